This design comes from an exercise in tuning for small area and a short achievable clock period on the open sky130 flow, not from production work.
At most, simulation tests tie the RTL to the original design; equivalence was not proved.
The runs stand in the order in which they began. Some may have run side by side, so a run need not build on the results above it, and the first need not be the original design.
The series may have gaps, and a smaller design here may also do less where the tests do not look.
Function not checked in runs 1 to 7, 14, 26 and 29: the RTL went through the layout flow alone.
Power and IR drop assume default switching activity.

<file path="design/flow/run.sh">
#!/bin/bash
# synth_recipe.tcl (not shown) runs the flow's synth.tcl, then flattens the netlist and writes it again
# the make line also repeats each setting of config.mk as NAME=value (left out here)
make -C /OpenROAD-flow-scripts/flow DESIGN_CONFIG=/design/flow/config.mk WORK_HOME=/design/flow/orfs CLKGATE_MAP_FILE= SYNTH_SCRIPT=/design/flow/synth_recipe.tcl finish
</file>
<file path="design/flow/config.mk">
export PLATFORM = sky130hd
export DESIGN_NAME = distortion
export DESIGN_NICKNAME = distortion
export VERILOG_FILES = /design/flow/design.v
export SDC_FILE = /design/flow/constraint.sdc
export NUM_CORES = 4
export LEC_CHECK = 0
export CAP_MARGIN = 20
export CORE_MARGIN = 2
export CORE_UTILIZATION = 40
export SLEW_MARGIN = 20
</file>
<file path="design/flow/constraint.sdc">
create_clock -name core_clock -period 7.5 [get_ports {clk}]
set_input_delay 1.5000 -clock core_clock [delete_from_list [all_inputs] [get_ports {clk}]]
set_output_delay 1.5000 -clock core_clock [all_outputs]
set_load 0.01 [all_outputs]
</file>
<file path="design/flow/design.v">
module register
#(
    parameter int WIDTH = 24
)
(
    input logic clk,
    input logic reset,
    input logic enable,
    input logic [WIDTH-1:0] in,
    output logic [WIDTH-1:0] out
);
always_ff @(posedge clk or posedge reset) begin
    if(reset)
        out <= '0;
    else if (enable)
        out <= in;
end
endmodule
module delay 
#(
    parameter int WIDTH = 24,
    parameter int CYCLES = 2
)
(
    input logic clk,
    input logic reset,
    input logic enable,
    input logic [WIDTH-1:0] in,
    output logic [WIDTH-1:0] out
);
logic [WIDTH-1:0] regs [CYCLES+1];
for(genvar i = 0; i < CYCLES; i++) begin : reg_array
    register #(.WIDTH(WIDTH))
    reg_array (
        .clk(clk),
        .reset(reset),
        .enable(enable),
        .in(regs[i]),
        .out(regs[i+1])
    );
end 
assign regs[0] = in;
assign out = regs[CYCLES];
endmodule
module multiplexer
#(
    parameter int WIDTH = 24
)
(
    input logic [WIDTH-1:0] in0,
    input logic [WIDTH-1:0] in1,
    input logic sel,
    output logic [WIDTH-1:0]out
);
assign out = sel == 1'b1 ? in1 : in0;
endmodule
module multiplier
#(
    parameter int WIDTH = 24
)
(
    input logic[WIDTH-1:0] a,
    input logic[WIDTH-1:0] b,
    output logic[2*WIDTH-1:0] product
);
assign product = signed'(a) * signed'(b); 
endmodule
module adder
#(
    parameter int WIDTH = 24
)
(
    input logic [WIDTH-1:0] in0, in1,
    input logic carry_in,
    output logic [WIDTH-1:0] sum,
    output logic carry_out
);
assign {carry_out, sum} = in0 + in1 + carry_in;
endmodule
module comparator
#(
    parameter int WIDTH = 24
)
(
    input logic [WIDTH-1:0] in0, in1,
    output logic out
);
    assign out = (in0 >= in1);
endmodule
module rectifier
#(
    parameter int WIDTH = 24
)
(
    input logic [WIDTH-1:0] in,
    output logic [WIDTH-1:0] out
);
    assign out = in[WIDTH-1] ? ~in + 1 : in;
endmodule
module distortion
#(
    parameter int WIDTH = 24
)
(
    input logic clk,
    input logic reset,
    input logic enable,
    input logic [WIDTH-1:0] in,
    input logic [WIDTH-1:0] gain,
    input logic [WIDTH-1:0] threshold,
    output logic [WIDTH-1:0] out
);
logic[WIDTH-1:0] data_register_out;
logic[WIDTH-1:0] gain_register_out;
logic[WIDTH-1:0] threshold_register_out; 
logic[2*WIDTH-1:0] data_register_out_fixed_point;
logic[2*WIDTH-1:0] gain_register_out_fixed_point;
logic[4*WIDTH-1:0] gained_signal;
logic[WIDTH-1:0] gained_signal_registered;
logic[WIDTH-1:0] comparator_in;
logic comparator_out;
logic[WIDTH-1:0] rectifier_out;
logic[WIDTH-1:0] gained_signal_delayed;
logic[WIDTH-1:0] clipped_signal;
logic[WIDTH-1:0] clip_level;
register #(.WIDTH(WIDTH)) data_in (.in(in), .out(data_register_out), .clk(clk), .reset(reset), .enable(enable));
register #(.WIDTH(WIDTH)) gain_knob_in (.in(gain), .out(gain_register_out), .clk(clk), .reset(reset), .enable(enable));
register #(.WIDTH(WIDTH)) threshold_in (.in(threshold), .out(threshold_register_out), .clk(clk), .reset(reset), .enable(enable));
assign data_register_out_fixed_point = {data_register_out, {WIDTH{1'b0}}};
assign gain_register_out_fixed_point = {20'b00000000000000000000, gain_register_out, 4'b0000};
multiplier #(.WIDTH(WIDTH*2)) gain_multiplier (.a(data_register_out_fixed_point), .b(gain_register_out_fixed_point), .product(gained_signal));
register #(.WIDTH(WIDTH)) multiplier_register (.in(gained_signal[3*WIDTH-1:2*WIDTH]), .out(gained_signal_registered), .clk(clk), .reset(reset), .enable(enable));
rectifier #(.WIDTH(WIDTH)) signal_rectifier (.in(gained_signal_registered), .out(rectifier_out));
register #(.WIDTH(WIDTH)) rectifier_register (.in(rectifier_out), .out(comparator_in), .clk(clk), .reset(reset), .enable(enable));
comparator #(.WIDTH(WIDTH)) threshold_comparator (.in0(comparator_in), .in1(threshold_register_out), .out(comparator_out));
register #(.WIDTH(WIDTH)) gained_signal_delay_register (.in(gained_signal_registered), .out(gained_signal_delayed), .clk(clk), .reset(reset), .enable(enable));
assign clip_level = gained_signal_delayed[WIDTH-1] ? (~threshold_register_out + 1'b1) : threshold_register_out;
multiplexer #(.WIDTH(WIDTH)) threshold_mux (.in0(gained_signal_delayed), .in1(clip_level), .sel(comparator_out), .out(clipped_signal));
register #(.WIDTH(WIDTH)) output_register (.in(clipped_signal), .out(out), .clk(clk), .reset(reset), .enable(enable));
endmodule
</file>
==> run notes, run 1 <==
* Final Setup Violations at 0
* Detailed-route vias per instance at 5.13
* List of cells traversed by the critical path: nand2_1, fa_1, inv_1, fa_1, inv_1, fa_1, inv_1, fa_1, fa_1, fa_1, inv_1, fa_1, inv_1, ha_1, o21ai_0, o21ai_0, a211o_1, nor4b_2, buf_4, o211a_1, nor3_1, or4_1, nand4_1
* CTS Hold Buffers Added at 0
* Number of nets in the synthesized netlist at 3460
* Class of the tightest hold or removal check: reg2reg
* Antenna violations before repair at 3
* Critical path buffers and inverters at 6
* CTS tree: yes
* Share of flip-flops with an asynchronous set or reset at 100%
* Core Area at around 64000 um^2
* DRC violations left at 0
* Placed inst area at 27900 um^2
* Final global-route overflow total at 0
* Mean area per synthesized cell at approximately 9.5 um^2
* Arrival time reported for the critical path endpoint at around 7.6 ns
* Startpoint of the worst-slack reg-to-reg timing path: data_in.out[16]
* Overall Global Routing Usage at about a fifth
* Worst path depth at 23
* Hold Path Cell Cnt at 2
* Cell Area, Synth at between 20000 and 30000 um^2
* Required @ worst endpoint at between 7 and 8 ns
* Slew of the pin with the lowest slew margin at 0.969 ns
* Number of violations reported at the end of detailed-routing iteration 0 at between 900 and 1000
* Setup slack of the critical path after layout at 0.322 ns
* Post-layout min period at approximately 7 ns
* Slew Limit Headroom at between 30% and 40%
* Ratio of cells with drive above 1 in the final layout at about 7.9%
* Routed length per instance at between 15 and 20 um
* Overall die area at roughly 67000 um^2
* Final Non-Filler Cells at 3636
* Setup slack of the most critical reg-to-reg path at between 0.3 and 0.4 ns
* Count of pins on the block boundary at 99
* Area used by multi-input combinational logic at roughly 19000 um^2
* Max-slew violations at 0
* Final number of hold-violating endpoints at 0
* CTS Buf Count at 17
* WS Path Type: reg2reg
* Number of filler cells placed in the layout at roughly 6100
* Layout area overhead at 10.8%
* Crit path largest cell delay at roughly 0.76 ns
* Number of clock sinks at ~170
* Sum of routed wire length over all layers at around 66000 um
* Maximum number of pins on one net before global-route repair at 111
* Number of antenna-violating nets in the routed design at 0
* Top_reg_cell synth: dfrtp_1
* Via count of the first global-routing pass at 20922
* Unique cell type count in the Yosys netlist at 61
* Count of synthesis-stage warnings from yosys at 1
* Slowest cell on the critical path: dfrtp_1
* Maximum buffer depth of the clock tree at 2
* Height of the die at 258 um
* Area of all sequential standard cells at about 4200 um^2
* Number of cells on the worst reg-to-reg path at 23
* Gate Count Post-Synth at around 2700
* Post-placement cell count at around 3600
* Crit path to: multiplier_register.out[19]
* CP Max Fanout at 14
* HPWL after DPL at approximately 54000 um
* CP startpoint kind: flip-flop
* H-tree levels at 4
* Clock Tree Root: clkbuf_16
* Cell taking the most area after synthesis: fa_1
* Commonest cells after routing, fill and taps aside: inv_1 (542), fa_1 (477), nand2_1 (374)
* End of the worst register-to-register path: multiplier_register.out[19]
* Kind of cell adding the most delay to the critical path: adder cells
* Setup repair after global routing missed its margin: true
* Sequential cell area fraction in the yosys report at around 16%
* Initial cell density of the core at between 40 and 50%
* Post-route fraction of the period consumed by the critical path at 95.7%
* First-pass iteration count of the detailed router at 6
* Die width at 258 um
* Number of placement rows at 93
* Post-CTS setup-driven buffer insertion count at 0
* Top cells by area in the synthesized netlist: fa_1 (37%), dfrtp_1 (16%), ha_1 (9.2%), inv_1 (7.9%), and2_1 (6.4%)
* Final design instance area without fill at about 29000 um^2
* Placer's final routability congestion estimate at ~0.9
* Total vias in the final route at approximately 19000
* Status: no timing/DRC/antenna violations
* Most common cell after layout, fill and taps aside: inv_1
* CTS clock-pin slew for the worst setup and hold paths at 0.09 ns
* Count of flip-flops with a built-in enable after synthesis at 0
* Final #Nets at 3511
* Maximum clock skew at final layout at 0.0174 ns
* Setup slack after placement at 0.241 ns
* Maximum achievable frequency at about 0.14 GHz
* Worst setup startpoint: data_in.out[16]
* Insertion delay of the later-clocked pin in the worst-skew pair at 0.48 ns
* Register bit count reported by yosys at 167
* Share of the synthesized area in the top cell type at 36.9%
* # diodes at 0
* Max-Cap Viols at 0
* Port Buffers at slightly below 100
* Global-route wire length before repair at between 100000 and 150000 um
* Cell with the most instances on the worst path: fa_1
* Endpoint type of the worst setup path: flip-flop
## registers in the layout, indices dropped and copies added (netlist names)
| register | flops |
|---|---|
| rectifier_register.out | 24 |
| threshold_in.out | 24 |
| multiplier_register.out | 24 |
| output_register.out | 24 |
| gained_signal_delay_register.out | 23 |
| data_in.out | 24 |
| gain_knob_in.out | 24 |
## metal layers
metal  vias to the layer above  wire length [um]  global-route usage [%]
met5                         -                 0                       0
met4                         0              2330                    7.71
li1                       8463                 -                       -
met2                       371             34400                    38.5
met1                      9716             27500                    26.6
met3                       110              1920                    1.93
## how the worst min path moves through the flow
stage	start	to	slack, ns
floorplan	rectifier_register.out[23]	rectifier_register.out[23]	0.46
global placement	output_register.out[0]	output_register.out[0]	0.50
detailed placement	output_register.out[0]	output_register.out[0]	0.50
CTS	output_register.out[0]	output_register.out[0]	0.51
global route	rectifier_register.out[23]	rectifier_register.out[23]	0.53
finish	output_register.out[0]	output_register.out[0]	0.51
## Yosys cell counts, types with 15 or more instances
cell and n:
inv_1 543, fa_1 477, nand2_1 374, and2_1 266, ha_1 191, dfrtp_1 167, clkbuf_1 137, mux2_2 79
o21ai_0 59, a21oi_1 53, nor2_1 49, xnor2_1 42, o2111ai_1 26, xor2_1 24, o311ai_0 21, a21o_1 20
nand2b_1 17, o31ai_1 16, nor2b_1 15
## logic make-up after synthesis
group / share of synthesized area, %
compound gates: 6.77
xor+xnor: 2.24
fa+ha+maj: 46.2
buf+inv: 9.97
flops: 16.2
mux: 3.56
simple gates: 15.1
## layout make-up
cell class,instances,share of cell area [%]
flip-flops and latches,167,14.7
repair buffers,174,5.57
clock buffers,17,1.49
well taps,855,3.73
inverters,544,7.15
multi-input cells,1864,66.7
clock inverters,15,0.677
## worst register-to-register path, delay by kind of cell, from the launching register on
| family | cells | cell delay, ns |
|---|---|---|
| compound gates | 4 | 0.77 |
| simple gates | 5 | 1.23 |
| buf+inv | 6 | 0.45 |
| fa+ha+maj | 8 | 3.90 |
| flops | 1 | 0.76 |
## per-stage QoR
stage,TNS (ns),hold WS [ns],util [%]
6_report,0,0.508,44.7
5_1_grt,-0.151,0.535,44.7
4_1_cts,0,0.513,44.5
3_5_place_dp,0,0.496,43.6
3_3_place_gp,0,0.497,43.6
2_1_floorplan,0,0.461,-
## timing repair
action                                  CTS  global route
endpoints found under the setup margin    0             8
endpoints found under the hold margin     0             0
resized for setup                         0            18
Power of run 1 is left out: the tool's default activity adds up to more than one toggle a clock period on the data nets, which glitch-free logic cannot reach.
==> run 2: changes to the inputs <==
==> design/flow/design.v (replaced) <==
module register
#(
    parameter int WIDTH = 24
)
(
    input logic clk,
    input logic reset,
    input logic enable,
    input logic [WIDTH-1:0] in,
    output logic [WIDTH-1:0] out
);
always_ff @(posedge clk or posedge reset) begin
    if(reset)
        out <= '0;
    else if (enable)
        out <= in;
end
endmodule
module delay 
#(
    parameter int WIDTH = 24,
    parameter int CYCLES = 2
)
(
    input logic clk,
    input logic reset,
    input logic enable,
    input logic [WIDTH-1:0] in,
    output logic [WIDTH-1:0] out
);
logic [WIDTH-1:0] regs [CYCLES+1];
for(genvar i = 0; i < CYCLES; i++) begin : reg_array
    register #(.WIDTH(WIDTH))
    reg_array (
        .clk(clk),
        .reset(reset),
        .enable(enable),
        .in(regs[i]),
        .out(regs[i+1])
    );
end 
assign regs[0] = in;
assign out = regs[CYCLES];
endmodule
module multiplexer
#(
    parameter int WIDTH = 24
)
(
    input logic [WIDTH-1:0] in0,
    input logic [WIDTH-1:0] in1,
    input logic sel,
    output logic [WIDTH-1:0]out
);
assign out = sel == 1'b1 ? in1 : in0;
endmodule
module multiplier
#(
    parameter int WIDTH = 24
)
(
    input logic[WIDTH-1:0] a,
    input logic[WIDTH-1:0] b,
    output logic[2*WIDTH-1:0] product
);
assign product = signed'(a) * signed'(b); 
endmodule
module adder
#(
    parameter int WIDTH = 24
)
(
    input logic [WIDTH-1:0] in0, in1,
    input logic carry_in,
    output logic [WIDTH-1:0] sum,
    output logic carry_out
);
assign {carry_out, sum} = in0 + in1 + carry_in;
endmodule
module comparator
#(
    parameter int WIDTH = 24
)
(
    input logic [WIDTH-1:0] in0, in1,
    output logic out
);
    assign out = (in0 >= in1);
endmodule
module rectifier
#(
    parameter int WIDTH = 24
)
(
    input logic [WIDTH-1:0] in,
    output logic [WIDTH-1:0] out
);
    assign out = in[WIDTH-1] ? ~in + 1 : in;
endmodule
module distortion
#(
    parameter int WIDTH = 24
)
(
    input logic clk,
    input logic reset,
    input logic enable,
    input logic [WIDTH-1:0] in,
    input logic [WIDTH-1:0] gain,
    input logic [WIDTH-1:0] threshold,
    output logic [WIDTH-1:0] out
);
logic [23:0] d;
logic [11:0] b_one, b_two, b_neg;
logic        b_g23;
logic [11:0] e_one, e_two, e_neg;
wire  [24:0] gx = {gain, 1'b0};
always_comb begin
    for (int i = 0; i < 12; i++) begin
        e_one[i] = gx[2*i+1] ^ gx[2*i];
        e_two[i] = (gx[2*i+2] & ~gx[2*i+1] & ~gx[2*i]) | (~gx[2*i+2] & gx[2*i+1] & gx[2*i]);
        e_neg[i] = gx[2*i+2] & ~(gx[2*i+1] & gx[2*i]);
    end
end
always_ff @(posedge clk or posedge reset) begin
    if (reset) begin
        d <= '0; b_one <= '0; b_two <= '0; b_neg <= '0; b_g23 <= 1'b0;
    end else if (enable) begin
        d <= in; b_one <= e_one; b_two <= e_two; b_neg <= e_neg; b_g23 <= gain[23];
    end
end
wire pp_0_0 = ((b_one[0] & d[0]) | (b_two[0] & 1'b0)) ^ b_neg[0];
wire pp_0_1 = ((b_one[0] & d[1]) | (b_two[0] & d[0])) ^ b_neg[0];
wire pp_0_2 = ((b_one[0] & d[2]) | (b_two[0] & d[1])) ^ b_neg[0];
wire pp_0_3 = ((b_one[0] & d[3]) | (b_two[0] & d[2])) ^ b_neg[0];
wire pp_0_4 = ((b_one[0] & d[4]) | (b_two[0] & d[3])) ^ b_neg[0];
wire pp_0_5 = ((b_one[0] & d[5]) | (b_two[0] & d[4])) ^ b_neg[0];
wire pp_0_6 = ((b_one[0] & d[6]) | (b_two[0] & d[5])) ^ b_neg[0];
wire pp_0_7 = ((b_one[0] & d[7]) | (b_two[0] & d[6])) ^ b_neg[0];
wire pp_0_8 = ((b_one[0] & d[8]) | (b_two[0] & d[7])) ^ b_neg[0];
wire pp_0_9 = ((b_one[0] & d[9]) | (b_two[0] & d[8])) ^ b_neg[0];
wire pp_0_10 = ((b_one[0] & d[10]) | (b_two[0] & d[9])) ^ b_neg[0];
wire pp_0_11 = ((b_one[0] & d[11]) | (b_two[0] & d[10])) ^ b_neg[0];
wire pp_0_12 = ((b_one[0] & d[12]) | (b_two[0] & d[11])) ^ b_neg[0];
wire pp_0_13 = ((b_one[0] & d[13]) | (b_two[0] & d[12])) ^ b_neg[0];
wire pp_0_14 = ((b_one[0] & d[14]) | (b_two[0] & d[13])) ^ b_neg[0];
wire pp_0_15 = ((b_one[0] & d[15]) | (b_two[0] & d[14])) ^ b_neg[0];
wire pp_0_16 = ((b_one[0] & d[16]) | (b_two[0] & d[15])) ^ b_neg[0];
wire pp_0_17 = ((b_one[0] & d[17]) | (b_two[0] & d[16])) ^ b_neg[0];
wire pp_0_18 = ((b_one[0] & d[18]) | (b_two[0] & d[17])) ^ b_neg[0];
wire pp_0_19 = ((b_one[0] & d[19]) | (b_two[0] & d[18])) ^ b_neg[0];
wire pp_0_20 = ((b_one[0] & d[20]) | (b_two[0] & d[19])) ^ b_neg[0];
wire pp_0_21 = ((b_one[0] & d[21]) | (b_two[0] & d[20])) ^ b_neg[0];
wire pp_0_22 = ((b_one[0] & d[22]) | (b_two[0] & d[21])) ^ b_neg[0];
wire pp_0_23 = ((b_one[0] & d[23]) | (b_two[0] & d[22])) ^ b_neg[0];
wire pp_0_24 = ~(((b_one[0] | b_two[0]) & d[23]) ^ b_neg[0]);
wire pp_1_0 = ((b_one[1] & d[0]) | (b_two[1] & 1'b0)) ^ b_neg[1];
wire pp_1_1 = ((b_one[1] & d[1]) | (b_two[1] & d[0])) ^ b_neg[1];
wire pp_1_2 = ((b_one[1] & d[2]) | (b_two[1] & d[1])) ^ b_neg[1];
wire pp_1_3 = ((b_one[1] & d[3]) | (b_two[1] & d[2])) ^ b_neg[1];
wire pp_1_4 = ((b_one[1] & d[4]) | (b_two[1] & d[3])) ^ b_neg[1];
wire pp_1_5 = ((b_one[1] & d[5]) | (b_two[1] & d[4])) ^ b_neg[1];
wire pp_1_6 = ((b_one[1] & d[6]) | (b_two[1] & d[5])) ^ b_neg[1];
wire pp_1_7 = ((b_one[1] & d[7]) | (b_two[1] & d[6])) ^ b_neg[1];
wire pp_1_8 = ((b_one[1] & d[8]) | (b_two[1] & d[7])) ^ b_neg[1];
wire pp_1_9 = ((b_one[1] & d[9]) | (b_two[1] & d[8])) ^ b_neg[1];
wire pp_1_10 = ((b_one[1] & d[10]) | (b_two[1] & d[9])) ^ b_neg[1];
wire pp_1_11 = ((b_one[1] & d[11]) | (b_two[1] & d[10])) ^ b_neg[1];
wire pp_1_12 = ((b_one[1] & d[12]) | (b_two[1] & d[11])) ^ b_neg[1];
wire pp_1_13 = ((b_one[1] & d[13]) | (b_two[1] & d[12])) ^ b_neg[1];
wire pp_1_14 = ((b_one[1] & d[14]) | (b_two[1] & d[13])) ^ b_neg[1];
wire pp_1_15 = ((b_one[1] & d[15]) | (b_two[1] & d[14])) ^ b_neg[1];
wire pp_1_16 = ((b_one[1] & d[16]) | (b_two[1] & d[15])) ^ b_neg[1];
wire pp_1_17 = ((b_one[1] & d[17]) | (b_two[1] & d[16])) ^ b_neg[1];
wire pp_1_18 = ((b_one[1] & d[18]) | (b_two[1] & d[17])) ^ b_neg[1];
wire pp_1_19 = ((b_one[1] & d[19]) | (b_two[1] & d[18])) ^ b_neg[1];
wire pp_1_20 = ((b_one[1] & d[20]) | (b_two[1] & d[19])) ^ b_neg[1];
wire pp_1_21 = ((b_one[1] & d[21]) | (b_two[1] & d[20])) ^ b_neg[1];
wire pp_1_22 = ((b_one[1] & d[22]) | (b_two[1] & d[21])) ^ b_neg[1];
wire pp_1_23 = ((b_one[1] & d[23]) | (b_two[1] & d[22])) ^ b_neg[1];
wire pp_1_24 = ~(((b_one[1] | b_two[1]) & d[23]) ^ b_neg[1]);
wire pp_2_0 = ((b_one[2] & d[0]) | (b_two[2] & 1'b0)) ^ b_neg[2];
wire pp_2_1 = ((b_one[2] & d[1]) | (b_two[2] & d[0])) ^ b_neg[2];
wire pp_2_2 = ((b_one[2] & d[2]) | (b_two[2] & d[1])) ^ b_neg[2];
wire pp_2_3 = ((b_one[2] & d[3]) | (b_two[2] & d[2])) ^ b_neg[2];
wire pp_2_4 = ((b_one[2] & d[4]) | (b_two[2] & d[3])) ^ b_neg[2];
wire pp_2_5 = ((b_one[2] & d[5]) | (b_two[2] & d[4])) ^ b_neg[2];
wire pp_2_6 = ((b_one[2] & d[6]) | (b_two[2] & d[5])) ^ b_neg[2];
wire pp_2_7 = ((b_one[2] & d[7]) | (b_two[2] & d[6])) ^ b_neg[2];
wire pp_2_8 = ((b_one[2] & d[8]) | (b_two[2] & d[7])) ^ b_neg[2];
wire pp_2_9 = ((b_one[2] & d[9]) | (b_two[2] & d[8])) ^ b_neg[2];
wire pp_2_10 = ((b_one[2] & d[10]) | (b_two[2] & d[9])) ^ b_neg[2];
wire pp_2_11 = ((b_one[2] & d[11]) | (b_two[2] & d[10])) ^ b_neg[2];
wire pp_2_12 = ((b_one[2] & d[12]) | (b_two[2] & d[11])) ^ b_neg[2];
wire pp_2_13 = ((b_one[2] & d[13]) | (b_two[2] & d[12])) ^ b_neg[2];
wire pp_2_14 = ((b_one[2] & d[14]) | (b_two[2] & d[13])) ^ b_neg[2];
wire pp_2_15 = ((b_one[2] & d[15]) | (b_two[2] & d[14])) ^ b_neg[2];
wire pp_2_16 = ((b_one[2] & d[16]) | (b_two[2] & d[15])) ^ b_neg[2];
wire pp_2_17 = ((b_one[2] & d[17]) | (b_two[2] & d[16])) ^ b_neg[2];
wire pp_2_18 = ((b_one[2] & d[18]) | (b_two[2] & d[17])) ^ b_neg[2];
wire pp_2_19 = ((b_one[2] & d[19]) | (b_two[2] & d[18])) ^ b_neg[2];
wire pp_2_20 = ((b_one[2] & d[20]) | (b_two[2] & d[19])) ^ b_neg[2];
wire pp_2_21 = ((b_one[2] & d[21]) | (b_two[2] & d[20])) ^ b_neg[2];
wire pp_2_22 = ((b_one[2] & d[22]) | (b_two[2] & d[21])) ^ b_neg[2];
wire pp_2_23 = ((b_one[2] & d[23]) | (b_two[2] & d[22])) ^ b_neg[2];
wire pp_2_24 = ~(((b_one[2] | b_two[2]) & d[23]) ^ b_neg[2]);
wire pp_3_0 = ((b_one[3] & d[0]) | (b_two[3] & 1'b0)) ^ b_neg[3];
wire pp_3_1 = ((b_one[3] & d[1]) | (b_two[3] & d[0])) ^ b_neg[3];
wire pp_3_2 = ((b_one[3] & d[2]) | (b_two[3] & d[1])) ^ b_neg[3];
wire pp_3_3 = ((b_one[3] & d[3]) | (b_two[3] & d[2])) ^ b_neg[3];
wire pp_3_4 = ((b_one[3] & d[4]) | (b_two[3] & d[3])) ^ b_neg[3];
wire pp_3_5 = ((b_one[3] & d[5]) | (b_two[3] & d[4])) ^ b_neg[3];
wire pp_3_6 = ((b_one[3] & d[6]) | (b_two[3] & d[5])) ^ b_neg[3];
wire pp_3_7 = ((b_one[3] & d[7]) | (b_two[3] & d[6])) ^ b_neg[3];
wire pp_3_8 = ((b_one[3] & d[8]) | (b_two[3] & d[7])) ^ b_neg[3];
wire pp_3_9 = ((b_one[3] & d[9]) | (b_two[3] & d[8])) ^ b_neg[3];
wire pp_3_10 = ((b_one[3] & d[10]) | (b_two[3] & d[9])) ^ b_neg[3];
wire pp_3_11 = ((b_one[3] & d[11]) | (b_two[3] & d[10])) ^ b_neg[3];
wire pp_3_12 = ((b_one[3] & d[12]) | (b_two[3] & d[11])) ^ b_neg[3];
wire pp_3_13 = ((b_one[3] & d[13]) | (b_two[3] & d[12])) ^ b_neg[3];
wire pp_3_14 = ((b_one[3] & d[14]) | (b_two[3] & d[13])) ^ b_neg[3];
wire pp_3_15 = ((b_one[3] & d[15]) | (b_two[3] & d[14])) ^ b_neg[3];
wire pp_3_16 = ((b_one[3] & d[16]) | (b_two[3] & d[15])) ^ b_neg[3];
wire pp_3_17 = ((b_one[3] & d[17]) | (b_two[3] & d[16])) ^ b_neg[3];
wire pp_3_18 = ((b_one[3] & d[18]) | (b_two[3] & d[17])) ^ b_neg[3];
wire pp_3_19 = ((b_one[3] & d[19]) | (b_two[3] & d[18])) ^ b_neg[3];
wire pp_3_20 = ((b_one[3] & d[20]) | (b_two[3] & d[19])) ^ b_neg[3];
wire pp_3_21 = ((b_one[3] & d[21]) | (b_two[3] & d[20])) ^ b_neg[3];
wire pp_3_22 = ((b_one[3] & d[22]) | (b_two[3] & d[21])) ^ b_neg[3];
wire pp_3_23 = ((b_one[3] & d[23]) | (b_two[3] & d[22])) ^ b_neg[3];
wire pp_3_24 = ~(((b_one[3] | b_two[3]) & d[23]) ^ b_neg[3]);
wire pp_4_0 = ((b_one[4] & d[0]) | (b_two[4] & 1'b0)) ^ b_neg[4];
wire pp_4_1 = ((b_one[4] & d[1]) | (b_two[4] & d[0])) ^ b_neg[4];
wire pp_4_2 = ((b_one[4] & d[2]) | (b_two[4] & d[1])) ^ b_neg[4];
wire pp_4_3 = ((b_one[4] & d[3]) | (b_two[4] & d[2])) ^ b_neg[4];
wire pp_4_4 = ((b_one[4] & d[4]) | (b_two[4] & d[3])) ^ b_neg[4];
wire pp_4_5 = ((b_one[4] & d[5]) | (b_two[4] & d[4])) ^ b_neg[4];
wire pp_4_6 = ((b_one[4] & d[6]) | (b_two[4] & d[5])) ^ b_neg[4];
wire pp_4_7 = ((b_one[4] & d[7]) | (b_two[4] & d[6])) ^ b_neg[4];
wire pp_4_8 = ((b_one[4] & d[8]) | (b_two[4] & d[7])) ^ b_neg[4];
wire pp_4_9 = ((b_one[4] & d[9]) | (b_two[4] & d[8])) ^ b_neg[4];
wire pp_4_10 = ((b_one[4] & d[10]) | (b_two[4] & d[9])) ^ b_neg[4];
wire pp_4_11 = ((b_one[4] & d[11]) | (b_two[4] & d[10])) ^ b_neg[4];
wire pp_4_12 = ((b_one[4] & d[12]) | (b_two[4] & d[11])) ^ b_neg[4];
wire pp_4_13 = ((b_one[4] & d[13]) | (b_two[4] & d[12])) ^ b_neg[4];
wire pp_4_14 = ((b_one[4] & d[14]) | (b_two[4] & d[13])) ^ b_neg[4];
wire pp_4_15 = ((b_one[4] & d[15]) | (b_two[4] & d[14])) ^ b_neg[4];
wire pp_4_16 = ((b_one[4] & d[16]) | (b_two[4] & d[15])) ^ b_neg[4];
wire pp_4_17 = ((b_one[4] & d[17]) | (b_two[4] & d[16])) ^ b_neg[4];
wire pp_4_18 = ((b_one[4] & d[18]) | (b_two[4] & d[17])) ^ b_neg[4];
wire pp_4_19 = ((b_one[4] & d[19]) | (b_two[4] & d[18])) ^ b_neg[4];
wire pp_4_20 = ((b_one[4] & d[20]) | (b_two[4] & d[19])) ^ b_neg[4];
wire pp_4_21 = ((b_one[4] & d[21]) | (b_two[4] & d[20])) ^ b_neg[4];
wire pp_4_22 = ((b_one[4] & d[22]) | (b_two[4] & d[21])) ^ b_neg[4];
wire pp_4_23 = ((b_one[4] & d[23]) | (b_two[4] & d[22])) ^ b_neg[4];
wire pp_4_24 = ~(((b_one[4] | b_two[4]) & d[23]) ^ b_neg[4]);
wire pp_5_0 = ((b_one[5] & d[0]) | (b_two[5] & 1'b0)) ^ b_neg[5];
wire pp_5_1 = ((b_one[5] & d[1]) | (b_two[5] & d[0])) ^ b_neg[5];
wire pp_5_2 = ((b_one[5] & d[2]) | (b_two[5] & d[1])) ^ b_neg[5];
wire pp_5_3 = ((b_one[5] & d[3]) | (b_two[5] & d[2])) ^ b_neg[5];
wire pp_5_4 = ((b_one[5] & d[4]) | (b_two[5] & d[3])) ^ b_neg[5];
wire pp_5_5 = ((b_one[5] & d[5]) | (b_two[5] & d[4])) ^ b_neg[5];
wire pp_5_6 = ((b_one[5] & d[6]) | (b_two[5] & d[5])) ^ b_neg[5];
wire pp_5_7 = ((b_one[5] & d[7]) | (b_two[5] & d[6])) ^ b_neg[5];
wire pp_5_8 = ((b_one[5] & d[8]) | (b_two[5] & d[7])) ^ b_neg[5];
wire pp_5_9 = ((b_one[5] & d[9]) | (b_two[5] & d[8])) ^ b_neg[5];
wire pp_5_10 = ((b_one[5] & d[10]) | (b_two[5] & d[9])) ^ b_neg[5];
wire pp_5_11 = ((b_one[5] & d[11]) | (b_two[5] & d[10])) ^ b_neg[5];
wire pp_5_12 = ((b_one[5] & d[12]) | (b_two[5] & d[11])) ^ b_neg[5];
wire pp_5_13 = ((b_one[5] & d[13]) | (b_two[5] & d[12])) ^ b_neg[5];
wire pp_5_14 = ((b_one[5] & d[14]) | (b_two[5] & d[13])) ^ b_neg[5];
wire pp_5_15 = ((b_one[5] & d[15]) | (b_two[5] & d[14])) ^ b_neg[5];
wire pp_5_16 = ((b_one[5] & d[16]) | (b_two[5] & d[15])) ^ b_neg[5];
wire pp_5_17 = ((b_one[5] & d[17]) | (b_two[5] & d[16])) ^ b_neg[5];
wire pp_5_18 = ((b_one[5] & d[18]) | (b_two[5] & d[17])) ^ b_neg[5];
wire pp_5_19 = ((b_one[5] & d[19]) | (b_two[5] & d[18])) ^ b_neg[5];
wire pp_5_20 = ((b_one[5] & d[20]) | (b_two[5] & d[19])) ^ b_neg[5];
wire pp_5_21 = ((b_one[5] & d[21]) | (b_two[5] & d[20])) ^ b_neg[5];
wire pp_5_22 = ((b_one[5] & d[22]) | (b_two[5] & d[21])) ^ b_neg[5];
wire pp_5_23 = ((b_one[5] & d[23]) | (b_two[5] & d[22])) ^ b_neg[5];
wire pp_5_24 = ~(((b_one[5] | b_two[5]) & d[23]) ^ b_neg[5]);
wire pp_6_0 = ((b_one[6] & d[0]) | (b_two[6] & 1'b0)) ^ b_neg[6];
wire pp_6_1 = ((b_one[6] & d[1]) | (b_two[6] & d[0])) ^ b_neg[6];
wire pp_6_2 = ((b_one[6] & d[2]) | (b_two[6] & d[1])) ^ b_neg[6];
wire pp_6_3 = ((b_one[6] & d[3]) | (b_two[6] & d[2])) ^ b_neg[6];
wire pp_6_4 = ((b_one[6] & d[4]) | (b_two[6] & d[3])) ^ b_neg[6];
wire pp_6_5 = ((b_one[6] & d[5]) | (b_two[6] & d[4])) ^ b_neg[6];
wire pp_6_6 = ((b_one[6] & d[6]) | (b_two[6] & d[5])) ^ b_neg[6];
wire pp_6_7 = ((b_one[6] & d[7]) | (b_two[6] & d[6])) ^ b_neg[6];
wire pp_6_8 = ((b_one[6] & d[8]) | (b_two[6] & d[7])) ^ b_neg[6];
wire pp_6_9 = ((b_one[6] & d[9]) | (b_two[6] & d[8])) ^ b_neg[6];
wire pp_6_10 = ((b_one[6] & d[10]) | (b_two[6] & d[9])) ^ b_neg[6];
wire pp_6_11 = ((b_one[6] & d[11]) | (b_two[6] & d[10])) ^ b_neg[6];
wire pp_6_12 = ((b_one[6] & d[12]) | (b_two[6] & d[11])) ^ b_neg[6];
wire pp_6_13 = ((b_one[6] & d[13]) | (b_two[6] & d[12])) ^ b_neg[6];
wire pp_6_14 = ((b_one[6] & d[14]) | (b_two[6] & d[13])) ^ b_neg[6];
wire pp_6_15 = ((b_one[6] & d[15]) | (b_two[6] & d[14])) ^ b_neg[6];
wire pp_6_16 = ((b_one[6] & d[16]) | (b_two[6] & d[15])) ^ b_neg[6];
wire pp_6_17 = ((b_one[6] & d[17]) | (b_two[6] & d[16])) ^ b_neg[6];
wire pp_6_18 = ((b_one[6] & d[18]) | (b_two[6] & d[17])) ^ b_neg[6];
wire pp_6_19 = ((b_one[6] & d[19]) | (b_two[6] & d[18])) ^ b_neg[6];
wire pp_6_20 = ((b_one[6] & d[20]) | (b_two[6] & d[19])) ^ b_neg[6];
wire pp_6_21 = ((b_one[6] & d[21]) | (b_two[6] & d[20])) ^ b_neg[6];
wire pp_6_22 = ((b_one[6] & d[22]) | (b_two[6] & d[21])) ^ b_neg[6];
wire pp_6_23 = ((b_one[6] & d[23]) | (b_two[6] & d[22])) ^ b_neg[6];
wire pp_6_24 = ~(((b_one[6] | b_two[6]) & d[23]) ^ b_neg[6]);
wire pp_7_0 = ((b_one[7] & d[0]) | (b_two[7] & 1'b0)) ^ b_neg[7];
wire pp_7_1 = ((b_one[7] & d[1]) | (b_two[7] & d[0])) ^ b_neg[7];
wire pp_7_2 = ((b_one[7] & d[2]) | (b_two[7] & d[1])) ^ b_neg[7];
wire pp_7_3 = ((b_one[7] & d[3]) | (b_two[7] & d[2])) ^ b_neg[7];
wire pp_7_4 = ((b_one[7] & d[4]) | (b_two[7] & d[3])) ^ b_neg[7];
wire pp_7_5 = ((b_one[7] & d[5]) | (b_two[7] & d[4])) ^ b_neg[7];
wire pp_7_6 = ((b_one[7] & d[6]) | (b_two[7] & d[5])) ^ b_neg[7];
wire pp_7_7 = ((b_one[7] & d[7]) | (b_two[7] & d[6])) ^ b_neg[7];
wire pp_7_8 = ((b_one[7] & d[8]) | (b_two[7] & d[7])) ^ b_neg[7];
wire pp_7_9 = ((b_one[7] & d[9]) | (b_two[7] & d[8])) ^ b_neg[7];
wire pp_7_10 = ((b_one[7] & d[10]) | (b_two[7] & d[9])) ^ b_neg[7];
wire pp_7_11 = ((b_one[7] & d[11]) | (b_two[7] & d[10])) ^ b_neg[7];
wire pp_7_12 = ((b_one[7] & d[12]) | (b_two[7] & d[11])) ^ b_neg[7];
wire pp_7_13 = ((b_one[7] & d[13]) | (b_two[7] & d[12])) ^ b_neg[7];
wire pp_7_14 = ((b_one[7] & d[14]) | (b_two[7] & d[13])) ^ b_neg[7];
wire pp_7_15 = ((b_one[7] & d[15]) | (b_two[7] & d[14])) ^ b_neg[7];
wire pp_7_16 = ((b_one[7] & d[16]) | (b_two[7] & d[15])) ^ b_neg[7];
wire pp_7_17 = ((b_one[7] & d[17]) | (b_two[7] & d[16])) ^ b_neg[7];
wire pp_7_18 = ((b_one[7] & d[18]) | (b_two[7] & d[17])) ^ b_neg[7];
wire pp_7_19 = ((b_one[7] & d[19]) | (b_two[7] & d[18])) ^ b_neg[7];
wire pp_7_20 = ((b_one[7] & d[20]) | (b_two[7] & d[19])) ^ b_neg[7];
wire pp_7_21 = ((b_one[7] & d[21]) | (b_two[7] & d[20])) ^ b_neg[7];
wire pp_7_22 = ((b_one[7] & d[22]) | (b_two[7] & d[21])) ^ b_neg[7];
wire pp_7_23 = ((b_one[7] & d[23]) | (b_two[7] & d[22])) ^ b_neg[7];
wire pp_7_24 = ~(((b_one[7] | b_two[7]) & d[23]) ^ b_neg[7]);
wire pp_8_0 = ((b_one[8] & d[0]) | (b_two[8] & 1'b0)) ^ b_neg[8];
wire pp_8_1 = ((b_one[8] & d[1]) | (b_two[8] & d[0])) ^ b_neg[8];
wire pp_8_2 = ((b_one[8] & d[2]) | (b_two[8] & d[1])) ^ b_neg[8];
wire pp_8_3 = ((b_one[8] & d[3]) | (b_two[8] & d[2])) ^ b_neg[8];
wire pp_8_4 = ((b_one[8] & d[4]) | (b_two[8] & d[3])) ^ b_neg[8];
wire pp_8_5 = ((b_one[8] & d[5]) | (b_two[8] & d[4])) ^ b_neg[8];
wire pp_8_6 = ((b_one[8] & d[6]) | (b_two[8] & d[5])) ^ b_neg[8];
wire pp_8_7 = ((b_one[8] & d[7]) | (b_two[8] & d[6])) ^ b_neg[8];
wire pp_8_8 = ((b_one[8] & d[8]) | (b_two[8] & d[7])) ^ b_neg[8];
wire pp_8_9 = ((b_one[8] & d[9]) | (b_two[8] & d[8])) ^ b_neg[8];
wire pp_8_10 = ((b_one[8] & d[10]) | (b_two[8] & d[9])) ^ b_neg[8];
wire pp_8_11 = ((b_one[8] & d[11]) | (b_two[8] & d[10])) ^ b_neg[8];
wire pp_8_12 = ((b_one[8] & d[12]) | (b_two[8] & d[11])) ^ b_neg[8];
wire pp_8_13 = ((b_one[8] & d[13]) | (b_two[8] & d[12])) ^ b_neg[8];
wire pp_8_14 = ((b_one[8] & d[14]) | (b_two[8] & d[13])) ^ b_neg[8];
wire pp_8_15 = ((b_one[8] & d[15]) | (b_two[8] & d[14])) ^ b_neg[8];
wire pp_8_16 = ((b_one[8] & d[16]) | (b_two[8] & d[15])) ^ b_neg[8];
wire pp_8_17 = ((b_one[8] & d[17]) | (b_two[8] & d[16])) ^ b_neg[8];
wire pp_8_18 = ((b_one[8] & d[18]) | (b_two[8] & d[17])) ^ b_neg[8];
wire pp_8_19 = ((b_one[8] & d[19]) | (b_two[8] & d[18])) ^ b_neg[8];
wire pp_8_20 = ((b_one[8] & d[20]) | (b_two[8] & d[19])) ^ b_neg[8];
wire pp_8_21 = ((b_one[8] & d[21]) | (b_two[8] & d[20])) ^ b_neg[8];
wire pp_8_22 = ((b_one[8] & d[22]) | (b_two[8] & d[21])) ^ b_neg[8];
wire pp_8_23 = ((b_one[8] & d[23]) | (b_two[8] & d[22])) ^ b_neg[8];
wire pp_8_24 = ~(((b_one[8] | b_two[8]) & d[23]) ^ b_neg[8]);
wire pp_9_0 = ((b_one[9] & d[0]) | (b_two[9] & 1'b0)) ^ b_neg[9];
wire pp_9_1 = ((b_one[9] & d[1]) | (b_two[9] & d[0])) ^ b_neg[9];
wire pp_9_2 = ((b_one[9] & d[2]) | (b_two[9] & d[1])) ^ b_neg[9];
wire pp_9_3 = ((b_one[9] & d[3]) | (b_two[9] & d[2])) ^ b_neg[9];
wire pp_9_4 = ((b_one[9] & d[4]) | (b_two[9] & d[3])) ^ b_neg[9];
wire pp_9_5 = ((b_one[9] & d[5]) | (b_two[9] & d[4])) ^ b_neg[9];
wire pp_9_6 = ((b_one[9] & d[6]) | (b_two[9] & d[5])) ^ b_neg[9];
wire pp_9_7 = ((b_one[9] & d[7]) | (b_two[9] & d[6])) ^ b_neg[9];
wire pp_9_8 = ((b_one[9] & d[8]) | (b_two[9] & d[7])) ^ b_neg[9];
wire pp_9_9 = ((b_one[9] & d[9]) | (b_two[9] & d[8])) ^ b_neg[9];
wire pp_9_10 = ((b_one[9] & d[10]) | (b_two[9] & d[9])) ^ b_neg[9];
wire pp_9_11 = ((b_one[9] & d[11]) | (b_two[9] & d[10])) ^ b_neg[9];
wire pp_9_12 = ((b_one[9] & d[12]) | (b_two[9] & d[11])) ^ b_neg[9];
wire pp_9_13 = ((b_one[9] & d[13]) | (b_two[9] & d[12])) ^ b_neg[9];
wire pp_9_14 = ((b_one[9] & d[14]) | (b_two[9] & d[13])) ^ b_neg[9];
wire pp_9_15 = ((b_one[9] & d[15]) | (b_two[9] & d[14])) ^ b_neg[9];
wire pp_9_16 = ((b_one[9] & d[16]) | (b_two[9] & d[15])) ^ b_neg[9];
wire pp_9_17 = ((b_one[9] & d[17]) | (b_two[9] & d[16])) ^ b_neg[9];
wire pp_9_18 = ((b_one[9] & d[18]) | (b_two[9] & d[17])) ^ b_neg[9];
wire pp_9_19 = ((b_one[9] & d[19]) | (b_two[9] & d[18])) ^ b_neg[9];
wire pp_9_20 = ((b_one[9] & d[20]) | (b_two[9] & d[19])) ^ b_neg[9];
wire pp_9_21 = ((b_one[9] & d[21]) | (b_two[9] & d[20])) ^ b_neg[9];
wire pp_9_22 = ((b_one[9] & d[22]) | (b_two[9] & d[21])) ^ b_neg[9];
wire pp_9_23 = ((b_one[9] & d[23]) | (b_two[9] & d[22])) ^ b_neg[9];
wire pp_9_24 = ~(((b_one[9] | b_two[9]) & d[23]) ^ b_neg[9]);
wire pp_10_0 = ((b_one[10] & d[0]) | (b_two[10] & 1'b0)) ^ b_neg[10];
wire pp_10_1 = ((b_one[10] & d[1]) | (b_two[10] & d[0])) ^ b_neg[10];
wire pp_10_2 = ((b_one[10] & d[2]) | (b_two[10] & d[1])) ^ b_neg[10];
wire pp_10_3 = ((b_one[10] & d[3]) | (b_two[10] & d[2])) ^ b_neg[10];
wire pp_10_4 = ((b_one[10] & d[4]) | (b_two[10] & d[3])) ^ b_neg[10];
wire pp_10_5 = ((b_one[10] & d[5]) | (b_two[10] & d[4])) ^ b_neg[10];
wire pp_10_6 = ((b_one[10] & d[6]) | (b_two[10] & d[5])) ^ b_neg[10];
wire pp_10_7 = ((b_one[10] & d[7]) | (b_two[10] & d[6])) ^ b_neg[10];
wire pp_10_8 = ((b_one[10] & d[8]) | (b_two[10] & d[7])) ^ b_neg[10];
wire pp_10_9 = ((b_one[10] & d[9]) | (b_two[10] & d[8])) ^ b_neg[10];
wire pp_10_10 = ((b_one[10] & d[10]) | (b_two[10] & d[9])) ^ b_neg[10];
wire pp_10_11 = ((b_one[10] & d[11]) | (b_two[10] & d[10])) ^ b_neg[10];
wire pp_10_12 = ((b_one[10] & d[12]) | (b_two[10] & d[11])) ^ b_neg[10];
wire pp_10_13 = ((b_one[10] & d[13]) | (b_two[10] & d[12])) ^ b_neg[10];
wire pp_10_14 = ((b_one[10] & d[14]) | (b_two[10] & d[13])) ^ b_neg[10];
wire pp_10_15 = ((b_one[10] & d[15]) | (b_two[10] & d[14])) ^ b_neg[10];
wire pp_10_16 = ((b_one[10] & d[16]) | (b_two[10] & d[15])) ^ b_neg[10];
wire pp_10_17 = ((b_one[10] & d[17]) | (b_two[10] & d[16])) ^ b_neg[10];
wire pp_10_18 = ((b_one[10] & d[18]) | (b_two[10] & d[17])) ^ b_neg[10];
wire pp_10_19 = ((b_one[10] & d[19]) | (b_two[10] & d[18])) ^ b_neg[10];
wire pp_10_20 = ((b_one[10] & d[20]) | (b_two[10] & d[19])) ^ b_neg[10];
wire pp_10_21 = ((b_one[10] & d[21]) | (b_two[10] & d[20])) ^ b_neg[10];
wire pp_10_22 = ((b_one[10] & d[22]) | (b_two[10] & d[21])) ^ b_neg[10];
wire pp_10_23 = ((b_one[10] & d[23]) | (b_two[10] & d[22])) ^ b_neg[10];
wire pp_11_0 = ((b_one[11] & d[0]) | (b_two[11] & 1'b0)) ^ b_neg[11];
wire pp_11_1 = ((b_one[11] & d[1]) | (b_two[11] & d[0])) ^ b_neg[11];
wire pp_11_2 = ((b_one[11] & d[2]) | (b_two[11] & d[1])) ^ b_neg[11];
wire pp_11_3 = ((b_one[11] & d[3]) | (b_two[11] & d[2])) ^ b_neg[11];
wire pp_11_4 = ((b_one[11] & d[4]) | (b_two[11] & d[3])) ^ b_neg[11];
wire pp_11_5 = ((b_one[11] & d[5]) | (b_two[11] & d[4])) ^ b_neg[11];
wire pp_11_6 = ((b_one[11] & d[6]) | (b_two[11] & d[5])) ^ b_neg[11];
wire pp_11_7 = ((b_one[11] & d[7]) | (b_two[11] & d[6])) ^ b_neg[11];
wire pp_11_8 = ((b_one[11] & d[8]) | (b_two[11] & d[7])) ^ b_neg[11];
wire pp_11_9 = ((b_one[11] & d[9]) | (b_two[11] & d[8])) ^ b_neg[11];
wire pp_11_10 = ((b_one[11] & d[10]) | (b_two[11] & d[9])) ^ b_neg[11];
wire pp_11_11 = ((b_one[11] & d[11]) | (b_two[11] & d[10])) ^ b_neg[11];
wire pp_11_12 = ((b_one[11] & d[12]) | (b_two[11] & d[11])) ^ b_neg[11];
wire pp_11_13 = ((b_one[11] & d[13]) | (b_two[11] & d[12])) ^ b_neg[11];
wire pp_11_14 = ((b_one[11] & d[14]) | (b_two[11] & d[13])) ^ b_neg[11];
wire pp_11_15 = ((b_one[11] & d[15]) | (b_two[11] & d[14])) ^ b_neg[11];
wire pp_11_16 = ((b_one[11] & d[16]) | (b_two[11] & d[15])) ^ b_neg[11];
wire pp_11_17 = ((b_one[11] & d[17]) | (b_two[11] & d[16])) ^ b_neg[11];
wire pp_11_18 = ((b_one[11] & d[18]) | (b_two[11] & d[17])) ^ b_neg[11];
wire pp_11_19 = ((b_one[11] & d[19]) | (b_two[11] & d[18])) ^ b_neg[11];
wire pp_11_20 = ((b_one[11] & d[20]) | (b_two[11] & d[19])) ^ b_neg[11];
wire pp_11_21 = ((b_one[11] & d[21]) | (b_two[11] & d[20])) ^ b_neg[11];
wire pp_12_0 = b_g23 & d[0];
wire pp_12_1 = b_g23 & d[1];
wire pp_12_2 = b_g23 & d[2];
wire pp_12_3 = b_g23 & d[3];
wire pp_12_4 = b_g23 & d[4];
wire pp_12_5 = b_g23 & d[5];
wire pp_12_6 = b_g23 & d[6];
wire pp_12_7 = b_g23 & d[7];
wire pp_12_8 = b_g23 & d[8];
wire pp_12_9 = b_g23 & d[9];
wire pp_12_10 = b_g23 & d[10];
wire pp_12_11 = b_g23 & d[11];
wire pp_12_12 = b_g23 & d[12];
wire pp_12_13 = b_g23 & d[13];
wire pp_12_14 = b_g23 & d[14];
wire pp_12_15 = b_g23 & d[15];
wire pp_12_16 = b_g23 & d[16];
wire pp_12_17 = b_g23 & d[17];
wire pp_12_18 = b_g23 & d[18];
wire pp_12_19 = b_g23 & d[19];
wire s1 = b_neg[8] ^ pp_0_16;
wire c2 = b_neg[8] & pp_0_16;
wire s3 = pp_0_17 ^ pp_1_15;
wire c4 = pp_0_17 & pp_1_15;
wire s5 = b_neg[9] ^ pp_0_18 ^ pp_1_16;
wire c6 = (b_neg[9] & pp_0_18) | (b_neg[9] & pp_1_16) | (pp_0_18 & pp_1_16);
wire s7 = pp_2_14 ^ pp_3_12;
wire c8 = pp_2_14 & pp_3_12;
wire s9 = pp_0_19 ^ pp_1_17 ^ pp_2_15;
wire c10 = (pp_0_19 & pp_1_17) | (pp_0_19 & pp_2_15) | (pp_1_17 & pp_2_15);
wire s11 = pp_3_13 ^ pp_4_11;
wire c12 = pp_3_13 & pp_4_11;
wire s13 = b_neg[10] ^ pp_0_20 ^ pp_1_18;
wire c14 = (b_neg[10] & pp_0_20) | (b_neg[10] & pp_1_18) | (pp_0_20 & pp_1_18);
wire s15 = pp_2_16 ^ pp_3_14 ^ pp_4_12;
wire c16 = (pp_2_16 & pp_3_14) | (pp_2_16 & pp_4_12) | (pp_3_14 & pp_4_12);
wire s17 = pp_5_10 ^ pp_6_8;
wire c18 = pp_5_10 & pp_6_8;
wire s19 = pp_0_21 ^ pp_1_19 ^ pp_2_17;
wire c20 = (pp_0_21 & pp_1_19) | (pp_0_21 & pp_2_17) | (pp_1_19 & pp_2_17);
wire s21 = pp_3_15 ^ pp_4_13 ^ pp_5_11;
wire c22 = (pp_3_15 & pp_4_13) | (pp_3_15 & pp_5_11) | (pp_4_13 & pp_5_11);
wire s23 = pp_6_9 ^ pp_7_7;
wire c24 = pp_6_9 & pp_7_7;
wire s25 = b_neg[11] ^ pp_0_22 ^ pp_1_20;
wire c26 = (b_neg[11] & pp_0_22) | (b_neg[11] & pp_1_20) | (pp_0_22 & pp_1_20);
wire s27 = pp_2_18 ^ pp_3_16 ^ pp_4_14;
wire c28 = (pp_2_18 & pp_3_16) | (pp_2_18 & pp_4_14) | (pp_3_16 & pp_4_14);
wire s29 = pp_5_12 ^ pp_6_10 ^ pp_7_8;
wire c30 = (pp_5_12 & pp_6_10) | (pp_5_12 & pp_7_8) | (pp_6_10 & pp_7_8);
wire s31 = pp_8_6 ^ pp_9_4;
wire c32 = pp_8_6 & pp_9_4;
wire s33 = pp_0_23 ^ pp_1_21 ^ pp_2_19;
wire c34 = (pp_0_23 & pp_1_21) | (pp_0_23 & pp_2_19) | (pp_1_21 & pp_2_19);
wire s35 = pp_3_17 ^ pp_4_15 ^ pp_5_13;
wire c36 = (pp_3_17 & pp_4_15) | (pp_3_17 & pp_5_13) | (pp_4_15 & pp_5_13);
wire s37 = pp_6_11 ^ pp_7_9 ^ pp_8_7;
wire c38 = (pp_6_11 & pp_7_9) | (pp_6_11 & pp_8_7) | (pp_7_9 & pp_8_7);
wire s39 = pp_9_5 ^ pp_10_3;
wire c40 = pp_9_5 & pp_10_3;
wire s41 = pp_12_0 ^ pp_0_24 ^ pp_1_22;
wire c42 = (pp_12_0 & pp_0_24) | (pp_12_0 & pp_1_22) | (pp_0_24 & pp_1_22);
wire s43 = pp_2_20 ^ pp_3_18 ^ pp_4_16;
wire c44 = (pp_2_20 & pp_3_18) | (pp_2_20 & pp_4_16) | (pp_3_18 & pp_4_16);
wire s45 = pp_5_14 ^ pp_6_12 ^ pp_7_10;
wire c46 = (pp_5_14 & pp_6_12) | (pp_5_14 & pp_7_10) | (pp_6_12 & pp_7_10);
wire s47 = pp_8_8 ^ pp_9_6 ^ pp_10_4;
wire c48 = (pp_8_8 & pp_9_6) | (pp_8_8 & pp_10_4) | (pp_9_6 & pp_10_4);
wire s49 = pp_12_1 ^ pp_1_23 ^ pp_2_21;
wire c50 = (pp_12_1 & pp_1_23) | (pp_12_1 & pp_2_21) | (pp_1_23 & pp_2_21);
wire s51 = pp_3_19 ^ pp_4_17 ^ pp_5_15;
wire c52 = (pp_3_19 & pp_4_17) | (pp_3_19 & pp_5_15) | (pp_4_17 & pp_5_15);
wire s53 = pp_6_13 ^ pp_7_11 ^ pp_8_9;
wire c54 = (pp_6_13 & pp_7_11) | (pp_6_13 & pp_8_9) | (pp_7_11 & pp_8_9);
wire s55 = pp_9_7 ^ pp_10_5;
wire c56 = pp_9_7 & pp_10_5;
wire s57 = pp_12_2 ^ pp_1_24 ^ pp_2_22;
wire c58 = (pp_12_2 & pp_1_24) | (pp_12_2 & pp_2_22) | (pp_1_24 & pp_2_22);
wire s59 = pp_3_20 ^ pp_4_18 ^ pp_5_16;
wire c60 = (pp_3_20 & pp_4_18) | (pp_3_20 & pp_5_16) | (pp_4_18 & pp_5_16);
wire s61 = pp_6_14 ^ pp_7_12 ^ pp_8_10;
wire c62 = (pp_6_14 & pp_7_12) | (pp_6_14 & pp_8_10) | (pp_7_12 & pp_8_10);
wire s63 = pp_9_8 ^ pp_10_6;
wire c64 = pp_9_8 & pp_10_6;
wire s65 = pp_12_3 ^ pp_2_23 ^ pp_3_21;
wire c66 = (pp_12_3 & pp_2_23) | (pp_12_3 & pp_3_21) | (pp_2_23 & pp_3_21);
wire s67 = pp_4_19 ^ pp_5_17 ^ pp_6_15;
wire c68 = (pp_4_19 & pp_5_17) | (pp_4_19 & pp_6_15) | (pp_5_17 & pp_6_15);
wire s69 = pp_7_13 ^ pp_8_11 ^ pp_9_9;
wire c70 = (pp_7_13 & pp_8_11) | (pp_7_13 & pp_9_9) | (pp_8_11 & pp_9_9);
wire s71 = pp_12_4 ^ pp_2_24 ^ pp_3_22;
wire c72 = (pp_12_4 & pp_2_24) | (pp_12_4 & pp_3_22) | (pp_2_24 & pp_3_22);
wire s73 = pp_4_20 ^ pp_5_18 ^ pp_6_16;
wire c74 = (pp_4_20 & pp_5_18) | (pp_4_20 & pp_6_16) | (pp_5_18 & pp_6_16);
wire s75 = pp_7_14 ^ pp_8_12;
wire c76 = pp_7_14 & pp_8_12;
wire s77 = pp_12_5 ^ pp_3_23 ^ pp_4_21;
wire c78 = (pp_12_5 & pp_3_23) | (pp_12_5 & pp_4_21) | (pp_3_23 & pp_4_21);
wire s79 = pp_5_19 ^ pp_6_17 ^ pp_7_15;
wire c80 = (pp_5_19 & pp_6_17) | (pp_5_19 & pp_7_15) | (pp_6_17 & pp_7_15);
wire s81 = pp_12_6 ^ pp_3_24 ^ pp_4_22;
wire c82 = (pp_12_6 & pp_3_24) | (pp_12_6 & pp_4_22) | (pp_3_24 & pp_4_22);
wire s83 = pp_5_20 ^ pp_6_18;
wire c84 = pp_5_20 & pp_6_18;
wire s85 = pp_12_7 ^ pp_4_23 ^ pp_5_21;
wire c86 = (pp_12_7 & pp_4_23) | (pp_12_7 & pp_5_21) | (pp_4_23 & pp_5_21);
wire s87 = pp_12_8 ^ pp_4_24;
wire c88 = pp_12_8 & pp_4_24;
wire s89 = b_neg[5] ^ pp_0_10;
wire c90 = b_neg[5] & pp_0_10;
wire s91 = pp_0_11 ^ pp_1_9;
wire c92 = pp_0_11 & pp_1_9;
wire s93 = b_neg[6] ^ pp_0_12 ^ pp_1_10;
wire c94 = (b_neg[6] & pp_0_12) | (b_neg[6] & pp_1_10) | (pp_0_12 & pp_1_10);
wire s95 = pp_2_8 ^ pp_3_6;
wire c96 = pp_2_8 & pp_3_6;
wire s97 = pp_0_13 ^ pp_1_11 ^ pp_2_9;
wire c98 = (pp_0_13 & pp_1_11) | (pp_0_13 & pp_2_9) | (pp_1_11 & pp_2_9);
wire s99 = pp_3_7 ^ pp_4_5;
wire c100 = pp_3_7 & pp_4_5;
wire s101 = b_neg[7] ^ pp_0_14 ^ pp_1_12;
wire c102 = (b_neg[7] & pp_0_14) | (b_neg[7] & pp_1_12) | (pp_0_14 & pp_1_12);
wire s103 = pp_2_10 ^ pp_3_8 ^ pp_4_6;
wire c104 = (pp_2_10 & pp_3_8) | (pp_2_10 & pp_4_6) | (pp_3_8 & pp_4_6);
wire s105 = pp_5_4 ^ pp_6_2;
wire c106 = pp_5_4 & pp_6_2;
wire s107 = pp_0_15 ^ pp_1_13 ^ pp_2_11;
wire c108 = (pp_0_15 & pp_1_13) | (pp_0_15 & pp_2_11) | (pp_1_13 & pp_2_11);
wire s109 = pp_3_9 ^ pp_4_7 ^ pp_5_5;
wire c110 = (pp_3_9 & pp_4_7) | (pp_3_9 & pp_5_5) | (pp_4_7 & pp_5_5);
wire s111 = pp_6_3 ^ pp_7_1;
wire c112 = pp_6_3 & pp_7_1;
wire s113 = pp_1_14 ^ pp_2_12 ^ pp_3_10;
wire c114 = (pp_1_14 & pp_2_12) | (pp_1_14 & pp_3_10) | (pp_2_12 & pp_3_10);
wire s115 = pp_4_8 ^ pp_5_6 ^ pp_6_4;
wire c116 = (pp_4_8 & pp_5_6) | (pp_4_8 & pp_6_4) | (pp_5_6 & pp_6_4);
wire s117 = pp_7_2 ^ pp_8_0 ^ s1;
wire c118 = (pp_7_2 & pp_8_0) | (pp_7_2 & s1) | (pp_8_0 & s1);
wire s119 = pp_2_13 ^ pp_3_11 ^ pp_4_9;
wire c120 = (pp_2_13 & pp_3_11) | (pp_2_13 & pp_4_9) | (pp_3_11 & pp_4_9);
wire s121 = pp_5_7 ^ pp_6_5 ^ pp_7_3;
wire c122 = (pp_5_7 & pp_6_5) | (pp_5_7 & pp_7_3) | (pp_6_5 & pp_7_3);
wire s123 = pp_8_1 ^ c2 ^ s3;
wire c124 = (pp_8_1 & c2) | (pp_8_1 & s3) | (c2 & s3);
wire s125 = pp_4_10 ^ pp_5_8 ^ pp_6_6;
wire c126 = (pp_4_10 & pp_5_8) | (pp_4_10 & pp_6_6) | (pp_5_8 & pp_6_6);
wire s127 = pp_7_4 ^ pp_8_2 ^ pp_9_0;
wire c128 = (pp_7_4 & pp_8_2) | (pp_7_4 & pp_9_0) | (pp_8_2 & pp_9_0);
wire s129 = c4 ^ s7 ^ s5;
wire c130 = (c4 & s7) | (c4 & s5) | (s7 & s5);
wire s131 = pp_5_9 ^ pp_6_7 ^ pp_7_5;
wire c132 = (pp_5_9 & pp_6_7) | (pp_5_9 & pp_7_5) | (pp_6_7 & pp_7_5);
wire s133 = pp_8_3 ^ pp_9_1 ^ c8;
wire c134 = (pp_8_3 & pp_9_1) | (pp_8_3 & c8) | (pp_9_1 & c8);
wire s135 = s11 ^ c6 ^ s9;
wire c136 = (s11 & c6) | (s11 & s9) | (c6 & s9);
wire s137 = pp_7_6 ^ pp_8_4 ^ pp_9_2;
wire c138 = (pp_7_6 & pp_8_4) | (pp_7_6 & pp_9_2) | (pp_8_4 & pp_9_2);
wire s139 = pp_10_0 ^ c12 ^ s17;
wire c140 = (pp_10_0 & c12) | (pp_10_0 & s17) | (c12 & s17);
wire s141 = c10 ^ s13 ^ s15;
wire c142 = (c10 & s13) | (c10 & s15) | (s13 & s15);
wire s143 = pp_8_5 ^ pp_9_3 ^ pp_10_1;
wire c144 = (pp_8_5 & pp_9_3) | (pp_8_5 & pp_10_1) | (pp_9_3 & pp_10_1);
wire s145 = c18 ^ s23 ^ c14;
wire c146 = (c18 & s23) | (c18 & c14) | (s23 & c14);
wire s147 = c16 ^ s19 ^ s21;
wire c148 = (c16 & s19) | (c16 & s21) | (s19 & s21);
wire s149 = pp_10_2 ^ pp_11_0 ^ c24;
wire c150 = (pp_10_2 & pp_11_0) | (pp_10_2 & c24) | (pp_11_0 & c24);
wire s151 = s31 ^ c20 ^ c22;
wire c152 = (s31 & c20) | (s31 & c22) | (c20 & c22);
wire s153 = s25 ^ s27 ^ s29;
wire c154 = (s25 & s27) | (s25 & s29) | (s27 & s29);
wire s155 = pp_11_1 ^ c32 ^ s39;
wire c156 = (pp_11_1 & c32) | (pp_11_1 & s39) | (c32 & s39);
wire s157 = c26 ^ c28 ^ c30;
wire c158 = (c26 & c28) | (c26 & c30) | (c28 & c30);
wire s159 = s33 ^ s35 ^ s37;
wire c160 = (s33 & s35) | (s33 & s37) | (s35 & s37);
wire s161 = pp_11_2 ^ c40 ^ c34;
wire c162 = (pp_11_2 & c40) | (pp_11_2 & c34) | (c40 & c34);
wire s163 = c36 ^ c38 ^ s41;
wire c164 = (c36 & c38) | (c36 & s41) | (c38 & s41);
wire s165 = s43 ^ s45 ^ s47;
wire c166 = (s43 & s45) | (s43 & s47) | (s45 & s47);
wire s167 = pp_11_3 ^ s55 ^ c42;
wire c168 = (pp_11_3 & s55) | (pp_11_3 & c42) | (s55 & c42);
wire s169 = c44 ^ c46 ^ c48;
wire c170 = (c44 & c46) | (c44 & c48) | (c46 & c48);
wire s171 = s49 ^ s51 ^ s53;
wire c172 = (s49 & s51) | (s49 & s53) | (s51 & s53);
wire s173 = pp_11_4 ^ c56 ^ s63;
wire c174 = (pp_11_4 & c56) | (pp_11_4 & s63) | (c56 & s63);
wire s175 = c50 ^ c52 ^ c54;
wire c176 = (c50 & c52) | (c50 & c54) | (c52 & c54);
wire s177 = s57 ^ s59 ^ s61;
wire c178 = (s57 & s59) | (s57 & s61) | (s59 & s61);
wire s179 = pp_10_7 ^ pp_11_5 ^ c64;
wire c180 = (pp_10_7 & pp_11_5) | (pp_10_7 & c64) | (pp_11_5 & c64);
wire s181 = c58 ^ c60 ^ c62;
wire c182 = (c58 & c60) | (c58 & c62) | (c60 & c62);
wire s183 = s65 ^ s67 ^ s69;
wire c184 = (s65 & s67) | (s65 & s69) | (s67 & s69);
wire s185 = pp_9_10 ^ pp_10_8 ^ pp_11_6;
wire c186 = (pp_9_10 & pp_10_8) | (pp_9_10 & pp_11_6) | (pp_10_8 & pp_11_6);
wire s187 = s75 ^ c66 ^ c68;
wire c188 = (s75 & c66) | (s75 & c68) | (c66 & c68);
wire s189 = c70 ^ s71 ^ s73;
wire c190 = (c70 & s71) | (c70 & s73) | (s71 & s73);
wire s191 = pp_8_13 ^ pp_9_11 ^ pp_10_9;
wire c192 = (pp_8_13 & pp_9_11) | (pp_8_13 & pp_10_9) | (pp_9_11 & pp_10_9);
wire s193 = pp_11_7 ^ c76 ^ c72;
wire c194 = (pp_11_7 & c76) | (pp_11_7 & c72) | (c76 & c72);
wire s195 = c74 ^ s77 ^ s79;
wire c196 = (c74 & s77) | (c74 & s79) | (s77 & s79);
wire s197 = pp_7_16 ^ pp_8_14 ^ pp_9_12;
wire c198 = (pp_7_16 & pp_8_14) | (pp_7_16 & pp_9_12) | (pp_8_14 & pp_9_12);
wire s199 = pp_10_10 ^ pp_11_8 ^ s83;
wire c200 = (pp_10_10 & pp_11_8) | (pp_10_10 & s83) | (pp_11_8 & s83);
wire s201 = c78 ^ c80 ^ s81;
wire c202 = (c78 & c80) | (c78 & s81) | (c80 & s81);
wire s203 = pp_6_19 ^ pp_7_17 ^ pp_8_15;
wire c204 = (pp_6_19 & pp_7_17) | (pp_6_19 & pp_8_15) | (pp_7_17 & pp_8_15);
wire s205 = pp_9_13 ^ pp_10_11 ^ pp_11_9;
wire c206 = (pp_9_13 & pp_10_11) | (pp_9_13 & pp_11_9) | (pp_10_11 & pp_11_9);
wire s207 = c84 ^ c82 ^ s85;
wire c208 = (c84 & c82) | (c84 & s85) | (c82 & s85);
wire s209 = pp_5_22 ^ pp_6_20 ^ pp_7_18;
wire c210 = (pp_5_22 & pp_6_20) | (pp_5_22 & pp_7_18) | (pp_6_20 & pp_7_18);
wire s211 = pp_8_16 ^ pp_9_14 ^ pp_10_12;
wire c212 = (pp_8_16 & pp_9_14) | (pp_8_16 & pp_10_12) | (pp_9_14 & pp_10_12);
wire s213 = pp_11_10 ^ s87 ^ c86;
wire c214 = (pp_11_10 & s87) | (pp_11_10 & c86) | (s87 & c86);
wire s215 = pp_12_9 ^ pp_5_23 ^ pp_6_21;
wire c216 = (pp_12_9 & pp_5_23) | (pp_12_9 & pp_6_21) | (pp_5_23 & pp_6_21);
wire s217 = pp_7_19 ^ pp_8_17 ^ pp_9_15;
wire c218 = (pp_7_19 & pp_8_17) | (pp_7_19 & pp_9_15) | (pp_8_17 & pp_9_15);
wire s219 = pp_10_13 ^ pp_11_11 ^ c88;
wire c220 = (pp_10_13 & pp_11_11) | (pp_10_13 & c88) | (pp_11_11 & c88);
wire s221 = pp_12_10 ^ pp_5_24 ^ pp_6_22;
wire c222 = (pp_12_10 & pp_5_24) | (pp_12_10 & pp_6_22) | (pp_5_24 & pp_6_22);
wire s223 = pp_7_20 ^ pp_8_18 ^ pp_9_16;
wire c224 = (pp_7_20 & pp_8_18) | (pp_7_20 & pp_9_16) | (pp_8_18 & pp_9_16);
wire s225 = pp_10_14 ^ pp_11_12;
wire c226 = pp_10_14 & pp_11_12;
wire s227 = pp_12_11 ^ pp_6_23 ^ pp_7_21;
wire c228 = (pp_12_11 & pp_6_23) | (pp_12_11 & pp_7_21) | (pp_6_23 & pp_7_21);
wire s229 = pp_8_19 ^ pp_9_17 ^ pp_10_15;
wire c230 = (pp_8_19 & pp_9_17) | (pp_8_19 & pp_10_15) | (pp_9_17 & pp_10_15);
wire s231 = pp_12_12 ^ pp_6_24 ^ pp_7_22;
wire c232 = (pp_12_12 & pp_6_24) | (pp_12_12 & pp_7_22) | (pp_6_24 & pp_7_22);
wire s233 = pp_8_20 ^ pp_9_18;
wire c234 = pp_8_20 & pp_9_18;
wire s235 = pp_12_13 ^ pp_7_23 ^ pp_8_21;
wire c236 = (pp_12_13 & pp_7_23) | (pp_12_13 & pp_8_21) | (pp_7_23 & pp_8_21);
wire s237 = pp_12_14 ^ pp_7_24;
wire c238 = pp_12_14 & pp_7_24;
wire s239 = b_neg[3] ^ pp_0_6;
wire c240 = b_neg[3] & pp_0_6;
wire s241 = pp_0_7 ^ pp_1_5;
wire c242 = pp_0_7 & pp_1_5;
wire s243 = b_neg[4] ^ pp_0_8 ^ pp_1_6;
wire c244 = (b_neg[4] & pp_0_8) | (b_neg[4] & pp_1_6) | (pp_0_8 & pp_1_6);
wire s245 = pp_2_4 ^ pp_3_2;
wire c246 = pp_2_4 & pp_3_2;
wire s247 = pp_0_9 ^ pp_1_7 ^ pp_2_5;
wire c248 = (pp_0_9 & pp_1_7) | (pp_0_9 & pp_2_5) | (pp_1_7 & pp_2_5);
wire s249 = pp_3_3 ^ pp_4_1;
wire c250 = pp_3_3 & pp_4_1;
wire s251 = pp_1_8 ^ pp_2_6 ^ pp_3_4;
wire c252 = (pp_1_8 & pp_2_6) | (pp_1_8 & pp_3_4) | (pp_2_6 & pp_3_4);
wire s253 = pp_4_2 ^ pp_5_0 ^ s89;
wire c254 = (pp_4_2 & pp_5_0) | (pp_4_2 & s89) | (pp_5_0 & s89);
wire s255 = pp_2_7 ^ pp_3_5 ^ pp_4_3;
wire c256 = (pp_2_7 & pp_3_5) | (pp_2_7 & pp_4_3) | (pp_3_5 & pp_4_3);
wire s257 = pp_5_1 ^ c90 ^ s91;
wire c258 = (pp_5_1 & c90) | (pp_5_1 & s91) | (c90 & s91);
wire s259 = pp_4_4 ^ pp_5_2 ^ pp_6_0;
wire c260 = (pp_4_4 & pp_5_2) | (pp_4_4 & pp_6_0) | (pp_5_2 & pp_6_0);
wire s261 = c92 ^ s95 ^ s93;
wire c262 = (c92 & s95) | (c92 & s93) | (s95 & s93);
wire s263 = pp_5_3 ^ pp_6_1 ^ c96;
wire c264 = (pp_5_3 & pp_6_1) | (pp_5_3 & c96) | (pp_6_1 & c96);
wire s265 = s99 ^ c94 ^ s97;
wire c266 = (s99 & c94) | (s99 & s97) | (c94 & s97);
wire s267 = pp_7_0 ^ c100 ^ s105;
wire c268 = (pp_7_0 & c100) | (pp_7_0 & s105) | (c100 & s105);
wire s269 = c98 ^ s101 ^ s103;
wire c270 = (c98 & s101) | (c98 & s103) | (s101 & s103);
wire s271 = c106 ^ s111 ^ c102;
wire c272 = (c106 & s111) | (c106 & c102) | (s111 & c102);
wire s273 = c104 ^ s107 ^ s109;
wire c274 = (c104 & s107) | (c104 & s109) | (s107 & s109);
wire s275 = c112 ^ c108 ^ c110;
wire c276 = (c112 & c108) | (c112 & c110) | (c108 & c110);
wire s277 = s113 ^ s115 ^ s117;
wire c278 = (s113 & s115) | (s113 & s117) | (s115 & s117);
wire s279 = c114 ^ c116 ^ s119;
wire c280 = (c114 & c116) | (c114 & s119) | (c116 & s119);
wire s281 = s121 ^ c118 ^ s123;
wire c282 = (s121 & c118) | (s121 & s123) | (c118 & s123);
wire s283 = c120 ^ c122 ^ s125;
wire c284 = (c120 & c122) | (c120 & s125) | (c122 & s125);
wire s285 = s127 ^ c124 ^ s129;
wire c286 = (s127 & c124) | (s127 & s129) | (c124 & s129);
wire s287 = c126 ^ c128 ^ s131;
wire c288 = (c126 & c128) | (c126 & s131) | (c128 & s131);
wire s289 = s133 ^ c130 ^ s135;
wire c290 = (s133 & c130) | (s133 & s135) | (c130 & s135);
wire s291 = c132 ^ s137 ^ c134;
wire c292 = (c132 & s137) | (c132 & c134) | (s137 & c134);
wire s293 = s139 ^ c136 ^ s141;
wire c294 = (s139 & c136) | (s139 & s141) | (c136 & s141);
wire s295 = c138 ^ s143 ^ c140;
wire c296 = (c138 & s143) | (c138 & c140) | (s143 & c140);
wire s297 = c142 ^ s145 ^ s147;
wire c298 = (c142 & s145) | (c142 & s147) | (s145 & s147);
wire s299 = c144 ^ s149 ^ c146;
wire c300 = (c144 & s149) | (c144 & c146) | (s149 & c146);
wire s301 = c148 ^ s151 ^ s153;
wire c302 = (c148 & s151) | (c148 & s153) | (s151 & s153);
wire s303 = c150 ^ s155 ^ c152;
wire c304 = (c150 & s155) | (c150 & c152) | (s155 & c152);
wire s305 = c154 ^ s157 ^ s159;
wire c306 = (c154 & s157) | (c154 & s159) | (s157 & s159);
wire s307 = c156 ^ c158 ^ c160;
wire c308 = (c156 & c158) | (c156 & c160) | (c158 & c160);
wire s309 = s161 ^ s163 ^ s165;
wire c310 = (s161 & s163) | (s161 & s165) | (s163 & s165);
wire s311 = c162 ^ c164 ^ c166;
wire c312 = (c162 & c164) | (c162 & c166) | (c164 & c166);
wire s313 = s167 ^ s169 ^ s171;
wire c314 = (s167 & s169) | (s167 & s171) | (s169 & s171);
wire s315 = s173 ^ c168 ^ c170;
wire c316 = (s173 & c168) | (s173 & c170) | (c168 & c170);
wire s317 = c172 ^ s175 ^ s177;
wire c318 = (c172 & s175) | (c172 & s177) | (s175 & s177);
wire s319 = c174 ^ s179 ^ c176;
wire c320 = (c174 & s179) | (c174 & c176) | (s179 & c176);
wire s321 = c178 ^ s181 ^ s183;
wire c322 = (c178 & s181) | (c178 & s183) | (s181 & s183);
wire s323 = s185 ^ c180 ^ c182;
wire c324 = (s185 & c180) | (s185 & c182) | (c180 & c182);
wire s325 = c184 ^ s187 ^ s189;
wire c326 = (c184 & s187) | (c184 & s189) | (s187 & s189);
wire s327 = c186 ^ s191 ^ c188;
wire c328 = (c186 & s191) | (c186 & c188) | (s191 & c188);
wire s329 = c190 ^ s193 ^ s195;
wire c330 = (c190 & s193) | (c190 & s195) | (s193 & s195);
wire s331 = c192 ^ s197 ^ s199;
wire c332 = (c192 & s197) | (c192 & s199) | (s197 & s199);
wire s333 = c194 ^ c196 ^ s201;
wire c334 = (c194 & c196) | (c194 & s201) | (c196 & s201);
wire s335 = c198 ^ s203 ^ s205;
wire c336 = (c198 & s203) | (c198 & s205) | (s203 & s205);
wire s337 = c200 ^ c202 ^ s207;
wire c338 = (c200 & c202) | (c200 & s207) | (c202 & s207);
wire s339 = c204 ^ c206 ^ s209;
wire c340 = (c204 & c206) | (c204 & s209) | (c206 & s209);
wire s341 = s211 ^ c208 ^ s213;
wire c342 = (s211 & c208) | (s211 & s213) | (c208 & s213);
wire s343 = c210 ^ c212 ^ s215;
wire c344 = (c210 & c212) | (c210 & s215) | (c212 & s215);
wire s345 = s217 ^ s219 ^ c214;
wire c346 = (s217 & s219) | (s217 & c214) | (s219 & c214);
wire s347 = s225 ^ c216 ^ c218;
wire c348 = (s225 & c216) | (s225 & c218) | (c216 & c218);
wire s349 = s221 ^ s223 ^ c220;
wire c350 = (s221 & s223) | (s221 & c220) | (s223 & c220);
wire s351 = pp_11_13 ^ c226 ^ c222;
wire c352 = (pp_11_13 & c226) | (pp_11_13 & c222) | (c226 & c222);
wire s353 = c224 ^ s227 ^ s229;
wire c354 = (c224 & s227) | (c224 & s229) | (s227 & s229);
wire s355 = pp_10_16 ^ pp_11_14 ^ s233;
wire c356 = (pp_10_16 & pp_11_14) | (pp_10_16 & s233) | (pp_11_14 & s233);
wire s357 = c228 ^ c230 ^ s231;
wire c358 = (c228 & c230) | (c228 & s231) | (c230 & s231);
wire s359 = pp_9_19 ^ pp_10_17 ^ pp_11_15;
wire c360 = (pp_9_19 & pp_10_17) | (pp_9_19 & pp_11_15) | (pp_10_17 & pp_11_15);
wire s361 = c234 ^ c232 ^ s235;
wire c362 = (c234 & c232) | (c234 & s235) | (c232 & s235);
wire s363 = pp_8_22 ^ pp_9_20 ^ pp_10_18;
wire c364 = (pp_8_22 & pp_9_20) | (pp_8_22 & pp_10_18) | (pp_9_20 & pp_10_18);
wire s365 = pp_11_16 ^ s237 ^ c236;
wire c366 = (pp_11_16 & s237) | (pp_11_16 & c236) | (s237 & c236);
wire s367 = pp_12_15 ^ pp_8_23 ^ pp_9_21;
wire c368 = (pp_12_15 & pp_8_23) | (pp_12_15 & pp_9_21) | (pp_8_23 & pp_9_21);
wire s369 = pp_10_19 ^ pp_11_17 ^ c238;
wire c370 = (pp_10_19 & pp_11_17) | (pp_10_19 & c238) | (pp_11_17 & c238);
wire s371 = pp_12_16 ^ pp_8_24 ^ pp_9_22;
wire c372 = (pp_12_16 & pp_8_24) | (pp_12_16 & pp_9_22) | (pp_8_24 & pp_9_22);
wire s373 = pp_10_20 ^ pp_11_18;
wire c374 = pp_10_20 & pp_11_18;
wire s375 = pp_12_17 ^ pp_9_23 ^ pp_10_21;
wire c376 = (pp_12_17 & pp_9_23) | (pp_12_17 & pp_10_21) | (pp_9_23 & pp_10_21);
wire s377 = pp_12_18 ^ pp_9_24;
wire c378 = pp_12_18 & pp_9_24;
logic [166:0] r2;
wire  [166:0] r2_d = {pp_11_21, pp_10_23, pp_12_19, c378, pp_11_20, pp_10_22, ~s377, c376, pp_11_19, s375, c374, c372, s373, ~s371, c370, c368, s369, s367, c366, c364, ~s365, s363, c362, c360, s361, s359, c358, c356, ~s357, s355, c354, c352, s353, s351, c350, c348, ~s349, s347, c346, c344, s345, s343, c342, c340, ~s341, s339, c338, c336, s337, s335, c334, c332, ~s333, s331, c330, c328, s329, s327, c326, c324, ~s325, s323, c322, c320, s321, s319, c318, c316, ~s317, s315, c314, c312, s313, s311, c310, c308, ~s309, s307, c306, c304, s305, s303, c302, c300, s301, s299, c298, c296, s297, s295, c294, c292, s293, s291, c290, c288, s289, s287, c286, c284, s285, s283, c282, c280, s281, s279, c278, c276, s277, s275, c274, c272, s273, s271, c270, c268, s269, s267, c266, c264, s265, s263, c262, c260, s261, s259, c258, c256, s257, s255, c254, c252, s253, s251, c250, c248, s249, s247, c246, c244, pp_4_0, s245, s243, c242, pp_3_1, pp_2_3, s241, c240, pp_3_0, pp_2_2, pp_1_4, s239, pp_2_1, pp_1_3, pp_0_5, pp_2_0, pp_1_2, pp_0_4, b_neg[2], pp_1_1, pp_0_3, pp_1_0, pp_0_2, b_neg[1], pp_0_1, pp_0_0, b_neg[0]};
always_ff @(posedge clk or posedge reset) begin
    if (reset) r2 <= '0;
    else if (enable) r2 <= r2_d;
end
wire q0 = r2[0];
wire q1 = r2[1];
wire q2 = r2[2];
wire q3 = r2[3];
wire q4 = r2[4];
wire q5 = r2[5];
wire q6 = r2[6];
wire q7 = r2[7];
wire q8 = r2[8];
wire q9 = r2[9];
wire q10 = r2[10];
wire q11 = r2[11];
wire q12 = r2[12];
wire q13 = r2[13];
wire q14 = r2[14];
wire q15 = r2[15];
wire q16 = r2[16];
wire q17 = r2[17];
wire q18 = r2[18];
wire q19 = r2[19];
wire q20 = r2[20];
wire q21 = r2[21];
wire q22 = r2[22];
wire q23 = r2[23];
wire q24 = r2[24];
wire q25 = r2[25];
wire q26 = r2[26];
wire q27 = r2[27];
wire q28 = r2[28];
wire q29 = r2[29];
wire q30 = r2[30];
wire q31 = r2[31];
wire q32 = r2[32];
wire q33 = r2[33];
wire q34 = r2[34];
wire q35 = r2[35];
wire q36 = r2[36];
wire q37 = r2[37];
wire q38 = r2[38];
wire q39 = r2[39];
wire q40 = r2[40];
wire q41 = r2[41];
wire q42 = r2[42];
wire q43 = r2[43];
wire q44 = r2[44];
wire q45 = r2[45];
wire q46 = r2[46];
wire q47 = r2[47];
wire q48 = r2[48];
wire q49 = r2[49];
wire q50 = r2[50];
wire q51 = r2[51];
wire q52 = r2[52];
wire q53 = r2[53];
wire q54 = r2[54];
wire q55 = r2[55];
wire q56 = r2[56];
wire q57 = r2[57];
wire q58 = r2[58];
wire q59 = r2[59];
wire q60 = r2[60];
wire q61 = r2[61];
wire q62 = r2[62];
wire q63 = r2[63];
wire q64 = r2[64];
wire q65 = r2[65];
wire q66 = r2[66];
wire q67 = r2[67];
wire q68 = r2[68];
wire q69 = r2[69];
wire q70 = r2[70];
wire q71 = r2[71];
wire q72 = r2[72];
wire q73 = r2[73];
wire q74 = r2[74];
wire q75 = r2[75];
wire q76 = r2[76];
wire q77 = r2[77];
wire q78 = r2[78];
wire q79 = r2[79];
wire q80 = r2[80];
wire q81 = r2[81];
wire q82 = r2[82];
wire q83 = r2[83];
wire q84 = r2[84];
wire q85 = r2[85];
wire q86 = r2[86];
wire q87 = r2[87];
wire q88 = r2[88];
wire q89 = r2[89];
wire q90 = r2[90] ^ 1'b1;
wire q91 = r2[91];
wire q92 = r2[92];
wire q93 = r2[93];
wire q94 = r2[94];
wire q95 = r2[95];
wire q96 = r2[96];
wire q97 = r2[97];
wire q98 = r2[98] ^ 1'b1;
wire q99 = r2[99];
wire q100 = r2[100];
wire q101 = r2[101];
wire q102 = r2[102];
wire q103 = r2[103];
wire q104 = r2[104];
wire q105 = r2[105];
wire q106 = r2[106] ^ 1'b1;
wire q107 = r2[107];
wire q108 = r2[108];
wire q109 = r2[109];
wire q110 = r2[110];
wire q111 = r2[111];
wire q112 = r2[112];
wire q113 = r2[113];
wire q114 = r2[114] ^ 1'b1;
wire q115 = r2[115];
wire q116 = r2[116];
wire q117 = r2[117];
wire q118 = r2[118];
wire q119 = r2[119];
wire q120 = r2[120];
wire q121 = r2[121];
wire q122 = r2[122] ^ 1'b1;
wire q123 = r2[123];
wire q124 = r2[124];
wire q125 = r2[125];
wire q126 = r2[126];
wire q127 = r2[127];
wire q128 = r2[128];
wire q129 = r2[129];
wire q130 = r2[130] ^ 1'b1;
wire q131 = r2[131];
wire q132 = r2[132];
wire q133 = r2[133];
wire q134 = r2[134];
wire q135 = r2[135];
wire q136 = r2[136];
wire q137 = r2[137];
wire q138 = r2[138] ^ 1'b1;
wire q139 = r2[139];
wire q140 = r2[140];
wire q141 = r2[141];
wire q142 = r2[142];
wire q143 = r2[143];
wire q144 = r2[144];
wire q145 = r2[145];
wire q146 = r2[146] ^ 1'b1;
wire q147 = r2[147];
wire q148 = r2[148];
wire q149 = r2[149];
wire q150 = r2[150];
wire q151 = r2[151];
wire q152 = r2[152];
wire q153 = r2[153] ^ 1'b1;
wire q154 = r2[154];
wire q155 = r2[155];
wire q156 = r2[156];
wire q157 = r2[157];
wire q158 = r2[158];
wire q159 = r2[159];
wire q160 = r2[160] ^ 1'b1;
wire q161 = r2[161];
wire q162 = r2[162];
wire q163 = r2[163];
wire q164 = r2[164];
wire q165 = r2[165];
wire q166 = r2[166];
wire s379 = 1'b1 ^ q87;
wire c380 = 1'b1 & q87;
wire s381 = 1'b1 ^ q91 ^ q92;
wire c382 = (1'b1 & q91) | (1'b1 & q92) | (q91 & q92);
wire s383 = q95 ^ q96;
wire c384 = q95 & q96;
wire s385 = 1'b1 ^ q99 ^ q100;
wire c386 = (1'b1 & q99) | (1'b1 & q100) | (q99 & q100);
wire s387 = q103 ^ q104;
wire c388 = q103 & q104;
wire s389 = 1'b1 ^ q107 ^ q108;
wire c390 = (1'b1 & q107) | (1'b1 & q108) | (q107 & q108);
wire s391 = q111 ^ q112;
wire c392 = q111 & q112;
wire s393 = 1'b1 ^ q115 ^ q116;
wire c394 = (1'b1 & q115) | (1'b1 & q116) | (q115 & q116);
wire s395 = q119 ^ q120;
wire c396 = q119 & q120;
wire s397 = 1'b1 ^ q123 ^ q124;
wire c398 = (1'b1 & q123) | (1'b1 & q124) | (q123 & q124);
wire s399 = q127 ^ q128;
wire c400 = q127 & q128;
wire s401 = 1'b1 ^ q131 ^ q132;
wire c402 = (1'b1 & q131) | (1'b1 & q132) | (q131 & q132);
wire s403 = q135 ^ q136;
wire c404 = q135 & q136;
wire s405 = 1'b1 ^ q139 ^ q140;
wire c406 = (1'b1 & q139) | (1'b1 & q140) | (q139 & q140);
wire s407 = q143 ^ q144;
wire c408 = q143 & q144;
wire s409 = 1'b1 ^ q147 ^ q148;
wire c410 = (1'b1 & q147) | (1'b1 & q148) | (q147 & q148);
wire s411 = q151 ^ q152;
wire c412 = q151 & q152;
wire s413 = 1'b1 ^ q155 ^ q156;
wire c414 = (1'b1 & q155) | (1'b1 & q156) | (q155 & q156);
wire s415 = q159 ^ q160;
wire c416 = q159 & q160;
wire s417 = 1'b1 ^ q163 ^ q164;
wire c418 = (1'b1 & q163) | (1'b1 & q164) | (q163 & q164);
wire s419 = q8 ^ q9;
wire c420 = q8 & q9;
wire s421 = q12 ^ q13;
wire c422 = q12 & q13;
wire s423 = q15 ^ q16 ^ q17;
wire c424 = (q15 & q16) | (q15 & q17) | (q16 & q17);
wire s425 = q19 ^ q20 ^ q21;
wire c426 = (q19 & q20) | (q19 & q21) | (q20 & q21);
wire s427 = q23 ^ q24 ^ q25;
wire c428 = (q23 & q24) | (q23 & q25) | (q24 & q25);
wire s429 = q27 ^ q28 ^ q29;
wire c430 = (q27 & q28) | (q27 & q29) | (q28 & q29);
wire s431 = q31 ^ q32 ^ q33;
wire c432 = (q31 & q32) | (q31 & q33) | (q32 & q33);
wire s433 = q35 ^ q36 ^ q37;
wire c434 = (q35 & q36) | (q35 & q37) | (q36 & q37);
wire s435 = q39 ^ q40 ^ q41;
wire c436 = (q39 & q40) | (q39 & q41) | (q40 & q41);
wire s437 = q43 ^ q44 ^ q45;
wire c438 = (q43 & q44) | (q43 & q45) | (q44 & q45);
wire s439 = q47 ^ q48 ^ q49;
wire c440 = (q47 & q48) | (q47 & q49) | (q48 & q49);
wire s441 = q51 ^ q52 ^ q53;
wire c442 = (q51 & q52) | (q51 & q53) | (q52 & q53);
wire s443 = q55 ^ q56 ^ q57;
wire c444 = (q55 & q56) | (q55 & q57) | (q56 & q57);
wire s445 = q59 ^ q60 ^ q61;
wire c446 = (q59 & q60) | (q59 & q61) | (q60 & q61);
wire s447 = q63 ^ q64 ^ q65;
wire c448 = (q63 & q64) | (q63 & q65) | (q64 & q65);
wire s449 = q67 ^ q68 ^ q69;
wire c450 = (q67 & q68) | (q67 & q69) | (q68 & q69);
wire s451 = q71 ^ q72 ^ q73;
wire c452 = (q71 & q72) | (q71 & q73) | (q72 & q73);
wire s453 = q75 ^ q76 ^ q77;
wire c454 = (q75 & q76) | (q75 & q77) | (q76 & q77);
wire s455 = q79 ^ q80 ^ q81;
wire c456 = (q79 & q80) | (q79 & q81) | (q80 & q81);
wire s457 = q83 ^ q84 ^ q85;
wire c458 = (q83 & q84) | (q83 & q85) | (q84 & q85);
wire s459 = q88 ^ q89 ^ q90;
wire c460 = (q88 & q89) | (q88 & q90) | (q89 & q90);
wire s461 = q93 ^ q94 ^ c380;
wire c462 = (q93 & q94) | (q93 & c380) | (q94 & c380);
wire s463 = q97 ^ q98 ^ s383;
wire c464 = (q97 & q98) | (q97 & s383) | (q98 & s383);
wire s465 = q101 ^ q102 ^ c384;
wire c466 = (q101 & q102) | (q101 & c384) | (q102 & c384);
wire s467 = q105 ^ q106 ^ s387;
wire c468 = (q105 & q106) | (q105 & s387) | (q106 & s387);
wire s469 = q109 ^ q110 ^ c388;
wire c470 = (q109 & q110) | (q109 & c388) | (q110 & c388);
wire s471 = q113 ^ q114 ^ s391;
wire c472 = (q113 & q114) | (q113 & s391) | (q114 & s391);
wire s473 = q117 ^ q118 ^ c392;
wire c474 = (q117 & q118) | (q117 & c392) | (q118 & c392);
wire s475 = q121 ^ q122 ^ s395;
wire c476 = (q121 & q122) | (q121 & s395) | (q122 & s395);
wire s477 = q125 ^ q126 ^ c396;
wire c478 = (q125 & q126) | (q125 & c396) | (q126 & c396);
wire s479 = q129 ^ q130 ^ s399;
wire c480 = (q129 & q130) | (q129 & s399) | (q130 & s399);
wire s481 = q133 ^ q134 ^ c400;
wire c482 = (q133 & q134) | (q133 & c400) | (q134 & c400);
wire s483 = q137 ^ q138 ^ s403;
wire c484 = (q137 & q138) | (q137 & s403) | (q138 & s403);
wire s485 = q141 ^ q142 ^ c404;
wire c486 = (q141 & q142) | (q141 & c404) | (q142 & c404);
wire s487 = q145 ^ q146 ^ s407;
wire c488 = (q145 & q146) | (q145 & s407) | (q146 & s407);
wire s489 = q149 ^ q150 ^ c408;
wire c490 = (q149 & q150) | (q149 & c408) | (q150 & c408);
wire s491 = q153 ^ q154 ^ s411;
wire c492 = (q153 & q154) | (q153 & s411) | (q154 & s411);
wire s493 = q157 ^ q158 ^ c412;
wire c494 = (q157 & q158) | (q157 & c412) | (q158 & c412);
wire s495 = q161 ^ q162 ^ s415;
wire c496 = (q161 & q162) | (q161 & s415) | (q162 & s415);
wire s497 = q165 ^ q166 ^ c416;
wire c498 = (q165 & q166) | (q165 & c416) | (q166 & c416);
wire s499 = q3 ^ q4;
wire c500 = q3 & q4;
wire s501 = q6 ^ q7;
wire c502 = q6 & q7;
wire s503 = q10 ^ q11 ^ s419;
wire c504 = (q10 & q11) | (q10 & s419) | (q11 & s419);
wire s505 = q14 ^ c420 ^ s421;
wire c506 = (q14 & c420) | (q14 & s421) | (c420 & s421);
wire s507 = q18 ^ c422 ^ s423;
wire c508 = (q18 & c422) | (q18 & s423) | (c422 & s423);
wire s509 = q22 ^ c424 ^ s425;
wire c510 = (q22 & c424) | (q22 & s425) | (c424 & s425);
wire s511 = q26 ^ c426 ^ s427;
wire c512 = (q26 & c426) | (q26 & s427) | (c426 & s427);
wire s513 = q30 ^ c428 ^ s429;
wire c514 = (q30 & c428) | (q30 & s429) | (c428 & s429);
wire s515 = q34 ^ c430 ^ s431;
wire c516 = (q34 & c430) | (q34 & s431) | (c430 & s431);
wire s517 = q38 ^ c432 ^ s433;
wire c518 = (q38 & c432) | (q38 & s433) | (c432 & s433);
wire s519 = q42 ^ c434 ^ s435;
wire c520 = (q42 & c434) | (q42 & s435) | (c434 & s435);
wire s521 = q46 ^ c436 ^ s437;
wire c522 = (q46 & c436) | (q46 & s437) | (c436 & s437);
wire s523 = q50 ^ c438 ^ s439;
wire c524 = (q50 & c438) | (q50 & s439) | (c438 & s439);
wire s525 = q54 ^ c440 ^ s441;
wire c526 = (q54 & c440) | (q54 & s441) | (c440 & s441);
wire s527 = q58 ^ c442 ^ s443;
wire c528 = (q58 & c442) | (q58 & s443) | (c442 & s443);
wire s529 = q62 ^ c444 ^ s445;
wire c530 = (q62 & c444) | (q62 & s445) | (c444 & s445);
wire s531 = q66 ^ c446 ^ s447;
wire c532 = (q66 & c446) | (q66 & s447) | (c446 & s447);
wire s533 = q70 ^ c448 ^ s449;
wire c534 = (q70 & c448) | (q70 & s449) | (c448 & s449);
wire s535 = q74 ^ c450 ^ s451;
wire c536 = (q74 & c450) | (q74 & s451) | (c450 & s451);
wire s537 = q78 ^ c452 ^ s453;
wire c538 = (q78 & c452) | (q78 & s453) | (c452 & s453);
wire s539 = q82 ^ c454 ^ s455;
wire c540 = (q82 & c454) | (q82 & s455) | (c454 & s455);
wire s541 = q86 ^ c456 ^ s457;
wire c542 = (q86 & c456) | (q86 & s457) | (c456 & s457);
wire s543 = s379 ^ c458 ^ s459;
wire c544 = (s379 & c458) | (s379 & s459) | (c458 & s459);
wire s545 = c460 ^ s381 ^ s461;
wire c546 = (c460 & s381) | (c460 & s461) | (s381 & s461);
wire s547 = c382 ^ c462 ^ s463;
wire c548 = (c382 & c462) | (c382 & s463) | (c462 & s463);
wire s549 = s385 ^ c464 ^ s465;
wire c550 = (s385 & c464) | (s385 & s465) | (c464 & s465);
wire s551 = c386 ^ c466 ^ s467;
wire c552 = (c386 & c466) | (c386 & s467) | (c466 & s467);
wire s553 = s389 ^ c468 ^ s469;
wire c554 = (s389 & c468) | (s389 & s469) | (c468 & s469);
wire s555 = c390 ^ c470 ^ s471;
wire c556 = (c390 & c470) | (c390 & s471) | (c470 & s471);
wire s557 = s393 ^ c472 ^ s473;
wire c558 = (s393 & c472) | (s393 & s473) | (c472 & s473);
wire s559 = c394 ^ c474 ^ s475;
wire c560 = (c394 & c474) | (c394 & s475) | (c474 & s475);
wire s561 = s397 ^ c476 ^ s477;
wire c562 = (s397 & c476) | (s397 & s477) | (c476 & s477);
wire s563 = c398 ^ c478 ^ s479;
wire c564 = (c398 & c478) | (c398 & s479) | (c478 & s479);
wire s565 = s401 ^ c480 ^ s481;
wire c566 = (s401 & c480) | (s401 & s481) | (c480 & s481);
wire s567 = c402 ^ c482 ^ s483;
wire c568 = (c402 & c482) | (c402 & s483) | (c482 & s483);
wire s569 = s405 ^ c484 ^ s485;
wire c570 = (s405 & c484) | (s405 & s485) | (c484 & s485);
wire s571 = c406 ^ c486 ^ s487;
wire c572 = (c406 & c486) | (c406 & s487) | (c486 & s487);
wire s573 = s409 ^ c488 ^ s489;
wire c574 = (s409 & c488) | (s409 & s489) | (c488 & s489);
wire s575 = c410 ^ c490 ^ s491;
wire c576 = (c410 & c490) | (c410 & s491) | (c490 & s491);
wire s577 = s413 ^ c492 ^ s493;
wire c578 = (s413 & c492) | (s413 & s493) | (c492 & s493);
wire s579 = c414 ^ c494 ^ s495;
wire c580 = (c414 & c494) | (c414 & s495) | (c494 & s495);
wire s581 = s417 ^ c496 ^ s497;
wire c582 = (s417 & c496) | (s417 & s497) | (c496 & s497);
wire [43:0] ra = {c580, c578, c576, c574, c572, c570, c568, c566, c564, c562, c560, c558, c556, c554, c552, c550, c548, c546, c544, c542, c540, c538, c536, c534, c532, c530, c528, c526, c524, c522, c520, c518, c516, c514, c512, c510, c508, c506, c504, c502, c500, s499, q2, q0};
wire [43:0] rb = {s581, s579, s577, s575, s573, s571, s569, s567, s565, s563, s561, s559, s557, s555, s553, s551, s549, s547, s545, s543, s541, s539, s537, s535, s533, s531, s529, s527, s525, s523, s521, s519, s517, s515, s513, s511, s509, s507, s505, s503, s501, q5, 1'b0, q1};
wire [43:0] psum = ra + rb;
logic [23:0] x, t;
always_ff @(posedge clk or posedge reset) begin
    if (reset) begin
        x <= '0; t <= '0;
    end else if (enable) begin
        x <= psum[43:20]; t <= threshold;
    end
end
wire        cmp_pos = x >= t;
wire [25:0] neg_sum = {{2{x[23]}}, x} + {2'b00, t} + 26'h3FFFFFF;
wire        cmp_neg = neg_sum[25];
wire        cmp = x[23] ? cmp_neg : cmp_pos;
wire [23:0] lvl = x[23] ? (~t + 24'd1) : t;
always_ff @(posedge clk or posedge reset) begin
    if (reset) out <= '0;
    else if (enable) out <= cmp ? lvl : x;
end
endmodule
--- a/design/flow/config.mk
+++ b/design/flow/config.mk
@@ -8,4 +8,5 @@
 export CAP_MARGIN = 20
 export CORE_MARGIN = 2
 export CORE_UTILIZATION = 40
+export SETUP_SLACK_MARGIN = 4.7
 export SLEW_MARGIN = 20
==> run 2 against run 1 <==
Still clean. Die area up 6.1%. Via count up 20%. Wire length up 38%. Cell count up 7.3%. Largest cell class unchanged.
==> run notes, run 2 <==
* CTS clock-pin slew for the worst setup and hold paths at ~0.06 ns
* Setup slack of the most critical reg-to-reg path at around 3.9 ns
* Cell Area, Synth at 27400 um^2
* Maximum clock skew at final layout at ~0.03 ns
* Worst hold path startpoint: out[11]
* Number of violations reported at the end of detailed-routing iteration 0 at roughly 2100
* WHS Endpoint: out[11]
* Register bit count reported by yosys at 300
* CP Max Fanout at 5
* Count of synthesis-stage warnings from yosys at 1
* Antenna violations before repair at 0
* Cell with the most instances on the worst path: fa_1
* Critical path buffers and inverters at 2
* Number of clock sinks at 300
* Number of placement rows at 96
* Overall die area at 70700 um^2
* Slew of the pin with the lowest slew margin at between 1 and 1.5 ns
* Most common cell after layout, fill and taps aside: inv_1
* Final Setup Violations at 0
* Final #Nets at approximately 3500
* Insertion delay of the later-clocked pin in the worst-skew pair at approximately 0.57 ns
* Post-layout min period at 3.59 ns
* # diodes at 0
* Number of cells on the worst reg-to-reg path at 13
* Routed length per instance at between 20 and 25 um
* Detailed-route vias per instance at 5.76
* Unique cell type count in the Yosys netlist at 70
* First-pass iteration count of the detailed router at 6
* Slowest cell on the critical path: fa_1
* Mean area per synthesized cell at between 9 and 10 um^2
* Maximum achievable frequency at approximately 0.28 GHz
* Kind of cell adding the most delay to the critical path: compound AO/OA/AOI/OAI gates
* Largest register FFs at between 150 and 200
* WS Path Type: reg2reg
* Initial cell density of the core at just over 40%
* CTS tree: yes
* Port Buffers at 98
* Endpoint type of the worst setup path: flip-flop
* Class of the tightest hold or removal check: reg2reg
* Max-Cap Viols at 0
* Ratio of cells with drive above 1 in the final layout at about a quarter
* Arrival time reported for the critical path endpoint at around 4 ns
* Required @ worst endpoint at ~7.9 ns
* CP startpoint kind: flip-flop
* Final number of hold-violating endpoints at 0
* Core Area at a little under 70000 um^2
* Share of flip-flops with an asynchronous set or reset at 100%
* Setup TNS at 0 ns
* Layout area overhead at 23.9%
* Top_reg_cell synth: dfrtp_1
* Height of the die at roughly 270 um
* Top cells by area in the synthesized netlist: dfrtp_1 (27%), fa_1 (17%), xnor2_1 (8.8%), ha_1 (7.9%), a22oi_1 (7.5%)
* Largest register by flop count: r2
* Sequential cell area fraction in the yosys report at 27.4%
* DRC violations left at 0
* List of cells traversed by the critical path: inv_2, fa_1, fa_1, inv_1, ha_4, a21oi_1, nor2b_1, a221oi_2, o211ai_4, a211o_4, a31o_4, a211oi_2, o21ai_1
* Share of the synthesized area in the top cell type at 27.4%
* Global-route wire length before repair at about 140000 um
* Final global-route overflow total at 0
* Placer's final routability congestion estimate at 0.905
* Most numerous cell in the Yosys netlist: inv_1
* Count of flip-flops with a built-in enable after synthesis at 0
* Crit path largest cell delay at about 0.50 ns
* Maximum buffer depth of the clock tree at 3
* Post-route fraction of the period consumed by the critical path at 47.8%
* Hold Path Cell Cnt at 1
* Count of pins on the block boundary at 99
* Top cell types by occurrence after synthesis: inv_1 (412), dfrtp_1 (300), xnor2_1 (277)
* Via count of the first global-routing pass at roughly 24000
* Sum of routed wire length over all layers at roughly 91000 um
* Maximum number of pins on one net before global-route repair at 200
* Clock Tree Root: clkbuf_16
* Total vias in the final route at 22478
* Max-slew violations at 0
* Gate Count Post-Synth at 2890
* Die width at roughly 270 um
* CTS Hold Buffers Added at 0
* Commonest cells after routing, fill and taps aside: inv_1 (358), dfrtp_1 (272), xnor2_1 (266)
* HPWL after DPL at between 50000 and 60000 um
* Overall Global Routing Usage at between 20% and 30%
* Slew Limit Headroom at between 30% and 40%
* H-tree levels at 2
* Cell taking the most area after synthesis: dfrtp_1
* CTS Buf Count at 38
* Number of antenna-violating nets in the routed design at 0
* Status: no timing/DRC/antenna violations
* Number of nets in the synthesized netlist at around 3400
* End of the worst register-to-register path: x[16]
* Startpoint of the worst-slack reg-to-reg timing path: r2[73]
* Setup repair after global routing missed its margin: true
==> run 2: cell count changes after synthesis, moves of 19 or more <==
cell | before | now
and2_1 | 266 | 17
a21oi_1 | 53 | 83
xnor2_1 | 42 | 277
fa_1 | 477 | 237
clkbuf_1 | 137 | 221
dfrtp_1 | 167 | 300
o21ai_0 | 59 | 182
o2bb2ai_1 | 1 | 23
nand2_1 | 374 | 198
o2111ai_1 | 26 | 1
xor2_1 | 24 | 63
buf_1 | 3 | 22
inv_1 | 543 | 412
a22oi_1 | 1 | 275
==> run 2: routing by layer <==
metal  track usage (%)  vias to the layer above  wire [um]
li1                  -                     9838          -
met1              34.2                    11234      37400
met2              40.6                     1128      40800
met3              5.04                      278       8390
met4              11.4                        0       4520
met5                 0                        -          0
==> run 2: worst max path at each step <==
stage	startpoint	end	slack (ns)	depth (start not counted)
finish	r2[73]	x[16]	3.91	13
global route	r2[65]	x[16]	3.83	13
CTS	r2[136]	x[23]	3.96	12
detailed placement	r2[24]	x[19]	3.53	13
global placement	x[23]	out[2]	3.65	8
floorplan	reset	b_g23	2.01	1
==> run 2: final cells by class <==
type	instances	area, um^2
Tap cell	882	1100
Fill cell	6067	34200
Inverter	416	1580
Sequential cell	300	7570
Clock inverter	10	110
Timing Repair Buffer	300	3400
Clock buffer	58	1140
Multi-Input combinational cell	1934	19100
==> run 2: what timing repair did <==
item,CTS,global route
hold endpoints to repair,0,0
gates resized for setup,372,166
pin swaps,112,109
gates cloned,16,2
setup buffers,104,28
endpoints found under the setup margin,190,143
==> run 2: stage by stage <==
stage / setup slack (ns) / std cells / utilization (%) / instance area (um^2) / hold WS, ns
6_report: 3.91 / 3900 / 49.8 / 34000 / 0.479
5_1_grt: 3.83 / 3900 / 49.8 / 34000 / 0.504
4_1_cts: 3.96 / 3870 / 48.6 / 33200 / 0.485
3_5_place_dp: 3.53 / 3682 / 43.0 / 29300 / 0.475
3_3_place_gp: 3.65 / 3681 / 43.0 / 29300 / 0.471
2_1_floorplan: 2.01 / 2890 / - / 28000 / 0.481
==> run 2: logic make-up after synthesis <==
kind of cell               synth area share, %
AOI/OAI and AO/OA                         17.4
xor gates and xnor gates                  10.9
adders and majority gates                 25.2
buffers and inverters                     9.09
DFF                                       27.4
muxes                                     3.90
and+or+nand+nor                           6.21
Power of run 2 is not shown: the default activity estimate is doubtful for this run.
==> run 3: changes to the inputs <==
--- a/design/flow/design.v
+++ b/design/flow/design.v
@@ -823,8 +823,88 @@
 wire c376 = (pp_12_17 & pp_9_23) | (pp_12_17 & pp_10_21) | (pp_9_23 & pp_10_21);
 wire s377 = pp_12_18 ^ pp_9_24;
 wire c378 = pp_12_18 & pp_9_24;
-logic [166:0] r2;
-wire  [166:0] r2_d = {pp_11_21, pp_10_23, pp_12_19, c378, pp_11_20, pp_10_22, ~s377, c376, pp_11_19, s375, c374, c372, s373, ~s371, c370, c368, s369, s367, c366, c364, ~s365, s363, c362, c360, s361, s359, c358, c356, ~s357, s355, c354, c352, s353, s351, c350, c348, ~s349, s347, c346, c344, s345, s343, c342, c340, ~s341, s339, c338, c336, s337, s335, c334, c332, ~s333, s331, c330, c328, s329, s327, c326, c324, ~s325, s323, c322, c320, s321, s319, c318, c316, ~s317, s315, c314, c312, s313, s311, c310, c308, ~s309, s307, c306, c304, s305, s303, c302, c300, s301, s299, c298, c296, s297, s295, c294, c292, s293, s291, c290, c288, s289, s287, c286, c284, s285, s283, c282, c280, s281, s279, c278, c276, s277, s275, c274, c272, s273, s271, c270, c268, s269, s267, c266, c264, s265, s263, c262, c260, s261, s259, c258, c256, s257, s255, c254, c252, s253, s251, c250, c248, s249, s247, c246, c244, pp_4_0, s245, s243, c242, pp_3_1, pp_2_3, s241, c240, pp_3_0, pp_2_2, pp_1_4, s239, pp_2_1, pp_1_3, pp_0_5, pp_2_0, pp_1_2, pp_0_4, b_neg[2], pp_1_1, pp_0_3, pp_1_0, pp_0_2, b_neg[1], pp_0_1, pp_0_0, b_neg[0]};
+wire s379 = b_neg[2] ^ pp_0_4;
+wire c380 = b_neg[2] & pp_0_4;
+wire s381 = pp_0_5 ^ pp_1_3;
+wire c382 = pp_0_5 & pp_1_3;
+wire s383 = pp_1_4 ^ pp_2_2 ^ pp_3_0;
+wire c384 = (pp_1_4 & pp_2_2) | (pp_1_4 & pp_3_0) | (pp_2_2 & pp_3_0);
+wire s385 = pp_2_3 ^ pp_3_1 ^ c240;
+wire c386 = (pp_2_3 & pp_3_1) | (pp_2_3 & c240) | (pp_3_1 & c240);
+wire s387 = pp_4_0 ^ c242 ^ s245;
+wire c388 = (pp_4_0 & c242) | (pp_4_0 & s245) | (c242 & s245);
+wire s389 = c246 ^ s249 ^ c244;
+wire c390 = (c246 & s249) | (c246 & c244) | (s249 & c244);
+wire s391 = c250 ^ c248 ^ s251;
+wire c392 = (c250 & c248) | (c250 & s251) | (c248 & s251);
+wire s393 = c252 ^ s255 ^ c254;
+wire c394 = (c252 & s255) | (c252 & c254) | (s255 & c254);
+wire s395 = c256 ^ s259 ^ c258;
+wire c396 = (c256 & s259) | (c256 & c258) | (s259 & c258);
+wire s397 = c260 ^ s263 ^ c262;
+wire c398 = (c260 & s263) | (c260 & c262) | (s263 & c262);
+wire s399 = c264 ^ s267 ^ c266;
+wire c400 = (c264 & s267) | (c264 & c266) | (s267 & c266);
+wire s401 = c268 ^ c270 ^ s271;
+wire c402 = (c268 & c270) | (c268 & s271) | (c270 & s271);
+wire s403 = c272 ^ c274 ^ s275;
+wire c404 = (c272 & c274) | (c272 & s275) | (c274 & s275);
+wire s405 = c276 ^ s279 ^ c278;
+wire c406 = (c276 & s279) | (c276 & c278) | (s279 & c278);
+wire s407 = c280 ^ s283 ^ c282;
+wire c408 = (c280 & s283) | (c280 & c282) | (s283 & c282);
+wire s409 = c284 ^ s287 ^ c286;
+wire c410 = (c284 & s287) | (c284 & c286) | (s287 & c286);
+wire s411 = c288 ^ s291 ^ c290;
+wire c412 = (c288 & s291) | (c288 & c290) | (s291 & c290);
+wire s413 = c292 ^ s295 ^ c294;
+wire c414 = (c292 & s295) | (c292 & c294) | (s295 & c294);
+wire s415 = c296 ^ s299 ^ c298;
+wire c416 = (c296 & s299) | (c296 & c298) | (s299 & c298);
+wire s417 = c300 ^ s303 ^ c302;
+wire c418 = (c300 & s303) | (c300 & c302) | (s303 & c302);
+wire s419 = c304 ^ s307 ^ c306;
+wire c420 = (c304 & s307) | (c304 & c306) | (s307 & c306);
+wire s421 = c308 ^ s311 ^ c310;
+wire c422 = (c308 & s311) | (c308 & c310) | (s311 & c310);
+wire s423 = c312 ^ s315 ^ c314;
+wire c424 = (c312 & s315) | (c312 & c314) | (s315 & c314);
+wire s425 = c316 ^ s319 ^ c318;
+wire c426 = (c316 & s319) | (c316 & c318) | (s319 & c318);
+wire s427 = c320 ^ s323 ^ c322;
+wire c428 = (c320 & s323) | (c320 & c322) | (s323 & c322);
+wire s429 = c324 ^ s327 ^ c326;
+wire c430 = (c324 & s327) | (c324 & c326) | (s327 & c326);
+wire s431 = c328 ^ s331 ^ c330;
+wire c432 = (c328 & s331) | (c328 & c330) | (s331 & c330);
+wire s433 = s335 ^ c332 ^ c334;
+wire c434 = (s335 & c332) | (s335 & c334) | (c332 & c334);
+wire s435 = c336 ^ s339 ^ s341;
+wire c436 = (c336 & s339) | (c336 & s341) | (s339 & s341);
+wire s437 = c340 ^ s343 ^ c342;
+wire c438 = (c340 & s343) | (c340 & c342) | (s343 & c342);
+wire s439 = c344 ^ s347 ^ s349;
+wire c440 = (c344 & s347) | (c344 & s349) | (s347 & s349);
+wire s441 = c348 ^ s351 ^ s353;
+wire c442 = (c348 & s351) | (c348 & s353) | (s351 & s353);
+wire s443 = s355 ^ c352 ^ c354;
+wire c444 = (s355 & c352) | (s355 & c354) | (c352 & c354);
+wire s445 = s359 ^ c356 ^ c358;
+wire c446 = (s359 & c356) | (s359 & c358) | (c356 & c358);
+wire s447 = c360 ^ s363 ^ c362;
+wire c448 = (c360 & s363) | (c360 & c362) | (s363 & c362);
+wire s449 = c364 ^ s367 ^ s369;
+wire c450 = (c364 & s367) | (c364 & s369) | (s367 & s369);
+wire s451 = s373 ^ c368 ^ s371;
+wire c452 = (s373 & c368) | (s373 & s371) | (c368 & s371);
+wire s453 = pp_11_19 ^ c374 ^ c372;
+wire c454 = (pp_11_19 & c374) | (pp_11_19 & c372) | (c374 & c372);
+wire s455 = pp_10_22 ^ pp_11_20 ^ s377;
+wire c456 = (pp_10_22 & pp_11_20) | (pp_10_22 & s377) | (pp_11_20 & s377);
+wire s457 = pp_12_19 ^ pp_10_23 ^ pp_11_21;
+wire c458 = (pp_12_19 & pp_10_23) | (pp_12_19 & pp_11_21) | (pp_10_23 & pp_11_21);
+logic [127:0] r2;
+wire  [127:0] r2_d = {c378, s457, c456, c376, ~s455, c454, s375, s453, c452, c370, ~s451, c450, c366, s449, c448, ~s365, s447, c446, s361, s445, c444, ~s357, s443, c442, c350, s441, c440, c346, ~s439, c438, s345, s437, c436, c338, ~s435, c434, s337, s433, c432, ~s333, s431, c430, s329, s429, c428, ~s325, s427, c426, s321, s425, c424, ~s317, s423, c422, s313, s421, c420, ~s309, s419, c418, s305, s417, c416, s301, s415, c414, s297, s413, c412, s293, s411, c410, s289, s409, c408, s285, s407, c406, s281, s405, c404, s277, s403, c402, s273, s401, c400, s269, s399, c398, s265, s397, c396, s261, s395, c394, s257, s393, c392, s253, s391, c390, s247, s389, c388, s243, s387, c386, s241, s385, c384, s239, s383, c382, pp_2_1, s381, c380, pp_2_0, pp_1_2, s379, pp_1_1, pp_0_3, pp_1_0, pp_0_2, b_neg[1], pp_0_1, pp_0_0, b_neg[0]};
 always_ff @(posedge clk or posedge reset) begin
     if (reset) r2 <= '0;
     else if (enable) r2 <= r2_d;
@@ -899,36 +979,36 @@
 wire q67 = r2[67];
 wire q68 = r2[68];
 wire q69 = r2[69];
-wire q70 = r2[70];
+wire q70 = r2[70] ^ 1'b1;
 wire q71 = r2[71];
 wire q72 = r2[72];
 wire q73 = r2[73];
 wire q74 = r2[74];
 wire q75 = r2[75];
-wire q76 = r2[76];
+wire q76 = r2[76] ^ 1'b1;
 wire q77 = r2[77];
 wire q78 = r2[78];
 wire q79 = r2[79];
 wire q80 = r2[80];
 wire q81 = r2[81];
-wire q82 = r2[82];
+wire q82 = r2[82] ^ 1'b1;
 wire q83 = r2[83];
 wire q84 = r2[84];
 wire q85 = r2[85];
 wire q86 = r2[86];
 wire q87 = r2[87];
-wire q88 = r2[88];
+wire q88 = r2[88] ^ 1'b1;
 wire q89 = r2[89];
-wire q90 = r2[90] ^ 1'b1;
+wire q90 = r2[90];
 wire q91 = r2[91];
 wire q92 = r2[92];
-wire q93 = r2[93];
+wire q93 = r2[93] ^ 1'b1;
 wire q94 = r2[94];
 wire q95 = r2[95];
 wire q96 = r2[96];
 wire q97 = r2[97];
-wire q98 = r2[98] ^ 1'b1;
-wire q99 = r2[99];
+wire q98 = r2[98];
+wire q99 = r2[99] ^ 1'b1;
 wire q100 = r2[100];
 wire q101 = r2[101];
 wire q102 = r2[102];
@@ -941,265 +1021,146 @@
 wire q109 = r2[109];
 wire q110 = r2[110];
 wire q111 = r2[111];
-wire q112 = r2[112];
+wire q112 = r2[112] ^ 1'b1;
 wire q113 = r2[113];
-wire q114 = r2[114] ^ 1'b1;
+wire q114 = r2[114];
 wire q115 = r2[115];
 wire q116 = r2[116];
-wire q117 = r2[117];
+wire q117 = r2[117] ^ 1'b1;
 wire q118 = r2[118];
 wire q119 = r2[119];
 wire q120 = r2[120];
 wire q121 = r2[121];
-wire q122 = r2[122] ^ 1'b1;
-wire q123 = r2[123];
+wire q122 = r2[122];
+wire q123 = r2[123] ^ 1'b1;
 wire q124 = r2[124];
 wire q125 = r2[125];
 wire q126 = r2[126];
 wire q127 = r2[127];
-wire q128 = r2[128];
-wire q129 = r2[129];
-wire q130 = r2[130] ^ 1'b1;
-wire q131 = r2[131];
-wire q132 = r2[132];
-wire q133 = r2[133];
-wire q134 = r2[134];
-wire q135 = r2[135];
-wire q136 = r2[136];
-wire q137 = r2[137];
-wire q138 = r2[138] ^ 1'b1;
-wire q139 = r2[139];
-wire q140 = r2[140];
-wire q141 = r2[141];
-wire q142 = r2[142];
-wire q143 = r2[143];
-wire q144 = r2[144];
-wire q145 = r2[145];
-wire q146 = r2[146] ^ 1'b1;
-wire q147 = r2[147];
-wire q148 = r2[148];
-wire q149 = r2[149];
-wire q150 = r2[150];
-wire q151 = r2[151];
-wire q152 = r2[152];
-wire q153 = r2[153] ^ 1'b1;
-wire q154 = r2[154];
-wire q155 = r2[155];
-wire q156 = r2[156];
-wire q157 = r2[157];
-wire q158 = r2[158];
-wire q159 = r2[159];
-wire q160 = r2[160] ^ 1'b1;
-wire q161 = r2[161];
-wire q162 = r2[162];
-wire q163 = r2[163];
-wire q164 = r2[164];
-wire q165 = r2[165];
-wire q166 = r2[166];
-wire s379 = 1'b1 ^ q87;
-wire c380 = 1'b1 & q87;
-wire s381 = 1'b1 ^ q91 ^ q92;
-wire c382 = (1'b1 & q91) | (1'b1 & q92) | (q91 & q92);
-wire s383 = q95 ^ q96;
-wire c384 = q95 & q96;
-wire s385 = 1'b1 ^ q99 ^ q100;
-wire c386 = (1'b1 & q99) | (1'b1 & q100) | (q99 & q100);
-wire s387 = q103 ^ q104;
-wire c388 = q103 & q104;
-wire s389 = 1'b1 ^ q107 ^ q108;
-wire c390 = (1'b1 & q107) | (1'b1 & q108) | (q107 & q108);
-wire s391 = q111 ^ q112;
-wire c392 = q111 & q112;
-wire s393 = 1'b1 ^ q115 ^ q116;
-wire c394 = (1'b1 & q115) | (1'b1 & q116) | (q115 & q116);
-wire s395 = q119 ^ q120;
-wire c396 = q119 & q120;
-wire s397 = 1'b1 ^ q123 ^ q124;
-wire c398 = (1'b1 & q123) | (1'b1 & q124) | (q123 & q124);
-wire s399 = q127 ^ q128;
-wire c400 = q127 & q128;
-wire s401 = 1'b1 ^ q131 ^ q132;
-wire c402 = (1'b1 & q131) | (1'b1 & q132) | (q131 & q132);
-wire s403 = q135 ^ q136;
-wire c404 = q135 & q136;
-wire s405 = 1'b1 ^ q139 ^ q140;
-wire c406 = (1'b1 & q139) | (1'b1 & q140) | (q139 & q140);
-wire s407 = q143 ^ q144;
-wire c408 = q143 & q144;
-wire s409 = 1'b1 ^ q147 ^ q148;
-wire c410 = (1'b1 & q147) | (1'b1 & q148) | (q147 & q148);
-wire s411 = q151 ^ q152;
-wire c412 = q151 & q152;
-wire s413 = 1'b1 ^ q155 ^ q156;
-wire c414 = (1'b1 & q155) | (1'b1 & q156) | (q155 & q156);
-wire s415 = q159 ^ q160;
-wire c416 = q159 & q160;
-wire s417 = 1'b1 ^ q163 ^ q164;
-wire c418 = (1'b1 & q163) | (1'b1 & q164) | (q163 & q164);
-wire s419 = q8 ^ q9;
-wire c420 = q8 & q9;
-wire s421 = q12 ^ q13;
-wire c422 = q12 & q13;
-wire s423 = q15 ^ q16 ^ q17;
-wire c424 = (q15 & q16) | (q15 & q17) | (q16 & q17);
-wire s425 = q19 ^ q20 ^ q21;
-wire c426 = (q19 & q20) | (q19 & q21) | (q20 & q21);
-wire s427 = q23 ^ q24 ^ q25;
-wire c428 = (q23 & q24) | (q23 & q25) | (q24 & q25);
-wire s429 = q27 ^ q28 ^ q29;
-wire c430 = (q27 & q28) | (q27 & q29) | (q28 & q29);
-wire s431 = q31 ^ q32 ^ q33;
-wire c432 = (q31 & q32) | (q31 & q33) | (q32 & q33);
-wire s433 = q35 ^ q36 ^ q37;
-wire c434 = (q35 & q36) | (q35 & q37) | (q36 & q37);
-wire s435 = q39 ^ q40 ^ q41;
-wire c436 = (q39 & q40) | (q39 & q41) | (q40 & q41);
-wire s437 = q43 ^ q44 ^ q45;
-wire c438 = (q43 & q44) | (q43 & q45) | (q44 & q45);
-wire s439 = q47 ^ q48 ^ q49;
-wire c440 = (q47 & q48) | (q47 & q49) | (q48 & q49);
-wire s441 = q51 ^ q52 ^ q53;
-wire c442 = (q51 & q52) | (q51 & q53) | (q52 & q53);
-wire s443 = q55 ^ q56 ^ q57;
-wire c444 = (q55 & q56) | (q55 & q57) | (q56 & q57);
-wire s445 = q59 ^ q60 ^ q61;
-wire c446 = (q59 & q60) | (q59 & q61) | (q60 & q61);
-wire s447 = q63 ^ q64 ^ q65;
-wire c448 = (q63 & q64) | (q63 & q65) | (q64 & q65);
-wire s449 = q67 ^ q68 ^ q69;
-wire c450 = (q67 & q68) | (q67 & q69) | (q68 & q69);
-wire s451 = q71 ^ q72 ^ q73;
-wire c452 = (q71 & q72) | (q71 & q73) | (q72 & q73);
-wire s453 = q75 ^ q76 ^ q77;
-wire c454 = (q75 & q76) | (q75 & q77) | (q76 & q77);
-wire s455 = q79 ^ q80 ^ q81;
-wire c456 = (q79 & q80) | (q79 & q81) | (q80 & q81);
-wire s457 = q83 ^ q84 ^ q85;
-wire c458 = (q83 & q84) | (q83 & q85) | (q84 & q85);
-wire s459 = q88 ^ q89 ^ q90;
-wire c460 = (q88 & q89) | (q88 & q90) | (q89 & q90);
-wire s461 = q93 ^ q94 ^ c380;
-wire c462 = (q93 & q94) | (q93 & c380) | (q94 & c380);
-wire s463 = q97 ^ q98 ^ s383;
-wire c464 = (q97 & q98) | (q97 & s383) | (q98 & s383);
-wire s465 = q101 ^ q102 ^ c384;
-wire c466 = (q101 & q102) | (q101 & c384) | (q102 & c384);
-wire s467 = q105 ^ q106 ^ s387;
-wire c468 = (q105 & q106) | (q105 & s387) | (q106 & s387);
-wire s469 = q109 ^ q110 ^ c388;
-wire c470 = (q109 & q110) | (q109 & c388) | (q110 & c388);
-wire s471 = q113 ^ q114 ^ s391;
-wire c472 = (q113 & q114) | (q113 & s391) | (q114 & s391);
-wire s473 = q117 ^ q118 ^ c392;
-wire c474 = (q117 & q118) | (q117 & c392) | (q118 & c392);
-wire s475 = q121 ^ q122 ^ s395;
-wire c476 = (q121 & q122) | (q121 & s395) | (q122 & s395);
-wire s477 = q125 ^ q126 ^ c396;
-wire c478 = (q125 & q126) | (q125 & c396) | (q126 & c396);
-wire s479 = q129 ^ q130 ^ s399;
-wire c480 = (q129 & q130) | (q129 & s399) | (q130 & s399);
-wire s481 = q133 ^ q134 ^ c400;
-wire c482 = (q133 & q134) | (q133 & c400) | (q134 & c400);
-wire s483 = q137 ^ q138 ^ s403;
-wire c484 = (q137 & q138) | (q137 & s403) | (q138 & s403);
-wire s485 = q141 ^ q142 ^ c404;
-wire c486 = (q141 & q142) | (q141 & c404) | (q142 & c404);
-wire s487 = q145 ^ q146 ^ s407;
-wire c488 = (q145 & q146) | (q145 & s407) | (q146 & s407);
-wire s489 = q149 ^ q150 ^ c408;
-wire c490 = (q149 & q150) | (q149 & c408) | (q150 & c408);
-wire s491 = q153 ^ q154 ^ s411;
-wire c492 = (q153 & q154) | (q153 & s411) | (q154 & s411);
-wire s493 = q157 ^ q158 ^ c412;
-wire c494 = (q157 & q158) | (q157 & c412) | (q158 & c412);
-wire s495 = q161 ^ q162 ^ s415;
-wire c496 = (q161 & q162) | (q161 & s415) | (q162 & s415);
-wire s497 = q165 ^ q166 ^ c416;
-wire c498 = (q165 & q166) | (q165 & c416) | (q166 & c416);
+wire s459 = 1'b1 ^ q68;
+wire c460 = 1'b1 & q68;
+wire s461 = 1'b1 ^ q71 ^ q72;
+wire c462 = (1'b1 & q71) | (1'b1 & q72) | (q71 & q72);
+wire s463 = q74 ^ q75;
+wire c464 = q74 & q75;
+wire s465 = 1'b1 ^ q77 ^ q78;
+wire c466 = (1'b1 & q77) | (1'b1 & q78) | (q77 & q78);
+wire s467 = q80 ^ q81;
+wire c468 = q80 & q81;
+wire s469 = 1'b1 ^ q83 ^ q84;
+wire c470 = (1'b1 & q83) | (1'b1 & q84) | (q83 & q84);
+wire s471 = q86 ^ q87;
+wire c472 = q86 & q87;
+wire s473 = 1'b1 ^ q89 ^ q90;
+wire c474 = (1'b1 & q89) | (1'b1 & q90) | (q89 & q90);
+wire s475 = q92 ^ q93;
+wire c476 = q92 & q93;
+wire s477 = 1'b1 ^ q95 ^ q96;
+wire c478 = (1'b1 & q95) | (1'b1 & q96) | (q95 & q96);
+wire s479 = q98 ^ q99;
+wire c480 = q98 & q99;
+wire s481 = 1'b1 ^ q101 ^ q102;
+wire c482 = (1'b1 & q101) | (1'b1 & q102) | (q101 & q102);
+wire s483 = q104 ^ q105;
+wire c484 = q104 & q105;
+wire s485 = 1'b1 ^ q107 ^ q108;
+wire c486 = (1'b1 & q107) | (1'b1 & q108) | (q107 & q108);
+wire s487 = q110 ^ q111;
+wire c488 = q110 & q111;
+wire s489 = 1'b1 ^ q113 ^ q114;
+wire c490 = (1'b1 & q113) | (1'b1 & q114) | (q113 & q114);
+wire s491 = q116 ^ q117;
+wire c492 = q116 & q117;
+wire s493 = 1'b1 ^ q119 ^ q120;
+wire c494 = (1'b1 & q119) | (1'b1 & q120) | (q119 & q120);
+wire s495 = q122 ^ q123;
+wire c496 = q122 & q123;
+wire s497 = 1'b1 ^ q125 ^ q126;
+wire c498 = (1'b1 & q125) | (1'b1 & q126) | (q125 & q126);
 wire s499 = q3 ^ q4;
 wire c500 = q3 & q4;
 wire s501 = q6 ^ q7;
 wire c502 = q6 & q7;
-wire s503 = q10 ^ q11 ^ s419;
-wire c504 = (q10 & q11) | (q10 & s419) | (q11 & s419);
-wire s505 = q14 ^ c420 ^ s421;
-wire c506 = (q14 & c420) | (q14 & s421) | (c420 & s421);
-wire s507 = q18 ^ c422 ^ s423;
-wire c508 = (q18 & c422) | (q18 & s423) | (c422 & s423);
-wire s509 = q22 ^ c424 ^ s425;
-wire c510 = (q22 & c424) | (q22 & s425) | (c424 & s425);
-wire s511 = q26 ^ c426 ^ s427;
-wire c512 = (q26 & c426) | (q26 & s427) | (c426 & s427);
-wire s513 = q30 ^ c428 ^ s429;
-wire c514 = (q30 & c428) | (q30 & s429) | (c428 & s429);
-wire s515 = q34 ^ c430 ^ s431;
-wire c516 = (q34 & c430) | (q34 & s431) | (c430 & s431);
-wire s517 = q38 ^ c432 ^ s433;
-wire c518 = (q38 & c432) | (q38 & s433) | (c432 & s433);
-wire s519 = q42 ^ c434 ^ s435;
-wire c520 = (q42 & c434) | (q42 & s435) | (c434 & s435);
-wire s521 = q46 ^ c436 ^ s437;
-wire c522 = (q46 & c436) | (q46 & s437) | (c436 & s437);
-wire s523 = q50 ^ c438 ^ s439;
-wire c524 = (q50 & c438) | (q50 & s439) | (c438 & s439);
-wire s525 = q54 ^ c440 ^ s441;
-wire c526 = (q54 & c440) | (q54 & s441) | (c440 & s441);
-wire s527 = q58 ^ c442 ^ s443;
-wire c528 = (q58 & c442) | (q58 & s443) | (c442 & s443);
-wire s529 = q62 ^ c444 ^ s445;
-wire c530 = (q62 & c444) | (q62 & s445) | (c444 & s445);
-wire s531 = q66 ^ c446 ^ s447;
-wire c532 = (q66 & c446) | (q66 & s447) | (c446 & s447);
-wire s533 = q70 ^ c448 ^ s449;
-wire c534 = (q70 & c448) | (q70 & s449) | (c448 & s449);
-wire s535 = q74 ^ c450 ^ s451;
-wire c536 = (q74 & c450) | (q74 & s451) | (c450 & s451);
-wire s537 = q78 ^ c452 ^ s453;
-wire c538 = (q78 & c452) | (q78 & s453) | (c452 & s453);
-wire s539 = q82 ^ c454 ^ s455;
-wire c540 = (q82 & c454) | (q82 & s455) | (c454 & s455);
-wire s541 = q86 ^ c456 ^ s457;
-wire c542 = (q86 & c456) | (q86 & s457) | (c456 & s457);
-wire s543 = s379 ^ c458 ^ s459;
-wire c544 = (s379 & c458) | (s379 & s459) | (c458 & s459);
-wire s545 = c460 ^ s381 ^ s461;
-wire c546 = (c460 & s381) | (c460 & s461) | (s381 & s461);
-wire s547 = c382 ^ c462 ^ s463;
-wire c548 = (c382 & c462) | (c382 & s463) | (c462 & s463);
-wire s549 = s385 ^ c464 ^ s465;
-wire c550 = (s385 & c464) | (s385 & s465) | (c464 & s465);
-wire s551 = c386 ^ c466 ^ s467;
-wire c552 = (c386 & c466) | (c386 & s467) | (c466 & s467);
-wire s553 = s389 ^ c468 ^ s469;
-wire c554 = (s389 & c468) | (s389 & s469) | (c468 & s469);
-wire s555 = c390 ^ c470 ^ s471;
-wire c556 = (c390 & c470) | (c390 & s471) | (c470 & s471);
-wire s557 = s393 ^ c472 ^ s473;
-wire c558 = (s393 & c472) | (s393 & s473) | (c472 & s473);
-wire s559 = c394 ^ c474 ^ s475;
-wire c560 = (c394 & c474) | (c394 & s475) | (c474 & s475);
-wire s561 = s397 ^ c476 ^ s477;
-wire c562 = (s397 & c476) | (s397 & s477) | (c476 & s477);
-wire s563 = c398 ^ c478 ^ s479;
-wire c564 = (c398 & c478) | (c398 & s479) | (c478 & s479);
-wire s565 = s401 ^ c480 ^ s481;
-wire c566 = (s401 & c480) | (s401 & s481) | (c480 & s481);
-wire s567 = c402 ^ c482 ^ s483;
-wire c568 = (c402 & c482) | (c402 & s483) | (c482 & s483);
-wire s569 = s405 ^ c484 ^ s485;
-wire c570 = (s405 & c484) | (s405 & s485) | (c484 & s485);
-wire s571 = c406 ^ c486 ^ s487;
-wire c572 = (c406 & c486) | (c406 & s487) | (c486 & s487);
-wire s573 = s409 ^ c488 ^ s489;
-wire c574 = (s409 & c488) | (s409 & s489) | (c488 & s489);
-wire s575 = c410 ^ c490 ^ s491;
-wire c576 = (c410 & c490) | (c410 & s491) | (c490 & s491);
-wire s577 = s413 ^ c492 ^ s493;
-wire c578 = (s413 & c492) | (s413 & s493) | (c492 & s493);
-wire s579 = c414 ^ c494 ^ s495;
-wire c580 = (c414 & c494) | (c414 & s495) | (c494 & s495);
-wire s581 = s417 ^ c496 ^ s497;
-wire c582 = (s417 & c496) | (s417 & s497) | (c496 & s497);
+wire s503 = q8 ^ q9 ^ q10;
+wire c504 = (q8 & q9) | (q8 & q10) | (q9 & q10);
+wire s505 = q11 ^ q12 ^ q13;
+wire c506 = (q11 & q12) | (q11 & q13) | (q12 & q13);
+wire s507 = q14 ^ q15 ^ q16;
+wire c508 = (q14 & q15) | (q14 & q16) | (q15 & q16);
+wire s509 = q17 ^ q18 ^ q19;
+wire c510 = (q17 & q18) | (q17 & q19) | (q18 & q19);
+wire s511 = q20 ^ q21 ^ q22;
+wire c512 = (q20 & q21) | (q20 & q22) | (q21 & q22);
+wire s513 = q23 ^ q24 ^ q25;
+wire c514 = (q23 & q24) | (q23 & q25) | (q24 & q25);
+wire s515 = q26 ^ q27 ^ q28;
+wire c516 = (q26 & q27) | (q26 & q28) | (q27 & q28);
+wire s517 = q29 ^ q30 ^ q31;
+wire c518 = (q29 & q30) | (q29 & q31) | (q30 & q31);
+wire s519 = q32 ^ q33 ^ q34;
+wire c520 = (q32 & q33) | (q32 & q34) | (q33 & q34);
+wire s521 = q35 ^ q36 ^ q37;
+wire c522 = (q35 & q36) | (q35 & q37) | (q36 & q37);
+wire s523 = q38 ^ q39 ^ q40;
+wire c524 = (q38 & q39) | (q38 & q40) | (q39 & q40);
+wire s525 = q41 ^ q42 ^ q43;
+wire c526 = (q41 & q42) | (q41 & q43) | (q42 & q43);
+wire s527 = q44 ^ q45 ^ q46;
+wire c528 = (q44 & q45) | (q44 & q46) | (q45 & q46);
+wire s529 = q47 ^ q48 ^ q49;
+wire c530 = (q47 & q48) | (q47 & q49) | (q48 & q49);
+wire s531 = q50 ^ q51 ^ q52;
+wire c532 = (q50 & q51) | (q50 & q52) | (q51 & q52);
+wire s533 = q53 ^ q54 ^ q55;
+wire c534 = (q53 & q54) | (q53 & q55) | (q54 & q55);
+wire s535 = q56 ^ q57 ^ q58;
+wire c536 = (q56 & q57) | (q56 & q58) | (q57 & q58);
+wire s537 = q59 ^ q60 ^ q61;
+wire c538 = (q59 & q60) | (q59 & q61) | (q60 & q61);
+wire s539 = q62 ^ q63 ^ q64;
+wire c540 = (q62 & q63) | (q62 & q64) | (q63 & q64);
+wire s541 = q65 ^ q66 ^ q67;
+wire c542 = (q65 & q66) | (q65 & q67) | (q66 & q67);
+wire s543 = q69 ^ q70 ^ s459;
+wire c544 = (q69 & q70) | (q69 & s459) | (q70 & s459);
+wire s545 = q73 ^ c460 ^ s461;
+wire c546 = (q73 & c460) | (q73 & s461) | (c460 & s461);
+wire s547 = q76 ^ s463 ^ c462;
+wire c548 = (q76 & s463) | (q76 & c462) | (s463 & c462);
+wire s549 = q79 ^ c464 ^ s465;
+wire c550 = (q79 & c464) | (q79 & s465) | (c464 & s465);
+wire s551 = q82 ^ s467 ^ c466;
+wire c552 = (q82 & s467) | (q82 & c466) | (s467 & c466);
+wire s553 = q85 ^ c468 ^ s469;
+wire c554 = (q85 & c468) | (q85 & s469) | (c468 & s469);
+wire s555 = q88 ^ s471 ^ c470;
+wire c556 = (q88 & s471) | (q88 & c470) | (s471 & c470);
+wire s557 = q91 ^ c472 ^ s473;
+wire c558 = (q91 & c472) | (q91 & s473) | (c472 & s473);
+wire s559 = q94 ^ s475 ^ c474;
+wire c560 = (q94 & s475) | (q94 & c474) | (s475 & c474);
+wire s561 = q97 ^ c476 ^ s477;
+wire c562 = (q97 & c476) | (q97 & s477) | (c476 & s477);
+wire s563 = q100 ^ s479 ^ c478;
+wire c564 = (q100 & s479) | (q100 & c478) | (s479 & c478);
+wire s565 = q103 ^ c480 ^ s481;
+wire c566 = (q103 & c480) | (q103 & s481) | (c480 & s481);
+wire s567 = q106 ^ s483 ^ c482;
+wire c568 = (q106 & s483) | (q106 & c482) | (s483 & c482);
+wire s569 = q109 ^ c484 ^ s485;
+wire c570 = (q109 & c484) | (q109 & s485) | (c484 & s485);
+wire s571 = q112 ^ s487 ^ c486;
+wire c572 = (q112 & s487) | (q112 & c486) | (s487 & c486);
+wire s573 = q115 ^ c488 ^ s489;
+wire c574 = (q115 & c488) | (q115 & s489) | (c488 & s489);
+wire s575 = q118 ^ s491 ^ c490;
+wire c576 = (q118 & s491) | (q118 & c490) | (s491 & c490);
+wire s577 = q121 ^ c492 ^ s493;
+wire c578 = (q121 & c492) | (q121 & s493) | (c492 & s493);
+wire s579 = q124 ^ s495 ^ c494;
+wire c580 = (q124 & s495) | (q124 & c494) | (s495 & c494);
+wire s581 = q127 ^ c496 ^ s497;
+wire c582 = (q127 & c496) | (q127 & s497) | (c496 & s497);
 wire [43:0] ra = {c580, c578, c576, c574, c572, c570, c568, c566, c564, c562, c560, c558, c556, c554, c552, c550, c548, c546, c544, c542, c540, c538, c536, c534, c532, c530, c528, c526, c524, c522, c520, c518, c516, c514, c512, c510, c508, c506, c504, c502, c500, s499, q2, q0};
 wire [43:0] rb = {s581, s579, s577, s575, s573, s571, s569, s567, s565, s563, s561, s559, s557, s555, s553, s551, s549, s547, s545, s543, s541, s539, s537, s535, s533, s531, s529, s527, s525, s523, s521, s519, s517, s515, s513, s511, s509, s507, s505, s503, s501, q5, 1'b0, q1};
 wire [43:0] psum = ra + rb;
==> run 3 against run 2 <==
Cell count fell by 5.7%. Maximum frequency increased by 3.9%. Still clean on timing, DRC and antenna. Via count shrank 4.6%.
==> run notes, run 3 <==
* Count of pins on the block boundary at slightly below 100
* Cell taking the most area after synthesis: dfrtp_1
* Number of filler cells placed in the layout at 5714
* Top cell types by occurrence after synthesis: inv_1 (374), xnor2_1 (319), a22oi_1 (275)
* Final number of hold-violating endpoints at 0
* HPWL after DPL at 54500 um
* Cell Area, Synth at about 26000 um^2
* Max-slew violations at 0
* Clock Tree Root: clkbuf_16
* CTS clock-pin slew for the worst setup and hold paths at approximately 0.050 ns
* DRC violations left at 0
* Port Buffers at 98
* Unique cell type count in the Yosys netlist at 76
* Global-route wire length before repair at about 130000 um
* Register bit count reported by yosys at around 260
* Final #Nets at between 3000 and 4000
* Post-layout min period at about 3.5 ns
* Routed length per instance at between 20 and 25 um
* Class of the tightest hold or removal check: reg2reg
* Count of flip-flops with a built-in enable after synthesis at 0
* Setup repair after global routing missed its margin: true
* CP startpoint kind: flip-flop
* Crit path largest cell delay at around 0.54 ns
* Ratio of cells with drive above 1 in the final layout at a little under 30%
* Mean area per synthesized cell at ~9.7 um^2
* Number of placement rows at slightly above 90
* Maximum achievable frequency at 0.290 GHz
* Met1 track demand over resource at a little over a third
* Maximum clock skew at final layout at 0.0229 ns
* Top cells by area in the synthesized netlist: dfrtp_1 (25%), fa_1 (18%), xnor2_1 (11%), ha_1 (8.3%), a22oi_1 (8.0%)
* Initial cell density of the core at between 40 and 50%
* Via count of the first global-routing pass at around 22000
* Status: no timing/DRC/antenna violations
* Die width at ~260 um
* Largest register FFs at about 130
* Slew Limit Headroom at ~44%
* Number of antenna-violating nets in the routed design at 0
* Share of the synthesized area in the top cell type at 25.2%
* Gate Count Post-Synth at approximately 2700
* Grt met2 use at 40.2%
* CP Max Fanout at 4
* CTS Buf Count at 36
* Layout area overhead at 26.9%
* Final Setup Violations at 0
* Number of nets in the synthesized netlist at ~3200
* Arrival time reported for the critical path endpoint at roughly 3.9 ns
* Insertion delay of the later-clocked pin in the worst-skew pair at roughly 0.57 ns
* Max-Cap Viols at 0
* WS Path Type: reg2reg
* Final global-route overflow total at 0
* Most numerous cell in the Yosys netlist: inv_1
* Layer with the highest usage: met2
* Commonest cells after routing, fill and taps aside: inv_1 (305), xnor2_1 (268), dfrtp_1 (236)
* Total vias in the final route at 21455
* CTS tree: yes
* Most common cell after layout, fill and taps aside: inv_1
* Core Area at roughly 64000 um^2
* Share of flip-flops with an asynchronous set or reset at between 90% and 100%
* Overall Global Routing Usage at about a quarter
* Slowest cell on the critical path: fa_1
* Endpoint type of the worst setup path: flip-flop
* Height of the die at 259 um
* Antenna violations before repair at 0
* Critical path buffers and inverters at 0
* Overall die area at roughly 67000 um^2
* Number of violations reported at the end of detailed-routing iteration 0 at between 1500 and 2000
* Maximum buffer depth of the clock tree at 3
* Maximum number of pins on one net before global-route repair at approximately 160
* Detailed-route vias per instance at a little under 6
* Required @ worst endpoint at 7.97 ns
* Slew of the pin with the lowest slew margin at between 0.8 and 0.9 ns
* H-tree levels at 2
* Post-route fraction of the period consumed by the critical path at 46.0%
* First-pass iteration count of the detailed router at 6
* Met3 usage in global routing at a little over 6%
* Setup TNS at 0 ns
* Sequential cell area fraction in the yosys report at approximately 25%
* Placer's final routability congestion estimate at around 0.88
* Sum of routed wire length over all layers at 87900 um
* Largest register by flop count: r2
* List of cells traversed by the critical path: fa_1, ha_4, nand4_1, or4_1, a211o_1, and4_4, or3_4, a211oi_2, o211ai_1, o311ai_1
* Top_reg_cell synth: dfrtp_1
* Kind of cell adding the most delay to the critical path: simple AND/OR/NAND/NOR gates
* Number of clock sinks at about 260
* Count of synthesis-stage warnings from yosys at 1
==> run 3: tightest hold or removal path, cell delays in order, from the launching register on <==
cell and delay [ns]:
dfrtp_1 0.33, nand2_1 0.06, o311ai_1 0.06
==> run 3: metal layers <==
layer | vias to the layer above | share of wire [%]
met3 | 207 | 9.3
met2 | 1071 | 45
met1 | 10919 | 42
met5 | - | 0
met4 | 0 | 3.6
li1 | 9258 | -
==> run 3: cells by family after synthesis <==
logic type | synth area share [%]
and+or+nand+nor | 5.79
AOI/OAI and AO/OA | 16.5
muxes | 5.55
adders and majority gates | 26.7
DFF | 25.2
buffers and inverters | 8.94
xor gates and xnor gates | 11.3
==> run 3: repair_timing <==
action	CTS	global route
cloned	21	2
buffers inserted	96	28
pin swaps	129	98
endpoints found under the setup margin	262	309
hold buffers	0	0
gates resized for setup	395	159
==> run 3: path summary, 6_finish.rpt <==
check	start	to	slack, ns	depth (start not counted)
max reg2reg	r2[34]	x[23]	4.05	10
min in group asynchronous	reset	t[21]	1.47	2
min reg2reg	out[6]	out[6]	0.49	2
max in group asynchronous	reset	b_neg[3]	5.19	4
max	r2[34]	x[23]	4.05	10
min	out[6]	out[6]	0.49	2
==> run 3: through the flow <==
step / cells / instance area, um^2 / util (%) / setup WS, ns / hold WS (ns)
after floorplan: 2684 / 27400 / - / 2.56 / 0.477
after global placement: 3470 / 28200 / 44.0 / 3.07 / 0.491
after detailed placement: 3470 / 28200 / 44.0 / 2.98 / 0.495
after CTS: 3648 / 32000 / 49.8 / 4.10 / 0.503
after global routing: 3678 / 32900 / 51.2 / 4.00 / 0.508
final: 3679 / 32900 / 51.2 / 4.05 / 0.491
==> run 3: layout make-up <==
| class | count | area (um^2) | share of cell area [%] |
|---|---|---|---|
| multi-input combinational | 1815 | 18900 | 57.6 |
| timing repair inverter | 1 | 5.00 | 0.0152 |
| timing repair buffer | 304 | 3630 | 11.1 |
| tap | 855 | 1070 | 3.25 |
| inverter | 381 | 1490 | 4.52 |
| clock inverter | 9 | 119 | 0.362 |
| antenna | 1 | 2.50 | 0.00761 |
| clock buffer | 52 | 1050 | 3.20 |
| sequential | 261 | 6580 | 20.0 |
Power of run 3 is not shown: the default activity estimate is doubtful for this run.
==> run 4: changes to the inputs <==
--- a/design/flow/config.mk
+++ b/design/flow/config.mk
@@ -8,5 +8,5 @@
 export CAP_MARGIN = 20
 export CORE_MARGIN = 2
 export CORE_UTILIZATION = 40
-export SETUP_SLACK_MARGIN = 4.7
+export SETUP_SLACK_MARGIN = 0
 export SLEW_MARGIN = 20
==> run 4 against run 3 <==
Area after synthesis did not move. Sequential cell count unchanged. Largest cell class unchanged. First-iteration DRC count fell by 4.4%. Critical path depth is 2 lower. Cell count shrank 4.2%. Sequential share of layout area rose by 2.7 points. Maximum frequency shrank 25%. Via count shrank 6.2%.
==> run notes, run 4 <==
* Maximum achievable frequency at roughly 0.22 GHz
* Largest register by flop count: r2
* Max-slew violations at 0
* Cell with the most instances on the worst path: fa_1
* Count of synthesis-stage warnings from yosys at 1
* Setup repair after global routing missed its margin: false
* Antenna violations before repair at 0
* Count of flip-flops with a built-in enable after synthesis at 0
* Share of the synthesized area in the top cell type at between 20 and 30%
* CTS Hold Buffers Added at 0
* Register bit count reported by yosys at about 260
* DRC violations left at 0
* Top cell types by occurrence after synthesis: inv_1 (374), xnor2_1 (319), a22oi_1 (275)
* Maximum buffer depth of the clock tree at 3
* Area used by multi-input combinational logic at between 15000 and 20000 um^2
* Maximum clock skew at final layout at ~0.039 ns
* Post-route fraction of the period consumed by the critical path at about three fifths
* Crit path largest cell delay at 0.96 ns
* Post-Synth Simple-Gate Area at 5.79%
* H-tree levels at 2
* Max-Cap Viols at 0
* Top cells by area in the synthesized netlist: dfrtp_1 (25%), fa_1 (18%), xnor2_1 (11%), ha_1 (8.3%), a22oi_1 (8.0%)
* Arrival time reported for the critical path endpoint at ~5.0 ns
* Via count of the first global-routing pass at 20919
* Number of placement rows at 93
* Post-layout min period at between 4 and 5 ns
* Synth Area in Adders at approximately a quarter
* CTS clock-pin slew for the worst setup and hold paths at around 0.050 ns
* Multiplexer fraction of the synthesized cell area at 5.55%
* Top_reg_cell synth: dfrtp_1
* Height of the die at 259 um
* WS Path Type: reg2reg
* Post-CTS setup-driven buffer insertion count at 0
* Layout area overhead at 10.8%
* Slew of the pin with the lowest slew margin at around 1.1 ns
* Required @ worst endpoint at 7.93 ns
* Commonest cells after routing, fill and taps aside: inv_1 (372), xnor2_1 (319), a22oi_1 (275)
* Die width at ~260 um
* Insertion delay of the later-clocked pin in the worst-skew pair at roughly 0.58 ns
* Count of pins on the block boundary at 99
* Placer's final routability congestion estimate at 0.891
* Xor-xnor portion of the synthesized cell area at between 10% and 20%
* CTS tree: yes
* Setup TNS at 0 ns
* Sum of routed wire length over all layers at between 70000 and 80000 um
* Gate Count Post-Synth at 2684
* Status: no timing/DRC/antenna violations
* Overall die area at 66800 um^2
* Mean area per synthesized cell at ~9.7 um^2
* Port Buffers at a little under 100
* Post-CTS resize count at 0
* Routed length per instance at 21.8 um
* Final #Nets at 3132
* Number of clock sinks at ~260
* CTS Buf Count at 35
* Core Area at around 64000 um^2
* Maximum number of pins on one net before global-route repair at approximately 200
* First-pass iteration count of the detailed router at 6
* Final global-route overflow total at 0
* Cell Area, Synth at 25900 um^2
* Sequential cell area fraction in the yosys report at between 20% and 30%
* Most numerous cell in the Yosys netlist: inv_1
* Number of antenna-violating nets in the routed design at 0
* Dominant combinational cell family by area after synthesis: adder cells
* Compound-Gate Fraction of Synth Area at around 17%
* Final Setup Violations at 0
* Class of the tightest hold or removal check: reg2reg
* Largest register FFs at 128
* Area of all sequential standard cells at 6530 um^2
* CP Max Fanout at 15
* List of cells traversed by the critical path: clkinv_1, xnor2_1, fa_1, inv_1, fa_1, fa_1, fa_1, mux2_2
* Total vias in the final route at just over 20000
* Number of nets in the synthesized netlist at roughly 3200
* CP startpoint kind: flip-flop
* Final number of hold-violating endpoints at 0
* Number of violations reported at the end of detailed-routing iteration 0 at between 1500 and 2000
* Number of filler cells placed in the layout at a little over 6000
* Cell taking the most area after synthesis: dfrtp_1
* Initial cell density of the core at around two fifths
* Most common cell after layout, fill and taps aside: inv_1
* Detailed-route vias per instance at approximately 5.7
* Global-route wire length before repair at ~120000 um
* Endpoint type of the worst setup path: flip-flop
* HPWL after DPL at between 50000 and 60000 um
* Overall Global Routing Usage at 23.2%
* Clock Tree Root: clkbuf_16
* Slowest cell on the critical path: clkinv_1
* Share of flip-flops with an asynchronous set or reset at between 90% and 100%
* Slew Limit Headroom at between 20% and 30%
* Unique cell type count in the Yosys netlist at between 70 and 80
* Ratio of cells with drive above 1 in the final layout at approximately 10%
==> run 4: cell counts after synthesis <==
No cell type changed its count.
==> run 4: final timing paths <==
| path | start | end | slack, ns | depth (start not counted) |
|---|---|---|---|---|
| min in group asynchronous | reset | r2[121] | 1.41 | 3 |
| worst min register to register | out[9] | out[9] | 0.50 | 2 |
| worst max-delay path | b_neg[4] | r2[60] | 2.91 | 8 |
| worst min-delay path | out[9] | out[9] | 0.50 | 2 |
| max in group asynchronous | reset | r2[29] | 4.72 | 4 |
| worst max register to register | b_neg[4] | r2[60] | 2.91 | 8 |
==> run 4: area by class of cell <==
type | count | share of cell area (%)
Clock inverter | 8 | 0.384
Inverter | 381 | 4.99
Sequential cell | 261 | 22.8
Clock buffer | 50 | 3.63
Multi-Input combinational cell | 1812 | 59.5
Tap cell | 855 | 3.73
Timing Repair Buffer | 156 | 5.04
Antenna cell | 2 | 0.0174
==> run 4: worst max-delay path: cells and delay by family, from the launching register on <==
kind       cells  cell delay (ns)
fa+ha+maj      4             1.78
xor+xnor       1             0.50
mux            1             0.27
buf+inv        2             1.04
flops          1             0.88
==> run 4: metrics by stage <==
step           hold WS, ns  instance area (um^2)  setup slack, ns  std cells  utilization [%]
2_1_floorplan        0.480                 25900             2.56       2684                -
3_3_place_gp         0.489                 27600             3.08       3465             42.9
3_5_place_dp         0.493                 27600             2.94       3465             42.9
4_1_cts              0.506                 28700             2.94       3523             44.7
5_1_grt              0.518                 28700             2.77       3523             44.7
6_report             0.501                 28700             2.91       3525             44.7
==> run 4: layer usage <==
layer  up-vias  track usage (%)  part of all wire, %
met2       934             35.7                   45
met4         0             7.37                  2.9
met1     10116             32.7                   44
li1       8912                -                    -
met5         -                0                    0
met3       153             4.69                  8.6
==> run 4: logic make-up (layout without fill, tap and decap cells) <==
| group | after synthesis | in the layout |
|---|---|---|
| AOI/OAI and AO/OA | 611 | 611 |
| buffers and inverters | 611 | 595 |
| adders and majority gates | 410 | 410 |
| xor gates and xnor gates | 334 | 334 |
| and+or+nand+nor | 328 | 328 |
| DFF | 261 | 261 |
| muxes | 129 | 129 |
| other | 0 | 2 |
Power of run 4 is not shown: the default activity estimate is doubtful for this run.
--- run 5: outline of the changes from run 4 ---
design/flow/design.v: 1184 -> 1651 lines; modules unchanged: 7
  distortion: edited, 1085 -> 1552 lines, shown in part
==> module distortion as of run 5, first 45 of 1552 lines <==
module distortion
#(
    parameter int WIDTH = 24
)
(
    input logic clk,
    input logic reset,
    input logic enable,
    input logic [WIDTH-1:0] in,
    input logic [WIDTH-1:0] gain,
    input logic [WIDTH-1:0] threshold,
    output logic [WIDTH-1:0] out
);
logic [23:0] d;
logic [11:0] b_one, b_two, b_neg;
logic        b_g23;
logic [11:0] e_one, e_two, e_neg;
wire  [24:0] gx = {gain, 1'b0};
always_comb begin
    for (int i = 0; i < 12; i++) begin
        e_one[i] = gx[2*i+1] ^ gx[2*i];
        e_two[i] = (gx[2*i+2] & ~gx[2*i+1] & ~gx[2*i]) | (~gx[2*i+2] & gx[2*i+1] & gx[2*i]);
        e_neg[i] = gx[2*i+2] & ~(gx[2*i+1] & gx[2*i]);
    end
end
always_ff @(posedge clk or posedge reset) begin
    if (reset) begin
        d <= '0; b_one <= '0; b_two <= '0; b_neg <= '0; b_g23 <= 1'b0;
    end else if (enable) begin
        d <= in; b_one <= e_one; b_two <= e_two; b_neg <= e_neg; b_g23 <= gain[23];
    end
end
wire pp_0_0 = ((b_one[0] & d[0]) | (b_two[0] & 1'b0)) ^ b_neg[0];
wire pp_0_1 = ((b_one[0] & d[1]) | (b_two[0] & d[0])) ^ b_neg[0];
wire pp_0_2 = ((b_one[0] & d[2]) | (b_two[0] & d[1])) ^ b_neg[0];
wire pp_0_3 = ((b_one[0] & d[3]) | (b_two[0] & d[2])) ^ b_neg[0];
wire pp_0_4 = ((b_one[0] & d[4]) | (b_two[0] & d[3])) ^ b_neg[0];
wire pp_0_5 = ((b_one[0] & d[5]) | (b_two[0] & d[4])) ^ b_neg[0];
wire pp_0_6 = ((b_one[0] & d[6]) | (b_two[0] & d[5])) ^ b_neg[0];
wire pp_0_7 = ((b_one[0] & d[7]) | (b_two[0] & d[6])) ^ b_neg[0];
wire pp_0_8 = ((b_one[0] & d[8]) | (b_two[0] & d[7])) ^ b_neg[0];
wire pp_0_9 = ((b_one[0] & d[9]) | (b_two[0] & d[8])) ^ b_neg[0];
wire pp_0_10 = ((b_one[0] & d[10]) | (b_two[0] & d[9])) ^ b_neg[0];
wire pp_0_11 = ((b_one[0] & d[11]) | (b_two[0] & d[10])) ^ b_neg[0];
wire pp_0_12 = ((b_one[0] & d[12]) | (b_two[0] & d[11])) ^ b_neg[0];
--- a/design/flow/config.mk
+++ b/design/flow/config.mk
@@ -8,5 +8,5 @@
 export CAP_MARGIN = 20
 export CORE_MARGIN = 2
 export CORE_UTILIZATION = 40
-export SETUP_SLACK_MARGIN = 0
+export SETUP_SLACK_MARGIN = 4.7
 export SLEW_MARGIN = 20
==> run 5 against run 4 <==
Still clean on timing, DRC and antenna. Utilization increased by 10 points. First-iteration DRC count increased by 0.32%. Sequential share of layout area decreased by 5.2 points. Cell area increased by 18%. Via count increased by 4.4%. Critical path depth increased by 3. Largest cell class unchanged. Highest routed layer unchanged.
==> run notes, run 5 <==
* Routed length per instance at around 22 um
* Final #Nets at between 3000 and 4000
* Global-route wire length before repair at about 120000 um
* Sum of routed wire length over all layers at 82400 um
* HPWL after DPL at ~49000 um
* Number of violations reported at the end of detailed-routing iteration 0 at about 1900
* Dominant combinational cell family by area after synthesis: adder cells
* Via count of the first global-routing pass at 21409
* Endpoint type of the worst setup path: flip-flop
* Number of clock sinks at roughly 230
* Max-slew violations at 0
* Largest register FFs at 101
* Final global-route overflow total at 0
* WS Path Type: reg2reg
* Slew Limit Headroom at between 40% and 50%
* Crit path to: r2[55]
* Sequential cell area fraction in the yosys report at between 20% and 30%
* CTS clock-pin slew for the worst setup and hold paths at about 0.060 ns
* Number of antenna-violating nets in the routed design at 0
* Height of the die at between 200 and 300 um
* Xor-xnor portion of the synthesized cell area at about an eighth
* Clock Tree Root: clkbuf_16
* Share of flip-flops with an asynchronous set or reset at 100%
* Post-route fraction of the period consumed by the critical path at between 40 and 50%
* Setup slack of the most critical reg-to-reg path at 4.17 ns
* Mean area per synthesized cell at between 9 and 10 um^2
* Port Buffers at 98
* Ratio of cells with drive above 1 in the final layout at between 30% and 40%
* CP startpoint kind: flip-flop
* Maximum achievable frequency at 0.300 GHz
* Final Setup Violations at 0
* Core Area at about 62000 um^2
* Maximum number of pins on one net before global-route repair at between 150 and 200
* Top cells by area in the synthesized netlist: dfrtp_1 (23%), fa_1 (19%), xnor2_1 (11%), ha_1 (9.5%), a22oi_1 (8.2%)
* Maximum buffer depth of the clock tree at 3
* Cell Area, Synth at approximately 25000 um^2
* Top cell types by occurrence after synthesis: inv_1 (414), xnor2_1 (327), a22oi_1 (275)
* Top_reg_cell synth: dfrtp_1
* Multiplexer fraction of the synthesized cell area at around 4.8%
* Startpoint of the worst-slack reg-to-reg timing path: d[16]
* Largest register by flop count: r2
* Register bit count reported by yosys at 234
* Post-layout min period at 3.33 ns
* H-tree levels at 1
* Final number of hold-violating endpoints at 0
* Count of flip-flops with a built-in enable after synthesis at 0
* Commonest cells after routing, fill and taps aside: inv_1 (331), xnor2_1 (264), dfrtp_1 (191)
* Arrival time reported for the critical path endpoint at around 3.8 ns
* Worst setup startpoint: d[16]
* DRC violations left at 0
* Required @ worst endpoint at between 7 and 8 ns
* CP Max Fanout at 5
* Status: no timing/DRC/antenna violations
* Most numerous cell in the Yosys netlist: inv_1
* Setup TNS at 0 ns
* Post-placement cell count at 3415
* Overall die area at between 60000 and 70000 um^2
* First-pass iteration count of the detailed router at 6
* Class of the tightest hold or removal check: reg2reg
* Total vias in the final route at roughly 21000
* Count of pins on the block boundary at 99
* Slew of the pin with the lowest slew margin at 0.894 ns
* Share of the synthesized area in the top cell type at a little under a quarter
* Layout area overhead at 35.0%
* Setup repair after global routing missed its margin: true
* End of the worst register-to-register path: r2[55]
* Compound-Gate Fraction of Synth Area at 16.3%
* Number of placement rows at 91
* CTS tree: yes
* Insertion delay of the later-clocked pin in the worst-skew pair at 0.61 ns
* Number of nets in the synthesized netlist at around 3200
* Final Non-Filler Cells at 3722
* Gate Count Post-Synth at between 2000 and 3000
* Max-Cap Viols at 0
* Count of synthesis-stage warnings from yosys at 1
* Unique cell type count in the Yosys netlist at 64
* Die width at between 200 and 300 um
* Initial cell density of the core at about two fifths
* Maximum clock skew at final layout at approximately 0.016 ns
* CTS Buf Count at 31
* # diodes at 0
* Post-Synth Simple-Gate Area at about 5.4%
* Antenna violations before repair at 0
* Number of cells on the worst reg-to-reg path at 11
* Detailed-route vias per instance at approximately 5.6
* Placer's final routability congestion estimate at just under 0.9
* Overall Global Routing Usage at 24.2%
* Synth Area in Adders at 28.8%
* Cell taking the most area after synthesis: dfrtp_1
* Most common cell after layout, fill and taps aside: inv_1
run 5: changes by cell type in the layout (fill, tap and decap cells not counted), sizes merged, moves of 11 or more:
cell           change
dfrtp             -27
o311ai            -16
inv               +42
mux2              -20
clkdlybuf4s15     +20
a311o             +12
buf              +232
nor2b             +11
a2111oi           +11
o2111ai           -20
clkdlybuf4s50     -24
nand2             -20
ha                +18
run 5: metal layers:
metal	vias to the layer above	GRT usage, %	routed length [um]
met3	306	4.45	7650
met5	-	0	0
met1	10337	32.1	33300
met4	0	9.87	5040
met2	1123	39.0	36400
li1	9241	-	-
run 5: how the worst min path moves through the flow:
stage                        start  endpoint  depth (start not counted)
after floorplan              r2[2]     r2[2]                          2
after global placement        d[0]      d[0]                          1
after detailed placement  b_one[2]  b_one[2]                          1
after CTS                   r2[56]    r2[56]                          2
after global routing        r2[25]    r2[25]                          1
final                      out[17]   out[17]                          2
run 5: per-stage QoR:
step	util, %	hold slack [ns]	worst slack (ns)	cell area, um^2
floorplan	-	0.467	2.94	26800
global placement	44.6	0.490	3.46	27600
detailed placement	44.6	0.497	3.43	27600
CTS	51.4	0.512	4.25	31800
global route	54.8	0.529	4.07	33900
finish	54.8	0.509	4.17	33900
run 5: critical path, stage by stage (launching register included):
cell and delay (ns):
dfrtp_2 0.44, buf_12 0.15, clkbuf_16 0.15, a22oi_2 0.18, xnor2_2 0.09, fa_1 0.57, inv_2 0.05, fa_2 0.56
inv_2 0.05, fa_2 0.36, fa_2 0.52, a21oi_1 0.05
run 5: kinds of logic after synthesis:
| logic type | Yosys count |
|---|---|
| DFF | 234 |
| and+or+nand+nor | 301 |
| AOI/OAI and AO/OA | 591 |
| xor gates and xnor gates | 335 |
| muxes | 107 |
| adders and majority gates | 432 |
| buffers and inverters | 645 |
run 5: timing repair:
item                                    CTS  global route
endpoints found under the setup margin  164           291
pin swaps                               157           178
gates cloned                             17            14
hold buffers                              0             0
buffers inserted                        123            96
resized for setup                       507           251
run 5: layout make-up:
type,instances,area [um^2]
clock buffers,44,905
clock inverters,13,171
fillers,5228,28000
inverters,425,1740
multi-input cells,1768,19400
flip-flops and latches,234,5940
well taps,837,1050
repair buffers,401,4620
Power of run 5 is not shown: the default activity estimate is doubtful for this run.
==> run 6: changes to the inputs <==
--- a/design/flow/config.mk
+++ b/design/flow/config.mk
@@ -7,6 +7,7 @@
 export LEC_CHECK = 0
 export CAP_MARGIN = 20
 export CORE_MARGIN = 2
-export CORE_UTILIZATION = 40
+export CORE_UTILIZATION = 60
+export PLACE_DENSITY = 0.75
 export SETUP_SLACK_MARGIN = 4.7
 export SLEW_MARGIN = 20
==> run 6 against run 5 <==
Die area decreased by 33%. Clock skew grew 0.0033 ns. Wire length increased by 11%. Cell area decreased by 1.7%. Critical path depth up 1. Via count up 7.8%. Cell count decreased by 8.8%. Highest routed layer unchanged. Non-clock buffer count fell by 17. First-iteration DRC count is 72% higher. Sequential cell count unchanged.
==> run notes, run 6 <==
* Max-Cap Viols at 0
* Detailed-route vias per instance at between 6 and 7
* Global-route wire length before repair at ~120000 um
* Number of violations reported at the end of detailed-routing iteration 0 at ~3200
* Final number of hold-violating endpoints at 0
* Slew of the pin with the lowest slew margin at between 0.8 and 0.9 ns
* Arrival time reported for the critical path endpoint at approximately 4.0 ns
* Antenna violations before repair at 1
* Cell Area, Synth at approximately 25000 um^2
* Register bit count reported by yosys at 234
* Count of pins on the block boundary at just under 100
* DRC violations left at 0
* CTS Hold Buffers Added at 0
* Count of flip-flops with a built-in enable after synthesis at 0
* Commonest cells after routing, fill and taps aside: inv_1 (324), xnor2_1 (258), dfrtp_1 (194)
* Share of the synthesized area in the top cell type at 23.4%
* List of cells traversed by the critical path: buf_6, buf_4, a22oi_2, xnor2_1, ha_1, inv_1, fa_2, fa_1, inv_2, fa_2, nand2_1, o21ai_0
* Gate Count Post-Synth at approximately 2600
* Slew Limit Headroom at about 45%
* CP Max Fanout at 5
* Unique cell type count in the Yosys netlist at 64
* Most numerous cell in the Yosys netlist: inv_1
* Sequential cell area fraction in the yosys report at a little under a quarter
* Max-slew violations at 0
* Number of clock sinks at ~230
* Slowest cell on the critical path: dfrtp_2
* Largest register FFs at between 100 and 150
* HPWL after DPL at 47500 um
* Required @ worst endpoint at roughly 8 ns
* Setup repair after global routing missed its margin: true
* Maximum buffer depth of the clock tree at 3
* Crit path largest cell delay at approximately 0.55 ns
* Initial cell density of the core at between 60% and 70%
* Mean area per synthesized cell at between 9 and 10 um^2
* Cell taking the most area after synthesis: dfrtp_1
* H-tree levels at 1
* CP startpoint kind: flip-flop
* Routed length per instance at between 20 and 30 um
* Maximum achievable frequency at approximately 0.29 GHz
* Ratio of cells with drive above 1 in the final layout at a little over a third
* Endpoint type of the worst setup path: flip-flop
* Total vias in the final route at between 20000 and 25000
* WS Path Type: reg2reg
* Final #Nets at between 3000 and 4000
* Maximum clock skew at final layout at between 0.015 and 0.02 ns
* Class of the tightest hold or removal check: reg2reg
* Clock Tree Root: clkbuf_16
* Count of synthesis-stage warnings from yosys at 1
* Number of filler cells placed in the layout at 2157
* Post-layout min period at 3.49 ns
* Top cells by area in the synthesized netlist: dfrtp_1 (23%), fa_1 (19%), xnor2_1 (11%), ha_1 (9.5%), a22oi_1 (8.2%)
* Final Hold Slack at around 0.50 ns
* Port Buffers at 98
* Largest register by flop count: r2
* Top cell types by occurrence after synthesis: inv_1 (414), xnor2_1 (327), a22oi_1 (275)
* Maximum number of pins on one net before global-route repair at ~160
* Via count of the first global-routing pass at 22162
* Final global-route overflow total at 0
* CTS Buf Count at 28
* Sum of routed wire length over all layers at a little over 90000 um
* Top_reg_cell synth: dfrtp_1
* Cell with the most instances on the worst path: fa_2
* Insertion delay of the later-clocked pin in the worst-skew pair at about 0.60 ns
* Overall die area at ~43000 um^2
* Number of nets in the synthesized netlist at approximately 3200
* Overall Global Routing Usage at around a third
* Post-route fraction of the period consumed by the critical path at 46.5%
* Final Setup Violations at 0
* Share of flip-flops with an asynchronous set or reset at between 90% and 100%
* Most common cell after layout, fill and taps aside: inv_1
* CTS tree: yes
* Layout area overhead at 32.8%
* First-pass iteration count of the detailed router at 9
* Number of antenna-violating nets in the routed design at 0
* Status: no timing/DRC/antenna violations
* Height of the die at roughly 210 um
* Number of placement rows at 74
* CTS clock-pin slew for the worst setup and hold paths at 0.07 ns
* Core Area at about 41000 um^2
* Placer's final routability congestion estimate at approximately 0.96
* Die width at approximately 210 um
* Setup TNS at 0 ns
* # diodes at 0
-- run 6: cell count changes in the layout (fill, tap and decap cells not counted), sizes merged --
cell / previous run / this run
inv: 419 / 418
clkdlybuf4s15: 20 / 1
dlygate4sd2: 1 / 23
bufbuf: 1 / 2
bufinv: 3 / 5
clkbuf: 59 / 45
clkinvlp: 6 / 11
clkinv: 10 / 11
buf: 291 / 272
-- run 6: final cells by class --
type | instances | area, um^2 | share of cell area (%)
flip-flops and latches | 234 | 5940 | 17.9
clock inverters | 20 | 268 | 0.805
multi-input cells | 1768 | 19600 | 58.8
well taps | 532 | 666 | 2.00
repair buffers | 384 | 4400 | 13.2
clock buffers | 32 | 736 | 2.21
inverters | 425 | 1710 | 5.12
-- run 6: final timing paths --
path / to / cells after the start / startpoint / slack (ns)
worst min-delay path: out[14] / 2 / out[14] / 0.50
worst min register to register: out[14] / 2 / out[14] / 0.50
max in group asynchronous: x[2] / 3 / reset / 5.07
min in group asynchronous: out[18] / 2 / reset / 1.41
worst max register to register: r2[61] / 12 / d[13] / 4.01
worst max-delay path: r2[61] / 12 / d[13] / 4.01
-- run 6: kinds of logic (layout without fill, tap and decap cells) --
group | after synthesis | after routing | share of synthesized area (%)
buffers and inverters | 645 | 861 | 9.66
flip-flops | 234 | 234 | 23.4
adder cells (fa/ha/maj) | 432 | 432 | 28.8
AO/OA/AOI/OAI | 591 | 592 | 16.3
XOR/XNOR | 335 | 335 | 11.7
AND/OR/NAND/NOR | 301 | 302 | 5.40
multiplexers | 107 | 107 | 4.76
-- run 6: worst max-delay path: cells and delay by family (launching register included) --
family | cells | cell delay [ns]
adders and majority gates | 4 | 1.84
AOI/OAI and AO/OA | 2 | 0.33
buffers and inverters | 4 | 0.48
xor gates and xnor gates | 1 | 0.13
and+or+nand+nor | 1 | 0.07
DFF | 1 | 0.55
-- run 6: repair_timing --
item | CTS | global route
cloned | 13 | 13
pin swaps | 141 | 187
resized for setup | 430 | 317
setup buffers | 109 | 101
endpoints found under the setup margin | 201 | 293
-- run 6: stage by stage --
stage,setup slack (ns),utilization (%),area [um^2],instances
2_1_floorplan,2.94,-,26800,2645
3_3_place_gp,3.56,66.2,27200,3107
3_5_place_dp,3.41,66.2,27200,3107
4_1_cts,4.24,75.0,30800,3281
5_1_grt,4.02,81.1,33300,3395
6_report,4.01,81.1,33300,3395
-- run 6: metal layers --
layer	global-route usage, %	wire length (um)	up-vias
met3	9.06	11700	717
met4	20.0	7890	0
met2	56.3	40900	1802
li1	-	-	9181
met1	43.8	31100	10952
met5	0	0	-
Power of run 6 is not shown: the default activity estimate is doubtful for this run.
==> run 7: changes to the inputs <==
--- a/design/flow/config.mk
+++ b/design/flow/config.mk
@@ -7,7 +7,6 @@
 export LEC_CHECK = 0
 export CAP_MARGIN = 20
 export CORE_MARGIN = 2
-export CORE_UTILIZATION = 60
-export PLACE_DENSITY = 0.75
-export SETUP_SLACK_MARGIN = 4.7
+export CORE_UTILIZATION = 40
+export SETUP_SLACK_MARGIN = 4.3
 export SLEW_MARGIN = 20
==> run 7 against run 6 <==
Critical path depth down 1. Global-route usage down 12 points. Synthesized cell count unchanged. Non-clock buffer count down 114. Sequential cell count unchanged. Hold slack better by 0.0037 ns. Via count down 11%. Utilization down 31 points. Cell area down 7.6%. Largest cell class unchanged. Highest routed layer unchanged.
==> run notes, run 7 <==
* Slew Limit Headroom at ~39%
* Antenna violations before repair at 0
* Maximum clock skew at final layout at between 0.01 and 0.015 ns
* Count of flip-flops with a built-in enable after synthesis at 0
* Count of pins on the block boundary at 99
* Max-Cap Viols at 0
* Cell taking the most area after synthesis: dfrtp_1
* Largest register FFs at 101
* Number of placement rows at 91
* Overall die area at between 60000 and 70000 um^2
* Overall Global Routing Usage at a little under a quarter
* Number of violations reported at the end of detailed-routing iteration 0 at 2013
* CP startpoint kind: flip-flop
* Routed length per instance at about 22 um
* Post-layout min period at 3.39 ns
* Most common cell after layout, fill and taps aside: inv_1
* Setup slack of the most critical reg-to-reg path at approximately 4.1 ns
* Detailed-route vias per instance at 5.60
* Class of the tightest hold or removal check: reg2reg
* Cell Area, Synth at about 25000 um^2
* Height of the die at ~250 um
* H-tree levels at 1
* Global-route wire length before repair at 120000 um
* Worst hold path startpoint: r2[4]
* Slowest cell on the critical path: fa_2
* WS Path Type: reg2reg
* Count of synthesis-stage warnings from yosys at 1
* Mean area per synthesized cell at 9.48 um^2
* Crit path to: r2[46]
* Placer's final routability congestion estimate at slightly above 0.9
* Final number of hold-violating endpoints at 0
* List of cells traversed by the critical path: buf_12, buf_6, a22oi_2, xnor2_2, fa_2, fa_2, inv_2, fa_2, fa_2, nand2_1, o21ai_1
* Endpoint type of the worst setup path: flip-flop
* Arrival time reported for the critical path endpoint at slightly below 4 ns
* Via count of the first global-routing pass at 20916
* Largest register by flop count: r2
* Number of clock sinks at around 230
* # diodes at 0
* Share of the synthesized area in the top cell type at a little under a quarter
* Post-route fraction of the period consumed by the critical path at a little under half
* Final Setup Violations at 0
* Share of flip-flops with an asynchronous set or reset at 100%
* Maximum buffer depth of the clock tree at 3
* Gate Count Post-Synth at roughly 2600
* CTS clock-pin slew for the worst setup and hold paths at 0.06 ns
* Worst setup startpoint: b_one[1]
* Worst path depth at 11
* Register bit count reported by yosys at around 230
* DRC violations left at 0
* Die width at between 200 and 300 um
* Number of filler cells placed in the layout at 5518
* Maximum achievable frequency at just under 0.3 GHz
* Layout area overhead at 22.7%
* Critical path buffers and inverters at 3
* CP Max Fanout at 5
* Startpoint of the worst-slack reg-to-reg timing path: b_one[1]
* Number of nets in the synthesized netlist at approximately 3200
* Cell with the most instances on the worst path: fa_2
* End of the worst register-to-register path: r2[46]
* Initial cell density of the core at roughly two fifths
* Kind of cell adding the most delay to the critical path: adder cells
* Setup repair after global routing missed its margin: true
* Final #Nets at 3237
* Slew of the pin with the lowest slew margin at between 0.9 and 1 ns
* Top_reg_cell synth: dfrtp_1
* Total vias in the final route at approximately 20000
* Most numerous cell in the Yosys netlist: inv_1
* Final global-route overflow total at 0
* Core Area at between 60000 and 70000 um^2
* CTS Buf Count at 31
* Status: no timing/DRC/antenna violations
* Top cell types by occurrence after synthesis: inv_1 (414), xnor2_1 (327), a22oi_1 (275)
* Maximum number of pins on one net before global-route repair at 161
* Setup TNS at 0 ns
* Ratio of cells with drive above 1 in the final layout at approximately a quarter
* CTS tree: yes
* Insertion delay of the later-clocked pin in the worst-skew pair at around 0.6 ns
* Commonest cells after routing, fill and taps aside: inv_1 (375), xnor2_1 (297), dfrtp_1 (201)
* Port Buffers at 98
* Sequential cell area fraction in the yosys report at approximately a quarter
* Area used by multi-input combinational logic at approximately 18000 um^2
* First-pass iteration count of the detailed router at 6
* Top cells by area in the synthesized netlist: dfrtp_1 (23%), fa_1 (19%), xnor2_1 (11%), ha_1 (9.5%), a22oi_1 (8.2%)
* Area of all sequential standard cells at 5960 um^2
* Number of cells on the worst reg-to-reg path at 11
* Clock Tree Root: clkbuf_16
* HPWL after DPL at 49200 um
* Crit path largest cell delay at ~0.58 ns
* Sum of routed wire length over all layers at 77500 um
* Max-slew violations at 0
* Unique cell type count in the Yosys netlist at 64
* CTS Hold Buffers Added at 0
* Number of antenna-violating nets in the routed design at 0
* Required @ worst endpoint at 8.02 ns
## run 7: cell counts after synthesis
Identical to the previous run, type by type.
## run 7: area by class of cell
cell class                      count  area share, %
Multi-Input combinational cell   1768           59.0
Sequential cell                   234           19.4
Clock buffer                       41           2.68
Clock inverter                     13          0.622
Timing Repair Buffer              270           9.44
Tap cell                          837           3.40
Inverter                          425           5.47
## run 7: how the worst min path moves through the flow
stage                   to  slack (ns)  depth (start not counted)
finish               r2[4]        0.51                          1
global route        r2[14]        0.54                          1
CTS                   d[0]        0.51                          1
detailed placement   d[22]        0.50                          1
global placement     d[16]        0.49                          1
floorplan            r2[2]        0.47                          2
## run 7: cells by family (layout without fill, tap and decap cells)
family | Yosys count | count (layout) | share of synthesized area [%]
AO/OA/AOI/OAI | 591 | 592 | 16.3
multiplexers | 107 | 107 | 4.76
flip-flops | 234 | 234 | 23.4
adder cells (fa/ha/maj) | 432 | 432 | 28.8
buffers and inverters | 645 | 749 | 9.66
XOR/XNOR | 335 | 335 | 11.7
AND/OR/NAND/NOR | 301 | 302 | 5.40
## run 7: metal layers
| metal | track usage (%) | vias up | wire length (um) |
|---|---|---|---|
| met3 | 4.89 | 228 | 7040 |
| met5 | 0 | - | 0 |
| met2 | 38.2 | 1008 | 35000 |
| met1 | 31.5 | 9939 | 32200 |
| li1 | - | 8933 | - |
| met4 | 9.14 | 0 | 3280 |
## run 7: worst register-to-register path, delay by kind of cell (launching register included)
kind	cells	cell delay, ns
adders and majority gates	4	1.96
DFF	1	0.49
buffers and inverters	3	0.33
AOI/OAI and AO/OA	2	0.32
xor gates and xnor gates	1	0.16
and+or+nand+nor	1	0.05
## run 7: repair_timing
item / in CTS / in global routing
endpoints found under the setup margin: 166 / 96
pin swaps: 66 / 166
gates cloned: 2 / 3
buffers inserted: 85 / 43
gates resized for setup: 269 / 258
## run 7: metrics by stage
step	util (%)	hold WS, ns	worst slack (ns)	cells	area (um^2)
after floorplan	-	0.467	2.94	2645	25400
after global placement	43.2	0.492	3.26	3401	26700
after detailed placement	43.2	0.497	3.24	3401	26700
after CTS	47.5	0.515	4.12	3542	29400
after global routing	49.8	0.535	4.04	3588	30800
final	49.8	0.508	4.11	3588	30800
Power of run 7 is not shown: the default activity estimate is doubtful for this run.
==> run 8: changes to the inputs <==
--- a/design/flow/design.v
+++ b/design/flow/design.v
@@ -122,10 +122,16 @@
         e_neg[i] = gx[2*i+2] & ~(gx[2*i+1] & gx[2*i]);
     end
 end
+logic v1, v2;
 always_ff @(posedge clk or posedge reset) begin
     if (reset) begin
-        d <= '0; b_one <= '0; b_two <= '0; b_neg <= '0; b_g23 <= 1'b0;
+        v1 <= 1'b0; v2 <= 1'b0;
     end else if (enable) begin
+        v1 <= 1'b1; v2 <= v1;
+    end
+end
+always_ff @(posedge clk) begin
+    if (enable) begin
         d <= in; b_one <= e_one; b_two <= e_two; b_neg <= e_neg; b_g23 <= gain[23];
     end
 end
@@ -951,16 +957,11 @@
 wire c504 = (s287 & c418) | (s287 & s419) | (c418 & s419);
 wire s505 = s291 ^ c420 ^ s421;
 wire c506 = (s291 & c420) | (s291 & s421) | (c420 & s421);
-wire s507 = s295 ^ c422;
-wire c508 = s295 & c422;
-wire s509 = s299 ^ c508;
-wire c510 = s299 & c508;
 wire [8:0] lowsum = {1'b0, c486, c484, c482, c480, c478, pp_1_0, pp_0_1, b_neg[0]} + {1'b0, s487, s485, s483, s481, s479, s477, 1'b0, pp_0_0};
 logic [100:0] r2;
-wire  [100:0] r2_d = {c474, ~s475, c394, s473, c472, ~s393, c470, ~s471, c388, c468, ~s469, c384, s467, c466, ~s383, s465, c464, ~s379, s463, c462, ~s375, c460, s461, ~s371, c458, ~s459, c364, ~s457, c456, s363, ~s455, c454, c356, s453, c452, ~s355, s451, c450, ~s351, s449, c448, ~s347, s447, c446, ~s343, ~s445, c444, ~s339, s443, c442, s335, s441, c440, s331, s439, c438, s327, s437, c436, s323, s435, c434, s319, s433, c432, s315, s431, c430, s311, s429, c428, s307, s427, c510, c426, s303, s509, s425, c424, c506, s423, s507, s505, c504, s503, c502, s501, c500, s499, c498, s497, c496, s495, c494, s493, c492, s491, c490, lowsum[8], s489, c488};
-always_ff @(posedge clk or posedge reset) begin
-    if (reset) r2 <= '0;
-    else if (enable) r2 <= r2_d;
+wire  [100:0] r2_d = {c474, s475, c394, s473, c472, s393, c470, s471, c388, c468, s469, c384, s467, c466, s383, s465, c464, s379, s463, c462, s375, c460, s461, s371, c458, s459, c364, s457, c456, s363, s455, c454, c356, s453, c452, s355, s451, c450, s351, s449, c448, s347, s447, c446, s343, s445, c444, s339, s443, c442, s335, s441, c440, s331, s439, c438, s327, s437, c436, s323, s435, c434, s319, s433, c432, s315, s431, c430, s311, s429, c428, s307, s427, c426, s303, s425, c424, s299, s423, c422, s295, c506, s505, c504, s503, c502, s501, c500, s499, c498, s497, c496, c494, s495, s493, c492, s491, c490, lowsum[8], s489, c488};
+always_ff @(posedge clk) begin
+    if (enable) r2 <= r2_d;
 end
 wire q0 = r2[0];
 wire q1 = r2[1];
@@ -1015,181 +1016,113 @@
 wire q50 = r2[50];
 wire q51 = r2[51];
 wire q52 = r2[52];
-wire q53 = r2[53] ^ 1'b1;
+wire q53 = r2[53];
 wire q54 = r2[54];
-wire q55 = r2[55] ^ 1'b1;
-wire q56 = r2[56] ^ 1'b1;
+wire q55 = r2[55];
+wire q56 = r2[56];
 wire q57 = r2[57];
 wire q58 = r2[58];
-wire q59 = r2[59] ^ 1'b1;
+wire q59 = r2[59];
 wire q60 = r2[60];
 wire q61 = r2[61];
-wire q62 = r2[62] ^ 1'b1;
+wire q62 = r2[62];
 wire q63 = r2[63];
 wire q64 = r2[64];
-wire q65 = r2[65] ^ 1'b1;
+wire q65 = r2[65];
 wire q66 = r2[66];
 wire q67 = r2[67];
 wire q68 = r2[68];
 wire q69 = r2[69];
-wire q70 = r2[70] ^ 1'b1;
+wire q70 = r2[70];
 wire q71 = r2[71];
 wire q72 = r2[72];
-wire q73 = r2[73] ^ 1'b1;
+wire q73 = r2[73];
 wire q74 = r2[74];
-wire q75 = r2[75] ^ 1'b1;
+wire q75 = r2[75];
 wire q76 = r2[76];
-wire q77 = r2[77] ^ 1'b1;
+wire q77 = r2[77];
 wire q78 = r2[78];
 wire q79 = r2[79];
-wire q80 = r2[80] ^ 1'b1;
+wire q80 = r2[80];
 wire q81 = r2[81];
 wire q82 = r2[82];
-wire q83 = r2[83] ^ 1'b1;
+wire q83 = r2[83];
 wire q84 = r2[84];
 wire q85 = r2[85];
-wire q86 = r2[86] ^ 1'b1;
+wire q86 = r2[86];
 wire q87 = r2[87];
 wire q88 = r2[88];
 wire q89 = r2[89];
-wire q90 = r2[90] ^ 1'b1;
+wire q90 = r2[90];
 wire q91 = r2[91];
 wire q92 = r2[92];
-wire q93 = r2[93] ^ 1'b1;
+wire q93 = r2[93];
 wire q94 = r2[94];
-wire q95 = r2[95] ^ 1'b1;
+wire q95 = r2[95];
 wire q96 = r2[96];
 wire q97 = r2[97];
 wire q98 = r2[98];
-wire q99 = r2[99] ^ 1'b1;
+wire q99 = r2[99];
 wire q100 = r2[100];
-wire s511 = q25 ^ q26;
-wire c512 = q25 & q26;
-wire s513 = q29 ^ q30;
-wire c514 = q29 & q30;
-wire s515 = q32 ^ q33;
-wire c516 = q32 & q33;
-wire s517 = q35 ^ q36;
-wire c518 = q35 & q36;
-wire s519 = q38 ^ q39;
-wire c520 = q38 & q39;
-wire s521 = q41 ^ q42;
-wire c522 = q41 & q42;
-wire s523 = q44 ^ q45;
-wire c524 = q44 & q45;
-wire s525 = q47 ^ q48;
-wire c526 = q47 & q48;
-wire s527 = q50 ^ q51;
-wire c528 = q50 & q51;
-wire s529 = q53 ^ q54;
-wire c530 = q53 & q54;
-wire s531 = q56 ^ q57;
-wire c532 = q56 & q57;
-wire s533 = q59 ^ q60;
-wire c534 = q59 & q60;
-wire s535 = q62 ^ q63;
-wire c536 = q62 & q63;
-wire s537 = q65 ^ q66;
-wire c538 = q65 & q66;
-wire s539 = q68 ^ q69;
-wire c540 = q68 & q69;
-wire s541 = q71 ^ q72;
-wire c542 = q71 & q72;
-wire s543 = q74 ^ q75;
-wire c544 = q74 & q75;
-wire s545 = q77 ^ q78;
-wire c546 = q77 & q78;
-wire s547 = q80 ^ q81;
-wire c548 = q80 & q81;
-wire s549 = q83 ^ q84;
-wire c550 = q83 & q84;
-wire s551 = q86 ^ q87;
-wire c552 = q86 & q87;
-wire s553 = q89 ^ q90;
-wire c554 = q89 & q90;
-wire s555 = q92 ^ q93;
-wire c556 = q92 & q93;
-wire s557 = q95 ^ q96;
-wire c558 = q95 & q96;
-wire s559 = q98 ^ q99;
-wire c560 = q98 & q99;
-wire s561 = q0 ^ q1;
-wire c562 = q0 & q1;
-wire s563 = q3 ^ q4;
-wire c564 = q3 & q4;
-wire s565 = q5 ^ q6;
-wire c566 = q5 & q6;
-wire s567 = q7 ^ q8;
-wire c568 = q7 & q8;
-wire s569 = q9 ^ q10;
-wire c570 = q9 & q10;
-wire s571 = q11 ^ q12;
-wire c572 = q11 & q12;
-wire s573 = q13 ^ q14;
-wire c574 = q13 & q14;
-wire s575 = q15 ^ q16;
-wire c576 = q15 & q16;
-wire s577 = q17 ^ q18;
-wire c578 = q17 & q18;
-wire s579 = q19 ^ q20 ^ q21;
-wire c580 = (q19 & q20) | (q19 & q21) | (q20 & q21);
-wire s581 = q22 ^ q23 ^ q24;
-wire c582 = (q22 & q23) | (q22 & q24) | (q23 & q24);
-wire s583 = q27 ^ q28 ^ s511;
-wire c584 = (q27 & q28) | (q27 & s511) | (q28 & s511);
-wire s585 = q31 ^ c512 ^ s513;
-wire c586 = (q31 & c512) | (q31 & s513) | (c512 & s513);
-wire s587 = q34 ^ c514 ^ s515;
-wire c588 = (q34 & c514) | (q34 & s515) | (c514 & s515);
-wire s589 = q37 ^ c516 ^ s517;
-wire c590 = (q37 & c516) | (q37 & s517) | (c516 & s517);
-wire s591 = q40 ^ c518 ^ s519;
-wire c592 = (q40 & c518) | (q40 & s519) | (c518 & s519);
-wire s593 = q43 ^ c520 ^ s521;
-wire c594 = (q43 & c520) | (q43 & s521) | (c520 & s521);
-wire s595 = q46 ^ c522 ^ s523;
-wire c596 = (q46 & c522) | (q46 & s523) | (c522 & s523);
-wire s597 = q49 ^ c524 ^ s525;
-wire c598 = (q49 & c524) | (q49 & s525) | (c524 & s525);
-wire s599 = q52 ^ c526 ^ s527;
-wire c600 = (q52 & c526) | (q52 & s527) | (c526 & s527);
-wire s601 = q55 ^ c528 ^ s529;
-wire c602 = (q55 & c528) | (q55 & s529) | (c528 & s529);
-wire s603 = q58 ^ c530 ^ s531;
-wire c604 = (q58 & c530) | (q58 & s531) | (c530 & s531);
-wire s605 = q61 ^ c532 ^ s533;
-wire c606 = (q61 & c532) | (q61 & s533) | (c532 & s533);
-wire s607 = q64 ^ c534 ^ s535;
-wire c608 = (q64 & c534) | (q64 & s535) | (c534 & s535);
-wire s609 = q67 ^ c536 ^ s537;
-wire c610 = (q67 & c536) | (q67 & s537) | (c536 & s537);
-wire s611 = q70 ^ c538 ^ s539;
-wire c612 = (q70 & c538) | (q70 & s539) | (c538 & s539);
-wire s613 = q73 ^ c540 ^ s541;
-wire c614 = (q73 & c540) | (q73 & s541) | (c540 & s541);
-wire s615 = q76 ^ c542 ^ s543;
-wire c616 = (q76 & c542) | (q76 & s543) | (c542 & s543);
-wire s617 = q79 ^ c544 ^ s545;
-wire c618 = (q79 & c544) | (q79 & s545) | (c544 & s545);
-wire s619 = q82 ^ c546 ^ s547;
-wire c620 = (q82 & c546) | (q82 & s547) | (c546 & s547);
-wire s621 = q85 ^ c548 ^ s549;
-wire c622 = (q85 & c548) | (q85 & s549) | (c548 & s549);
-wire s623 = q88 ^ c550 ^ s551;
-wire c624 = (q88 & c550) | (q88 & s551) | (c550 & s551);
-wire s625 = q91 ^ c552 ^ s553;
-wire c626 = (q91 & c552) | (q91 & s553) | (c552 & s553);
-wire s627 = q94 ^ c554 ^ s555;
-wire c628 = (q94 & c554) | (q94 & s555) | (c554 & s555);
-wire s629 = q97 ^ c556 ^ s557;
-wire c630 = (q97 & c556) | (q97 & s557) | (c556 & s557);
-wire s631 = q100 ^ c558 ^ s559;
-wire c632 = (q100 & c558) | (q100 & s559) | (c558 & s559);
-wire [43:0] ra = {c630, c628, c626, c624, c622, c620, c618, c616, c614, c612, c610, c608, c606, c604, c602, c600, c598, c596, c594, c592, c590, c588, c586, c584, c582, c580, c578, c576, c574, c572, c570, c568, c566, c564, c562, s561, 1'b0, 1'b0, 1'b0, 1'b0, 1'b0, 1'b0, 1'b0, 1'b0};
-wire [43:0] rb = {s631, s629, s627, s625, s623, s621, s619, s617, s615, s613, s611, s609, s607, s605, s603, s601, s599, s597, s595, s593, s591, s589, s587, s585, s583, s581, s579, s577, s575, s573, s571, s569, s567, s565, s563, q2, 1'b0, 1'b0, 1'b0, 1'b0, 1'b0, 1'b0, 1'b0, 1'b0};
-wire [35:0] pa = ra[43:8], pb = rb[43:8];
-wire [35:0] pg0 = pa & pb, pp0 = pa ^ pb;
-wire [35:0] pg1, pp1;
+wire s561 = q19 ^ q20 ^ q21;
+wire c562 = (q19 & q20) | (q19 & q21) | (q20 & q21);
+wire s563 = q23 ^ q24 ^ q25;
+wire c564 = (q23 & q24) | (q23 & q25) | (q24 & q25);
+wire s565 = q26 ^ q27 ^ q28;
+wire c566 = (q26 & q27) | (q26 & q28) | (q27 & q28);
+wire s567 = q29 ^ q30 ^ q31;
+wire c568 = (q29 & q30) | (q29 & q31) | (q30 & q31);
+wire s569 = q32 ^ q33 ^ q34;
+wire c570 = (q32 & q33) | (q32 & q34) | (q33 & q34);
+wire s571 = q35 ^ q36 ^ q37;
+wire c572 = (q35 & q36) | (q35 & q37) | (q36 & q37);
+wire s573 = q38 ^ q39 ^ q40;
+wire c574 = (q38 & q39) | (q38 & q40) | (q39 & q40);
+wire s575 = q41 ^ q42 ^ q43;
+wire c576 = (q41 & q42) | (q41 & q43) | (q42 & q43);
+wire s577 = q44 ^ q45 ^ q46;
+wire c578 = (q44 & q45) | (q44 & q46) | (q45 & q46);
+wire s579 = q47 ^ q48 ^ q49;
+wire c580 = (q47 & q48) | (q47 & q49) | (q48 & q49);
+wire s581 = q50 ^ q51 ^ q52;
+wire c582 = (q50 & q51) | (q50 & q52) | (q51 & q52);
+wire s583 = q53 ^ q54 ^ q55;
+wire c584 = (q53 & q54) | (q53 & q55) | (q54 & q55);
+wire s585 = q56 ^ q57 ^ q58;
+wire c586 = (q56 & q57) | (q56 & q58) | (q57 & q58);
+wire s587 = q59 ^ q60 ^ q61;
+wire c588 = (q59 & q60) | (q59 & q61) | (q60 & q61);
+wire s589 = q62 ^ q63 ^ q64;
+wire c590 = (q62 & q63) | (q62 & q64) | (q63 & q64);
+wire s591 = q65 ^ q66 ^ q67;
+wire c592 = (q65 & q66) | (q65 & q67) | (q66 & q67);
+wire s593 = q68 ^ q69 ^ q70;
+wire c594 = (q68 & q69) | (q68 & q70) | (q69 & q70);
+wire s595 = q71 ^ q72 ^ q73;
+wire c596 = (q71 & q72) | (q71 & q73) | (q72 & q73);
+wire s597 = q74 ^ q75 ^ q76;
+wire c598 = (q74 & q75) | (q74 & q76) | (q75 & q76);
+wire s599 = q77 ^ q78 ^ q79;
+wire c600 = (q77 & q78) | (q77 & q79) | (q78 & q79);
+wire s601 = q80 ^ q81 ^ q82;
+wire c602 = (q80 & q81) | (q80 & q82) | (q81 & q82);
+wire s603 = q83 ^ q84 ^ q85;
+wire c604 = (q83 & q84) | (q83 & q85) | (q84 & q85);
+wire s605 = q86 ^ q87 ^ q88;
+wire c606 = (q86 & q87) | (q86 & q88) | (q87 & q88);
+wire s607 = q89 ^ q90 ^ q91;
+wire c608 = (q89 & q90) | (q89 & q91) | (q90 & q91);
+wire s609 = q92 ^ q93 ^ q94;
+wire c610 = (q92 & q93) | (q92 & q94) | (q93 & q94);
+wire s611 = q95 ^ q96 ^ q97;
+wire c612 = (q95 & q96) | (q95 & q97) | (q96 & q97);
+wire s613 = q98 ^ q99 ^ q100;
+wire c614 = (q98 & q99) | (q98 & q100) | (q99 & q100);
+wire [43:0] ra = {c612, c610, c608, c606, c604, c602, c600, c598, c596, c594, c592, c590, c588, c586, c584, c582, c580, c578, c576, c574, c572, c570, c568, c566, c564, c562, s561, q17, q15, q13, q11, q9, q7, q5, q3, q0, 1'b0, 1'b0, 1'b0, 1'b0, 1'b0, 1'b0, 1'b0, 1'b0};
+wire [43:0] rb = {s613, s611, s609, s607, s605, s603, s601, s599, s597, s595, s593, s591, s589, s587, s585, s583, s581, s579, s577, s575, s573, s571, s569, s567, s565, s563, q22, q18, q16, q14, q12, q10, q8, q6, q4, q1, 1'b0, 1'b0, 1'b0, 1'b0, 1'b0, 1'b0, 1'b0, 1'b0};
+wire [36:0] pa = {ra[43:8], q2}, pb = {rb[43:8], q2};
+wire [36:0] pg0 = pa & pb, pp0 = pa ^ pb;
+wire [36:0] pg1, pp1;
 assign pg1[0] = pg0[0];
 assign pp1[0] = pp0[0];
 assign pg1[1] = pg0[1] | (pp0[1] & pg0[0]);
@@ -1262,7 +1195,9 @@
 assign pp1[34] = pp0[34] & pp0[33];
 assign pg1[35] = pg0[35] | (pp0[35] & pg0[34]);
 assign pp1[35] = pp0[35] & pp0[34];
-wire [35:0] pg2, pp2;
+assign pg1[36] = pg0[36] | (pp0[36] & pg0[35]);
+assign pp1[36] = pp0[36] & pp0[35];
+wire [36:0] pg2, pp2;
 assign pg2[0] = pg1[0];
 assign pp2[0] = pp1[0];
 assign pg2[1] = pg1[1];
@@ -1335,7 +1270,9 @@
 assign pp2[34] = pp1[34] & pp1[32];
 assign pg2[35] = pg1[35] | (pp1[35] & pg1[33]);
 assign pp2[35] = pp1[35] & pp1[33];
-wire [35:0] pg3, pp3;
+assign pg2[36] = pg1[36] | (pp1[36] & pg1[34]);
+assign pp2[36] = pp1[36] & pp1[34];
+wire [36:0] pg3, pp3;
 assign pg3[0] = pg2[0];
 assign pp3[0] = pp2[0];
 assign pg3[1] = pg2[1];
@@ -1408,7 +1345,9 @@
 assign pp3[34] = pp2[34] & pp2[30];
 assign pg3[35] = pg2[35] | (pp2[35] & pg2[31]);
 assign pp3[35] = pp2[35] & pp2[31];
-wire [35:0] pg4, pp4;
+assign pg3[36] = pg2[36] | (pp2[36] & pg2[32]);
+assign pp3[36] = pp2[36] & pp2[32];
+wire [36:0] pg4, pp4;
 assign pg4[0] = pg3[0];
 assign pp4[0] = pp3[0];
 assign pg4[1] = pg3[1];
@@ -1481,7 +1420,9 @@
 assign pp4[34] = pp3[34] & pp3[26];
 assign pg4[35] = pg3[35] | (pp3[35] & pg3[27]);
 assign pp4[35] = pp3[35] & pp3[27];
-wire [35:0] pg5, pp5;
+assign pg4[36] = pg3[36] | (pp3[36] & pg3[28]);
+assign pp4[36] = pp3[36] & pp3[28];
+wire [36:0] pg5, pp5;
 assign pg5[0] = pg4[0];
 assign pp5[0] = pp4[0];
 assign pg5[1] = pg4[1];
@@ -1554,7 +1495,9 @@
 assign pp5[34] = pp4[34] & pp4[18];
 assign pg5[35] = pg4[35] | (pp4[35] & pg4[19]);
 assign pp5[35] = pp4[35] & pp4[19];
-wire [35:0] pg6, pp6;
+assign pg5[36] = pg4[36] | (pp4[36] & pg4[20]);
+assign pp5[36] = pp4[36] & pp4[20];
+wire [36:0] pg6, pp6;
 assign pg6[0] = pg5[0];
 assign pp6[0] = pp5[0];
 assign pg6[1] = pg5[1];
@@ -1627,16 +1570,17 @@
 assign pp6[34] = pp5[34] & pp5[2];
 assign pg6[35] = pg5[35] | (pp5[35] & pg5[3]);
 assign pp6[35] = pp5[35] & pp5[3];
-wire [35:0] pcarry = {pg6[34:0], 1'b0};
-wire [43:0] psum;
-assign psum[43:8] = pp0 ^ pcarry;
-assign psum[7:0] = '0;
+assign pg6[36] = pg5[36] | (pp5[36] & pg5[4]);
+assign pp6[36] = pp5[36] & pp5[4];
+wire [36:0] pcarry = {pg6[35:0], 1'b0};
+wire [36:0] psum_w = pp0 ^ pcarry;
+wire [43:0] psum = {psum_w, 7'b0};
 logic [23:0] x, t;
 always_ff @(posedge clk or posedge reset) begin
     if (reset) begin
         x <= '0; t <= '0;
     end else if (enable) begin
-        x <= psum[43:20]; t <= threshold;
+        x <= v2 ? psum[43:20] : '0; t <= threshold;
     end
 end
 wire        cmp_pos = x >= t;
--- a/design/flow/config.mk
+++ b/design/flow/config.mk
@@ -8,5 +8,6 @@
 export CAP_MARGIN = 20
 export CORE_MARGIN = 2
 export CORE_UTILIZATION = 40
-export SETUP_SLACK_MARGIN = 4.3
+export SETUP_SLACK_MARGIN = 4.4
 export SLEW_MARGIN = 20
+export TNS_END_PERCENT = 0
==> run 8 against run 7 <==
Worst setup slack improved by 0.088 ns. Area after synthesis fell by 6.5%. Cell count fell by 13%. Highest routed layer unchanged. Synthesized cell count fell by 15%.
==> run notes, run 8 <==
* Status: no timing/DRC/antenna violations
* Setup slack after placement at roughly 3.2 ns
* Port Buffers at 98
* Top cells by area in the synthesized netlist: edfxtp_1 (21%), fa_1 (21%), a22oi_1 (8.8%), ha_1 (8.4%), dfrtp_1 (7.9%)
* Setup repair after global routing missed its margin: true
* Number of clock sinks at about 240
* Power per Cell Area at between 400 and 500 nW/um^2
* CTS tree: yes
* Sum of routed wire length over all layers at 68900 um
* Class of the tightest hold or removal check: reg2reg
* Antenna violations before repair at 1
* Count of synthesis-stage warnings from yosys at 1
* WS Path Type: reg2reg
* Most common cell after layout, fill and taps aside: inv_1
* Overall die area at around 60000 um^2
* Most numerous cell in the Yosys netlist: inv_1
* Number of nets in the synthesized netlist at 2728
* Number of placement rows at 88
* Overall Power at between 10 and 15 mW
* CTS clock-pin slew for the worst setup and hold paths at ~0.06 ns
* Post-route fraction of the period consumed by the critical path at approximately 44%
* Sequential cell area fraction in the yosys report at between 20 and 30%
* Commonest cells after routing, fill and taps aside: inv_1 (296), a22oi_1 (240), fa_1 (219)
* Final Non-Filler Cells at 3108
* Count of flip-flops with a built-in enable after synthesis at between 150 and 200
* CTS Buf Count at 29
* Global-route wire length before repair at ~110000 um
* Final global-route overflow total at 0
* Post-placement cell count at 2983
* CTS Hold Buffers Added at 0
* Share of flip-flops with an asynchronous set or reset at 31.4%
* Total vias in the final route at between 15000 and 20000
* Lkg Pwr at around 11 nW
* Maximum achievable frequency at roughly 0.30 GHz
* List of cells traversed by the critical path: buf_6, clkbuf_16, a22oi_2, xor2_1, fa_1, inv_1, fa_1, inv_1, fa_2, inv_2, fa_1
* Final Setup Violations at 0
* Insertion delay of the later-clocked pin in the worst-skew pair at 0.61 ns
* Layout area overhead at 17.2%
* Share of the synthesized area in the top cell type at around a fifth
* Endpoint type of the worst setup path: flip-flop
* Area used by multi-input combinational logic at between 15000 and 20000 um^2
* Post-layout min period at roughly 3.3 ns
* Max-slew violations at 0
* Count of pins on the block boundary at just under 100
* CP startpoint kind: flip-flop
* Routed length per instance at ~22 um
* Crit path largest cell delay at roughly 0.55 ns
* Slew of the pin with the lowest slew margin at 0.975 ns
* Placer's final routability congestion estimate at between 0.8 and 0.9
* Die width at around 250 um
* Area of all sequential standard cells at 6720 um^2
* Setup TNS at 0 ns
* Final number of hold-violating endpoints at 0
* Unique cell type count in the Yosys netlist at 74
* Mean area per synthesized cell at around 10 um^2
* First-pass iteration count of the detailed router at 7
* Largest register by flop count: r2
* Ratio of cells with drive above 1 in the final layout at between 10% and 20%
* Via count of the first global-routing pass at approximately 19000
* Kind of cell adding the most delay to the critical path: adder cells
* Critical path buffers and inverters at 5
* Setup slack of the critical path after layout at roughly 4.2 ns
* Height of the die at about 250 um
* Cell with the most instances on the worst path: fa_1
* DRC violations left at 0
* HPWL after DPL at ~44000 um
* Slew Limit Headroom at 34.9%
* Register bit count reported by yosys at approximately 240
* Initial cell density of the core at roughly 40%
* Top cell types by occurrence after synthesis: inv_1 (302), a22oi_1 (274), fa_1 (241)
* Gate Count Post-Synth at ~2300
* Maximum clock skew at final layout at between 0.01 and 0.015 ns
* Required @ worst endpoint at slightly below 8 ns
* Number of violations reported at the end of detailed-routing iteration 0 at 1717
* Arrival time reported for the critical path endpoint at around 3.6 ns
* Max-Cap Viols at 0
* Detailed-route vias per instance at 5.73
* H-tree levels at 1
* Cell Area, Synth at 23400 um^2
* Core utilization of the finished layout at a little under half
* Maximum vdd drop at roughly 0.26 mV
* Number of antenna-violating nets in the routed design at 0
* Number of filler cells placed in the layout at around 5300
* Cell taking the most area after synthesis: edfxtp_1
* CP Max Fanout at 6
* Final #Nets at approximately 2800
* Maximum buffer depth of the clock tree at 3
* Clock Tree Root: clkbuf_16
* Largest register FFs at 101
* Core Area at 57800 um^2
* Top_reg_cell synth: edfxtp_1
* Overall Global Routing Usage at a little under a quarter
* Maximum number of pins on one net before global-route repair at 75
* Slowest cell on the critical path: fa_1
==> run 8: changes by cell type after synthesis, moves of 31 or more <==
cell	before	now
edfxtp_1	0	162
dfrtp_1	234	74
xor2_1	8	131
xnor2_1	327	206
inv_1	414	302
mux2_2	98	1
nand2_1	146	92
nor2_1	69	27
ha_1	190	157
o21ai_0	105	74
==> run 8: area by class of cell <==
class / instances / share of cell area, %
multi-input combinational: 1530 / 55.7
sequential: 236 / 24.5
timing repair buffer: 217 / 8.68
inverter: 305 / 4.23
tap: 765 / 3.49
clock buffer: 31 / 2.67
clock inverter: 23 / 0.788
antenna: 1 / 0.00911
==> run 8: cell families after synthesis <==
family                     Yosys count  share of synthesized area [%]
muxes                                1                         0.0481
AOI/OAI and AO/OA                  543                           16.4
and+or+nand+nor                    248                           5.39
DFF                                236                           28.7
buffers and inverters              492                           7.98
adders and majority gates          398                           29.0
xor gates and xnor gates           337                           12.6
==> run 8: final timing paths <==
kind | start | endpoint | slack [ns] | depth (start not counted)
hold / removal | v1 | v1 | 0.47 | 1
max in group asynchronous | reset | t[6] | 5.26 | 3
setup / recovery | d[20] | r2[64] | 4.20 | 11
min in group asynchronous | reset | out[22] | 1.55 | 3
hold reg to reg | v1 | v1 | 0.47 | 1
setup reg to reg | d[20] | r2[64] | 4.20 | 11
==> run 8: where the power goes <==
group          switching, mW  internal, mW  total, mW
clock network          0.613         0.788       1.40
registers              0.280          2.26       2.55
logic                   4.76          3.66       8.42
total                   5.65          6.72       12.4
==> run 8: metal layers <==
layer	vias up	wire, um	track usage [%]
met5	-	0	0
met4	0	2970	9.95
met3	229	6570	4.99
met2	932	30800	35.4
met1	8830	28500	30.7
li1	7826	-	-
==> run 8: through the flow <==
| stage | area, um^2 | hold slack, ns |
|---|---|---|
| 2_1_floorplan | 23500 | 0.431 |
| 3_3_place_gp | 25000 | 0.444 |
| 3_5_place_dp | 25100 | 0.452 |
| 4_1_cts | 27000 | 0.467 |
| 5_1_grt | 27500 | 0.484 |
| 6_report | 27500 | 0.469 |
==> run 8: what timing repair did <==
action | in CTS | in global routing
pin swaps | 13 | 26
resized for setup | 70 | 79
setup endpoints to repair | 122 | 158
gates cloned | 5 | 3
setup buffers | 53 | 9
==> run 9: changes to the inputs <==
--- a/design/flow/config.mk
+++ b/design/flow/config.mk
@@ -8,6 +8,5 @@
 export CAP_MARGIN = 20
 export CORE_MARGIN = 2
 export CORE_UTILIZATION = 40
-export SETUP_SLACK_MARGIN = 4.4
+export SETUP_SLACK_MARGIN = 4.2
 export SLEW_MARGIN = 20
-export TNS_END_PERCENT = 0
==> run 9 against run 8 <==
Sequential cell count is the same. Largest cell class unchanged. Wire length grew 0.66%. Sequential power is essentially flat. Largest power group unchanged. Critical path depth shrank 3. Cell count is essentially flat. Critical endpoint is now r2[40]. Combinational power shrank 0.8%.
==> run notes, run 9 <==
* Sequential cell area fraction in the yosys report at between 20% and 30%
* Setup slack of the critical path after layout at 4.16 ns
* Clock Tree Root: clkbuf_16
* Cell taking the most area after synthesis: edfxtp_1
* Class of the tightest hold or removal check: reg2reg
* Required @ worst endpoint at 7.84 ns
* Maximum vdd drop at roughly 0.25 mV
* Gate Count Post-Synth at around 2300
* DRC violations left at 0
* Top cells by area in the synthesized netlist: edfxtp_1 (21%), fa_1 (21%), a22oi_1 (8.8%), ha_1 (8.4%), dfrtp_1 (7.9%)
* Cell Area, Synth at approximately 23000 um^2
* Setup TNS at 0 ns
* Post-layout min period at 3.34 ns
* CTS tree: yes
* Layout area overhead at 17.7%
* Initial cell density of the core at 40.5%
* Final number of hold-violating endpoints at 0
* Maximum number of pins on one net before global-route repair at 97
* Count of synthesis-stage warnings from yosys at 1
* # diodes at 0
* Final #Nets at ~2800
* Setup slack after placement at about 3.1 ns
* Max-slew violations at 0
* Maximum clock skew at final layout at about 0.016 ns
* Count of flip-flops with a built-in enable after synthesis at approximately 160
* Largest register FFs at slightly above 100
* Max-Cap Viols at 0
* Routed length per instance at between 20 and 25 um
* Post-route fraction of the period consumed by the critical path at 44.5%
* Most numerous cell in the Yosys netlist: inv_1
* Maximum buffer depth of the clock tree at 3
* Insertion delay of the later-clocked pin in the worst-skew pair at around 0.60 ns
* Port Buffers at between 90 and 100
* Arrival time reported for the critical path endpoint at ~3.7 ns
* Number of placement rows at 88
* Endpoint type of the worst setup path: flip-flop
* Top cell types by occurrence after synthesis: inv_1 (302), a22oi_1 (274), fa_1 (241)
* Count of pins on the block boundary at 99
* Height of the die at ~250 um
* Number of violations reported at the end of detailed-routing iteration 0 at between 1500 and 2000
* CTS Buf Count at 30
* Maximum achievable frequency at between 0.2 and 0.3 GHz
* Overall Power at ~12 mW
* CP Max Fanout at 4
* CP startpoint kind: flip-flop
* Core utilization of the finished layout at between 40% and 50%
* Total vias in the final route at about 18000
* Mean area per synthesized cell at slightly above 10 um^2
* Global-route wire length before repair at 107000 um
* H-tree levels at 1
* Most common cell after layout, fill and taps aside: inv_1
* Number of antenna-violating nets in the routed design at 0
* Status: no timing/DRC/antenna violations
* Core Area at just under 60000 um^2
* Final Non-Filler Cells at between 3000 and 4000
* Number of clock sinks at 236
* Lkg Pwr at 11.5 nW
* Share of flip-flops with an asynchronous set or reset at 31.4%
* Unique cell type count in the Yosys netlist at 74
* Largest register by flop count: r2
* Final global-route overflow total at 0
* Overall Global Routing Usage at 22.7%
* Slew Limit Headroom at about a third
* Slew of the pin with the lowest slew margin at around 1 ns
* Antenna violations before repair at 0
* Detailed-route vias per instance at 5.70
* Placer's final routability congestion estimate at approximately 0.88
* CTS clock-pin slew for the worst setup and hold paths at about 0.06 ns
* Power per Cell Area at ~450 nW/um^2
* Final Setup Violations at 0
* WS Path Type: reg2reg
* Sum of routed wire length over all layers at a little under 70000 um
* Register bit count reported by yosys at ~240
* Number of nets in the synthesized netlist at about 2700
* HPWL after DPL at about 44000 um
* Via count of the first global-routing pass at between 15000 and 20000
* Ratio of cells with drive above 1 in the final layout at about an eighth
* First-pass iteration count of the detailed router at 6
* Overall die area at slightly above 60000 um^2
* Post-placement cell count at 2979
* Setup repair after global routing missed its margin: true
* Die width at approximately 250 um
* Share of the synthesized area in the top cell type at about a fifth
* Top_reg_cell synth: edfxtp_1
* Commonest cells after routing, fill and taps aside: inv_1 (300), a22oi_1 (233), fa_1 (218)
==> run 9: cell counts after synthesis <==
Identical to the previous run, type by type.
==> run 9: what timing repair did <==
action	CTS	global route
pin swaps	10	26
gates resized for setup	22	121
hold buffers	0	0
endpoints found under the setup margin	113	68
gates cloned	1	6
buffers inserted	55	13
==> run 9: critical path: stages (launching register included) <==
cell      delay, ns
edfxtp_1       0.54
buf_6          0.21
a22oi_2        0.24
xor2_2         0.12
fa_2           0.42
fa_2           0.64
inv_1          0.08
fa_1           0.41
fa_1           0.43
==> run 9: cells by family (layout without fill, tap and decap cells) <==
family                   count (synthesis)  in the layout  synth area share, %
AO/OA/AOI/OAI                          543            544                 16.4
XOR/XNOR                               337            337                 12.6
adder cells (fa/ha/maj)                398            398                 29.0
buffers and inverters                  492            580                 7.98
flip-flops                             236            236                 28.7
multiplexers                             1              1               0.0481
AND/OR/NAND/NOR                        248            249                 5.39
==> run 9: final cells by class <==
| type | count | area [um^2] |
|---|---|---|
| Multi-Input combinational cell | 1529 | 15300 |
| Tap cell | 765 | 957 |
| Timing Repair Buffer | 220 | 2390 |
| Fill cell | 5274 | 30200 |
| Inverter | 305 | 1160 |
| Clock buffer | 34 | 766 |
| Sequential cell | 236 | 6720 |
| Clock inverter | 21 | 324 |
==> run 9: final timing paths <==
check	start	to	slack [ns]	cells past startpoint
worst max register to register	b_one[0]	r2[40]	4.16	8
min in group asynchronous	reset	t[21]	1.57	3
worst min-delay path	v1	v1	0.47	1
max in group asynchronous	reset	t[6]	5.26	3
worst min register to register	v1	v1	0.47	1
worst max-delay path	b_one[0]	r2[40]	4.16	8
==> run 9: through the flow <==
stage / instance area (um^2) / hold slack [ns]
after floorplan: 23500 / 0.431
after global placement: 25000 / 0.445
after detailed placement: 25000 / 0.451
after CTS: 26800 / 0.468
after global routing: 27600 / 0.479
final: 27600 / 0.471
==> run 9: power breakdown <==
part / internal, mW / total (mW) / switching (mW) / leakage, nW
clock network: 0.978 / 1.58 / 0.598 / 0.512
logic: 3.63 / 8.35 / 4.71 / 8.52
registers: 2.27 / 2.55 / 0.280 / 2.47
total: 6.88 / 12.5 / 5.59 / 11.5
==> run 9: per-layer routing <==
| metal | part of all wire, % | global-route usage, % | vias to the layer above |
|---|---|---|---|
| met5 | 0 | 0 | - |
| met4 | 4.1 | 8.95 | 0 |
| met3 | 10 | 5.54 | 203 |
| met2 | 45 | 35.6 | 1015 |
| met1 | 41 | 30.4 | 8707 |
| li1 | - | - | 7803 |
==> run 10: changes to the inputs <==
--- a/design/flow/config.mk
+++ b/design/flow/config.mk
@@ -8,5 +8,5 @@
 export CAP_MARGIN = 20
 export CORE_MARGIN = 2
 export CORE_UTILIZATION = 40
-export SETUP_SLACK_MARGIN = 4.2
+export SETUP_SLACK_MARGIN = 4.3
 export SLEW_MARGIN = 20
==> run 10 against run 9 <==
Still clean. Clock skew fell by 0.0010 ns. Cell count rose by 0.48%. Synthesized cell count did not move. Worst setup slack improved by 0.035 ns. Non-clock buffer count rose by 13. Critical path depth rose by 1. First-iteration DRC count fell by 6.5%. Critical path type unchanged. Highest routed layer unchanged.
==> run notes, run 10 <==
* Status: no timing/DRC/antenna violations
* Required @ worst endpoint at 7.84 ns
* Sequential share of power at between 20% and 30%
* Power per Cell Area at approximately 450 nW/um^2
* Overall die area at between 60000 and 70000 um^2
* Unique cell type count in the Yosys netlist at 74
* Share of the synthesized area in the top cell type at approximately 21%
* Sum of routed wire length over all layers at ~70000 um
* Register bit count reported by yosys at between 200 and 250
* Count of flip-flops with a built-in enable after synthesis at 162
* Insertion delay of the later-clocked pin in the worst-skew pair at just over 0.6 ns
* Maximum vdd drop at 0.313 mV
* Post-route fraction of the period consumed by the critical path at roughly 44%
* Routed length per instance at ~22 um
* Final #Nets at approximately 2800
* Setup slack of the most critical reg-to-reg path at 4.20 ns
* Fraction of power consumed by the clock network at ~11%
* WS Path Type: reg2reg
* Maximum clock skew at final layout at approximately 0.015 ns
* Gate power share at between 60% and 70%
* Most numerous cell in the Yosys netlist: inv_1
* CTS clock-pin slew for the worst setup and hold paths at 0.06 ns
* Proportion of total power due to net switching at 45.2%
* Lkg Pwr at roughly 12 nW
* Initial cell density of the core at between 40% and 50%
* Dominant combinational cell family by area after synthesis: adder cells
* Number of cells on the worst reg-to-reg path at 9
* Antenna violations before repair at 0
* Most common cell after layout, fill and taps aside: inv_1
* Detailed-route vias per instance at roughly 5.7
* H-tree levels at 1
* Layout area overhead at 19.4%
* Count of synthesis-stage warnings from yosys at 1
* CP Max Fanout at 4
* Gate Count Post-Synth at around 2300
* Number of antenna-violating nets in the routed design at 0
* Clock Tree Root: clkbuf_16
* Top_reg_cell synth: edfxtp_1
* Total vias in the final route at approximately 18000
* Synth Area in Adders at between 20% and 30%
* Die width at between 200 and 250 um
* Number of violations reported at the end of detailed-routing iteration 0 at 1777
* Number of nets in the synthesized netlist at around 2700
* Setup slack of the critical path after layout at between 4 and 5 ns
* Slew of the pin with the lowest slew margin at 0.956 ns
* Port Buffers at 98
* Maximum achievable frequency at just over 0.3 GHz
* Final global-route overflow total at 0
* Top cells by area in the synthesized netlist: edfxtp_1 (21%), fa_1 (21%), a22oi_1 (8.8%), ha_1 (8.4%), dfrtp_1 (7.9%)
* Mean area per synthesized cell at a little over 10 um^2
* Max-slew violations at 0
* WHS Endpoint: v1
* Top cell types by occurrence after synthesis: inv_1 (302), a22oi_1 (274), fa_1 (241)
* CTS Buf Count at 30
* Setup repair after global routing missed its margin: true
* Cell Area, Synth at about 23000 um^2
* Final design instance area without fill at between 20000 and 30000 um^2
* DRC violations left at 0
* Arrival time reported for the critical path endpoint at between 3 and 4 ns
* Class of the tightest hold or removal check: reg2reg
* Slew Limit Headroom at between 30% and 40%
* Overall Global Routing Usage at 22.5%
* Number of placement rows at 88
* HPWL after DPL at around 44000 um
* Maximum buffer depth of the clock tree at 3
* Startpoint of the worst-slack reg-to-reg timing path: b_two[0]
* CTS Hold Buffers Added at 0
* CTS tree: yes
* Final number of hold-violating endpoints at 0
* Endpoint type of the worst setup path: flip-flop
* Compound-Gate Fraction of Synth Area at roughly 16%
* # diodes at 0
* Post-layout min period at between 3 and 4 ns
* Number of clock sinks at around 240
* Multiplexer fraction of the synthesized cell area at less than 1%
* Max-Cap Viols at 0
* CP startpoint kind: flip-flop
* Height of the die at around 250 um
* Setup TNS at 0 ns
* Share of flip-flops with an asynchronous set or reset at 31.4%
* Largest register FFs at between 100 and 150
* Placer's final routability congestion estimate at 0.905
* Maximum number of pins on one net before global-route repair at approximately 120
* Commonest cells after routing, fill and taps aside: inv_1 (289), a22oi_1 (218), fa_1 (204)
* End of the worst register-to-register path: r2[43]
* Final Setup Violations at 0
* Largest register by flop count: r2
* Ratio of cells with drive above 1 in the final layout at between 10% and 20%
* Count of pins on the block boundary at 99
* Core Area at between 50000 and 60000 um^2
* Xor-xnor portion of the synthesized cell area at 12.6%
* Global-route wire length before repair at about 110000 um
* First-pass iteration count of the detailed router at 6
* Worst hold path startpoint: v1
* Placed inst area at ~25000 um^2
* Cell taking the most area after synthesis: edfxtp_1
* Post-Synth Simple-Gate Area at under 10%
* Net Sw Power at about 5.7 mW
* Setup slack after placement at 3.62 ns
* Via count of the first global-routing pass at roughly 18000
* Hold Path Cell Cnt at 1
* Internal Dissipation at just under 7 mW
* Sequential cell area fraction in the yosys report at 28.7%
[run 10: cells by family after synthesis]
group,count (synthesis)
compound gates,543
buf+inv,492
fa+ha+maj,398
xor+xnor,337
simple gates,248
flops,236
mux,1
[run 10: cell type report]
| class | count | area [um^2] |
|---|---|---|
| Clock buffer | 33 | 762 |
| Clock inverter | 23 | 221 |
| Fill cell | 5208 | 29800 |
| Inverter | 305 | 1160 |
| Multi-Input combinational cell | 1529 | 15600 |
| Sequential cell | 236 | 6720 |
| Tap cell | 765 | 957 |
| Timing Repair Buffer | 233 | 2580 |
| Timing Repair inverter | 1 | 5.00 |
[run 10: worst max path at each step]
| stage | start | endpoint | slack (ns) | depth (start not counted) |
|---|---|---|---|---|
| finish | b_two[0] | r2[43] | 4.20 | 9 |
| floorplan | b_neg[7] | r2[64] | 4.30 | 10 |
| global route | b_two[0] | r2[43] | 4.14 | 9 |
| global placement | b_neg[6] | r2[46] | 3.72 | 7 |
| CTS | b_two[0] | r2[43] | 4.22 | 9 |
| detailed placement | b_neg[6] | r2[46] | 3.62 | 7 |
[run 10: critical path, cell delays in order (launching register included)]
cell and delay (ns):
edfxtp_1 0.54, buf_6 0.19, a22oi_2 0.18, xnor2_2 0.09, fa_1 0.59, inv_2 0.07, fa_2 0.52, inv_2 0.04
fa_2 0.36, fa_2 0.45
[run 10: what timing repair did]
action | 4_1_cts | 5_1_grt
resized for setup | 86 | 158
cloned | 5 | 7
setup buffers | 51 | 26
pin swaps | 26 | 60
endpoints found under the setup margin | 113 | 83
[run 10: metal layers]
| metal | global-route usage [%] | part of all wire, % | up-vias |
|---|---|---|---|
| li1 | - | - | 7849 |
| met2 | 35.8 | 45 | 942 |
| met1 | 29.8 | 41 | 8811 |
| met3 | 4.61 | 9.0 | 217 |
| met5 | 0 | 0 | - |
| met4 | 9.22 | 4.7 | 0 |
[run 10: power by group through the flow]
| stage | registers [mW] | clock network [mW] | logic [mW] |
|---|---|---|---|
| 6_report | 2.56 | 1.45 | 8.68 |
| 2_1_floorplan | 2.52 | 0 | 5.64 |
| 3_5_place_dp | 2.62 | 0 | 7.87 |
| 4_1_cts | 2.56 | 1.49 | 8.23 |
| 5_1_grt | 2.61 | 1.53 | 9.77 |
| 3_3_place_gp | 2.61 | 0 | 7.63 |
[run 10: through the flow]
stage	hold WS [ns]	utilization [%]	instances	power (mW)
after floorplan	0.431	-	2255	8.16
after global placement	0.444	43.3	2979	10.2
after detailed placement	0.447	43.3	2980	10.5
after CTS	0.465	46.7	3092	12.3
after global routing	0.481	48.4	3125	13.9
final	0.465	48.4	3125	12.7
==> run 11: changes to the inputs <==
--- a/design/flow/config.mk
+++ b/design/flow/config.mk
@@ -8,5 +8,6 @@
 export CAP_MARGIN = 20
 export CORE_MARGIN = 2
 export CORE_UTILIZATION = 40
-export SETUP_SLACK_MARGIN = 4.3
+export SETUP_SLACK_MARGIN = 4.6
 export SLEW_MARGIN = 20
+export TNS_END_PERCENT = 0
==> run 11 against run 10 <==
Still clean. Critical path depth up 2. Cell count down 0.54%. Clock power down 3%. Via count about the same. Clock-buffer cell count down 2. Sequential cell count unchanged. Non-clock buffer count down 16. Sequential share of layout area up 0.45 points. Synthesized cell count unchanged. Critical path type unchanged.
==> run notes, run 11 <==
* CP Max Fanout at 6
* Commonest cells after routing, fill and taps aside: inv_1 (296), a22oi_1 (240), fa_1 (219)
* Slew Limit Headroom at 34.9%
* Setup repair after global routing missed its margin: true
* Cell Area, Synth at about 23000 um^2
* Crit path to: r2[64]
* Status: no timing/DRC/antenna violations
* H-tree levels at 1
* Setup slack of the most critical reg-to-reg path at around 4.2 ns
* Slowest cell on the critical path: fa_1
* CTS Buf Count at 29
* HPWL after DPL at ~44000 um
* Number of clock sinks at between 200 and 250
* Sequential cell area fraction in the yosys report at between 20% and 30%
* Overall Global Routing Usage at a little under a quarter
* Post-route fraction of the period consumed by the critical path at around 44%
* Final Setup Violations at 0
* Count of flip-flops with a built-in enable after synthesis at between 150 and 200
* Worst setup startpoint: d[20]
* Post-placement cell count at approximately 3000
* Antenna violations before repair at 1
* Final number of hold-violating endpoints at 0
* Placer's final routability congestion estimate at 0.894
* Register bit count reported by yosys at ~240
* Most numerous cell in the Yosys netlist: inv_1
* WS Path Type: reg2reg
* Maximum clock skew at final layout at between 0.01 and 0.015 ns
* Initial cell density of the core at 40.5%
* Worst path depth at 11
* List of cells traversed by the critical path: buf_6, clkbuf_16, a22oi_2, xor2_1, fa_1, inv_1, fa_1, inv_1, fa_2, inv_2, fa_1
* Share of the synthesized area in the top cell type at 20.8%
* Ratio of cells with drive above 1 in the final layout at roughly an eighth
* Multiplexer fraction of the synthesized cell area at 0.0481%
* Startpoint of the worst-slack reg-to-reg timing path: d[20]
* Compound-Gate Fraction of Synth Area at between 10% and 20%
* Number of antenna-violating nets in the routed design at 0
* Setup TNS at 0 ns
* Insertion delay of the later-clocked pin in the worst-skew pair at slightly above 0.6 ns
* Final #Nets at about 2800
* Power per Cell Area at ~450 nW/um^2
* Core Area at ~58000 um^2
* Final global-route overflow total at 0
* Layout area overhead at 17.2%
* Arrival time reported for the critical path endpoint at around 3.6 ns
* Global-route wire length before repair at 107000 um
* Routed length per instance at ~22 um
* Xor-xnor portion of the synthesized cell area at about an eighth
* Most common cell after layout, fill and taps aside: inv_1
* Mean area per synthesized cell at 10.4 um^2
* Cell taking the most area after synthesis: edfxtp_1
* Final design instance area without fill at 27500 um^2
* Top cell types by occurrence after synthesis: inv_1 (302), a22oi_1 (274), fa_1 (241)
* Largest register by flop count: r2
* Class of the tightest hold or removal check: reg2reg
* Maximum buffer depth of the clock tree at 3
* Max-slew violations at 0
* Final Non-Filler Cells at 3108
* CTS clock-pin slew for the worst setup and hold paths at 0.06 ns
* Lkg Pwr at around 11 nW
* Overall die area at just over 60000 um^2
* Number of filler cells placed in the layout at ~5300
* Maximum achievable frequency at about 0.3 GHz
* Height of the die at ~250 um
* Top_reg_cell synth: edfxtp_1
* Endpoint type of the worst setup path: flip-flop
* Die width at ~250 um
* Count of pins on the block boundary at 99
* Required @ worst endpoint at between 7 and 8 ns
* Synth Area in Adders at ~29%
* Number of cells on the worst reg-to-reg path at 11
* CTS tree: yes
* Top cells by area in the synthesized netlist: edfxtp_1 (21%), fa_1 (21%), a22oi_1 (8.8%), ha_1 (8.4%), dfrtp_1 (7.9%)
* Unique cell type count in the Yosys netlist at between 70 and 80
* Number of nets in the synthesized netlist at approximately 2700
* Total vias in the final route at around 18000
* Maximum vdd drop at approximately 0.26 mV
* Worst hold path startpoint: v1
* Via count of the first global-routing pass at 18623
* End of the worst register-to-register path: r2[64]
* Gate Count Post-Synth at approximately 2300
* Share of flip-flops with an asynchronous set or reset at 31.4%
* First-pass iteration count of the detailed router at 7
* Dominant combinational cell family by area after synthesis: adder cells
* Cell with the most instances on the worst path: fa_1
* Max-Cap Viols at 0
* Largest register FFs at ~100
* Clock Tree Root: clkbuf_16
* Critical path buffers and inverters at 5
* Number of placement rows at approximately 90
* Crit path largest cell delay at 0.55 ns
* Slew of the pin with the lowest slew margin at about 0.97 ns
* Count of synthesis-stage warnings from yosys at 1
* Post-layout min period at 3.30 ns
* Sum of routed wire length over all layers at between 60000 and 70000 um
* DRC violations left at 0
* Detailed-route vias per instance at around 5.7
* Port Buffers at between 90 and 100
* Number of violations reported at the end of detailed-routing iteration 0 at 1717
* Placed inst area at between 20000 and 30000 um^2
* Post-Synth Simple-Gate Area at 5.39%
* CP startpoint kind: flip-flop
* Kind of cell adding the most delay to the critical path: adder cells
* Maximum number of pins on one net before global-route repair at 75
## run 11: layout make-up
cell class                 count  area (um^2)  area share [%]
timing repair buffer         217         2380            8.68
clock inverter                23          216           0.788
antenna                        1         2.50         0.00911
multi-input combinational   1530        15300            55.7
clock buffer                  31          733            2.67
sequential                   236         6720            24.5
tap                          765          957            3.49
inverter                     305         1160            4.23
## run 11: worst min path at each step
stage	to	cells past startpoint
2_1_floorplan	v1	1
3_3_place_gp	v1	1
3_5_place_dp	v1	1
4_1_cts	v1	1
5_1_grt	v1	1
6_report	v1	1
## run 11: per-stage QoR
| step | hold slack, ns | setup slack (ns) | power, mW | util [%] |
|---|---|---|---|---|
| after floorplan | 0.431 | 4.12 | 8.15 | - |
| after global placement | 0.444 | 3.32 | 10.2 | 43.3 |
| after detailed placement | 0.452 | 3.19 | 10.5 | 43.4 |
| after CTS | 0.467 | 4.24 | 12.3 | 46.6 |
| after global routing | 0.484 | 4.12 | 13.6 | 47.5 |
| final | 0.469 | 4.20 | 12.4 | 47.5 |
## run 11: cell families after synthesis
group,Yosys count
compound gates,543
xor+xnor,337
fa+ha+maj,398
buf+inv,492
flops,236
mux,1
simple gates,248
## run 11: timing repair
item	4_1_cts	5_1_grt
gates resized for setup	70	79
hold buffers	0	0
pin swaps	13	26
setup endpoints to repair	218	204
cloned	5	3
setup buffers	53	9
## run 11: layer usage
metal / wire length (um) / global-route usage [%] / share of wire (%) / up-vias
li1: - / - / - / 7826
met1: 28500 / 30.7 / 41 / 8830
met2: 30800 / 35.4 / 45 / 932
met3: 6570 / 4.99 / 9.5 / 229
met4: 2970 / 9.95 / 4.3 / 0
met5: 0 / 0 / 0 / -
## run 11: where the power goes
part	switching, mW	internal [mW]	total (mW)
logic	4.76	3.66	8.42
clock network	0.613	0.788	1.40
registers	0.280	2.26	2.55
==> run 12: changes to the inputs <==
--- a/design/flow/config.mk
+++ b/design/flow/config.mk
@@ -5,9 +5,10 @@
 export SDC_FILE = /design/flow/constraint.sdc
 export NUM_CORES = 4
 export LEC_CHECK = 0
+export ABC_AREA = 1
 export CAP_MARGIN = 20
 export CORE_MARGIN = 2
 export CORE_UTILIZATION = 40
-export SETUP_SLACK_MARGIN = 4.6
+export SETUP_SLACK_MARGIN = 4.4
 export SLEW_MARGIN = 20
 export TNS_END_PERCENT = 0
==> run 12 against run 11 <==
Still clean. Clock-buffer cell count rose by 4. Maximum frequency decreased by 4.5%. Hold slack got worse by 0.0063 ns. Wire length grew 20%. Sequential share of layout area shrank 1.6 points. Largest cell class unchanged.
==> run notes, run 12 <==
* Core Area at about 60000 um^2
* Sum of routed wire length over all layers at just over 80000 um
* Most numerous cell in the Yosys netlist: inv_1
* Class of the tightest hold or removal check: reg2reg
* Initial cell density of the core at about 40%
* Via count of the first global-routing pass at around 21000
* Ratio of cells with drive above 1 in the final layout at approximately 16%
* Top cell types by occurrence after synthesis: inv_1 (427), nand2_1 (399), xor2_1 (312)
* Final #Nets at 3373
* Antenna violations before repair at 0
* Sequential cell area fraction in the yosys report at between 20 and 30%
* CP Max Fanout at 6
* Register bit count reported by yosys at 236
* Setup repair after global routing missed its margin: true
* Status: no timing/DRC/antenna violations
* Top cells by area in the synthesized netlist: edfxtp_1 (20%), fa_1 (20%), xor2_1 (11%), ha_1 (8.1%), dfrtp_1 (7.6%)
* Count of pins on the block boundary at 99
* Commonest cells after routing, fill and taps aside: nand2_1 (399), inv_1 (386), xor2_1 (296)
* Most common cell after layout, fill and taps aside: nand2_1
* Routed length per instance at about 22 um
* Post-route fraction of the period consumed by the critical path at between 40% and 50%
* Maximum number of pins on one net before global-route repair at 94
* Count of synthesis-stage warnings from yosys at 1
* Number of clock sinks at 236
* Number of violations reported at the end of detailed-routing iteration 0 at approximately 2100
* Maximum achievable frequency at between 0.2 and 0.3 GHz
* Maximum clock skew at final layout at between 0.02 and 0.025 ns
* Max-slew violations at 0
* DRC violations left at 0
* Count of flip-flops with a built-in enable after synthesis at 162
* Mean area per synthesized cell at ~9 um^2
* Arrival time reported for the critical path endpoint at between 3 and 4 ns
* WS Path Type: reg2reg
* CTS Hold Buffers Added at 0
* Total vias in the final route at 20598
* Share of flip-flops with an asynchronous set or reset at between 30% and 40%
* Slew Limit Headroom at 34.8%
* Slew of the pin with the lowest slew margin at a little under 1 ns
* Largest register by flop count: r2
* Insertion delay of the later-clocked pin in the worst-skew pair at around 0.6 ns
* Endpoint type of the worst setup path: flip-flop
* Final number of hold-violating endpoints at 0
* Gate Count Post-Synth at 2689
* Unique cell type count in the Yosys netlist at 41
* CTS clock-pin slew for the worst setup and hold paths at roughly 0.06 ns
* Overall Global Routing Usage at around a quarter
* Die width at about 250 um
* Required @ worst endpoint at 7.82 ns
* Setup TNS at 0 ns
* Number of nets in the synthesized netlist at approximately 3200
* CTS Buf Count at 30
* Layout area overhead at 21.0%
* # diodes at 0
* CTS tree: yes
* Maximum buffer depth of the clock tree at 3
* Post-layout min period at approximately 3.5 ns
* H-tree levels at 1
* Final Setup Violations at 0
* First-pass iteration count of the detailed router at 6
* Max-Cap Viols at 0
* Height of the die at between 200 and 300 um
* Number of antenna-violating nets in the routed design at 0
* CP startpoint kind: flip-flop
* Port Buffers at 98
* Cell Area, Synth at about 24000 um^2
* Share of the synthesized area in the top cell type at 20.0%
* Clock Tree Root: clkbuf_16
* Global-route wire length before repair at roughly 120000 um
* Placer's final routability congestion estimate at about 0.98
* Overall die area at 62700 um^2
* Top_reg_cell synth: edfxtp_1
* Final global-route overflow total at 0
* Cell taking the most area after synthesis: edfxtp_1
* Number of placement rows at 90
* HPWL after DPL at 53400 um
* Largest register FFs at roughly 100
* Detailed-route vias per instance at roughly 5.6
## run 12: cell count changes after synthesis, moves of 25 or more
cell,delta
clkbuf_1,-92
a21o_1,-25
nand3_1,+74
inv_1,+125
xor2_1,+181
nand2_1,+307
xnor2_1,-202
o22ai_1,+261
nor2_1,+93
a22oi_1,-274
## run 12: cell type report
class	instances	area [um^2]
timing repair buffer	295	2950
tap	782	978
clock buffer	35	769
fill	5538	30800
multi-input combinational	1854	15700
inverter	454	1850
clock inverter	20	200
timing repair inverter	29	213
sequential	236	6720
## run 12: cells by family after synthesis
family	after synthesis	share of synthesized area, %
simple gates	695	12.5
compound gates	445	10.8
xor+xnor	316	11.4
fa+ha+maj	398	27.9
flops	236	27.6
buf+inv	599	9.69
## run 12: stage by stage
step / hold WS [ns] / utilization [%] / instances / setup WS, ns / area (um^2)
6_report: 0.463 / 48.8 / 3705 / 4.04 / 29400
2_1_floorplan: 0.419 / - / 2689 / 4.19 / 24300
4_1_cts: 0.471 / 47.6 / 3665 / 4.17 / 28700
3_3_place_gp: 0.434 / 42.8 / 3448 / 3.29 / 25800
3_5_place_dp: 0.457 / 42.8 / 3448 / 3.20 / 25800
5_1_grt: 0.494 / 48.8 / 3705 / 4.03 / 29400
## run 12: path summary, 6_finish.rpt
kind | from | endpoint | slack, ns | cells past startpoint
max reg2reg | b_one[5] | r2[18] | 4.04 | 8
min reg2reg | v1 | v1 | 0.46 | 2
max | b_one[5] | r2[18] | 4.04 | 8
max in group asynchronous | reset | x[7] | 5.28 | 3
min | v1 | v1 | 0.46 | 2
min in group asynchronous | reset | out[15] | 1.58 | 3
## run 12: repair_timing
action	4_1_cts	5_1_grt
cloned	29	1
pin swaps	14	32
resized for setup	137	74
setup endpoints to repair	88	63
buffers inserted	133	39
endpoints found under the hold margin	0	0
## run 12: layer usage
| metal | GRT usage, % | vias up | share of wire, % | wire [um] |
|---|---|---|---|---|
| met1 | 32.0 | 9831 | 39 | 31900 |
| met4 | 15.4 | 0 | 7.7 | 6400 |
| met3 | 6.28 | 394 | 9.8 | 8120 |
| met2 | 41.4 | 1219 | 44 | 36100 |
| met5 | 0 | - | 0 | 0 |
| li1 | - | 9154 | - | - |
## run 12: worst max-delay path: stages (launching register included)
cell	delay, ns
edfxtp_1	0.45
buf_4	0.19
clkinvlp_4	0.24
buf_6	0.23
o22ai_1	0.21
xor2_1	0.32
fa_1	0.55
fa_1	0.52
fa_1	0.48
Power of run 12 is not shown: the default activity estimate is doubtful for this run.
==> run 13: changes to the inputs <==
--- a/design/flow/design.v
+++ b/design/flow/design.v
@@ -122,12 +122,12 @@
         e_neg[i] = gx[2*i+2] & ~(gx[2*i+1] & gx[2*i]);
     end
 end
-logic v1, v2;
+logic v1, v2, v3;
 always_ff @(posedge clk or posedge reset) begin
     if (reset) begin
-        v1 <= 1'b0; v2 <= 1'b0;
+        v1 <= 1'b0; v2 <= 1'b0; v3 <= 1'b0;
     end else if (enable) begin
-        v1 <= 1'b1; v2 <= v1;
+        v1 <= 1'b1; v2 <= v1; v3 <= v2;
     end
 end
 always_ff @(posedge clk) begin
@@ -1576,11 +1576,9 @@
 wire [36:0] psum_w = pp0 ^ pcarry;
 wire [43:0] psum = {psum_w, 7'b0};
 logic [23:0] x, t;
-always_ff @(posedge clk or posedge reset) begin
-    if (reset) begin
-        x <= '0; t <= '0;
-    end else if (enable) begin
-        x <= v2 ? psum[43:20] : '0; t <= threshold;
+always_ff @(posedge clk) begin
+    if (enable) begin
+        x <= psum[43:20]; t <= threshold;
     end
 end
 wire        cmp_pos = x >= t;
@@ -1590,6 +1588,6 @@
 wire [23:0] lvl = x[23] ? (~t + 24'd1) : t;
 always_ff @(posedge clk or posedge reset) begin
     if (reset) out <= '0;
-    else if (enable) out <= cmp ? lvl : x;
+    else if (enable) out <= v3 ? (cmp ? lvl : x) : '0;
 end
 endmodule
--- a/design/flow/config.mk
+++ b/design/flow/config.mk
@@ -5,7 +5,6 @@
 export SDC_FILE = /design/flow/constraint.sdc
 export NUM_CORES = 4
 export LEC_CHECK = 0
-export ABC_AREA = 1
 export CAP_MARGIN = 20
 export CORE_MARGIN = 2
 export CORE_UTILIZATION = 40
==> run 13 against run 12 <==
Critical endpoint is now r2[37]. Non-clock buffer count shrank 72. Die area shrank 5.7%. First-iteration DRC count shrank 33%. Cell count shrank 20%. Synthesized cell count shrank 22%.
==> run notes, run 13 <==
* Setup slack after placement at 3.35 ns
* Sequential cell area fraction in the yosys report at 30.5%
* Post-route fraction of the period consumed by the critical path at around 44%
* Proportion of total power due to net switching at between 40% and 50%
* Maximum achievable frequency at ~0.30 GHz
* Sequential share of power at around a quarter
* Grt met2 use at about a third
* Crit path largest cell delay at between 0.5 and 0.6 ns
* Setup slack of the critical path after layout at around 4.2 ns
* Endpoint type of the worst setup path: flip-flop
* Met3 usage in global routing at 5.99%
* CP startpoint kind: flip-flop
* Commonest cells after routing, fill and taps aside: inv_1 (327), a22oi_1 (258), xnor2_1 (228)
* Number of clock sinks at roughly 240
* Number of nets in the synthesized netlist at approximately 2600
* Slowest cell on the critical path: fa_1
* Routed length per instance at roughly 22 um
* Clock Tree Root: clkbuf_16
* Maximum clock skew at final layout at around 0.019 ns
* Total vias in the final route at approximately 16000
* Layout area overhead at 17.2%
* Overall Global Routing Usage at between 20 and 25%
* Top_reg_cell synth: edfxtp_1
* Share of flip-flops with an asynchronous set or reset at between 10% and 20%
* Setup slack of the most critical reg-to-reg path at 4.19 ns
* Register bit count reported by yosys at roughly 240
* Unique cell type count in the Yosys netlist at 60
* Crit path to: r2[37]
* Placer's final routability congestion estimate at about 0.88
* Gate Count Post-Synth at ~2100
* Arrival time reported for the critical path endpoint at 3.63 ns
* Worst path depth at 10
* First-pass iteration count of the detailed router at 6
* HPWL after DPL at roughly 41000 um
* Count of flip-flops with a built-in enable after synthesis at between 200 and 250
* Sum of routed wire length over all layers at ~65000 um
* Final Setup Violations at 0
* Via count of the first global-routing pass at about 18000
* Lkg Pwr at approximately 11 nW
* Insertion delay of the later-clocked pin in the worst-skew pair at roughly 0.6 ns
* Overall die area at 59200 um^2
* Startpoint of the worst-slack reg-to-reg timing path: b_one[6]
* End of the worst register-to-register path: r2[37]
* Cell taking the most area after synthesis: edfxtp_1
* Final global-route overflow total at 0
* Layer with the highest usage: met2
* Final number of hold-violating endpoints at 0
* Slew Limit Headroom at between 40% and 50%
* CTS Buf Count at 29
* Fraction of power consumed by the clock network at between 10% and 20%
* Most common cell after layout, fill and taps aside: inv_1
* CTS Hold Buffers Added at 0
* Setup TNS at 0 ns
* Cell Area, Synth at approximately 23000 um^2
* CTS clock-pin slew for the worst setup and hold paths at approximately 0.06 ns
* Setup repair after global routing missed its margin: true
* Worst setup startpoint: b_one[6]
* Net Sw Power at 5.07 mW
* Critical path buffers and inverters at 4
* Gate power share at roughly 64%
* Share of the synthesized area in the top cell type at approximately 28%
* Kind of cell adding the most delay to the critical path: adder cells
* CP Max Fanout at 5
* Height of the die at 243 um
* Die width at between 200 and 250 um
* Maximum buffer depth of the clock tree at 3
* DRC violations left at 0
* WS Path Type: reg2reg
* Detailed-route vias per instance at between 5 and 6
* Largest register FFs at 101
* Max-slew violations at 0
* Mean area per synthesized cell at ~11 um^2
* # diodes at 0
* Antenna violations before repair at 0
* Number of cells on the worst reg-to-reg path at 10
* Core Area at 56500 um^2
* Number of antenna-violating nets in the routed design at 0
* Final #Nets at approximately 2700
* Count of pins on the block boundary at between 90 and 100
* Port Buffers at about 100
* Count of synthesis-stage warnings from yosys at 1
* Post-layout min period at roughly 3.3 ns
* Ratio of cells with drive above 1 in the final layout at between 10% and 20%
* Top cell types by occurrence after synthesis: inv_1 (329), a22oi_1 (273), fa_1 (241)
* Required @ worst endpoint at 7.83 ns
* Top cells by area in the synthesized netlist: edfxtp_1 (28%), fa_1 (21%), a22oi_1 (8.9%), xnor2_1 (8.9%), ha_1 (8.6%)
* Internal Dissipation at between 6 and 7 mW
* H-tree levels at 1
* List of cells traversed by the critical path: buf_4, buf_4, a22oi_1, xnor2_1, ha_1, inv_1, fa_1, fa_1, inv_1, fa_1
* Slew of the pin with the lowest slew margin at between 0.7 and 0.8 ns
* Cell with the most instances on the worst path: fa_1
* Global-route wire length before repair at between 100000 and 150000 um
* Max-Cap Viols at 0
* Status: no timing/DRC/antenna violations
* Number of placement rows at 87
* Maximum number of pins on one net before global-route repair at 86
* Number of violations reported at the end of detailed-routing iteration 0 at ~1400
* Maximum vdd drop at roughly 0.21 mV
* Power per Cell Area at between 400 and 500 nW/um^2
* Met1 track demand over resource at around 30%
* Most numerous cell in the Yosys netlist: inv_1
* CTS tree: yes
* Class of the tightest hold or removal check: reg2reg
* Largest register by flop count: r2
* Initial cell density of the core at 40.5%
==> run 13: cell count changes after synthesis, sizes merged, moves of 116 or more <==
cell	delta
nand2	-375
a22oi	+273
o22ai	-253
xnor2	+228
xor2	-204
inv	-116
==> run 13: per-stage QoR <==
| stage | power (mW) | cell area (um^2) | util (%) | cells | hold WS (ns) |
|---|---|---|---|---|---|
| 2_1_floorplan | 7.80 | 23200 | - | 2104 | 0.431 |
| 3_3_place_gp | 9.73 | 24600 | 43.5 | 2832 | 0.445 |
| 3_5_place_dp | 10.0 | 24700 | 43.6 | 2835 | 0.458 |
| 4_1_cts | 11.9 | 26700 | 47.3 | 2964 | 0.473 |
| 5_1_grt | 13.1 | 26800 | 47.5 | 2966 | 0.485 |
| 6_report | 11.9 | 26800 | 47.5 | 2966 | 0.470 |
==> run 13: worst min-delay path by stage <==
| stage | from | end | slack [ns] | cells after the start |
|---|---|---|---|---|
| 3_3_place_gp | v1 | v1 | 0.45 | 1 |
| 4_1_cts | v1 | v1 | 0.47 | 1 |
| 5_1_grt | v1 | v1 | 0.48 | 1 |
| 2_1_floorplan | v1 | v1 | 0.43 | 1 |
| 3_5_place_dp | v1 | v1 | 0.46 | 1 |
| 6_report | v1 | v1 | 0.47 | 1 |
==> run 13: final cells by class <==
cell class | instances | area [um^2]
Clock inverter | 14 | 214
Sequential cell | 237 | 6980
Tap cell | 756 | 946
Multi-Input combinational cell | 1364 | 14300
Timing Repair Buffer | 223 | 2340
Fill cell | 5131 | 29700
Clock buffer | 40 | 798
Inverter | 332 | 1250
==> run 13: repair_timing <==
item | CTS | global route
gates resized for setup | 64 | 24
setup endpoints to repair | 119 | 86
pin swaps | 17 | 8
gates cloned | 2 | 0
hold endpoints to repair | 0 | 0
setup buffers | 73 | 2
==> run 13: per-layer routing <==
metal  vias up  part of all wire [%]
li1       7270                     -
met1      8081                    41
met2       893                    44
met3       198                    11
met4         2                   3.8
met5         -                 0.035
==> run 13: cells by family after synthesis <==
family / Yosys count / share of synthesized area (%)
AOI/OAI and AO/OA: 443 / 13.8
and+or+nand+nor: 158 / 3.66
buffers and inverters: 503 / 8.31
muxes: 25 / 1.10
DFF: 237 / 30.5
xor gates and xnor gates: 340 / 13.0
adders and majority gates: 398 / 29.6
==> run 13: power by group through the flow <==
stage               sequential, mW  combinational, mW  clock (mW)
global placement              2.87               6.86           0
floorplan                     2.73               5.07           0
CTS                           2.77               7.59        1.54
detailed placement            2.88               7.13           0
global route                  2.83               8.66        1.59
finish                        2.77               7.63        1.50
==> run 14: changes to the inputs <==
--- a/design/flow/design.v
+++ b/design/flow/design.v
@@ -130,8 +130,10 @@
         v1 <= 1'b1; v2 <= v1; v3 <= v2;
     end
 end
-always_ff @(posedge clk) begin
-    if (enable) begin
+always_ff @(posedge clk or posedge reset) begin
+    if (reset) begin
+        d <= '0; b_one <= '0; b_two <= '0; b_neg <= '0; b_g23 <= 1'b0;
+    end else if (enable) begin
         d <= in; b_one <= e_one; b_two <= e_two; b_neg <= e_neg; b_g23 <= gain[23];
     end
 end
==> run 14 against run 13 <==
Via count is 5.0% higher. Wire length is 7.2% higher. Cell count is 3.4% higher. Global-route usage is 1.2 points higher. Hold slack worse by 0.0049 ns. Cell area is 0.83% lower.
==> run notes, run 14 <==
* Maximum clock skew at final layout at 0.0196 ns
* Setup repair after global routing missed its margin: true
* DR WL met3 at approximately 6600 um
* Insertion delay of the later-clocked pin in the worst-skew pair at 0.59 ns
* Max layer used: met4
* Max-slew violations at 0
* Wire length on met2 at approximately 32000 um
* Detailed-route vias per instance at about 5.6
* Number of clock sinks at ~240
* Routed length per instance at between 20 and 25 um
* Sum of routed wire length over all layers at 69700 um
* Final Hold Slack at between 0.4 and 0.5 ns
* Placer's final routability congestion estimate at ~0.9
* Arrival time reported for the critical path endpoint at ~3.8 ns
* CTS tree: yes
* Number of violations reported at the end of detailed-routing iteration 0 at between 1500 and 2000
* WS Path Type: reg2reg
* Number of cells on the worst reg-to-reg path at 8
* Die width at approximately 250 um
* Cell Area, Synth at roughly 23000 um^2
* Maximum achievable frequency at around 0.29 GHz
* Final Setup Violations at 0
* CTS Buf Count at 29
* Status: no timing/DRC/antenna violations
* H-tree levels at 1
* # diodes at 0
* CTS clock-pin slew for the worst setup and hold paths at ~0.07 ns
* Core Area at just under 60000 um^2
* Count of flip-flops with a built-in enable after synthesis at roughly 150
* CTS Hold Buffers Added at 0
* Overall die area at 60500 um^2
* Cell taking the most area after synthesis: fa_1
* Count of pins on the block boundary at 99
* Worst path depth at 8
* Post-route fraction of the period consumed by the critical path at 45.8%
* Mean area per synthesized cell at roughly 10 um^2
* DRC violations left at 0
* Slew Limit Headroom at between 30% and 40%
* Required @ worst endpoint at ~7.8 ns
* Total vias in the final route at roughly 17000
* WHS Endpoint: v1
* HPWL after DPL at between 40000 and 50000 um
* Port Buffers at slightly below 100
* Overall Global Routing Usage at 23.2%
* Layout area overhead at 13.6%
* Sequential cell area fraction in the yosys report at 28.5%
* Share of the synthesized area in the top cell type at roughly a fifth
* Register bit count reported by yosys at ~240
* Worst hold path startpoint: v1
* Count of synthesis-stage warnings from yosys at 1
* List of cells traversed by the critical path: buf_4, inv_2, xnor2_1, fa_1, fa_1, fa_1, inv_1, fa_1
* Endpoint type of the worst setup path: flip-flop
* Maximum number of pins on one net before global-route repair at 150
* Slew of the pin with the lowest slew margin at around 0.97 ns
* End of the worst register-to-register path: r2[52]
* Final number of hold-violating endpoints at 0
* Top cells by area in the synthesized netlist: fa_1 (21%), edfxtp_1 (19%), xnor2_1 (13%), dfrtp_1 (9.4%), a22oi_1 (8.7%)
* Top cell types by occurrence after synthesis: inv_1 (336), xnor2_1 (335), a22oi_1 (273)
* Top_reg_cell synth: edfxtp_1
* Slowest cell on the critical path: fa_1
* Startpoint of the worst-slack reg-to-reg timing path: b_neg[8]
* Most common cell after layout, fill and taps aside: xnor2_1
* Via count of the first global-routing pass at around 19000
* Setup TNS at 0 ns
* Largest register FFs at roughly 100
* Maximum buffer depth of the clock tree at 3
* Critical path buffers and inverters at 3
* First-pass iteration count of the detailed router at 6
* Hold Path Cell Cnt at 1
* Cell with the most instances on the worst path: fa_1
* Crit path largest cell delay at 0.50 ns
* Number of nets in the synthesized netlist at roughly 2700
* Number of placement rows at 88
* Unique cell type count in the Yosys netlist at 55
* Largest register by flop count: r2
* Class of the tightest hold or removal check: reg2reg
* Final global-route overflow total at 0
* Final #Nets at roughly 2800
* Setup slack of the most critical reg-to-reg path at a little over 4 ns
* CP startpoint kind: flip-flop
* CP Max Fanout at 18
* Initial cell density of the core at about two fifths
* Post-layout min period at between 3 and 4 ns
* Ratio of cells with drive above 1 in the final layout at 10.7%
* Max-Cap Viols at 0
* Global-route wire length before repair at around 110000 um
* Share of flip-flops with an asynchronous set or reset at between 30% and 40%
* Total routed wire length on the met1 layer at between 20000 and 30000 um
* Clock Tree Root: clkbuf_16
* Kind of cell adding the most delay to the critical path: adder cells
* Antenna violations before repair at 0
* Most numerous cell in the Yosys netlist: inv_1
* Commonest cells after routing, fill and taps aside: xnor2_1 (334), inv_1 (324), a22oi_1 (273)
* Height of the die at ~250 um
* Number of antenna-violating nets in the routed design at 0
* Gate Count Post-Synth at roughly 2200
-- run 14: cell count changes after synthesis, moves of 19 or more --
cell	delta
a21oi_1	+29
mux2_2	+36
xnor2_1	+103
xor2_1	-102
nor2_1	+19
nand2_1	+22
dfrtp_1	+61
edfxtp_1	-61
-- run 14: logic make-up (layout without fill, tap and decap cells) --
logic type / count (synthesis) / after routing / synth area share (%)
and+or+nand+nor: 190 / 190 / 4.03
DFF: 237 / 237 / 28.5
buffers and inverters: 534 / 587 / 8.66
xor gates and xnor gates: 341 / 341 / 12.7
AOI/OAI and AO/OA: 486 / 486 / 14.3
muxes: 62 / 62 / 2.85
adders and majority gates: 398 / 398 / 29.0
-- run 14: cell type report --
class	count	area (um^2)
Fill cell	5369	31200
Multi-Input combinational cell	1477	14800
Sequential cell	237	6740
Timing Repair Buffer	188	1780
Inverter	345	1330
Tap cell	765	957
Clock buffer	35	758
Clock inverter	19	221
-- run 14: what timing repair did --
action	in CTS	in global routing
gates resized for setup	60	23
pin swaps	11	3
gates cloned	2	0
buffers inserted	22	20
setup endpoints to repair	118	103
endpoints found under the hold margin	0	0
-- run 14: metrics by stage --
step | cells | util [%] | worst slack, ns | area, um^2
3_3_place_gp | 2968 | 43.3 | 3.23 | 25000
3_5_place_dp | 2968 | 43.3 | 3.19 | 25000
5_1_grt | 3066 | 46.1 | 4.00 | 26600
6_report | 3066 | 46.1 | 4.06 | 26600
4_1_cts | 3046 | 45.7 | 4.06 | 26400
2_1_floorplan | 2248 | - | 3.82 | 23400
-- run 14: worst max path at each step --
stage | endpoint | startpoint | slack [ns]
floorplan | r2[70] | b_neg[4] | 3.82
global placement | r2[64] | b_neg[7] | 3.23
finish | r2[52] | b_neg[8] | 4.06
CTS | out[5] | x[21] | 4.06
global route | out[18] | t[19] | 4.00
detailed placement | r2[64] | b_neg[7] | 3.19
-- run 14: routing by layer --
metal / vias up / global-route usage [%]
li1: 7619 / -
met1: 8545 / 30.8
met2: 922 / 36.7
met3: 181 / 5.28
met4: 0 / 9.18
met5: - / 0
-- run 14: worst register-to-register path: cells and delay by family (launching register included) --
family,cells,cell delay (ns)
XOR/XNOR,1,0.33
adder cells (fa/ha/maj),4,1.82
buffers and inverters,3,0.71
flip-flops,1,0.32
Power of run 14 is not shown: the default activity estimate is doubtful for this run.
==> run 15: changes to the inputs <==
--- a/design/flow/design.v
+++ b/design/flow/design.v
@@ -130,10 +130,8 @@
         v1 <= 1'b1; v2 <= v1; v3 <= v2;
     end
 end
-always_ff @(posedge clk or posedge reset) begin
-    if (reset) begin
-        d <= '0; b_one <= '0; b_two <= '0; b_neg <= '0; b_g23 <= 1'b0;
-    end else if (enable) begin
+always_ff @(posedge clk) begin
+    if (enable) begin
         d <= in; b_one <= e_one; b_two <= e_two; b_neg <= e_neg; b_g23 <= gain[23];
     end
 end
==> design/flow/flow/run.sh (new file) <==
#!/bin/bash
# The standard layout (standard.sh), with one change: the buffers that
# buffer_ports puts on every input and output port are plain buf_1 cells
# instead of the default clkdlybuf4s50_1 delay buffers. The make output goes to
# standard.log; ORFS keeps each step's own log under orfs/logs/.
set -euo pipefail
export BUFFER_PORTS_ARGS="-buffer_cell sky130_fd_sc_hd__buf_1"
bash standard.sh > standard.log 2>&1
==> design/flow/standard.sh (new file) <==
#!/bin/bash
# synth_recipe.tcl (not shown) runs the flow's synth.tcl, then flattens the netlist and writes it again
# the make line also repeats each setting of config.mk as NAME=value (left out here)
make -C /OpenROAD-flow-scripts/flow DESIGN_CONFIG=/design/flow/config.mk WORK_HOME=/design/flow/orfs CLKGATE_MAP_FILE= SYNTH_SCRIPT=/design/flow/synth_recipe.tcl "${@:-finish}"
removed: design/flow/run.sh
==> run 15 against run 14 <==
Clock-buffer cell count down 5. Largest cell class unchanged. Utilization up 1.0 points. Global-route usage down 1.1 points.
==> run notes, run 15 <==
* Status: no timing/DRC/antenna violations
* Internal Dissipation at ~6.6 mW
* Final Non-Filler Cells at ~3000
* Port Buffers at 98
* H-tree levels at 1
* Insertion delay of the later-clocked pin in the worst-skew pair at about 0.58 ns
* WS Path Type: reg2reg
* Register bit count reported by yosys at 237
* Number of antenna-violating nets in the routed design at 0
* Number of filler cells placed in the layout at 5079
* Core Area at ~56000 um^2
* Count of flip-flops with a built-in enable after synthesis at 210
* Number of violations reported at the end of detailed-routing iteration 0 at approximately 1700
* Ratio of cells with drive above 1 in the final layout at between 10% and 20%
* Met3 usage in global routing at a little over 6%
* Post-route fraction of the period consumed by the critical path at between 40% and 50%
* Gate power share at roughly 65%
* Mean area per synthesized cell at approximately 11 um^2
* Largest register by flop count: r2
* Unique cell type count in the Yosys netlist at 60
* Number of clock sinks at roughly 240
* Total vias in the final route at 16648
* CTS Buf Count at 28
* Placed inst area at 24000 um^2
* Most common cell after layout, fill and taps aside: inv_1
* Lkg Pwr at 11.0 nW
* Top cells by area in the synthesized netlist: edfxtp_1 (28%), fa_1 (21%), a22oi_1 (8.9%), xnor2_1 (8.9%), ha_1 (8.6%)
* Cell Area, Synth at between 20000 and 25000 um^2
* Detailed-route vias per instance at roughly 5.6
* Number of nets in the synthesized netlist at 2577
* Top cell types by occurrence after synthesis: inv_1 (329), a22oi_1 (273), fa_1 (241)
* CTS tree: yes
* Antenna violations before repair at 0
* Slowest cell on the critical path: fa_1
* Overall die area at 59200 um^2
* DRC violations left at 0
* Share of flip-flops with an asynchronous set or reset at between 10% and 20%
* Final number of hold-violating endpoints at 0
* CTS Hold Buffers Added at 0
* Slew of the pin with the lowest slew margin at about 0.78 ns
* Maximum buffer depth of the clock tree at 3
* Final design instance area without fill at about 27000 um^2
* Cell taking the most area after synthesis: edfxtp_1
* # diodes at 0
* Count of pins on the block boundary at between 90 and 100
* Top_reg_cell synth: edfxtp_1
* Sequential share of power at roughly a quarter
* Max-Cap Viols at 0
* Final #Nets at roughly 2700
* Proportion of total power due to net switching at a little over two fifths
* Gate Count Post-Synth at 2104
* Maximum achievable frequency at 0.304 GHz
* Final Hold Slack at about 0.46 ns
* Required @ worst endpoint at between 7 and 8 ns
* CP Max Fanout at 12
* HPWL after DPL at just over 40000 um
* List of cells traversed by the critical path: buf_12, a22oi_2, xnor2_1, fa_1, inv_2, fa_2, inv_1, fa_2, fa_1
* CP startpoint kind: flip-flop
* Post-layout min period at roughly 3.3 ns
* Critical path buffers and inverters at 3
* Maximum vdd drop at 0.203 mV
* CTS clock-pin slew for the worst setup and hold paths at around 0.060 ns
* Global-route wire length before repair at 102000 um
* Overall Global Routing Usage at between 20% and 30%
* Arrival time reported for the critical path endpoint at 3.60 ns
* Maximum clock skew at final layout at between 0.01 and 0.015 ns
* Height of the die at ~240 um
* Fraction of power consumed by the clock network at between 10% and 20%
* Maximum number of pins on one net before global-route repair at 96
* Post-placement cell count at between 2000 and 3000
* Clock Tree Root: clkbuf_16
* Setup TNS at 0 ns
* Via count of the first global-routing pass at 17564
* Grt met2 use at 33.7%
* First-pass iteration count of the detailed router at 6
* Max-slew violations at 0
* Sequential cell area fraction in the yosys report at a little under a third
* Initial cell density of the core at between 40% and 50%
* Met1 track demand over resource at 29.1%
* Largest register FFs at around 100
* Class of the tightest hold or removal check: reg2reg
* Setup repair after global routing missed its margin: true
* Die width at approximately 240 um
* Layout area overhead at 16.1%
* Net Sw Power at between 5 and 6 mW
* Overall Power at between 10 and 15 mW
* Most numerous cell in the Yosys netlist: inv_1
* Kind of cell adding the most delay to the critical path: adder cells
* Endpoint type of the worst setup path: flip-flop
* Number of placement rows at 87
* Sum of routed wire length over all layers at ~66000 um
* Final global-route overflow total at 0
* Final Setup Violations at 0
* Power per Cell Area at approximately 440 nW/um^2
* Commonest cells after routing, fill and taps aside: inv_1 (326), xnor2_1 (225), a22oi_1 (223)
* Placer's final routability congestion estimate at 0.895
* Layer with the highest usage: met2
* Count of synthesis-stage warnings from yosys at 1
* Slew Limit Headroom at between 40% and 50%
* Crit path largest cell delay at roughly 0.6 ns
* Routed length per instance at about 22 um
* Share of the synthesized area in the top cell type at between 20 and 30%
run 15: changes by cell type in the layout (fill, tap and decap cells not counted), sizes merged, moves of 13 or more:
cell,before,now
a21oi,60,31
xor2,6,108
nor2,40,21
edfxtp,149,210
xnor2,335,232
buf,91,225
mux2,38,2
clkdlybuf4s50,97,0
inv,346,333
dfrtp,88,27
nand2,72,50
nand2b,2,15
run 15: worst paths after layout:
check	start	end	slack, ns	cells past startpoint
setup / recovery	b_one[2]	r2[49]	4.21	9
hold / removal	v1	v1	0.46	1
setup reg to reg	b_one[2]	r2[49]	4.21	9
hold reg to reg	v1	v1	0.46	1
max in group asynchronous	reset	out[16]	6.17	2
min in group asynchronous	reset	out[1]	0.95	2
run 15: area by class of cell:
class | count | area (um^2) | area share, %
Multi-Input combinational cell | 1364 | 14600 | 54.9
Clock inverter | 21 | 133 | 0.499
Timing Repair Buffer | 231 | 1980 | 7.45
Sequential cell | 237 | 6980 | 26.3
Tap cell | 756 | 946 | 3.56
Inverter | 332 | 1250 | 4.71
Clock buffer | 30 | 708 | 2.66
run 15: cells by family after synthesis:
group | synth area share, %
buffers and inverters | 8.31
AOI/OAI and AO/OA | 13.8
adders and majority gates | 29.6
xor gates and xnor gates | 13.0
DFF | 30.5
and+or+nand+nor | 3.66
muxes | 1.10
run 15: per-stage QoR:
step	setup WS [ns]	utilization, %
after floorplan	4.35	-
after global placement	3.51	42.5
after detailed placement	3.44	42.5
after CTS	4.28	46.3
after global routing	4.17	47.1
final	4.21	47.1
run 15: power groups by stage:
stage / Clock (mW) / Sequential (mW) / Combinational [mW]
floorplan: 0 / 2.73 / 5.07
global route: 1.35 / 2.83 / 8.65
finish: 1.26 / 2.77 / 7.62
global placement: 0 / 2.85 / 6.82
detailed placement: 0 / 2.86 / 7.00
CTS: 1.29 / 2.77 / 7.44
run 15: timing repair:
action                     in CTS  in global routing
setup buffers                  74                  6
gates cloned                    6                  0
setup endpoints to repair     180                149
pin swaps                      26                 29
gates resized for setup        95                 76
run 15: per-layer routing:
metal | routed length, um | vias up
met2 | 28200 | 980
li1 | - | 7272
met4 | 3850 | 0
met5 | 0 | -
met1 | 26700 | 8130
met3 | 7060 | 266
==> run 16: changes to the inputs <==
==> design/flow/run.sh (new file) <==
#!/bin/bash
# synth_recipe.tcl (not shown) runs the flow's synth.tcl, then flattens the netlist and writes it again
# the make line also repeats each setting of config.mk as NAME=value (left out here)
make -C /OpenROAD-flow-scripts/flow DESIGN_CONFIG=/design/flow/config.mk WORK_HOME=/design/flow/orfs CLKGATE_MAP_FILE= SYNTH_SCRIPT=/design/flow/synth_recipe.tcl finish
--- a/design/flow/config.mk
+++ b/design/flow/config.mk
@@ -7,7 +7,7 @@
 export LEC_CHECK = 0
 export CAP_MARGIN = 20
 export CORE_MARGIN = 2
-export CORE_UTILIZATION = 40
+export CORE_UTILIZATION = 50
 export SETUP_SLACK_MARGIN = 4.4
 export SLEW_MARGIN = 20
 export TNS_END_PERCENT = 0
removed: design/flow/flow/run.sh
removed: design/flow/standard.sh
==> run 16 against run 15 <==
Still clean on timing, DRC and antenna. Power is 1.1% higher. First-iteration DRC count is 3.3% higher. Die area is 20% lower. Register-to-register slack hardly changed. Largest cell class unchanged.
==> run notes, run 16 <==
* Final global-route overflow total at 0
* Clock Tree Root: clkbuf_16
* Gate Count Post-Synth at 2104
* Number of cells on the worst reg-to-reg path at 9
* Worst setup startpoint: b_two[0]
* Layout area overhead at 15.0%
* Overall Global Routing Usage at 26.9%
* DR WL met3 at approximately 5800 um
* Unique cell type count in the Yosys netlist at 60
* Required @ worst endpoint at roughly 7.8 ns
* Total vias in the final route at 16279
* Maximum clock skew at final layout at 0.0225 ns
* Most common cell after layout, fill and taps aside: inv_1
* Height of the die at approximately 220 um
* Setup slack of the most critical reg-to-reg path at between 4 and 5 ns
* Global-route wire length before repair at slightly below 100000 um
* Share of the synthesized area in the top cell type at between 20% and 30%
* Number of filler cells placed in the layout at 3893
* Number of placement rows at just under 80
* Setup repair after global routing missed its margin: true
* Register bit count reported by yosys at between 200 and 250
* Wire length on met2 at 28600 um
* Sequential cell area fraction in the yosys report at between 30% and 40%
* Arrival time reported for the critical path endpoint at roughly 3.6 ns
* Antenna violations before repair at 1
* Core Area at 45300 um^2
* CTS Hold Buffers Added at 0
* Final #Nets at ~2600
* CTS tree: yes
* Class of the tightest hold or removal check: reg2reg
* Power per Cell Area at 447 nW/um^2
* Overall die area at 47500 um^2
* CP startpoint kind: flip-flop
* Maximum achievable frequency at about 0.30 GHz
* Count of flip-flops with a built-in enable after synthesis at between 200 and 250
* Maximum buffer depth of the clock tree at 3
* Number of clock sinks at around 240
* Count of synthesis-stage warnings from yosys at 1
* Slew Limit Headroom at approximately a third
* Lkg Pwr at approximately 11 nW
* Final number of hold-violating endpoints at 0
* HPWL after DPL at 40300 um
* Share of flip-flops with an asynchronous set or reset at a little under an eighth
* Most numerous cell in the Yosys netlist: inv_1
* Largest register FFs at around 100
* Area used by multi-input combinational logic at between 10000 and 15000 um^2
* Setup TNS at 0 ns
* Area of all sequential standard cells at 6980 um^2
* Post-route fraction of the period consumed by the critical path at a little over two fifths
* Number of violations reported at the end of detailed-routing iteration 0 at ~1700
* Top cells by area in the synthesized netlist: edfxtp_1 (28%), fa_1 (21%), a22oi_1 (8.9%), xnor2_1 (8.9%), ha_1 (8.6%)
* Maximum vdd drop at about 0.24 mV
* Routed length per instance at around 22 um
* H-tree levels at 1
* Endpoint type of the worst setup path: flip-flop
* Post-layout min period at 3.30 ns
* End of the worst register-to-register path: r2[49]
* Top cell types by occurrence after synthesis: inv_1 (329), a22oi_1 (273), fa_1 (241)
* CTS clock-pin slew for the worst setup and hold paths at approximately 0.060 ns
* # diodes at 0
* Number of antenna-violating nets in the routed design at 0
* Core utilization of the finished layout at 58.2%
* Final Setup Violations at 0
* Mean area per synthesized cell at ~11 um^2
* Top_reg_cell synth: edfxtp_1
* CP Max Fanout at 6
* Die width at roughly 220 um
* Port Buffers at 98
* Crit path to: r2[49]
* Cell Area, Synth at 22900 um^2
* Count of pins on the block boundary at between 90 and 100
* Max layer used: met5
* Number of nets in the synthesized netlist at between 2000 and 3000
* Initial cell density of the core at about 51%
* Max-slew violations at 0
* DRC violations left at 0
* Startpoint of the worst-slack reg-to-reg timing path: b_two[0]
* Status: no timing/DRC/antenna violations
* Via count of the first global-routing pass at 17166
* Ratio of cells with drive above 1 in the final layout at about a tenth
* Placer's final routability congestion estimate at ~0.9
* Maximum number of pins on one net before global-route repair at 75
* Detailed-route vias per instance at 5.86
* WS Path Type: reg2reg
* Max-Cap Viols at 0
* Cell taking the most area after synthesis: edfxtp_1
* Commonest cells after routing, fill and taps aside: inv_1 (327), a22oi_1 (257), xnor2_1 (230)
* Largest register by flop count: r2
* Sum of routed wire length over all layers at roughly 63000 um
* Slew of the pin with the lowest slew margin at slightly below 1 ns
* Total routed wire length on the met1 layer at 26100 um
* First-pass iteration count of the detailed router at 5
* CTS Buf Count at 28
* Insertion delay of the later-clocked pin in the worst-skew pair at approximately 0.58 ns
-- run 16: area by class of cell --
cell class | count | area share, %
sequential | 237 | 26.5
clock inverter | 20 | 0.817
tap | 600 | 2.85
multi-input combinational | 1364 | 54.5
timing repair buffer | 196 | 7.85
clock buffer | 31 | 2.70
inverter | 332 | 4.76
-- run 16: metal layers --
metal  vias up  GRT usage, %
li1       7190             -
met1      8129          35.8
met2       802          42.9
met3       156          7.02
met4         2          8.57
met5         -             0
-- run 16: what timing repair did --
action	CTS	global route
pin swaps	11	14
buffers inserted	31	8
resized for setup	49	50
gates cloned	1	2
setup endpoints to repair	114	80
-- run 16: worst min-delay path by stage --
stage,cells past startpoint,from,slack [ns],end
finish,1,v1,0.48,v1
global route,1,v1,0.50,v1
CTS,1,v1,0.47,v1
detailed placement,1,v1,0.46,v1
global placement,1,v1,0.45,v1
floorplan,1,v1,0.43,v1
-- run 16: worst max-delay path, stage by stage, from the launching register on --
cell	delay, ns
edfxtp_1	0.45
buf_12	0.18
o21ai_4	0.15
xor2_2	0.20
buf_4	0.16
fa_2	0.45
fa_2	0.54
inv_1	0.05
fa_2	0.34
fa_1	0.51
-- run 16: per-stage QoR --
| step | area [um^2] | setup WS (ns) | hold WS [ns] | instances | total power, mW |
|---|---|---|---|---|---|
| global route | 26300 | 4.14 | 0.503 | 2780 | 12.9 |
| detailed placement | 24500 | 3.37 | 0.455 | 2687 | 9.93 |
| finish | 26300 | 4.20 | 0.477 | 2780 | 11.8 |
| global placement | 24500 | 3.48 | 0.447 | 2687 | 9.71 |
| CTS | 26000 | 4.27 | 0.472 | 2770 | 11.6 |
| floorplan | 23200 | 4.35 | 0.431 | 2104 | 7.80 |
-- run 16: logic make-up (layout without fill, tap and decap cells) --
| group | count (synthesis) | in the layout | share of synthesized area, % |
|---|---|---|---|
| muxes | 25 | 25 | 1.10 |
| adders and majority gates | 398 | 398 | 29.6 |
| buffers and inverters | 503 | 579 | 8.31 |
| and+or+nand+nor | 158 | 158 | 3.66 |
| xor gates and xnor gates | 340 | 340 | 13.0 |
| DFF | 237 | 237 | 30.5 |
| AOI/OAI and AO/OA | 443 | 443 | 13.8 |
-- run 16: power breakdown --
part / internal (mW) / switching (mW) / leakage, nW
sequential: 2.48 / 0.272 / 2.37
combinational: 3.47 / 4.20 / 8.12
clock: 0.793 / 0.565 / 0.450
total: 6.74 / 5.04 / 10.9
==> run 17: changes to the inputs <==
--- a/design/flow/config.mk
+++ b/design/flow/config.mk
@@ -7,7 +7,7 @@
 export LEC_CHECK = 0
 export CAP_MARGIN = 20
 export CORE_MARGIN = 2
-export CORE_UTILIZATION = 50
+export CORE_UTILIZATION = 30
 export SETUP_SLACK_MARGIN = 4.4
 export SLEW_MARGIN = 20
 export TNS_END_PERCENT = 0
==> run 17 against run 16 <==
Largest cell class unchanged. Critical path depth is the same. Cell count rose by 15%. Global-route usage down 9.6 points. Critical path type unchanged. Clock power increased by 12%. Register-to-register slack improved by 0.03 ns. Combinational power rose by 2%. Cell area up 3.9%.
==> run notes, run 17 <==
* Top_reg_cell synth: edfxtp_1
* Layout area overhead at 19.5%
* Final Setup Violations at 0
* Max-slew violations at 0
* Endpoint type of the worst setup path: flip-flop
* Sum of routed wire length over all layers at about 69000 um
* Gate Count Post-Synth at 2104
* CTS clock-pin slew for the worst setup and hold paths at 0.06 ns
* # diodes at 0
* Slew of the pin with the lowest slew margin at roughly 0.90 ns
* Maximum vdd drop at approximately 0.20 mV
* Top cells by area in the synthesized netlist: edfxtp_1 (28%), fa_1 (21%), a22oi_1 (8.9%), xnor2_1 (8.9%), ha_1 (8.6%)
* Final #Nets at 2659
* Post-placement cell count at around 3100
* Sequential cell area fraction in the yosys report at a little under a third
* CTS tree: yes
* Maximum buffer depth of the clock tree at 3
* Share of flip-flops with an asynchronous set or reset at about 11%
* Final Non-Filler Cells at about 3200
* Most common cell after layout, fill and taps aside: inv_1
* Final Hold Slack at around 0.47 ns
* Total vias in the final route at ~17000
* CTS Hold Buffers Added at 0
* Port Buffers at just under 100
* Height of the die at between 200 and 300 um
* Register bit count reported by yosys at between 200 and 250
* Placer's final routability congestion estimate at 0.868
* Kind of cell adding the most delay to the critical path: adder cells
* Max-Cap Viols at 0
* HPWL after DPL at between 40000 and 50000 um
* List of cells traversed by the critical path: buf_6, clkbuf_16, a22oi_2, xor2_2, fa_2, fa_2, fa_1, inv_1, fa_1
* Overall Global Routing Usage at between 10% and 20%
* Number of clock sinks at about 240
* Antenna violations before repair at 0
* Initial cell density of the core at between 30 and 40%
* Maximum number of pins on one net before global-route repair at approximately 90
* Largest register by flop count: r2
* H-tree levels at 1
* Setup TNS at 0 ns
* Slowest cell on the critical path: fa_1
* Core Area at 75700 um^2
* Cell taking the most area after synthesis: edfxtp_1
* Required @ worst endpoint at slightly below 8 ns
* Crit path largest cell delay at between 0.5 and 0.6 ns
* Critical path buffers and inverters at 3
* Post-route fraction of the period consumed by the critical path at 43.5%
* Die width at 280 um
* WS Path Type: reg2reg
* Class of the tightest hold or removal check: reg2reg
* Via count of the first global-routing pass at 17399
* Number of nets in the synthesized netlist at 2577
* Cell Area, Synth at 22900 um^2
* Clock Tree Root: clkbuf_16
* Overall die area at between 70000 and 80000 um^2
* Number of antenna-violating nets in the routed design at 0
* Slew Limit Headroom at slightly below 40%
* Count of flip-flops with a built-in enable after synthesis at 210
* CP startpoint kind: flip-flop
* Setup slack after placement at roughly 3.4 ns
* Count of synthesis-stage warnings from yosys at 1
* Post-layout min period at about 3.3 ns
* Global-route wire length before repair at around 100000 um
* Arrival time reported for the critical path endpoint at 3.60 ns
* Maximum achievable frequency at around 0.3 GHz
* Setup slack of the critical path after layout at 4.23 ns
* Lkg Pwr at between 10 and 15 nW
* Mean area per synthesized cell at between 10 and 15 um^2
* Largest register FFs at 101
* Setup repair after global routing missed its margin: true
* DRC violations left at 0
* First-pass iteration count of the detailed router at 8
* CTS Buf Count at 30
* Final number of hold-violating endpoints at 0
* Count of pins on the block boundary at roughly 100
* Maximum clock skew at final layout at 0.0172 ns
* Detailed-route vias per instance at 5.19
* Number of placement rows at just over 100
* Most numerous cell in the Yosys netlist: inv_1
* CP Max Fanout at 6
* Commonest cells after routing, fill and taps aside: inv_1 (325), a22oi_1 (254), xnor2_1 (230)
* Power per Cell Area at ~440 nW/um^2
* Top cell types by occurrence after synthesis: inv_1 (329), a22oi_1 (273), fa_1 (241)
* Insertion delay of the later-clocked pin in the worst-skew pair at between 0.6 and 0.7 ns
* Unique cell type count in the Yosys netlist at 60
* Ratio of cells with drive above 1 in the final layout at 12.0%
* Final global-route overflow total at 0
* Routed length per instance at about 22 um
* Share of the synthesized area in the top cell type at between 20 and 30%
* Number of violations reported at the end of detailed-routing iteration 0 at roughly 1500
* Status: no timing/DRC/antenna violations
* Number of filler cells placed in the layout at approximately 7400
==> run 17: changes by cell type in the layout (fill, tap and decap cells not counted), sizes merged <==
cell | previous run | this run
bufbuf | 1 | 0
buf | 96 | 120
a21oi | 31 | 32
clkinvlp | 2 | 5
bufinv | 3 | 5
clkbuf | 33 | 36
clkinv | 15 | 12
==> run 17: worst paths after layout <==
kind / startpoint / end / slack (ns) / cells after the start
worst min register to register: v1 / v1 / 0.47 / 1
worst max-delay path: b_two[5] / r2[18] / 4.23 / 9
worst min-delay path: v1 / v1 / 0.47 / 1
worst max register to register: b_two[5] / r2[18] / 4.23 / 9
max in group asynchronous: reset / out[12] / 5.81 / 2
min in group asynchronous: reset / out[1] / 1.29 / 2
==> run 17: what timing repair did <==
action                     CTS  global route
pin swaps                   15            20
setup endpoints to repair  114            82
resized for setup           56            61
buffers inserted            67             7
gates cloned                 1             3
==> run 17: layout make-up <==
| class | instances | area [um^2] | share of cell area (%) |
|---|---|---|---|
| Multi-Input combinational cell | 1365 | 14500 | 52.8 |
| Sequential cell | 237 | 6980 | 25.5 |
| Tap cell | 978 | 1220 | 4.47 |
| Clock inverter | 22 | 285 | 1.04 |
| Timing Repair Buffer | 220 | 2390 | 8.74 |
| Clock buffer | 33 | 762 | 2.78 |
| Inverter | 332 | 1260 | 4.62 |
==> run 17: stage by stage <==
stage	utilization, %	power (mW)	cell area (um^2)
after floorplan	-	7.80	23200
after global placement	32.9	9.68	24900
after detailed placement	32.9	9.93	24900
after CTS	35.6	12.0	26900
after global routing	36.2	13.3	27400
final	36.2	12.1	27400
==> run 17: logic make-up after synthesis <==
logic type | Yosys count | share of synthesized area [%]
xor+xnor | 340 | 13.0
buf+inv | 503 | 8.31
compound gates | 443 | 13.8
flops | 237 | 30.5
simple gates | 158 | 3.66
mux | 25 | 1.10
fa+ha+maj | 398 | 29.6
==> run 17: worst register-to-register path, stage by stage, from the launching register on <==
cell and delay (ns):
edfxtp_1 0.45, buf_6 0.17, clkbuf_16 0.17, a22oi_2 0.21, xor2_2 0.20, fa_2 0.46, fa_2 0.36, fa_1 0.51
inv_1 0.05, fa_1 0.44
==> run 17: layer usage <==
metal	up-vias	routed length [um]	GRT usage, %
met5	-	0	0
li1	7259	-	-
met3	186	6390	3.83
met4	0	2730	6.27
met1	8248	28100	22.7
met2	858	31400	27.8
==> run 17: report_power, final <==
group	switching, mW	internal (mW)	total [mW]
Combinational	4.25	3.55	7.80
Clock	0.620	0.911	1.53
Sequential	0.304	2.48	2.79
==> run 18: changes to the inputs <==
==> design/flow/flow/run.sh (new file) <==
#!/bin/bash
# The standard layout (standard.sh) with two changes:
#  1. after the standard synthesis, flow/fixinv.py chooses the polarity of each
#     full-adder cell so that fewer inverters sit between adders (a full adder
#     is self-dual); registers and logic function are unchanged;
#  2. buffer_ports puts plain buf_1 cells on the ports instead of the default
#     clkdlybuf4s50_1 delay buffers (every port still gets its buffer).
# Each tool's output goes to a log file here; ORFS keeps each step's log under
# orfs/logs/.
set -euo pipefail
export BUFFER_PORTS_ARGS="-buffer_cell sky130_fd_sc_hd__buf_1"
R=orfs/results/${FLOW_PLATFORM:-sky130hd}/distortion/base
bash standard.sh synth > standard_synth.log 2>&1
cp $R/1_2_yosys.v $R/1_2_yosys.std.v
python3 flow/fixinv.py $R/1_2_yosys.std.v $R/1_2_yosys.v > fixinv.log 2>&1
rm -f $R/1_synth.odb $R/1_synth.sdc
bash standard.sh > standard.log 2>&1
==> design/flow/flow/fixinv.py (new file) <==
#!/usr/bin/env python3
"""Move inverters around full adders in a mapped sky130 netlist.

A full adder is self-dual: FA(~a, ~b, ~c) = (~sum, ~cout). Yosys's adder
extraction leaves many single inverters between adder cells. This script
chooses, for every fa_* cell, whether it works on inverted signals, so that
as few inverters as possible are needed, then rebuilds the netlist with one
inverter per signal that still needs an inverted copy. The logic function of
every output and register input is unchanged; no register is touched.

usage: fixinv.py IN.v OUT.v
"""
import re
import sys
from collections import defaultdict

OUT_PINS = {"X", "Y", "Q", "Q_N", "SUM", "COUT", "HI", "LO", "GCLK"}
INV_RE = re.compile(r"sky130_fd_sc_hd__(inv|clkinv)_\d+$")
FA_RE = re.compile(r"sky130_fd_sc_hd__fa_\d+$")

src = open(sys.argv[1]).read()
inst_re = re.compile(r"^(\s*)(sky130_fd_sc_hd__\w+)\s+(\S+)\s*\((.*?)\);\s*$", re.S | re.M)
pin_re = re.compile(r"\.(\w+)\(\s*(.*?)\s*\)(?=\s*,|\s*$)", re.S)

hdr = src[:src.index(");")]
ports = set()
for m in re.finditer(r"^\s*(input|output)\s+(\[\d+:\d+\]\s+)?(\S+);", src, re.M):
    name = m.group(3)
    if m.group(2):
        hi, lo = map(int, re.findall(r"\d+", m.group(2)))
        for i in range(min(hi, lo), max(hi, lo) + 1):
            ports.add(f"{name}[{i}]")
    ports.add(name)

insts = []   # [type, name, [(pin, net)]]
for m in inst_re.finditer(src):
    pins = [(p, n.strip()) for p, n in pin_re.findall(m.group(4))]
    insts.append([m.group(2), m.group(3), pins, m.start(), m.end()])

driver = {}
for k, (typ, name, pins, _, _) in enumerate(insts):
    for p, n in pins:
        if p in OUT_PINS:
            driver[n] = (k, p)


def is_handled_inv(k):
    typ, name, pins, _, _ = insts[k]
    if not INV_RE.search(typ):
        return False
    d = dict(pins)
    a, y = d.get("A"), d.get("Y")
    if a is None or y is None:
        return False
    if y in ports or a == "clk" or y == "clk":
        return False
    if a.startswith("1'") or a.startswith("\\1'"):
        return False
    return True


handled = {k for k in range(len(insts)) if is_handled_inv(k)}


def resolve(net):
    """Follow handled inverters back to the base signal: (base_net, parity)."""
    q = 0
    seen = 0
    while net in driver and driver[net][0] in handled:
        k = driver[net][0]
        net = dict(insts[k][2])["A"]
        q ^= 1
        seen += 1
        if seen > 1000:
            raise SystemExit("inverter loop")
    return net, q


# consumer pins of non-handled cells
cons = []    # (inst k, pin index, base net, parity)
for k, (typ, name, pins, _, _) in enumerate(insts):
    if k in handled:
        continue
    for j, (p, n) in enumerate(pins):
        if p in OUT_PINS:
            continue
        b, q = resolve(n)
        cons.append((k, j, b, q))

fa = [k for k in range(len(insts)) if FA_RE.search(insts[k][0])]
flip = defaultdict(int)
by_src = defaultdict(list)
for c in cons:
    by_src[c[2]].append(c)
fa_inputs = defaultdict(list)
for c in cons:
    if FA_RE.search(insts[c[0]][0]):
        fa_inputs[c[0]].append(c)
fa_outnets = defaultdict(list)
for n, (k, p) in driver.items():
    if FA_RE.search(insts[k][0]):
        fa_outnets[k].append(n)


def fmt(n):
    return n + " " if n.startswith("\\") else n


def avail(net):
    d = driver.get(net)
    if d and FA_RE.search(insts[d[0]][0]):
        return flip[d[0]]
    return 0


def need(c):
    k, j, b, q = c
    pk = flip[k] if FA_RE.search(insts[k][0]) else 0
    return q ^ pk ^ avail(b)


def src_cost(b):
    return 1 if any(need(c) for c in by_src[b]) else 0


def local_cost(k):
    nets = set(fa_outnets[k]) | {c[2] for c in fa_inputs[k]}
    return sum(src_cost(b) for b in nets)


before = sum(src_cost(b) for b in by_src)


def greedy():
    for _ in range(50):
        changed = False
        for k in fa:
            c0 = local_cost(k)
            flip[k] ^= 1
            c1 = local_cost(k)
            if c1 < c0:
                changed = True
            else:
                flip[k] ^= 1
        if not changed:
            break


# greedy descent, then simulated annealing from the best state (fixed seed)
import random
import math
rng = random.Random(1)
greedy()
cur = sum(src_cost(b) for b in by_src)
best, best_flip = cur, dict(flip)
T = 2.0
for it in range(60000):
    k = fa[rng.randrange(len(fa))]
    c0 = local_cost(k)
    flip[k] ^= 1
    c1 = local_cost(k)
    d = c1 - c0
    if d <= 0 or rng.random() < math.exp(-d / T):
        cur += d
        if cur < best:
            best, best_flip = cur, dict(flip)
    else:
        flip[k] ^= 1
    T = max(0.05, T * 0.9999)
flip.clear()
flip.update(best_flip)
greedy()
after = sum(src_cost(b) for b in by_src)
print(f"fixinv: {len(handled)} inverters before, {after} after "
      f"(base signals needing an inverted copy: {before} -> {after}); "
      f"{sum(flip.values())} of {len(fa)} adders flipped", file=sys.stderr)

# rebuild
newnet = {}
extra = []
cnt = 0
for b in sorted(by_src):
    if src_cost(b):
        cnt += 1
        nn = f"_fixinv_n{cnt}_"
        newnet[b] = nn
        extra.append((nn, f"  sky130_fd_sc_hd__inv_1 _fixinv_i{cnt}_ (\n    .A({fmt(b)}),\n    .Y({nn})\n  );\n"))
newpins = {}
for c in cons:
    k, j, b, q = c
    newpins[(k, j)] = newnet[b] if need(c) else b

out = []
pos = 0
for k, (typ, name, pins, s, e) in enumerate(insts):
    out.append(src[pos:s])
    pos = e
    if k in handled:
        continue
    lines = []
    for j, (p, n) in enumerate(pins):
        lines.append(f"    .{p}({fmt(newpins.get((k, j), n))})")
    out.append(f"  {typ} {name} (\n" + ",\n".join(lines) + "\n  );")
tail = src[pos:]
out.append(tail)
text = "".join(out)
decl = "".join(f"  wire {nn};\n" for nn, _ in extra)
cells = "".join(c for _, c in extra)
i = text.rindex("endmodule")
text = text[:i] + cells + text[i:]
j = text.index("  wire ")
text = text[:j] + decl + text[j:]
open(sys.argv[2], "w").write(text)
==> design/flow/standard.sh (new file) <==
#!/bin/bash
# synth_recipe.tcl (not shown) runs the flow's synth.tcl, then flattens the netlist and writes it again
# the make line also repeats each setting of config.mk as NAME=value (left out here)
make -C /OpenROAD-flow-scripts/flow DESIGN_CONFIG=/design/flow/config.mk WORK_HOME=/design/flow/orfs CLKGATE_MAP_FILE= SYNTH_SCRIPT=/design/flow/synth_recipe.tcl "${@:-finish}"
--- a/design/flow/config.mk
+++ b/design/flow/config.mk
@@ -7,7 +7,7 @@
 export LEC_CHECK = 0
 export CAP_MARGIN = 20
 export CORE_MARGIN = 2
-export CORE_UTILIZATION = 30
+export CORE_UTILIZATION = 40
 export SETUP_SLACK_MARGIN = 4.4
 export SLEW_MARGIN = 20
 export TNS_END_PERCENT = 0
removed: design/flow/run.sh
==> run 18 against run 17 <==
Critical path depth is 1 lower. Maximum frequency is 1.4% lower. Wire length is 7.5% lower. Area after synthesis is 1.7% lower. Worst setup slack worse by 0.047 ns. Register-to-register slack worse by 0.05 ns. First-iteration DRC count is 0.33% higher. Largest power group unchanged. Highest routed layer unchanged.
==> run notes, run 18 <==
* Number of placement rows at 86
* Count of pins on the block boundary at 99
* CP startpoint kind: flip-flop
* Number of violations reported at the end of detailed-routing iteration 0 at 1506
* Mean area per synthesized cell at 11.3 um^2
* Routed length per instance at between 20 and 25 um
* Max-slew violations at 0
* Overall Global Routing Usage at 21.9%
* Ratio of cells with drive above 1 in the final layout at ~11%
* Maximum vdd drop at around 0.27 mV
* CP Max Fanout at 25
* Via count of the first global-routing pass at around 17000
* Power per Cell Area at 456 nW/um^2
* Antenna violations before repair at 0
* Most common cell after layout, fill and taps aside: a22oi_1
* Core Area at roughly 55000 um^2
* Status: no timing/DRC/antenna violations
* Global-route wire length before repair at 97700 um
* Cell Area, Synth at 22500 um^2
* Post-placement cell count at roughly 2700
* WS Path Type: reg2reg
* Commonest cells after routing, fill and taps aside: a22oi_1 (262), fa_1 (233), xnor2_1 (230)
* Sequential share of power at between 20% and 30%
* Initial cell density of the core at about two fifths
* Hold Path Cell Cnt at 1
* Max-Cap Viols at 0
* Placer's final routability congestion estimate at just over 0.9
* Largest register FFs at between 100 and 150
* DRC violations left at 0
* Number of antenna-violating nets in the routed design at 0
* CTS Hold Buffers Added at 0
* Die width at between 200 and 250 um
* Arrival time reported for the critical path endpoint at around 3.6 ns
* Number of nets in the synthesized netlist at 2472
* Final global-route overflow total at 0
* Number of filler cells placed in the layout at between 5000 and 6000
* Required @ worst endpoint at 7.82 ns
* Setup TNS at 0 ns
* HPWL after DPL at between 30000 and 40000 um
* Gate Count Post-Synth at 1999
* Largest register by flop count: r2
* CTS tree: yes
* Worst hold path startpoint: v1
* Maximum buffer depth of the clock tree at 3
* Maximum achievable frequency at 0.302 GHz
* Internal Dissipation at 6.78 mW
* Lkg Pwr at 10.4 nW
* Clock Tree Root: clkbuf_16
* End of the worst register-to-register path: r2[46]
* Gate power share at a little under two thirds
* Detailed-route vias per instance at 5.62
* Number of clock sinks at roughly 240
* Startpoint of the worst-slack reg-to-reg timing path: d[11]
* Class of the tightest hold or removal check: reg2reg
* # diodes at 0
* Maximum clock skew at final layout at around 0.035 ns
* Setup slack of the most critical reg-to-reg path at approximately 4.2 ns
* Height of the die at between 200 and 250 um
* Post-route fraction of the period consumed by the critical path at between 40 and 50%
* Slew Limit Headroom at approximately a third
* CTS clock-pin slew for the worst setup and hold paths at 0.06 ns
* Final number of hold-violating endpoints at 0
* Overall die area at a little under 60000 um^2
* Setup repair after global routing missed its margin: true
* Layout area overhead at 14.3%
* Final Setup Violations at 0
* Endpoint type of the worst setup path: flip-flop
* Final #Nets at between 2000 and 3000
* Count of synthesis-stage warnings from yosys at 1
* WHS Endpoint: v1
* First-pass iteration count of the detailed router at 6
* Number of cells on the worst reg-to-reg path at 8
* Total vias in the final route at about 16000
* Slew of the pin with the lowest slew margin at 0.986 ns
* Fraction of power consumed by the clock network at 12.9%
* Sum of routed wire length over all layers at between 60000 and 70000 um
* Proportion of total power due to net switching at 42.3%
* Final Non-Filler Cells at between 2000 and 3000
* Maximum number of pins on one net before global-route repair at just over 80
* Overall Power at between 10 and 15 mW
* Net Sw Power at 4.96 mW
* Port Buffers at a little under 100
* CTS Buf Count at 30
* H-tree levels at 1
* Insertion delay of the later-clocked pin in the worst-skew pair at 0.60 ns
* Post-layout min period at about 3.3 ns
-- run 18: power groups by stage --
stage / combinational, mW / clock (mW) / sequential, mW
finish: 7.45 / 1.51 / 2.78
global route: 8.48 / 1.60 / 2.83
CTS: 7.21 / 1.55 / 2.78
detailed placement: 6.80 / 0 / 2.88
global placement: 6.63 / 0 / 2.87
floorplan: 5.00 / 0 / 2.73
-- run 18: per-stage QoR --
step	util (%)	setup WS, ns	instance area, um^2	hold slack [ns]
floorplan	-	4.35	22700	0.431
global placement	42.5	3.52	23600	0.447
detailed placement	42.5	3.46	23600	0.450
CTS	46.0	4.25	25500	0.468
global route	46.4	4.14	25700	0.476
finish	46.4	4.19	25700	0.466
-- run 18: layer usage --
metal / vias to the layer above / wire [um] / global-route usage (%)
li1: 7068 / - / -
met1: 7882 / 26700 / 29.5
met2: 911 / 27500 / 33.6
met3: 188 / 6450 / 5.43
met4: 0 / 2770 / 9.78
met5: - / 0 / 0
-- run 18: area by class of cell --
cell class	count	area [um^2]	share of cell area, %
tap	748	936	3.64
clock inverter	23	274	1.07
timing repair buffer	225	1630	6.35
inverter	227	863	3.36
clock buffer	32	758	2.95
sequential	237	6980	27.1
multi-input combinational	1365	14300	55.5
-- run 18: critical path, stage by stage, from the launching register on --
cell and delay [ns]:
edfxtp_1 0.32, buf_4 0.38, a22oi_1 0.20, xnor2_1 0.18, fa_1 0.50, inv_1 0.05, fa_1 0.42, fa_1 0.53
fa_1 0.41
-- run 18: worst max-delay path by stage --
stage | from | to | slack (ns) | cells past startpoint
2_1_floorplan | d[15] | r2[46] | 4.35 | 8
3_3_place_gp | b_neg[4] | r2[43] | 3.52 | 7
6_report | d[11] | r2[46] | 4.19 | 8
5_1_grt | d[23] | r2[58] | 4.14 | 8
4_1_cts | b_one[0] | r2[31] | 4.25 | 9
3_5_place_dp | b_neg[4] | r2[43] | 3.46 | 7
-- run 18: repair_timing --
| item | in CTS | in global routing |
|---|---|---|
| gates cloned | 3 | 0 |
| setup buffers | 63 | 13 |
| gates resized for setup | 52 | 22 |
| pin swaps | 12 | 11 |
| endpoints found under the setup margin | 119 | 82 |
==> run 19: changes to the inputs <==
--- a/design/flow/config.mk
+++ b/design/flow/config.mk
@@ -7,7 +7,7 @@
 export LEC_CHECK = 0
 export CAP_MARGIN = 20
 export CORE_MARGIN = 2
-export CORE_UTILIZATION = 40
+export CORE_UTILIZATION = 60
 export SETUP_SLACK_MARGIN = 4.4
 export SLEW_MARGIN = 20
 export TNS_END_PERCENT = 0
==> run 19 against run 18 <==
Still clean. Worst setup slack better by 0.052 ns. Area after synthesis unchanged. Global-route usage up 10 points. Cell count down 10%. Synthesized cell count unchanged. Sequential cell count unchanged. Cell area down 1.3%. Via count down 0.19%. Combinational power up 0.8%. Hold slack better by 0.015 ns.
==> run notes, run 19 <==
* End of the worst register-to-register path: r2[49]
* Ratio of cells with drive above 1 in the final layout at 11.3%
* Proportion of total power due to net switching at about 43%
* CP startpoint kind: flip-flop
* Routed length per instance at approximately 24 um
* Setup slack after placement at approximately 3.5 ns
* Detailed-route vias per instance at approximately 6.2
* Power per Cell Area at approximately 460 nW/um^2
* Number of cells on the worst reg-to-reg path at 8
* Lkg Pwr at between 10 and 15 nW
* Maximum number of pins on one net before global-route repair at between 100 and 150
* Setup slack of the most critical reg-to-reg path at 4.24 ns
* CTS Buf Count at 27
* Total vias in the final route at around 16000
* Worst setup startpoint: b_neg[0]
* Layout area overhead at 12.8%
* Clock Tree Root: clkbuf_16
* Number of violations reported at the end of detailed-routing iteration 0 at about 1600
* Class of the tightest hold or removal check: reg2reg
* WS Path Type: reg2reg
* CTS clock-pin slew for the worst setup and hold paths at about 0.06 ns
* Slowest cell on the critical path: fa_1
* Number of placement rows at 70
* Max-Cap Viols at 0
* Count of pins on the block boundary at a little under 100
* Height of the die at approximately 200 um
* Largest register by flop count: r2
* Final global-route overflow total at 0
* Cell Area, Synth at 22500 um^2
* HPWL after DPL at a little under 40000 um
* Most common cell after layout, fill and taps aside: a22oi_1
* Cell with the most instances on the worst path: fa_1
* Fraction of power consumed by the clock network at between 10% and 20%
* Setup TNS at 0 ns
* Core utilization of the finished layout at approximately 69%
* Number of nets in the synthesized netlist at roughly 2500
* Setup slack of the critical path after layout at between 4 and 5 ns
* Final number of hold-violating endpoints at 0
* Die width at 198 um
* Global-route wire length before repair at between 90000 and 100000 um
* Startpoint of the worst-slack reg-to-reg timing path: b_neg[0]
* Placer's final routability congestion estimate at approximately 0.96
* Sum of routed wire length over all layers at roughly 62000 um
* Maximum achievable frequency at around 0.3 GHz
* CTS tree: yes
* Final #Nets at ~2600
* Mean area per synthesized cell at 11.3 um^2
* Setup repair after global routing missed its margin: true
* Crit path largest cell delay at approximately 0.50 ns
* Required @ worst endpoint at between 7 and 8 ns
* Sequential share of power at between 20% and 30%
* Final Setup Violations at 0
* Max-slew violations at 0
* Number of clock sinks at roughly 240
* Via count of the first global-routing pass at 16437
* Maximum vdd drop at 0.213 mV
* Initial cell density of the core at just over 60%
* Maximum clock skew at final layout at between 0.015 and 0.02 ns
* Maximum buffer depth of the clock tree at 3
* Gate power share at 64.6%
* Endpoint type of the worst setup path: flip-flop
* Largest register FFs at approximately 100
* Slew Limit Headroom at about 36%
* First-pass iteration count of the detailed router at 7
* H-tree levels at 1
* Port Buffers at a little under 100
* Hold Path Cell Cnt at 1
* Count of synthesis-stage warnings from yosys at 1
* Status: no timing/DRC/antenna violations
* List of cells traversed by the critical path: buf_4, xor2_2, buf_4, fa_1, fa_1, inv_1, fa_1, fa_1
* Commonest cells after routing, fill and taps aside: a22oi_1 (254), fa_1 (231), xnor2_1 (229)
* Overall Power at ~12 mW
* # diodes at 0
* Antenna violations before repair at 0
* WHS Endpoint: v1
* Insertion delay of the later-clocked pin in the worst-skew pair at just under 0.6 ns
* Core Area at ~37000 um^2
* Net Sw Power at roughly 5.0 mW
* Critical path buffers and inverters at 3
* Internal Dissipation at between 6 and 7 mW
* Number of antenna-violating nets in the routed design at 0
* CP Max Fanout at 24
* Kind of cell adding the most delay to the critical path: adder cells
* Post-layout min period at roughly 3.3 ns
* Post-route fraction of the period consumed by the critical path at a little over two fifths
* Worst hold path startpoint: v1
* Gate Count Post-Synth at 1999
* Overall die area at between 30000 and 40000 um^2
* Arrival time reported for the critical path endpoint at 3.57 ns
* Overall Global Routing Usage at between 30% and 40%
* Slew of the pin with the lowest slew margin at 0.955 ns
* DRC violations left at 0
## run 19: timing repair
action | CTS | global route
pin swaps | 13 | 14
buffers inserted | 56 | 18
endpoints found under the setup margin | 117 | 81
resized for setup | 61 | 38
hold buffers | 0 | 0
cloned | 4 | 1
## run 19: per-layer routing
metal / up-vias / routed length [um] / global-route usage, % / share of wire, %
met5: - / 0 / 0 / 0
li1: 7053 / - / - / -
met3: 173 / 7560 / 9.94 / 12
met2: 938 / 26800 / 49.1 / 43
met4: 0 / 2170 / 9.47 / 3.5
met1: 7855 / 25100 / 44.7 / 41
## run 19: final cells by class
type	instances	area, um^2
sequential	237	6980
clock buffer	31	691
clock inverter	19	209
timing repair buffer	223	1720
tap	468	586
inverter	227	860
fill	2761	11400
multi-input combinational	1365	14300
## run 19: how the worst max path moves through the flow
stage                         end  cells after the start
after floorplan            r2[46]                      8
after global placement     r2[46]                      7
after detailed placement   r2[61]                      7
after CTS                  r2[31]                      8
after global routing      out[16]                     11
final                      r2[49]                      8
## run 19: per-stage QoR
stage | hold WS [ns] | area [um^2] | instances
global route | 0.512 | 25400 | 2570
finish | 0.480 | 25400 | 2570
CTS | 0.481 | 25000 | 2551
global placement | 0.448 | 23200 | 2441
floorplan | 0.431 | 22700 | 1999
detailed placement | 0.456 | 23200 | 2441
## run 19: power groups by stage
stage	registers [mW]	logic, mW	clock network, mW
finish	2.77	7.51	1.34
global route	2.83	8.46	1.43
CTS	2.77	7.30	1.38
detailed placement	2.85	6.92	0
global placement	2.83	6.69	0
floorplan	2.73	5.00	0
## run 19: worst register-to-register path: cells and delay by family (launching register included)
kind	cells	cell delay [ns]
fa+ha+maj	4	1.78
buf+inv	3	0.64
xor+xnor	1	0.29
flops	1	0.32
==> run 20: changes to the inputs <==
--- a/design/flow/config.mk
+++ b/design/flow/config.mk
@@ -7,7 +7,7 @@
 export LEC_CHECK = 0
 export CAP_MARGIN = 20
 export CORE_MARGIN = 2
-export CORE_UTILIZATION = 60
+export CORE_UTILIZATION = 50
 export SETUP_SLACK_MARGIN = 4.4
 export SLEW_MARGIN = 20
 export TNS_END_PERCENT = 0
==> run 20 against run 19 <==
Maximum frequency shrank 0.14%. Combinational power is essentially flat. Clock power grew 19%. Power grew 2.4%. Largest power group unchanged. Worst setup slack lost 0.0044 ns. Clock-buffer cell count shrank 2. Clock skew is essentially flat. Cell area grew 1.1%. Synthesized cell count is the same. Hold slack lost 0.019 ns.
==> run notes, run 20 <==
* Status: no timing/DRC/antenna violations
* Total vias in the final route at 16026
* Number of clock sinks at ~240
* Maximum clock skew at final layout at between 0.015 and 0.02 ns
* Class of the tightest hold or removal check: reg2reg
* Slowest cell on the critical path: fa_1
* Worst path depth at 9
* H-tree levels at 1
* Final global-route overflow total at 0
* Startpoint of the worst-slack reg-to-reg timing path: d[21]
* Arrival time reported for the critical path endpoint at 3.58 ns
* Endpoint type of the worst setup path: flip-flop
* HPWL after DPL at between 30000 and 40000 um
* # diodes at 0
* Kind of cell adding the most delay to the critical path: adder cells
* Global-route wire length before repair at 98500 um
* Count of pins on the block boundary at 99
* DRC violations left at 0
* Worst setup startpoint: d[21]
* Sum of routed wire length over all layers at between 60000 and 70000 um
* Number of nets in the synthesized netlist at around 2500
* Layout area overhead at 14.0%
* Clock Tree Root: clkbuf_16
* Number of violations reported at the end of detailed-routing iteration 0 at 1478
* Largest register by flop count: r2
* Crit path largest cell delay at around 0.57 ns
* Via count of the first global-routing pass at 16839
* Placer's final routability congestion estimate at between 0.8 and 0.9
* Post-route fraction of the period consumed by the critical path at 43.5%
* Setup repair after global routing missed its margin: true
* Overall Power at roughly 12 mW
* CTS Buf Count at 29
* Cell with the most instances on the worst path: fa_1
* Power per Cell Area at between 400 and 500 nW/um^2
* Overall Global Routing Usage at a little over a quarter
* List of cells traversed by the critical path: buf_12, a22oi_2, xnor2_2, fa_1, inv_2, fa_1, inv_1, fa_1, fa_1
* Insertion delay of the later-clocked pin in the worst-skew pair at between 0.5 and 0.6 ns
* Core Area at 44300 um^2
* Count of synthesis-stage warnings from yosys at 1
* Cell Area, Synth at around 23000 um^2
* CP startpoint kind: flip-flop
* Critical path buffers and inverters at 3
* Post-layout min period at 3.27 ns
* Slew Limit Headroom at between 30% and 40%
* Die width at around 220 um
* Final #Nets at 2544
* Setup slack of the most critical reg-to-reg path at roughly 4.2 ns
* Overall die area at around 47000 um^2
* Max-Cap Viols at 0
* Post-placement cell count at 2567
* Number of placement rows at 77
* Commonest cells after routing, fill and taps aside: a22oi_1 (258), fa_1 (233), xnor2_1 (229)
* CP Max Fanout at 12
* Detailed-route vias per instance at ~6.0
* CTS Hold Buffers Added at 0
* Worst hold path startpoint: v1
* Max-slew violations at 0
* End of the worst register-to-register path: r2[43]
* Number of antenna-violating nets in the routed design at 0
* Number of filler cells placed in the layout at roughly 3800
* Required @ worst endpoint at between 7 and 8 ns
* Crit path to: r2[43]
* Setup TNS at 0 ns
* Setup slack of the critical path after layout at 4.23 ns
* Maximum buffer depth of the clock tree at 3
* Final number of hold-violating endpoints at 0
* Height of the die at between 200 and 250 um
* Routed length per instance at around 23 um
* Most common cell after layout, fill and taps aside: a22oi_1
* Port Buffers at 98
* Final Non-Filler Cells at between 2000 and 3000
* Mean area per synthesized cell at approximately 11 um^2
* Final Hold Slack at ~0.46 ns
* Number of cells on the worst reg-to-reg path at 9
* First-pass iteration count of the detailed router at 6
* Initial cell density of the core at 50.8%
* Gate Count Post-Synth at 1999
* Maximum number of pins on one net before global-route repair at 75
* Maximum achievable frequency at just over 0.3 GHz
* Setup slack after placement at about 3.3 ns
* Slew of the pin with the lowest slew margin at between 0.9 and 1 ns
* CTS tree: yes
* Lkg Pwr at around 10 nW
* Maximum vdd drop at 0.285 mV
* Ratio of cells with drive above 1 in the final layout at about 11%
* Hold Path Cell Cnt at 1
* Antenna violations before repair at 0
* WS Path Type: reg2reg
* Largest register FFs at between 100 and 150
* CTS clock-pin slew for the worst setup and hold paths at 0.06 ns
* Final Setup Violations at 0
-- run 20: power breakdown --
part	total (mW)	leakage, nW	internal (mW)	switching, mW
logic	7.53	7.47	3.41	4.13
registers	2.77	2.37	2.48	0.286
clock network	1.59	0.531	1.01	0.580
total	11.9	10.4	6.90	4.99
-- run 20: worst min path at each step --
stage,to,slack [ns]
floorplan,v1,0.43
global placement,v1,0.45
detailed placement,v1,0.45
CTS,v1,0.47
global route,v1,0.47
finish,v1,0.46
-- run 20: layer usage --
layer	part of all wire (%)	vias to the layer above	GRT usage [%]	wire, um
li1	-	7040	-	-
met1	41	7984	37.6	26100
met2	44	859	41.8	27900
met3	11	143	8.31	7190
met4	2.9	0	8.52	1850
met5	0	-	0	0
-- run 20: layout make-up --
class                   count  area (um^2)  area share [%]
inverters                 227          863            3.36
flip-flops and latches    237         6980            27.2
well taps                 592          741            2.89
clock buffers              29          726            2.83
multi-input cells        1365        14300            55.9
repair buffers            211         1640            6.40
clock inverters            25          360            1.40
-- run 20: metrics by stage --
step / util, % / cell area (um^2)
after global routing: 57.9 / 25700
after CTS: 57.5 / 25500
final: 57.9 / 25700
after floorplan: - / 22700
after global placement: 52.7 / 23400
after detailed placement: 52.7 / 23400
-- run 20: timing repair --
action                                  CTS  global route
hold endpoints to repair                  0             0
buffers inserted                         59             2
gates cloned                              3             1
pin swaps                                14             9
gates resized for setup                  72            33
endpoints found under the setup margin  119            78
==> run 21: changes to the inputs <==
--- a/design/flow/config.mk
+++ b/design/flow/config.mk
@@ -7,7 +7,9 @@
 export LEC_CHECK = 0
 export CAP_MARGIN = 20
 export CORE_MARGIN = 2
-export CORE_UTILIZATION = 50
+export CORE_UTILIZATION = 60
+export CTS_BUF_LIST = sky130_fd_sc_hd__clkbuf_4 sky130_fd_sc_hd__clkbuf_8
+export CTS_CLUSTER_SIZE = 20
 export SETUP_SLACK_MARGIN = 4.4
 export SLEW_MARGIN = 20
 export TNS_END_PERCENT = 0
==> run 21 against run 20 <==
Power shrank 3.2%. Critical path type unchanged. Combinational power down 0.9%. Utilization rose by 10 points. Via count grew 0.70%. Maximum frequency grew 0.62%.
==> run notes, run 21 <==
* CP startpoint kind: flip-flop
* WS Path Type: reg2reg
* Max-Cap Viols at 0
* Post-route fraction of the period consumed by the critical path at between 40 and 50%
* Final number of hold-violating endpoints at 0
* Sequential share of power at approximately 24%
* Maximum number of pins on one net before global-route repair at 118
* HPWL after DPL at between 30000 and 40000 um
* Count of synthesis-stage warnings from yosys at 1
* Post-layout min period at around 3.2 ns
* Commonest cells after routing, fill and taps aside: a22oi_1 (261), fa_1 (237), xnor2_1 (230)
* Clock Tree Root: clkbuf_8
* Final global-route overflow total at 0
* Global-route wire length before repair at 95100 um
* Setup TNS at 0 ns
* Required @ worst endpoint at between 7 and 8 ns
* Number of clock sinks at approximately 240
* Max-slew violations at 0
* Largest register FFs at between 100 and 150
* Number of antenna-violating nets in the routed design at 0
* Placed inst area at 23200 um^2
* Maximum vdd drop at 0.264 mV
* Net Sw Power at a little under 5 mW
* Final Setup Violations at 0
* Port Buffers at 98
* Initial cell density of the core at approximately three fifths
* Core Area at 36800 um^2
* Final #Nets at 2557
* CTS tree: yes
* Placer's final routability congestion estimate at between 0.9 and 1
* Class of the tightest hold or removal check: reg2reg
* Antenna violations before repair at 1
* Internal Dissipation at around 6.6 mW
* Layout area overhead at 11.7%
* Most common cell after layout, fill and taps aside: a22oi_1
* Slew Limit Headroom at between 30% and 40%
* Fraction of power consumed by the clock network at about 11%
* Insertion delay of the later-clocked pin in the worst-skew pair at 0.62 ns
* Status: no timing/DRC/antenna violations
* DRC violations left at 0
* Overall die area at between 30000 and 40000 um^2
* Number of nets in the synthesized netlist at about 2500
* Gate Count Post-Synth at between 1500 and 2000
* Count of pins on the block boundary at a little under 100
* # diodes at 0
* Maximum clock skew at final layout at a little over 0.03 ns
* Largest register by flop count: r2
* Die width at slightly below 200 um
* Gate power share at roughly 65%
* CTS Buf Count at between 40 and 50
* Setup repair after global routing missed its margin: true
* Overall Global Routing Usage at approximately a third
* Mean area per synthesized cell at between 10 and 15 um^2
* Cell Area, Synth at between 20000 and 25000 um^2
* Ratio of cells with drive above 1 in the final layout at between 10% and 20%
* Maximum buffer depth of the clock tree at 3
* Number of violations reported at the end of detailed-routing iteration 0 at roughly 1700
* Total vias in the final route at between 15000 and 20000
* Arrival time reported for the critical path endpoint at about 3.6 ns
* CP Max Fanout at 12
* CTS Hold Buffers Added at 0
* Slew of the pin with the lowest slew margin at between 0.9 and 1 ns
* Routed length per instance at 24.0 um
* Via count of the first global-routing pass at around 17000
* Detailed-route vias per instance at between 6 and 7
* First-pass iteration count of the detailed router at 6
* Endpoint type of the worst setup path: flip-flop
* Maximum achievable frequency at ~0.31 GHz
* Power per Cell Area at around 460 nW/um^2
* CTS clock-pin slew for the worst setup and hold paths at around 0.06 ns
* H-tree levels at 2
* Sum of routed wire length over all layers at between 60000 and 70000 um
* Height of the die at between 150 and 200 um
* Number of placement rows at 70
* Overall Power at 11.5 mW
* Lkg Pwr at 10.3 nW
* Proportion of total power due to net switching at 43.1%
* Final design instance area without fill at roughly 25000 um^2
==> run 21: cell types whose count changed in the layout (fill, tap and decap cells not counted), moves of 8 or more <==
cell and delta:
clkbuf_16 -29, buf_6 -8, clkbuf_4 +14, clkbuf_8 +45
buf_4 +11
==> run 21: power by group through the flow <==
stage / clock [mW] / sequential (mW) / combinational [mW]
after CTS: 1.33 / 2.78 / 7.28
after global routing: 1.37 / 2.83 / 8.38
after global placement: 0 / 2.83 / 6.69
after floorplan: 0 / 2.73 / 5.00
final: 1.29 / 2.77 / 7.46
after detailed placement: 0 / 2.85 / 6.92
==> run 21: stage by stage <==
stage	util [%]	hold WS [ns]	setup slack (ns)	instances
after floorplan	-	0.431	4.35	1999
after global placement	63.1	0.448	3.53	2441
after detailed placement	63.1	0.456	3.48	2441
after CTS	67.6	0.471	4.29	2569
after global routing	68.3	0.501	4.09	2582
final	68.3	0.472	4.25	2582
==> run 21: what timing repair did <==
| action | 4_1_cts | 5_1_grt |
|---|---|---|
| gates resized for setup | 41 | 37 |
| pin swaps | 13 | 8 |
| cloned | 3 | 1 |
| buffers inserted | 50 | 12 |
| setup endpoints to repair | 116 | 80 |
==> run 21: worst paths after layout <==
path	start	endpoint	slack [ns]	depth (start not counted)
min in group asynchronous	reset	out[7]	0.95	2
max in group asynchronous	reset	out[2]	6.13	2
max reg2reg	d[16]	r2[18]	4.25	8
min	v1	v1	0.47	1
min reg2reg	v1	v1	0.47	1
max	d[16]	r2[18]	4.25	8
==> run 21: cell type report <==
class                           instances  area, um^2
Multi-Input combinational cell       1365       14300
Inverter                              227         860
Fill cell                            2802       11600
Sequential cell                       237        6980
Timing Repair Buffer                  210        1540
Clock inverter                         16         158
Clock buffer                           59         724
Tap cell                              468         586
==> run 21: critical path, stage by stage, from the launching register on <==
cell and delay (ns):
edfxtp_1 0.44, buf_4 0.18, bufbuf_16 0.28, a22oi_1 0.20
xnor2_1 0.15, ha_1 0.28, fa_1 0.52, fa_1 0.46
fa_1 0.48
==> run 21: per-layer routing <==
layer  part of all wire [%]  GRT usage (%)  vias up
met5                      0              0        -
met4                    4.1           12.3        0
met3                     12           9.66      202
met2                     43           49.6      987
met1                     40           44.5     7892
li1                       -              -     7057
==> run 22: changes to the inputs <==
--- a/design/flow/config.mk
+++ b/design/flow/config.mk
@@ -8,8 +8,9 @@
 export CAP_MARGIN = 20
 export CORE_MARGIN = 2
 export CORE_UTILIZATION = 60
-export CTS_BUF_LIST = sky130_fd_sc_hd__clkbuf_4 sky130_fd_sc_hd__clkbuf_8
-export CTS_CLUSTER_SIZE = 20
+export CTS_BUF_LIST = sky130_fd_sc_hd__clkbuf_8
+export CTS_CLUSTER_DIAMETER = 60
+export CTS_CLUSTER_SIZE = 30
 export SETUP_SLACK_MARGIN = 4.4
 export SLEW_MARGIN = 20
 export TNS_END_PERCENT = 0
==> run 22 against run 21 <==
Worst setup slack lost 0.020 ns. Sequential share of layout area is essentially flat. First-iteration DRC count shrank 13%. Global-route usage shrank 0.30 points. Synthesized cell count is the same. Clock-buffer cell count shrank 33.
==> run notes, run 22 <==
* Status: no timing/DRC/antenna violations
* Insertion delay of the later-clocked pin in the worst-skew pair at roughly 0.64 ns
* Mean area per synthesized cell at 11.3 um^2
* Maximum achievable frequency at roughly 0.31 GHz
* Number of nets in the synthesized netlist at around 2500
* Initial cell density of the core at ~61%
* Number of filler cells placed in the layout at between 2000 and 3000
* CTS tree: yes
* Slew of the pin with the lowest slew margin at about 0.94 ns
* Number of placement rows at 70
* Maximum buffer depth of the clock tree at 3
* CTS Buf Count at 26
* Maximum clock skew at final layout at about 0.037 ns
* Clock Tree Root: clkbuf_8
* Final Setup Violations at 0
* Final Non-Filler Cells at about 2600
* Max-slew violations at 0
* CP startpoint kind: flip-flop
* DRC violations left at 0
* Ratio of cells with drive above 1 in the final layout at 12.3%
* Sum of routed wire length over all layers at around 62000 um
* Required @ worst endpoint at around 8 ns
* Die width at just under 200 um
* Core Area at 36800 um^2
* Global-route wire length before repair at 94900 um
* CTS clock-pin slew for the worst setup and hold paths at 0.12 ns
* Number of clock sinks at approximately 240
* Number of violations reported at the end of detailed-routing iteration 0 at approximately 1500
* H-tree levels at 1
* Gate Count Post-Synth at between 1500 and 2000
* Final global-route overflow total at 0
* Final #Nets at between 2000 and 3000
* Port Buffers at 98
* Via count of the first global-routing pass at between 15000 and 20000
* Detailed-route vias per instance at roughly 6.3
* Area of all sequential standard cells at 6980 um^2
* Lkg Pwr at ~10 nW
* Max-Cap Viols at 0
* Maximum number of pins on one net before global-route repair at around 120
* Overall Global Routing Usage at 32.3%
* Setup repair after global routing missed its margin: true
* Arrival time reported for the critical path endpoint at approximately 3.6 ns
* First-pass iteration count of the detailed router at 6
* HPWL after DPL at 39200 um
* Maximum vdd drop at approximately 0.21 mV
* Largest register FFs at between 100 and 150
* Number of antenna-violating nets in the routed design at 0
* Antenna violations before repair at 0
* Overall die area at approximately 39000 um^2
* Cell Area, Synth at 22500 um^2
* Power per Cell Area at between 400 and 500 nW/um^2
* Number of cells on the worst reg-to-reg path at 8
* CP Max Fanout at 7
* Routed length per instance at 24.1 um
* Total vias in the final route at 16056
* Layout area overhead at 11.7%
* Setup TNS at 0 ns
* Class of the tightest hold or removal check: reg2reg
* Hold Path Cell Cnt at 1
* Placer's final routability congestion estimate at 0.964
* WS Path Type: reg2reg
* Count of pins on the block boundary at 99
* Area used by multi-input combinational logic at between 10000 and 15000 um^2
* Height of the die at a little under 200 um
* # diodes at 0
* Most common cell after layout, fill and taps aside: a22oi_1
* Largest register by flop count: r2
* Post-placement cell count at approximately 2400
* Endpoint type of the worst setup path: flip-flop
* Post-layout min period at around 3.3 ns
* Count of synthesis-stage warnings from yosys at 1
* Commonest cells after routing, fill and taps aside: a22oi_1 (250), xnor2_1 (227), fa_1 (222), inv_1 (222), edfxtp_1 (210)
* Post-route fraction of the period consumed by the critical path at a little over two fifths
* Final number of hold-violating endpoints at 0
* Slew Limit Headroom at 37.2%
## run 22: repair_timing
item | CTS | global route
pin swaps | 28 | 15
hold buffers | 0 | 0
buffers inserted | 56 | 13
gates resized for setup | 67 | 45
endpoints found under the setup margin | 117 | 82
gates cloned | 5 | 0
## run 22: critical path: stages (launching register included)
cell      delay, ns
edfxtp_1       0.50
buf_12         0.20
a22oi_2        0.19
xor2_1         0.11
fa_1           0.55
inv_1          0.05
fa_1           0.50
fa_2           0.37
fa_1           0.55
## run 22: routing by layer
layer,global-route usage [%],share of wire [%],vias up
li1,-,-,7044
met1,43.8,40,7919
met2,50.0,44,922
met3,9.94,12,169
met4,10.0,3.5,2
met5,1.92,0.16,-
## run 22: area by class of cell
class	instances	area share [%]
clock buffers	26	1.42
multi-input cells	1365	57.3
repair buffers	218	6.55
clock inverters	22	1.17
well taps	468	2.33
flip-flops and latches	237	27.8
inverters	227	3.42
## run 22: final timing paths
path,from,end,slack (ns)
max,b_one[0],r2[31],4.23
min,v1,v1,0.48
max reg2reg,b_one[0],r2[31],4.23
min reg2reg,v1,v1,0.48
max in group asynchronous,reset,out[21],6.16
min in group asynchronous,reset,out[1],0.92
## run 22: per-stage QoR
step	cell area [um^2]	util, %	total power [mW]	hold slack [ns]	setup slack (ns)
after floorplan	22700	-	7.74	0.431	4.35
after CTS	24800	67.5	11.2	0.484	4.29
final	25100	68.3	11.4	0.482	4.23
after global routing	25100	68.3	12.4	0.513	4.18
after global placement	23200	63.1	9.52	0.448	3.53
after detailed placement	23200	63.1	9.77	0.456	3.48
## run 22: power by group
group / switching (mW) / internal, mW
Clock: 0.630 / 0.405
Combinational: 4.16 / 3.40
Sequential: 0.284 / 2.48
==> run 23: changes to the inputs <==
--- a/design/flow/flow/fixinv.py
+++ b/design/flow/flow/fixinv.py
@@ -113,6 +113,9 @@
     return 0
 
 
+ABS_RE = re.compile(r"sky130_fd_sc_hd__(ha|xor2|xnor2)_\d+$")
+
+
 def need(c):
     k, j, b, q = c
     pk = flip[k] if FA_RE.search(insts[k][0]) else 0
@@ -120,7 +123,8 @@
 
 
 def src_cost(b):
-    return 1 if any(need(c) for c in by_src[b]) else 0
+    # half adders and xor cells absorb inversions (see below), so they do not count
+    return 1 if any(need(c) and not ABS_RE.search(insts[c[0]][0]) for c in by_src[b]) else 0
 
 
 def local_cost(k):
@@ -170,7 +174,77 @@
 flip.clear()
 flip.update(best_flip)
 greedy()
+# Half adders and 2-input xor cells can absorb inverted inputs by changing
+# cell: HA(~a, ~b) = (a ^ b, ~(a | b)), HA(~a, b) = (~(a ^ b), ~a & b),
+# xor(~a, b) = xnor(a, b). Cells that take this get new types and connect
+# straight to the signals.
+absorbed = set()
+retype = {}      # inst k -> list of replacement cells (type, name, [(pin, net)])
+HA_RE = re.compile(r"sky130_fd_sc_hd__ha_\d+$")
+X2_RE = re.compile(r"sky130_fd_sc_hd__x(n?)or2_\d+$")
+pins_of = defaultdict(dict)
+for c in cons:
+    pins_of[c[0]][insts[c[0]][2][c[1]][0]] = c
+for k, (typ, name, pins, _, _) in enumerate(insts):
+    if k in handled:
+        continue
+    d = dict(pins)
+    if HA_RE.search(typ):
+        ca, cb = pins_of[k].get("A"), pins_of[k].get("B")
+        if ca is None or cb is None:
+            continue
+        na, nb = need(ca), need(cb)
+        if not (na or nb):
+            continue
+        a, b = ca[2], cb[2]
+        s_net, c_net = d.get("SUM"), d.get("COUT")
+        cells = []
+        if na and nb:
+            if s_net:
+                cells.append(("sky130_fd_sc_hd__xor2_1", name + "_x", [("A", a), ("B", b), ("X", s_net)]))
+            if c_net:
+                cells.append(("sky130_fd_sc_hd__nor2_1", name + "_c", [("A", a), ("B", b), ("Y", c_net)]))
+        else:
+            inv_, keep = (a, b) if na else (b, a)
+            if s_net:
+                cells.append(("sky130_fd_sc_hd__xnor2_1", name + "_x", [("A", a), ("B", b), ("Y", s_net)]))
+            if c_net:
+                cells.append(("sky130_fd_sc_hd__nor2b_1", name + "_c", [("A", inv_), ("B_N", keep), ("Y", c_net)]))
+        retype[k] = cells
+        absorbed.add(ca)
+        absorbed.add(cb)
+    elif X2_RE.search(typ):
+        ca, cb = pins_of[k].get("A"), pins_of[k].get("B")
+        if ca is None or cb is None:
+            continue
+        na, nb = need(ca), need(cb)
+        if not (na or nb):
+            continue
+        xnor = X2_RE.search(typ).group(1) == "n"
+        if na ^ nb:
+            xnor = not xnor
+        onet = d.get("Y") if "Y" in d else d.get("X")
+        if xnor:
+            cells = [("sky130_fd_sc_hd__xnor2_1", name, [("A", ca[2]), ("B", cb[2]), ("Y", onet)])]
+        else:
+            cells = [("sky130_fd_sc_hd__xor2_1", name, [("A", ca[2]), ("B", cb[2]), ("X", onet)])]
+        retype[k] = cells
+        absorbed.add(ca)
+        absorbed.add(cb)
+
+need_plain = need
+
+
+def need(c):
+    return 0 if c in absorbed else need_plain(c)
+
+
+def src_cost(b):
+    return 1 if any(need(c) for c in by_src[b]) else 0
+
+
 after = sum(src_cost(b) for b in by_src)
+print(f"fixinv: {len(retype)} half adders / xor cells rewritten", file=sys.stderr)
 print(f"fixinv: {len(handled)} inverters before, {after} after "
       f"(base signals needing an inverted copy: {before} -> {after}); "
       f"{sum(flip.values())} of {len(fa)} adders flipped", file=sys.stderr)
@@ -196,6 +270,12 @@
     out.append(src[pos:s])
     pos = e
     if k in handled:
+        continue
+    if k in retype:
+        blocks = []
+        for t2, n2, p2 in retype[k]:
+            blocks.append(f"  {t2} {fmt(n2)} (\n" + ",\n".join(f"    .{p}({fmt(n)})" for p, n in p2) + "\n  );")
+        out.append("\n".join(blocks))
         continue
     lines = []
     for j, (p, n) in enumerate(pins):
--- a/design/flow/config.mk
+++ b/design/flow/config.mk
@@ -8,9 +8,8 @@
 export CAP_MARGIN = 20
 export CORE_MARGIN = 2
 export CORE_UTILIZATION = 60
-export CTS_BUF_LIST = sky130_fd_sc_hd__clkbuf_8
-export CTS_CLUSTER_DIAMETER = 60
-export CTS_CLUSTER_SIZE = 30
+export CTS_BUF_LIST = sky130_fd_sc_hd__clkbuf_4 sky130_fd_sc_hd__clkbuf_8
+export CTS_CLUSTER_SIZE = 20
 export SETUP_SLACK_MARGIN = 4.4
 export SLEW_MARGIN = 20
 export TNS_END_PERCENT = 0
==> run 23 against run 22 <==
Combinational power increased by 2%. Sequential power increased by 1%. Cell area increased by 0.19%. Sequential share of layout area decreased by 0.054 points. Synthesized cell count decreased by 0.95%. Clock skew decreased by 0.011 ns. Cell count increased by 0.59%. Critical endpoint is now r2[46].
==> run notes, run 23 <==
* Status: no timing/DRC/antenna violations
* Post-layout min period at about 3.3 ns
* Height of the die at about 200 um
* CTS clock-pin slew for the worst setup and hold paths at approximately 0.060 ns
* Max-slew violations at 0
* Max-Cap Viols at 0
* Final #Nets at between 2000 and 2500
* Clock Tree Root: clkbuf_8
* Most common cell after layout, fill and taps aside: a22oi_1
* Placed inst area at approximately 23000 um^2
* Core utilization of the finished layout at approximately 69%
* Slowest cell on the critical path: fa_1
* # diodes at 0
* CP Max Fanout at 25
* Net Sw Power at between 5 and 6 mW
* CP startpoint kind: flip-flop
* Largest register by flop count: r2
* Maximum number of pins on one net before global-route repair at 73
* Maximum vdd drop at about 0.27 mV
* Gate power share at ~66%
* Number of nets in the synthesized netlist at about 2400
* Required @ worst endpoint at 7.85 ns
* Initial cell density of the core at 60.7%
* First-pass iteration count of the detailed router at 7
* Sum of routed wire length over all layers at approximately 63000 um
* CTS Hold Buffers Added at 0
* Class of the tightest hold or removal check: reg2reg
* Number of clock sinks at 237
* Final design instance area without fill at roughly 25000 um^2
* Insertion delay of the later-clocked pin in the worst-skew pair at roughly 0.61 ns
* Fraction of power consumed by the clock network at about 10%
* WS Path Type: reg2reg
* Count of pins on the block boundary at approximately 100
* Arrival time reported for the critical path endpoint at around 3.7 ns
* Routed length per instance at approximately 25 um
* Sequential share of power at approximately a quarter
* Lkg Pwr at about 9.9 nW
* Global-route wire length before repair at between 90000 and 100000 um
* Layout area overhead at 13.9%
* Number of violations reported at the end of detailed-routing iteration 0 at approximately 1900
* Area of all sequential standard cells at approximately 7000 um^2
* Detailed-route vias per instance at 6.30
* Maximum achievable frequency at 0.302 GHz
* Final number of hold-violating endpoints at 0
* Final Non-Filler Cells at 2578
* Number of antenna-violating nets in the routed design at 0
* Proportion of total power due to net switching at a little over two fifths
* Setup TNS at 0 ns
* CTS Buf Count at 43
* Largest register FFs at between 100 and 150
* Area used by multi-input combinational logic at about 14000 um^2
* Ratio of cells with drive above 1 in the final layout at ~14%
* List of cells traversed by the critical path: buf_4, a22oi_1, xor2_1, fa_1, inv_1, fa_1, fa_1, fa_1
* Count of synthesis-stage warnings from yosys at 1
* Final Setup Violations at 0
* Post-route fraction of the period consumed by the critical path at ~44%
* Number of filler cells placed in the layout at approximately 2700
* Cell Area, Synth at about 22000 um^2
* Maximum clock skew at final layout at 0.0259 ns
* Cell with the most instances on the worst path: fa_1
* Setup repair after global routing missed its margin: true
* Post-placement cell count at 2426
* DRC violations left at 0
* Mean area per synthesized cell at between 10 and 15 um^2
* Antenna violations before repair at 2
* Via count of the first global-routing pass at around 17000
* Endpoint type of the worst setup path: flip-flop
* CTS tree: yes
* Maximum buffer depth of the clock tree at 3
* Final global-route overflow total at 0
* Slew of the pin with the lowest slew margin at 0.920 ns
* H-tree levels at 2
* Slew Limit Headroom at 38.7%
* Hold Path Cell Cnt at 1
* Core Area at between 30000 and 40000 um^2
* Overall die area at 38400 um^2
* Port Buffers at approximately 100
* Placer's final routability congestion estimate at 0.920
* Overall Global Routing Usage at about a third
* Total vias in the final route at around 16000
* Crit path largest cell delay at slightly above 0.6 ns
* HPWL after DPL at 39800 um
* Commonest cells after routing, fill and taps aside: a22oi_1 (242), fa_1 (220), xnor2_1 (210), edfxtp_1 (210), xor2_1 (169)
* Die width at slightly below 200 um
* Number of cells on the worst reg-to-reg path at 8
* Number of placement rows at 70
* Power per Cell Area at 466 nW/um^2
* Gate Count Post-Synth at a little under 2000
* Internal Dissipation at between 6 and 7 mW
==> run 23: layout make-up <==
type | count | area share, %
Multi-Input combinational cell | 1412 | 57.1
Sequential cell | 237 | 27.7
Timing Repair Buffer | 221 | 7.09
Clock buffer | 52 | 2.62
Inverter | 161 | 2.43
Tap cell | 468 | 2.32
Clock inverter | 27 | 0.671
==> run 23: per-layer routing <==
metal / GRT usage, % / wire, um / share of wire [%]
met1: 45.4 / 25400 / 40
met2: 51.6 / 28100 / 44
met3: 11.3 / 7860 / 12
met4: 12.1 / 1910 / 3.0
met5: 1.66 / 110 / 0.17
==> run 23: worst paths after layout <==
path / from / slack (ns) / endpoint
worst max-delay path: d[3] / 4.19 / r2[46]
worst min-delay path: v1 / 0.48 / v1
worst max register to register: d[3] / 4.19 / r2[46]
worst min register to register: v1 / 0.48 / v1
max in group asynchronous: reset / 6.17 / out[0]
min in group asynchronous: reset / 0.93 / out[14]
==> run 23: critical path, delay by kind of cell (launching register included) <==
kind                     cells  cell delay [ns]
XOR/XNOR                     1             0.18
adder cells (fa/ha/maj)      4             1.96
AO/OA/AOI/OAI                1             0.14
buffers and inverters        2             0.44
flip-flops                   1             0.32
==> run 23: metrics by stage <==
step / setup slack (ns) / hold slack, ns / power, mW
3_3_place_gp: 3.51 / 0.449 / 9.52
3_5_place_dp: 3.39 / 0.456 / 9.84
6_report: 4.19 / 0.479 / 11.7
4_1_cts: 4.25 / 0.478 / 11.5
5_1_grt: 4.13 / 0.507 / 12.8
2_1_floorplan: 4.35 / 0.431 / 7.76
==> run 23: power groups by stage <==
| stage | combinational, mW | clock [mW] | sequential [mW] |
|---|---|---|---|
| 2_1_floorplan | 5.01 | 0 | 2.76 |
| 3_3_place_gp | 6.65 | 0 | 2.87 |
| 3_5_place_dp | 6.96 | 0 | 2.87 |
| 4_1_cts | 7.43 | 1.24 | 2.80 |
| 5_1_grt | 8.64 | 1.29 | 2.85 |
| 6_report | 7.73 | 1.21 | 2.80 |
==> run 23: repair_timing <==
| item | 4_1_cts | 5_1_grt |
|---|---|---|
| buffers inserted | 59 | 8 |
| pin swaps | 37 | 36 |
| gates cloned | 6 | 0 |
| gates resized for setup | 87 | 63 |
| setup endpoints to repair | 115 | 88 |
==> run 24: changes to the inputs <==
--- a/design/flow/flow/fixinv.py
+++ b/design/flow/flow/fixinv.py
@@ -96,9 +96,12 @@
 for c in cons:
     if FA_RE.search(insts[c[0]][0]):
         fa_inputs[c[0]].append(c)
+X2_RE = re.compile(r"sky130_fd_sc_hd__x(n?)or2_\d+$")
+# xor2/xnor2 cells: the output polarity is free (swap xor2 <-> xnor2)
+x2 = [k for k in range(len(insts)) if k not in handled and X2_RE.search(insts[k][0])]
 fa_outnets = defaultdict(list)
 for n, (k, p) in driver.items():
-    if FA_RE.search(insts[k][0]):
+    if FA_RE.search(insts[k][0]) or X2_RE.search(insts[k][0]):
         fa_outnets[k].append(n)
 
 
@@ -108,7 +111,7 @@
 
 def avail(net):
     d = driver.get(net)
-    if d and FA_RE.search(insts[d[0]][0]):
+    if d and (FA_RE.search(insts[d[0]][0]) or X2_RE.search(insts[d[0]][0])):
         return flip[d[0]]
     return 0
 
@@ -138,7 +141,7 @@
 def greedy():
     for _ in range(50):
         changed = False
-        for k in fa:
+        for k in fa + x2:
             c0 = local_cost(k)
             flip[k] ^= 1
             c1 = local_cost(k)
@@ -159,7 +162,7 @@
 best, best_flip = cur, dict(flip)
 T = 2.0
 for it in range(60000):
-    k = fa[rng.randrange(len(fa))]
+    k = (fa + x2)[rng.randrange(len(fa) + len(x2))]
     c0 = local_cost(k)
     flip[k] ^= 1
     c1 = local_cost(k)
@@ -181,7 +184,6 @@
 absorbed = set()
 retype = {}      # inst k -> list of replacement cells (type, name, [(pin, net)])
 HA_RE = re.compile(r"sky130_fd_sc_hd__ha_\d+$")
-X2_RE = re.compile(r"sky130_fd_sc_hd__x(n?)or2_\d+$")
 pins_of = defaultdict(dict)
 for c in cons:
     pins_of[c[0]][insts[c[0]][2][c[1]][0]] = c
@@ -218,10 +220,10 @@
         if ca is None or cb is None:
             continue
         na, nb = need(ca), need(cb)
-        if not (na or nb):
+        if not (na or nb or flip[k]):
             continue
         xnor = X2_RE.search(typ).group(1) == "n"
-        if na ^ nb:
+        if na ^ nb ^ flip[k]:
             xnor = not xnor
         onet = d.get("Y") if "Y" in d else d.get("X")
         if xnor:
@@ -247,7 +249,7 @@
 print(f"fixinv: {len(retype)} half adders / xor cells rewritten", file=sys.stderr)
 print(f"fixinv: {len(handled)} inverters before, {after} after "
       f"(base signals needing an inverted copy: {before} -> {after}); "
-      f"{sum(flip.values())} of {len(fa)} adders flipped", file=sys.stderr)
+      f"{sum(flip[k] for k in fa)} of {len(fa)} adders and {sum(flip[k] for k in x2)} of {len(x2)} xor cells flipped", file=sys.stderr)
 
 # rebuild
 newnet = {}
==> run 24 against run 23 <==
Clock skew up 0.015 ns. Cell count down 2.6%. Cell area down 3.2%. Wire length down 3.0%. Utilization down 0.93 points. Worst setup slack worse by 0.0067 ns. Hold slack worse by 0.0035 ns.
==> run notes, run 24 <==
* Status: no timing/DRC/antenna violations
* Largest register by flop count: r2
* Setup repair after global routing missed its margin: true
* Placer's final routability congestion estimate at ~0.9
* # diodes at 0
* Layout area overhead at 11.5%
* List of cells traversed by the critical path: nor4_2, nand2_1, or4_4, or4_4, or4_4, o41ai_4, xnor2_1, mux2i_1, o22ai_1
* Cell with the most instances on the worst path: or4_4
* WS Path Type: reg2reg
* Class of the tightest hold or removal check: reg2reg
* Worst hold path startpoint: v1
* Cell Area, Synth at 21900 um^2
* CTS Buf Count at between 40 and 50
* Global-route wire length before repair at roughly 95000 um
* Port Buffers at around 100
* Via count of the first global-routing pass at ~16000
* Post-layout min period at between 3 and 4 ns
* Maximum number of pins on one net before global-route repair at approximately 140
* Insertion delay of the later-clocked pin in the worst-skew pair at between 0.6 and 0.7 ns
* Antenna violations before repair at 0
* Final #Nets at between 2000 and 2500
* Required @ worst endpoint at 7.95 ns
* Final Non-Filler Cells at 2512
* Post-placement cell count at 2362
* Arrival time reported for the critical path endpoint at around 3.8 ns
* DRC violations left at 0
* Setup TNS at 0 ns
* Number of violations reported at the end of detailed-routing iteration 0 at around 2000
* Setup slack after placement at between 3 and 4 ns
* Number of antenna-violating nets in the routed design at 0
* Gate Count Post-Synth at approximately 1900
* Most common cell after layout, fill and taps aside: xnor2_1
* CP Max Fanout at 4
* Largest register FFs at 101
* Power per Cell Area at about 470 nW/um^2
* Setup slack of the most critical reg-to-reg path at 4.18 ns
* Crit path largest cell delay at roughly 0.49 ns
* Wire length on met2 at approximately 27000 um
* Routed length per instance at roughly 25 um
* Slowest cell on the critical path: or4_4
* H-tree levels at 2
* Number of clock sinks at between 200 and 250
* Endpoint type of the worst setup path: flip-flop
* Detailed-route vias per instance at about 6.4
* Final number of hold-violating endpoints at 0
* Overall Global Routing Usage at between 30 and 40%
* Number of placement rows at 69
* CP startpoint kind: flip-flop
* Max layer used: met4
* Maximum achievable frequency at roughly 0.30 GHz
* Clock Tree Root: clkbuf_8
* Count of synthesis-stage warnings from yosys at 1
* CTS Hold Buffers Added at 0
* Post-route fraction of the period consumed by the critical path at 44.2%
* Slew Limit Headroom at a little over a third
* Kind of cell adding the most delay to the critical path: simple AND/OR/NAND/NOR gates
* Number of filler cells placed in the layout at between 2000 and 3000
* Sum of routed wire length over all layers at a little over 60000 um
* Initial cell density of the core at 61.2%
* Count of pins on the block boundary at just under 100
* Height of the die at 195 um
* Slew of the pin with the lowest slew margin at 0.954 ns
* CTS clock-pin slew for the worst setup and hold paths at roughly 0.06 ns
* Die width at just under 200 um
* Maximum buffer depth of the clock tree at 3
* DR WL met3 at a little over 7000 um
* Max-slew violations at 0
* Total routed wire length on the met1 layer at 25100 um
* Startpoint of the worst-slack reg-to-reg timing path: t[3]
* Setup slack of the critical path after layout at roughly 4.2 ns
* Maximum vdd drop at roughly 0.28 mV
* Worst setup startpoint: t[3]
* Overall die area at 38000 um^2
* CTS tree: yes
* Final global-route overflow total at 0
* Lkg Pwr at ~9.2 nW
* Max-Cap Viols at 0
* Maximum clock skew at final layout at a little over 0.04 ns
* Final Setup Violations at 0
* HPWL after DPL at 38900 um
* Mean area per synthesized cell at 11.3 um^2
* Critical path buffers and inverters at 0
* Number of nets in the synthesized netlist at about 2300
* Core Area at ~36000 um^2
* Final Hold Slack at approximately 0.48 ns
* Ratio of cells with drive above 1 in the final layout at approximately 11%
* First-pass iteration count of the detailed router at 7
* Total vias in the final route at between 15000 and 20000
* Commonest cells after routing, fill and taps aside: xnor2_1 (282), a22oi_1 (271), fa_1 (239)
[run 24: metrics by stage]
stage	power (mW)	util (%)	area, um^2
6_report	11.5	68.2	24400
5_1_grt	12.5	68.2	24400
3_3_place_gp	9.54	63.1	22500
4_1_cts	11.4	67.8	24200
3_5_place_dp	9.78	63.1	22500
2_1_floorplan	7.75	-	22000
[run 24: area by class of cell]
| cell class | count | area [um^2] | area share (%) |
|---|---|---|---|
| Clock buffer | 56 | 696 | 2.85 |
| Clock inverter | 22 | 181 | 0.744 |
| Inverter | 84 | 323 | 1.32 |
| Multi-Input combinational cell | 1436 | 14100 | 57.9 |
| Sequential cell | 237 | 6980 | 28.6 |
| Tap cell | 461 | 577 | 2.37 |
| Timing Repair Buffer | 216 | 1500 | 6.14 |
[run 24: final timing paths]
| kind | cells after the start | end |
|---|---|---|
| min in group asynchronous | 2 | out[3] |
| worst max register to register | 9 | out[21] |
| max in group asynchronous | 2 | out[18] |
| worst min register to register | 1 | v1 |
| worst min-delay path | 1 | v1 |
| worst max-delay path | 9 | out[21] |
[run 24: layer usage]
layer,GRT usage (%),vias up
met5,0,-
met4,11.1,0
met3,9.61,180
met2,49.4,1031
met1,45.8,7832
li1,-,6932
[run 24: power by group]
part           switching (mW)  internal [mW]  total, mW  leakage (nW)
Sequential              0.307           2.48       2.79          2.37
Combinational            4.09           3.38       7.47          6.41
Clock                   0.576          0.711       1.29         0.458
[run 24: what timing repair did]
| action | in CTS | in global routing |
|---|---|---|
| setup endpoints to repair | 116 | 84 |
| buffers inserted | 64 | 8 |
| gates resized for setup | 34 | 14 |
| pin swaps | 12 | 6 |
| hold endpoints to repair | 0 | 0 |
==> run 25: changes to the inputs <==
--- a/design/flow/config.mk
+++ b/design/flow/config.mk
@@ -10,6 +10,6 @@
 export CORE_UTILIZATION = 60
 export CTS_BUF_LIST = sky130_fd_sc_hd__clkbuf_4 sky130_fd_sc_hd__clkbuf_8
 export CTS_CLUSTER_SIZE = 20
-export SETUP_SLACK_MARGIN = 4.4
+export SETUP_SLACK_MARGIN = 4.0
 export SLEW_MARGIN = 20
 export TNS_END_PERCENT = 0
==> run 25 against run 24 <==
Still clean on timing, DRC and antenna. Synthesized cell count unchanged. Clock power about the same. Die area unchanged. Non-clock buffer count decreased by 39. Sequential power about the same.
==> run notes, run 25 <==
* Core utilization of the finished layout at 66.4%
* HPWL after DPL at 39000 um
* Setup slack of the critical path after layout at between 3 and 4 ns
* First-pass iteration count of the detailed router at 7
* Setup TNS at 0 ns
* Sequential share of power at 25.3%
* Count of pins on the block boundary at 99
* Slew of the pin with the lowest slew margin at slightly below 1 ns
* Gate Count Post-Synth at between 1500 and 2000
* Final design instance area without fill at approximately 24000 um^2
* Insertion delay of the later-clocked pin in the worst-skew pair at ~0.6 ns
* Internal Dissipation at around 6.3 mW
* Total vias in the final route at roughly 16000
* Overall Power at between 10 and 15 mW
* Core Area at 35700 um^2
* Routed length per instance at 24.2 um
* Most common cell after layout, fill and taps aside: xnor2_1
* CTS tree: yes
* Fraction of power consumed by the clock network at approximately 11%
* H-tree levels at 2
* Number of placement rows at roughly 70
* Lkg Pwr at 8.98 nW
* Global-route wire length before repair at a little over 90000 um
* Hold Path Cell Cnt at 1
* Proportion of total power due to net switching at 43.2%
* Status: no timing/DRC/antenna violations
* Ratio of cells with drive above 1 in the final layout at approximately 8.6%
* Cell Area, Synth at around 22000 um^2
* Post-route fraction of the period consumed by the critical path at a little under half
* Detailed-route vias per instance at 6.34
* CTS Buf Count at between 40 and 50
* Endpoint type of the worst setup path: flip-flop
* Slew Limit Headroom at around 35%
* Startpoint of the worst-slack reg-to-reg timing path: b_one[6]
* CP startpoint kind: flip-flop
* Port Buffers at 98
* Sum of routed wire length over all layers at 59900 um
* Maximum number of pins on one net before global-route repair at 72
* Die width at approximately 190 um
* Overall Global Routing Usage at about 32%
* Setup repair after global routing missed its margin: true
* WS Path Type: reg2reg
* Arrival time reported for the critical path endpoint at 3.91 ns
* Maximum achievable frequency at 0.280 GHz
* Final Setup Violations at 0
* Mean area per synthesized cell at around 11 um^2
* Placer's final routability congestion estimate at approximately 0.87
* # diodes at 0
* CP Max Fanout at 14
* Count of synthesis-stage warnings from yosys at 1
* Maximum vdd drop at 0.302 mV
* Placed inst area at 22600 um^2
* Max-slew violations at 0
* CTS clock-pin slew for the worst setup and hold paths at around 0.06 ns
* Via count of the first global-routing pass at ~16000
* Clock Tree Root: clkbuf_8
* Number of violations reported at the end of detailed-routing iteration 0 at between 1500 and 2000
* Final #Nets at approximately 2400
* Number of clock sinks at roughly 240
* Required @ worst endpoint at just under 8 ns
* Final number of hold-violating endpoints at 0
* Number of cells on the worst reg-to-reg path at 6
* Height of the die at between 150 and 200 um
* Overall die area at 38000 um^2
* Gate power share at a little under two thirds
* DRC violations left at 0
* Power per Cell Area at around 470 nW/um^2
* Setup slack of the most critical reg-to-reg path at ~3.9 ns
* Commonest cells after routing, fill and taps aside: xnor2_1 (282), a22oi_1 (273), fa_1 (241)
* Largest register by flop count: r2
* Setup slack after placement at between 3 and 4 ns
* Net Sw Power at approximately 4.8 mW
* Max-Cap Viols at 0
* Antenna violations before repair at 0
* Number of filler cells placed in the layout at approximately 2800
* Largest register FFs at between 100 and 150
* Final global-route overflow total at 0
* End of the worst register-to-register path: r2[46]
* Maximum clock skew at final layout at ~0.03 ns
* Number of antenna-violating nets in the routed design at 0
* Worst hold path startpoint: v1
* Layout area overhead at 8.52%
* Initial cell density of the core at 61.2%
* Maximum buffer depth of the clock tree at 3
* Post-layout min period at ~3.6 ns
* Class of the tightest hold or removal check: reg2reg
* Number of nets in the synthesized netlist at about 2300
* WHS Endpoint: v1
## run 25: changes by cell type in the layout (fill, tap and decap cells not counted), sizes merged
cell,before,now
clkinvlp,4,3
buf,215,176
inv,83,84
bufinv,3,2
clkbuf,57,58
clkinv,16,18
## run 25: worst max path at each step
stage | from | endpoint | cells past startpoint
finish | b_one[6] | r2[46] | 6
global placement | b_neg[4] | r2[70] | 6
detailed placement | b_neg[4] | r2[52] | 6
CTS | x[23] | out[21] | 9
floorplan | b_neg[2] | r2[46] | 8
global route | r2[23] | x[17] | 11
## run 25: layout make-up
cell class	instances	area [um^2]	area share (%)
Clock buffer	57	716	3.02
Clock inverter	23	164	0.691
Inverter	84	319	1.34
Multi-Input combinational cell	1436	13900	58.8
Sequential cell	237	6980	29.4
Tap cell	461	577	2.43
Timing Repair Buffer	177	1030	4.34
## run 25: stage by stage
step,instances,hold slack [ns]
after floorplan,1928,0.431
after global placement,2364,0.448
after detailed placement,2366,0.455
after CTS,2459,0.470
after global routing,2475,0.509
final,2475,0.471
## run 25: what timing repair did
action | in CTS | in global routing
resized for setup | 2 | 5
pin swaps | 0 | 2
setup buffers | 13 | 16
hold buffers | 0 | 0
setup endpoints to repair | 85 | 65
## run 25: routing by layer
layer  up-vias  share of wire (%)  routed length (um)  global-route usage, %
li1       6850                  -                   -                      -
met1      7715                 41               24800                   45.4
met2       961                 43               26100                   47.8
met3       161                 12                7150                   9.77
met4         0                3.2                1900                   11.7
met5         -                  0                   0                      0
## run 25: worst max-delay path, stage by stage, from the launching register on
cell and delay (ns):
edfxtp_1 0.95, a22oi_1 0.22, xor2_1 0.22, fa_1 0.45, fa_1 0.47, fa_1 0.56
fa_1 0.43
## run 25: power by group through the flow
stage	logic [mW]	clock network, mW	registers, mW
floorplan	4.93	0	2.76
global placement	6.63	0	2.88
detailed placement	6.86	0	2.89
CTS	6.94	1.29	2.84
global route	7.92	1.34	2.88
finish	7.05	1.26	2.82
==> run 26: changes to the inputs <==
--- a/design/flow/design.v
+++ b/design/flow/design.v
@@ -1585,7 +1585,13 @@
 wire [25:0] neg_sum = {{2{x[23]}}, x} + {2'b00, t} + 26'h3FFFFFF;
 wire        cmp_neg = neg_sum[25];
 wire        cmp = x[23] ? cmp_neg : cmp_pos;
-wire [23:0] lvl = x[23] ? (~t + 24'd1) : t;
+wire [23:0] tor0 = {t[22:0], 1'b0};
+wire [23:0] tor1 = tor0 | {tor0[22:0], 1'b0};
+wire [23:0] tor2 = tor1 | {tor1[21:0], 2'b0};
+wire [23:0] tor3 = tor2 | {tor2[19:0], 4'b0};
+wire [23:0] tor4 = tor3 | {tor3[15:0], 8'b0};
+wire [23:0] tor5 = tor4 | {tor4[7:0], 16'b0};
+wire [23:0] lvl = t ^ ({24{x[23]}} & tor5);
 always_ff @(posedge clk or posedge reset) begin
     if (reset) out <= '0;
     else if (enable) out <= v3 ? (cmp ? lvl : x) : '0;
--- a/design/flow/config.mk
+++ b/design/flow/config.mk
@@ -10,6 +10,6 @@
 export CORE_UTILIZATION = 60
 export CTS_BUF_LIST = sky130_fd_sc_hd__clkbuf_4 sky130_fd_sc_hd__clkbuf_8
 export CTS_CLUSTER_SIZE = 20
-export SETUP_SLACK_MARGIN = 4.0
+export SETUP_SLACK_MARGIN = 4.4
 export SLEW_MARGIN = 20
 export TNS_END_PERCENT = 0
==> run 26 against run 25 <==
Clock skew is 0.017 ns higher. First-iteration DRC count is 0.49% lower. Die area is 2.0% higher. Critical path type unchanged. Largest cell class unchanged.
==> run notes, run 26 <==
* Overall Global Routing Usage at 33.5%
* Final Non-Filler Cells at around 2600
* Max-Cap Viols at 0
* Clock Tree Root: clkbuf_8
* Routed length per instance at ~25 um
* Overall die area at 38800 um^2
* Number of cells on the worst reg-to-reg path at 8
* Mean area per synthesized cell at between 10 and 15 um^2
* Ratio of cells with drive above 1 in the final layout at approximately an eighth
* Setup TNS at 0 ns
* Setup repair after global routing missed its margin: true
* CTS Hold Buffers Added at 0
* Slew Limit Headroom at roughly a third
* DRC violations left at 0
* Arrival time reported for the critical path endpoint at 3.61 ns
* CTS Buf Count at 45
* Detailed-route vias per instance at between 6 and 7
* Commonest cells after routing, fill and taps aside: xnor2_1 (272), a22oi_1 (252), fa_1 (224)
* Port Buffers at 98
* Setup slack of the critical path after layout at between 4 and 5 ns
* CP startpoint kind: flip-flop
* Max-slew violations at 0
* Maximum number of pins on one net before global-route repair at around 170
* Layout area overhead at 12.7%
* End of the worst register-to-register path: r2[25]
* Final Setup Violations at 0
* Number of nets in the synthesized netlist at between 2000 and 2500
* Die width at 197 um
* Endpoint type of the worst setup path: flip-flop
* Post-route fraction of the period consumed by the critical path at 43.1%
* Via count of the first global-routing pass at around 18000
* Status: no timing/DRC/antenna violations
* Number of violations reported at the end of detailed-routing iteration 0 at about 1800
* Insertion delay of the later-clocked pin in the worst-skew pair at 0.67 ns
* Post-placement cell count at approximately 2500
* Post-layout min period at ~3.2 ns
* Core Area at 36600 um^2
* Antenna violations before repair at 0
* CTS clock-pin slew for the worst setup and hold paths at around 0.060 ns
* Final #Nets at roughly 2500
* WHS Endpoint: v1
* Number of antenna-violating nets in the routed design at 0
* Required @ worst endpoint at 7.87 ns
* Cell Area, Synth at approximately 22000 um^2
* Worst setup startpoint: b_two[0]
* Total vias in the final route at between 15000 and 20000
* Sum of routed wire length over all layers at ~64000 um
* CTS tree: yes
* H-tree levels at 2
* Number of placement rows at 70
* First-pass iteration count of the detailed router at 6
* Count of pins on the block boundary at 99
* WS Path Type: reg2reg
* Largest register FFs at about 100
* CP Max Fanout at 12
* Most common cell after layout, fill and taps aside: xnor2_1
* Setup slack of the most critical reg-to-reg path at between 4 and 5 ns
* HPWL after DPL at 40100 um
* Final global-route overflow total at 0
* Class of the tightest hold or removal check: reg2reg
* Startpoint of the worst-slack reg-to-reg timing path: b_two[0]
* Maximum clock skew at final layout at between 0.04 and 0.05 ns
* Global-route wire length before repair at 98600 um
* Count of synthesis-stage warnings from yosys at 1
* Hold Path Cell Cnt at 1
* Setup slack after placement at roughly 3.3 ns
* Placer's final routability congestion estimate at between 0.8 and 0.9
* Maximum buffer depth of the clock tree at 3
* Maximum achievable frequency at roughly 0.3 GHz
* Slew of the pin with the lowest slew margin at around 1 ns
* Initial cell density of the core at 61.0%
* Gate Count Post-Synth at approximately 2000
* Largest register by flop count: r2
* Height of the die at slightly below 200 um
* Final number of hold-violating endpoints at 0
* Worst hold path startpoint: v1
* Number of clock sinks at 237
* # diodes at 0
[run 26: how the worst max path moves through the flow]
stage,to,slack [ns],cells past startpoint
5_1_grt,r2[40],4.20,8
2_1_floorplan,r2[52],4.35,7
3_5_place_dp,r2[18],3.31,6
6_report,r2[25],4.26,8
4_1_cts,r2[18],4.29,7
3_3_place_gp,r2[70],3.35,6
[run 26: routing by layer]
metal / global-route usage, % / wire length [um] / vias to the layer above
met3: 11.3 / 8150 / 227
met1: 43.1 / 24400 / 8313
met4: 13.8 / 2590 / 0
li1: - / - / 7285
met5: 0 / 0 / -
met2: 52.1 / 29200 / 1084
[run 26: metrics by stage]
step | area, um^2 | util [%] | hold WS, ns
global route | 25200 | 68.7 | 0.491
floorplan | 22500 | - | 0.431
detailed placement | 23100 | 63.2 | 0.448
CTS | 24900 | 68.1 | 0.468
finish | 25200 | 68.7 | 0.468
global placement | 23100 | 63.0 | 0.450
[run 26: cell type report]
class	instances	area [um^2]
fillers	2765	11500
inverters	86	330
well taps	468	586
multi-input cells	1517	14700
repair buffers	205	1590
flip-flops and latches	237	6980
clock buffers	58	729
clock inverters	26	221
[run 26: worst max-delay path, cell delays in order, from the launching register on]
cell       delay, ns
edfxtp_1        0.43
buf_4           0.17
bufbuf_16       0.28
a22oi_1         0.17
xor2_1          0.24
xor2_1          0.23
fa_1            0.45
fa_1            0.47
fa_1            0.51
[run 26: what timing repair did]
item | CTS | global route
resized for setup | 99 | 50
endpoints found under the setup margin | 121 | 87
buffers inserted | 39 | 1
cloned | 3 | 2
pin swaps | 37 | 21
Power of run 26 is not shown: the default activity estimate is doubtful for this run.
==> run 27: changes to the inputs <==
--- a/design/flow/design.v
+++ b/design/flow/design.v
@@ -1585,13 +1585,7 @@
 wire [25:0] neg_sum = {{2{x[23]}}, x} + {2'b00, t} + 26'h3FFFFFF;
 wire        cmp_neg = neg_sum[25];
 wire        cmp = x[23] ? cmp_neg : cmp_pos;
-wire [23:0] tor0 = {t[22:0], 1'b0};
-wire [23:0] tor1 = tor0 | {tor0[22:0], 1'b0};
-wire [23:0] tor2 = tor1 | {tor1[21:0], 2'b0};
-wire [23:0] tor3 = tor2 | {tor2[19:0], 4'b0};
-wire [23:0] tor4 = tor3 | {tor3[15:0], 8'b0};
-wire [23:0] tor5 = tor4 | {tor4[7:0], 16'b0};
-wire [23:0] lvl = t ^ ({24{x[23]}} & tor5);
+wire [23:0] lvl = x[23] ? (~t + 24'd1) : t;
 always_ff @(posedge clk or posedge reset) begin
     if (reset) out <= '0;
     else if (enable) out <= v3 ? (cmp ? lvl : x) : '0;
--- a/design/flow/config.mk
+++ b/design/flow/config.mk
@@ -10,6 +10,6 @@
 export CORE_UTILIZATION = 60
 export CTS_BUF_LIST = sky130_fd_sc_hd__clkbuf_4 sky130_fd_sc_hd__clkbuf_8
 export CTS_CLUSTER_SIZE = 20
-export SETUP_SLACK_MARGIN = 4.4
+export SETUP_SLACK_MARGIN = 4.2
 export SLEW_MARGIN = 20
 export TNS_END_PERCENT = 0
==> run 27 against run 26 <==
Non-clock buffer count rose by 14. Hold slack gained 0.014 ns. Sequential share of layout area is 0.82 points higher. Cell area down 2.9%. Cell count shrank 3.2%. Critical path type unchanged. Highest routed layer unchanged.
==> run notes, run 27 <==
* List of cells traversed by the critical path: buf_4, a22oi_1, xnor2_1, fa_1, fa_1, fa_1, fa_1
* CTS tree: yes
* Post-route fraction of the period consumed by the critical path at 43.8%
* Maximum buffer depth of the clock tree at 3
* Die width at approximately 190 um
* Max layer used: met4
* Count of synthesis-stage warnings from yosys at 1
* Maximum achievable frequency at between 0.3 and 0.4 GHz
* Final design instance area without fill at approximately 24000 um^2
* Count of pins on the block boundary at slightly below 100
* Height of the die at 195 um
* Core Area at around 36000 um^2
* Number of nets in the synthesized netlist at 2305
* Maximum clock skew at final layout at between 0.03 and 0.04 ns
* Worst setup startpoint: d[23]
* CP startpoint kind: flip-flop
* DRC violations left at 0
* Startpoint of the worst-slack reg-to-reg timing path: d[23]
* Slew of the pin with the lowest slew margin at roughly 0.96 ns
* Final #Nets at approximately 2400
* Ratio of cells with drive above 1 in the final layout at roughly an eighth
* HPWL after DPL at around 39000 um
* Final global-route overflow total at 0
* Slew Limit Headroom at between 30% and 40%
* Slowest cell on the critical path: fa_1
* Number of clock sinks at about 240
* Worst hold path startpoint: v1
* Mean area per synthesized cell at 11.3 um^2
* Detailed-route vias per instance at around 6.3
* Maximum number of pins on one net before global-route repair at between 70 and 80
* Number of antenna-violating nets in the routed design at 0
* Wire length on met2 at roughly 26000 um
* Routed length per instance at 24.1 um
* Number of placement rows at about 70
* Max-Cap Viols at 0
* Power per Cell Area at 467 nW/um^2
* CTS Buf Count at 43
* Status: no timing/DRC/antenna violations
* Kind of cell adding the most delay to the critical path: adder cells
* Final Setup Violations at 0
* Class of the tightest hold or removal check: reg2reg
* Overall Global Routing Usage at ~32%
* Placer's final routability congestion estimate at 0.875
* Cell with the most instances on the worst path: fa_1
* H-tree levels at 2
* CP Max Fanout at 10
* Largest register by flop count: r2
* Critical path buffers and inverters at 1
* Port Buffers at 98
* CTS Hold Buffers Added at 0
* Post-layout min period at roughly 3.3 ns
* First-pass iteration count of the detailed router at 7
* Largest register FFs at 101
* WHS Endpoint: v1
* Overall die area at ~38000 um^2
* Endpoint type of the worst setup path: flip-flop
* Lkg Pwr at 9.27 nW
* Clock Tree Root: clkbuf_8
* Final number of hold-violating endpoints at 0
* Setup repair after global routing missed its margin: true
* Antenna violations before repair at 1
* DR WL met3 at about 7300 um
* Number of cells on the worst reg-to-reg path at 7
* Global-route wire length before repair at 93700 um
* Setup TNS at 0 ns
* Sum of routed wire length over all layers at 60600 um
* Number of violations reported at the end of detailed-routing iteration 0 at 1518
* Max-slew violations at 0
* Setup slack of the most critical reg-to-reg path at 4.21 ns
* End of the worst register-to-register path: r2[43]
* Total vias in the final route at about 16000
* Maximum vdd drop at 0.269 mV
* Number of filler cells placed in the layout at between 2000 and 3000
* Commonest cells after routing, fill and taps aside: xnor2_1 (279), a22oi_1 (271), fa_1 (239)
* Gate Count Post-Synth at ~1900
* Cell Area, Synth at 21900 um^2
* Crit path largest cell delay at 0.59 ns
* Required @ worst endpoint at 7.86 ns
* Layout area overhead at 11.7%
* Placed inst area at 22600 um^2
* Most common cell after layout, fill and taps aside: xnor2_1
* Via count of the first global-routing pass at 16219
* Insertion delay of the later-clocked pin in the worst-skew pair at approximately 0.64 ns
* WS Path Type: reg2reg
* CTS clock-pin slew for the worst setup and hold paths at roughly 0.06 ns
* Total routed wire length on the met1 layer at around 25000 um
* Arrival time reported for the critical path endpoint at about 3.7 ns
* Hold Path Cell Cnt at 1
* Initial cell density of the core at between 60% and 70%
[run 27: cell count changes in the layout (fill, tap and decap cells not counted), sizes merged, moves of 8 or more]
cell    change
o21ai      -13
xnor2       +8
o22ai      +22
clkinv     -11
buf        +15
a21oi      -34
mux2i      +21
nor3       -19
o32ai      -23
[run 27: cell type report]
class	instances	area, um^2	share of cell area (%)
well taps	461	577	2.36
repair buffers	219	1540	6.30
clock inverters	14	129	0.528
clock buffers	63	748	3.06
multi-input cells	1436	14100	57.8
diodes	1	2.50	0.0102
inverters	84	323	1.32
flip-flops and latches	237	6980	28.6
[run 27: repair_timing]
item,CTS,global route
setup endpoints to repair,82,72
pin swaps,3,15
gates resized for setup,7,55
setup buffers,36,34
[run 27: per-stage QoR]
step | total power, mW | hold slack, ns | setup WS (ns) | util, % | std cells
3_3_place_gp | 9.49 | 0.450 | 3.49 | 63.1 | 2365
3_5_place_dp | 9.68 | 0.458 | 3.44 | 63.2 | 2367
5_1_grt | 12.5 | 0.524 | 4.12 | 68.3 | 2515
4_1_cts | 11.1 | 0.479 | 4.13 | 66.8 | 2480
2_1_floorplan | 7.69 | 0.431 | 4.07 | - | 1928
6_report | 11.4 | 0.482 | 4.21 | 68.3 | 2515
[run 27: how the worst max path moves through the flow]
| stage | to | cells after the start |
|---|---|---|
| final | r2[43] | 7 |
| after global routing | x[22] | 13 |
| after CTS | r2[52] | 6 |
| after detailed placement | r2[52] | 6 |
| after global placement | r2[70] | 6 |
| after floorplan | r2[52] | 7 |
[run 27: routing by layer]
layer	up-vias	track usage [%]
met5	-	0
met4	0	10.5
met3	150	10.3
met2	933	47.8
met1	7944	45.6
li1	6929	-
[run 27: power breakdown]
part | internal, mW | switching [mW]
Sequential | 2.48 | 0.312
Combinational | 3.33 | 4.01
Clock | 0.712 | 0.560
[run 27: worst reg2reg max path: cells and delay by family (launching register included)]
family / cells / cell delay, ns
flip-flops: 1 / 0.45
AO/OA/AOI/OAI: 1 / 0.22
adder cells (fa/ha/maj): 4 / 2.03
XOR/XNOR: 1 / 0.13
buffers and inverters: 1 / 0.23
==> run 28: changes to the inputs <==
--- a/design/flow/flow/fixinv.py
+++ b/design/flow/flow/fixinv.py
@@ -126,8 +126,16 @@
 
 
 def src_cost(b):
-    # half adders and xor cells absorb inversions (see below), so they do not count
-    return 1 if any(need(c) and not ABS_RE.search(insts[c[0]][0]) for c in by_src[b]) else 0
+    # half adders and xor cells absorb inversions (see below), so they do not
+    # count. An inverter between two adders (on the adder-tree paths, which set
+    # the clock period) counts double.
+    w = 0
+    d = driver.get(b)
+    from_fa = bool(d and FA_RE.search(insts[d[0]][0]))
+    for c in by_src[b]:
+        if need(c) and not ABS_RE.search(insts[c[0]][0]):
+            w = max(w, 2 if (from_fa and FA_RE.search(insts[c[0]][0])) else 1)
+    return w
 
 
 def local_cost(k):
--- a/design/flow/config.mk
+++ b/design/flow/config.mk
@@ -10,6 +10,6 @@
 export CORE_UTILIZATION = 60
 export CTS_BUF_LIST = sky130_fd_sc_hd__clkbuf_4 sky130_fd_sc_hd__clkbuf_8
 export CTS_CLUSTER_SIZE = 20
-export SETUP_SLACK_MARGIN = 4.2
+export SETUP_SLACK_MARGIN = 4.4
 export SLEW_MARGIN = 20
 export TNS_END_PERCENT = 0
==> run 28 against run 27 <==
Critical path depth increased by 2. Utilization rose by 1.3 points. Clock-buffer cell count fell by 4. Power up 2.3%. Sequential cell count stayed put. Die area hardly changed. Clock skew down 0.0050 ns. Via count grew 0.39%. Maximum frequency rose by 0.49%. Global-route usage rose by 0.95 points.
==> run notes, run 28 <==
* Status: no timing/DRC/antenna violations
* Final Setup Violations at 0
* Most common cell after layout, fill and taps aside: xnor2_1
* Total vias in the final route at around 16000
* Fraction of power consumed by the clock network at 11.0%
* WS Path Type: reg2reg
* Global-route wire length before repair at 95800 um
* Core Area at 35700 um^2
* DRC violations left at 0
* List of cells traversed by the critical path: buf_4, buf_6, buf_8, a22oi_2, xor2_1, xor2_1, fa_1, fa_1, fa_1
* Class of the tightest hold or removal check: reg2reg
* Number of clock sinks at between 200 and 250
* Post-route fraction of the period consumed by the critical path at 43.6%
* Net Sw Power at approximately 5 mW
* Initial cell density of the core at approximately three fifths
* Internal Dissipation at between 6 and 7 mW
* Detailed-route vias per instance at about 6.4
* Gate power share at between 60% and 70%
* CP Max Fanout at 9
* Count of synthesis-stage warnings from yosys at 1
* Slew Limit Headroom at between 30% and 40%
* Largest register by flop count: r2
* Via count of the first global-routing pass at 16173
* Count of pins on the block boundary at a little under 100
* Max-Cap Viols at 0
* Required @ worst endpoint at 7.83 ns
* Mean area per synthesized cell at 11.4 um^2
* CTS tree: yes
* Overall Power at approximately 12 mW
* CTS clock-pin slew for the worst setup and hold paths at around 0.060 ns
* Max-slew violations at 0
* Number of nets in the synthesized netlist at approximately 2300
* Ratio of cells with drive above 1 in the final layout at 14.8%
* Number of filler cells placed in the layout at around 2600
* Height of the die at ~190 um
* Cell with the most instances on the worst path: fa_1
* Clock Tree Root: clkbuf_8
* HPWL after DPL at ~39000 um
* Final #Nets at 2404
* Number of antenna-violating nets in the routed design at 0
* # diodes at 0
* Overall Global Routing Usage at about 33%
* Final global-route overflow total at 0
* Setup TNS at 0 ns
* Maximum achievable frequency at slightly above 0.3 GHz
* Maximum number of pins on one net before global-route repair at 148
* Kind of cell adding the most delay to the critical path: adder cells
* Die width at between 150 and 200 um
* Sum of routed wire length over all layers at a little over 60000 um
* Port Buffers at 98
* Cell Area, Synth at around 22000 um^2
* Gate Count Post-Synth at 1923
* Commonest cells after routing, fill and taps aside: xnor2_1 (283), a22oi_1 (252), fa_1 (211)
* Post-layout min period at between 3 and 4 ns
* Arrival time reported for the critical path endpoint at ~3.6 ns
* CP startpoint kind: flip-flop
* Endpoint type of the worst setup path: flip-flop
* Routed length per instance at approximately 25 um
* Slowest cell on the critical path: fa_1
* Final number of hold-violating endpoints at 0
* Slew of the pin with the lowest slew margin at 0.921 ns
* Number of violations reported at the end of detailed-routing iteration 0 at 2138
* Antenna violations before repair at 0
* Maximum clock skew at final layout at roughly 0.035 ns
* Number of placement rows at 69
* Largest register FFs at about 100
* First-pass iteration count of the detailed router at 6
* Insertion delay of the later-clocked pin in the worst-skew pair at 0.62 ns
* Maximum buffer depth of the clock tree at 3
* Layout area overhead at 13.8%
* Placer's final routability congestion estimate at ~0.89
* Setup repair after global routing missed its margin: true
* CTS Buf Count at 43
* Sequential share of power at roughly a quarter
* Critical path buffers and inverters at 3
* H-tree levels at 2
* Proportion of total power due to net switching at between 40% and 50%
* Lkg Pwr at 9.35 nW
* Power per Cell Area at 469 nW/um^2
* Overall die area at ~38000 um^2
* Crit path largest cell delay at ~0.50 ns
* Maximum vdd drop at 0.353 mV
## run 28: timing repair
action | in CTS | in global routing
setup endpoints to repair | 118 | 83
gates cloned | 2 | 0
buffers inserted | 75 | 9
hold buffers | 0 | 0
pin swaps | 52 | 33
gates resized for setup | 106 | 31
## run 28: final timing paths
check                          from       to  slack (ns)  cells past startpoint
setup / recovery           b_one[0]   r2[25]        4.23                      9
hold / removal                   v1       v1        0.48                      1
setup reg to reg           b_one[0]   r2[25]        4.23                      9
hold reg to reg                  v1       v1        0.48                      1
max in group asynchronous     reset   out[3]        6.21                      3
min in group asynchronous     reset  out[18]        0.84                      2
## run 28: per-stage QoR
stage / std cells / cell area (um^2) / util, % / hold slack, ns / setup WS, ns
floorplan: 1923 / 22000 / - / 0.431 / 4.35
global placement: 2353 / 22500 / 63.0 / 0.447 / 3.52
detailed placement: 2353 / 22500 / 63.0 / 0.465 / 3.39
CTS: 2503 / 24600 / 68.9 / 0.479 / 4.31
global route: 2513 / 24900 / 69.6 / 0.513 / 4.18
finish: 2513 / 24900 / 69.6 / 0.480 / 4.23
## run 28: area by class of cell
class	instances	area, um^2	area share, %
Clock buffer	59	737	2.96
Clock inverter	14	146	0.588
Multi-Input combinational cell	1434	14400	57.9
Inverter	82	315	1.27
Tap cell	461	577	2.32
Sequential cell	237	6980	28.1
Timing Repair Buffer	226	1710	6.89
## run 28: power groups by stage
stage	Combinational [mW]	Sequential, mW	Clock (mW)
after floorplan	4.99	2.76	0
after global placement	6.57	2.90	0
after detailed placement	6.82	2.92	0
after CTS	7.40	2.80	1.33
after global routing	8.49	2.85	1.37
final	7.58	2.80	1.29
## run 28: worst reg2reg max path, delay by kind of cell, from the launching register on
family	cells	cell delay (ns)
fa+ha+maj	3	1.37
xor+xnor	2	0.56
buf+inv	3	0.43
flops	1	0.42
compound gates	1	0.20
## run 28: routing by layer
layer | vias up | GRT usage [%] | wire length, um
li1 | 6930 | - | -
met1 | 7897 | 47.7 | 25400
met2 | 1030 | 50.4 | 27500
met3 | 161 | 8.68 | 7410
met4 | 0 | 9.98 | 1890
met5 | - | 0 | 0
==> run 29: changes to the inputs <==
--- a/design/flow/design.v
+++ b/design/flow/design.v
@@ -1585,7 +1585,13 @@
 wire [25:0] neg_sum = {{2{x[23]}}, x} + {2'b00, t} + 26'h3FFFFFF;
 wire        cmp_neg = neg_sum[25];
 wire        cmp = x[23] ? cmp_neg : cmp_pos;
-wire [23:0] lvl = x[23] ? (~t + 24'd1) : t;
+wire [23:0] tor0 = {t[22:0], 1'b0};
+wire [23:0] tor1 = tor0 | {tor0[22:0], 1'b0};
+wire [23:0] tor2 = tor1 | {tor1[21:0], 2'b0};
+wire [23:0] tor3 = tor2 | {tor2[19:0], 4'b0};
+wire [23:0] tor4 = tor3 | {tor3[15:0], 8'b0};
+wire [23:0] tor5 = tor4 | {tor4[7:0], 16'b0};
+wire [23:0] lvl = t ^ ({24{x[23]}} & tor5);
 always_ff @(posedge clk or posedge reset) begin
     if (reset) out <= '0;
     else if (enable) out <= v3 ? (cmp ? lvl : x) : '0;
==> run 29 against run 28 <==
Largest cell class unchanged. Maximum frequency is 1.8% higher. Cell count is 3.6% higher. Still clean. Critical path depth is 2 higher. Critical path type unchanged. Die area up 2.2%.
==> run notes, run 29 <==
* CTS clock-pin slew for the worst setup and hold paths at 0.07 ns
* Maximum number of pins on one net before global-route repair at roughly 180
* Setup TNS at 0 ns
* Slew Limit Headroom at 26.5%
* Gate Count Post-Synth at between 2000 and 2500
* Commonest cells after routing, fill and taps aside: xnor2_1 (272), a22oi_1 (233), edfxtp_1 (210)
* Required @ worst endpoint at 7.86 ns
* Most common cell after layout, fill and taps aside: xnor2_1
* Via count of the first global-routing pass at between 15000 and 20000
* Slew of the pin with the lowest slew margin at around 1.1 ns
* Cell with the most instances on the worst path: a21oi_1
* Number of filler cells placed in the layout at about 2700
* WS Path Type: reg2reg
* Initial cell density of the core at 61.0%
* Height of the die at ~200 um
* Mean area per synthesized cell at 11.0 um^2
* Endpoint type of the worst setup path: flip-flop
* Final #Nets at 2477
* First-pass iteration count of the detailed router at 7
* Largest register by flop count: r2
* Count of synthesis-stage warnings from yosys at 1
* Number of violations reported at the end of detailed-routing iteration 0 at around 1700
* Area used by multi-input combinational logic at 14900 um^2
* Port Buffers at 98
* Hold Path Cell Cnt at 1
* Clock Tree Root: clkbuf_8
* Number of cells on the worst reg-to-reg path at 11
* Maximum achievable frequency at approximately 0.31 GHz
* HPWL after DPL at roughly 40000 um
* Antenna violations before repair at 2
* CTS Buf Count at between 40 and 50
* Cell Area, Synth at between 20000 and 25000 um^2
* Number of nets in the synthesized netlist at roughly 2400
* Maximum clock skew at final layout at 0.0211 ns
* Ratio of cells with drive above 1 in the final layout at 14.9%
* DRC violations left at 0
* Number of antenna-violating nets in the routed design at 0
* Global-route wire length before repair at a little under 100000 um
* Max-Cap Viols at 0
* Slowest cell on the critical path: edfxtp_1
* Area of all sequential standard cells at ~7000 um^2
* Sum of routed wire length over all layers at 63400 um
* Max-slew violations at 0
* Die width at between 150 and 200 um
* Core Area at ~37000 um^2
* Final global-route overflow total at 0
* Post-layout min period at around 3.2 ns
* Maximum buffer depth of the clock tree at 3
* List of cells traversed by the critical path: fa_1, ha_2, nand4_1, a21oi_2, o311ai_2, a211oi_2, buf_4, a21oi_1, o21bai_1, a21oi_1, xnor2_1
* Post-route fraction of the period consumed by the critical path at 42.8%
* Crit path largest cell delay at roughly 0.5 ns
* Total vias in the final route at around 17000
* Routed length per instance at roughly 24 um
* H-tree levels at 2
* CP Max Fanout at 5
* Final number of hold-violating endpoints at 0
* Final Setup Violations at 0
* Insertion delay of the later-clocked pin in the worst-skew pair at around 0.63 ns
* Overall die area at between 30000 and 40000 um^2
* Detailed-route vias per instance at 6.47
* CP startpoint kind: flip-flop
* CTS tree: yes
* Count of pins on the block boundary at 99
* Placer's final routability congestion estimate at roughly 0.9
* Class of the tightest hold or removal check: reg2reg
* Arrival time reported for the critical path endpoint at around 3.6 ns
* Overall Global Routing Usage at 33.3%
* Setup repair after global routing missed its margin: true
* Number of clock sinks at 237
* Largest register FFs at around 100
* Status: no timing/DRC/antenna violations
* Number of placement rows at 70
* Layout area overhead at 14.0%
run 29: layout make-up:
class                      instances  share of cell area, %
clock buffer                      56                   2.76
timing repair buffer             207                   6.59
inverter                          89                   1.34
antenna                            3                 0.0295
tap                              468                   2.30
multi-input combinational       1517                   58.6
clock inverter                    27                  0.948
sequential                       237                   27.4
run 29: worst paths after layout:
check                      slack [ns]    from  endpoint
max                              4.29  r2[28]     x[10]
max in group asynchronous        6.17   reset    out[3]
min reg2reg                      0.48      v1        v1
min                              0.48      v1        v1
max reg2reg                      4.29  r2[28]     x[10]
min in group asynchronous        0.93   reset   out[22]
run 29: metal layers:
| metal | up-vias | global-route usage [%] | wire length (um) |
|---|---|---|---|
| li1 | 7306 | - | - |
| met3 | 210 | 11.3 | 7740 |
| met4 | 2 | 12.4 | 2480 |
| met1 | 8298 | 44.3 | 25100 |
| met5 | - | 0 | 11 |
| met2 | 1039 | 51.0 | 28100 |
run 29: critical path, delay by kind of cell, from the launching register on:
family	cells	cell delay, ns
compound gates	6	1.14
fa+ha+maj	2	0.86
flops	1	0.49
buf+inv	1	0.18
xor+xnor	1	0.14
simple gates	1	0.13
run 29: stage by stage:
step	hold WS, ns	worst slack, ns	instances	utilization, %	area (um^2)
2_1_floorplan	0.431	4.36	2024	-	22500
3_3_place_gp	0.452	3.45	2467	63.0	23100
3_5_place_dp	0.454	3.38	2468	63.0	23100
4_1_cts	0.476	4.33	2592	68.4	25000
5_1_grt	0.516	4.21	2601	69.5	25500
6_report	0.477	4.29	2604	69.5	25500
run 29: repair_timing:
action                                  4_1_cts  5_1_grt
buffers inserted                             34        9
hold buffers                                  0        0
gates cloned                                  7        0
endpoints found under the setup margin      116       87
pin swaps                                    49       44
resized for setup                           144       71
Power of run 29 is not shown: the default activity estimate is doubtful for this run.
==> run 30: changes to the inputs <==
--- a/design/flow/design.v
+++ b/design/flow/design.v
@@ -1585,13 +1585,7 @@
 wire [25:0] neg_sum = {{2{x[23]}}, x} + {2'b00, t} + 26'h3FFFFFF;
 wire        cmp_neg = neg_sum[25];
 wire        cmp = x[23] ? cmp_neg : cmp_pos;
-wire [23:0] tor0 = {t[22:0], 1'b0};
-wire [23:0] tor1 = tor0 | {tor0[22:0], 1'b0};
-wire [23:0] tor2 = tor1 | {tor1[21:0], 2'b0};
-wire [23:0] tor3 = tor2 | {tor2[19:0], 4'b0};
-wire [23:0] tor4 = tor3 | {tor3[15:0], 8'b0};
-wire [23:0] tor5 = tor4 | {tor4[7:0], 16'b0};
-wire [23:0] lvl = t ^ ({24{x[23]}} & tor5);
+wire [23:0] lvl = x[23] ? (~t + 24'd1) : t;
 always_ff @(posedge clk or posedge reset) begin
     if (reset) out <= '0;
     else if (enable) out <= v3 ? (cmp ? lvl : x) : '0;
--- a/design/flow/flow/fixinv.py
+++ b/design/flow/flow/fixinv.py
@@ -126,16 +126,8 @@
 
 
 def src_cost(b):
-    # half adders and xor cells absorb inversions (see below), so they do not
-    # count. An inverter between two adders (on the adder-tree paths, which set
-    # the clock period) counts double.
-    w = 0
-    d = driver.get(b)
-    from_fa = bool(d and FA_RE.search(insts[d[0]][0]))
-    for c in by_src[b]:
-        if need(c) and not ABS_RE.search(insts[c[0]][0]):
-            w = max(w, 2 if (from_fa and FA_RE.search(insts[c[0]][0])) else 1)
-    return w
+    # half adders and xor cells absorb inversions (see below), so they do not count
+    return 1 if any(need(c) and not ABS_RE.search(insts[c[0]][0]) for c in by_src[b]) else 0
 
 
 def local_cost(k):
==> design/flow/config.mk (replaced) <==
export PLATFORM = sky130hd
export DESIGN_NAME = distortion
export DESIGN_NICKNAME = distortion
export VERILOG_FILES = /design/flow/design.v
export SDC_FILE = /design/flow/constraint.sdc
export NUM_CORES = 4
export LEC_CHECK = 0
export CAP_MARGIN = 10
export CORE_MARGIN = 2
export CORE_UTILIZATION = 60
export CTS_BUF_LIST = sky130_fd_sc_hd__clkbuf_4 sky130_fd_sc_hd__clkbuf_8
export CTS_CLUSTER_SIZE = 20
export SETUP_SLACK_MARGIN = 4.2
export SLEW_MARGIN = 10
export TNS_END_PERCENT = 0
==> run 30 against run 29 <==
Critical path type unchanged. Clock skew grew 0.016 ns. Synthesized cell count is 4.7% lower. Sequential share of layout area is 1.2 points higher. Hold slack better by 0.0058 ns. First-iteration DRC count down 4.0%. Cell area decreased by 4.4%. Die area decreased by 2.0%. Critical path depth is 4 lower. Cell count down 3.7%.
==> run notes, run 30 <==
* CTS tree: yes
* Number of nets in the synthesized netlist at about 2300
* Routed length per instance at 24.1 um
* Final Non-Filler Cells at 2507
* First-pass iteration count of the detailed router at 9
* # diodes at 0
* Maximum vdd drop at 0.308 mV
* Status: no timing/DRC/antenna violations
* Maximum clock skew at final layout at approximately 0.037 ns
* Number of placement rows at 69
* Detailed-route vias per instance at approximately 6.3
* WS Path Type: reg2reg
* Gate Count Post-Synth at ~1900
* Post-layout min period at between 3 and 4 ns
* Lkg Pwr at 9.23 nW
* Most common cell after layout, fill and taps aside: xnor2_1
* CTS Buf Count at 43
* Count of synthesis-stage warnings from yosys at 1
* Count of pins on the block boundary at 99
* CP Max Fanout at 24
* Overall Global Routing Usage at about a third
* Antenna violations before repair at 0
* Arrival time reported for the critical path endpoint at approximately 3.7 ns
* Port Buffers at between 90 and 100
* Cell Area, Synth at around 22000 um^2
* Slew Limit Headroom at just under 30%
* Endpoint type of the worst setup path: flip-flop
* Mean area per synthesized cell at 11.3 um^2
* CP startpoint kind: flip-flop
* Max-Cap Viols at 0
* Setup repair after global routing missed its margin: true
* Final #Nets at around 2400
* Final number of hold-violating endpoints at 0
* Ratio of cells with drive above 1 in the final layout at 11.4%
* Insertion delay of the later-clocked pin in the worst-skew pair at slightly above 0.6 ns
* Number of clock sinks at about 240
* Die width at ~190 um
* Maximum achievable frequency at ~0.3 GHz
* Core Area at 35700 um^2
* Setup slack of the critical path after layout at 4.18 ns
* Setup TNS at 0 ns
* Class of the tightest hold or removal check: reg2reg
* Overall die area at ~38000 um^2
* Overall Power at about 11 mW
* Setup slack after placement at between 3 and 4 ns
* Clock Tree Root: clkbuf_8
* Required @ worst endpoint at about 7.8 ns
* Final Setup Violations at 0
* Sum of routed wire length over all layers at between 60000 and 70000 um
* CTS clock-pin slew for the worst setup and hold paths at about 0.060 ns
* Largest register by flop count: r2
* Placer's final routability congestion estimate at between 0.8 and 0.9
* Number of antenna-violating nets in the routed design at 0
* Final Hold Slack at between 0.4 and 0.5 ns
* Placed inst area at between 20000 and 25000 um^2
* Max-slew violations at 0
* Commonest cells after routing, fill and taps aside: xnor2_1 (277), a22oi_1 (268), fa_1 (237)
* Post-route fraction of the period consumed by the critical path at approximately 44%
* Maximum number of pins on one net before global-route repair at between 70 and 80
* Final design instance area without fill at roughly 24000 um^2
* Number of violations reported at the end of detailed-routing iteration 0 at 1661
* Height of the die at 195 um
* Largest register FFs at slightly above 100
* DRC violations left at 0
* Slew of the pin with the lowest slew margin at 1.05 ns
* Final global-route overflow total at 0
* Maximum buffer depth of the clock tree at 3
* Global-route wire length before repair at 94300 um
* HPWL after DPL at ~38000 um
* CTS Hold Buffers Added at 0
* Power per Cell Area at roughly 470 nW/um^2
* Total vias in the final route at 15813
* Via count of the first global-routing pass at roughly 16000
* Post-placement cell count at between 2000 and 2500
* Layout area overhead at 11.3%
* H-tree levels at 2
* Core utilization of the finished layout at about two thirds
* Initial cell density of the core at around 60%
==> run 30: path summary, 6_finish.rpt <==
| path | startpoint | end | slack [ns] | cells past startpoint |
|---|---|---|---|---|
| min in group asynchronous | reset | out[22] | 1.13 | 2 |
| setup / recovery | b_two[3] | r2[52] | 4.18 | 7 |
| hold / removal | v1 | v1 | 0.48 | 1 |
| hold reg to reg | v1 | v1 | 0.48 | 1 |
| setup reg to reg | b_two[3] | r2[52] | 4.18 | 7 |
| max in group asynchronous | reset | out[2] | 5.73 | 2 |
==> run 30: power by group <==
part	switching [mW]	internal (mW)	leakage [nW]
combinational	4.00	3.31	6.41
sequential	0.314	2.48	2.37
clock	0.562	0.671	0.447
==> run 30: final cells by class <==
type                       instances  area (um^2)
multi-input combinational       1436        14100
timing repair buffer             211         1470
tap                              461          577
clock inverter                    18          113
inverter                          84          323
fill                            2689        11400
sequential                       237         6980
clock buffer                      60          738
==> run 30: per-layer routing <==
metal / global-route usage (%) / vias to the layer above / wire (um)
met5: 1.28 / - / 65
met4: 10.7 / 2 / 1820
met3: 9.63 / 156 / 7080
met2: 48.5 / 938 / 26300
met1: 45.7 / 7806 / 25200
li1: - / 6911 / -
==> run 30: worst max-delay path: stages (launching register included) <==
cell	delay, ns
edfxtp_1	0.32
buf_4	0.33
a22oi_1	0.18
xnor2_1	0.31
fa_1	0.51
fa_1	0.45
fa_1	0.52
fa_1	0.42
==> run 30: what timing repair did <==
item / CTS / global route
setup endpoints to repair: 85 / 61
buffers inserted: 44 / 20
resized for setup: 16 / 50
pin swaps: 3 / 13
==> run 31: changes to the inputs <==
--- a/design/flow/config.mk
+++ b/design/flow/config.mk
@@ -5,11 +5,11 @@
 export SDC_FILE = /design/flow/constraint.sdc
 export NUM_CORES = 4
 export LEC_CHECK = 0
-export CAP_MARGIN = 10
+export CAP_MARGIN = 5
 export CORE_MARGIN = 2
 export CORE_UTILIZATION = 60
 export CTS_BUF_LIST = sky130_fd_sc_hd__clkbuf_4 sky130_fd_sc_hd__clkbuf_8
 export CTS_CLUSTER_SIZE = 20
 export SETUP_SLACK_MARGIN = 4.2
-export SLEW_MARGIN = 10
+export SLEW_MARGIN = 5
 export TNS_END_PERCENT = 0
==> run 31 against run 30 <==
Via count unchanged. Cell area stayed put. Sequential share of layout area unchanged. Sequential cell count stayed put. Register-to-register slack barely moved. Area after synthesis is the same. First-iteration DRC count unchanged. Non-clock buffer count unchanged.
==> run notes, run 31 <==
* Port Buffers at 98
* CTS Hold Buffers Added at 0
* Overall die area at 38000 um^2
* Slowest cell on the critical path: fa_1
* WS Path Type: reg2reg
* H-tree levels at 2
* Setup TNS at 0 ns
* Lkg Pwr at around 9.2 nW
* Total vias in the final route at 15813
* Count of synthesis-stage warnings from yosys at 1
* Gate power share at between 60 and 70%
* HPWL after DPL at 38400 um
* Slew Limit Headroom at just under 30%
* Sum of routed wire length over all layers at around 61000 um
* Routed length per instance at between 20 and 25 um
* Ratio of cells with drive above 1 in the final layout at between 10% and 20%
* Height of the die at between 150 and 200 um
* Number of nets in the synthesized netlist at 2305
* # diodes at 0
* Worst hold path startpoint: v1
* Number of cells on the worst reg-to-reg path at 7
* Post-placement cell count at approximately 2400
* Global-route wire length before repair at 94300 um
* Antenna violations before repair at 0
* Critical path buffers and inverters at 1
* Max-Cap Viols at 0
* Most common cell after layout, fill and taps aside: xnor2_1
* Hold Path Cell Cnt at 1
* End of the worst register-to-register path: r2[52]
* Final Non-Filler Cells at around 2500
* Startpoint of the worst-slack reg-to-reg timing path: b_two[3]
* Maximum achievable frequency at roughly 0.3 GHz
* Initial cell density of the core at between 60 and 70%
* Final number of hold-violating endpoints at 0
* Final Setup Violations at 0
* CP Max Fanout at 24
* Placer's final routability congestion estimate at 0.875
* Status: no timing/DRC/antenna violations
* Core utilization of the finished layout at around 70%
* Overall Global Routing Usage at between 30 and 40%
* DRC violations left at 0
* Setup slack after placement at 3.43 ns
* Count of pins on the block boundary at just under 100
* Commonest cells after routing, fill and taps aside: xnor2_1 (277), a22oi_1 (268), fa_1 (237)
* Net Sw Power at 4.87 mW
* Layout area overhead at 11.3%
* Fraction of power consumed by the clock network at a little over a tenth
* First-pass iteration count of the detailed router at 9
* Core Area at roughly 36000 um^2
* Final design instance area without fill at ~24000 um^2
* Number of placement rows at 69
* Post-route fraction of the period consumed by the critical path at 44.2%
* Maximum vdd drop at ~0.31 mV
* Detailed-route vias per instance at 6.31
* Slew of the pin with the lowest slew margin at ~1.1 ns
* Required @ worst endpoint at a little under 8 ns
* Arrival time reported for the critical path endpoint at 3.66 ns
* Insertion delay of the later-clocked pin in the worst-skew pair at 0.61 ns
* CTS tree: yes
* Maximum clock skew at final layout at 0.0373 ns
* Max-slew violations at 0
* Placed inst area at ~23000 um^2
* Number of clock sinks at between 200 and 250
* Largest register by flop count: r2
* CTS Buf Count at 43
* Setup slack of the critical path after layout at ~4.2 ns
* Via count of the first global-routing pass at 16249
* Setup slack of the most critical reg-to-reg path at 4.18 ns
* Internal Dissipation at between 6 and 7 mW
* Number of violations reported at the end of detailed-routing iteration 0 at ~1700
* Kind of cell adding the most delay to the critical path: adder cells
* Class of the tightest hold or removal check: reg2reg
* Endpoint type of the worst setup path: flip-flop
* Gate Count Post-Synth at about 1900
* Number of filler cells placed in the layout at approximately 2700
* Setup repair after global routing missed its margin: true
* Final #Nets at roughly 2400
* WHS Endpoint: v1
* Post-layout min period at between 3 and 4 ns
* Cell Area, Synth at around 22000 um^2
* Mean area per synthesized cell at between 10 and 15 um^2
* Crit path largest cell delay at 0.52 ns
* Power per Cell Area at between 400 and 500 nW/um^2
* Cell with the most instances on the worst path: fa_1
* Largest register FFs at slightly above 100
* List of cells traversed by the critical path: buf_4, a22oi_1, xnor2_1, fa_1, fa_1, fa_1, fa_1
* Die width at between 150 and 200 um
* Final global-route overflow total at 0
* Sequential share of power at approximately 25%
* Maximum buffer depth of the clock tree at 3
* Proportion of total power due to net switching at 43.0%
* Number of antenna-violating nets in the routed design at 0
* Clock Tree Root: clkbuf_8
* CTS clock-pin slew for the worst setup and hold paths at around 0.060 ns
* CP startpoint kind: flip-flop
* Maximum number of pins on one net before global-route repair at 77
## run 31: layer usage
layer / vias to the layer above / wire [um] / global-route usage, % / share of wire (%)
li1: 6911 / - / - / -
met1: 7806 / 25200 / 45.7 / 42
met2: 938 / 26300 / 48.5 / 43
met3: 156 / 7080 / 9.63 / 12
met4: 2 / 1820 / 10.7 / 3.0
met5: - / 65 / 1.28 / 0.11
## run 31: repair_timing
| item | 4_1_cts | 5_1_grt |
|---|---|---|
| buffers inserted | 44 | 20 |
| endpoints found under the setup margin | 85 | 61 |
| pin swaps | 3 | 13 |
| gates resized for setup | 16 | 50 |
## run 31: how the worst max path moves through the flow
stage	from	slack, ns	to	cells past startpoint
floorplan	b_neg[2]	4.07	r2[52]	7
global placement	b_neg[4]	3.49	r2[70]	6
detailed placement	b_neg[4]	3.43	r2[70]	6
CTS	b_one[2]	4.16	r2[52]	7
global route	b_two[4]	4.14	r2[43]	8
finish	b_two[3]	4.18	r2[52]	7
## run 31: power by group through the flow
stage	Combinational, mW	Sequential (mW)	Clock [mW]
floorplan	4.93	2.76	0
global placement	6.64	2.85	0
detailed placement	6.79	2.87	0
CTS	7.04	2.79	1.27
global route	8.22	2.85	1.32
finish	7.30	2.80	1.23
## run 31: cell type report
| class | instances | area (um^2) | share of cell area, % |
|---|---|---|---|
| Sequential cell | 237 | 6980 | 28.7 |
| Clock inverter | 18 | 113 | 0.462 |
| Multi-Input combinational cell | 1436 | 14100 | 58.1 |
| Timing Repair Buffer | 211 | 1470 | 6.05 |
| Inverter | 84 | 323 | 1.33 |
| Clock buffer | 60 | 738 | 3.03 |
| Tap cell | 461 | 577 | 2.37 |
## run 31: stage by stage
step / power (mW) / hold slack, ns
4_1_cts: 11.1 / 0.480
6_report: 11.3 / 0.482
2_1_floorplan: 7.69 / 0.431
3_5_place_dp: 9.66 / 0.458
3_3_place_gp: 9.49 / 0.450
5_1_grt: 12.4 / 0.524

## afterwards: timing with drivers on the ports
In the flow no input, the clock included, has a driving cell. The finished layouts below were timed again as built, in two steps.
Step 1: set_driving_cell puts a clkbuf_16 on clk and a buf_2 on each other input, an assumption about the parent block.
Step 2 times the ports against the registers' clock, not the clock port: input delays grow and output delays shrink by t, the midpoint of the rising clock arrivals with the driver on.
a / b / c = no drivers / after step 1 / after step 2; a / b = the first two.
| run | t, ns | slack for setup (ns) | hold WS [ns] | clock arrival spread, ns | worst slew at a driven data input, ns |
|---|---|---|---|---|---|
| run 1 | 0.534 | 0.322 / 0.322 / 0.322 | 0.508 / 0.508 / 0.508 | 0.017 / 0.017 | 0.05 |
| run 2 | 0.617 | 3.915 / 3.915 / 3.915 | 0.479 / 0.479 / 0.479 | 0.031 / 0.031 | 0.06 |
| run 3 | 0.617 | 4.050 / 4.050 / 3.857 | 0.491 / 0.491 / 0.491 | 0.023 / 0.023 | 0.19 |
| run 4 | 0.618 | 2.914 / 2.914 / 2.914 | 0.501 / 0.501 / 0.501 | 0.039 / 0.040 | 0.11 |
| run 5 | 0.667 | 4.171 / 4.171 / 4.025 | 0.509 / 0.509 / 0.509 | 0.017 / 0.017 | 0.09 |
| run 6 | 0.649 | 4.011 / 4.011 / 3.891 | 0.504 / 0.504 / 0.504 | 0.020 / 0.020 | 0.06 |
| run 7 | 0.659 | 4.111 / 4.111 / 3.801 | 0.508 / 0.508 / 0.508 | 0.012 / 0.012 | 0.06 |
| run 8 | 0.665 | 4.199 / 4.199 / 3.825 | 0.469 / 0.469 / 0.469 | 0.014 / 0.015 | 0.06 |
| run 9 | 0.655 | 4.163 / 4.163 / 3.751 | 0.471 / 0.471 / 0.471 | 0.019 / 0.019 | 0.05 |
| run 10 | 0.667 | 4.198 / 4.198 / 3.916 | 0.465 / 0.465 / 0.465 | 0.016 / 0.016 | 0.05 |
| run 11 | 0.665 | 4.199 / 4.199 / 3.825 | 0.469 / 0.469 / 0.469 | 0.014 / 0.015 | 0.06 |
| run 12 | 0.643 | 4.044 / 4.044 / 4.044 | 0.463 / 0.463 / 0.463 | 0.021 / 0.021 | 0.05 |
| run 13 | 0.643 | 4.194 / 4.194 / 4.043 | 0.470 / 0.470 / 0.470 | 0.019 / 0.020 | 0.05 |
| run 14 | 0.649 | 4.062 / 4.062 / 4.062 | 0.465 / 0.465 / 0.465 | 0.020 / 0.020 | 0.07 |
| run 15 | 0.639 | 4.209 / 4.209 / 3.898 | 0.463 / 0.463 / 0.463 | 0.015 / 0.015 | 0.06 |
| run 16 | 0.633 | 4.202 / 4.202 / 4.202 | 0.477 / 0.477 / 0.477 | 0.024 / 0.023 | 0.06 |
| run 17 | 0.661 | 4.234 / 4.234 / 4.234 | 0.470 / 0.470 / 0.470 | 0.018 / 0.018 | 0.08 |
| run 18 | 0.647 | 4.187 / 4.187 / 4.123 | 0.466 / 0.466 / 0.466 | 0.035 / 0.035 | 0.04 |
| run 19 | 0.622 | 4.238 / 4.238 / 4.104 | 0.480 / 0.480 / 0.480 | 0.018 / 0.018 | 0.05 |
| run 20 | 0.629 | 4.234 / 4.234 / 4.148 | 0.462 / 0.462 / 0.462 | 0.017 / 0.017 | 0.04 |
| run 21 | 0.653 | 4.254 / 4.254 / 4.070 | 0.472 / 0.472 / 0.472 | 0.031 / 0.031 | 0.05 |
| run 22 | 0.677 | 4.235 / 4.235 / 4.108 | 0.482 / 0.482 / 0.482 | 0.037 / 0.037 | 0.05 |
| run 23 | 0.653 | 4.191 / 4.191 / 4.180 | 0.479 / 0.479 / 0.479 | 0.032 / 0.032 | 0.04 |
| run 24 | 0.667 | 4.184 / 4.184 / 3.749 | 0.475 / 0.475 / 0.475 | 0.041 / 0.041 | 0.04 |
| run 25 | 0.646 | 3.931 / 3.931 / 3.931 | 0.471 / 0.471 / 0.471 | 0.030 / 0.030 | 0.05 |
| run 26 | 0.697 | 4.264 / 4.264 / 4.264 | 0.468 / 0.468 / 0.468 | 0.047 / 0.048 | 0.04 |
| run 27 | 0.667 | 4.213 / 4.213 / 4.213 | 0.482 / 0.482 / 0.482 | 0.040 / 0.040 | 0.04 |
| run 28 | 0.657 | 4.229 / 4.229 / 3.731 | 0.480 / 0.480 / 0.480 | 0.035 / 0.035 | 0.04 |
| run 29 | 0.673 | 4.287 / 4.287 / 3.856 | 0.477 / 0.477 / 0.477 | 0.022 / 0.021 | 0.04 |
| run 30 | 0.639 | 4.183 / 4.183 / 4.183 | 0.482 / 0.482 / 0.482 | 0.038 / 0.038 | 0.04 |
| run 31 | 0.639 | 4.183 / 4.183 / 4.183 | 0.482 / 0.482 / 0.482 | 0.038 / 0.038 | 0.04 |
After both steps every run listed still meets setup and hold. For run 28, which loses most, drivers alone change the setup slack by 0.000 ns; drivers and shift together by -0.498 ns.
